What follows belongs to an exercise in optimizing a design on an open flow for small area and a short achievable clock period; a production flow would make more cautious choices.
At most, simulation tests tie the RTL to the original design; equivalence was not proved.
Order is by start time. A run may have started before the one above it ended, and the first run may already hold edits.
Some runs may be left out. An edit can pass the tests and still lose a function that they never use.
No functional check of the RTL was part of runs 3 to 13, 18 to 21 and 28.
No activity file was given, so power comes from the tool's default toggle rates.

--- design.v ---
module ALU (
	input wire [15:0] ex_ir,
	input wire [15:0] reg_A,
	input wire [15:0] reg_B,
	input wire cfin,
	input wire [15:0] ALUi,
	output reg cfout,
	output reg [15:0] ALUo
    );
always @ (*)      
    case(ex_ir[15:11])
        5'b00010   : {cfout, ALUo} <= reg_A + reg_B;
        5'b00011  : {cfout, ALUo} <= reg_A + reg_B;
        5'b01000    : {cfout, ALUo} <= reg_A + reg_B;
        5'b01001   : {cfout, ALUo} <= reg_A + reg_B;
        5'b00100   : {cfout, ALUo} <= {cfin, reg_B};
        5'b10001   : {cfout, ALUo} <= reg_A + reg_B + cfin;
        5'b10010    : {cfout, ALUo} <= reg_A - reg_B;
        5'b10011   : {cfout, ALUo} <= reg_A - reg_B;
        5'b10100   : {cfout, ALUo} <= reg_A - reg_B - cfin;
        5'b01100    : {cfout, ALUo} <= reg_A - reg_B;
        5'b01101    : {cfout, ALUo} <= reg_A & reg_B;
        5'b01110     : {cfout, ALUo} <= reg_A | reg_B;
        5'b01111    : {cfout, ALUo} <= reg_A ^ reg_B;
        5'b00100    : {cfout, ALUo} <= reg_A << reg_B[3:0];
        5'b00101    : {cfout, ALUo} <= reg_A >> reg_B[3:0];
        5'b00110    : {cfout, ALUo} <= $signed(reg_A) <<< reg_B[3:0];
        5'b00111    : {cfout, ALUo} <= $signed(reg_A) >>> reg_B[3:0];
        5'b11010     : {cfout, ALUo} <= reg_A + reg_B;
        5'b11011    : {cfout, ALUo} <= reg_A + reg_B;
        5'b11100     : {cfout, ALUo} <= reg_A + reg_B;
        5'b11101    : {cfout, ALUo} <= reg_A + reg_B;
        5'b11110     : {cfout, ALUo} <= reg_A + reg_B;
        5'b11111    : {cfout, ALUo} <= reg_A + reg_B;
        default : {cfout, ALUo} <= {cfin, ALUi};
     endcase
endmodule
module JP (
	input wire [15:0] mem_ir,
	input wire zf,
	input wire sf,
	input wire cf,
	output wire jump
    );
assign jump = (
				   ((mem_ir[15:11] == 5'b11010 ) && (zf == 1'b1))
				|| ((mem_ir[15:11] == 5'b11011) && (zf == 1'b0))
				|| ((mem_ir[15:11] == 5'b11100 ) && (sf == 1'b1))
				|| ((mem_ir[15:11] == 5'b11101) && (sf == 1'b0))
				|| ((mem_ir[15:11] == 5'b11110)  && (cf == 1'b1))
				|| ((mem_ir[15:11] == 5'b11111) && (cf == 1'b0))
			  );
endmodule
module CPU_Control (
	input wire clock,
	input wire reset,
	input wire [15:0] wb_ir,
	output reg state
	);
reg next_state;
always @ (posedge clock or negedge reset) begin
	if (!reset)
		state <= 1'b1;
	else
		state <= next_state;
end
always @ (*) begin
	if((wb_ir[15:11] == 5'b00001))
		next_state<=1'b0;
	else
		next_state<=state;
end
endmodule
module IF (
	input wire clock,
	input wire reset,
	input wire state,
	input wire [15:0] reg_C,
	input wire jump,
	input wire [15:0] mem_ir,
	input wire [15:0] i_datain,
	output reg [15:0] id_ir,
	output wire [7:0] i_addr
    );
reg [7:0] pc;
assign i_addr = pc;
always @ (posedge clock or negedge reset) begin
	if (!reset) begin
		id_ir <= 16'b0000_0000_0000_0000;
		pc <= 8'b0000_0000;
	end
	else if (state == 1'b1) begin
		if (jump) begin
			id_ir <= 16'b0000_0000_0000_0000;
			pc <= reg_C[7:0];
		end
		else if (id_ir[15:11] == 5'b11000) begin
			id_ir <= 16'b0000_0000_0000_0000;
			pc <= id_ir[7:0];
		end
		else if (  
			     (id_ir[15:11] == 5'b00010) &&
			     	(   (( (i_datain[15:11] == 5'b00100) || (i_datain[15:11] == 5'b00111) 
			     		|| (i_datain[15:11] == 5'b00101) || (i_datain[15:11] == 5'b00110)
	            		) && (id_ir[10:8] == i_datain[6:4]))
			     	|| 
	                    ((
	                    	(i_datain[15:11] == 5'b01000) || (i_datain[15:11] == 5'b10001)
	                    ||	(i_datain[15:11] == 5'b10010) || (i_datain[15:11] == 5'b10100)
	                    ||	(i_datain[15:11] == 5'b01100) || (i_datain[15:11] == 5'b01101)
	                    ||	(i_datain[15:11] == 5'b01110)  || (i_datain[15:11] == 5'b01111)
	                    ) && ((id_ir[10:8] == i_datain[6:4]) || (id_ir[10:8] == i_datain[2:0])))
	                ||
	                	((i_datain[15:11] == 5'b01001) || (i_datain[15:11] == 5'b10011)
						|| i_datain[15:11] == 5'b00100 || (i_datain[15:11] == 5'b00100)) 
	                	&& (id_ir[10:8] == i_datain[10:8])
	                ) 
			    ) begin
			id_ir <= 16'b0000_0000_0000_0000;
			pc <= pc;
		end
		else begin 
			pc <= pc + 1'b1;
			id_ir <= i_datain;
		end 
	end
end
endmodule
module ID (
    input wire clock,
    input wire reset,
    input wire state,
    input wire [15:0] id_ir,
    input wire [15:0] mem_ir,
    input wire [15:0] wb_ir,
    input wire [15:0] ALUo,
    input wire [15:0] reg_C,
    input wire [15:0] reg_C1,
    input wire [15:0] d_datain,
    input wire [15:0] gr0,
    input wire [15:0] gr1,
    input wire [15:0] gr2,
    input wire [15:0] gr3,
    input wire [15:0] gr4,
    input wire [15:0] gr5,
    input wire [15:0] gr6,
    input wire [15:0] gr7,
    input wire jump,
    output reg [15:0] ex_ir,
    output reg [15:0] reg_A,
    output reg [15:0] reg_B,
    output reg [15:0] smdr
    );
wire [15:0] gr [7:0];
assign gr[0] = gr0;
assign gr[1] = gr1;
assign gr[2] = gr2;
assign gr[3] = gr3;
assign gr[4] = gr4;
assign gr[5] = gr5;
assign gr[6] = gr6;
assign gr[7] = gr7;
always @ (posedge clock or negedge reset) begin
    if(!reset) begin
        ex_ir <= 16'b0000_0000_0000_0000;
        reg_A <= 16'b0000_0000_0000_0000;
        reg_B <= 16'b0000_0000_0000_0000;
        smdr  <= 16'b0000_0000_0000_0000;
    end
    else if (state == 1'b1) begin
        if (id_ir[15:11] == 5'b11000 || jump) 
            ex_ir <= 16'b0000_0000_0000_0000;
        else begin
            ex_ir <= id_ir;
            if (  
                   (id_ir[15:11] == 5'b11010) || (id_ir[15:11] == 5'b11011)
                || (id_ir[15:11] == 5'b11100) || (id_ir[15:11] == 5'b11101)
                || (id_ir[15:11] == 5'b11110) || (id_ir[15:11] == 5'b11111)
                || (id_ir[15:11] == 5'b01001)|| (id_ir[15:11] == 5'b10011)
                ||  (id_ir[15:11] == 5'b00100)
               ) begin
                    if ( 
                        (
                             (ex_ir[15:11] == 5'b00111) || (ex_ir[15:11] == 5'b00100)
                        ||  (ex_ir[15:11] == 5'b01000)  || (ex_ir[15:11] == 5'b01001)
                        ||  (ex_ir[15:11] == 5'b10001) || (ex_ir[15:11] == 5'b10010)
                        ||  (ex_ir[15:11] == 5'b10011) || (ex_ir[15:11] == 5'b10100)
                        ||  (ex_ir[15:11] == 5'b01101)  || (ex_ir[15:11] == 5'b01110)
                        ||  (ex_ir[15:11] == 5'b01111)  || (ex_ir[15:11] == 5'b00100)
                        ||  (ex_ir[15:11] == 5'b00101)  || (ex_ir[15:11] == 5'b00110)
                        ) && (id_ir[10:8] == ex_ir[10:8])
                       )
                        reg_A <= ALUo;
                    else if (
                        (
                            (mem_ir[15:11] == 5'b00111)  || (mem_ir[15:11] == 5'b00100)
                        ||  (mem_ir[15:11] == 5'b01000)  || (mem_ir[15:11] == 5'b01001)
                        ||  (mem_ir[15:11] == 5'b10001) || (mem_ir[15:11] == 5'b10010)
                        ||  (mem_ir[15:11] == 5'b10011) || (mem_ir[15:11] == 5'b10100)
                        ||  (mem_ir[15:11] == 5'b01101)  || (mem_ir[15:11] == 5'b01110)
                        ||  (mem_ir[15:11] == 5'b01111)  || (mem_ir[15:11] == 5'b00100)
                        ||  (mem_ir[15:11] == 5'b00101)  || (mem_ir[15:11] == 5'b00110) 
                        ) && (id_ir[10:8] == mem_ir[10:8])
                       )
                        reg_A <= reg_C;
                    else if ((mem_ir[15:11] == 5'b00010) && (id_ir[10:8] == mem_ir[10:8]))  
                        reg_A <= d_datain;
                    else if (
                        (
                            (wb_ir[15:11] == 5'b00111)  || (wb_ir[15:11] == 5'b00100)
                        ||  (wb_ir[15:11] == 5'b01000)  || (wb_ir[15:11] == 5'b01001)
                        ||  (wb_ir[15:11] == 5'b10001) || (wb_ir[15:11] == 5'b10010)
                        ||  (wb_ir[15:11] == 5'b10011) || (wb_ir[15:11] == 5'b10100)
                        ||  (wb_ir[15:11] == 5'b01101)  || (wb_ir[15:11] == 5'b01110)
                        ||  (wb_ir[15:11] == 5'b01111)  || (wb_ir[15:11] == 5'b00100)
                        ||  (wb_ir[15:11] == 5'b00101)  || (wb_ir[15:11] == 5'b00110)
                        ||  (wb_ir[15:11] == 5'b00010)
                        ) && (id_ir[10:8] == wb_ir[10:8])
                       )
                        reg_A <= reg_C1;
                    else
                        reg_A <= gr[id_ir[10:8]];
                end
            else if (
                        (id_ir[15:11] == 5'b00010)|| (id_ir[15:11] == 5'b00011)
                     || (id_ir[15:11] == 5'b01000) || (id_ir[15:11] == 5'b10001)
                     || (id_ir[15:11] == 5'b10010) || (id_ir[15:11] == 5'b10100)
                     || (id_ir[15:11] == 5'b01100) || (id_ir[15:11] == 5'b01101)
                     || (id_ir[15:11] == 5'b01110)  || (id_ir[15:11] == 5'b01111)
                     || (id_ir[15:11] == 5'b00100) || (id_ir[15:11] == 5'b00101)
                     || (id_ir[15:11] == 5'b00110) || (id_ir[15:11] == 5'b00111)
                    ) begin
                    if ( 
                        (
                            (ex_ir[15:11] == 5'b00111)  || (ex_ir[15:11] == 5'b00100)
                        ||  (ex_ir[15:11] == 5'b01000)  || (ex_ir[15:11] == 5'b01001)
                        ||  (ex_ir[15:11] == 5'b10001) || (ex_ir[15:11] == 5'b10010)
                        ||  (ex_ir[15:11] == 5'b10011) || (ex_ir[15:11] == 5'b10100)
                        ||  (ex_ir[15:11] == 5'b01101)  || (ex_ir[15:11] == 5'b01110)
                        ||  (ex_ir[15:11] == 5'b01111)  || (ex_ir[15:11] == 5'b00100)
                        ||  (ex_ir[15:11] == 5'b00101)  || (ex_ir[15:11] == 5'b00110)
                        ) && (id_ir[6:4] == ex_ir[10:8])
                       )
                        reg_A <= ALUo;
                    else if (
                        (
                            (mem_ir[15:11] == 5'b00111)  || (mem_ir[15:11] == 5'b00100)
                        ||  (mem_ir[15:11] == 5'b01000)  || (mem_ir[15:11] == 5'b01001)
                        ||  (mem_ir[15:11] == 5'b10001) || (mem_ir[15:11] == 5'b10010)
                        ||  (mem_ir[15:11] == 5'b10011) || (mem_ir[15:11] == 5'b10100)
                        ||  (mem_ir[15:11] == 5'b01101)  || (mem_ir[15:11] == 5'b01110)
                        ||  (mem_ir[15:11] == 5'b01111)  || (mem_ir[15:11] == 5'b00100)
                        ||  (mem_ir[15:11] == 5'b00101)  || (mem_ir[15:11] == 5'b00110)
                        ) && (id_ir[6:4] == mem_ir[10:8])
                       )
                        reg_A <= reg_C;
                    else if ((mem_ir[15:11] == 5'b00010) && (id_ir[6:4] == mem_ir[10:8]))  
                        reg_A <= d_datain;
                    else if (
                        (
                            (wb_ir[15:11] == 5'b00111)  || (wb_ir[15:11] == 5'b00100)
                        ||  (wb_ir[15:11] == 5'b01000)  || (wb_ir[15:11] == 5'b01001)
                        ||  (wb_ir[15:11] == 5'b10001) || (wb_ir[15:11] == 5'b10010)
                        ||  (wb_ir[15:11] == 5'b10011) || (wb_ir[15:11] == 5'b10100)
                        ||  (wb_ir[15:11] == 5'b01101)  || (wb_ir[15:11] == 5'b01110)
                        ||  (wb_ir[15:11] == 5'b01111)  || (wb_ir[15:11] == 5'b00100)
                        ||  (wb_ir[15:11] == 5'b00101)  || (wb_ir[15:11] == 5'b00110)
                        ||  (wb_ir[15:11] == 5'b00010)
                        ) && (id_ir[6:4] == wb_ir[10:8])
                       )
                        reg_A <= reg_C1;
                    else
                        reg_A <= gr[id_ir[6:4]];
                    end
            if (  
                    (id_ir[15:11] == 5'b00010) || (id_ir[15:11] == 5'b00100)
                 || (id_ir[15:11] == 5'b00101)  || (id_ir[15:11] == 5'b00110)
                 || (id_ir[15:11] == 5'b00111)  || (id_ir[15:11] == 5'b00011)
               )
                reg_B <= {12'b0000_0000_0000, id_ir[3:0]};
            else if (
                       (id_ir[15:11] == 5'b11010) || (id_ir[15:11] == 5'b11011)
                    || (id_ir[15:11] == 5'b11100) || (id_ir[15:11] == 5'b11101)
                    || (id_ir[15:11] == 5'b11110) || (id_ir[15:11] == 5'b11111)
                    || (id_ir[15:11] == 5'b01001) || (id_ir[15:11] == 5'b10011)
                    || (id_ir[15:11] == 5'b00100)
                    )
                reg_B <= {8'b0000_0000, id_ir[7:0]};
            else if (
                        (id_ir[15:11] == 5'b01000) || (id_ir[15:11] == 5'b10001)
                     || (id_ir[15:11] == 5'b10010) || (id_ir[15:11] == 5'b10100)
                     || (id_ir[15:11] == 5'b01100) || (id_ir[15:11] == 5'b01101)
                     || (id_ir[15:11] == 5'b01110)  || (id_ir[15:11] == 5'b01111)
                    ) begin
                        if (
                            (
                                (ex_ir[15:11] == 5'b00111)  || (ex_ir[15:11] == 5'b00100)
                            ||  (ex_ir[15:11] == 5'b01000)  || (ex_ir[15:11] == 5'b01001)
                            ||  (ex_ir[15:11] == 5'b10001) || (ex_ir[15:11] == 5'b10010)
                            ||  (ex_ir[15:11] == 5'b10011) || (ex_ir[15:11] == 5'b10100)
                            ||  (ex_ir[15:11] == 5'b01101)  || (ex_ir[15:11] == 5'b01110)
                            ||  (ex_ir[15:11] == 5'b01111)  || (ex_ir[15:11] == 5'b00100)
                            ||  (ex_ir[15:11] == 5'b00101)  || (ex_ir[15:11] == 5'b00110)
                            ) && (id_ir[2:0] == ex_ir[10:8])
                           )
                            reg_B <= ALUo;
                        else if (
                            (
                                (mem_ir[15:11] == 5'b00111)  || (mem_ir[15:11] == 5'b00100)
                            ||  (mem_ir[15:11] == 5'b01000)  || (mem_ir[15:11] == 5'b01001)
                            ||  (mem_ir[15:11] == 5'b10001) || (mem_ir[15:11] == 5'b10010)
                            ||  (mem_ir[15:11] == 5'b10011) || (mem_ir[15:11] == 5'b10100)
                            ||  (mem_ir[15:11] == 5'b01101)  || (mem_ir[15:11] == 5'b01110)
                            ||  (mem_ir[15:11] == 5'b01111)  || (mem_ir[15:11] == 5'b00100)
                            ||  (mem_ir[15:11] == 5'b00101)  || (mem_ir[15:11] == 5'b00110)
                            ) && (id_ir[2:0] == mem_ir[10:8])
                           )
                            reg_B <= reg_C;
                        else if ((mem_ir[15:11] == 5'b00010) && (id_ir[2:0] == mem_ir[10:8]))  
                            reg_B <= d_datain;
                        else if (
                            (
                                (wb_ir[15:11] == 5'b00111)  || (wb_ir[15:11] == 5'b00100)
                            ||  (wb_ir[15:11] == 5'b01000)  || (wb_ir[15:11] == 5'b01001)
                            ||  (wb_ir[15:11] == 5'b10001) || (wb_ir[15:11] == 5'b10010)
                            ||  (wb_ir[15:11] == 5'b10011) || (wb_ir[15:11] == 5'b10100)
                            ||  (wb_ir[15:11] == 5'b01101)  || (wb_ir[15:11] == 5'b01110)
                            ||  (wb_ir[15:11] == 5'b01111)  || (wb_ir[15:11] == 5'b00100)
                            ||  (wb_ir[15:11] == 5'b00101)  || (wb_ir[15:11] == 5'b00110)
                            ||  (wb_ir[15:11] == 5'b00010)
                            ) && (id_ir[2:0] == wb_ir[10:8])
                           )
                            reg_B <= reg_C1;
                        else 
                            reg_B <= gr[id_ir[2:0]];
                    end
            if (id_ir[15:11] == 5'b00011) begin
                if (
                    (
                        (ex_ir[15:11] == 5'b00111)  || (ex_ir[15:11] == 5'b00100)
                    ||  (ex_ir[15:11] == 5'b01000)  || (ex_ir[15:11] == 5'b01001)
                    ||  (ex_ir[15:11] == 5'b10001) || (ex_ir[15:11] == 5'b10010)
                    ||  (ex_ir[15:11] == 5'b10011) || (ex_ir[15:11] == 5'b10100)
                    ||  (ex_ir[15:11] == 5'b01101)  || (ex_ir[15:11] == 5'b01110)
                    ||  (ex_ir[15:11] == 5'b01111)  || (ex_ir[15:11] == 5'b00100)
                    ||  (ex_ir[15:11] == 5'b00101)  || (ex_ir[15:11] == 5'b00110)
                    ) && (id_ir[10:8] == ex_ir[10:8])
                   )
                    smdr <= ALUo;
                else if (
                    (
                        (mem_ir[15:11] == 5'b00111)  ||(mem_ir[15:11] == 5'b00100)
                    ||  (mem_ir[15:11] == 5'b01000)  || (mem_ir[15:11] == 5'b01001)
                    ||  (mem_ir[15:11] == 5'b10001) || (mem_ir[15:11] == 5'b10010)
                    ||  (mem_ir[15:11] == 5'b10011) || (mem_ir[15:11] == 5'b10100)
                    ||  (mem_ir[15:11] == 5'b01101)  || (mem_ir[15:11] == 5'b01110)
                    ||  (mem_ir[15:11] == 5'b01111)  || (mem_ir[15:11] == 5'b00100)
                    ||  (mem_ir[15:11] == 5'b00101)  || (mem_ir[15:11] == 5'b00110)
                    ) && (id_ir[10:8] == mem_ir[10:8])
                   )
                    smdr <= reg_C;
                else if ((mem_ir[15:11] == 5'b00010) && (id_ir[10:8] == mem_ir[10:8]))  
                    smdr <= d_datain;
                else if (
                    (
                        (wb_ir[15:11] == 5'b00111)  || (wb_ir[15:11] == 5'b00100)
                    ||  (wb_ir[15:11] == 5'b01000)  || (wb_ir[15:11] == 5'b01001)
                    ||  (wb_ir[15:11] == 5'b10001) || (wb_ir[15:11] == 5'b10010)
                    ||  (wb_ir[15:11] == 5'b10011) || (wb_ir[15:11] == 5'b10100)
                    ||  (wb_ir[15:11] == 5'b01101)  || (wb_ir[15:11] == 5'b01110)
                    ||  (wb_ir[15:11] == 5'b01111)  || (wb_ir[15:11] == 5'b00100)
                    ||  (wb_ir[15:11] == 5'b00101)  || (wb_ir[15:11] == 5'b00110)
                    ||  (wb_ir[15:11] == 5'b00010)
                    ) && (id_ir[10:8] == wb_ir[10:8])
                   )
                    smdr <= reg_C1;
                else
                    smdr <= gr[id_ir[10:8]];
            end
        end
    end
end
endmodule
module EX (
	input wire clock,
	input wire reset,
	input wire state,
	input wire [15:0] ex_ir,
	input wire [15:0] reg_B,
	input wire [15:0] reg_A,
	input wire [15:0] smdr,
	input wire jump,
	output wire [15:0] ALUo,
	output reg [15:0] mem_ir,
	output reg zf,
	output reg sf,
	output reg cf,
	output reg [15:0] reg_C,
	output reg dw,
	output reg [15:0] smdr1
	);
wire [15:0] ALUi;
wire cfin, cfout;
ALU ALU (
	.ex_ir(ex_ir), .reg_A(reg_A), .reg_B(reg_B),
	.cfin(cfin), .cfout(cfout),
	.ALUo(ALUo), .ALUi(ALUi)
		);
assign cfin = cf;
assign ALUi = reg_C;
always @ (posedge clock or negedge reset) begin
	if(!reset) begin
		mem_ir <= 16'b0000_0000_0000_0000;
		smdr1  <= 16'b0000_0000_0000_0000;
		reg_C  <= 16'b0000_0000_0000_0000;
		dw     <= 1'b0;
		zf     <= 1'b0;
		sf     <= 1'b0;
		cf     <= 1'b0;
	end
	else if (state == 1'b1) begin
		if (jump)
			mem_ir <= 16'b0000_0000_0000_0000;
		else begin
			mem_ir <= ex_ir;
			reg_C <= ALUo;
			if (
				(ex_ir[15:11] == 5'b01000)  
			 || (ex_ir[15:11] == 5'b01001) || (ex_ir[15:11] == 5'b10001)
			 || (ex_ir[15:11] == 5'b10010)  || (ex_ir[15:11] == 5'b10011)
			 || (ex_ir[15:11] == 5'b10100) || (ex_ir[15:11] == 5'b01100)
			   ) begin
				if (ALUo == 16'b0000_0000_0000_0000)
					zf <= 1'b1;
				else
					zf <= 1'b0;
				if (ALUo[15] == 1'b1)
					sf <= 1'b1;
				else
					sf <= 1'b0;
				cf <= cfout;
			end
			if (ex_ir[15:11] == 5'b00011) begin
				dw    <= 1'b1;
				smdr1 <= smdr;
			end
			else begin
				dw <= 1'b0;
				smdr1 <= 16'b0000_0000_0000_0000;
			end
		end
	end	
end
endmodule
module MEM (
    input wire clock,
    input wire reset,
    input wire state,
    input wire [15:0] mem_ir,
    input wire [15:0] reg_C,
    input wire dw,
    input wire hit,
    input wire [15:0] d_datain,
    input wire [15:0] smdr1,
    output reg [15:0] wb_ir,
    output reg [15:0] reg_C1,
    output wire [15:0] d_dataout,
    output wire [15:0] d_addr,
    output wire d_we
    );
assign d_addr = reg_C;
assign d_dataout = smdr1;
assign d_we = dw;
always @ (posedge clock or negedge reset) begin
    if(!reset) begin
        wb_ir     <= 16'b0000_0000_0000_0000;
        reg_C1    <= 16'b0000_0000_0000_0000;
    end
    else if (state == 1'b1) begin
        wb_ir <= mem_ir;
        if (mem_ir[15:11] == 5'b00010) begin
            reg_C1 <= d_datain;
        end else
            reg_C1 <= reg_C;
    end
end
endmodule
module WB (
	input wire clock,
	input wire reset,
	input wire state,
	input wire [15:0] wb_ir,
	input wire [15:0] reg_C1,
	output reg [15:0] gr0,
	output reg [15:0] gr1,
	output reg [15:0] gr2,
	output reg [15:0] gr3,
	output reg [15:0] gr4,
	output reg [15:0] gr5,
	output reg [15:0] gr6,
	output reg [15:0] gr7
    );
always @ (posedge clock or negedge reset) begin 
	if(!reset) begin
		gr7 <= 16'b0000_0000_0000_0000;
		gr6 <= 16'b0000_0000_0000_0000;
		gr5 <= 16'b0000_0000_0000_0000;
		gr4 <= 16'b0000_0000_0000_0000;
		gr3 <= 16'b0000_0000_0000_0000;
		gr2 <= 16'b0000_0000_0000_0000;
		gr1 <= 16'b0000_0000_0000_0000;
		gr0 <= 16'b0000_0000_0000_0000;
	end
	else if (state == 1'b1) begin
		if (
			(wb_ir[15:11] == 5'b00010) || (wb_ir[15:11] == 5'b00100)
		 || (wb_ir[15:11] == 5'b01000)  || (wb_ir[15:11] == 5'b01001)
		 || (wb_ir[15:11] == 5'b10001) || (wb_ir[15:11] == 5'b10010)
		 || (wb_ir[15:11] == 5'b10011) || (wb_ir[15:11] == 5'b10100)
		 || (wb_ir[15:11] == 5'b01101)  || (wb_ir[15:11] == 5'b01110)
		 || (wb_ir[15:11] == 5'b01111)  || (wb_ir[15:11] == 5'b00100)
		 || (wb_ir[15:11] == 5'b00101)  || (wb_ir[15:11] == 5'b00110)
		 || (wb_ir[15:11] == 5'b00111)
		   )
			case(wb_ir[10:8])
				3'b000 : gr0 <= reg_C1;
				3'b001 : gr1 <= reg_C1;
				3'b010 : gr2 <= reg_C1;
				3'b011 : gr3 <= reg_C1;
				3'b100 : gr4 <= reg_C1;
				3'b101 : gr5 <= reg_C1;
				3'b110 : gr6 <= reg_C1;
				3'b111 : gr7 <= reg_C1;
			endcase
	end
end
endmodule
module PCPU (
	input wire clock,
	input wire [15:0] d_datain,
	input wire enable,
	input wire [15:0] i_datain,
	input wire reset,
	input wire start,
	output wire [15:0] d_addr,
	output wire [15:0] d_dataout,
	output wire d_we,
	output wire [7:0] i_addr,
	output wire [15:0] regi0,
	output wire [15:0] regi1,
	output wire [15:0] regi2,
	output wire [15:0] regi3,
	output wire [15:0] regi4,
	output wire [15:0] regi5,
	output wire [15:0] regi6,
	output wire [15:0] regi7,
	output wire [2:0] wb_addr
);
wire state;
wire [15:0] reg_A;
wire [15:0] reg_B;
wire [15:0] reg_C;
wire [15:0] reg_C1;
wire [15:0] smdr;
wire [15:0] smdr1;
wire dw;
wire zf, sf, cf;
wire jump;
wire [15:0] ex_ir;
wire [15:0] mem_ir;
wire [15:0] wb_ir;
wire [15:0] id_ir;
wire [15:0] ALUo;
assign wb_addr=wb_ir[10:8];
reg [15:0] gr [7:0];
wire [15:0] gr0;
wire [15:0] gr1;
wire [15:0] gr2;
wire [15:0] gr3;
wire [15:0] gr4;
wire [15:0] gr5;
wire [15:0] gr6;
wire [15:0] gr7;
always @ (*) begin
	gr[0] <= gr0;
	gr[1] <= gr1;
	gr[2] <= gr2;
	gr[3] <= gr3;
	gr[4] <= gr4;
	gr[5] <= gr5;
	gr[6] <= gr6;
	gr[7] <= gr7;
end
assign regi0 = gr[0];
assign regi1 = gr[1];
assign regi2 = gr[2];
assign regi3 = gr[3];
assign regi4 = gr[4];
assign regi5 = gr[5];
assign regi6 = gr[6];
assign regi7 = gr[7];
CPU_Control co (
	.clock(clock), .reset(reset), .state(state),
	.wb_ir(wb_ir)
	);
IF IF (
	.clock(clock), .reset(reset), .state(state),
	.reg_C(reg_C), .jump(jump),
	.mem_ir(mem_ir), .i_addr(i_addr), .i_datain(i_datain),
	.id_ir(id_ir)
	  );
ID ID (
	.clock(clock), .reset(reset), .state(state),
	.id_ir(id_ir), .ex_ir(ex_ir), .mem_ir(mem_ir), .wb_ir(wb_ir),
	.ALUo(ALUo), .reg_C(reg_C), .reg_C1(reg_C1), .d_datain(d_datain),
	.reg_A(reg_A), .reg_B(reg_B), .smdr(smdr), .jump(jump),
	.gr0(gr[0]), .gr1(gr[1]), .gr2(gr[2]), .gr3(gr[3]),
	.gr4(gr[4]), .gr5(gr[5]), .gr6(gr[6]), .gr7(gr[7])
	  );
EX EX (
	.clock(clock), .reset(reset), .state(state),
	.ex_ir(ex_ir), .mem_ir(mem_ir), .jump(jump),
	.ALUo(ALUo),
	.reg_A(reg_A), .reg_B(reg_B),
	.smdr(smdr), .smdr1(smdr1),
	.zf(zf), .sf(sf), .cf(cf),
	.reg_C(reg_C), .dw(dw)
	  );
MEM MEM (
	.clock(clock), .reset(reset), .state(state),
	.d_dataout(d_dataout), .d_addr(d_addr), .d_we(d_we),
	.reg_C(reg_C), .dw(dw), .smdr1(smdr1), .mem_ir(mem_ir),
	.wb_ir(wb_ir), .reg_C1(reg_C1),
	.d_datain(d_datain)
	    );
WB WB (
	.clock(clock), .reset(reset), .state(state),
	.wb_ir(wb_ir), .reg_C1(reg_C1),
	.gr0(gr0), .gr1(gr1), .gr2(gr2), .gr3(gr3),
	.gr4(gr4), .gr5(gr5), .gr6(gr6), .gr7(gr7)
	  );
JP JP (
	.mem_ir(mem_ir), .zf(zf), .sf(sf), .cf(cf),
	.jump(jump)
	  );
endmodule
--- config.mk ---
export PLATFORM = sky130hd
export DESIGN_NAME = PCPU
export DESIGN_NICKNAME = PCPU
export VERILOG_FILES = /design/flow/design.v
export SDC_FILE = /design/flow/constraint.sdc
export NUM_CORES = 4
export LEC_CHECK = 0
export CAP_MARGIN = 20
export CORE_MARGIN = 2
export CORE_UTILIZATION = 40
export SLEW_MARGIN = 20
--- run.sh ---
#!/bin/bash
# synth_recipe.tcl (not shown) runs the flow's synth.tcl, then flattens the netlist and writes it again
# the make line also repeats each setting of config.mk as NAME=value (left out here)
make -C /OpenROAD-flow-scripts/flow DESIGN_CONFIG=/design/flow/config.mk WORK_HOME=/design/flow/orfs CLKGATE_MAP_FILE= SYNTH_SCRIPT=/design/flow/synth_recipe.tcl finish
--- constraint.sdc ---
create_clock -name core_clock -period 6.0 [get_ports {clock}]
set_input_delay 1.2000 -clock core_clock [delete_from_list [all_inputs] [get_ports {clock}]]
set_output_delay 1.2000 -clock core_clock [all_outputs]
set_load 0.01 [all_outputs]
==> summary.txt, run 1 <==
* Antenna violations before repair at 4
* I/O Buffers at 205
* Diode count at 0
* Area of the die at approximately 58,000 um2
* Hold Path Class: reg -> reg
* Sum Neg Setup Slack at 0 ps
* Most used cell, CP: o21ai_1
* Grt total ovfl at 0
* Hold Vio Cnt, Final at 0
* Top_reg_cell synth: dfrtp_1
* CP peak stage delay at 750 ps
* FFs w/ async S/R, synth at 1.00
* Max Fclk at 208 MHz
* Die height at 241 um
* Vias at 22,200
* Reg2Reg Launch Point: ID.reg_A[4]$_DFFE_PN0P_
* Vias in the first global route at ~21,000
* Clock Pin Slew Worst Setup and Hold Paths at about 70 ps
* Worst Skew at 30.1 ps
* Critical Path Fanout Max at 15
* Final wirelength at between 90 and 100 mm
* NumNets Final at ~2,800
* Post-synth EDFFs at 0
* Initial Util at 0.406
* Slew margin rel. at 0.261
* CTS root buf: clkbuf_16
* Dpl hpwl at 68.6 mm
* Fin crit share at 0.803
* Yosys cell types at a little over 90
* Later-pin clock latency in the skew report at around 590 ps
* Residual DRC count at 0
* CTS H-tree depth at 1
* Hold endpoint: EX.dw$_DFFE_PN0P_
* Routability cong. at 0.997
* CTS Buf Count at 28
* Max-cap violations at 0
* Share of cells above drive strength 1 at 0.135
* Synth Warn # at 10
* R2r setup slk at 1180 ps
* DR iter-0 viols at about 2,600
* Worst R2R Path Depth at 13
* Detail Route Antenna Nets at 0
* Final design instance area without fill at 26,000 um2
* Terminus of the critical flop-to-flop path: ID.reg_A[15]$_DFFE_PN0P_
* Gate Count Post-Synth at 2,640
* Synthesized net count at 2,732
* Hold_buf cts at 0
* Setup-failing EPs final at 0
* Final Non-Filler Cells at 3,495
* Slew Limit Fails at 0
* First-pass GRT wire length at 140 mm
* Cell count along the critical path at 13
* Row count at 86
* CP max stage cell: dfrtp_1
* CP endpoint kind: register
* Hold depth at 1
* Largest net degree at the start of global routing at 105
* Area post-placement at between 20,000 and 30,000 um2
* Clock sink total at 277
* Placed insts at 3,443
* Crit path cell chain: inv_1 > ha_1 > a21o_1 > a41o_1 > o21ai_0 > or2_2 > nor3_2 > nand3_1 > o31a_1 > o21ai_1 > o211a_4 > o21ai_1 > a221o_1
* Routed WL per cell at 26.7 um
* Mapped cell area at around 22,000 um2
* First-pass detailed-route iteration total at 6
* Core Footprint at 55,200 um2
* Crit path required time at 6450 ps
* Final min period at 4820 ps
* Yosys reg bits at 277
* Post-CTS Setup Bufs at 0
* Clk buf depth at 3
* Gr usage total at 0.317
* Critical path arrival at 5270 ps
* TritonCTS clock tree: yes
* Seq/Total Area, Yosys at 0.310
* Critical path startpoint category: register
* Status: finished clean
* Buf+Inv Stages, Crit Path at 1
* Worst-margin pin slew at 1110 ps
* Syn avg cell area at 8.48 um2
* Min-delay src: EX.dw$_DFFE_PN0P_
* DR vias/cell at 6.35
* Unrepaired setup endpoints after global routing: no
* Area growth syn-to-layout at 16.2%
* Delay-heaviest family, CP: compound AO/OA/AOI/OAI gates
* IO Pins at 208
* Die X-Extent at 241 um
* Critical path type: reg -> reg
* # resized after CTS at 0
metal layers:
metal | global-route usage | vias to the layer above | wire length [um]
li1 | - | 9907 | -
met1 | 0.422 | 10800 | 38400
met2 | 0.503 | 1200 | 42000
met3 | 0.0454 | 248 | 7460
met4 | 0.163 | 8 | 5370
met5 | 0 | - | 51
cell type report:
cell class              instances  area, um2
clock buffers                  39        782
multi-input cells            2045      14200
well taps                     748        936
repair buffers                276       2600
fillers                      5322      29200
inverters                      97        364
flip-flops and latches        277       6940
clock inverters                13        139
logic make-up after synthesis:
kind of cell             after synthesis  synth area share
AO/OA/AOI/OAI                        814             0.241
adder cells (fa/ha/maj)               56            0.0320
flip-flops                           277             0.310
AND/OR/NAND/NOR                      816             0.166
buffers and inverters                318            0.0562
multiplexers                         272             0.160
XOR/XNOR                              87            0.0350
how the worst max path moves through the flow:
stage / slack [ps] / startpoint / endpoint
after CTS: 1290 / ID.reg_A[4]$_DFFE_PN0P_ / ID.reg_A[14]$_DFFE_PN0P_
after global routing: 840 / ID.reg_B[1]$_DFFE_PN0P_ / ID.reg_A[9]$_DFFE_PN0P_
after floorplan: 2140 / ID.reg_B[1]$_DFFE_PN0P_ / ID.reg_A[9]$_DFFE_PN0P_
final: 1180 / ID.reg_A[4]$_DFFE_PN0P_ / ID.reg_A[15]$_DFFE_PN0P_
after detailed placement: 1310 / ID.reg_A[4]$_DFFE_PN0P_ / ID.reg_A[14]$_DFFE_PN0P_
after global placement: 1370 / ID.reg_A[4]$_DFFE_PN0P_ / ID.reg_A[14]$_DFFE_PN0P_
Yosys cell counts, types with 10 or more instances:
master     count  area, um2
mux2_2       149       1680
nor2_1       231        867
and2_1        12       75.1
dfrtp_1      276       6910
a211oi_1      49        368
o211ai_1      37        278
a21oi_1      173        866
mux2i_1       70        701
a221oi_1      30        263
nor3_1        54        270
and3_1        18        113
nand3_1       59        295
nand2_1      313       1170
buf_2         33        165
a31o_2        10       87.6
a31oi_1       38        238
ha_1          54        676
nand2b_1      18        113
o21ai_0      210       1050
nand4_1       15       93.8
o2111ai_1     10       87.6
inv_1         88        330
a22oi_1       26        195
xor2_1        18        158
nor4_1        11       68.8
o22ai_1       49        307
a22o_1        32        280
xnor2_1       66        578
buf_1         23       86.3
nor2b_1       23        144
or3_1         11       68.8
mux4_2        53       1190
o221ai_1      20        175
clkbuf_1     160        601
stage by stage:
step	hold WS (ps)	worst slack (ps)	util
after global placement	463	1370	0.454
after floorplan	448	2140	-
after global routing	502	844	0.471
final	483	1180	0.471
after CTS	487	1290	0.471
after detailed placement	473	1310	0.454
placed cells by master (no fill, tap or decap), types with 17 or more instances in the layout:
cell type / instances
nand2_1: 313
dfrtp_1: 270
nor2_1: 231
o21ai_0: 209
clkdlybuf4s50_1: 204
a21oi_1: 173
mux2_2: 149
inv_1: 88
mux2i_1: 70
buf_4: 70
xnor2_1: 66
nand3_1: 59
ha_1: 54
mux4_2: 53
nor3_1: 52
o22ai_1: 49
a211oi_1: 49
o211ai_1: 37
a31oi_1: 36
a22o_1: 32
a221oi_1: 30
clkbuf_16: 28
a22oi_1: 26
nor2b_1: 23
o221ai_1: 20
xor2_1: 18
and3_1: 18
nand2b_1: 17
Power of run 1 is not shown: the default activity estimate is doubtful for this run.
==> run 2: changes to the inputs <==
==> design.v (replaced) <==
module PCPU (
	input wire clock,
	input wire [15:0] d_datain,
	input wire enable,
	input wire [15:0] i_datain,
	input wire reset,
	input wire start,
	output wire [15:0] d_addr,
	output wire [15:0] d_dataout,
	output wire d_we,
	output wire [7:0] i_addr,
	output wire [15:0] regi0,
	output wire [15:0] regi1,
	output wire [15:0] regi2,
	output wire [15:0] regi3,
	output wire [15:0] regi4,
	output wire [15:0] regi5,
	output wire [15:0] regi6,
	output wire [15:0] regi7,
	output wire [2:0] wb_addr
);
localparam [4:0] OP_LOAD = 5'b00010, OP_STORE = 5'b00011, OP_MOVI = 5'b00100,
                 OP_SHR  = 5'b00101, OP_CAL   = 5'b00110, OP_CAR  = 5'b00111,
                 OP_ADD  = 5'b01000, OP_ADDI  = 5'b01001, OP_ADDC = 5'b10001,
                 OP_SUB  = 5'b10010, OP_SUBI  = 5'b10011, OP_SUBC = 5'b10100,
                 OP_CMP  = 5'b01100, OP_AND   = 5'b01101, OP_OR   = 5'b01110,
                 OP_XOR  = 5'b01111, OP_JUMP  = 5'b11000, OP_HALT = 5'b00001;
reg        run;                  
reg [7:0]  pc;
reg [4:0]  id_op;
reg [2:0]  id_rd;
reg [7:0]  id_lo;                
reg [4:0]  ex_op;
reg [2:0]  ex_rd;
reg        ex_sub;               
reg        ex_usec;              
reg [15:0] reg_A, reg_B, smdr;
reg        mem_wr, mem_load, mem_fs, mem_halt;
reg [2:0]  mem_rd;
reg        dw, jump;
reg [15:0] reg_C, smdr1;
reg        zf, sf, cf;
reg        wb_wr, wb_halt;
reg [2:0]  wb_rd;
reg [15:0] reg_C1;
reg [15:0] gr [0:7];
assign i_addr    = pc;
assign d_addr    = reg_C;
assign d_dataout = smdr1;
assign d_we      = dw;
assign wb_addr   = wb_rd;
assign regi0 = gr[0];
assign regi1 = gr[1];
assign regi2 = gr[2];
assign regi3 = gr[3];
assign regi4 = gr[4];
assign regi5 = gr[5];
assign regi6 = gr[6];
assign regi7 = gr[7];
wire wb_we = run & wb_wr;
wire [15:0] grn [0:7];           
genvar gi;
generate
	for (gi = 0; gi < 8; gi = gi + 1) begin : g_rf
		assign grn[gi] = (wb_we && wb_rd == gi) ? reg_C1 : gr[gi];
		always @(posedge clock or negedge reset)
			if (!reset) gr[gi] <= 16'd0;
			else        gr[gi] <= grn[gi];
	end
endgenerate
wire [15:0] c1n = mem_load ? d_datain : reg_C;
wire ex_wr = (ex_op == OP_MOVI) || (ex_op == OP_SHR) || (ex_op == OP_CAL) ||
             (ex_op == OP_CAR)  || (ex_op == OP_ADD) || (ex_op == OP_ADDI) ||
             (ex_op == OP_ADDC) || (ex_op == OP_SUB) || (ex_op == OP_SUBI) ||
             (ex_op == OP_SUBC) || (ex_op == OP_AND) || (ex_op == OP_OR) ||
             (ex_op == OP_XOR);
wire ex_fs = (ex_op == OP_ADD)  || (ex_op == OP_ADDI) || (ex_op == OP_ADDC) ||
             (ex_op == OP_SUB)  || (ex_op == OP_SUBI) || (ex_op == OP_SUBC) ||
             (ex_op == OP_CMP);
wire ex_load  = ex_op == OP_LOAD;
wire ex_store = ex_op == OP_STORE;
wire ex_halt  = ex_op == OP_HALT;
wire ex_br    = (ex_op[4:3] == 2'b11) && (ex_op[2:1] != 2'b00);
wire        cin = ex_sub ^ (ex_usec & cf);
wire [15:0] bx  = reg_B ^ {16{ex_sub}};
wire [17:0] sum18 = {1'b0, reg_A, 1'b1} + {1'b0, bx, cin};
wire [15:0] sum = sum18[16:1];
wire        cout = sum18[17];
wire        is_cal = ex_op == OP_CAL;
wire [15:0] a_rev;
genvar bi;
generate
	for (bi = 0; bi < 16; bi = bi + 1) begin : g_rev
		assign a_rev[bi] = reg_A[15 - bi];
	end
endgenerate
wire [15:0] sh_in = is_cal ? a_rev : reg_A;
wire        fill  = (ex_op == OP_CAR) & reg_A[15];
wire [3:0]  n = reg_B[3:0];
wire [15:0] s1 = n[0] ? {fill, sh_in[15:1]} : sh_in;
wire [15:0] s2 = n[1] ? {{2{fill}}, s1[15:2]} : s1;
wire [15:0] s3 = n[2] ? {{4{fill}}, s2[15:4]} : s2;
wire [15:0] s4 = n[3] ? {{8{fill}}, s3[15:8]} : s3;
wire [15:0] s4_rev;
generate
	for (bi = 0; bi < 16; bi = bi + 1) begin : g_rev2
		assign s4_rev[bi] = s4[15 - bi];
	end
endgenerate
reg [15:0] alu;
always @(*) begin
	case (ex_op)
		OP_MOVI: alu = reg_B;
		OP_AND:  alu = reg_A & reg_B;
		OP_OR:   alu = reg_A | reg_B;
		OP_XOR:  alu = reg_A ^ reg_B;
		OP_SHR:  alu = s4;
		OP_CAR:  alu = s4;
		OP_CAL:  alu = s4_rev;
		default: alu = sum;
	endcase
end
wire id_rdA = (id_op[4:3] == 2'b11 && id_op[2:1] != 2'b00) ||
              (id_op == OP_ADDI) || (id_op == OP_SUBI) || (id_op == OP_MOVI);
wire id_store = id_op == OP_STORE;
wire id_imm4 = (id_op == OP_LOAD) || (id_op == OP_STORE) || (id_op == OP_MOVI) ||
               (id_op == OP_SHR)  || (id_op == OP_CAL)   || (id_op == OP_CAR);
wire id_imm8 = (id_op[4:3] == 2'b11 && id_op[2:1] != 2'b00) ||
               (id_op == OP_ADDI) || (id_op == OP_SUBI);
wire id_jump = id_op == OP_JUMP;
wire [2:0] aA = id_rdA ? id_rd : id_lo[6:4];
wire [2:0] aB = id_store ? id_rd : id_lo[2:0];
wire fA_ex  = ex_wr  && ex_rd  == aA;
wire fA_mem = mem_wr && mem_rd == aA;
wire fB_ex  = ex_wr  && ex_rd  == aB;
wire fB_mem = mem_wr && mem_rd == aB;
wire [15:0] rA = fA_ex ? alu : fA_mem ? c1n : grn[aA];
wire [15:0] rB = fB_ex ? alu : fB_mem ? c1n : grn[aB];
wire id_sub  = (id_op == OP_SUB) || (id_op == OP_SUBI) || (id_op == OP_SUBC) || (id_op == OP_CMP);
wire id_usec = (id_op == OP_ADDC) || (id_op == OP_SUBC);
wire [4:0] i_op = i_datain[15:11];
wire id_load = id_op == OP_LOAD;
wire stall = id_load && (
	((i_op[4:2] == 3'b001) && (id_rd == i_datain[6:4])) ||
	(((i_op == OP_ADD) || (i_op == OP_ADDC) || (i_op == OP_SUB) || (i_op == OP_SUBC) ||
	  (i_op == OP_CMP) || (i_op == OP_AND)  || (i_op == OP_OR)  || (i_op == OP_XOR)) &&
	 ((id_rd == i_datain[6:4]) || (id_rd == i_datain[2:0]))) ||
	(((i_op == OP_ADDI) || (i_op == OP_SUBI) || (i_op == OP_MOVI)) && (id_rd == i_datain[10:8])));
wire zf_now = mem_fs ? (reg_C == 16'd0) : zf;
reg  cond;
always @(*) begin
	case (ex_op[2:1])
		2'b01:   cond = zf_now;
		2'b10:   cond = sf;
		default: cond = cf;
	endcase
end
always @(posedge clock or negedge reset) begin
	if (!reset) begin
		run <= 1'b1;
		pc <= 8'd0;
		id_op <= 5'd0; id_rd <= 3'd0;
		ex_op <= 5'd0; ex_rd <= 3'd0; ex_sub <= 1'b0; ex_usec <= 1'b0;
		mem_wr <= 1'b0; mem_load <= 1'b0; mem_fs <= 1'b0; mem_halt <= 1'b0;
		mem_rd <= 3'd0; dw <= 1'b0; jump <= 1'b0;
		zf <= 1'b0; sf <= 1'b0; cf <= 1'b0;
		wb_wr <= 1'b0; wb_halt <= 1'b0; wb_rd <= 3'd0;
	end else begin
		run <= run & ~wb_halt;
		if (run) begin
			if (jump)         pc <= reg_C[7:0];
			else if (id_jump) pc <= id_lo;
			else if (!stall)  pc <= pc + 8'd1;
		end
		if (jump || id_jump || stall) begin
			id_op <= 5'd0; id_rd <= 3'd0;
		end else begin
			id_op <= i_datain[15:11]; id_rd <= i_datain[10:8];
		end
		if (jump || id_jump) begin
			ex_op <= 5'd0; ex_rd <= 3'd0; ex_sub <= 1'b0; ex_usec <= 1'b0;
		end else begin
			ex_op <= id_op; ex_rd <= id_rd; ex_sub <= id_sub; ex_usec <= id_usec;
		end
		if (jump) begin
			mem_wr <= 1'b0; mem_load <= 1'b0; mem_fs <= 1'b0; mem_halt <= 1'b0;
			mem_rd <= 3'd0;
		end else begin
			mem_wr <= ex_wr | ex_load; mem_load <= ex_load; mem_fs <= ex_fs;
			mem_halt <= ex_halt; mem_rd <= ex_rd;
		end
		if (run) dw <= ex_store & ~jump;
		jump <= ~jump & ex_br & (cond ^ ex_op[0]);
		zf <= zf_now;
		if (ex_fs && !jump) begin
			sf <= alu[15];
			cf <= cout ^ ex_sub;
		end
		wb_wr <= mem_wr; wb_halt <= mem_halt;
		if (run) wb_rd <= mem_rd;
	end
end
always @(posedge clock) begin
	id_lo <= i_datain[7:0];
	reg_A <= rA;
	reg_B <= id_imm4 ? {12'd0, id_lo[3:0]} : id_imm8 ? {8'd0, id_lo} : rB;
	smdr  <= rB;
	if (run) begin
		reg_C <= alu;
		smdr1 <= smdr;
	end
	reg_C1 <= c1n;
end
endmodule
==> summary.txt, run 2 <==
* Status: finished clean
* Crit path required time at 6320 ps
* Area of the die at ~44,000 um2
* # resized after CTS at 0
* Grt total ovfl at 0
* Max Fclk at 224 MHz
* Max rail drop VDD at 0.194 mV
* Gate Count Post-Synth at 1,715
* Critical path startpoint category: register
* Routability cong. at 0.982
* Seq/Total Area, Yosys at 0.401
* Initial Util at 0.407
* Hold_buf cts at 0
* Mapped cell area at around 17,000 um2
* Post-synth EDFFs at 32
* Residual DRC count at 0
* Delay-heaviest family, CP: compound AO/OA/AOI/OAI gates
* Critical path arrival at between 4000 and 5000 ps
* FFs w/ async S/R, synth at 0.623
* Routed WL per cell at 28.4 um
* Area post-placement at 19,300 um2
* Largest net degree at the start of global routing at 76
* Post-synth top cells: 171 x dfrtp_1, 121 x nand2_1, 109 x mux2_2
* Antenna violations before repair at 1
* Yosys reg bits at 276
* Vias in the first global route at 15,000
* Clock sink total at around 280
* Max-cap violations at 0
* DR vias/cell at approximately 6.5
* Most common cell after layout, fill and taps aside: clkdlybuf4s50_1
* I/O Buffers at between 200 and 250
* Slew Limit Fails at 0
* Area growth syn-to-layout at 21.4%
* Unrepaired setup endpoints after global routing: no
* First-pass detailed-route iteration total at 8
* Setup-failing EPs final at 0
* Hold Path Class: reg -> reg
* Vias at roughly 16,000
* Final min period at 4470 ps
* Gr usage total at 0.309
* Worst-margin pin slew at ~1200 ps
* Critical Path Fanout Max at 19
* Fillers at 3,838
* Share of the synthesized area in the top cell type at 0.256
* Post-CTS Setup Bufs at 0
* Diode count at 0
* CP endpoint kind: register
* Largest area contributor in the netlist: dfrtp_1
* First-pass GRT wire length at roughly 100 mm
* Clock Pin Slew Worst Setup and Hold Paths at ~60 ps
* CTS Buf Count at 30
* IO Pins at 208
* NumNets Final at 1,974
* Detail Route Antenna Nets at 0
* Yosys cell types at 101
* Synthesized net count at 1,804
* Die height at 209 um
* Final Non-Filler Cells at 2,441
* CP peak stage delay at 1090 ps
* Final design instance area without fill at 20,300 um2
* Final wirelength at 69.2 mm
* Syn avg cell area at 9.76 um2
* Main area contributors after synthesis: dfrtp_1 26%, dfxtp_1 8.6%, mux2_2 7.3%
* Most flops, register: gr
* Static leakage at 8.72 nW
* CTS root buf: clkbuf_16
* Share of cells above drive strength 1 at 0.125
* CP max stage cell: dfrtp_1
* Worst Skew at 9.63 ps
* Placed insts at 2,385
* Commonest cells after routing, fill and taps aside: 204 x clkdlybuf4s50_1, 171 x dfrtp_1, 121 x nand2_1
* TritonCTS clock tree: yes
* PwrDens at 365 nW/um2
* Clk buf depth at 3
* Die X-Extent at 209 um
* Top-count cell post-synth: dfrtp_1
* CTS H-tree depth at 1
* Synth Warn # at 2
* Critical path type: reg -> reg
* Hold Vio Cnt, Final at 0
* Row count at 74
* Later-pin clock latency in the skew report at 570 ps
* Core Footprint at 41,100 um2
* Buf+Inv Stages, Crit Path at 1
* Max FFs per register at 128
* Total power draw at ~0.0074 W
* Fin crit share at 0.746
* Dpl hpwl at approximately 52 mm
* Slew margin rel. at 0.184
* DR iter-0 viols at around 1,700
* Crit path cell chain: nand3b_1 > and2_1 > fa_1 > nor2b_1 > o31ai_1 > a21oi_1 > a311o_1 > o41ai_1 > mux2i_1 > nor3_1 > inv_1
* Sum Neg Setup Slack at 0 ps
* Top_reg_cell synth: dfrtp_1
run 2: cell count changes in the layout (fill, tap and decap cells not counted), moves of 25 or more:
| cell | delta |
|---|---|
| nand2_1 | -192 |
| o21ai_0 | -143 |
| nor2_1 | -139 |
| dfrtp_1 | -99 |
| a21oi_1 | -87 |
| dfxtp_1 | +72 |
| xnor2_1 | -46 |
| buf_4 | -45 |
| mux4_2 | -43 |
| mux2_2 | -40 |
| a22oi_1 | +32 |
| edfxtp_1 | +32 |
| a211oi_1 | -28 |
| o22ai_1 | -25 |
run 2: layer usage:
metal  vias up  track usage  part of all wire
met5         -       0.0122           0.00081
met4         2       0.0983             0.035
met3       147       0.0640              0.10
met2       978        0.463              0.43
met1      7819        0.445              0.44
li1       6838            -                 -
run 2: layout make-up:
type                       count  area (um2)  share of cell area
inverter                     105         394              0.0194
tap                          532         666              0.0327
clock inverter                21         245              0.0121
timing repair buffer         230        2240               0.110
sequential                   276        6710               0.330
clock buffer                  35         779              0.0383
multi-input combinational   1242        9300               0.457
run 2: path summary, 6_finish.rpt:
kind / from / to / slack, ps / cells after the start
setup / recovery: ex_sub$_DFF_PN0_ / reg_C[15]$_DFFE_PP_ / 1530 / 11
hold / removal: mem_halt$_DFF_PN0_ / wb_halt$_DFF_PN0_ / 370 / 0
setup reg to reg: ex_sub$_DFF_PN0_ / reg_C[15]$_DFFE_PP_ / 1530 / 11
hold reg to reg: mem_halt$_DFF_PN0_ / wb_halt$_DFF_PN0_ / 370 / 0
max in group asynchronous: reset / gr[6][14]$_DFF_PN0_ / 4130 / 2
min in group asynchronous: reset / gr[6][4]$_DFF_PN0_ / 640 / 1
run 2: through the flow:
| step | hold slack, ps | utilization | setup WS (ps) |
|---|---|---|---|
| after floorplan | 331 | - | 2350 |
| after global placement | 335 | 0.469 | 1730 |
| after detailed placement | 343 | 0.470 | 1610 |
| after CTS | 372 | 0.494 | 1610 |
| after global routing | 394 | 0.495 | 1260 |
| final | 367 | 0.495 | 1530 |
run 2: kinds of logic (layout without fill, tap and decap cells):
logic type	count (synthesis)	after routing	share of synthesized area
DFF	276	276	0.401
adders and majority gates	53	53	0.0401
and+or+nand+nor	455	455	0.142
xor gates and xnor gates	49	49	0.0256
buffers and inverters	197	391	0.0471
muxes	181	181	0.124
AOI/OAI and AO/OA	504	504	0.220
run 2: report_power, final:
part	switching, W	internal (W)	leakage, nW
Combinational	0.00195	0.00102	5.00
Sequential	0.000406	0.00212	3.21
Clock	0.000780	0.00114	0.503
Total	0.00314	0.00429	8.72
==> run 3: changes to the inputs <==
--- a/design.v
+++ b/design.v
@@ -34,7 +34,9 @@
 reg [2:0]  ex_rd;
 reg        ex_sub;               
 reg        ex_usec;              
-reg [15:0] reg_A, reg_B, smdr;
+reg        ex_i4;                
+reg [3:0]  ex_imm4;
+reg [15:0] reg_A, reg_B;
 reg        mem_wr, mem_load, mem_fs, mem_halt;
 reg [2:0]  mem_rd;
 reg        dw, jump;
@@ -82,7 +84,8 @@
 wire ex_halt  = ex_op == OP_HALT;
 wire ex_br    = (ex_op[4:3] == 2'b11) && (ex_op[2:1] != 2'b00);
 wire        cin = ex_sub ^ (ex_usec & cf);
-wire [15:0] bx  = reg_B ^ {16{ex_sub}};
+wire [15:0] bop = ex_i4 ? {12'd0, ex_imm4} : reg_B;
+wire [15:0] bx  = bop ^ {16{ex_sub}};
 wire [17:0] sum18 = {1'b0, reg_A, 1'b1} + {1'b0, bx, cin};
 wire [15:0] sum = sum18[16:1];
 wire        cout = sum18[17];
@@ -96,7 +99,7 @@
 endgenerate
 wire [15:0] sh_in = is_cal ? a_rev : reg_A;
 wire        fill  = (ex_op == OP_CAR) & reg_A[15];
-wire [3:0]  n = reg_B[3:0];
+wire [3:0]  n = ex_imm4;
 wire [15:0] s1 = n[0] ? {fill, sh_in[15:1]} : sh_in;
 wire [15:0] s2 = n[1] ? {{2{fill}}, s1[15:2]} : s1;
 wire [15:0] s3 = n[2] ? {{4{fill}}, s2[15:4]} : s2;
@@ -110,7 +113,7 @@
 reg [15:0] alu;
 always @(*) begin
 	case (ex_op)
-		OP_MOVI: alu = reg_B;
+		OP_MOVI: alu = {12'd0, ex_imm4};
 		OP_AND:  alu = reg_A & reg_B;
 		OP_OR:   alu = reg_A | reg_B;
 		OP_XOR:  alu = reg_A ^ reg_B;
@@ -160,7 +163,7 @@
 		run <= 1'b1;
 		pc <= 8'd0;
 		id_op <= 5'd0; id_rd <= 3'd0;
-		ex_op <= 5'd0; ex_rd <= 3'd0; ex_sub <= 1'b0; ex_usec <= 1'b0;
+		ex_op <= 5'd0; ex_rd <= 3'd0; ex_sub <= 1'b0; ex_usec <= 1'b0; ex_i4 <= 1'b0;
 		mem_wr <= 1'b0; mem_load <= 1'b0; mem_fs <= 1'b0; mem_halt <= 1'b0;
 		mem_rd <= 3'd0; dw <= 1'b0; jump <= 1'b0;
 		zf <= 1'b0; sf <= 1'b0; cf <= 1'b0;
@@ -178,9 +181,9 @@
 			id_op <= i_datain[15:11]; id_rd <= i_datain[10:8];
 		end
 		if (jump || id_jump) begin
-			ex_op <= 5'd0; ex_rd <= 3'd0; ex_sub <= 1'b0; ex_usec <= 1'b0;
+			ex_op <= 5'd0; ex_rd <= 3'd0; ex_sub <= 1'b0; ex_usec <= 1'b0; ex_i4 <= 1'b0;
 		end else begin
-			ex_op <= id_op; ex_rd <= id_rd; ex_sub <= id_sub; ex_usec <= id_usec;
+			ex_op <= id_op; ex_rd <= id_rd; ex_sub <= id_sub; ex_usec <= id_usec; ex_i4 <= id_imm4;
 		end
 		if (jump) begin
 			mem_wr <= 1'b0; mem_load <= 1'b0; mem_fs <= 1'b0; mem_halt <= 1'b0;
@@ -203,11 +206,11 @@
 always @(posedge clock) begin
 	id_lo <= i_datain[7:0];
 	reg_A <= rA;
-	reg_B <= id_imm4 ? {12'd0, id_lo[3:0]} : id_imm8 ? {8'd0, id_lo} : rB;
-	smdr  <= rB;
+	reg_B <= id_imm8 ? {8'd0, id_lo} : rB;
+	ex_imm4 <= id_lo[3:0];
 	if (run) begin
 		reg_C <= alu;
-		smdr1 <= smdr;
+		smdr1 <= reg_B;
 	end
 	reg_C1 <= c1n;
 end
--- a/config.mk
+++ b/config.mk
@@ -7,5 +7,7 @@
 export LEC_CHECK = 0
 export CAP_MARGIN = 20
 export CORE_MARGIN = 2
-export CORE_UTILIZATION = 40
+export CORE_UTILIZATION = 60
+export CTS_BUF_LIST = sky130_fd_sc_hd__clkbuf_4
+export CTS_CLUSTER_SIZE = 30
 export SLEW_MARGIN = 20
==> summary.txt, run 3 <==
* Status: finished clean
* Worst setup margin at approximately 1600 ps
* Synthesized net count at 1,827
* Max FFs per register at 128
* Seq/Total Area, Yosys at 0.393
* CTS Buf Count at 70
* Crit path cell chain: xnor2_1 > ha_1 > and2_1 > a2111o_1 > a211oi_1 > o31ai_1 > xnor2_1 > nor2_1 > nor4b_1 > o22ai_1
* Clock Pin Slew Worst Setup and Hold Paths at 70 ps
* Setup-failing EPs final at 0
* Vias in the first global route at ~16,000
* Yosys cell types at 101
* Critical path arrival at 4940 ps
* Sum Neg Setup Slack at 0 ps
* Clock sink total at 265
* Start point of the critical path: ex_sub$_DFF_PN0_
* Syn avg cell area at between 9 and 10 um2
* Share of cells above drive strength 1 at 0.156
* Final min period at ~4400 ps
* Share of the synthesized area in the top cell type at 0.260
* Yosys reg bits at 265
* # resized after CTS at 0
* Area growth syn-to-layout at 20.2%
* CP peak stage delay at 1050 ps
* Commonest cells after routing, fill and taps aside: 204 x clkdlybuf4s50_1, 172 x dfrtp_1, 128 x inv_1
* Grt total ovfl at 0
* CP max stage cell: dfrtp_1
* Terminus of the critical flop-to-flop path: reg_A[10]$_DFF_P_
* CTS root buf: clkbuf_4
* Area post-placement at 18,900 um2
* Crit path required time at 6510 ps
* Critical path type: reg -> reg
* Max Fclk at about 230 MHz
* Main area contributors after synthesis: dfrtp_1 26%, dfxtp_1 7.3%, mux2_2 6.9%
* Synth Warn # at 2
* Largest area contributor in the netlist: dfrtp_1
* Fin crit share at 0.738
* Max-cap violations at 0
* Min-delay src: mem_halt$_DFF_PN0_
* Fillers at 1,921
* Max rail drop VDD at ~0.28 mV
* TritonCTS clock tree: yes
* Largest net degree at the start of global routing at approximately 110
* Register area at ~6500 um2
* CP Capture Point: reg_A[10]$_DFF_P_
* Later-pin clock latency in the skew report at 740 ps
* Row count at 60
* I/O Buffers at roughly 210
* Unrepaired setup endpoints after global routing: no
* Most flops, register: gr
* Post-Place Setup Slack at about 1800 ps
* Hold Path Class: reg -> reg
* Routed WL per cell at 27.4 um
* DR vias/cell at 7.13
* Hold Vio Cnt, Final at 0
* Top_reg_cell synth: dfrtp_1
* Post-CTS Setup Bufs at 0
* Worst R2R Path Depth at 10
* Slew margin rel. at 0.246
* Multi-input logic area at ~9100 um2
* First-pass detailed-route iteration total at 9
* Die X-Extent at roughly 170 um
* Most used cell, CP: xnor2_1
* PwrDens at 331 nW/um2
* Post-synth top cells: 172 x dfrtp_1, 128 x inv_1, 109 x nor2_1
* IO Pins at 208
* Gate Count Post-Synth at 1,738
* FFs w/ async S/R, synth at 0.653
* Routability cong. at 0.988
* Worst Skew at 107 ps
* Core Footprint at 27,000 um2
* Clk buf depth at 3
* Final design instance area without fill at 19,900 um2
* Mapped cell area at 16,500 um2
* Gr usage total at 0.442
* Area of the die at 28,900 um2
* Residual DRC count at 0
* Detail Route Antenna Nets at 0
* First-pass GRT wire length at just under 100 mm
* Initial Util at 0.612
* Critical Path Fanout Max at 21
* Post-synth EDFFs at 32
* Most common cell after layout, fill and taps aside: clkdlybuf4s50_1
* CP endpoint kind: register
* Final wirelength at around 64 mm
* Antenna violations before repair at 1
* CTS H-tree depth at 3
* R2r setup slk at 1570 ps
* Dpl hpwl at 45.9 mm
* Top-count cell post-synth: dfrtp_1
* Slew Limit Fails at 0
* Vias at 16,700
* Reg2Reg Launch Point: ex_sub$_DFF_PN0_
* Hold_buf cts at 0
* Critical path startpoint category: register
* Worst-margin pin slew at 1130 ps
* Die height at ~170 um
* NumNets Final at 2,037
* Static leakage at 8.80 nW
* DR iter-0 viols at roughly 2,700
==> run 3: cell count changes after synthesis, moves of 11 or more <==
cell,delta
inv_1,+25
a21o_1,+11
xor2_1,-16
and2_1,-12
mux2i_1,+11
o221ai_1,-12
dfxtp_1,-12
nand2_1,-20
o22ai_1,+12
a22oi_1,-28
xnor2_1,+20
nor2_1,+17
==> run 3: worst min path at each step <==
stage,cells after the start,endpoint
3_5_place_dp,0,wb_halt$_DFF_PN0_
6_report,0,wb_halt$_DFF_PN0_
5_1_grt,0,wb_halt$_DFF_PN0_
4_1_cts,0,wb_halt$_DFF_PN0_
2_1_floorplan,0,ex_imm4[0]$_DFF_P_
3_3_place_gp,0,wb_halt$_DFF_PN0_
==> run 3: kinds of logic (layout without fill, tap and decap cells) <==
logic type                 count (synthesis)  after routing  synth area share
other                                      0              1                 0
adders and majority gates                 53             53            0.0406
buffers and inverters                    239            506            0.0573
muxes                                    187            187             0.130
AOI/OAI and AO/OA                        500            500             0.214
DFF                                      265            265             0.393
and+or+nand+nor                          441            441             0.137
xor gates and xnor gates                  53             53            0.0281
==> run 3: worst max-delay path, delay by kind of cell (launching register included) <==
| kind | cells | cell delay (ps) |
|---|---|---|
| DFF | 1 | 1050 |
| and+or+nand+nor | 3 | 1050 |
| xor gates and xnor gates | 2 | 380 |
| AOI/OAI and AO/OA | 4 | 1470 |
| adders and majority gates | 1 | 330 |
==> run 3: through the flow <==
| stage | cells | total power (W) | hold WS (ps) | util |
|---|---|---|---|---|
| 2_1_floorplan | 1738 | 0.00391 | 329 | - |
| 3_3_place_gp | 2217 | 0.00467 | 344 | 0.699 |
| 3_5_place_dp | 2217 | 0.00472 | 337 | 0.699 |
| 4_1_cts | 2346 | 0.00645 | 359 | 0.735 |
| 5_1_grt | 2347 | 0.00685 | 370 | 0.735 |
| 6_report | 2347 | 0.00657 | 363 | 0.735 |
==> run 3: layout make-up <==
class                   instances  share of cell area
clock inverters                22             0.00900
well taps                     341              0.0215
flip-flops and latches        265               0.327
multi-input cells            1234               0.459
repair buffers                246               0.119
clock buffers                 107              0.0404
inverters                     131              0.0247
diodes                          1            0.000126
==> run 3: power by group <==
group | internal [W] | leakage [nW] | switching [W] | total [W]
Sequential | 0.00200 | 3.12 | 0.000360 | 0.00236
Clock | 0.000919 | 0.578 | 0.000833 | 0.00175
Combinational | 0.000920 | 5.10 | 0.00154 | 0.00246
==> run 3: routing by layer <==
metal | vias to the layer above | GRT usage | share of wire
li1 | 6926 | - | -
met1 | 7973 | 0.593 | 0.37
met2 | 1492 | 0.664 | 0.43
met3 | 350 | 0.118 | 0.14
met4 | 0 | 0.221 | 0.058
met5 | - | 0 | 0
==> run 4: changes to the inputs <==
--- a/config.mk
+++ b/config.mk
@@ -8,6 +8,5 @@
 export CAP_MARGIN = 20
 export CORE_MARGIN = 2
 export CORE_UTILIZATION = 60
-export CTS_BUF_LIST = sky130_fd_sc_hd__clkbuf_4
-export CTS_CLUSTER_SIZE = 30
+export SETUP_SLACK_MARGIN = 2.5
 export SLEW_MARGIN = 20
==> summary.txt, run 4 <==
* Area growth syn-to-layout at 22.8%
* Clk buf depth at 3
* Vias in the first global route at between 15,000 and 20,000
* Synth Warn # at 2
* Gate Count Post-Synth at 1,738
* Max rail drop VDD at 0.324 mV
* Unrepaired setup endpoints after global routing: yes
* Residual DRC count at 0
* Delay-heaviest family, CP: compound AO/OA/AOI/OAI gates
* Yosys reg bits at 265
* Post-synth top cells: 172 x dfrtp_1, 128 x inv_1, 109 x nor2_1
* Crit path required time at ~6400 ps
* Most common cell after layout, fill and taps aside: clkdlybuf4s50_1
* Gr usage total at 0.438
* Sum Neg Setup Slack at 0 ps
* Die X-Extent at 170 um
* R2r setup slk at approximately 2500 ps
* Grt total ovfl at 0
* Status: finished clean
* Routed WL per cell at 28.0 um
* Clock sink total at 265
* PwrDens at between 300 and 400 nW/um2
* Largest net degree at the start of global routing at 93
* Worst R2R Path Depth at 12
* Main area contributors after synthesis: dfrtp_1 26%, dfxtp_1 7.3%, mux2_2 6.9%
* First-pass detailed-route iteration total at 9
* Layout Utilization at 0.751
* Share of the synthesized area in the top cell type at 0.260
* Clock Pin Slew Worst Setup and Hold Paths at 60 ps
* Slew margin rel. at 0.259
* CTS H-tree depth at 1
* Slew Limit Fails at 0
* Terminus of the critical flop-to-flop path: reg_B[14]$_SDFF_PN0_
* Top-count cell post-synth: dfrtp_1
* Hold Vio Cnt, Final at 0
* Critical path startpoint category: register
* Synthesized net count at 1,827
* Total power draw at 0.00675 W
* TritonCTS clock tree: yes
* Area of the die at 28,900 um2
* Placed insts at 2,218
* Worst Skew at 55.1 ps
* Fin crit share at 0.580
* Max Fclk at around 290 MHz
* Critical path type: reg -> reg
* Dpl hpwl at 45.5 mm
* Yosys cell types at 101
* Hold_buf cts at 0
* Critical Path Fanout Max at 25
* Detail Route Antenna Nets at 0
* Share of cells above drive strength 1 at 0.149
* Worst-margin pin slew at 1100 ps
* FFs w/ async S/R, synth at 0.653
* Mapped cell area at roughly 17,000 um2
* Min-delay src: mem_halt$_DFF_PN0_
* Final design instance area without fill at 20,300 um2
* Max FFs per register at 128
* Later-pin clock latency in the skew report at roughly 590 ps
* Initial Util at 0.612
* Syn avg cell area at 9.51 um2
* Buf+Inv Stages, Crit Path at 1
* DR vias/cell at 7.24
* DR iter-0 viols at 2,770
* CP peak stage delay at 490 ps
* Diode count at 0
* Most flops, register: gr
* Top_reg_cell synth: dfrtp_1
* Vias at about 17,000
* Reg2Reg Launch Point: ex_imm4[0]$_DFF_P_
* Static leakage at 8.86 nW
* Die height at 170 um
* Crit path cell chain: buf_12 > mux2i_1 > xnor2_1 > ha_1 > and4b_1 > a2111o_1 > a211oi_4 > nor4_2 > or4_1 > a31o_2 > o21ai_2 > o22ai_1
* Hold Path Class: reg -> reg
* IO Pins at 208
* Hold endpoint: wb_halt$_DFF_PN0_
* I/O Buffers at 205
* Commonest cells after routing, fill and taps aside: 204 x clkdlybuf4s50_1, 169 x dfrtp_1, 128 x inv_1
* Fillers at 1,859
* Critical path arrival at between 3000 and 4000 ps
* Largest area contributor in the netlist: dfrtp_1
* Routability cong. at 1.00
* CTS Buf Count at 28
* CP endpoint kind: register
* Max-cap violations at 0
* First-pass GRT wire length at 95.2 mm
* Final Non-Filler Cells at around 2,300
* Final wirelength at ~64 mm
* Post-synth EDFFs at 32
* NumNets Final at 2,022
* Setup-failing EPs final at 0
* Antenna violations before repair at 1
* CP max stage cell: a2111o_1
* Final min period at 3480 ps
* Seq/Total Area, Yosys at 0.393
* CTS root buf: clkbuf_16
* Core Footprint at 27,000 um2
* Area post-placement at 18,900 um2
* Hold depth at 0
* Row count at 60
==> run 4: metal layers <==
metal  vias to the layer above  wire length, um  track usage
met5                         -               13            0
met4                         2             4150        0.212
met3                       358             9040        0.113
met2                      1446            27400        0.650
met1                      7959            23800        0.600
li1                       6853                -            -
==> run 4: per-stage QoR <==
stage / hold WS [ps] / setup WS, ps
after global routing: 355 / 2440
after CTS: 351 / 2500
after global placement: 336 / 2050
after floorplan: 329 / 2530
after detailed placement: 349 / 1940
final: 349 / 2520
==> run 4: cell families (layout without fill, tap and decap cells) <==
logic type                 Yosys count  count (layout)  share of synthesized area
xor gates and xnor gates            53              53                     0.0281
adders and majority gates           53              53                     0.0406
muxes                              187             187                      0.130
DFF                                265             265                      0.393
buffers and inverters              239             455                     0.0573
AOI/OAI and AO/OA                  500             500                      0.214
and+or+nand+nor                    441             441                      0.137
==> run 4: worst max path at each step <==
stage | depth (start not counted) | from | to
6_report | 12 | ex_imm4[0]$_DFF_P_ | reg_B[14]$_SDFF_PN0_
3_5_place_dp | 11 | ex_sub$_DFF_PN0_ | reg_C[13]$_DFFE_PP_
3_3_place_gp | 7 | id_op[2]$_DFF_PN0_ | reg_B[12]$_SDFF_PN0_
2_1_floorplan | 14 | ex_imm4[0]$_DFF_P_ | reg_C[14]$_DFFE_PP_
5_1_grt | 12 | ex_imm4[0]$_DFF_P_ | reg_C[14]$_DFFE_PP_
4_1_cts | 8 | ex_op[3]$_DFF_PN0_ | reg_B[11]$_SDFF_PN0_
==> run 4: what timing repair did <==
| action | in CTS | in global routing |
|---|---|---|
| buffers inserted | 5 | 21 |
| gates resized for setup | 25 | 25 |
| pin swaps | 5 | 13 |
| setup endpoints to repair | 44 | 38 |
| hold endpoints to repair | 0 | 0 |
==> run 4: power by group <==
| group | leakage [nW] | switching [W] | internal (W) |
|---|---|---|---|
| clock | 0.453 | 0.000754 | 0.00100 |
| sequential | 3.11 | 0.000347 | 0.00201 |
| combinational | 5.29 | 0.00165 | 0.000996 |
==> run 4: final cells by class <==
type / count / area, um2 / area share
clock buffers: 41 / 790 / 0.0389
clock inverters: 10 / 131 / 0.00647
inverters: 131 / 495 / 0.0244
multi-input cells: 1234 / 9300 / 0.458
flip-flops and latches: 265 / 6500 / 0.320
well taps: 341 / 427 / 0.0210
repair buffers: 273 / 2650 / 0.131
==> run 5: changes to the inputs <==
--- a/design.v
+++ b/design.v
@@ -110,19 +110,25 @@
 		assign s4_rev[bi] = s4[15 - bi];
 	end
 endgenerate
-reg [15:0] alu;
+reg [3:0] lut;
 always @(*) begin
 	case (ex_op)
-		OP_MOVI: alu = {12'd0, ex_imm4};
-		OP_AND:  alu = reg_A & reg_B;
-		OP_OR:   alu = reg_A | reg_B;
-		OP_XOR:  alu = reg_A ^ reg_B;
-		OP_SHR:  alu = s4;
-		OP_CAR:  alu = s4;
-		OP_CAL:  alu = s4_rev;
-		default: alu = sum;
+		OP_AND:  lut = 4'b1000;
+		OP_OR:   lut = 4'b1110;
+		OP_XOR:  lut = 4'b0110;
+		default: lut = 4'b1010;         
 	endcase
 end
+wire ex_shift = (ex_op == OP_SHR) || (ex_op == OP_CAL) || (ex_op == OP_CAR);
+wire ex_logic = (ex_op == OP_AND) || (ex_op == OP_OR) || (ex_op == OP_XOR) || (ex_op == OP_MOVI);
+wire [15:0] lg;
+generate
+	for (bi = 0; bi < 16; bi = bi + 1) begin : g_lut
+		assign lg[bi] = lut[{reg_A[bi], bop[bi]}];
+	end
+endgenerate
+wire [15:0] sh  = is_cal ? s4_rev : s4;
+wire [15:0] alu = ex_logic ? lg : ex_shift ? sh : sum;
 wire id_rdA = (id_op[4:3] == 2'b11 && id_op[2:1] != 2'b00) ||
               (id_op == OP_ADDI) || (id_op == OP_SUBI) || (id_op == OP_MOVI);
 wire id_store = id_op == OP_STORE;
@@ -137,6 +143,17 @@
 wire fA_mem = mem_wr && mem_rd == aA;
 wire fB_ex  = ex_wr  && ex_rd  == aB;
 wire fB_mem = mem_wr && mem_rd == aB;
+wire [7:0] selA = 8'd1 << aA;
+wire [7:0] selB = 8'd1 << aB;
+reg [15:0] rfA, rfB;
+integer ri;
+always @(*) begin
+	rfA = 16'd0; rfB = 16'd0;
+	for (ri = 0; ri < 8; ri = ri + 1) begin
+		rfA = rfA | ({16{selA[ri]}} & grn[ri]);
+		rfB = rfB | ({16{selB[ri]}} & grn[ri]);
+	end
+end
 wire [15:0] rA = fA_ex ? alu : fA_mem ? c1n : grn[aA];
 wire [15:0] rB = fB_ex ? alu : fB_mem ? c1n : grn[aB];
 wire id_sub  = (id_op == OP_SUB) || (id_op == OP_SUBI) || (id_op == OP_SUBC) || (id_op == OP_CMP);
--- a/config.mk
+++ b/config.mk
@@ -8,5 +8,5 @@
 export CAP_MARGIN = 20
 export CORE_MARGIN = 2
 export CORE_UTILIZATION = 60
-export SETUP_SLACK_MARGIN = 2.5
+export SETUP_SLACK_MARGIN = 3.5
 export SLEW_MARGIN = 20
==> summary.txt, run 5 <==
* Status: finished clean
* CTS root buf: clkbuf_16
* Max Fclk at 296 MHz
* Post-Place Setup Slack at 2020 ps
* Area post-placement at around 18,000 um2
* Reg2Reg Launch Point: ex_i4$_DFF_PN0_
* Clock Pin Slew Worst Setup and Hold Paths at 70 ps
* NumNets Final at 1,947
* Hold depth at 0
* Diode count at 0
* Detail Route Antenna Nets at 0
* CP endpoint kind: register
* Die height at between 150 and 200 um
* Initial Util at 0.612
* Critical Path Fanout Max at 6
* Worst setup margin at about 2600 ps
* Sum Neg Setup Slack at 0 ps
* Most common cell after layout, fill and taps aside: dfrtp_1
* Vias at 16,600
* Hold Vio Cnt, Final at 0
* Worst R2R Path Depth at 10
* Hold endpoint: wb_halt$_DFF_PN0_
* Area growth syn-to-layout at 37.6%
* Largest area contributor in the netlist: dfrtp_1
* R2r setup slk at 2620 ps
* Max FFs per register at about 130
* Syn avg cell area at 9.90 um2
* Gate Count Post-Synth at 1,561
* Setup-failing EPs final at 0
* Grt total ovfl at 0
* IO Pins at 208
* Post-synth EDFFs at 32
* First-pass detailed-route iteration total at 9
* Final wirelength at roughly 67 mm
* Die X-Extent at 164 um
* Worst-margin pin slew at 1130 ps
* Hold Path Class: reg -> reg
* Synthesized net count at 1,618
* Dpl hpwl at slightly below 40 mm
* First-pass GRT wire length at 94.6 mm
* Antenna violations before repair at 0
* Slew margin rel. at 0.246
* Fin crit share at 0.563
* Post-synth top cells: 172 x dfrtp_1, 112 x mux2_2, 94 x nand2_1
* Yosys reg bits at roughly 270
* TritonCTS clock tree: yes
* Crit path required time at approximately 6300 ps
* Main area contributors after synthesis: dfrtp_1 28%, mux2_2 8.2%, dfxtp_1 7.8%
* Commonest cells after routing, fill and taps aside: 159 x dfrtp_1, 154 x dlygate4sd2_1, 152 x buf_4
* I/O Buffers at around 210
* Clk buf depth at 3
* Min-delay src: mem_halt$_DFF_PN0_
* Clock sink total at 265
* Most flops, register: gr
* FFs w/ async S/R, synth at 0.653
* Critical path arrival at between 3000 and 4000 ps
* DR iter-0 viols at 2,922
* Row count at 58
* CTS H-tree depth at 1
* Max-cap violations at 0
* Later-pin clock latency in the skew report at 590 ps
* Area of the die at around 27,000 um2
* Static leakage at ~9.9 nW
* Max rail drop VDD at ~0.28 mV
* Share of cells above drive strength 1 at 0.303
* Terminus of the critical flop-to-flop path: reg_C[15]$_DFFE_PP_
* Final min period at 3380 ps
* Synth Warn # at 2
* Share of the synthesized area in the top cell type at 0.279
* Top_reg_cell synth: dfrtp_1
* Critical path type: reg -> reg
* Final design instance area without fill at 21,300 um2
* Gr usage total at 0.467
* Slew Limit Fails at 0
* Mapped cell area at 15,400 um2
* Worst Skew at slightly below 20 ps
* PwrDens at between 300 and 400 nW/um2
* Largest net degree at the start of global routing at between 150 and 200
* CTS Buf Count at 29
* Routed WL per cell at just under 30 um
* Top-count cell post-synth: dfrtp_1
* Residual DRC count at 0
* DR vias/cell at 7.41
* Yosys cell types at 83
* Core Footprint at about 25,000 um2
* Seq/Total Area, Yosys at 0.420
* Routability cong. at 1.00
* Critical path startpoint category: register
* Vias in the first global route at 15,800
* Fin Hold WS at 356 ps
* Unrepaired setup endpoints after global routing: yes
run 5: cell count changes after synthesis, sizes merged, moves of 16 or more:
cell | before | now
a22oi | 30 | 61
ha | 52 | 20
inv | 130 | 79
nand4 | 8 | 24
nor2 | 113 | 80
nor3 | 34 | 17
o22ai | 36 | 10
run 5: layout make-up:
cell class	instances	area, um2
Multi-Input combinational cell	1116	9410
Sequential cell	265	6530
Fill cell	1406	4000
Timing Repair Buffer	399	3590
Clock buffer	44	915
Tap cell	330	413
Inverter	79	300
Clock inverter	9	95.1
run 5: worst max-delay path by stage:
stage                             startpoint                   to  slack, ps  cells past startpoint
final                        ex_i4$_DFF_PN0_  reg_C[15]$_DFFE_PP_       2620                     10
after global routing         ex_i4$_DFF_PN0_  reg_C[13]$_DFFE_PP_       2610                     11
after CTS                 ex_op[0]$_DFF_PN0_  reg_C[12]$_DFFE_PP_       2750                      8
after detailed placement  ex_op[3]$_DFF_PN0_   reg_C[3]$_DFFE_PP_       2020                      8
after global placement    ex_op[3]$_DFF_PN0_   reg_C[3]$_DFFE_PP_       2020                      8
after floorplan              ex_i4$_DFF_PN0_  reg_C[11]$_DFFE_PP_       2880                     13
run 5: worst max-delay path, stage by stage, from the launching register on:
cell	delay (ps)
dfrtp_4	530
buf_12	170
nor2b_2	230
xor2_1	120
ha_1	470
nor2_1	110
o21ai_0	730
a31oi_4	170
o21a_1	240
o21ai_4	260
nand2_1	90
run 5: cells by family after synthesis:
| group | after synthesis | synth area share |
|---|---|---|
| xor+xnor | 65 | 0.0369 |
| buf+inv | 182 | 0.0465 |
| flops | 265 | 0.420 |
| fa+ha+maj | 21 | 0.0175 |
| compound gates | 471 | 0.213 |
| mux | 187 | 0.143 |
| simple gates | 370 | 0.123 |
run 5: where the power goes:
| part | switching, W | leakage [nW] | internal [W] | total [W] |
|---|---|---|---|---|
| clock | 0.000789 | 0.499 | 0.00110 | 0.00189 |
| sequential | 0.000343 | 3.15 | 0.00201 | 0.00235 |
| combinational | 0.00205 | 6.24 | 0.00149 | 0.00355 |
run 5: routing by layer:
metal | track usage | share of wire
met1 | 0.590 | 0.33
met2 | 0.713 | 0.42
met3 | 0.149 | 0.16
met4 | 0.260 | 0.083
met5 | 0 | 0
run 5: metrics by stage:
stage	util	power [W]	std cells
final	0.842	0.00779	2242
after global routing	0.842	0.00795	2242
after CTS	0.821	0.00714	2210
after detailed placement	0.712	0.00460	2021
after global placement	0.712	0.00456	2021
after floorplan	-	0.00389	1561
run 5: what timing repair did:
item / 4_1_cts / 5_1_grt
pin swaps: 78 / 65
hold buffers: 0 / 0
cloned: 3 / 1
setup endpoints to repair: 290 / 86
gates resized for setup: 368 / 92
buffers inserted: 133 / 31
==> run 6: changes to the inputs <==
--- a/config.mk
+++ b/config.mk
@@ -8,5 +8,5 @@
 export CAP_MARGIN = 20
 export CORE_MARGIN = 2
 export CORE_UTILIZATION = 60
-export SETUP_SLACK_MARGIN = 3.5
+export SETUP_SLACK_MARGIN = 3.0
 export SLEW_MARGIN = 20
==> summary.txt, run 6 <==
* Status: finished clean
* Vias in the first global route at approximately 15,000
* CTS root buf: clkbuf_16
* Critical path type: reg -> reg
* Critical path startpoint category: register
* Die height at 164 um
* DR vias/cell at 7.09
* Largest area contributor in the netlist: dfrtp_1
* CTS Buf Count at 28
* R2r setup slk at 2680 ps
* Final design instance area without fill at 20,200 um2
* First-pass GRT wire length at a little under 90 mm
* Most flops, register: gr
* Yosys cell types at 83
* CTS H-tree depth at 1
* Total power draw at between 0.007 and 0.008 W
* Crit path required time at 6350 ps
* FFs w/ async S/R, synth at 0.653
* Yosys reg bits at 265
* Largest net degree at the start of global routing at 71
* Fin crit share at 0.554
* IO Pins at ~210
* Final Non-Filler Cells at 2,152
* CP endpoint kind: register
* Static leakage at around 8.5 nW
* Share of the synthesized area in the top cell type at 0.279
* Antenna violations before repair at 0
* Main area contributors after synthesis: dfrtp_1 28%, mux2_2 8.2%, dfxtp_1 7.8%
* Commonest cells after routing, fill and taps aside: 203 x clkdlybuf4s50_1, 163 x dfrtp_1, 110 x mux2_2
* Later-pin clock latency in the skew report at 600 ps
* Detail Route Antenna Nets at 0
* Sum Neg Setup Slack at 0 ps
* Reg2Reg Launch Point: ex_i4$_DFF_PN0_
* Mapped cell area at 15,400 um2
* Share of cells above drive strength 1 at 0.228
* TritonCTS clock tree: yes
* Slew margin rel. at 0.308
* Routed WL per cell at 27.5 um
* Post-synth EDFFs at 32
* PwrDens at 358 nW/um2
* Max Fclk at between 300 and 400 MHz
* Area of the die at 27,000 um2
* First-pass detailed-route iteration total at 10
* Clk buf depth at 3
* Residual DRC count at 0
* Synthesized net count at between 1,500 and 2,000
* Initial Util at 0.612
* Top_reg_cell synth: dfrtp_1
* DR iter-0 viols at 2,294
* Vias at 15,300
* Synth Warn # at 2
* Fin Hold WS at 364 ps
* I/O Buffers at slightly above 200
* Critical Path Fanout Max at 5
* Area post-placement at 17,800 um2
* Final min period at approximately 3300 ps
* Die X-Extent at ~160 um
* Post-synth top cells: 172 x dfrtp_1, 112 x mux2_2, 94 x nand2_1
* Clock Pin Slew Worst Setup and Hold Paths at 70 ps
* Dpl hpwl at between 30 and 40 mm
* Placed insts at approximately 2,000
* Grt total ovfl at 0
* Max-cap violations at 0
* Worst Skew at 58.0 ps
* Max FFs per register at 128
* Most common cell after layout, fill and taps aside: clkdlybuf4s50_1
* Row count at 58
* Gr usage total at 0.429
* Syn avg cell area at 9.90 um2
* Max rail drop VDD at just over 0.3 mV
* Start point of the critical path: ex_i4$_DFF_PN0_
* Final wirelength at 59.2 mm
* Top-count cell post-synth: dfrtp_1
* Hold Vio Cnt, Final at 0
* Routability cong. at between 1 and 1.5
* Worst-margin pin slew at 1030 ps
* Unrepaired setup endpoints after global routing: yes
* Area growth syn-to-layout at 30.8%
* CP Capture Point: reg_C[10]$_DFFE_PP_
* Core Footprint at 25,300 um2
* Clock sink total at 265
* Setup-failing EPs final at 0
* Critical path arrival at between 3000 and 4000 ps
* Gate Count Post-Synth at 1,561
* Slew Limit Fails at 0
* NumNets Final at 1,856
* Terminus of the critical flop-to-flop path: reg_C[10]$_DFFE_PP_
* Hold Path Class: reg -> reg
* Seq/Total Area, Yosys at 0.420
* Worst R2R Path Depth at 16
-- run 6: changes by cell type in the layout (fill, tap and decap cells not counted), sizes merged --
cell | before | now
clkinv | 6 | 14
clkdlybuf4s15 | 10 | 0
clkdlybuf4s50 | 21 | 203
clkbuf | 53 | 33
dlymetal6s2s | 4 | 1
inv | 79 | 80
buf | 200 | 104
bufbuf | 1 | 2
and2 | 22 | 21
diode | 0 | 1
bufinv | 1 | 2
dlygate4sd2 | 154 | 0
-- run 6: power by group --
group          switching (W)  total, W  internal, W  leakage [nW]
clock               0.000771   0.00176     0.000984         0.456
sequential          0.000320   0.00233      0.00201          3.15
combinational        0.00185   0.00315      0.00130          4.94
total                0.00294   0.00724      0.00430          8.54
-- run 6: worst max-delay path, stage by stage (launching register included) --
cell and delay, ps:
dfrtp_4 530, mux2_4 340, xor2_1 160, ha_1 330, buf_4 120, buf_6 110
buf_6 100, nand2_4 50, a211oi_4 170, buf_6 180, nor3_4 60, buf_4 140
o31ai_2 200, xnor2_1 200, a21oi_2 120, a31oi_4 240, inv_1 60
-- run 6: how the worst min path moves through the flow --
stage	start	end	slack (ps)	cells past startpoint
floorplan	mem_halt$_DFF_PN0_	wb_halt$_DFF_PN0_	330	0
CTS	mem_halt$_DFF_PN0_	wb_halt$_DFF_PN0_	370	0
finish	mem_halt$_DFF_PN0_	wb_halt$_DFF_PN0_	360	0
detailed placement	mem_halt$_DFF_PN0_	wb_halt$_DFF_PN0_	350	0
global placement	mem_halt$_DFF_PN0_	wb_halt$_DFF_PN0_	330	0
global route	mem_halt$_DFF_PN0_	wb_halt$_DFF_PN0_	370	0
-- run 6: area by class of cell --
| cell class | instances | area (um2) |
|---|---|---|
| multi-input combinational | 1115 | 9030 |
| tap | 330 | 413 |
| timing repair buffer | 310 | 3020 |
| inverter | 79 | 300 |
| antenna | 1 | 2.50 |
| clock buffer | 33 | 751 |
| clock inverter | 19 | 171 |
| fill | 1652 | 5050 |
| sequential | 265 | 6510 |
-- run 6: metrics by stage --
stage / util / setup slack (ps)
final: 0.800 / 2680
after CTS: 0.785 / 2730
after floorplan: - / 2870
after detailed placement: 0.706 / 1960
after global routing: 0.800 / 2630
after global placement: 0.706 / 2000
-- run 6: cells by family (layout without fill, tap and decap cells) --
| kind of cell | after synthesis | count (layout) | share of synthesized area |
|---|---|---|---|
| xor gates and xnor gates | 65 | 65 | 0.0369 |
| AOI/OAI and AO/OA | 471 | 471 | 0.213 |
| adders and majority gates | 21 | 21 | 0.0175 |
| DFF | 265 | 265 | 0.420 |
| buffers and inverters | 182 | 441 | 0.0465 |
| and+or+nand+nor | 370 | 371 | 0.123 |
| muxes | 187 | 187 | 0.143 |
| other | 0 | 1 | 0 |
-- run 6: metal layers --
metal / GRT usage / share of wire / wire, um
met1: 0.576 / 0.37 / 21700
met2: 0.648 / 0.43 / 25700
met3: 0.127 / 0.14 / 8480
met4: 0.189 / 0.057 / 3370
met5: 0 / 0 / 0
-- run 6: repair_timing --
item                       in CTS  in global routing
hold buffers                    0                  0
gates resized for setup       126                 58
buffers inserted               54                 14
setup endpoints to repair      54                 65
pin swaps                      43                 32
cloned                          3                  0
==> run 7: changes to the inputs <==
==> flow/run.sh (new file) <==
#!/bin/bash
# Standard layout, with the port buffers made from the smallest buffer cell and
# the clock tree built without dummy loads.
set -euo pipefail
export BUFFER_PORTS_ARGS="-buffer_cell sky130_fd_sc_hd__buf_1"
export CTS_ARGS="-sink_clustering_enable -repair_clock_nets -dont_use_dummy_load"
bash standard.sh > standard.log 2>&1
==> standard.sh (new file) <==
#!/bin/bash
# synth_recipe.tcl (not shown) runs the flow's synth.tcl, then flattens the netlist and writes it again
# the make line also repeats each setting of config.mk as NAME=value (left out here)
make -C /OpenROAD-flow-scripts/flow DESIGN_CONFIG=/design/flow/config.mk WORK_HOME=/design/flow/orfs CLKGATE_MAP_FILE= SYNTH_SCRIPT=/design/flow/synth_recipe.tcl "${@:-finish}"
removed: run.sh
==> summary.txt, run 7 <==
* Critical path arrival at 3570 ps
* Core Footprint at 25,300 um2
* Start point of the critical path: ex_op[3]$_DFF_PN0_
* Most flops, register: gr
* Comb pwr share at 0.451
* Switching share of power at 0.400
* Max Fclk at approximately 300 MHz
* Clock Pin Slew Worst Setup and Hold Paths at roughly 50 ps
* I/O Buffers at 205
* IO Pins at 208
* TritonCTS clock tree: yes
* Initial Util at 0.612
* Total power draw at 0.00697 W
* FFs w/ async S/R, synth at 0.653
* Final wirelength at 57.3 mm
* Routed WL per cell at ~27 um
* Fillers at 1,809
* Cell internal pwr at about 0.0042 W
* Post-synth top cells: 172 x dfrtp_1, 112 x mux2_2, 94 x nand2_1
* Layout Utilization at 0.751
* Seq/Total Area, Yosys at 0.420
* Critical path type: reg -> reg
* Detail Route Antenna Nets at 0
* Largest area contributor in the netlist: dfrtp_1
* First-pass detailed-route iteration total at 9
* Sum Neg Setup Slack at 0 ps
* Hold_buf cts at 0
* Residual DRC count at 0
* Vias at 15,000
* Hold Vio Cnt, Final at 0
* Clock sink total at approximately 270
* Fin crit share at 0.551
* Slew margin rel. at 0.348
* Worst Skew at 59.2 ps
* Commonest cells after routing, fill and taps aside: 204 x buf_1, 162 x dfrtp_1, 110 x mux2_2
* Worst-margin pin slew at between 900 and 1000 ps
* Seq pwr share at 0.335
* Max FFs per register at between 100 and 150
* Share of cells above drive strength 1 at 0.242
* Vias in the first global route at about 14,000
* Post-synth EDFFs at 32
* Hold Path Class: reg -> reg
* Slew Limit Fails at 0
* CTS Buf Count at 29
* Die height at 164 um
* Synthesized net count at 1,618
* Grt total ovfl at 0
* Row count at 58
* Yosys cell types at between 80 and 90
* Area of the die at 27,000 um2
* Terminus of the critical flop-to-flop path: reg_C[12]$_DFFE_PP_
* Share of the synthesized area in the top cell type at 0.279
* Max rail drop VDD at 0.255 mV
* Antenna violations before repair at 0
* Yosys reg bits at 265
* Reg2Reg Launch Point: ex_op[3]$_DFF_PN0_
* Most common cell after layout, fill and taps aside: buf_1
* Unrepaired setup endpoints after global routing: yes
* Main area contributors after synthesis: dfrtp_1 28%, mux2_2 8.2%, dfxtp_1 7.8%
* Mapped cell area at around 15,000 um2
* Syn avg cell area at 9.90 um2
* Worst R2R Path Depth at 8
* Critical path startpoint category: register
* Post-Place Setup Slack at 2000 ps
* CP Capture Point: reg_C[12]$_DFFE_PP_
* CTS root buf: clkbuf_16
* Max-cap violations at 0
* Synth Warn # at 2
* Dpl hpwl at around 40 mm
* First-pass GRT wire length at 83.1 mm
* Worst setup margin at 2690 ps
* CTS H-tree depth at 1
* Multi-input logic area at 9110 um2
* Top-count cell post-synth: dfrtp_1
* Routability cong. at 1.02
* DR iter-0 viols at 2,109
* Largest net degree at the start of global routing at 147
* PwrDens at ~370 nW/um2
* DR vias/cell at 7.02
* Final min period at 3310 ps
* CP endpoint kind: register
* Status: finished clean
* Switching Power at 0.00279 W
* Gr usage total at 0.409
* Gate Count Post-Synth at 1,561
* Later-pin clock latency in the skew report at 570 ps
* Area growth syn-to-layout at 22.8%
* Clk buf depth at 3
* Setup-failing EPs final at 0
* Crit path required time at approximately 6300 ps
* Register area at 6520 um2
* Top_reg_cell synth: dfrtp_1
* Static leakage at 8.04 nW
* Critical Path Fanout Max at 3
* NumNets Final at 1,872
* Die X-Extent at 164 um
* R2r setup slk at 2690 ps
* Clock power share at 0.215
==> run 7: cell types whose count changed in the layout (fill, tap and decap cells not counted), sizes merged <==
cell           delta
or4b              +1
dlymetal6s2s      -1
clkbuf            -2
clkdlybuf4s50   -203
bufinv            -2
clkinv           -14
inv               -2
buf             +216
clkinvlp          -1
==> run 7: repair_timing <==
action,in CTS,in global routing
pin swaps,47,36
gates cloned,3,2
setup endpoints to repair,51,50
gates resized for setup,149,72
setup buffers,44,37
==> run 7: worst min path at each step <==
stage,from,end,slack [ps],depth (start not counted)
after floorplan,mem_halt$_DFF_PN0_,wb_halt$_DFF_PN0_,330,0
after global placement,mem_halt$_DFF_PN0_,wb_halt$_DFF_PN0_,330,0
after detailed placement,mem_halt$_DFF_PN0_,wb_halt$_DFF_PN0_,340,0
after CTS,mem_halt$_DFF_PN0_,wb_halt$_DFF_PN0_,350,0
after global routing,mem_halt$_DFF_PN0_,wb_halt$_DFF_PN0_,350,0
final,mem_halt$_DFF_PN0_,wb_halt$_DFF_PN0_,350,0
==> run 7: cells by family (layout without fill, tap and decap cells) <==
| family | Yosys count | after routing | share of synthesized area |
|---|---|---|---|
| DFF | 265 | 265 | 0.420 |
| muxes | 187 | 187 | 0.143 |
| other | 0 | 1 | 0 |
| buffers and inverters | 182 | 432 | 0.0465 |
| xor gates and xnor gates | 65 | 65 | 0.0369 |
| and+or+nand+nor | 370 | 372 | 0.123 |
| adders and majority gates | 21 | 21 | 0.0175 |
| AOI/OAI and AO/OA | 471 | 471 | 0.213 |
==> run 7: stage by stage <==
stage / hold slack [ps] / instance area [um2] / instances
global route: 351 / 19000 / 2143
floorplan: 331 / 15500 / 1561
CTS: 350 / 18300 / 2104
detailed placement: 339 / 16600 / 2028
finish: 352 / 19000 / 2144
global placement: 334 / 16600 / 2028
==> run 7: layout make-up <==
| cell class | instances | area share |
|---|---|---|
| multi-input combinational | 1116 | 0.480 |
| sequential | 265 | 0.343 |
| timing repair buffer | 324 | 0.100 |
| clock buffer | 29 | 0.0382 |
| tap | 330 | 0.0218 |
| inverter | 79 | 0.0158 |
| antenna | 1 | 0.000132 |
==> run 7: critical path, cell delays in order, from the launching register on <==
cell and delay, ps:
dfrtp_4 500, or3b_4 450, nor2_8 160, mux4_2 540, mux2_4 300, mux4_2 490, nand3b_1 240, a31oi_4 300
inv_2 50
==> run 7: power by group through the flow <==
stage                     logic (W)  registers [W]  clock network (W)
after detailed placement    0.00221        0.00234                  0
after CTS                   0.00275        0.00231            0.00150
after global routing        0.00331        0.00234            0.00156
after global placement      0.00218        0.00234                  0
final                       0.00314        0.00234            0.00150
after floorplan             0.00169        0.00215                  0
==> run 7: routing by layer <==
| metal | track usage | share of wire | vias up |
|---|---|---|---|
| met1 | 0.573 | 0.38 | 7295 |
| met5 | 0 | 0 | - |
| li1 | - | - | 6380 |
| met4 | 0.155 | 0.049 | 0 |
| met2 | 0.611 | 0.43 | 1146 |
| met3 | 0.106 | 0.13 | 221 |
==> run 8: changes to the inputs <==
--- a/design.v
+++ b/design.v
@@ -34,9 +34,7 @@
 reg [2:0]  ex_rd;
 reg        ex_sub;               
 reg        ex_usec;              
-reg        ex_i4;                
-reg [3:0]  ex_imm4;
-reg [15:0] reg_A, reg_B;
+reg [15:0] reg_A, reg_B, smdr;
 reg        mem_wr, mem_load, mem_fs, mem_halt;
 reg [2:0]  mem_rd;
 reg        dw, jump;
@@ -84,7 +82,7 @@
 wire ex_halt  = ex_op == OP_HALT;
 wire ex_br    = (ex_op[4:3] == 2'b11) && (ex_op[2:1] != 2'b00);
 wire        cin = ex_sub ^ (ex_usec & cf);
-wire [15:0] bop = ex_i4 ? {12'd0, ex_imm4} : reg_B;
+wire [15:0] bop = reg_B;
 wire [15:0] bx  = bop ^ {16{ex_sub}};
 wire [17:0] sum18 = {1'b0, reg_A, 1'b1} + {1'b0, bx, cin};
 wire [15:0] sum = sum18[16:1];
@@ -99,7 +97,7 @@
 endgenerate
 wire [15:0] sh_in = is_cal ? a_rev : reg_A;
 wire        fill  = (ex_op == OP_CAR) & reg_A[15];
-wire [3:0]  n = ex_imm4;
+wire [3:0]  n = reg_B[3:0];
 wire [15:0] s1 = n[0] ? {fill, sh_in[15:1]} : sh_in;
 wire [15:0] s2 = n[1] ? {{2{fill}}, s1[15:2]} : s1;
 wire [15:0] s3 = n[2] ? {{4{fill}}, s2[15:4]} : s2;
@@ -180,7 +178,7 @@
 		run <= 1'b1;
 		pc <= 8'd0;
 		id_op <= 5'd0; id_rd <= 3'd0;
-		ex_op <= 5'd0; ex_rd <= 3'd0; ex_sub <= 1'b0; ex_usec <= 1'b0; ex_i4 <= 1'b0;
+		ex_op <= 5'd0; ex_rd <= 3'd0;
 		mem_wr <= 1'b0; mem_load <= 1'b0; mem_fs <= 1'b0; mem_halt <= 1'b0;
 		mem_rd <= 3'd0; dw <= 1'b0; jump <= 1'b0;
 		zf <= 1'b0; sf <= 1'b0; cf <= 1'b0;
@@ -198,9 +196,9 @@
 			id_op <= i_datain[15:11]; id_rd <= i_datain[10:8];
 		end
 		if (jump || id_jump) begin
-			ex_op <= 5'd0; ex_rd <= 3'd0; ex_sub <= 1'b0; ex_usec <= 1'b0; ex_i4 <= 1'b0;
+			ex_op <= 5'd0; ex_rd <= 3'd0;
 		end else begin
-			ex_op <= id_op; ex_rd <= id_rd; ex_sub <= id_sub; ex_usec <= id_usec; ex_i4 <= id_imm4;
+			ex_op <= id_op; ex_rd <= id_rd;
 		end
 		if (jump) begin
 			mem_wr <= 1'b0; mem_load <= 1'b0; mem_fs <= 1'b0; mem_halt <= 1'b0;
@@ -223,11 +221,13 @@
 always @(posedge clock) begin
 	id_lo <= i_datain[7:0];
 	reg_A <= rA;
-	reg_B <= id_imm8 ? {8'd0, id_lo} : rB;
-	ex_imm4 <= id_lo[3:0];
+	reg_B <= id_imm4 ? {12'd0, id_lo[3:0]} : id_imm8 ? {8'd0, id_lo} : rB;
+	smdr  <= rB;
+	ex_sub  <= id_sub;
+	ex_usec <= id_usec;
 	if (run) begin
 		reg_C <= alu;
-		smdr1 <= reg_B;
+		smdr1 <= smdr;
 	end
 	reg_C1 <= c1n;
 end
==> run.sh (new file) <==
#!/bin/bash
# synth_recipe.tcl (not shown) runs the flow's synth.tcl, then flattens the netlist and writes it again
# the make line also repeats each setting of config.mk as NAME=value (left out here)
make -C /OpenROAD-flow-scripts/flow DESIGN_CONFIG=/design/flow/config.mk WORK_HOME=/design/flow/orfs CLKGATE_MAP_FILE= SYNTH_SCRIPT=/design/flow/synth_recipe.tcl finish
removed: flow/run.sh
removed: standard.sh
==> summary.txt, run 8 <==
* Status: finished clean
* Slew Limit Fails at 0
* Clock sink total at 276
* Vias at ~19,000
* I/O Buffers at 205
* DR vias/cell at 7.71
* Clock Pin Slew Worst Setup and Hold Paths at 70 ps
* CTS H-tree depth at 1
* Critical path type: reg -> reg
* Area post-placement at 19,300 um2
* Die X-Extent at 172 um
* Top_reg_cell synth: dfrtp_1
* Max-cap violations at 0
* Dpl hpwl at roughly 50 mm
* Grt total ovfl at 0
* IO Pins at approximately 210
* Diode count at 0
* Vias in the first global route at 17,400
* Hold endpoint: run$_DFF_PN1_
* Largest area contributor in the netlist: dfrtp_1
* Crit path required time at between 6000 and 7000 ps
* Hold Vio Cnt, Final at 0
* Share of cells above drive strength 1 at 0.264
* Share of the synthesized area in the top cell type at 0.251
* Final design instance area without fill at 22,800 um2
* Final min period at 3340 ps
* Main area contributors after synthesis: dfrtp_1 25%, dfxtp_1 8.8%, mux2_2 7.6%
* Most common cell after layout, fill and taps aside: clkdlybuf4s50_1
* Post-synth top cells: 169 x dfrtp_1, 133 x nand2_1, 118 x a21oi_1
* Hold depth at 1
* Slew margin rel. at 0.252
* NumNets Final at 2,162
* R2r setup slk at between 2000 and 3000 ps
* Switching share of power at 0.441
* Clock power share at 0.216
* Placed insts at 2,295
* Terminus of the critical flop-to-flop path: reg_A[1]$_DFF_P_
* CTS Buf Count at 29
* Hold_buf cts at 0
* Syn avg cell area at 9.45 um2
* Start point of the critical path: id_op[3]$_DFF_PN0_
* Row count at 61
* Max FFs per register at ~130
* Most flops, register: gr
* CP endpoint kind: register
* Clk buf depth at 3
* Cell internal pwr at 0.00496 W
* Sum Neg Setup Slack at 0 ps
* Post-synth EDFFs at 32
* Commonest cells after routing, fill and taps aside: 203 x clkdlybuf4s50_1, 160 x dfrtp_1, 154 x buf_4
* Max rail drop VDD at 0.274 mV
* Final wirelength at about 81 mm
* Worst Skew at 37.2 ps
* First-pass detailed-route iteration total at 17
* Routability cong. at roughly 1.1
* First-pass GRT wire length at 109 mm
* Critical Path Fanout Max at 9
* Unrepaired setup endpoints after global routing: yes
* TritonCTS clock tree: yes
* Area growth syn-to-layout at 35.5%
* Core Footprint at 27,700 um2
* Reg2Reg Launch Point: id_op[3]$_DFF_PN0_
* Max Fclk at 300 MHz
* PwrDens at slightly below 400 nW/um2
* Static leakage at approximately 9.6 nW
* Seq pwr share at 0.293
* Synth Warn # at 2
* Gr busiest metal: met2
* Met1 Resource Use GR at 0.633
* Worst-margin pin slew at around 1100 ps
* Switching Power at 0.00391 W
* Min-delay src: wb_halt$_DFF_PN0_
* Detail Route Antenna Nets at 0
* Fin crit share at 0.556
* Critical path arrival at 3820 ps
* Die height at 172 um
* Seq/Total Area, Yosys at 0.398
* Comb pwr share at 0.491
* Worst R2R Path Depth at 11
* Layout Utilization at 0.824
* Residual DRC count at 0
* Setup-failing EPs final at 0
* Antenna violations before repair at 0
* Largest net degree at the start of global routing at 140
* Synthesized net count at 1,839
* Later-pin clock latency in the skew report at roughly 600 ps
* Gate Count Post-Synth at 1,782
* CTS root buf: clkbuf_16
* Top-count cell post-synth: dfrtp_1
* DR iter-0 viols at roughly 4,000
* Yosys cell types at roughly 100
* Mapped cell area at 16,800 um2
* Gr usage total at 0.500
* Grt met2 use at 0.727
* Area of the die at 29,400 um2
* Initial Util at 0.608
* Routed WL per cell at approximately 32 um
* Critical path startpoint category: register
* FFs w/ async S/R, synth at 0.616
* Yosys reg bits at 276
* GRT met3 Usage at 0.200
* Hold Path Class: reg -> reg
* Final Non-Filler Cells at ~2,500
[run 8: cell types whose count changed after synthesis, moves of 12 or more]
cell	before	now
nand3_1	40	61
and2_1	20	41
a22oi_1	61	48
a222oi_1	28	11
clkbuf_1	82	61
xor2_1	18	31
o22ai_1	10	22
o21ai_0	72	100
nand2_1	94	133
a21oi_1	88	118
a211oi_1	34	22
xnor2_1	47	27
dfxtp_1	60	74
buf_2	9	30
[run 8: kinds of logic (layout without fill, tap and decap cells)]
logic type                 Yosys count  count (layout)  share of synthesized area
AOI/OAI and AO/OA                  578             579                      0.242
DFF                                276             276                      0.398
muxes                              179             179                      0.121
xor gates and xnor gates            58              58                     0.0302
buffers and inverters              191             535                     0.0470
adders and majority gates           21              21                     0.0160
and+or+nand+nor                    479             480                      0.147
[run 8: routing by layer]
layer  vias to the layer above  share of wire  routed length, um
met2                      2176           0.40              32800
met1                      9011           0.33              27000
met3                       757           0.17              14200
met4                         0          0.087               7060
met5                         -              0                  0
li1                       7366              -                  -
[run 8: area by class of cell]
cell class	count	area, um2
clock buffers	42	857
clock inverters	12	139
fillers	1515	4880
inverters	79	302
multi-input cells	1317	10400
flip-flops and latches	276	6720
well taps	378	473
repair buffers	402	3900
[run 8: worst max-delay path by stage]
stage	end	slack [ps]	cells past startpoint
final	reg_A[1]$_DFF_P_	2660	11
after global routing	reg_B[6]$_SDFF_PP0_	2670	12
after CTS	reg_B[15]$_SDFF_PP0_	2970	12
after detailed placement	reg_B[13]$_SDFF_PP0_	1700	11
after global placement	reg_B[15]$_SDFF_PP0_	1700	11
after floorplan	reg_B[0]$_DFF_P_	2990	9
[run 8: power by group through the flow]
stage | logic [W] | clock network (W) | registers [W]
detailed placement | 0.00313 | 0 | 0.00255
floorplan | 0.00232 | 0 | 0.00228
CTS | 0.00358 | 0.00187 | 0.00252
finish | 0.00436 | 0.00191 | 0.00260
global placement | 0.00310 | 0 | 0.00255
global route | 0.00449 | 0.00195 | 0.00258
[run 8: repair_timing]
action	in CTS	in global routing
resized for setup	160	122
setup endpoints to repair	84	73
buffers inserted	78	72
hold endpoints to repair	0	0
pin swaps	40	48
cloned	5	2
[run 8: per-stage QoR]
stage	hold slack (ps)	power, W	setup slack (ps)
after floorplan	331	0.00460	2990
after global placement	335	0.00564	1700
after detailed placement	349	0.00568	1700
after CTS	363	0.00798	2970
after global routing	396	0.00902	2670
final	373	0.00887	2660
[run 8: worst max-delay path, stage by stage (launching register included)]
cell	delay, ps
dfrtp_2	440
buf_4	140
buf_4	130
nand2_1	220
a2bb2oi_4	300
buf_4	180
nand2_2	120
o21ai_2	810
a22oi_1	310
o2111ai_2	190
o211ai_1	190
a22oi_1	210
==> run 9: changes to the inputs <==
==> flow/run.sh (new file) <==
#!/bin/bash
# Standard layout, with the port buffers made from the smallest buffer cell and
# the clock tree built without dummy loads.
set -euo pipefail
export BUFFER_PORTS_ARGS="-buffer_cell sky130_fd_sc_hd__buf_1"
export CTS_ARGS="-sink_clustering_enable -repair_clock_nets -dont_use_dummy_load"
bash standard.sh > standard.log 2>&1
==> standard.sh (new file) <==
#!/bin/bash
# synth_recipe.tcl (not shown) runs the flow's synth.tcl, then flattens the netlist and writes it again
# the make line also repeats each setting of config.mk as NAME=value (left out here)
make -C /OpenROAD-flow-scripts/flow DESIGN_CONFIG=/design/flow/config.mk WORK_HOME=/design/flow/orfs CLKGATE_MAP_FILE= SYNTH_SCRIPT=/design/flow/synth_recipe.tcl "${@:-finish}"
--- a/config.mk
+++ b/config.mk
@@ -8,5 +8,5 @@
 export CAP_MARGIN = 20
 export CORE_MARGIN = 2
 export CORE_UTILIZATION = 60
-export SETUP_SLACK_MARGIN = 3.0
+export SETUP_SLACK_MARGIN = 2.7
 export SLEW_MARGIN = 20
removed: run.sh
==> summary.txt, run 9 <==
* Final design instance area without fill at 19,500 um2
* Seq/Total Area, Yosys at 0.398
* Slew Limit Fails at 0
* Routability cong. at 1.04
* Critical path type: reg -> reg
* FFs w/ async S/R, synth at 0.616
* Vias at 17,100
* Diode count at 0
* Final wirelength at 66.1 mm
* Sum Neg Setup Slack at 0 ps
* CTS root buf: clkbuf_16
* Worst Skew at 45.6 ps
* Seq pwr share at 0.336
* Slew margin rel. at 0.163
* Clk buf depth at 3
* Comb pwr share at 0.472
* Syn avg cell area at 9.45 um2
* Clock power share at 0.192
* Multi-input logic area at 9740 um2
* Die height at 172 um
* Largest area contributor in the netlist: dfrtp_1
* Residual DRC count at 0
* Status: finished clean
* Gate Count Post-Synth at between 1,500 and 2,000
* Main area contributors after synthesis: dfrtp_1 25%, dfxtp_1 8.8%, mux2_2 7.6%
* Fin crit share at 0.548
* I/O Buffers at approximately 210
* Critical path startpoint category: register
* Switching share of power at 0.435
* Area post-placement at 17,900 um2
* PwrDens at between 300 and 400 nW/um2
* Largest net degree at the start of global routing at 171
* Detail Route Antenna Nets at 0
* Hold Path Class: reg -> reg
* Most common cell after layout, fill and taps aside: buf_1
* Vias in the first global route at 15,400
* Register area at 6710 um2
* Max-cap violations at 0
* CTS H-tree depth at 1
* Fillers at roughly 2,200
* Row count at 61
* Synth Warn # at 2
* Max FFs per register at 128
* Share of the synthesized area in the top cell type at 0.251
* Hold_buf cts at 0
* Setup-failing EPs final at 0
* CP endpoint kind: register
* Post-synth top cells: 169 x dfrtp_1, 133 x nand2_1, 118 x a21oi_1
* Clock Pin Slew Worst Setup and Hold Paths at 60 ps
* Area growth syn-to-layout at 15.9%
* Die X-Extent at 172 um
* Max rail drop VDD at about 0.24 mV
* Most flops, register: gr
* NumNets Final at 2,064
* Yosys reg bits at 276
* CTS Buf Count at 27
* Top-count cell post-synth: dfrtp_1
* Synthesized net count at 1,839
* Yosys cell types at 103
* Mapped cell area at 16,800 um2
* Dpl hpwl at 47.8 mm
* Post-synth EDFFs at 32
* DR iter-0 viols at 2,813
* Later-pin clock latency in the skew report at 560 ps
* First-pass GRT wire length at 95.7 mm
* Crit path required time at 6480 ps
* Grt total ovfl at 0
* Core Footprint at 27,700 um2
* Critical Path Fanout Max at 11
* Clock sink total at 276
* Unrepaired setup endpoints after global routing: yes
* Critical path arrival at 3770 ps
* Static leakage at 8.28 nW
* Cell internal pwr at 0.00424 W
* DR vias/cell at 7.16
* Switching Power at about 0.0033 W
* Commonest cells after routing, fill and taps aside: 204 x buf_1, 162 x dfrtp_1, 128 x nand2_1
* Area of the die at 29,400 um2
* Share of cells above drive strength 1 at 0.180
* Max Fclk at 304 MHz
* Gr usage total at 0.437
* Hold Vio Cnt, Final at 0
* First-pass detailed-route iteration total at 9
* Initial Util at 0.608
* TritonCTS clock tree: yes
* R2r setup slk at 2710 ps
* Worst-margin pin slew at about 1200 ps
* Final min period at 3290 ps
* Routed WL per cell at 27.8 um
* IO Pins at 208
* Antenna violations before repair at 1
* Top_reg_cell synth: dfrtp_1
-- run 9: cell counts after synthesis --
Identical to the previous run, type by type.
-- run 9: area by class of cell --
| type | count | share of cell area |
|---|---|---|
| Inverter | 79 | 0.0154 |
| Timing Repair Buffer | 307 | 0.0834 |
| Clock buffer | 27 | 0.0346 |
| Tap cell | 378 | 0.0242 |
| Multi-Input combinational cell | 1316 | 0.499 |
| Sequential cell | 276 | 0.344 |
-- run 9: timing repair --
action	4_1_cts	5_1_grt
setup endpoints to repair	63	48
cloned	1	0
buffers inserted	13	48
resized for setup	63	47
pin swaps	7	19
-- run 9: cell families (layout without fill, tap and decap cells) --
kind of cell    after synthesis  in the layout  share of synthesized area
simple gates                479            480                      0.147
fa+ha+maj                    21             21                     0.0160
flops                       276            276                      0.398
mux                         179            179                      0.121
compound gates              578            578                      0.242
buf+inv                     191            413                     0.0470
xor+xnor                     58             58                     0.0302
-- run 9: worst paths after layout --
| path | start | end | cells past startpoint |
|---|---|---|---|
| worst min-delay path | mem_halt$_DFF_PN0_ | wb_halt$_DFF_PN0_ | 0 |
| worst max register to register | id_op[4]$_DFF_PN0_ | reg_B[5]$_SDFF_PP0_ | 9 |
| worst max-delay path | id_op[4]$_DFF_PN0_ | reg_B[5]$_SDFF_PP0_ | 9 |
| worst min register to register | mem_halt$_DFF_PN0_ | wb_halt$_DFF_PN0_ | 0 |
| max in group asynchronous | reset | id_op[0]$_DFF_PN0_ | 2 |
| min in group asynchronous | reset | gr[5][5]$_DFF_PN0_ | 2 |
-- run 9: power groups by stage --
stage               registers [W]  logic, W  clock network (W)
finish                    0.00252   0.00354            0.00144
global route              0.00252   0.00373            0.00151
CTS                       0.00249   0.00320            0.00144
detailed placement        0.00252   0.00308                  0
global placement          0.00252   0.00305                  0
floorplan                 0.00228   0.00231                  0
-- run 9: worst max-delay path: stages, from the launching register on --
cell	delay, ps
dfrtp_2	510
nor4b_4	320
buf_4	190
nand2_2	160
mux2i_1	970
nand2_1	120
o211ai_1	180
o221ai_2	190
a32oi_2	370
a22o_1	200
-- run 9: layer usage --
layer | track usage | part of all wire | up-vias
met5 | 0 | 0 | -
met4 | 0.187 | 0.057 | 0
met3 | 0.122 | 0.15 | 305
met2 | 0.638 | 0.42 | 1411
met1 | 0.610 | 0.38 | 8192
li1 | - | - | 7148
-- run 9: per-stage QoR --
stage | hold WS [ps] | worst slack [ps] | std cells | utilization | total power (W)
global placement | 337 | 1730 | 2294 | 0.647 | 0.00557
finish | 360 | 2710 | 2383 | 0.705 | 0.00750
detailed placement | 338 | 1640 | 2294 | 0.647 | 0.00560
floorplan | 331 | 2730 | 1782 | - | 0.00459
CTS | 361 | 2560 | 2335 | 0.684 | 0.00712
global route | 375 | 2640 | 2383 | 0.705 | 0.00777
==> run 10: changes to the inputs <==
--- a/design.v
+++ b/design.v
@@ -88,26 +88,18 @@
 wire [15:0] sum = sum18[16:1];
 wire        cout = sum18[17];
 wire        is_cal = ex_op == OP_CAL;
-wire [15:0] a_rev;
-genvar bi;
-generate
-	for (bi = 0; bi < 16; bi = bi + 1) begin : g_rev
-		assign a_rev[bi] = reg_A[15 - bi];
-	end
-endgenerate
-wire [15:0] sh_in = is_cal ? a_rev : reg_A;
-wire        fill  = (ex_op == OP_CAR) & reg_A[15];
-wire [3:0]  n = reg_B[3:0];
-wire [15:0] s1 = n[0] ? {fill, sh_in[15:1]} : sh_in;
-wire [15:0] s2 = n[1] ? {{2{fill}}, s1[15:2]} : s1;
-wire [15:0] s3 = n[2] ? {{4{fill}}, s2[15:4]} : s2;
-wire [15:0] s4 = n[3] ? {{8{fill}}, s3[15:8]} : s3;
-wire [15:0] s4_rev;
-generate
-	for (bi = 0; bi < 16; bi = bi + 1) begin : g_rev2
-		assign s4_rev[bi] = s4[15 - bi];
-	end
-endgenerate
+wire        fill   = (ex_op == OP_CAR) & reg_A[15];
+wire [3:0]  r  = reg_B[3:0];
+wire [15:0] q1 = r[0] ? {reg_A[14:0], reg_A[15]}  : reg_A;
+wire [15:0] q2 = r[1] ? {q1[13:0], q1[15:14]}     : q1;
+wire [15:0] q3 = r[2] ? {q2[11:0], q2[15:12]}     : q2;
+wire [15:0] q4 = r[3] ? {q3[7:0],  q3[15:8]}      : q3;
+reg  [15:0] keep;
+integer ki;
+always @(*)
+	for (ki = 0; ki < 16; ki = ki + 1)
+		keep[ki] = is_cal ? (ki >= r) : ((r == 4'd0) || (ki < r));
+wire [15:0] sh = (q4 & keep) | ({16{fill}} & ~keep);
 reg [3:0] lut;
 always @(*) begin
 	case (ex_op)
@@ -120,12 +112,12 @@
 wire ex_shift = (ex_op == OP_SHR) || (ex_op == OP_CAL) || (ex_op == OP_CAR);
 wire ex_logic = (ex_op == OP_AND) || (ex_op == OP_OR) || (ex_op == OP_XOR) || (ex_op == OP_MOVI);
 wire [15:0] lg;
+genvar bi;
 generate
 	for (bi = 0; bi < 16; bi = bi + 1) begin : g_lut
 		assign lg[bi] = lut[{reg_A[bi], bop[bi]}];
 	end
 endgenerate
-wire [15:0] sh  = is_cal ? s4_rev : s4;
 wire [15:0] alu = ex_logic ? lg : ex_shift ? sh : sum;
 wire id_rdA = (id_op[4:3] == 2'b11 && id_op[2:1] != 2'b00) ||
               (id_op == OP_ADDI) || (id_op == OP_SUBI) || (id_op == OP_MOVI);
@@ -135,6 +127,7 @@
 wire id_imm8 = (id_op[4:3] == 2'b11 && id_op[2:1] != 2'b00) ||
                (id_op == OP_ADDI) || (id_op == OP_SUBI);
 wire id_jump = id_op == OP_JUMP;
+wire id_rsh  = (id_op == OP_SHR) || (id_op == OP_CAR);
 wire [2:0] aA = id_rdA ? id_rd : id_lo[6:4];
 wire [2:0] aB = id_store ? id_rd : id_lo[2:0];
 wire fA_ex  = ex_wr  && ex_rd  == aA;
@@ -221,7 +214,7 @@
 always @(posedge clock) begin
 	id_lo <= i_datain[7:0];
 	reg_A <= rA;
-	reg_B <= id_imm4 ? {12'd0, id_lo[3:0]} : id_imm8 ? {8'd0, id_lo} : rB;
+	reg_B <= id_rsh ? {12'd0, 4'd0 - id_lo[3:0]} : id_imm4 ? {12'd0, id_lo[3:0]} : id_imm8 ? {8'd0, id_lo} : rB;
 	smdr  <= rB;
 	ex_sub  <= id_sub;
 	ex_usec <= id_usec;
==> flow/run.sh (replaced) <==
#!/bin/bash
# Standard layout (standard.sh) with two changes: the port buffers use
# the smallest buffer cell, and the clock tree is built with larger sink
# clusters and no dummy loads. Each tool's output is in standard.log and in
# orfs/logs/.
set -euo pipefail
export BUFFER_PORTS_ARGS="-buffer_cell sky130_fd_sc_hd__buf_1"
export CTS_ARGS="-sink_clustering_enable -repair_clock_nets -dont_use_dummy_load -sink_clustering_size 25 -sink_clustering_max_diameter 80"
bash standard.sh > standard.log 2>&1
--- a/config.mk
+++ b/config.mk
@@ -7,6 +7,6 @@
 export LEC_CHECK = 0
 export CAP_MARGIN = 20
 export CORE_MARGIN = 2
-export CORE_UTILIZATION = 60
-export SETUP_SLACK_MARGIN = 2.7
+export CORE_UTILIZATION = 50
+export SETUP_SLACK_MARGIN = 3.0
 export SLEW_MARGIN = 20
==> summary.txt, run 10 <==
* Status: finished clean
* Start point of the critical path: ex_sub$_DFF_P_
* Max Fclk at between 300 and 400 MHz
* Slew margin rel. at 0.198
* Die height at 187 um
* Terminus of the critical flop-to-flop path: reg_A[11]$_DFF_P_
* Comb pwr share at 0.532
* Top Layer Used: met5
* Top_reg_cell synth: dfrtp_1
* CTS H-tree depth at 1
* Routed WL per cell at approximately 28 um
* Post-synth top cells: 169 x dfrtp_1, 130 x mux2_2, 122 x nor2_1
* PwrDens at 384 nW/um2
* Hold Path Class: reg -> reg
* Antenna violations before repair at 1
* Switching share of power at 0.435
* Largest area contributor in the netlist: dfrtp_1
* Cell internal pwr at 0.00448 W
* Die X-Extent at 187 um
* Mapped cell area at 16,700 um2
* Dpl hpwl at around 45 mm
* Detail Route Antenna Nets at 0
* Final min period at roughly 3200 ps
* Gate Count Post-Synth at 1,678
* Yosys cell types at between 100 and 150
* Crit path required time at 6430 ps
* TritonCTS clock tree: yes
* Worst-margin pin slew at 1190 ps
* Seq pwr share at 0.326
* Initial Util at 0.509
* Clk buf depth at 3
* Diode count at 0
* Static leakage at 8.75 nW
* Clock sink total at ~280
* Sum Neg Setup Slack at 0 ps
* Area of the die at 34,800 um2
* Top-count cell post-synth: dfrtp_1
* Critical Path Fanout Max at 7
* Yosys reg bits at 276
* Met2 Routed Length at 29.0 mm
* FFs w/ async S/R, synth at 0.616
* Unrepaired setup endpoints after global routing: yes
* NumNets Final at 2,022
* Row count at 66
* DR iter-0 viols at 2,108
* Gr usage total at 0.366
* Seq/Total Area, Yosys at 0.402
* Switching Power at around 0.0034 W
* Commonest cells after routing, fill and taps aside: 204 x buf_1, 160 x dfrtp_1, 134 x buf_4
* Max rail drop VDD at 0.300 mV
* Worst Skew at roughly 54 ps
* Final wirelength at 66.6 mm
* Area growth syn-to-layout at 23.9%
* I/O Buffers at 205
* Fin crit share at 0.538
* Grt total ovfl at 0
* Critical path startpoint category: register
* Met3 WL at 7.63 mm
* Max FFs per register at 128
* Main area contributors after synthesis: dfrtp_1 25%, dfxtp_1 8.9%, mux2_2 8.8%
* Core Footprint at 32,700 um2
* CTS root buf: clkbuf_16
* Slew Limit Fails at 0
* Layout Utilization at 0.631
* Clock power share at 0.141
* DR vias/cell at 6.64
* Critical path arrival at 3660 ps
* Critical path type: reg -> reg
* Synth Warn # at 2
* Later-pin clock latency in the skew report at 520 ps
* IO Pins at 208
* R2r setup slk at 2770 ps
* Syn avg cell area at 9.93 um2
* Routability cong. at between 0.9 and 1
* First-pass detailed-route iteration total at 9
* Share of cells above drive strength 1 at 0.266
* Share of the synthesized area in the top cell type at 0.254
* CP endpoint kind: register
* Clock Pin Slew Worst Setup and Hold Paths at roughly 80 ps
* Reg2Reg Launch Point: ex_sub$_DFF_P_
* Residual DRC count at 0
* Largest net degree at the start of global routing at 171
* Max-cap violations at 0
* Most flops, register: gr
* Hold Vio Cnt, Final at 0
* CTS Buf Count at 17
* Worst R2R Path Depth at 12
* Met1 Wirelength at 26.7 mm
* Hold_buf cts at 0
* Vias in the first global route at 14,700
* Setup-failing EPs final at 0
* Most common cell after layout, fill and taps aside: buf_1
* CP Capture Point: reg_A[11]$_DFF_P_
* First-pass GRT wire length at 96.6 mm
* Post-synth EDFFs at 32
* Synthesized net count at around 1,700
* Vias at approximately 16,000
## run 10: cell types whose count changed after synthesis, sizes merged, moves of 12 or more
| cell | before | now |
|---|---|---|
| nand2 | 134 | 79 |
| nor2 | 81 | 124 |
| a21oi | 119 | 91 |
| o21ai | 105 | 77 |
| mux2i | 58 | 79 |
| and2 | 42 | 23 |
| nand3 | 62 | 43 |
| mux2 | 113 | 130 |
| a221oi | 15 | 30 |
| mux4 | 8 | 21 |
| a22oi | 48 | 36 |
## run 10: power by group through the flow
stage	registers [W]	clock network, W	logic [W]
2_1_floorplan	0.00234	0	0.00245
3_3_place_gp	0.00261	0	0.00314
3_5_place_dp	0.00261	0	0.00316
4_1_cts	0.00253	0.00113	0.00368
5_1_grt	0.00260	0.00119	0.00444
6_report	0.00258	0.00112	0.00422
## run 10: worst min-delay path by stage
stage / from / end / slack (ps) / cells past startpoint
6_report: mem_halt$_DFF_PN0_ / wb_halt$_DFF_PN0_ / 350 / 0
5_1_grt: mem_halt$_DFF_PN0_ / wb_halt$_DFF_PN0_ / 370 / 0
4_1_cts: mem_halt$_DFF_PN0_ / wb_halt$_DFF_PN0_ / 350 / 0
3_5_place_dp: mem_halt$_DFF_PN0_ / wb_halt$_DFF_PN0_ / 350 / 0
3_3_place_gp: mem_halt$_DFF_PN0_ / wb_halt$_DFF_PN0_ / 340 / 0
2_1_floorplan: mem_halt$_DFF_PN0_ / wb_halt$_DFF_PN0_ / 330 / 0
## run 10: critical path: stages, from the launching register on
cell and delay (ps):
dfxtp_4 370, buf_12 140, xor2_2 170, inv_2 60
fa_2 440, nor2b_4 130, o31a_1 170, o31a_1 300
a41o_1 270, a21oi_2 70, or4_4 590, mux2_4 290
a31oi_1 140
## run 10: logic make-up (layout without fill, tap and decap cells)
group / after synthesis / count (layout) / share of synthesized area
flip-flops: 276 / 276 / 0.402
adder cells (fa/ha/maj): 22 / 22 / 0.0170
XOR/XNOR: 59 / 59 / 0.0310
multiplexers: 230 / 230 / 0.164
buffers and inverters: 191 / 471 / 0.0501
AND/OR/NAND/NOR: 426 / 430 / 0.132
AO/OA/AOI/OAI: 474 / 474 / 0.204
## run 10: area by class of cell
| cell class | instances | area (um2) |
|---|---|---|
| clock buffers | 17 | 425 |
| well taps | 442 | 553 |
| flip-flops and latches | 276 | 6730 |
| repair buffers | 376 | 2420 |
| fillers | 2802 | 12100 |
| inverters | 78 | 294 |
| multi-input cells | 1215 | 10200 |
## run 10: per-layer routing
layer,GRT usage,vias up
li1,-,6891
met1,0.518,7786
met2,0.558,1089
met3,0.0726,199
met4,0.136,2
met5,0,-
## run 10: what timing repair did
item	in CTS	in global routing
endpoints found under the setup margin	65	51
pin swaps	34	66
setup buffers	75	64
gates cloned	5	2
gates resized for setup	108	99
## run 10: per-stage QoR
stage	power, W	cell area, um2	worst slack [ps]	hold WS (ps)	instances
2_1_floorplan	0.00479	16800	2750	331	1678
3_3_place_gp	0.00575	17900	1910	335	2241
3_5_place_dp	0.00577	17900	1990	347	2241
4_1_cts	0.00735	19600	2830	354	2338
5_1_grt	0.00824	20600	2670	367	2404
6_report	0.00792	20600	2770	351	2404
==> run 11: changes to the inputs <==
--- a/config.mk
+++ b/config.mk
@@ -8,5 +8,5 @@
 export CAP_MARGIN = 20
 export CORE_MARGIN = 2
 export CORE_UTILIZATION = 50
-export SETUP_SLACK_MARGIN = 3.0
+export SETUP_SLACK_MARGIN = 2.5
 export SLEW_MARGIN = 20
==> summary.txt, run 11 <==
* Status: finished clean
* PwrDens at 381 nW/um2
* Fin crit share at 0.584
* Largest area contributor in the netlist: dfrtp_1
* Antenna violations before repair at 1
* I/O Buffers at about 200
* Slew margin rel. at 0.268
* R2r setup slk at approximately 2500 ps
* Hold Vio Cnt, Final at 0
* Max Fclk at 286 MHz
* Hold endpoint: wb_halt$_DFF_PN0_
* Most common cell after layout, fill and taps aside: buf_1
* Synthesized net count at around 1,700
* Post-synth EDFFs at 32
* Residual DRC count at 0
* Gr usage total at 0.345
* Largest net degree at the start of global routing at ~170
* Seq/Total Area, Yosys at 0.402
* Vias at 15,100
* First-pass detailed-route iteration total at 6
* Clock sink total at 276
* Hold depth at 0
* Max FFs per register at ~130
* Top-count cell post-synth: dfrtp_1
* Detail Route Antenna Nets at 0
* Clk buf depth at 3
* Initial Util at 0.509
* Die height at 187 um
* CTS root buf: clkbuf_16
* Sum Neg Setup Slack at 0 ps
* NumNets Final at between 1,500 and 2,000
* Routed WL per cell at 27.2 um
* TritonCTS clock tree: yes
* Max-cap violations at 0
* Terminus of the critical flop-to-flop path: smdr[2]$_DFF_P_
* Final design instance area without fill at 18,600 um2
* Critical Path Fanout Max at 12
* DR iter-0 viols at ~1,900
* Worst R2R Path Depth at 9
* Core Footprint at 32,700 um2
* Syn avg cell area at 9.93 um2
* Vias in the first global route at 14,100
* Die X-Extent at between 150 and 200 um
* Clock Pin Slew Worst Setup and Hold Paths at 90 ps
* Slew Limit Fails at 0
* Final min period at 3500 ps
* Static leakage at just under 8 nW
* Fillers at between 3,000 and 4,000
* Max rail drop VDD at 0.226 mV
* Unrepaired setup endpoints after global routing: no
* Gate Count Post-Synth at 1,678
* Main area contributors after synthesis: dfrtp_1 25%, dfxtp_1 8.9%, mux2_2 8.8%
* Hold Path Class: reg -> reg
* Worst Skew at 45.7 ps
* Final Non-Filler Cells at 2,283
* DR vias/cell at 6.64
* Most flops, register: gr
* Critical path startpoint category: register
* Placed insts at roughly 2,300
* Yosys reg bits at 276
* Mapped cell area at between 15,000 and 20,000 um2
* Area of the die at 34,800 um2
* First-pass GRT wire length at 91.4 mm
* Share of cells above drive strength 1 at 0.162
* Later-pin clock latency in the skew report at 530 ps
* Hold_buf cts at 0
* Commonest cells after routing, fill and taps aside: 204 x buf_1, 166 x dfrtp_1, 130 x mux2_2
* Final wirelength at between 60 and 70 mm
* Row count at 66
* Worst-margin pin slew at 1090 ps
* Share of the synthesized area in the top cell type at 0.254
* Area post-placement at 17,800 um2
* Min-delay src: mem_halt$_DFF_PN0_
* Critical path arrival at 3890 ps
* Critical path type: reg -> reg
* Post-synth top cells: 169 x dfrtp_1, 130 x mux2_2, 122 x nor2_1
* Synth Warn # at 2
* Crit path required time at 6390 ps
* CTS H-tree depth at 1
* Fin Hold WS at 353 ps
* Routability cong. at between 0.9 and 1
* Reg2Reg Launch Point: id_op[1]$_DFF_PN0_
* Diode count at 0
* Yosys cell types at 102
* Dpl hpwl at 44.7 mm
* Area growth syn-to-layout at 11.7%
* Layout Utilization at 0.569
* CTS Buf Count at 17
* Setup-failing EPs final at 0
* Grt total ovfl at 0
* CP endpoint kind: register
* IO Pins at around 210
* FFs w/ async S/R, synth at 0.616
* Top_reg_cell synth: dfrtp_1
==> run 11: cell count changes in the layout (fill, tap and decap cells not counted), sizes merged <==
| cell | before | now |
|---|---|---|
| clkbuf | 19 | 18 |
| or4b | 2 | 1 |
| clkinvlp | 0 | 1 |
| clkinv | 3 | 2 |
| nor2 | 127 | 125 |
| buf | 372 | 255 |
==> run 11: layer usage <==
layer	up-vias	share of wire	GRT usage
li1	6648	-	-
met1	7416	0.43	0.503
met2	940	0.43	0.514
met3	144	0.095	0.0527
met4	0	0.045	0.140
met5	-	0	0
==> run 11: critical path, stage by stage (launching register included) <==
cell and delay (ps):
dfrtp_1 520, or4b_4 410, nor2_8 100, buf_12 150, o31ai_1 860, a222oi_1 170
or2_2 340, a32oi_1 330, a21oi_1 200, nor2_1 270
==> run 11: where the power goes <==
| group | leakage (nW) | total, W | internal (W) | switching, W |
|---|---|---|---|---|
| Sequential | 3.20 | 0.00253 | 0.00214 | 0.000387 |
| Clock | 0.209 | 0.00113 | 0.000507 | 0.000619 |
| Combinational | 4.51 | 0.00344 | 0.00138 | 0.00206 |
| Total | 7.92 | 0.00709 | 0.00403 | 0.00306 |
==> run 11: worst max path at each step <==
stage,startpoint,endpoint,depth (start not counted)
final,id_op[1]$_DFF_PN0_,smdr[2]$_DFF_P_,9
after CTS,id_op[2]$_DFF_PN0_,reg_B[0]$_DFF_P_,8
after floorplan,reg_B[1]$_DFF_P_,reg_C[15]$_DFFE_PP_,13
after detailed placement,reg_B[0]$_DFF_P_,reg_B[4]$_SDFF_PP0_,11
after global routing,id_op[1]$_DFF_PN0_,reg_B[10]$_SDFF_PP0_,8
after global placement,id_op[2]$_DFF_PN0_,reg_B[0]$_DFF_P_,8
==> run 11: metrics by stage <==
step           total power [W]  setup slack, ps
2_1_floorplan          0.00469             2510
3_3_place_gp           0.00566             2130
3_5_place_dp           0.00569             2040
4_1_cts                0.00695             2500
5_1_grt                0.00742             2500
6_report               0.00709             2500
==> run 11: logic make-up (layout without fill, tap and decap cells) <==
kind of cell	Yosys count	in the layout	share of synthesized area
buffers and inverters	191	353	0.0501
adder cells (fa/ha/maj)	22	22	0.0170
multiplexers	230	230	0.164
XOR/XNOR	59	59	0.0310
flip-flops	276	276	0.402
AND/OR/NAND/NOR	426	427	0.132
AO/OA/AOI/OAI	474	474	0.204
==> run 11: timing repair <==
item	in CTS	in global routing
resized for setup	25	20
pin swaps	4	3
gates cloned	2	1
endpoints found under the setup margin	40	32
buffers inserted	5	5
==> run 11: final cells by class <==
class,instances,area [um2],area share
Clock buffer,17,425,0.0229
Tap cell,442,553,0.0297
Multi-Input combinational cell,1212,9340,0.502
Timing Repair Buffer,258,1280,0.0690
Inverter,78,297,0.0159
Sequential cell,276,6710,0.360
==> run 12: changes to the inputs <==
--- a/design.v
+++ b/design.v
@@ -30,6 +30,7 @@
 reg [4:0]  id_op;
 reg [2:0]  id_rd;
 reg [7:0]  id_lo;                
+reg [7:0]  id_sA, id_sB;         
 reg [4:0]  ex_op;
 reg [2:0]  ex_rd;
 reg        ex_sub;               
@@ -128,25 +129,25 @@
                (id_op == OP_ADDI) || (id_op == OP_SUBI);
 wire id_jump = id_op == OP_JUMP;
 wire id_rsh  = (id_op == OP_SHR) || (id_op == OP_CAR);
-wire [2:0] aA = id_rdA ? id_rd : id_lo[6:4];
-wire [2:0] aB = id_store ? id_rd : id_lo[2:0];
-wire fA_ex  = ex_wr  && ex_rd  == aA;
-wire fA_mem = mem_wr && mem_rd == aA;
-wire fB_ex  = ex_wr  && ex_rd  == aB;
-wire fB_mem = mem_wr && mem_rd == aB;
-wire [7:0] selA = 8'd1 << aA;
-wire [7:0] selB = 8'd1 << aB;
+wire [4:0] f_op = i_datain[15:11];
+wire f_rdA = (f_op[4:3] == 2'b11 && f_op[2:1] != 2'b00) ||
+             (f_op == OP_ADDI) || (f_op == OP_SUBI) || (f_op == OP_MOVI);
+wire f_store = f_op == OP_STORE;
+wire fA_ex  = ex_wr  && id_sA[ex_rd];
+wire fA_mem = mem_wr && id_sA[mem_rd];
+wire fB_ex  = ex_wr  && id_sB[ex_rd];
+wire fB_mem = mem_wr && id_sB[mem_rd];
 reg [15:0] rfA, rfB;
 integer ri;
 always @(*) begin
 	rfA = 16'd0; rfB = 16'd0;
 	for (ri = 0; ri < 8; ri = ri + 1) begin
-		rfA = rfA | ({16{selA[ri]}} & grn[ri]);
-		rfB = rfB | ({16{selB[ri]}} & grn[ri]);
-	end
-end
-wire [15:0] rA = fA_ex ? alu : fA_mem ? c1n : grn[aA];
-wire [15:0] rB = fB_ex ? alu : fB_mem ? c1n : grn[aB];
+		rfA = rfA | ({16{id_sA[ri]}} & gr[ri]);
+		rfB = rfB | ({16{id_sB[ri]}} & gr[ri]);
+	end
+end
+wire [15:0] rA = fA_ex ? alu : fA_mem ? c1n : (wb_we & id_sA[wb_rd]) ? reg_C1 : rfA;
+wire [15:0] rB = fB_ex ? alu : fB_mem ? c1n : (wb_we & id_sB[wb_rd]) ? reg_C1 : rfB;
 wire id_sub  = (id_op == OP_SUB) || (id_op == OP_SUBI) || (id_op == OP_SUBC) || (id_op == OP_CMP);
 wire id_usec = (id_op == OP_ADDC) || (id_op == OP_SUBC);
 wire [4:0] i_op = i_datain[15:11];
@@ -213,6 +214,8 @@
 end
 always @(posedge clock) begin
 	id_lo <= i_datain[7:0];
+	id_sA <= 8'd1 << (f_rdA ? i_datain[10:8] : i_datain[6:4]);
+	id_sB <= 8'd1 << (f_store ? i_datain[10:8] : i_datain[2:0]);
 	reg_A <= rA;
 	reg_B <= id_rsh ? {12'd0, 4'd0 - id_lo[3:0]} : id_imm4 ? {12'd0, id_lo[3:0]} : id_imm8 ? {8'd0, id_lo} : rB;
 	smdr  <= rB;
--- a/config.mk
+++ b/config.mk
@@ -8,5 +8,5 @@
 export CAP_MARGIN = 20
 export CORE_MARGIN = 2
 export CORE_UTILIZATION = 50
-export SETUP_SLACK_MARGIN = 2.5
+export SETUP_SLACK_MARGIN = 2.7
 export SLEW_MARGIN = 20
==> summary.txt, run 12 <==
* Slew margin rel. at 0.227
* Slew Limit Fails at 0
* Clk buf depth at 3
* Clock Pin Slew Worst Setup and Hold Paths at 100 ps
* Clock sink total at between 200 and 300
* Layout Utilization at 0.561
* Crit path required time at 6390 ps
* Critical path type: reg -> reg
* Worst Skew at 74.9 ps
* Final wirelength at 55.6 mm
* Mapped cell area at 16,600 um2
* Total power draw at 0.00563 W
* Register area at 7020 um2
* Syn avg cell area at 10.3 um2
* Worst-margin pin slew at between 1000 and 1500 ps
* CP peak stage delay at 580 ps
* Max FFs per register at about 130
* Top-count cell post-synth: dfrtp_1
* First-pass detailed-route iteration total at 7
* Max rail drop VDD at 0.198 mV
* CP endpoint kind: register
* I/O Buffers at approximately 210
* CTS Buf Count at 17
* Area growth syn-to-layout at 10.3%
* Routability cong. at 0.914
* Hold Path Class: reg -> reg
* Start point of the critical path: reg_B[0]$_DFF_P_
* Routed WL per cell at around 25 um
* Commonest cells after routing, fill and taps aside: 204 x buf_1, 169 x dfrtp_1, 158 x mux2_2
* Worst R2R Path Depth at 9
* Seq/Total Area, Yosys at 0.423
* Initial Util at 0.509
* Largest net degree at the start of global routing at ~170
* Later-pin clock latency in the skew report at ~540 ps
* Critical path startpoint category: register
* Vias in the first global route at about 14,000
* Post-synth EDFFs at 32
* CTS root buf: clkbuf_16
* Residual DRC count at 0
* Hold Vio Cnt, Final at 0
* Area of the die at approximately 35,000 um2
* Crit path cell chain: buf_12 > mux4_2 > mux4_2 > a311oi_1 > nor2_1 > a31o_1 > nor3_4 > inv_2 > mux2_4
* Top_reg_cell synth: dfrtp_1
* Most used cell, CP: mux4_2
* NumNets Final at between 1,500 and 2,000
* Share of the synthesized area in the top cell type at 0.255
* Setup-failing EPs final at 0
* DR vias/cell at 6.49
* Max-cap violations at 0
* Dpl hpwl at about 39 mm
* IO Pins at 208
* Final min period at approximately 3200 ps
* Core Footprint at ~33,000 um2
* Static leakage at between 7 and 8 nW
* Share of cells above drive strength 1 at 0.166
* Status: finished clean
* CTS H-tree depth at 1
* Fin crit share at 0.530
* Yosys reg bits at ~290
* First-pass GRT wire length at 83.7 mm
* Fillers at 2,935
* TritonCTS clock tree: yes
* Sum Neg Setup Slack at 0 ps
* Hold_buf cts at 0
* CP max stage cell: mux4_2
* Largest area contributor in the netlist: dfrtp_1
* Critical path arrival at 3570 ps
* Die height at ~190 um
* Max Fclk at 314 MHz
* Detail Route Antenna Nets at 0
* Antenna violations before repair at 1
* Yosys cell types at 85
* Gate Count Post-Synth at approximately 1,600
* Hold depth at 0
* Min-delay src: mem_halt$_DFF_PN0_
* Most common cell after layout, fill and taps aside: buf_1
* Row count at 66
* FFs w/ async S/R, synth at 0.582
* Multi-input logic area at 8970 um2
* PwrDens at 308 nW/um2
* Unrepaired setup endpoints after global routing: no
* Synthesized net count at 1,666
* Vias at about 14,000
* Diode count at 0
* Synth Warn # at 2
* Post-synth top cells: 169 x dfrtp_1, 158 x mux2_2, 128 x a22oi_1
* Gr usage total at 0.320
* Main area contributors after synthesis: dfrtp_1 25%, dfxtp_1 11%, mux2_2 11%
* Most flops, register: gr
* DR iter-0 viols at 1,453
* Die X-Extent at 186 um
* Reg2Reg Launch Point: reg_B[0]$_DFF_P_
* Grt total ovfl at 0
* Critical Path Fanout Max at 20
==> run 12: cell count changes in the layout (fill, tap and decap cells not counted), sizes merged, moves of 15 or more <==
cell	before	now
a221oi	30	6
o21ai	77	47
dfxtp	74	90
nand4	12	32
mux4	21	36
a22oi	36	128
mux2	130	161
nor2	125	99
inv	75	43
nand3	43	24
==> run 12: metrics by stage <==
step | instance area, um2 | hold slack [ps] | cells | setup WS [ps]
6_report | 18300 | 357 | 2186 | 2820
5_1_grt | 18300 | 375 | 2186 | 2650
4_1_cts | 18200 | 359 | 2182 | 2600
3_5_place_dp | 17800 | 338 | 2165 | 2340
3_3_place_gp | 17800 | 335 | 2165 | 2320
2_1_floorplan | 16600 | 331 | 1608 | 2710
==> run 12: worst max-delay path: cells and delay by family (launching register included) <==
family / cells / cell delay [ps]
muxes: 3 / 1330
buffers and inverters: 2 / 290
AOI/OAI and AO/OA: 2 / 610
and+or+nand+nor: 2 / 350
DFF: 1 / 480
==> run 12: path summary, 6_finish.rpt <==
kind,end,slack [ps]
worst max-delay path,sf$_DFFE_PN0P_,2820
worst min-delay path,wb_halt$_DFF_PN0_,360
worst max register to register,sf$_DFFE_PN0P_,2820
worst min register to register,wb_halt$_DFF_PN0_,360
max in group asynchronous,cf$_DFFE_PN0P_,4340
min in group asynchronous,gr[4][4]$_DFFE_PN0P_,800
==> run 12: power by group <==
group	switching, W	internal (W)	leakage, nW
Combinational	0.00123	0.000802	3.86
Sequential	0.000271	0.00218	3.37
Clock	0.000645	0.000508	0.209
Total	0.00215	0.00349	7.43
==> run 12: timing repair <==
action,in CTS,in global routing
setup buffers,0,4
pin swaps,0,1
resized for setup,5,16
setup endpoints to repair,23,31
==> run 12: final cells by class <==
class / instances / share of cell area
multi-input cells: 1139 / 0.490
flip-flops and latches: 292 / 0.384
repair buffers: 252 / 0.0638
well taps: 442 / 0.0302
clock buffers: 17 / 0.0232
inverters: 44 / 0.00923
==> run 12: routing by layer <==
layer  wire length, um  track usage  vias up
met5                 8            0        -
met2             25200        0.504      711
met4              2750        0.144        2
met3              4710       0.0617      159
met1             22900        0.429     7003
li1                  -            -     6320
==> run 12: cell families after synthesis <==
| kind of cell | Yosys count | share of synthesized area |
|---|---|---|
| buf+inv | 177 | 0.0422 |
| xor+xnor | 42 | 0.0222 |
| flops | 292 | 0.423 |
| compound gates | 432 | 0.181 |
| mux | 268 | 0.201 |
| fa+ha+maj | 23 | 0.0176 |
| simple gates | 374 | 0.113 |
==> run 13: changes to the inputs <==
--- a/design.v
+++ b/design.v
@@ -90,17 +90,18 @@
 wire        cout = sum18[17];
 wire        is_cal = ex_op == OP_CAL;
 wire        fill   = (ex_op == OP_CAR) & reg_A[15];
-wire [3:0]  r  = reg_B[3:0];
-wire [15:0] q1 = r[0] ? {reg_A[14:0], reg_A[15]}  : reg_A;
-wire [15:0] q2 = r[1] ? {q1[13:0], q1[15:14]}     : q1;
-wire [15:0] q3 = r[2] ? {q2[11:0], q2[15:12]}     : q2;
-wire [15:0] q4 = r[3] ? {q3[7:0],  q3[15:8]}      : q3;
-reg  [15:0] keep;
-integer ki;
-always @(*)
-	for (ki = 0; ki < 16; ki = ki + 1)
-		keep[ki] = is_cal ? (ki >= r) : ((r == 4'd0) || (ki < r));
-wire [15:0] sh = (q4 & keep) | ({16{fill}} & ~keep);
+wire [3:0]  n = reg_B[3:0];
+wire [15:0] a_rev, s4_rev;
+generate for (gi = 0; gi < 16; gi = gi + 1) begin : g_rv
+	assign a_rev[gi] = reg_A[15 - gi];
+	assign s4_rev[gi] = s4[15 - gi];
+end endgenerate
+wire [15:0] sh_in = is_cal ? a_rev : reg_A;
+wire [15:0] s1 = n[0] ? {fill, sh_in[15:1]} : sh_in;
+wire [15:0] s2 = n[1] ? {{2{fill}}, s1[15:2]} : s1;
+wire [15:0] s3 = n[2] ? {{4{fill}}, s2[15:4]} : s2;
+wire [15:0] s4 = n[3] ? {{8{fill}}, s3[15:8]} : s3;
+wire [15:0] sh = is_cal ? s4_rev : s4;
 reg [3:0] lut;
 always @(*) begin
 	case (ex_op)
@@ -217,7 +218,7 @@
 	id_sA <= 8'd1 << (f_rdA ? i_datain[10:8] : i_datain[6:4]);
 	id_sB <= 8'd1 << (f_store ? i_datain[10:8] : i_datain[2:0]);
 	reg_A <= rA;
-	reg_B <= id_rsh ? {12'd0, 4'd0 - id_lo[3:0]} : id_imm4 ? {12'd0, id_lo[3:0]} : id_imm8 ? {8'd0, id_lo} : rB;
+	reg_B <= id_imm4 ? {12'd0, id_lo[3:0]} : id_imm8 ? {8'd0, id_lo} : rB;
 	smdr  <= rB;
 	ex_sub  <= id_sub;
 	ex_usec <= id_usec;
==> summary.txt, run 13 <==
* Final min period at about 3300 ps
* Final wirelength at 56.8 mm
* DR iter-0 viols at 1,358
* Seq/Total Area, Yosys at 0.428
* Critical path startpoint category: register
* Gate Count Post-Synth at 1,610
* Sum Neg Setup Slack at 0 ps
* Critical path type: reg -> reg
* Yosys cell types at 81
* Largest area contributor in the netlist: dfrtp_1
* Total power draw at slightly above 0.006 W
* CTS Buf Count at 17
* Diode count at 0
* CTS root buf: clkbuf_16
* Residual DRC count at 0
* Max rail drop VDD at ~0.27 mV
* Slew margin rel. at 0.205
* I/O Buffers at around 210
* TritonCTS clock tree: yes
* First-pass GRT wire length at 84.3 mm
* Core Footprint at 32,400 um2
* Most flops, register: gr
* Initial Util at 0.506
* Vias in the first global route at about 14,000
* Clk buf depth at 3
* Clock sink total at 292
* Mapped cell area at 16,400 um2
* Dpl hpwl at roughly 39 mm
* NumNets Final at ~1,800
* Worst setup margin at approximately 2700 ps
* Worst-margin pin slew at ~1200 ps
* Antenna violations before repair at 0
* IO Pins at 208
* Grt total ovfl at 0
* Crit path required time at 6270 ps
* Unrepaired setup endpoints after global routing: yes
* Final Non-Filler Cells at 2,204
* Gr usage total at 0.326
* Slew Limit Fails at 0
* Static leakage at 7.56 nW
* Post-synth top cells: 169 x dfrtp_1, 156 x mux2_2, 140 x a22oi_1
* Largest net degree at the start of global routing at 171
* Commonest cells after routing, fill and taps aside: 204 x buf_1, 166 x dfrtp_1, 156 x mux2_2
* CTS H-tree depth at 1
* PwrDens at about 330 nW/um2
* Fin Hold WS at 353 ps
* CP endpoint kind: register
* FFs w/ async S/R, synth at 0.582
* Placed insts at 2,156
* Main area contributors after synthesis: dfrtp_1 26%, dfxtp_1 11%, mux2_2 11%
* Row count at 66
* First-pass detailed-route iteration total at 5
* Critical Path Fanout Max at 5
* Die X-Extent at 185 um
* Most common cell after layout, fill and taps aside: buf_1
* Area of the die at 34,200 um2
* Share of the synthesized area in the top cell type at 0.258
* Synth Warn # at 2
* Share of cells above drive strength 1 at 0.186
* Max-cap violations at 0
* Routability cong. at 0.949
* Clock Pin Slew Worst Setup and Hold Paths at 90 ps
* Hold_buf cts at 0
* Fin crit share at 0.554
* Hold Path Class: reg -> reg
* Max FFs per register at 128
* Detail Route Antenna Nets at 0
* Post-Place Setup Slack at 1970 ps
* Later-pin clock latency in the skew report at 520 ps
* Worst Skew at 49.6 ps
* Area growth syn-to-layout at 13.1%
* Vias at roughly 14,000
* Fillers at ~3,000
* Top_reg_cell synth: dfrtp_1
* Hold Vio Cnt, Final at 0
* Die height at 185 um
* Critical path arrival at 3590 ps
* Yosys reg bits at 292
* Syn avg cell area at 10.2 um2
* Setup-failing EPs final at 0
* Max Fclk at 301 MHz
* Routed WL per cell at around 26 um
* DR vias/cell at 6.51
* Synthesized net count at approximately 1,700
* Status: finished clean
* Post-synth EDFFs at 32
* Top-count cell post-synth: dfrtp_1
run 13: final cells by class:
type,instances,area [um2],area share
Sequential cell,292,7030,0.380
Timing Repair Buffer,272,1440,0.0778
Tap cell,442,553,0.0299
Clock buffer,17,425,0.0230
Multi-Input combinational cell,1154,8970,0.484
Inverter,27,101,0.00547
run 13: worst paths after layout:
path	end	cells after the start	slack [ps]	startpoint
setup / recovery	reg_C[14]$_DFFE_PP_	10	2670	ex_op[3]$_DFF_PN0_
max in group asynchronous	gr[4][13]$_DFFE_PN0P_	2	4430	reset
setup reg to reg	reg_C[14]$_DFFE_PP_	10	2670	ex_op[3]$_DFF_PN0_
hold / removal	wb_halt$_DFF_PN0_	0	350	mem_halt$_DFF_PN0_
hold reg to reg	wb_halt$_DFF_PN0_	0	350	mem_halt$_DFF_PN0_
min in group asynchronous	gr[3][5]$_DFFE_PN0P_	2	860	reset
run 13: what timing repair did:
item / 4_1_cts / 5_1_grt
setup endpoints to repair: 62 / 41
buffers inserted: 12 / 15
resized for setup: 28 / 41
gates cloned: 1 / 3
pin swaps: 9 / 15
run 13: cell families (layout without fill, tap and decap cells):
| family | after synthesis | in the layout | share of synthesized area |
|---|---|---|---|
| flip-flops | 292 | 292 | 0.428 |
| adder cells (fa/ha/maj) | 21 | 21 | 0.0165 |
| multiplexers | 234 | 234 | 0.173 |
| buffers and inverters | 164 | 316 | 0.0388 |
| XOR/XNOR | 48 | 48 | 0.0257 |
| AND/OR/NAND/NOR | 399 | 399 | 0.124 |
| AO/OA/AOI/OAI | 452 | 452 | 0.194 |
run 13: worst max-delay path: stages, from the launching register on:
cell,delay (ps)
dfrtp_2,430
buf_12,130
or3b_4,420
nor2_4,190
mux4_2,560
mux4_2,510
mux2i_1,190
a221oi_2,120
o41ai_2,310
buf_4,180
inv_1,40
run 13: per-stage QoR:
step / instance area [um2] / utilization
final: 18500 / 0.572
after global routing: 18500 / 0.572
after CTS: 18200 / 0.561
after detailed placement: 17500 / 0.540
after global placement: 17500 / 0.540
after floorplan: 16400 / -
run 13: power by group:
part	switching, W	leakage [nW]	total [W]	internal [W]
logic	0.00142	3.99	0.00242	0.000994
clock network	0.000640	0.209	0.00115	0.000508
registers	0.000306	3.36	0.00249	0.00218
total	0.00237	7.56	0.00606	0.00369
run 13: per-layer routing:
metal  track usage  vias to the layer above  share of wire
met5             0                        -              0
met4         0.143                        0          0.051
met3        0.0676                      188          0.084
met2         0.521                      751           0.46
met1         0.429                     7028           0.41
li1              -                     6374              -
==> run 14: changes to the inputs <==
--- a/design.v
+++ b/design.v
@@ -36,6 +36,7 @@
 reg        ex_sub;               
 reg        ex_usec;              
 reg [15:0] reg_A, reg_B, smdr;
+reg [3:0]  ex_sh;                
 reg        mem_wr, mem_load, mem_fs, mem_halt;
 reg [2:0]  mem_rd;
 reg        dw, jump;
@@ -90,18 +91,17 @@
 wire        cout = sum18[17];
 wire        is_cal = ex_op == OP_CAL;
 wire        fill   = (ex_op == OP_CAR) & reg_A[15];
-wire [3:0]  n = reg_B[3:0];
-wire [15:0] a_rev, s4_rev;
-generate for (gi = 0; gi < 16; gi = gi + 1) begin : g_rv
-	assign a_rev[gi] = reg_A[15 - gi];
-	assign s4_rev[gi] = s4[15 - gi];
-end endgenerate
-wire [15:0] sh_in = is_cal ? a_rev : reg_A;
-wire [15:0] s1 = n[0] ? {fill, sh_in[15:1]} : sh_in;
-wire [15:0] s2 = n[1] ? {{2{fill}}, s1[15:2]} : s1;
-wire [15:0] s3 = n[2] ? {{4{fill}}, s2[15:4]} : s2;
-wire [15:0] s4 = n[3] ? {{8{fill}}, s3[15:8]} : s3;
-wire [15:0] sh = is_cal ? s4_rev : s4;
+wire [3:0]  r  = ex_sh;
+wire [15:0] q1 = r[0] ? {reg_A[14:0], reg_A[15]}  : reg_A;
+wire [15:0] q2 = r[1] ? {q1[13:0], q1[15:14]}     : q1;
+wire [15:0] q3 = r[2] ? {q2[11:0], q2[15:12]}     : q2;
+wire [15:0] q4 = r[3] ? {q3[7:0],  q3[15:8]}      : q3;
+reg  [15:0] keep;
+integer ki;
+always @(*)
+	for (ki = 0; ki < 16; ki = ki + 1)
+		keep[ki] = is_cal ? (ki >= r) : ((r == 4'd0) || (ki < r));
+wire [15:0] sh = (q4 & keep) | ({16{fill}} & ~keep);
 reg [3:0] lut;
 always @(*) begin
 	case (ex_op)
@@ -120,7 +120,9 @@
 		assign lg[bi] = lut[{reg_A[bi], bop[bi]}];
 	end
 endgenerate
-wire [15:0] alu = ex_logic ? lg : ex_shift ? sh : sum;
+wire ex_arith = ~(ex_logic | ex_shift);
+wire [15:0] alu_ns = ex_logic ? lg : sh;        
+wire [15:0] alu = ex_arith ? sum : alu_ns;
 wire id_rdA = (id_op[4:3] == 2'b11 && id_op[2:1] != 2'b00) ||
               (id_op == OP_ADDI) || (id_op == OP_SUBI) || (id_op == OP_MOVI);
 wire id_store = id_op == OP_STORE;
@@ -147,8 +149,8 @@
 		rfB = rfB | ({16{id_sB[ri]}} & gr[ri]);
 	end
 end
-wire [15:0] rA = fA_ex ? alu : fA_mem ? c1n : (wb_we & id_sA[wb_rd]) ? reg_C1 : rfA;
-wire [15:0] rB = fB_ex ? alu : fB_mem ? c1n : (wb_we & id_sB[wb_rd]) ? reg_C1 : rfB;
+wire [15:0] rA = (fA_ex & ex_arith) ? sum : fA_ex ? alu_ns : fA_mem ? c1n : (wb_we & id_sA[wb_rd]) ? reg_C1 : rfA;
+wire [15:0] rB = (fB_ex & ex_arith) ? sum : fB_ex ? alu_ns : fB_mem ? c1n : (wb_we & id_sB[wb_rd]) ? reg_C1 : rfB;
 wire id_sub  = (id_op == OP_SUB) || (id_op == OP_SUBI) || (id_op == OP_SUBC) || (id_op == OP_CMP);
 wire id_usec = (id_op == OP_ADDC) || (id_op == OP_SUBC);
 wire [4:0] i_op = i_datain[15:11];
@@ -218,6 +220,7 @@
 	id_sA <= 8'd1 << (f_rdA ? i_datain[10:8] : i_datain[6:4]);
 	id_sB <= 8'd1 << (f_store ? i_datain[10:8] : i_datain[2:0]);
 	reg_A <= rA;
+	ex_sh <= id_rsh ? 4'd0 - id_lo[3:0] : id_lo[3:0];
 	reg_B <= id_imm4 ? {12'd0, id_lo[3:0]} : id_imm8 ? {8'd0, id_lo} : rB;
 	smdr  <= rB;
 	ex_sub  <= id_sub;
==> summary.txt, run 14 <==
* Status: finished clean
* Max FFs per register at 128
* Switching share of power at 0.357
* Largest net degree at the start of global routing at approximately 100
* First-pass detailed-route iteration total at 6
* GRT met3 Usage at 0.0689
* Post-synth EDFFs at 32
* Hold Path Class: reg -> reg
* Max Fclk at 313 MHz
* Die X-Extent at 184 um
* Register area at between 7000 and 8000 um2
* Setup-failing EPs final at 0
* Detail Route Antenna Nets at 0
* Slew Limit Fails at 0
* Fin Hold WS at 354 ps
* Clk buf depth at 3
* Area growth syn-to-layout at 10.1%
* Gate Count Post-Synth at 1,504
* Critical path arrival at 3590 ps
* Post-synth top cells: 174 x mux2_2, 169 x dfrtp_1, 107 x a22oi_1
* TritonCTS clock tree: yes
* DR vias/cell at 6.57
* Critical path startpoint category: primary input
* Largest area contributor in the netlist: dfrtp_1
* First-pass GRT wire length at between 80 and 90 mm
* Critical Path Fanout Max at 7
* Comb pwr share at 0.315
* Max rail drop VDD at 0.182 mV
* Critical path type: in -> reg
* Fillers at 2,826
* Core Footprint at 31,700 um2
* Clock sink total at a little under 300
* Worst-margin pin slew at 1100 ps
* Cell internal pwr at 0.00347 W
* Grt met2 use at 0.504
* Multi-input logic area at 8570 um2
* Most flops, register: gr
* Top_reg_cell synth: dfrtp_1
* Seq/Total Area, Yosys at 0.438
* Delay-heaviest family, CP: compound AO/OA/AOI/OAI gates
* Layout Utilization at 0.563
* CP endpoint kind: register
* Hold Vio Cnt, Final at 0
* Clock Pin Slew Worst Setup and Hold Paths at roughly 80 ps
* Synth Warn # at 2
* PwrDens at between 300 and 400 nW/um2
* Residual DRC count at 0
* Vias at approximately 13,000
* Switching Power at 0.00193 W
* Gr busiest metal: met2
* Met1 Resource Use GR at 0.427
* FFs w/ async S/R, synth at 0.574
* Buf+Inv Stages, Crit Path at 1
* Crit path cell chain: buf_1 > nor2b_1 > a21oi_1 > nor3_1 > a41oi_1 > o41ai_2 > a31oi_1 > mux2_2
* Grt total ovfl at 0
* Mapped cell area at 16,200 um2
* NumNets Final at 1,702
* Seq pwr share at 0.459
* CTS root buf: clkbuf_16
* Clock power share at 0.227
* Gr usage total at 0.315
* Top-count cell post-synth: mux2_2
* Final design instance area without fill at 17,900 um2
* Routability cong. at about 0.94
* Sum Neg Setup Slack at 0 ps
* DR iter-0 viols at between 1,000 and 1,500
* Worst Skew at 60.4 ps
* I/O Buffers at 205
* Initial Util at 0.511
* Synthesized net count at about 1,600
* Crit path required time at 6400 ps
* Syn avg cell area at 10.8 um2
* CTS H-tree depth at 1
* Share of the synthesized area in the top cell type at 0.261
* Routed WL per cell at 26.4 um
* Later-pin clock latency in the skew report at around 530 ps
* Area post-placement at ~17,000 um2
* Die height at 184 um
* Slew margin rel. at 0.268
* Commonest cells after routing, fill and taps aside: 204 x buf_1, 174 x mux2_2, 169 x dfrtp_1
* Main area contributors after synthesis: dfrtp_1 26%, mux2_2 12%, dfxtp_1 12%
* Antenna violations before repair at 1
* Total power draw at 0.00540 W
* Yosys cell types at 76
* CTS Buf Count at 19
* IO Pins at 208
* Area of the die at around 34,000 um2
* Most common cell after layout, fill and taps aside: buf_1
* Vias in the first global route at 12,900
* Share of cells above drive strength 1 at 0.175
* Yosys reg bits at about 300
* Fin crit share at 0.532
* CP max stage cell: o41ai_2
* Final wirelength at 54.0 mm
* CP peak stage delay at around 560 ps
* Static leakage at 7.44 nW
* Dpl hpwl at between 30 and 40 mm
* Max-cap violations at 0
* Final min period at 3190 ps
* Row count at 65
* Unrepaired setup endpoints after global routing: no
-- run 14: cell types whose count changed after synthesis, moves of 9 or more --
cell and change:
a221oi_1 +9, a22o_1 +14, a22oi_1 -33, and2_1 -10
clkbuf_1 -11, mux2_2 +18, mux2i_1 +10, mux4_1 +10
nand2_1 -46, nor2_1 -14, o21a_1 -12
-- run 14: logic make-up (layout without fill, tap and decap cells) --
family / count (synthesis) / after routing / synth area share
other: 0 / 1 / 0
muxes: 272 / 272 / 0.209
DFF: 296 / 296 / 0.438
buffers and inverters: 155 / 293 / 0.0377
and+or+nand+nor: 298 / 298 / 0.0938
xor gates and xnor gates: 45 / 45 / 0.0243
AOI/OAI and AO/OA: 416 / 416 / 0.180
adders and majority gates: 22 / 22 / 0.0174
-- run 14: cell type report --
cell class / instances / share of cell area
Antenna cell: 1 / 0.000140
Clock buffer: 19 / 0.0266
Inverter: 28 / 0.00589
Multi-Input combinational cell: 1053 / 0.480
Sequential cell: 296 / 0.398
Tap cell: 402 / 0.0282
Timing Repair Buffer: 246 / 0.0612
-- run 14: metal layers --
metal	share of wire	routed length (um)
met5	0.00024	13
met4	0.032	1710
met3	0.087	4700
met2	0.46	25000
met1	0.42	22500
-- run 14: power groups by stage --
stage | combinational (W) | sequential, W | clock (W)
2_1_floorplan | 0.00126 | 0.00238 | 0
3_3_place_gp | 0.00161 | 0.00252 | 0
3_5_place_dp | 0.00164 | 0.00252 | 0
4_1_cts | 0.00168 | 0.00247 | 0.00125
5_1_grt | 0.00185 | 0.00250 | 0.00131
6_report | 0.00170 | 0.00248 | 0.00122
-- run 14: path summary, 6_finish.rpt --
check                                          start               endpoint  slack, ps  cells after the start
worst max-delay path                    i_datain[11]      pc[3]$_DFFE_PN0P_       2810                      8
worst min-delay path              mem_halt$_DFF_PN0_      wb_halt$_DFF_PN0_        350                      0
worst max register to register  wb_rd[0]$_DFFE_PN0P_   reg_B[13]$_SDFF_PP0_       2830                      8
worst min register to register    mem_halt$_DFF_PN0_      wb_halt$_DFF_PN0_        350                      0
max in group asynchronous                      reset         cf$_DFFE_PN0P_       4020                      2
min in group asynchronous                      reset  gr[7][12]$_DFFE_PN0P_        800                      1
-- run 14: through the flow --
step,setup WS (ps),cells
floorplan,2820,1504
detailed placement,1890,2022
CTS,2790,2044
finish,2810,2045
global placement,1940,2022
global route,2700,2044
-- run 14: repair_timing --
action	4_1_cts	5_1_grt
hold buffers	0	0
setup endpoints to repair	57	6
setup buffers	3	0
pin swaps	0	1
resized for setup	6	3
==> run 15: changes to the inputs <==
--- a/config.mk
+++ b/config.mk
@@ -8,5 +8,5 @@
 export CAP_MARGIN = 20
 export CORE_MARGIN = 2
 export CORE_UTILIZATION = 50
-export SETUP_SLACK_MARGIN = 2.7
+export SETUP_SLACK_MARGIN = 3.0
 export SLEW_MARGIN = 20
==> summary.txt, run 15 <==
* Status: finished clean
* Unrepaired setup endpoints after global routing: yes
* Largest net degree at the start of global routing at approximately 170
* Share of cells above drive strength 1 at 0.192
* Critical path startpoint category: primary input
* Core Footprint at 31,700 um2
* Max rail drop VDD at 0.185 mV
* Switching share of power at 0.360
* Seq/Total Area, Yosys at 0.438
* CP peak stage delay at 500 ps
* Critical Path Fanout Max at 7
* CTS root buf: clkbuf_16
* Main area contributors after synthesis: dfrtp_1 26%, mux2_2 12%, dfxtp_1 12%
* Crit path required time at 6390 ps
* Layout Utilization at 0.568
* Critical path arrival at 3410 ps
* CTS Buf Count at 19
* Switching Power at 0.00198 W
* FFs w/ async S/R, synth at 0.574
* Register area at 7110 um2
* Comb pwr share at 0.324
* DR iter-0 viols at approximately 1,200
* DR vias/cell at about 6.6
* I/O Buffers at slightly above 200
* Vias at 13,500
* Cell internal pwr at approximately 0.0035 W
* Max FFs per register at 128
* Gate Count Post-Synth at 1,504
* Hold Vio Cnt, Final at 0
* Final wirelength at between 50 and 60 mm
* Critical path type: in -> reg
* Hold Path Class: reg -> reg
* IO Pins at 208
* Max Fclk at ~330 MHz
* Detail Route Antenna Nets at 0
* Residual DRC count at 0
* Final min period at 3010 ps
* Top_reg_cell synth: dfrtp_1
* Share of the synthesized area in the top cell type at 0.261
* Worst Skew at 48.9 ps
* Commonest cells after routing, fill and taps aside: 204 x buf_1, 174 x mux2_2, 168 x dfrtp_1
* Later-pin clock latency in the skew report at about 530 ps
* Crit path cell chain: buf_1 > nor2b_1 > a21oi_1 > nor3_1 > a41oi_1 > o41ai_4 > a31oi_4 > mux2_2
* Multi-input logic area at 8720 um2
* Max-cap violations at 0
* Die height at roughly 180 um
* Largest area contributor in the netlist: dfrtp_1
* CP endpoint kind: register
* Routability cong. at 0.954
* Clk buf depth at 3
* Syn avg cell area at 10.8 um2
* Initial Util at 0.511
* Die X-Extent at roughly 180 um
* Row count at 65
* Post-synth top cells: 174 x mux2_2, 169 x dfrtp_1, 107 x a22oi_1
* Seq pwr share at 0.452
* Clock sink total at 296
* Top-count cell post-synth: mux2_2
* Slew margin rel. at 0.293
* Slew Limit Fails at 0
* CTS H-tree depth at 1
* Routed WL per cell at around 26 um
* Sum Neg Setup Slack at 0 ps
* PwrDens at roughly 300 nW/um2
* Area of the die at 33,900 um2
* Dpl hpwl at 37.1 mm
* Synth Warn # at 2
* Antenna violations before repair at 0
* First-pass detailed-route iteration total at 8
* Most common cell after layout, fill and taps aside: buf_1
* Clock power share at 0.224
* TritonCTS clock tree: yes
* Yosys cell types at 76
* Setup-failing EPs final at 0
* Worst-margin pin slew at 1060 ps
* Fillers at 2,805
* Grt total ovfl at 0
* CP max stage cell: o41ai_4
* NumNets Final at 1,703
* First-pass GRT wire length at between 80 and 90 mm
* Gr usage total at 0.318
* Fin crit share at 0.502
* Most flops, register: gr
* Vias in the first global route at 13,100
* Synthesized net count at 1,562
* Mapped cell area at approximately 16,000 um2
* Area growth syn-to-layout at 11.1%
* Static leakage at 7.48 nW
* Post-synth EDFFs at 32
* Clock Pin Slew Worst Setup and Hold Paths at 60 ps
* Diode count at 0
* Yosys reg bits at slightly below 300
==> run 15: cell counts after synthesis <==
No cell type changed its count.
==> run 15: power groups by stage <==
stage	Combinational, W	Sequential, W	Clock [W]
2_1_floorplan	0.00126	0.00238	0
4_1_cts	0.00169	0.00247	0.00126
5_1_grt	0.00192	0.00251	0.00133
6_report	0.00177	0.00248	0.00123
3_3_place_gp	0.00161	0.00252	0
3_5_place_dp	0.00164	0.00252	0
==> run 15: path summary, 6_finish.rpt <==
kind | from | to | slack (ps) | cells past startpoint
max | i_datain[11] | pc[3]$_DFFE_PN0P_ | 2990 | 8
min | mem_halt$_DFF_PN0_ | wb_halt$_DFF_PN0_ | 350 | 0
max reg2reg | reg_B[0]$_DFF_P_ | reg_A[15]$_DFF_P_ | 3100 | 10
min reg2reg | mem_halt$_DFF_PN0_ | wb_halt$_DFF_PN0_ | 350 | 0
max in group asynchronous | reset | cf$_DFFE_PN0P_ | 4310 | 2
min in group asynchronous | reset | gr[0][12]$_DFFE_PN0P_ | 810 | 2
==> run 15: logic make-up (layout without fill, tap and decap cells) <==
logic type               count (synthesis)  count (layout)  share of synthesized area
AO/OA/AOI/OAI                          416             416                      0.180
XOR/XNOR                                45              45                     0.0243
adder cells (fa/ha/maj)                 22              22                     0.0174
buffers and inverters                  155             294                     0.0377
flip-flops                             296             296                      0.438
multiplexers                           272             272                      0.209
AND/OR/NAND/NOR                        298             298                     0.0938
==> run 15: critical path, delay by kind of cell <==
family | cells | cell delay [ps]
and+or+nand+nor | 2 | 590
AOI/OAI and AO/OA | 4 | 1000
buffers and inverters | 1 | 250
muxes | 1 | 340
==> run 15: metrics by stage <==
stage	total power (W)	hold WS (ps)	setup WS (ps)	instances	instance area, um2
after floorplan	0.00364	331	3030	1504	16200
after global placement	0.00413	336	1670	2020	17300
after detailed placement	0.00417	348	1550	2020	17300
after CTS	0.00542	357	3000	2043	17900
after global routing	0.00576	371	2850	2045	18000
final	0.00548	354	2990	2045	18000
==> run 15: area by class of cell <==
cell class / instances / area share
Tap cell: 402 / 0.0279
Inverter: 28 / 0.00583
Timing Repair Buffer: 247 / 0.0613
Multi-Input combinational cell: 1053 / 0.484
Sequential cell: 296 / 0.395
Clock buffer: 19 / 0.0264
==> run 15: metal layers <==
metal,GRT usage,vias to the layer above,share of wire
met1,0.438,6765,0.42
met5,0,-,0
met4,0.128,0,0.045
met2,0.491,631,0.45
met3,0.0654,147,0.088
li1,-,5981,-
==> run 15: what timing repair did <==
item,CTS,global route
gates resized for setup,20,26
pin swaps,2,4
endpoints found under the setup margin,75,58
cloned,0,0
buffers inserted,4,2
hold buffers,0,0
==> run 16: changes to the inputs <==
--- a/config.mk
+++ b/config.mk
@@ -8,5 +8,5 @@
 export CAP_MARGIN = 20
 export CORE_MARGIN = 2
 export CORE_UTILIZATION = 50
-export SETUP_SLACK_MARGIN = 3.0
+export SETUP_SLACK_MARGIN = 3.4
 export SLEW_MARGIN = 20
==> summary.txt, run 16 <==
* Grt total ovfl at 0
* Share of cells above drive strength 1 at 0.258
* Gate Count Post-Synth at 1,504
* Top-count cell post-synth: mux2_2
* Most used cell, CP: xor2_1
* Crit path required time at 6450 ps
* Top_reg_cell synth: dfrtp_1
* Max FFs per register at around 130
* Routability cong. at 0.909
* IO Pins at 208
* Placed insts at 2,021
* Core Footprint at between 30,000 and 40,000 um2
* Register area at a little over 7000 um2
* Diode count at 0
* I/O Buffers at between 200 and 250
* Final wirelength at roughly 56 mm
* TritonCTS clock tree: yes
* Setup-failing EPs final at 0
* Die height at 184 um
* Detail Route Antenna Nets at 0
* CP max stage cell: dfxtp_4
* Later-pin clock latency in the skew report at 510 ps
* Clock Pin Slew Worst Setup and Hold Paths at 90 ps
* Area post-placement at 17,400 um2
* Clock sink total at 296
* Post-synth top cells: 174 x mux2_2, 169 x dfrtp_1, 107 x a22oi_1
* Critical Path Fanout Max at 5
* Most common cell after layout, fill and taps aside: buf_1
* Max Fclk at approximately 350 MHz
* Unrepaired setup endpoints after global routing: yes
* Largest area contributor in the netlist: dfrtp_1
* Routed WL per cell at 26.8 um
* Max rail drop VDD at 0.259 mV
* Area of the die at 33,900 um2
* Layout Utilization at 0.595
* Most flops, register: gr
* Delay-heaviest family, CP: compound AO/OA/AOI/OAI gates
* Vias at 13,800
* Gr usage total at 0.320
* Dpl hpwl at 37.1 mm
* CTS Buf Count at 16
* Crit path cell chain: buf_12 > xor2_1 > ha_1 > or2_4 > o31a_1 > a31oi_4 > buf_4 > xor2_1 > a221oi_2 > a2bb2oi_2 > o221a_2
* Max-cap violations at 0
* Seq/Total Area, Yosys at 0.438
* Synthesized net count at about 1,600
* FFs w/ async S/R, synth at 0.574
* DR iter-0 viols at 1,043
* CTS H-tree depth at 1
* Hold_buf cts at 0
* Clk buf depth at 3
* Residual DRC count at 0
* Commonest cells after routing, fill and taps aside: 200 x buf_1, 168 x mux2_2, 164 x dfrtp_1
* Status: finished clean
* First-pass detailed-route iteration total at 6
* Critical path type: reg -> reg
* Post-synth EDFFs at 32
* Slew margin rel. at 0.182
* Final Non-Filler Cells at 2,082
* Worst Skew at 40.2 ps
* Worst-margin pin slew at between 1000 and 1500 ps
* Final min period at 2820 ps
* Yosys reg bits at 296
* Syn avg cell area at ~11 um2
* Die X-Extent at 184 um
* Area growth syn-to-layout at 16.3%
* Main area contributors after synthesis: dfrtp_1 26%, mux2_2 12%, dfxtp_1 12%
* Share of the synthesized area in the top cell type at 0.261
* CTS root buf: clkbuf_16
* Initial Util at 0.511
* Critical path arrival at 3270 ps
* Largest net degree at the start of global routing at 127
* Yosys cell types at 76
* First-pass GRT wire length at 82.2 mm
* Sum Neg Setup Slack at 0 ps
* CP peak stage delay at 390 ps
* Row count at 65
* CP endpoint kind: register
* PwrDens at 305 nW/um2
* Total power draw at 0.00575 W
* Synth Warn # at 2
* Buf+Inv Stages, Crit Path at 2
* Fillers at 2,782
* Slew Limit Fails at 0
* Hold Vio Cnt, Final at 0
* Vias in the first global route at approximately 13,000
* Multi-input logic area at 9130 um2
* Final design instance area without fill at about 19,000 um2
* Critical path startpoint category: register
* Antenna violations before repair at 0
* Static leakage at 7.70 nW
* NumNets Final at between 1,500 and 2,000
* Mapped cell area at approximately 16,000 um2
* DR vias/cell at 6.62
* Hold Path Class: reg -> reg
* Fin crit share at 0.470
[run 16: cell counts after synthesis]
Identical to the previous run, type by type.
[run 16: report_power, final]
| group | switching [W] | internal [W] | total [W] |
|---|---|---|---|
| registers | 0.000266 | 0.00224 | 0.00250 |
| logic | 0.00122 | 0.000922 | 0.00214 |
| clock network | 0.000628 | 0.000480 | 0.00111 |
[run 16: cells by family after synthesis]
kind of cell,after synthesis,synth area share
XOR/XNOR,45,0.0243
flip-flops,296,0.438
AO/OA/AOI/OAI,416,0.180
adder cells (fa/ha/maj),22,0.0174
AND/OR/NAND/NOR,298,0.0938
buffers and inverters,155,0.0377
multiplexers,272,0.209
[run 16: through the flow]
step	hold slack (ps)	worst slack, ps
after floorplan	331	3300
after global placement	335	2310
after detailed placement	339	2300
after CTS	364	3200
after global routing	367	3090
final	358	3180
[run 16: worst paths after layout]
kind	from	to	slack (ps)	depth (start not counted)
hold / removal	mem_halt$_DFF_PN0_	wb_halt$_DFF_PN0_	360	0
hold reg to reg	mem_halt$_DFF_PN0_	wb_halt$_DFF_PN0_	360	0
setup reg to reg	ex_sub$_DFF_P_	reg_B[7]$_SDFF_PP0_	3180	11
max in group asynchronous	reset	ex_op[3]$_DFF_PN0_	4060	2
min in group asynchronous	reset	gr[1][12]$_DFFE_PN0P_	740	1
setup / recovery	ex_sub$_DFF_P_	reg_B[7]$_SDFF_PP0_	3180	11
[run 16: worst register-to-register path: stages (launching register included)]
cell,delay [ps]
dfxtp_4,390
buf_12,150
xor2_1,150
ha_1,310
or2_4,240
o31a_1,150
a31oi_4,250
buf_4,150
xor2_1,70
a221oi_2,390
a2bb2oi_2,270
o221a_2,230
[run 16: layout make-up]
cell class                      count  share of cell area
Tap cell                          402              0.0267
Inverter                           28             0.00597
Sequential cell                   296               0.378
Clock buffer                       16              0.0212
Timing Repair Buffer              287              0.0846
Multi-Input combinational cell   1053               0.484
[run 16: layer usage]
layer / vias up / GRT usage / routed length (um) / share of wire
met5: - / 0 / 0 / 0
met4: 0 / 0.106 / 2140 / 0.038
met3: 145 / 0.0485 / 3980 / 0.071
met2: 664 / 0.529 / 26600 / 0.48
met1: 6909 / 0.431 / 23000 / 0.41
li1: 6067 / - / - / -
[run 16: timing repair]
action,CTS,global route
cloned,2,2
gates resized for setup,94,79
pin swaps,26,26
buffers inserted,25,16
endpoints found under the setup margin,136,97
==> run 17: changes to the inputs <==
--- a/design.v
+++ b/design.v
@@ -155,12 +155,18 @@
 wire id_usec = (id_op == OP_ADDC) || (id_op == OP_SUBC);
 wire [4:0] i_op = i_datain[15:11];
 wire id_load = id_op == OP_LOAD;
-wire stall = id_load && (
-	((i_op[4:2] == 3'b001) && (id_rd == i_datain[6:4])) ||
-	(((i_op == OP_ADD) || (i_op == OP_ADDC) || (i_op == OP_SUB) || (i_op == OP_SUBC) ||
-	  (i_op == OP_CMP) || (i_op == OP_AND)  || (i_op == OP_OR)  || (i_op == OP_XOR)) &&
-	 ((id_rd == i_datain[6:4]) || (id_rd == i_datain[2:0]))) ||
-	(((i_op == OP_ADDI) || (i_op == OP_SUBI) || (i_op == OP_MOVI)) && (id_rd == i_datain[10:8])));
+wire f_c1 = i_op[4:2] == 3'b001;                                    
+wire f_c2 = (i_op == OP_ADD) || (i_op == OP_ADDC) || (i_op == OP_SUB) || (i_op == OP_SUBC) ||
+            (i_op == OP_CMP) || (i_op == OP_AND)  || (i_op == OP_OR)  || (i_op == OP_XOR);
+wire f_c3 = (i_op == OP_ADDI) || (i_op == OP_SUBI) || (i_op == OP_MOVI);  
+wire hz = ((f_c1 | f_c2) & (id_rd == i_datain[6:4])) |
+          (f_c2 & (id_rd == i_datain[2:0])) |
+          (f_c3 & (id_rd == i_datain[10:8]));
+wire kill    = jump | id_jump;                  
+wire ld_live = id_load & ~jump;                 
+wire f_bub   = kill | (ld_live & hz);           
+wire pc_hold = ~run | (ld_live & hz);
+wire [7:0] pc_new = jump ? reg_C[7:0] : id_jump ? id_lo : pc + 8'd1;
 wire zf_now = mem_fs ? (reg_C == 16'd0) : zf;
 reg  cond;
 always @(*) begin
@@ -182,12 +188,8 @@
 		wb_wr <= 1'b0; wb_halt <= 1'b0; wb_rd <= 3'd0;
 	end else begin
 		run <= run & ~wb_halt;
-		if (run) begin
-			if (jump)         pc <= reg_C[7:0];
-			else if (id_jump) pc <= id_lo;
-			else if (!stall)  pc <= pc + 8'd1;
-		end
-		if (jump || id_jump || stall) begin
+		if (!pc_hold) pc <= pc_new;
+		if (f_bub) begin
 			id_op <= 5'd0; id_rd <= 3'd0;
 		end else begin
 			id_op <= i_datain[15:11]; id_rd <= i_datain[10:8];
==> summary.txt, run 17 <==
* Diode count at 0
* Share of the synthesized area in the top cell type at 0.259
* Max rail drop VDD at 0.197 mV
* Setup-failing EPs final at 0
* Main area contributors after synthesis: dfrtp_1 26%, mux2_2 12%, dfxtp_1 12%
* Fin crit share at 0.455
* Top_reg_cell synth: dfrtp_1
* Final min period at 2730 ps
* Clock Pin Slew Worst Setup and Hold Paths at 90 ps
* Routability cong. at 0.939
* Detail Route Antenna Nets at 0
* Crit path required time at 6370 ps
* Top-count cell post-synth: mux2_2
* Area of the die at 34,100 um2
* Hold Vio Cnt, Final at 0
* Hold Path Class: reg -> reg
* Final wirelength at slightly below 60 mm
* Critical path arrival at 3100 ps
* Worst-margin pin slew at 1110 ps
* Clk buf depth at 3
* Largest area contributor in the netlist: dfrtp_1
* Antenna violations before repair at 0
* Vias in the first global route at 13,400
* Initial Util at 0.505
* I/O Buffers at 205
* Commonest cells after routing, fill and taps aside: 203 x buf_1, 165 x mux2_2, 162 x dfrtp_1
* Switching Power at around 0.0021 W
* First-pass GRT wire length at 85.2 mm
* Worst Skew at 50.5 ps
* Largest net degree at the start of global routing at 171
* Most flops, register: gr
* Static leakage at 8.04 nW
* DR iter-0 viols at ~1,400
* Routed WL per cell at 26.7 um
* Clock sink total at 296
* Clock power share at 0.193
* Grt total ovfl at 0
* CTS H-tree depth at 1
* Worst setup margin at 3270 ps
* Syn avg cell area at 10.7 um2
* Unrepaired setup endpoints after global routing: yes
* Gate Count Post-Synth at 1,527
* Synthesized net count at 1,585
* Seq/Total Area, Yosys at 0.435
* Row count at 66
* CTS root buf: clkbuf_16
* Later-pin clock latency in the skew report at 530 ps
* First-pass detailed-route iteration total at 5
* Cell internal pwr at 0.00369 W
* Max-cap violations at 0
* Layout Utilization at 0.603
* Status: finished clean
* Critical path startpoint category: register
* Dpl hpwl at 38.8 mm
* Synth Warn # at 2
* CTS Buf Count at 16
* TritonCTS clock tree: yes
* Comb pwr share at 0.378
* DR vias/cell at 6.52
* Share of cells above drive strength 1 at 0.275
* PwrDens at 298 nW/um2
* CP endpoint kind: register
* Critical Path Fanout Max at 10
* Post-synth top cells: 170 x mux2_2, 169 x dfrtp_1, 97 x nor2_1
* Vias at 14,200
* Slew Limit Fails at 0
* Critical path type: reg -> reg
* Yosys cell types at 83
* Yosys reg bits at a little under 300
* Seq pwr share at 0.429
* Core Footprint at 32,300 um2
* Gr usage total at 0.334
* Max FFs per register at ~130
* Post-synth EDFFs at 32
* IO Pins at between 200 and 250
* Most common cell after layout, fill and taps aside: buf_1
* Slew margin rel. at 0.260
* Max Fclk at between 300 and 400 MHz
* Die height at 185 um
* Switching share of power at 0.364
* Post-Place Setup Slack at between 2000 and 2500 ps
* Mapped cell area at 16,300 um2
* FFs w/ async S/R, synth at 0.574
* NumNets Final at ~1,800
* Die X-Extent at 185 um
* Residual DRC count at 0
* Sum Neg Setup Slack at 0 ps
* Area growth syn-to-layout at 19.4%
## run 17: changes by cell type after synthesis, sizes merged, moves of 7 or more
cell,change
mux2i,-14
a211oi,-10
nand2,+7
a221oi,+10
nand4,-8
buf,+10
nor3b,+13
xor2,+11
a22oi,-31
a21oi,+19
clkbuf,-8
o21ai,-9
a22o,+11
nor2,+33
## run 17: final cells by class
| cell class | instances | area [um2] |
|---|---|---|
| multi-input combinational | 1080 | 9390 |
| sequential | 296 | 7140 |
| clock buffer | 16 | 400 |
| inverter | 23 | 86.3 |
| tap | 442 | 553 |
| fill | 2737 | 12800 |
| timing repair buffer | 324 | 1890 |
## run 17: per-stage QoR
step                instances  instance area, um2  hold WS [ps]  power, W
detailed placement       2080               17500           342   0.00410
global route             2181               19500           393   0.00606
CTS                      2142               18700           364   0.00549
global placement         2079               17400           334   0.00408
floorplan                1527               16400           331   0.00359
finish                   2181               19500           363   0.00581
## run 17: power groups by stage
| stage | combinational [W] | sequential, W | clock (W) |
|---|---|---|---|
| after floorplan | 0.00125 | 0.00235 | 0 |
| after global placement | 0.00157 | 0.00251 | 0 |
| after detailed placement | 0.00158 | 0.00251 | 0 |
| after CTS | 0.00188 | 0.00247 | 0.00114 |
| after global routing | 0.00234 | 0.00251 | 0.00122 |
| final | 0.00220 | 0.00249 | 0.00112 |
## run 17: worst max-delay path, cell delays in order, from the launching register on
cell and delay, ps:
dfxtp_4 410, buf_6 130, buf_12 140, xor2_2 170, ha_1 310, a21o_1 160, a211o_1 290, nor2_2 130
a21oi_2 80, xor2_2 190, mux2_4 300, mux2_4 270
## run 17: final timing paths
kind                                   startpoint                   end  slack, ps  depth (start not counted)
worst max-delay path               ex_sub$_DFF_P_     reg_A[15]$_DFF_P_       3270                         11
worst min-delay path            wb_halt$_DFF_PN0_         run$_DFF_PN1_        360                          1
worst max register to register     ex_sub$_DFF_P_     reg_A[15]$_DFF_P_       3270                         11
worst min register to register  wb_halt$_DFF_PN0_         run$_DFF_PN1_        360                          1
max in group asynchronous                   reset    ex_op[1]$_DFF_PN0_       4290                          2
min in group asynchronous                   reset  gr[2][7]$_DFFE_PN0P_        860                          2
## run 17: repair_timing
| action | 4_1_cts | 5_1_grt |
|---|---|---|
| setup buffers | 43 | 38 |
| cloned | 3 | 1 |
| endpoints found under the setup margin | 120 | 67 |
| hold buffers | 0 | 0 |
| gates resized for setup | 102 | 92 |
| pin swaps | 31 | 38 |
## run 17: per-layer routing
metal,GRT usage,vias up,wire [um]
met5,0,-,0
met4,0.149,0,3440
met3,0.0719,202,5500
met2,0.526,788,26600
met1,0.443,7051,22700
li1,-,6180,-
## run 17: cell families after synthesis
| group | Yosys count | synth area share |
|---|---|---|
| AO/OA/AOI/OAI | 413 | 0.180 |
| AND/OR/NAND/NOR | 339 | 0.106 |
| flip-flops | 296 | 0.435 |
| multiplexers | 252 | 0.194 |
| buffers and inverters | 152 | 0.0384 |
| XOR/XNOR | 53 | 0.0285 |
| adder cells (fa/ha/maj) | 22 | 0.0173 |
==> run 18: changes to the inputs <==
--- a/design.v
+++ b/design.v
@@ -149,8 +149,12 @@
 		rfB = rfB | ({16{id_sB[ri]}} & gr[ri]);
 	end
 end
-wire [15:0] rA = (fA_ex & ex_arith) ? sum : fA_ex ? alu_ns : fA_mem ? c1n : (wb_we & id_sA[wb_rd]) ? reg_C1 : rfA;
-wire [15:0] rB = (fB_ex & ex_arith) ? sum : fB_ex ? alu_ns : fB_mem ? c1n : (wb_we & id_sB[wb_rd]) ? reg_C1 : rfB;
+wire [15:0] oA = fA_ex ? alu_ns : fA_mem ? c1n : (wb_we & id_sA[wb_rd]) ? reg_C1 : rfA;
+wire [15:0] oB = fB_ex ? alu_ns : fB_mem ? c1n : (wb_we & id_sB[wb_rd]) ? reg_C1 : rfB;
+wire [15:0] oBi = id_imm4 ? {12'd0, id_lo[3:0]} : id_imm8 ? {8'd0, id_lo} : oB;
+wire sA  = fA_ex & ex_arith;
+wire sB  = fB_ex & ex_arith;
+wire sBi = sB & ~id_imm4 & ~id_imm8;
 wire id_sub  = (id_op == OP_SUB) || (id_op == OP_SUBI) || (id_op == OP_SUBC) || (id_op == OP_CMP);
 wire id_usec = (id_op == OP_ADDC) || (id_op == OP_SUBC);
 wire [4:0] i_op = i_datain[15:11];
@@ -221,10 +225,10 @@
 	id_lo <= i_datain[7:0];
 	id_sA <= 8'd1 << (f_rdA ? i_datain[10:8] : i_datain[6:4]);
 	id_sB <= 8'd1 << (f_store ? i_datain[10:8] : i_datain[2:0]);
-	reg_A <= rA;
+	reg_A <= sA ? sum : oA;
 	ex_sh <= id_rsh ? 4'd0 - id_lo[3:0] : id_lo[3:0];
-	reg_B <= id_imm4 ? {12'd0, id_lo[3:0]} : id_imm8 ? {8'd0, id_lo} : rB;
-	smdr  <= rB;
+	reg_B <= sBi ? sum : oBi;
+	smdr  <= sB ? sum : oB;
 	ex_sub  <= id_sub;
 	ex_usec <= id_usec;
 	if (run) begin
==> summary.txt, run 18 <==
* Status: finished clean
* Post-synth EDFFs at 32
* Largest area contributor in the netlist: dfrtp_1
* Die height at 186 um
* Mapped cell area at 16,600 um2
* Critical path startpoint category: register
* Diode count at 0
* Hold Path Class: reg -> reg
* Setup-failing EPs final at 0
* TritonCTS clock tree: yes
* Yosys reg bits at 296
* Routability cong. at 0.894
* Crit path required time at 6290 ps
* Max rail drop VDD at 0.192 mV
* Clock sink total at 296
* I/O Buffers at 205
* Hold Vio Cnt, Final at 0
* Max Fclk at 344 MHz
* CTS Buf Count at 18
* Worst Skew at 73.0 ps
* Fin crit share at 0.485
* Max-cap violations at 0
* Core Footprint at 32,500 um2
* Synthesized net count at roughly 1,600
* Vias at 14,600
* Worst-margin pin slew at 1130 ps
* Dpl hpwl at 39.1 mm
* Main area contributors after synthesis: dfrtp_1 26%, dfxtp_1 11%, mux2_2 11%
* Top_reg_cell synth: dfrtp_1
* First-pass GRT wire length at 87.8 mm
* Max FFs per register at 128
* Area post-placement at 17,800 um2
* Row count at 66
* Detail Route Antenna Nets at 0
* Yosys cell types at about 90
* Seq/Total Area, Yosys at 0.429
* Initial Util at 0.509
* Gate Count Post-Synth at 1,556
* IO Pins at 208
* CP endpoint kind: register
* Die X-Extent at 186 um
* Slew Limit Fails at 0
* NumNets Final at approximately 1,800
* Reg2Reg Launch Point: ex_sub$_DFF_P_
* Unrepaired setup endpoints after global routing: yes
* Final wirelength at a little under 60 mm
* PwrDens at roughly 300 nW/um2
* Critical Path Fanout Max at 5
* Gr usage total at 0.339
* Area of the die at 34,600 um2
* Static leakage at 8.12 nW
* Largest net degree at the start of global routing at 115
* Top-count cell post-synth: dfrtp_1
* Residual DRC count at 0
* Syn avg cell area at 10.6 um2
* First-pass detailed-route iteration total at 5
* Critical path arrival at 3200 ps
* Synth Warn # at 2
* Critical path type: reg -> reg
* Sum Neg Setup Slack at 0 ps
* Most flops, register: gr
* Routed WL per cell at 26.8 um
* Final design instance area without fill at 19,800 um2
* Clock Pin Slew Worst Setup and Hold Paths at 100 ps
* Most common cell after layout, fill and taps aside: buf_1
* Vias in the first global route at 14,000
* Grt total ovfl at 0
* CTS H-tree depth at 1
* Post-synth top cells: 169 x dfrtp_1, 167 x mux2_2, 94 x dfxtp_1
* Area growth syn-to-layout at 19.8%
* Commonest cells after routing, fill and taps aside: 199 x buf_1, 162 x dfrtp_1, 155 x mux2_2
* Share of cells above drive strength 1 at 0.277
* DR iter-0 viols at 1,251
* CTS root buf: clkbuf_16
* FFs w/ async S/R, synth at 0.574
* Min-delay src: mem_halt$_DFF_PN0_
* DR vias/cell at 6.57
* Start point of the critical path: ex_sub$_DFF_P_
* Share of the synthesized area in the top cell type at 0.255
* Antenna violations before repair at 0
* Final min period at 2910 ps
* Slew margin rel. at 0.246
* Later-pin clock latency in the skew report at 520 ps
* Clk buf depth at 3
-- run 18: final cells by class --
cell class | count | area [um2]
inverter | 30 | 113
fill | 2785 | 12700
timing repair buffer | 327 | 1930
tap | 442 | 553
sequential | 296 | 7130
multi-input combinational | 1106 | 9660
clock buffer | 18 | 450
-- run 18: critical path: stages (launching register included) --
cell and delay (ps):
dfxtp_4 380, buf_12 140, xor2_1 150, ha_1 310
nor2b_4 140, o31a_1 270, o31a_1 280, o31a_1 360
xor2_2 180, a221oi_2 240, buf_4 180, inv_2 30
-- run 18: path summary, 6_finish.rpt --
kind                            cells after the start  slack (ps)               endpoint
worst max register to register                     11        3090    reg_C[13]$_DFFE_PP_
worst max-delay path                               11        3090    reg_C[13]$_DFFE_PP_
worst min register to register                      0         360      wb_halt$_DFF_PN0_
min in group asynchronous                           1         790   gr[4][5]$_DFFE_PN0P_
max in group asynchronous                           2        4080  gr[7][14]$_DFFE_PN0P_
worst min-delay path                                0         360      wb_halt$_DFF_PN0_
-- run 18: where the power goes --
| group | switching (W) | internal, W |
|---|---|---|
| Clock | 0.000655 | 0.000536 |
| Combinational | 0.00121 | 0.000976 |
| Sequential | 0.000277 | 0.00220 |
| Total | 0.00215 | 0.00371 |
-- run 18: routing by layer --
metal,vias to the layer above,wire length (um),track usage
met5,-,0,0
met1,7247,23300,0.445
met2,828,27700,0.551
met3,183,5850,0.0702
met4,0,2630,0.131
li1,6320,-,-
-- run 18: cell families (layout without fill, tap and decap cells) --
family / count (synthesis) / after routing / share of synthesized area
adders and majority gates: 22 / 22 / 0.0171
AOI/OAI and AO/OA: 421 / 421 / 0.181
and+or+nand+nor: 354 / 354 / 0.110
muxes: 263 / 263 / 0.201
DFF: 296 / 296 / 0.429
xor gates and xnor gates: 46 / 46 / 0.0243
buffers and inverters: 154 / 375 / 0.0382
-- run 18: stage by stage --
stage                     total power [W]  hold WS, ps  instances   util  worst slack, ps
final                             0.00586          360       2219  0.609             3090
after global routing              0.00610          372       2219  0.609             3000
after CTS                         0.00558          364       2187  0.589             3090
after detailed placement          0.00408          344       2120  0.546             2410
after global placement            0.00405          336       2120  0.546             2450
after floorplan                   0.00356          331       1556      -             3070
-- run 18: timing repair --
item                                    in CTS  in global routing
pin swaps                                   30                 41
endpoints found under the setup margin     125                 94
cloned                                       1                  2
hold buffers                                 0                  0
resized for setup                          132                 83
buffers inserted                            48                 30
==> run 19: changes to the inputs <==
--- a/design.v
+++ b/design.v
@@ -85,7 +85,7 @@
 wire ex_br    = (ex_op[4:3] == 2'b11) && (ex_op[2:1] != 2'b00);
 wire        cin = ex_sub ^ (ex_usec & cf);
 wire [15:0] bop = reg_B;
-wire [15:0] bx  = bop ^ {16{ex_sub}};
+wire [15:0] bx  = bop;                  
 wire [17:0] sum18 = {1'b0, reg_A, 1'b1} + {1'b0, bx, cin};
 wire [15:0] sum = sum18[16:1];
 wire        cout = sum18[17];
@@ -227,7 +227,7 @@
 	id_sB <= 8'd1 << (f_store ? i_datain[10:8] : i_datain[2:0]);
 	reg_A <= sA ? sum : oA;
 	ex_sh <= id_rsh ? 4'd0 - id_lo[3:0] : id_lo[3:0];
-	reg_B <= sBi ? sum : oBi;
+	reg_B <= (sBi ? sum : oBi) ^ {16{id_sub}};
 	smdr  <= sB ? sum : oB;
 	ex_sub  <= id_sub;
 	ex_usec <= id_usec;
==> summary.txt, run 19 <==
* Worst Skew at 36.3 ps
* FFs w/ async S/R, synth at 0.574
* Status: finished clean
* Fin Hold WS at between 300 and 400 ps
* Commonest cells after routing, fill and taps aside: 199 x buf_1, 163 x mux2_2, 160 x dfrtp_1
* First-pass GRT wire length at 84.2 mm
* CTS Buf Count at 16
* Clk buf depth at 3
* Max Fclk at 344 MHz
* Most common cell after layout, fill and taps aside: buf_1
* Later-pin clock latency in the skew report at 510 ps
* Mapped cell area at ~16,000 um2
* Synth Warn # at 2
* Synthesized net count at approximately 1,600
* Initial Util at 0.506
* CTS H-tree depth at 1
* I/O Buffers at 205
* Top_reg_cell synth: dfrtp_1
* Crit path required time at around 6400 ps
* CP max stage cell: dfrtp_1
* Final wirelength at 56.8 mm
* Static leakage at a little under 8 nW
* Core Footprint at 32,400 um2
* Top-count cell post-synth: dfrtp_1
* Antenna violations before repair at 1
* Gate Count Post-Synth at between 1,500 and 2,000
* Area growth syn-to-layout at 18.3%
* Delay-heaviest family, CP: compound AO/OA/AOI/OAI gates
* Critical path arrival at 3320 ps
* Clock sink total at 296
* IO Pins at 208
* Most flops, register: gr
* Grt total ovfl at 0
* Unrepaired setup endpoints after global routing: yes
* Routed WL per cell at ~26 um
* CTS root buf: clkbuf_16
* Largest net degree at the start of global routing at about 110
* Fin crit share at 0.485
* Dpl hpwl at between 30 and 40 mm
* CP peak stage delay at 410 ps
* Clock Pin Slew Worst Setup and Hold Paths at 100 ps
* Routability cong. at 0.922
* Die X-Extent at 185 um
* Critical path type: reg -> reg
* Vias at 14,300
* Critical path startpoint category: register
* Vias in the first global route at roughly 13,000
* Main area contributors after synthesis: dfrtp_1 26%, dfxtp_1 11%, mux2_2 11%
* Sum Neg Setup Slack at 0 ps
* DR vias/cell at 6.43
* Post-synth top cells: 169 x dfrtp_1, 165 x mux2_2, 117 x a22oi_1
* TritonCTS clock tree: yes
* Slew Limit Fails at 0
* Syn avg cell area at 10.4 um2
* Hold Path Class: reg -> reg
* Detail Route Antenna Nets at 0
* PwrDens at 305 nW/um2
* Slew margin rel. at 0.254
* Reg2Reg Launch Point: cf$_DFFE_PN0P_
* Worst-margin pin slew at between 1000 and 1500 ps
* Min-delay src: mem_halt$_DFF_PN0_
* Post-synth EDFFs at 32
* Critical Path Fanout Max at 5
* Largest area contributor in the netlist: dfrtp_1
* Buf+Inv Stages, Crit Path at 0
* NumNets Final at 1,835
* Yosys reg bits at 296
* Diode count at 0
* DR iter-0 viols at 1,534
* Yosys cell types at 80
* Crit path cell chain: a21boi_2 > nor2_2 > fa_2 > nor2b_2 > o31a_1 > a21oi_2 > o211ai_1 > mux2i_2 > a31oi_4 > a21o_1 > o21a_1
* Share of the synthesized area in the top cell type at 0.258
* Final min period at 2910 ps
* Gr usage total at 0.326
* CP endpoint kind: register
* Residual DRC count at 0
* Max rail drop VDD at 0.192 mV
* First-pass detailed-route iteration total at 8
* Die height at 185 um
* Max FFs per register at around 130
* Seq/Total Area, Yosys at 0.434
* Start point of the critical path: cf$_DFFE_PN0P_
* Share of cells above drive strength 1 at 0.266
* Area of the die at ~34,000 um2
* Hold Vio Cnt, Final at 0
* Hold_buf cts at 0
* Setup-failing EPs final at 0
* Row count at 66
* Max-cap violations at 0
## run 19: per-stage QoR
stage | util | cell area (um2) | worst slack (ps) | power, W | cells
2_1_floorplan | - | 16400 | 3260 | 0.00368 | 1568
3_3_place_gp | 0.540 | 17500 | 2330 | 0.00420 | 2120
3_5_place_dp | 0.540 | 17500 | 2320 | 0.00423 | 2120
4_1_cts | 0.576 | 18700 | 3150 | 0.00560 | 2176
5_1_grt | 0.599 | 19400 | 2980 | 0.00616 | 2217
6_report | 0.599 | 19400 | 3090 | 0.00590 | 2217
## run 19: final timing paths
path	end	cells after the start	slack, ps
min reg2reg	wb_halt$_DFF_PN0_	0	360
min	wb_halt$_DFF_PN0_	0	360
max in group asynchronous	ex_op[1]$_DFF_PN0_	2	3920
min in group asynchronous	gr[1][9]$_DFFE_PN0P_	1	850
max reg2reg	reg_A[15]$_DFF_P_	11	3090
max	reg_A[15]$_DFF_P_	11	3090
## run 19: final cells by class
cell class              instances  area, um2
fillers                      2798      13000
multi-input cells            1119       9360
flip-flops and latches        296       7180
repair buffers                313       1760
well taps                     442        553
clock buffers                  16        400
inverters                      31        125
## run 19: repair_timing
item	CTS	global route
endpoints found under the setup margin	135	84
hold endpoints to repair	0	0
buffers inserted	39	40
gates resized for setup	120	95
gates cloned	1	1
pin swaps	24	44
## run 19: report_power, final
part / total [W] / switching (W) / internal, W
combinational: 0.00220 / 0.00121 / 0.000991
sequential: 0.00258 / 0.000340 / 0.00224
clock: 0.00112 / 0.000639 / 0.000480
## run 19: logic make-up (layout without fill, tap and decap cells)
| family | Yosys count | after routing | synth area share |
|---|---|---|---|
| AOI/OAI and AO/OA | 414 | 414 | 0.174 |
| muxes | 271 | 271 | 0.205 |
| adders and majority gates | 22 | 22 | 0.0173 |
| and+or+nand+nor | 369 | 370 | 0.110 |
| buffers and inverters | 154 | 360 | 0.0372 |
| DFF | 296 | 296 | 0.434 |
| xor gates and xnor gates | 42 | 42 | 0.0225 |
## run 19: worst reg2reg max path: stages (launching register included)
cell and delay (ps):
dfrtp_1 410, a21boi_2 180, nor2_2 70, fa_2 350
nor2b_2 140, o31a_1 340, a21oi_2 100, o211ai_1 340
mux2i_2 350, a31oi_4 190, a21o_1 200, o21a_1 160
## run 19: metal layers
metal  vias up  GRT usage  share of wire
met4         0      0.149          0.052
met3       184     0.0667          0.090
met2       762      0.509           0.46
met5         -          0              0
met1      6971      0.437           0.40
li1       6333          -              -
==> run 20: changes to the inputs <==
--- a/design.v
+++ b/design.v
@@ -149,12 +149,8 @@
 		rfB = rfB | ({16{id_sB[ri]}} & gr[ri]);
 	end
 end
-wire [15:0] oA = fA_ex ? alu_ns : fA_mem ? c1n : (wb_we & id_sA[wb_rd]) ? reg_C1 : rfA;
-wire [15:0] oB = fB_ex ? alu_ns : fB_mem ? c1n : (wb_we & id_sB[wb_rd]) ? reg_C1 : rfB;
-wire [15:0] oBi = id_imm4 ? {12'd0, id_lo[3:0]} : id_imm8 ? {8'd0, id_lo} : oB;
-wire sA  = fA_ex & ex_arith;
-wire sB  = fB_ex & ex_arith;
-wire sBi = sB & ~id_imm4 & ~id_imm8;
+wire [15:0] rA = (fA_ex & ex_arith) ? sum : fA_ex ? alu_ns : fA_mem ? c1n : (wb_we & id_sA[wb_rd]) ? reg_C1 : rfA;
+wire [15:0] rB = (fB_ex & ex_arith) ? sum : fB_ex ? alu_ns : fB_mem ? c1n : (wb_we & id_sB[wb_rd]) ? reg_C1 : rfB;
 wire id_sub  = (id_op == OP_SUB) || (id_op == OP_SUBI) || (id_op == OP_SUBC) || (id_op == OP_CMP);
 wire id_usec = (id_op == OP_ADDC) || (id_op == OP_SUBC);
 wire [4:0] i_op = i_datain[15:11];
@@ -225,10 +221,10 @@
 	id_lo <= i_datain[7:0];
 	id_sA <= 8'd1 << (f_rdA ? i_datain[10:8] : i_datain[6:4]);
 	id_sB <= 8'd1 << (f_store ? i_datain[10:8] : i_datain[2:0]);
-	reg_A <= sA ? sum : oA;
+	reg_A <= rA;
 	ex_sh <= id_rsh ? 4'd0 - id_lo[3:0] : id_lo[3:0];
-	reg_B <= (sBi ? sum : oBi) ^ {16{id_sub}};
-	smdr  <= sB ? sum : oB;
+	reg_B <= (id_imm4 ? {12'd0, id_lo[3:0]} : id_imm8 ? {8'd0, id_lo} : rB) ^ {16{id_sub}};
+	smdr  <= rB;
 	ex_sub  <= id_sub;
 	ex_usec <= id_usec;
 	if (run) begin
==> summary.txt, run 20 <==
* Dpl hpwl at 38.3 mm
* Critical path type: reg -> reg
* PwrDens at 320 nW/um2
* Most common cell after layout, fill and taps aside: buf_1
* Post-synth EDFFs at 32
* Detail Route Antenna Nets at 0
* Post-synth top cells: 169 x dfrtp_1, 161 x mux2_2, 127 x a22oi_1
* Crit path required time at between 6000 and 7000 ps
* Vias at 14,300
* Area growth syn-to-layout at 16.4%
* Vias in the first global route at 13,600
* Top_reg_cell synth: dfrtp_1
* Fin crit share at 0.483
* Top-count cell post-synth: dfrtp_1
* Worst-margin pin slew at 1070 ps
* Grt total ovfl at 0
* Static leakage at 7.85 nW
* Clock sink total at ~300
* FFs w/ async S/R, synth at 0.574
* Synthesized net count at 1,641
* Yosys cell types at 92
* Final wirelength at around 57 mm
* Area of the die at 34,800 um2
* Routability cong. at 0.923
* Max Fclk at 345 MHz
* Max-cap violations at 0
* Hold Vio Cnt, Final at 0
* Fin Hold WS at 356 ps
* Share of cells above drive strength 1 at 0.257
* Core Footprint at 32,600 um2
* Clock Pin Slew Worst Setup and Hold Paths at 100 ps
* Mapped cell area at 16,600 um2
* CTS root buf: clkbuf_16
* Row count at 66
* Max FFs per register at 128
* IO Pins at 208
* Antenna violations before repair at 1
* Later-pin clock latency in the skew report at 520 ps
* First-pass detailed-route iteration total at 6
* Setup-failing EPs final at 0
* Status: finished clean
* Gr usage total at 0.316
* Unrepaired setup endpoints after global routing: yes
* Clk buf depth at 3
* Slew margin rel. at 0.288
* Share of the synthesized area in the top cell type at 0.254
* Post-Place Setup Slack at approximately 2700 ps
* CTS Buf Count at 17
* Seq/Total Area, Yosys at 0.427
* TritonCTS clock tree: yes
* Syn avg cell area at 10.5 um2
* NumNets Final at ~1,800
* Final min period at slightly below 3000 ps
* Hold Path Class: reg -> reg
* Gate Count Post-Synth at 1,583
* I/O Buffers at roughly 200
* CP endpoint kind: register
* Routed WL per cell at about 26 um
* Diode count at 0
* Residual DRC count at 0
* Max rail drop VDD at 0.291 mV
* Die X-Extent at approximately 190 um
* Critical Path Fanout Max at 6
* Total power draw at about 0.0062 W
* DR vias/cell at around 6.4
* DR iter-0 viols at approximately 1,300
* Worst setup margin at approximately 3100 ps
* Critical path arrival at 3340 ps
* Yosys reg bits at 296
* Sum Neg Setup Slack at 0 ps
* Main area contributors after synthesis: dfrtp_1 25%, dfxtp_1 11%, mux2_2 11%
* Largest area contributor in the netlist: dfrtp_1
* Critical path startpoint category: register
* Initial Util at 0.510
* Slew Limit Fails at 0
* Synth Warn # at 2
* Worst Skew at about 52 ps
* Die height at 186 um
* Commonest cells after routing, fill and taps aside: 199 x buf_1, 163 x dfrtp_1, 160 x mux2_2
* Largest net degree at the start of global routing at 171
* Most flops, register: gr
* First-pass GRT wire length at between 80 and 90 mm
* CTS H-tree depth at 1
## run 20: changes by cell type after synthesis, sizes merged, moves of 8 or more
cell	previous run	this run
o21ai	64	56
a22oi	117	127
clkbuf	93	57
xnor2	24	35
buf	30	70
## run 20: final cells by class
| cell class | instances | area, um2 |
|---|---|---|
| multi-input cells | 1132 | 9290 |
| well taps | 442 | 553 |
| repair buffers | 313 | 1860 |
| clock buffers | 17 | 425 |
| inverters | 29 | 113 |
| fillers | 2820 | 13200 |
| flip-flops and latches | 296 | 7140 |
## run 20: timing repair
item | in CTS | in global routing
resized for setup | 88 | 60
hold buffers | 0 | 0
endpoints found under the setup margin | 145 | 67
cloned | 3 | 2
endpoints found under the hold margin | 0 | 0
setup buffers | 44 | 30
pin swaps | 41 | 33
## run 20: routing by layer
metal,vias to the layer above,share of wire,wire length (um),global-route usage
li1,6349,-,-,-
met1,7071,0.41,23400,0.427
met2,731,0.46,26500,0.508
met3,167,0.083,4790,0.0493
met4,2,0.048,2730,0.129
met5,-,0.00023,13,0
## run 20: path summary, 6_finish.rpt
path	start	endpoint	slack [ps]	depth (start not counted)
hold / removal	mem_halt$_DFF_PN0_	wb_halt$_DFF_PN0_	360	0
setup / recovery	cf$_DFFE_PN0P_	reg_B[15]$_DFF_P_	3100	12
max in group asynchronous	reset	cf$_DFFE_PN0P_	4370	2
setup reg to reg	cf$_DFFE_PN0P_	reg_B[15]$_DFF_P_	3100	12
hold reg to reg	mem_halt$_DFF_PN0_	wb_halt$_DFF_PN0_	360	0
min in group asynchronous	reset	gr[1][3]$_DFFE_PN0P_	810	2
## run 20: critical path: stages (launching register included)
cell and delay [ps]:
dfrtp_1 420, a21bo_2 220, and2_4 140, fa_2 360
nor2b_2 150, o31a_1 300, buf_4 170, o2111ai_1 170
a21o_1 250, a221oi_4 270, o21a_1 210, a21oi_1 80
a31oi_1 140
## run 20: kinds of logic (layout without fill, tap and decap cells)
family | Yosys count | count (layout) | share of synthesized area
muxes | 256 | 256 | 0.188
and+or+nand+nor | 376 | 377 | 0.114
DFF | 296 | 296 | 0.427
xor gates and xnor gates | 59 | 59 | 0.0310
AOI/OAI and AO/OA | 418 | 418 | 0.180
adders and majority gates | 22 | 22 | 0.0170
buffers and inverters | 156 | 359 | 0.0433
## run 20: where the power goes
group          leakage, nW  total, W  internal (W)  switching (W)
Combinational         4.25   0.00246       0.00110        0.00136
Clock                0.209   0.00116      0.000509       0.000649
Sequential            3.40   0.00257       0.00224       0.000328
Total                 7.85   0.00619       0.00385        0.00234
## run 20: through the flow
stage                     utilization  instance area [um2]  instances
after global placement          0.541                17600       2133
after detailed placement        0.541                17600       2133
after floorplan                     -                16700       1583
after global routing            0.594                19400       2229
after CTS                       0.578                18900       2197
final                           0.594                19400       2229
==> run 21: changes to the inputs <==
--- a/design.v
+++ b/design.v
@@ -85,10 +85,10 @@
 wire ex_br    = (ex_op[4:3] == 2'b11) && (ex_op[2:1] != 2'b00);
 wire        cin = ex_sub ^ (ex_usec & cf);
 wire [15:0] bop = reg_B;
-wire [15:0] bx  = bop;                  
-wire [17:0] sum18 = {1'b0, reg_A, 1'b1} + {1'b0, bx, cin};
-wire [15:0] sum = sum18[16:1];
-wire        cout = sum18[17];
+wire [15:0] bx  = bop ^ {16{ex_sub}};
+wire [15:0] sum;
+wire        cout;
+PCPU_add u_add (.a(reg_A), .b(bx), .ci(cin), .s(sum), .co(cout));
 wire        is_cal = ex_op == OP_CAL;
 wire        fill   = (ex_op == OP_CAR) & reg_A[15];
 wire [3:0]  r  = ex_sh;
@@ -122,7 +122,8 @@
 endgenerate
 wire ex_arith = ~(ex_logic | ex_shift);
 wire [15:0] alu_ns = ex_logic ? lg : sh;        
-wire [15:0] alu = ex_arith ? sum : alu_ns;
+wire [15:0] alu;
+PCPU_mux16 u_malu (.s(ex_arith), .a(sum), .b(alu_ns), .y(alu));
 wire id_rdA = (id_op[4:3] == 2'b11 && id_op[2:1] != 2'b00) ||
               (id_op == OP_ADDI) || (id_op == OP_SUBI) || (id_op == OP_MOVI);
 wire id_store = id_op == OP_STORE;
@@ -149,8 +150,16 @@
 		rfB = rfB | ({16{id_sB[ri]}} & gr[ri]);
 	end
 end
-wire [15:0] rA = (fA_ex & ex_arith) ? sum : fA_ex ? alu_ns : fA_mem ? c1n : (wb_we & id_sA[wb_rd]) ? reg_C1 : rfA;
-wire [15:0] rB = (fB_ex & ex_arith) ? sum : fB_ex ? alu_ns : fB_mem ? c1n : (wb_we & id_sB[wb_rd]) ? reg_C1 : rfB;
+wire [15:0] oA = fA_ex ? alu_ns : fA_mem ? c1n : (wb_we & id_sA[wb_rd]) ? reg_C1 : rfA;
+wire [15:0] oB = fB_ex ? alu_ns : fB_mem ? c1n : (wb_we & id_sB[wb_rd]) ? reg_C1 : rfB;
+wire [15:0] oBi = id_imm4 ? {12'd0, id_lo[3:0]} : id_imm8 ? {8'd0, id_lo} : oB;
+wire sA  = fA_ex & ex_arith;
+wire sB  = fB_ex & ex_arith;
+wire sBi = sB & ~id_imm4 & ~id_imm8;
+wire [15:0] nA, nB, nS;
+PCPU_mux16 u_ma (.s(sA),  .a(sum), .b(oA),  .y(nA));
+PCPU_mux16 u_mb (.s(sBi), .a(sum), .b(oBi), .y(nB));
+PCPU_mux16 u_ms (.s(sB),  .a(sum), .b(oB),  .y(nS));
 wire id_sub  = (id_op == OP_SUB) || (id_op == OP_SUBI) || (id_op == OP_SUBC) || (id_op == OP_CMP);
 wire id_usec = (id_op == OP_ADDC) || (id_op == OP_SUBC);
 wire [4:0] i_op = i_datain[15:11];
@@ -221,10 +230,10 @@
 	id_lo <= i_datain[7:0];
 	id_sA <= 8'd1 << (f_rdA ? i_datain[10:8] : i_datain[6:4]);
 	id_sB <= 8'd1 << (f_store ? i_datain[10:8] : i_datain[2:0]);
-	reg_A <= rA;
+	reg_A <= nA;
 	ex_sh <= id_rsh ? 4'd0 - id_lo[3:0] : id_lo[3:0];
-	reg_B <= (id_imm4 ? {12'd0, id_lo[3:0]} : id_imm8 ? {8'd0, id_lo} : rB) ^ {16{id_sub}};
-	smdr  <= rB;
+	reg_B <= nB;
+	smdr  <= nS;
 	ex_sub  <= id_sub;
 	ex_usec <= id_usec;
 	if (run) begin
@@ -234,3 +243,22 @@
 	reg_C1 <= c1n;
 end
 endmodule
+module PCPU_add (
+	input  wire [15:0] a,
+	input  wire [15:0] b,
+	input  wire        ci,
+	output wire [15:0] s,
+	output wire        co
+);
+wire [17:0] t = {1'b0, a, 1'b1} + {1'b0, b, ci};
+assign s  = t[16:1];
+assign co = t[17];
+endmodule
+module PCPU_mux16 (
+	input  wire        s,
+	input  wire [15:0] a,
+	input  wire [15:0] b,
+	output wire [15:0] y
+);
+assign y = s ? a : b;
+endmodule
--- a/config.mk
+++ b/config.mk
@@ -10,3 +10,4 @@
 export CORE_UTILIZATION = 50
 export SETUP_SLACK_MARGIN = 3.4
 export SLEW_MARGIN = 20
+export SYNTH_HIERARCHICAL = 1
==> summary.txt, run 21 <==
* Hold Vio Cnt, Final at 0
* Crit path required time at 6400 ps
* Final min period at 2870 ps
* Die height at 191 um
* Max Fclk at approximately 350 MHz
* Top_reg_cell synth: dfrtp_1
* Share of cells above drive strength 1 at 0.348
* TritonCTS clock tree: yes
* First-pass detailed-route iteration total at 6
* Most common cell after layout, fill and taps aside: buf_1
* Hold depth at 0
* Mapped cell area at approximately 17,000 um2
* Max-cap violations at 0
* PwrDens at roughly 280 nW/um2
* Fillers at 2,902
* Top-count cell post-synth: mux2_2
* Row count at 68
* CTS root buf: clkbuf_16
* Vias at between 15,000 and 20,000
* Residual DRC count at 0
* Critical path startpoint category: register
* Combinational family with the most area after synthesis: multiplexers
* Most flops, register: gr
* Most used cell, CP: mux2_4
* Delay-heaviest family, CP: compound AO/OA/AOI/OAI gates
* Synth Warn # at 8
* Max rail drop VDD at 0.190 mV
* Grt total ovfl at 0
* Switching Power at 0.00214 W
* Post-synth top cells: 193 x mux2_2, 169 x dfrtp_1, 104 x a22oi_1
* Main area contributors after synthesis: dfrtp_1 24%, mux2_2 12%, dfxtp_1 11%
* Unrepaired setup endpoints after global routing: yes
* Antenna violations before repair at 0
* Vias in the first global route at 14,700
* CP endpoint kind: register
* Fin crit share at 0.478
* Max FFs per register at 128
* Largest net degree at the start of global routing at 171
* Commonest cells after routing, fill and taps aside: 199 x buf_1, 171 x mux2_2, 161 x dfrtp_1
* First-pass GRT wire length at 93.7 mm
* Hold Path Class: reg -> reg
* Routability cong. at 0.916
* Slew margin rel. at 0.247
* Area growth syn-to-layout at 23.8%
* Synthesized net count at 1,664
* Hold_buf cts at 0
* Slew Limit Fails at 0
* Sum Neg Setup Slack at 0 ps
* Share of the synthesized area in the top cell type at 0.242
* Initial Util at 0.507
* Grt met2 use at 0.558
* Later-pin clock latency in the skew report at between 500 and 600 ps
* Core Footprint at 34,500 um2
* Seq/Total Area, Yosys at 0.406
* CP max stage cell: dfxtp_4
* Adder-Cell Fraction of Synth Area at 0.0162
* Buf+Inv Stages, Crit Path at 1
* Area post-placement at roughly 19,000 um2
* Setup-failing EPs final at 0
* Post-Synth XOR/XNOR Area at 0.0271
* Cell internal pwr at roughly 0.0039 W
* Final Non-Filler Cells at 2,326
* CTS H-tree depth at 1
* Critical path arrival at roughly 3300 ps
* Mux contribution to synthesized area at 0.231
* IO Pins at around 210
* Clk buf depth at 3
* DR vias/cell at 6.58
* Worst R2R Path Depth at 11
* Gate Count Post-Synth at 1,606
* Gr busiest metal: met2
* Clock sink total at 296
* Final wirelength at 64.4 mm
* Crit path cell chain: buf_8 > xor2_2 > ha_4 > o21a_1 > o211ai_2 > a31oi_4 > nand2b_4 > a41oi_4 > xnor2_2 > mux2_4 > mux2_4
* Worst Skew at 72.8 ps
* Yosys reg bits at about 300
* Post-synthesis simple-gate area fraction at 0.0976
* Critical Path Fanout Max at 6
* Worst-margin pin slew at 1130 ps
* Detail Route Antenna Nets at 0
* CTS Buf Count at 20
* Post-synth EDFFs at 32
* Gr usage total at 0.341
* Switching share of power at 0.354
* Cell count along the critical path at 11
* Placed insts at 2,155
* Complex-gate fraction of the synthesized area at 0.174
* Dpl hpwl at 40.5 mm
* Clock power share at 0.210
* Yosys cell types at 94
* Largest area contributor in the netlist: dfrtp_1
* Status: finished clean
* Comb pwr share at 0.382
* Static leakage at a little over 9 nW
* NumNets Final at 1,930
* Seq pwr share at 0.408
* I/O Buffers at 205
* Critical path type: reg -> reg
* FFs w/ async S/R, synth at 0.574
* GRT met3 Usage at 0.0567
* Clock Pin Slew Worst Setup and Hold Paths at 70 ps
* CP peak stage delay at 500 ps
* Syn avg cell area at 10.9 um2
* Area of the die at ~36,000 um2
* Final design instance area without fill at roughly 22,000 um2
* Met1 Resource Use GR at 0.448
* Die X-Extent at 191 um
* DR iter-0 viols at 1,233
* Routed WL per cell at 27.7 um
==> run 21: changes by cell type after synthesis, moves of 10 or more <==
cell	change
clkbuf_1	+38
inv_1	+17
xnor2_1	-12
buf_2	-22
nand2_1	-33
a22o_1	+11
a22oi_1	-23
a221oi_1	+14
o21ai_0	-23
a21oi_1	-10
a31oi_1	+10
nor2_1	-37
mux2_4	+41
mux2_2	+32
==> run 21: path summary, 6_finish.rpt <==
path	start	to	slack, ps
worst max-delay path	ex_sub$_DFF_P_	sf$_DFFE_PN0P_	3130
worst min-delay path	mem_halt$_DFF_PN0_	wb_halt$_DFF_PN0_	360
worst max register to register	ex_sub$_DFF_P_	sf$_DFFE_PN0P_	3130
worst min register to register	mem_halt$_DFF_PN0_	wb_halt$_DFF_PN0_	360
max in group asynchronous	reset	ex_op[4]$_DFF_PN0_	4250
min in group asynchronous	reset	gr[4][13]$_DFFE_PN0P_	820
==> run 21: final cells by class <==
cell class | count | area (um2) | area share
Clock buffer | 20 | 500 | 0.0231
Antenna cell | 1 | 2.50 | 0.000116
Multi-Input combinational cell | 1126 | 10700 | 0.494
Sequential cell | 296 | 7150 | 0.331
Timing Repair Buffer | 379 | 2540 | 0.117
Tap cell | 455 | 569 | 0.0263
Inverter | 49 | 191 | 0.00884
==> run 21: metrics by stage <==
stage | setup slack (ps) | util | power [W] | hold WS, ps
floorplan | 3210 | - | 0.00364 | 331
global placement | 2200 | 0.537 | 0.00406 | 341
detailed placement | 2170 | 0.537 | 0.00408 | 351
CTS | 3180 | 0.596 | 0.00569 | 361
global route | 3090 | 0.628 | 0.00628 | 372
finish | 3130 | 0.628 | 0.00606 | 359
==> run 21: metal layers <==
metal	part of all wire	vias to the layer above
met2	0.47	810
met4	0.049	0
li1	-	6644
met3	0.076	191
met5	0	-
met1	0.40	7658
==> run 21: repair_timing <==
item	CTS	global route
resized for setup	158	143
setup endpoints to repair	173	84
pin swaps	40	58
cloned	6	1
setup buffers	95	48
==> run 21: modules after synthesis, one instance, submodules excluded <==
module,copies in the design,cells inside,area [um2]
PCPU,1,1424,15700
PCPU_add,1,110,807
PCPU_mux16,4,18,249
==> run 21: power groups by stage <==
stage | clock network [W] | registers, W | logic (W)
finish | 0.00128 | 0.00247 | 0.00231
global route | 0.00136 | 0.00249 | 0.00243
CTS | 0.00129 | 0.00245 | 0.00194
detailed placement | 0 | 0.00250 | 0.00158
global placement | 0 | 0.00250 | 0.00156
floorplan | 0 | 0.00234 | 0.00130
==> run 21: cells by family after synthesis <==
logic type / Yosys count
buffers and inverters: 186
and+or+nand+nor: 318
DFF: 296
AOI/OAI and AO/OA: 409
adders and majority gates: 22
xor gates and xnor gates: 54
muxes: 321
==> run 22: changes to the inputs <==
==> design.v: back to that of run 17 <==
--- a/config.mk
+++ b/config.mk
@@ -8,6 +8,5 @@
 export CAP_MARGIN = 20
 export CORE_MARGIN = 2
 export CORE_UTILIZATION = 50
-export SETUP_SLACK_MARGIN = 3.4
+export SETUP_SLACK_MARGIN = 3.7
 export SLEW_MARGIN = 20
-export SYNTH_HIERARCHICAL = 1
==> summary.txt, run 22 <==
* Buf+Inv Stages, Crit Path at 2
* Worst Skew at 37.1 ps
* Die X-Extent at 185 um
* Fin crit share at 0.468
* Top-count cell post-synth: mux2_2
* Synthesized net count at 1,585
* Critical path startpoint category: register
* IO Pins at 208
* Worst setup margin at 3190 ps
* Vias at 14,900
* Hold endpoint: wb_halt$_DFF_PN0_
* Slew Limit Fails at 0
* CP max stage cell: dfxtp_4
* Residual DRC count at 0
* Commonest cells after routing, fill and taps aside: 222 x buf_4, 158 x mux2_2, 157 x dfrtp_1
* Main area contributors after synthesis: dfrtp_1 26%, mux2_2 12%, dfxtp_1 12%
* Terminus of the critical flop-to-flop path: smdr[15]$_DFF_P_
* Clock sink total at approximately 300
* DR iter-0 viols at roughly 1,700
* Clk buf depth at 3
* Hold Vio Cnt, Final at 0
* First-pass detailed-route iteration total at 6
* Status: finished clean
* Die height at roughly 180 um
* Crit path required time at 6440 ps
* Max Fclk at 356 MHz
* Post-synth top cells: 170 x mux2_2, 169 x dfrtp_1, 97 x nor2_1
* Routability cong. at around 0.96
* Yosys reg bits at 296
* Critical Path Fanout Max at 8
* Share of the synthesized area in the top cell type at 0.259
* Routed WL per cell at 26.7 um
* Initial Util at 0.505
* Dpl hpwl at a little under 40 mm
* Antenna violations before repair at 1
* Detail Route Antenna Nets at 0
* Post-synth EDFFs at 32
* Share of cells above drive strength 1 at 0.399
* Gr usage total at 0.353
* Clock Pin Slew Worst Setup and Hold Paths at 100 ps
* DR vias/cell at 6.43
* Crit path cell chain: buf_4 > xor2_2 > fa_2 > nor2b_4 > o31a_1 > o211ai_1 > buf_4 > a21oi_4 > xor2_2 > mux2_4 > o21a_1
* PwrDens at 279 nW/um2
* Vias in the first global route at around 14,000
* Critical path type: reg -> reg
* Static leakage at just over 9 nW
* Placed insts at 2,081
* Top_reg_cell synth: dfrtp_1
* Syn avg cell area at 10.7 um2
* CTS Buf Count at 16
* CTS root buf: clkbuf_16
* Final min period at 2810 ps
* Most common cell after layout, fill and taps aside: buf_4
* Max FFs per register at 128
* Setup-failing EPs final at 0
* Grt total ovfl at 0
* Post-synthesis simple-gate area fraction at 0.106
* Adder-Cell Fraction of Synth Area at 0.0173
* Sum Neg Setup Slack at 0 ps
* Hold depth at 0
* Most flops, register: gr
* Area growth syn-to-layout at 28.9%
* Combinational family with the most area after synthesis: multiplexers
* Final Non-Filler Cells at 2,319
* Min-delay src: mem_halt$_DFF_PN0_
* Core Footprint at roughly 32,000 um2
* Largest area contributor in the netlist: dfrtp_1
* CTS H-tree depth at 1
* Seq/Total Area, Yosys at 0.435
* TritonCTS clock tree: yes
* Yosys cell types at 83
* CP endpoint kind: register
* R2r setup slk at 3190 ps
* Post-Place Setup Slack at 2260 ps
* Delay-heaviest family, CP: compound AO/OA/AOI/OAI gates
* Unrepaired setup endpoints after global routing: yes
* Area of the die at 34,100 um2
* Slew margin rel. at 0.303
* Mux contribution to synthesized area at 0.194
* Critical path arrival at 3240 ps
* Hold_buf cts at 0
* Largest net degree at the start of global routing at approximately 170
* Max-cap violations at 0
* Worst-margin pin slew at ~1000 ps
* Worst R2R Path Depth at 11
* Reg2Reg Launch Point: ex_sub$_DFF_P_
* Mapped cell area at 16,300 um2
* Gate Count Post-Synth at 1,527
* Later-pin clock latency in the skew report at 520 ps
* Hold Path Class: reg -> reg
* I/O Buffers at 205
* Complex-gate fraction of the synthesized area at 0.180
* FFs w/ async S/R, synth at 0.574
* CP peak stage delay at about 410 ps
* NumNets Final at 1,936
* Final wirelength at 61.8 mm
* Synth Warn # at 2
* Max rail drop VDD at roughly 0.2 mV
* Post-Synth XOR/XNOR Area at 0.0285
* First-pass GRT wire length at 89.3 mm
* Row count at 66
[run 22: cell count changes after synthesis, moves of 11 or more]
cell / delta
nand2_1: +16
mux2_4: -41
inv_1: -23
a22oi_1: -28
a22o_1: +11
nor2_1: +30
mux2_2: -23
and3_1: -11
o21ai_0: +35
[run 22: layout make-up]
type / instances / area, um2
sequential: 296 / 7130
fill: 2647 / 11300
antenna: 1 / 2.50
clock buffer: 16 / 400
timing repair buffer: 462 / 3170
tap: 442 / 553
inverter: 23 / 86.3
multi-input combinational: 1079 / 9660
[run 22: worst reg2reg max path: stages (launching register included)]
cell,delay (ps)
dfxtp_4,410
buf_4,160
xor2_2,170
fa_2,380
nor2b_4,120
o31a_1,270
o211ai_1,140
buf_4,180
a21oi_4,150
xor2_2,310
mux2_4,260
o21a_1,200
[run 22: worst max-delay path by stage]
stage / start / endpoint / slack (ps) / cells past startpoint
6_report: ex_sub$_DFF_P_ / smdr[15]$_DFF_P_ / 3190 / 11
3_3_place_gp: ex_sub$_DFF_P_ / smdr[15]$_DFF_P_ / 2290 / 10
5_1_grt: ex_sub$_DFF_P_ / reg_A[11]$_DFF_P_ / 3130 / 13
4_1_cts: ex_sub$_DFF_P_ / reg_A[15]$_DFF_P_ / 3220 / 11
3_5_place_dp: ex_sub$_DFF_P_ / smdr[15]$_DFF_P_ / 2260 / 10
2_1_floorplan: ex_sub$_DFF_P_ / reg_C[14]$_DFFE_PP_ / 3320 / 11
[run 22: repair_timing]
item | in CTS | in global routing
endpoints found under the setup margin | 264 | 170
cloned | 1 | 0
setup buffers | 141 | 79
gates resized for setup | 219 | 146
pin swaps | 48 | 31
[run 22: cells by family after synthesis]
kind of cell	count (synthesis)
AOI/OAI and AO/OA	413
xor gates and xnor gates	53
adders and majority gates	22
buffers and inverters	152
DFF	296
muxes	252
and+or+nand+nor	339
[run 22: stage by stage]
| stage | total power (W) | hold WS [ps] | util | cell area (um2) |
|---|---|---|---|---|
| floorplan | 0.00363 | 331 | - | 16600 |
| global placement | 0.00413 | 333 | 0.546 | 17600 |
| detailed placement | 0.00416 | 340 | 0.546 | 17600 |
| CTS | 0.00565 | 359 | 0.616 | 19900 |
| global route | 0.00608 | 371 | 0.651 | 21000 |
| finish | 0.00587 | 357 | 0.651 | 21000 |
[run 22: power breakdown]
part	leakage (nW)	switching, W	internal, W
Sequential	3.38	0.000269	0.00221
Combinational	5.66	0.00125	0.00101
Clock	0.197	0.000652	0.000481
Total	9.24	0.00217	0.00369
[run 22: metal layers]
layer | vias to the layer above | GRT usage | part of all wire | wire length (um)
met1 | 7375 | 0.467 | 0.39 | 24400
met5 | - | 0 | 0 | 0
li1 | 6471 | - | - | -
met2 | 861 | 0.549 | 0.46 | 28200
met3 | 212 | 0.0676 | 0.091 | 5630
met4 | 0 | 0.191 | 0.059 | 3650
==> run 23: changes to the inputs <==
--- a/config.mk
+++ b/config.mk
@@ -8,5 +8,5 @@
 export CAP_MARGIN = 20
 export CORE_MARGIN = 2
 export CORE_UTILIZATION = 50
-export SETUP_SLACK_MARGIN = 3.7
+export SETUP_SLACK_MARGIN = 3.2
 export SLEW_MARGIN = 20
==> summary.txt, run 23 <==
* Share of the synthesized area in the top cell type at 0.259
* Critical path startpoint category: register
* Syn avg cell area at around 11 um2
* Comb pwr share at 0.344
* Later-pin clock latency in the skew report at 530 ps
* Routability cong. at 0.957
* Post-synth EDFFs at 32
* Routed WL per cell at between 20 and 30 um
* Slew Limit Fails at 0
* Vias in the first global route at 13,100
* First-pass GRT wire length at around 83 mm
* Cell internal pwr at 0.00363 W
* Fin Hold WS at 358 ps
* Core Footprint at 32,300 um2
* CTS Buf Count at 19
* Row count at 66
* Yosys reg bits at 296
* TritonCTS clock tree: yes
* Mux contribution to synthesized area at 0.194
* Synth Warn # at 2
* Largest net degree at the start of global routing at 156
* Seq pwr share at 0.440
* Gate Count Post-Synth at about 1,500
* Crit path required time at 6230 ps
* Largest area contributor in the netlist: dfrtp_1
* Top-count cell post-synth: mux2_2
* I/O Buffers at 205
* Hold Path Class: reg -> reg
* Clock sink total at 296
* Diode count at 0
* Post-Synth XOR/XNOR Area at 0.0285
* PwrDens at approximately 300 nW/um2
* Initial Util at 0.505
* Die X-Extent at 185 um
* Max-cap violations at 0
* Crit path cell chain: buf_12 > buf_8 > xor2_2 > ha_2 > or3_1 > a211o_1 > a31oi_4 > a31oi_4 > a21boi_2 > xor2_2 > mux2i_1
* NumNets Final at approximately 1,800
* Final design instance area without fill at 18,700 um2
* Residual DRC count at 0
* Post-Place Setup Slack at roughly 2700 ps
* Post-synth top cells: 170 x mux2_2, 169 x dfrtp_1, 97 x nor2_1
* Vias at around 14,000
* Fin crit share at 0.486
* DR iter-0 viols at 1,412
* Detail Route Antenna Nets at 0
* Slew margin rel. at 0.359
* Top_reg_cell synth: dfrtp_1
* Dpl hpwl at 38.7 mm
* Clock Pin Slew Worst Setup and Hold Paths at 100 ps
* Reg2Reg Launch Point: ex_sub$_DFF_P_
* Gr usage total at 0.325
* Status: finished clean
* Max rail drop VDD at around 0.17 mV
* FFs w/ async S/R, synth at 0.574
* Commonest cells after routing, fill and taps aside: 202 x buf_1, 169 x mux2_2, 164 x dfrtp_1
* Area growth syn-to-layout at 14.9%
* Post-synthesis simple-gate area fraction at 0.106
* Sum Neg Setup Slack at 0 ps
* Most flops, register: gr
* Start point of the critical path: ex_sub$_DFF_P_
* Synthesized net count at around 1,600
* Adder-Cell Fraction of Synth Area at 0.0173
* First-pass detailed-route iteration total at 6
* Layout Utilization at 0.580
* Grt total ovfl at 0
* Mapped cell area at around 16,000 um2
* CTS root buf: clkbuf_16
* Hold Vio Cnt, Final at 0
* Complex-gate fraction of the synthesized area at 0.180
* Min-delay src: mem_halt$_DFF_PN0_
* Worst setup margin at 3080 ps
* Share of cells above drive strength 1 at 0.234
* CP endpoint kind: register
* Antenna violations before repair at 1
* Worst Skew at 78.5 ps
* CTS H-tree depth at 1
* Max FFs per register at 128
* Worst-margin pin slew at 962 ps
* CP peak stage delay at 380 ps
* IO Pins at around 210
* Clock power share at 0.216
* Switching Power at 0.00202 W
* Critical path type: reg -> reg
* Unrepaired setup endpoints after global routing: yes
* DR vias/cell at about 6.5
* Area of the die at 34,100 um2
* Final min period at a little under 3000 ps
* Critical path arrival at about 3200 ps
* Switching share of power at 0.357
* Setup-failing EPs final at 0
* Final wirelength at 56.8 mm
* Clk buf depth at 3
* Static leakage at about 7.7 nW
* Critical Path Fanout Max at 6
* CP max stage cell: dfxtp_4
* Die height at 185 um
* Max Fclk at approximately 340 MHz
* Yosys cell types at 83
* Combinational family with the most area after synthesis: multiplexers
* Seq/Total Area, Yosys at 0.435
* Area post-placement at 17,400 um2
* Main area contributors after synthesis: dfrtp_1 26%, mux2_2 12%, dfxtp_1 12%
* Most common cell after layout, fill and taps aside: buf_1
-- run 23: changes by cell type in the layout (fill, tap and decap cells not counted), sizes merged --
cell,change
buf,-149
diode,-1
clkbuf,-28
bufbuf,+1
-- run 23: per-stage QoR --
step / std cells / power [W]
after floorplan: 1527 / 0.00357
after global placement: 2082 / 0.00404
after detailed placement: 2082 / 0.00407
after CTS: 2119 / 0.00545
after global routing: 2142 / 0.00589
final: 2142 / 0.00565
-- run 23: logic make-up after synthesis --
| family | Yosys count |
|---|---|
| and+or+nand+nor | 339 |
| adders and majority gates | 22 |
| DFF | 296 |
| AOI/OAI and AO/OA | 413 |
| muxes | 252 |
| buffers and inverters | 152 |
| xor gates and xnor gates | 53 |
-- run 23: timing repair --
| action | CTS | global route |
|---|---|---|
| hold buffers | 0 | 0 |
| cloned | 1 | 0 |
| setup endpoints to repair | 93 | 68 |
| endpoints found under the hold margin | 0 | 0 |
| setup buffers | 17 | 23 |
| pin swaps | 18 | 28 |
| gates resized for setup | 65 | 60 |
-- run 23: power by group through the flow --
stage,clock [W],sequential [W],combinational [W]
after floorplan,0,0.00235,0.00122
after global routing,0.00132,0.00250,0.00207
final,0.00122,0.00249,0.00194
after global placement,0,0.00250,0.00154
after CTS,0.00125,0.00248,0.00172
after detailed placement,0,0.00251,0.00156
-- run 23: worst paths after layout --
path | slack [ps] | cells past startpoint | to
max | 3080 | 11 | reg_C[14]$_DFFE_PP_
min | 360 | 0 | wb_halt$_DFF_PN0_
max reg2reg | 3080 | 11 | reg_C[14]$_DFFE_PP_
min reg2reg | 360 | 0 | wb_halt$_DFF_PN0_
max in group asynchronous | 4250 | 2 | gr[2][11]$_DFFE_PN0P_
min in group asynchronous | 560 | 1 | ex_op[1]$_DFF_PN0_
-- run 23: layer usage --
metal / vias up / global-route usage / part of all wire
met4: 2 / 0.127 / 0.044
li1: 6096 / - / -
met1: 6906 / 0.431 / 0.40
met5: - / 0 / 0.00018
met2: 741 / 0.521 / 0.47
met3: 172 / 0.0694 / 0.094
-- run 23: final cells by class --
cell class	instances	area (um2)
tap	442	553
inverter	23	86.3
timing repair buffer	283	1470
fill	2816	13600
sequential	296	7120
multi-input combinational	1079	9030
clock buffer	19	475
-- run 23: critical path: cells and delay by family (launching register included) --
kind / cells / cell delay, ps
simple gates: 1 / 300
compound gates: 4 / 920
flops: 1 / 380
xor+xnor: 2 / 420
mux: 1 / 130
fa+ha+maj: 1 / 200
buf+inv: 2 / 260
==> run 24: changes to the inputs <==
--- a/config.mk
+++ b/config.mk
@@ -8,5 +8,6 @@
 export CAP_MARGIN = 20
 export CORE_MARGIN = 2
 export CORE_UTILIZATION = 50
-export SETUP_SLACK_MARGIN = 3.2
+export PLACE_DENSITY = 0.9
+export SETUP_SLACK_MARGIN = 3.4
 export SLEW_MARGIN = 20
==> summary.txt, run 24 <==
* Grt total ovfl at 0
* Syn avg cell area at 10.7 um2
* Critical path startpoint category: register
* CP endpoint kind: register
* Antenna violations before repair at 1
* Fin crit share at 0.472
* Dpl hpwl at approximately 38 mm
* Routed WL per cell at approximately 27 um
* Core Footprint at roughly 32,000 um2
* Setup-failing EPs final at 0
* Final wirelength at 58.3 mm
* Later-pin clock latency in the skew report at around 520 ps
* Final Non-Filler Cells at 2,152
* Max-cap violations at 0
* Status: finished clean
* First-pass GRT wire length at ~85 mm
* Gate Count Post-Synth at 1,527
* Hold Vio Cnt, Final at 0
* Worst setup margin at roughly 3200 ps
* Max FFs per register at approximately 130
* Critical path type: reg -> reg
* Max rail drop VDD at 0.208 mV
* DR vias/cell at about 7
* Mapped cell area at roughly 16,000 um2
* Met2 Routed Length at around 26 mm
* Share of cells above drive strength 1 at 0.272
* Initial Util at 0.505
* Hold endpoint: wb_halt$_DFF_PN0_
* Final min period at between 2000 and 3000 ps
* Vias at 14,800
* Clock sink total at 296
* Worst R2R Path Depth at 10
* Largest area contributor in the netlist: dfrtp_1
* Met3 WL at 7.78 mm
* Slew Limit Fails at 0
* Yosys reg bits at slightly below 300
* Top_reg_cell synth: dfrtp_1
* Post-Place Setup Slack at 2710 ps
* FFs w/ async S/R, synth at 0.574
* First-pass detailed-route iteration total at 6
* Area growth syn-to-layout at 18.6%
* Worst Skew at around 60 ps
* Row count at 66
* Gr usage total at 0.327
* CTS Buf Count at 17
* Share of the synthesized area in the top cell type at 0.259
* Unrepaired setup endpoints after global routing: yes
* Main area contributors after synthesis: dfrtp_1 26%, mux2_2 12%, dfxtp_1 12%
* I/O Buffers at around 200
* DR iter-0 viols at 2,008
* Slew margin rel. at 0.362
* Placed insts at 2,063
* Static leakage at 7.85 nW
* Top-count cell post-synth: mux2_2
* Clock Pin Slew Worst Setup and Hold Paths at 100 ps
* Routability cong. at 1.03
* Critical path arrival at 3090 ps
* Terminus of the critical flop-to-flop path: reg_C[14]$_DFFE_PP_
* Crit path required time at 6260 ps
* Area of the die at 34,100 um2
* Top Layer Used: met4
* Commonest cells after routing, fill and taps aside: 202 x buf_1, 165 x mux2_2, 162 x dfrtp_1
* Sum Neg Setup Slack at 0 ps
* Die height at 185 um
* IO Pins at 208
* Clk buf depth at 3
* NumNets Final at 1,769
* TritonCTS clock tree: yes
* Start point of the critical path: ex_sub$_DFF_P_
* Worst-margin pin slew at 957 ps
* Residual DRC count at 0
* Post-synth top cells: 170 x mux2_2, 169 x dfrtp_1, 97 x nor2_1
* Post-synth EDFFs at 32
* Hold Path Class: reg -> reg
* Synthesized net count at 1,585
* Synth Warn # at 2
* PwrDens at 304 nW/um2
* Hold depth at 0
* Critical Path Fanout Max at 5
* Die X-Extent at 185 um
* Max Fclk at between 300 and 400 MHz
* Min-delay src: mem_halt$_DFF_PN0_
* Most common cell after layout, fill and taps aside: buf_1
* Yosys cell types at 83
* CTS H-tree depth at 1
* Detail Route Antenna Nets at 0
* Seq/Total Area, Yosys at 0.435
* Vias in the first global route at 14,200
* CTS root buf: clkbuf_16
* Most flops, register: gr
* Reg2Reg Launch Point: ex_sub$_DFF_P_
* R2r setup slk at roughly 3200 ps
* Largest net degree at the start of global routing at 132
* Met1 Wirelength at 20.3 mm
-- run 24: cell counts after synthesis --
No cell type changed its count.
-- run 24: timing repair --
item / 4_1_cts / 5_1_grt
cloned: 3 / 1
endpoints found under the setup margin: 200 / 88
gates resized for setup: 123 / 86
pin swaps: 39 / 21
buffers inserted: 39 / 28
hold buffers: 0 / 0
-- run 24: per-stage QoR --
step,cell area (um2),total power [W],utilization,hold WS [ps]
detailed placement,17300,0.00408,0.537,336
global placement,17300,0.00405,0.537,333
floorplan,16400,0.00359,-,331
global route,19300,0.00606,0.599,369
CTS,18700,0.00551,0.579,357
finish,19300,0.00588,0.599,355
-- run 24: power by group --
part	switching (W)	internal [W]
clock network	0.000645	0.000508
logic	0.00121	0.000990
registers	0.000318	0.00221
total	0.00218	0.00370
-- run 24: critical path: stages, from the launching register on --
cell      delay (ps)
dfxtp_4          380
buf_12           140
xor2_4           200
ha_4             180
or3_1            370
a211o_1          310
a31oi_4          240
a31oi_4          180
a21boi_2         200
xor2_2           250
mux2i_1          140
-- run 24: worst max path at each step --
stage	to	depth (start not counted)
global placement	pc[0]$_DFFE_PN0N_	8
CTS	reg_B[4]$_SDFF_PP0_	11
detailed placement	pc[0]$_DFFE_PN0N_	8
floorplan	reg_C[14]$_DFFE_PP_	11
global route	reg_B[14]$_SDFF_PP0_	10
finish	reg_C[14]$_DFFE_PP_	10
-- run 24: final cells by class --
type                       instances  area [um2]
inverter                          23        86.3
fill                            2450       13000
timing repair buffer             294        1690
multi-input combinational       1079        9420
clock buffer                      17         425
sequential                       296        7150
tap                              442         553
antenna                            1        2.50
-- run 24: metal layers --
layer | global-route usage | vias up
met4 | 0.196 | 0
met1 | 0.412 | 7119
li1 | - | 6121
met5 | 0 | -
met2 | 0.504 | 1248
met3 | 0.0889 | 348
-- run 24: cells by family (layout without fill, tap and decap cells) --
family                     after synthesis  after routing  share of synthesized area
AOI/OAI and AO/OA                      413            413                      0.180
xor gates and xnor gates                53             53                     0.0285
adders and majority gates               22             22                     0.0173
buffers and inverters                  152            334                     0.0384
DFF                                    296            296                      0.435
muxes                                  252            252                      0.194
other                                    0              1                          0
and+or+nand+nor                        339            339                      0.106
==> run 25: changes to the inputs <==
--- a/flow/run.sh
+++ b/flow/run.sh
@@ -6,4 +6,5 @@
 set -euo pipefail
 export BUFFER_PORTS_ARGS="-buffer_cell sky130_fd_sc_hd__buf_1"
 export CTS_ARGS="-sink_clustering_enable -repair_clock_nets -dont_use_dummy_load -sink_clustering_size 25 -sink_clustering_max_diameter 80"
+export ADDER_MAP_FILE=
 bash standard.sh > standard.log 2>&1
--- a/config.mk
+++ b/config.mk
@@ -8,6 +8,6 @@
 export CAP_MARGIN = 20
 export CORE_MARGIN = 2
 export CORE_UTILIZATION = 50
-export PLACE_DENSITY = 0.9
+export PLACE_DENSITY = 0.75
 export SETUP_SLACK_MARGIN = 3.4
 export SLEW_MARGIN = 20
==> summary.txt, run 25 <==
* Status: finished clean
* Critical path arrival at approximately 3100 ps
* Top-count cell post-synth: dfrtp_1
* Worst Skew at 68.4 ps
* Vias in the first global route at about 15,000
* DR iter-0 viols at about 2,000
* Fin Hold WS at 358 ps
* Critical path startpoint category: register
* IO Pins at 208
* Diode count at 0
* Clock sink total at 296
* Residual DRC count at 0
* Largest area contributor in the netlist: dfrtp_1
* Fin crit share at 0.446
* Yosys reg bits at 296
* Post-synth EDFFs at 32
* Commonest cells after routing, fill and taps aside: 204 x buf_1, 160 x dfrtp_1, 159 x mux2_2
* Vias at 15,500
* Grt total ovfl at 0
* Crit path required time at 6410 ps
* Unrepaired setup endpoints after global routing: yes
* Most flops, register: gr
* Clock Pin Slew Worst Setup and Hold Paths at 90 ps
* FFs w/ async S/R, synth at 0.574
* Synth Warn # at 2
* CTS H-tree depth at 1
* Fillers at between 2,000 and 3,000
* Later-pin clock latency in the skew report at 520 ps
* Slew margin rel. at 0.350
* Post-synth top cells: 169 x dfrtp_1, 163 x mux2_2, 125 x a22oi_1
* TritonCTS clock tree: yes
* Synthesized net count at 1,759
* Hold Path Class: reg -> reg
* Max rail drop VDD at 0.207 mV
* Top_reg_cell synth: dfrtp_1
* Max FFs per register at 128
* Clk buf depth at 3
* Max Fclk at 374 MHz
* Worst R2R Path Depth at 7
* Final wirelength at 57.4 mm
* CP Capture Point: reg_B[0]$_DFF_P_
* Share of cells above drive strength 1 at 0.248
* Dpl hpwl at 37.6 mm
* Hold_buf cts at 0
* Start point of the critical path: id_sB[2]$_SDFF_PP0_
* Die height at 190 um
* Total power draw at 0.00511 W
* Area of the die at ~36,000 um2
* Reg2Reg Launch Point: id_sB[2]$_SDFF_PP0_
* DR vias/cell at 6.65
* Main area contributors after synthesis: dfrtp_1 24%, dfxtp_1 11%, mux2_2 11%
* Core Footprint at approximately 34,000 um2
* PwrDens at 257 nW/um2
* Final min period at 2680 ps
* Multi-input logic area at 9840 um2
* Routed WL per cell at 24.6 um
* Sum Neg Setup Slack at 0 ps
* Static leakage at 7.84 nW
* Hold Vio Cnt, Final at 0
* Terminus of the critical flop-to-flop path: reg_B[0]$_DFF_P_
* Yosys cell types at 99
* Initial Util at 0.504
* I/O Buffers at 205
* Row count at 68
* R2r setup slk at 3320 ps
* Register area at 7210 um2
* Gr usage total at 0.300
* Mapped cell area at approximately 17,000 um2
* Routability cong. at 0.935
* Antenna violations before repair at 0
* Setup-failing EPs final at 0
* Max-cap violations at 0
* Most common cell after layout, fill and taps aside: buf_1
* NumNets Final at 1,920
* Area growth syn-to-layout at 15.2%
* CTS root buf: clkbuf_16
* Die X-Extent at between 150 and 200 um
* CTS Buf Count at 16
* Seq/Total Area, Yosys at 0.411
* Slew Limit Fails at 0
* First-pass GRT wire length at 85.1 mm
* Worst-margin pin slew at 975 ps
* Critical Path Fanout Max at 19
* Detail Route Antenna Nets at 0
* Largest net degree at the start of global routing at 171
* First-pass detailed-route iteration total at 6
* CP endpoint kind: register
* Gate Count Post-Synth at between 1,500 and 2,000
* Critical path type: reg -> reg
* Share of the synthesized area in the top cell type at 0.245
* Syn avg cell area at 10.0 um2
run 25: area by class of cell:
cell class,instances,area share
multi-input combinational,1224,0.494
tap,455,0.0286
sequential,296,0.362
timing repair inverter,1,0.000377
inverter,46,0.00905
timing repair buffer,299,0.0858
clock buffer,16,0.0201
run 25: per-stage QoR:
| step | worst slack [ps] | utilization | instance area [um2] | cells |
|---|---|---|---|---|
| 2_1_floorplan | 3460 | - | 17300 | 1723 |
| 3_3_place_gp | 2330 | 0.528 | 18100 | 2238 |
| 3_5_place_dp | 2230 | 0.528 | 18100 | 2238 |
| 4_1_cts | 3360 | 0.561 | 19200 | 2298 |
| 5_1_grt | 3280 | 0.581 | 19900 | 2337 |
| 6_report | 3320 | 0.581 | 19900 | 2337 |
run 25: worst min-delay path by stage:
stage / slack [ps] / cells after the start / from / endpoint
global route: 380 / 0 / mem_halt$_DFF_PN0_ / wb_halt$_DFF_PN0_
detailed placement: 350 / 0 / mem_halt$_DFF_PN0_ / wb_halt$_DFF_PN0_
finish: 360 / 0 / mem_halt$_DFF_PN0_ / wb_halt$_DFF_PN0_
global placement: 330 / 0 / mem_halt$_DFF_PN0_ / wb_halt$_DFF_PN0_
CTS: 360 / 0 / mem_halt$_DFF_PN0_ / wb_halt$_DFF_PN0_
floorplan: 330 / 0 / mem_halt$_DFF_PN0_ / wb_halt$_DFF_PN0_
run 25: where the power goes:
group          leakage, nW  internal [W]  switching (W)  total (W)
clock                0.197      0.000480       0.000628    0.00111
combinational         4.24      0.000683       0.000876    0.00156
sequential            3.40       0.00216       0.000284    0.00244
total                 7.84       0.00332        0.00179    0.00511
run 25: what timing repair did:
| action | 4_1_cts | 5_1_grt |
|---|---|---|
| setup buffers | 39 | 36 |
| pin swaps | 21 | 27 |
| resized for setup | 105 | 86 |
| endpoints found under the setup margin | 174 | 72 |
| cloned | 5 | 3 |
run 25: cells by family after synthesis:
family / synth area share
AO/OA/AOI/OAI: 0.187
AND/OR/NAND/NOR: 0.119
flip-flops: 0.411
multiplexers: 0.183
buffers and inverters: 0.0515
XOR/XNOR: 0.0420
adder cells (fa/ha/maj): 0.00637
run 25: routing by layer:
metal  wire length [um]  global-route usage  up-vias
met5                  0                   0        -
met2              26700               0.493     1020
met3               5610              0.0590      246
li1                   -                   -     6706
met1              21600               0.379     7574
met4               3460               0.149        0
run 25: worst max-delay path, cell delays in order, from the launching register on:
cell	delay, ps
dfxtp_2	710
mux4_2	350
mux2i_1	160
nor2b_4	430
nor2_1	100
a211oi_1	380
a21oi_1	120
mux2_2	310
==> run 26: changes to the inputs <==
--- a/flow/run.sh
+++ b/flow/run.sh
@@ -6,5 +6,4 @@
 set -euo pipefail
 export BUFFER_PORTS_ARGS="-buffer_cell sky130_fd_sc_hd__buf_1"
 export CTS_ARGS="-sink_clustering_enable -repair_clock_nets -dont_use_dummy_load -sink_clustering_size 25 -sink_clustering_max_diameter 80"
-export ADDER_MAP_FILE=
 bash standard.sh > standard.log 2>&1
==> summary.txt, run 26 <==
* Status: finished clean
* Routability cong. at 0.993
* Hold endpoint: run$_DFF_PN1_
* Critical path arrival at 3120 ps
* Gr usage total at 0.320
* First-pass GRT wire length at 82.9 mm
* CTS Buf Count at 16
* Gate Count Post-Synth at 1,527
* Fin crit share at 0.455
* DR iter-0 viols at 1,548
* Max-cap violations at 0
* Dpl hpwl at 37.8 mm
* Mapped cell area at approximately 16,000 um2
* Register area at 7150 um2
* Clock sink total at 296
* R2r setup slk at 3270 ps
* Critical Path Fanout Max at 6
* Hold Path Class: reg -> reg
* Synthesized net count at 1,585
* PwrDens at 298 nW/um2
* Top_reg_cell synth: dfrtp_1
* FFs w/ async S/R, synth at 0.574
* Routed WL per cell at 26.1 um
* Hold depth at 1
* Buf+Inv Stages, Crit Path at 2
* Static leakage at 7.83 nW
* CTS root buf: clkbuf_16
* Min-delay src: wb_halt$_DFF_PN0_
* Syn avg cell area at 10.7 um2
* Share of cells above drive strength 1 at 0.263
* CP max stage cell: mux4_2
* Worst Skew at 46.6 ps
* CP endpoint kind: register
* Seq/Total Area, Yosys at 0.435
* Fillers at 2,684
* Hold_buf cts at 0
* Most flops, register: gr
* I/O Buffers at 205
* Later-pin clock latency in the skew report at 510 ps
* Max rail drop VDD at 0.216 mV
* Grt total ovfl at 0
* DR vias/cell at between 6 and 7
* Detail Route Antenna Nets at 0
* Diode count at 0
* IO Pins at between 200 and 250
* Synth Warn # at 2
* Crit path cell chain: buf_12 > buf_8 > mux4_2 > mux4_2 > nand2_2 > mux2i_2 > a211o_1 > a2bb2oi_2 > mux2_4
* Critical path startpoint category: register
* Clock Pin Slew Worst Setup and Hold Paths at ~100 ps
* First-pass detailed-route iteration total at 6
* Post-synth top cells: 170 x mux2_2, 169 x dfrtp_1, 97 x nor2_1
* Commonest cells after routing, fill and taps aside: 202 x buf_1, 162 x mux2_2, 162 x dfrtp_1
* CTS H-tree depth at 1
* Slew margin rel. at 0.366
* Area post-placement at 17,400 um2
* Most common cell after layout, fill and taps aside: buf_1
* Largest net degree at the start of global routing at 171
* Vias at around 14,000
* Terminus of the critical flop-to-flop path: reg_B[2]$_DFF_P_
* Largest area contributor in the netlist: dfrtp_1
* Post-synth EDFFs at 32
* Clk buf depth at 3
* Yosys cell types at between 80 and 90
* Critical path type: reg -> reg
* Crit path required time at 6390 ps
* Setup-failing EPs final at 0
* Final Non-Filler Cells at 2,148
* Main area contributors after synthesis: dfrtp_1 26%, mux2_2 12%, dfxtp_1 12%
* Placed insts at 2,072
* Die height at about 180 um
* Core Footprint at 32,300 um2
* Initial Util at 0.505
* Max Fclk at 366 MHz
* Sum Neg Setup Slack at 0 ps
* TritonCTS clock tree: yes
* Fin Hold WS at 360 ps
* Area growth syn-to-layout at 16.7%
* Area of the die at around 34,000 um2
* Hold Vio Cnt, Final at 0
* Vias in the first global route at about 14,000
* Final min period at approximately 2700 ps
* Final design instance area without fill at roughly 19,000 um2
* Residual DRC count at 0
* Multi-input logic area at slightly above 9000 um2
* Layout Utilization at 0.589
* CP peak stage delay at roughly 540 ps
* Delay-heaviest family, CP: multiplexers
* Antenna violations before repair at 0
* Slew Limit Fails at 0
* Reg2Reg Launch Point: ex_sh[0]$_DFF_P_
* NumNets Final at 1,766
* Die X-Extent at 185 um
* Final wirelength at between 50 and 60 mm
* Share of the synthesized area in the top cell type at 0.259
* Worst R2R Path Depth at 9
* Most used cell, CP: mux4_2
* Top-count cell post-synth: mux2_2
* Max FFs per register at about 130
* Unrepaired setup endpoints after global routing: yes
* Yosys reg bits at 296
* Worst-margin pin slew at about 950 ps
* Row count at between 60 and 70
[run 26: cell count changes after synthesis, moves of 15 or more]
cell | previous run | this run
ha_1 | 0 | 21
xnor2_1 | 46 | 16
a22oi_1 | 125 | 76
buf_2 | 38 | 19
inv_1 | 43 | 23
a21oi_1 | 94 | 79
nand2_1 | 101 | 74
a221oi_1 | 8 | 29
a22o_1 | 5 | 30
mux2i_1 | 67 | 50
[run 26: metrics by stage]
stage,worst slack (ps),power [W]
CTS,3310,0.00540
detailed placement,2410,0.00409
global placement,2440,0.00405
finish,3270,0.00567
floorplan,3320,0.00359
global route,3220,0.00589
[run 26: timing repair]
action / in CTS / in global routing
setup buffers: 43 / 15
endpoints found under the setup margin: 101 / 102
resized for setup: 111 / 81
pin swaps: 28 / 30
hold endpoints to repair: 0 / 0
cloned: 2 / 0
[run 26: cell families after synthesis]
kind of cell	Yosys count	share of synthesized area
AND/OR/NAND/NOR	339	0.106
flip-flops	296	0.435
adder cells (fa/ha/maj)	22	0.0173
buffers and inverters	152	0.0384
multiplexers	252	0.194
XOR/XNOR	53	0.0285
AO/OA/AOI/OAI	413	0.180
[run 26: layer usage]
metal	vias up	track usage	wire [um]
met3	200	0.0786	6060
met1	7052	0.411	21000
met4	0	0.145	2850
met5	-	0	0
li1	6116	-	-
met2	925	0.513	26100
[run 26: cell type report]
cell class,count,area share
multi-input combinational,1079,0.486
sequential,296,0.376
timing repair buffer,292,0.0836
tap,442,0.0291
clock buffer,16,0.0210
inverter,23,0.00454
[run 26: worst max path at each step]
| stage | from | end | cells past startpoint | slack (ps) |
|---|---|---|---|---|
| final | ex_sh[0]$_DFF_P_ | reg_B[2]$_DFF_P_ | 9 | 3270 |
| after detailed placement | ex_sub$_DFF_P_ | reg_A[15]$_DFF_P_ | 9 | 2410 |
| after floorplan | ex_sub$_DFF_P_ | reg_C[14]$_DFFE_PP_ | 11 | 3320 |
| after CTS | ex_sh[3]$_DFF_P_ | reg_B[12]$_SDFF_PP0_ | 8 | 3310 |
| after global routing | ex_sub$_DFF_P_ | reg_A[15]$_DFF_P_ | 12 | 3220 |
| after global placement | ex_sub$_DFF_P_ | smdr[15]$_DFF_P_ | 10 | 2440 |
[run 26: report_power, final]
part           switching, W  internal, W
logic               0.00115     0.000914
clock network      0.000624     0.000480
registers          0.000293      0.00221
[run 26: worst register-to-register path, cell delays in order (launching register included)]
cell and delay [ps]:
dfxtp_4 370, buf_12 120, buf_8 120, mux4_2 540
mux4_2 490, nand2_2 90, mux2i_2 90, a211o_1 350
a2bb2oi_2 200, mux2_4 260
==> run 27: changes to the inputs <==
--- a/config.mk
+++ b/config.mk
@@ -9,5 +9,5 @@
 export CORE_MARGIN = 2
 export CORE_UTILIZATION = 50
 export PLACE_DENSITY = 0.75
-export SETUP_SLACK_MARGIN = 3.4
+export SETUP_SLACK_MARGIN = 3.6
 export SLEW_MARGIN = 20
==> summary.txt, run 27 <==
* Vias at ~14,000
* Most used cell, CP: a31oi_4
* Clock power share at 0.190
* Slew margin rel. at 0.352
* Hold_buf cts at 0
* Area post-placement at 17,500 um2
* NumNets Final at approximately 1,800
* Critical Path Fanout Max at 5
* Area of the die at 34,100 um2
* Comb pwr share at 0.381
* Top-count cell post-synth: mux2_2
* Seq/Total Area, Yosys at 0.435
* Gr usage total at 0.326
* Yosys reg bits at about 300
* Die height at 185 um
* Routability cong. at 0.989
* Cell count along the critical path at 11
* Yosys cell types at 83
* Sum Neg Setup Slack at 0 ps
* Buf+Inv Stages, Crit Path at 2
* Adder-Cell Fraction of Synth Area at 0.0173
* Top_reg_cell synth: dfrtp_1
* I/O Buffers at around 200
* Switching share of power at 0.366
* IO Pins at 208
* CP peak stage delay at 400 ps
* Post-synthesis simple-gate area fraction at 0.106
* Row count at 66
* Post-Synth XOR/XNOR Area at 0.0285
* Max rail drop VDD at about 0.26 mV
* Max FFs per register at roughly 130
* Final min period at 2910 ps
* Crit path required time at 6410 ps
* Combinational family with the most area after synthesis: multiplexers
* Initial Util at 0.505
* Most common cell after layout, fill and taps aside: buf_1
* Share of the synthesized area in the top cell type at 0.259
* Post-Place Setup Slack at 2540 ps
* Crit path cell chain: buf_12 > xor2_4 > ha_4 > or3_1 > a211o_1 > a31oi_4 > a31oi_4 > buf_4 > a211oi_4 > xor2_2 > o21ai_1
* Largest area contributor in the netlist: dfrtp_1
* R2r setup slk at 3090 ps
* Synth Warn # at 2
* Vias in the first global route at approximately 14,000
* Later-pin clock latency in the skew report at 520 ps
* Max-cap violations at 0
* Dpl hpwl at 38.0 mm
* CTS root buf: clkbuf_16
* Hold Path Class: reg -> reg
* Critical path startpoint category: register
* Largest net degree at the start of global routing at 171
* Cell internal pwr at 0.00368 W
* CP endpoint kind: register
* TritonCTS clock tree: yes
* Clock sink total at between 200 and 300
* Syn avg cell area at 10.7 um2
* Final wirelength at 57.2 mm
* Max Fclk at approximately 340 MHz
* Most flops, register: gr
* First-pass GRT wire length at about 84 mm
* Reg2Reg Launch Point: ex_sub$_DFF_P_
* Detail Route Antenna Nets at 0
* Share of cells above drive strength 1 at 0.290
* Worst setup margin at slightly above 3000 ps
* Hold depth at 0
* Static leakage at 8.05 nW
* Core Footprint at 32,300 um2
* Unrepaired setup endpoints after global routing: yes
* Clock Pin Slew Worst Setup and Hold Paths at 100 ps
* Mux contribution to synthesized area at 0.194
* FFs w/ async S/R, synth at 0.574
* Worst Skew at roughly 48 ps
* Gate Count Post-Synth at 1,527
* Mapped cell area at between 15,000 and 20,000 um2
* Worst R2R Path Depth at 11
* Grt total ovfl at 0
* PwrDens at 298 nW/um2
* Slew Limit Fails at 0
* Routed WL per cell at ~26 um
* Delay-heaviest family, CP: compound AO/OA/AOI/OAI gates
* Hold endpoint: wb_halt$_DFF_PN0_
* Main area contributors after synthesis: dfrtp_1 26%, mux2_2 12%, dfxtp_1 12%
* Critical path arrival at about 3300 ps
* Fin Hold WS at 368 ps
* Synthesized net count at 1,585
* DR iter-0 viols at 1,705
* Worst-margin pin slew at between 900 and 1000 ps
* Post-synth top cells: 170 x mux2_2, 169 x dfrtp_1, 97 x nor2_1
* Setup-failing EPs final at 0
* Area growth syn-to-layout at 19.8%
* Complex-gate fraction of the synthesized area at 0.180
* Residual DRC count at 0
* Min-delay src: mem_halt$_DFF_PN0_
* Die X-Extent at approximately 180 um
* Final design instance area without fill at 19,500 um2
* Critical path type: reg -> reg
* CP max stage cell: dfxtp_4
* Seq pwr share at 0.428
* Status: finished clean
* DR vias/cell at 6.66
* First-pass detailed-route iteration total at 6
* Hold Vio Cnt, Final at 0
* Commonest cells after routing, fill and taps aside: 189 x buf_1, 161 x mux2_2, 158 x dfrtp_1
* Switching Power at 0.00213 W
* Post-synth EDFFs at 32
* CTS H-tree depth at 1
* Clk buf depth at 3
* Terminus of the critical flop-to-flop path: cf$_DFFE_PN0P_
* CTS Buf Count at 16
* Fin crit share at 0.485
* Antenna violations before repair at 1
* Fillers at 2,616
==> run 27: worst register-to-register path: cells and delay by family, from the launching register on <==
| family | cells | cell delay (ps) |
|---|---|---|
| xor+xnor | 2 | 420 |
| simple gates | 1 | 360 |
| buf+inv | 2 | 330 |
| compound gates | 5 | 1130 |
| fa+ha+maj | 1 | 170 |
| flops | 1 | 400 |
==> run 27: cells by family (layout without fill, tap and decap cells) <==
| kind of cell | after synthesis | count (layout) |
|---|---|---|
| AO/OA/AOI/OAI | 413 | 413 |
| AND/OR/NAND/NOR | 339 | 339 |
| flip-flops | 296 | 296 |
| multiplexers | 252 | 252 |
| buffers and inverters | 152 | 357 |
| XOR/XNOR | 53 | 53 |
| adder cells (fa/ha/maj) | 22 | 22 |
| other | 0 | 1 |
==> run 27: power groups by stage <==
stage | sequential (W) | clock [W] | combinational (W)
5_1_grt | 0.00250 | 0.00118 | 0.00235
6_report | 0.00249 | 0.00111 | 0.00221
4_1_cts | 0.00246 | 0.00112 | 0.00196
3_3_place_gp | 0.00250 | 0 | 0.00159
2_1_floorplan | 0.00235 | 0 | 0.00126
3_5_place_dp | 0.00251 | 0 | 0.00161
==> run 27: worst max path at each step <==
stage                     startpoint             endpoint
floorplan             ex_sub$_DFF_P_  reg_C[14]$_DFFE_PP_
CTS                   ex_sub$_DFF_P_  reg_C[14]$_DFFE_PP_
global placement    ex_sh[0]$_DFF_P_  reg_B[5]$_SDFF_PP0_
finish                ex_sub$_DFF_P_       cf$_DFFE_PN0P_
detailed placement      i_datain[11]    pc[0]$_DFFE_PN0N_
global route          ex_sub$_DFF_P_    reg_A[15]$_DFF_P_
==> run 27: metrics by stage <==
step,total power (W),util,cells
after floorplan,0.00361,-,1527
after global placement,0.00409,0.541,2073
after detailed placement,0.00412,0.541,2073
after CTS,0.00554,0.588,2152
after global routing,0.00603,0.604,2174
final,0.00581,0.605,2175
==> run 27: area by class of cell <==
type                       instances  area [um2]  area share
antenna                            1        2.50    0.000128
clock buffer                      16         400      0.0205
inverter                          23        86.3     0.00442
multi-input combinational       1079        9470       0.485
sequential                       296        7150       0.366
tap                              442         553      0.0283
timing repair buffer             318        1860      0.0951
==> run 27: what timing repair did <==
action / in CTS / in global routing
pin swaps: 42 / 34
endpoints found under the setup margin: 183 / 88
resized for setup: 142 / 78
buffers inserted: 61 / 22
gates cloned: 2 / 0
==> run 27: per-layer routing <==
metal | GRT usage | up-vias | routed length (um)
met1 | 0.421 | 7130 | 21300
met4 | 0.182 | 0 | 3520
met5 | 0 | - | 0
met3 | 0.0690 | 224 | 6200
met2 | 0.512 | 945 | 26200
li1 | - | 6178 | -
==> run 28: changes to the inputs <==
--- a/design.v
+++ b/design.v
@@ -34,9 +34,9 @@
 reg [4:0]  ex_op;
 reg [2:0]  ex_rd;
 reg        ex_sub;               
-reg        ex_usec;              
+reg        ex_ci_c, ex_ci_n, ex_ci_1;  
 reg [15:0] reg_A, reg_B, smdr;
-reg [3:0]  ex_sh;                
+reg [3:0]  ex_r1, ex_r4;         
 reg        mem_wr, mem_load, mem_fs, mem_halt;
 reg [2:0]  mem_rd;
 reg        dw, jump;
@@ -83,19 +83,19 @@
 wire ex_store = ex_op == OP_STORE;
 wire ex_halt  = ex_op == OP_HALT;
 wire ex_br    = (ex_op[4:3] == 2'b11) && (ex_op[2:1] != 2'b00);
-wire        cin = ex_sub ^ (ex_usec & cf);
+wire        cin = (ex_ci_c & cf) | (ex_ci_n & ~cf) | ex_ci_1;
 wire [15:0] bop = reg_B;
-wire [15:0] bx  = bop ^ {16{ex_sub}};
+wire [15:0] bx  = bop;                  
 wire [17:0] sum18 = {1'b0, reg_A, 1'b1} + {1'b0, bx, cin};
 wire [15:0] sum = sum18[16:1];
 wire        cout = sum18[17];
 wire        is_cal = ex_op == OP_CAL;
 wire        fill   = (ex_op == OP_CAR) & reg_A[15];
-wire [3:0]  r  = ex_sh;
-wire [15:0] q1 = r[0] ? {reg_A[14:0], reg_A[15]}  : reg_A;
-wire [15:0] q2 = r[1] ? {q1[13:0], q1[15:14]}     : q1;
-wire [15:0] q3 = r[2] ? {q2[11:0], q2[15:12]}     : q2;
-wire [15:0] q4 = r[3] ? {q3[7:0],  q3[15:8]}      : q3;
+wire [3:0]  r  = {ex_r4[2] | ex_r4[3], ex_r4[1] | ex_r4[3], ex_r1[2] | ex_r1[3], ex_r1[1] | ex_r1[3]};
+wire [15:0] q1 = ({16{ex_r1[0]}} & reg_A) | ({16{ex_r1[1]}} & {reg_A[14:0], reg_A[15]}) |
+                 ({16{ex_r1[2]}} & {reg_A[13:0], reg_A[15:14]}) | ({16{ex_r1[3]}} & {reg_A[12:0], reg_A[15:13]});
+wire [15:0] q4 = ({16{ex_r4[0]}} & q1) | ({16{ex_r4[1]}} & {q1[11:0], q1[15:12]}) |
+                 ({16{ex_r4[2]}} & {q1[7:0], q1[15:8]}) | ({16{ex_r4[3]}} & {q1[3:0], q1[15:4]});
 reg  [15:0] keep;
 integer ki;
 always @(*)
@@ -132,6 +132,7 @@
                (id_op == OP_ADDI) || (id_op == OP_SUBI);
 wire id_jump = id_op == OP_JUMP;
 wire id_rsh  = (id_op == OP_SHR) || (id_op == OP_CAR);
+wire [3:0] id_ramt = id_rsh ? 4'd0 - id_lo[3:0] : id_lo[3:0];
 wire [4:0] f_op = i_datain[15:11];
 wire f_rdA = (f_op[4:3] == 2'b11 && f_op[2:1] != 2'b00) ||
              (f_op == OP_ADDI) || (f_op == OP_SUBI) || (f_op == OP_MOVI);
@@ -222,11 +223,14 @@
 	id_sA <= 8'd1 << (f_rdA ? i_datain[10:8] : i_datain[6:4]);
 	id_sB <= 8'd1 << (f_store ? i_datain[10:8] : i_datain[2:0]);
 	reg_A <= rA;
-	ex_sh <= id_rsh ? 4'd0 - id_lo[3:0] : id_lo[3:0];
-	reg_B <= id_imm4 ? {12'd0, id_lo[3:0]} : id_imm8 ? {8'd0, id_lo} : rB;
+	ex_r1 <= 4'd1 << id_ramt[1:0];
+	ex_r4 <= 4'd1 << id_ramt[3:2];
+	reg_B <= (id_imm4 ? {12'd0, id_lo[3:0]} : id_imm8 ? {8'd0, id_lo} : rB) ^ {16{id_sub}};
 	smdr  <= rB;
 	ex_sub  <= id_sub;
-	ex_usec <= id_usec;
+	ex_ci_c <= id_usec & ~id_sub;
+	ex_ci_n <= id_usec & id_sub;
+	ex_ci_1 <= id_sub & ~id_usec;
 	if (run) begin
 		reg_C <= alu;
 		smdr1 <= smdr;
--- a/config.mk
+++ b/config.mk
@@ -9,5 +9,5 @@
 export CORE_MARGIN = 2
 export CORE_UTILIZATION = 50
 export PLACE_DENSITY = 0.75
-export SETUP_SLACK_MARGIN = 3.6
+export SETUP_SLACK_MARGIN = 3.4
 export SLEW_MARGIN = 20
==> summary.txt, run 28 <==
* Status: finished clean
* I/O Buffers at just over 200
* First-pass detailed-route iteration total at 8
* Share of cells above drive strength 1 at 0.241
* Detail Route Antenna Nets at 0
* Worst-margin pin slew at roughly 1000 ps
* Seq/Total Area, Yosys at 0.437
* Area growth syn-to-layout at 15.3%
* CTS Buf Count at 16
* Worst Skew at 55.4 ps
* Final min period at 2730 ps
* Largest area contributor in the netlist: dfrtp_1
* DR vias/cell at roughly 6.6
* Gate Count Post-Synth at 1,622
* Commonest cells after routing, fill and taps aside: 198 x buf_1, 187 x a22oi_1, 160 x dfrtp_1
* Static leakage at 7.79 nW
* Vias at 14,900
* FFs w/ async S/R, synth at 0.563
* Unrepaired setup endpoints after global routing: yes
* Fin crit share at 0.455
* Synth Warn # at 2
* Routed WL per cell at 24.7 um
* IO Pins at 208
* Hold_buf cts at 0
* Critical path startpoint category: register
* Slew Limit Fails at 0
* Later-pin clock latency in the skew report at 530 ps
* Start point of the critical path: cf$_DFFE_PN0P_
* Largest net degree at the start of global routing at 101
* Placed insts at 2,155
* NumNets Final at 1,858
* CTS H-tree depth at 1
* Core Footprint at roughly 33,000 um2
* Syn avg cell area at 10.2 um2
* Clock Pin Slew Worst Setup and Hold Paths at ~100 ps
* Terminus of the critical flop-to-flop path: reg_B[7]$_DFF_P_
* Clock sink total at a little over 300
* Grt total ovfl at 0
* TritonCTS clock tree: yes
* Synthesized net count at ~1,700
* Row count at 66
* Critical path type: reg -> reg
* Yosys cell types at 90
* DR iter-0 viols at 1,903
* Critical path arrival at between 3000 and 4000 ps
* CP max stage cell: dfrtp_1
* Antenna violations before repair at 4
* Layout Utilization at 0.585
* First-pass GRT wire length at 83.2 mm
* Slew margin rel. at 0.307
* CP Capture Point: reg_B[7]$_DFF_P_
* Die height at 186 um
* Max rail drop VDD at approximately 0.19 mV
* Clk buf depth at 3
* Post-synth top cells: 187 x a22oi_1, 169 x dfrtp_1, 161 x mux2_2
* Final wirelength at 55.4 mm
* Worst R2R Path Depth at 11
* Area of the die at 34,500 um2
* Post-synth EDFFs at 32
* Dpl hpwl at 37.5 mm
* Share of the synthesized area in the top cell type at 0.256
* Top_reg_cell synth: dfrtp_1
* Mapped cell area at about 17,000 um2
* Hold depth at 0
* Gr usage total at 0.314
* Main area contributors after synthesis: dfrtp_1 26%, dfxtp_1 12%, mux2_2 11%
* Max-cap violations at 0
* Most common cell after layout, fill and taps aside: buf_1
* CP peak stage delay at 410 ps
* Post-Place Setup Slack at 2680 ps
* Total power draw at 0.00558 W
* Yosys reg bits at between 300 and 400
* Vias in the first global route at 14,000
* Max Fclk at 366 MHz
* R2r setup slk at 3270 ps
* Residual DRC count at 0
* Top-count cell post-synth: a22oi_1
* Setup-failing EPs final at 0
* PwrDens at 293 nW/um2
* Reg2Reg Launch Point: cf$_DFFE_PN0P_
* Critical Path Fanout Max at 3
* Die X-Extent at 186 um
* Hold Path Class: reg -> reg
* Crit path required time at 6380 ps
* Worst setup margin at ~3300 ps
* Max FFs per register at 128
* Sum Neg Setup Slack at 0 ps
* CTS root buf: clkbuf_16
* Hold Vio Cnt, Final at 0
* CP endpoint kind: register
* Routability cong. at ~0.97
* Crit path cell chain: mux2_4 > nor2_4 > fa_2 > nor2b_2 > o2111ai_2 > a21o_1 > o21ai_1 > o311ai_2 > o21a_1 > mux2i_1 > a221oi_1
* Most flops, register: gr
* Initial Util at 0.507
* Final Non-Filler Cells at approximately 2,200
## run 28: cell count changes in the layout (fill, tap and decap cells not counted), sizes merged, moves of 16 or more
cell / change
mux4: -20
xor2: -20
a221oi: -21
nand2: +23
buf: -16
a22oi: +112
nor3b: -16
mux2i: +21
a22o: -22
## run 28: timing repair
item | 4_1_cts | 5_1_grt
endpoints found under the setup margin | 99 | 68
cloned | 0 | 1
resized for setup | 110 | 73
pin swaps | 40 | 41
setup buffers | 41 | 27
## run 28: kinds of logic after synthesis
family / Yosys count / share of synthesized area
adders and majority gates: 23 / 0.0177
buffers and inverters: 163 / 0.0406
and+or+nand+nor: 372 / 0.111
DFF: 302 / 0.437
xor gates and xnor gates: 43 / 0.0228
AOI/OAI and AO/OA: 474 / 0.200
muxes: 245 / 0.171
## run 28: cell type report
class                           instances  area, um2
Clock buffer                           16        400
Multi-Input combinational cell       1157       9130
Tap cell                              442        553
Fill cell                            2757      13500
Sequential cell                       302       7310
Inverter                               32        120
Timing Repair Buffer                  291       1510
Antenna cell                            4       10.0
## run 28: power breakdown
group          total, W  internal, W  switching, W
clock           0.00112     0.000480      0.000638
combinational   0.00186     0.000802       0.00106
sequential      0.00260      0.00227      0.000334
total           0.00558      0.00355       0.00203
## run 28: layer usage
metal  track usage  part of all wire  vias up
met2         0.493              0.45      995
met3        0.0567              0.10      235
met1         0.428              0.39     7241
met5             0                 0        -
li1              -                 -     6427
met4         0.132             0.054        0
## run 28: worst max-delay path: cells and delay by family, from the launching register on
kind	cells	cell delay, ps
simple gates	2	140
compound gates	6	1430
flops	1	410
fa+ha+maj	1	210
mux	2	420
## run 28: worst min-delay path by stage
stage	end	startpoint	slack, ps
after floorplan	wb_halt$_DFF_PN0_	mem_halt$_DFF_PN0_	330
after global placement	wb_halt$_DFF_PN0_	mem_halt$_DFF_PN0_	340
after detailed placement	wb_halt$_DFF_PN0_	mem_halt$_DFF_PN0_	340
after CTS	wb_halt$_DFF_PN0_	mem_halt$_DFF_PN0_	360
after global routing	wb_halt$_DFF_PN0_	mem_halt$_DFF_PN0_	380
final	wb_halt$_DFF_PN0_	mem_halt$_DFF_PN0_	360
## run 28: through the flow
step / cell area (um2) / hold WS [ps]
2_1_floorplan: 16600 / 331
3_3_place_gp: 17500 / 339
3_5_place_dp: 17500 / 336
4_1_cts: 18500 / 357
5_1_grt: 19000 / 378
6_report: 19000 / 356
==> run 29: changes to the inputs <==
--- a/design.v
+++ b/design.v
@@ -36,7 +36,7 @@
 reg        ex_sub;               
 reg        ex_ci_c, ex_ci_n, ex_ci_1;  
 reg [15:0] reg_A, reg_B, smdr;
-reg [3:0]  ex_r1, ex_r4;         
+reg [3:0]  ex_sh;                
 reg        mem_wr, mem_load, mem_fs, mem_halt;
 reg [2:0]  mem_rd;
 reg        dw, jump;
@@ -91,11 +91,11 @@
 wire        cout = sum18[17];
 wire        is_cal = ex_op == OP_CAL;
 wire        fill   = (ex_op == OP_CAR) & reg_A[15];
-wire [3:0]  r  = {ex_r4[2] | ex_r4[3], ex_r4[1] | ex_r4[3], ex_r1[2] | ex_r1[3], ex_r1[1] | ex_r1[3]};
-wire [15:0] q1 = ({16{ex_r1[0]}} & reg_A) | ({16{ex_r1[1]}} & {reg_A[14:0], reg_A[15]}) |
-                 ({16{ex_r1[2]}} & {reg_A[13:0], reg_A[15:14]}) | ({16{ex_r1[3]}} & {reg_A[12:0], reg_A[15:13]});
-wire [15:0] q4 = ({16{ex_r4[0]}} & q1) | ({16{ex_r4[1]}} & {q1[11:0], q1[15:12]}) |
-                 ({16{ex_r4[2]}} & {q1[7:0], q1[15:8]}) | ({16{ex_r4[3]}} & {q1[3:0], q1[15:4]});
+wire [3:0]  r  = ex_sh;
+wire [15:0] q1 = r[0] ? {reg_A[14:0], reg_A[15]}  : reg_A;
+wire [15:0] q2 = r[1] ? {q1[13:0], q1[15:14]}     : q1;
+wire [15:0] q3 = r[2] ? {q2[11:0], q2[15:12]}     : q2;
+wire [15:0] q4 = r[3] ? {q3[7:0],  q3[15:8]}      : q3;
 reg  [15:0] keep;
 integer ki;
 always @(*)
@@ -132,7 +132,6 @@
                (id_op == OP_ADDI) || (id_op == OP_SUBI);
 wire id_jump = id_op == OP_JUMP;
 wire id_rsh  = (id_op == OP_SHR) || (id_op == OP_CAR);
-wire [3:0] id_ramt = id_rsh ? 4'd0 - id_lo[3:0] : id_lo[3:0];
 wire [4:0] f_op = i_datain[15:11];
 wire f_rdA = (f_op[4:3] == 2'b11 && f_op[2:1] != 2'b00) ||
              (f_op == OP_ADDI) || (f_op == OP_SUBI) || (f_op == OP_MOVI);
@@ -223,8 +222,7 @@
 	id_sA <= 8'd1 << (f_rdA ? i_datain[10:8] : i_datain[6:4]);
 	id_sB <= 8'd1 << (f_store ? i_datain[10:8] : i_datain[2:0]);
 	reg_A <= rA;
-	ex_r1 <= 4'd1 << id_ramt[1:0];
-	ex_r4 <= 4'd1 << id_ramt[3:2];
+	ex_sh <= id_rsh ? 4'd0 - id_lo[3:0] : id_lo[3:0];
 	reg_B <= (id_imm4 ? {12'd0, id_lo[3:0]} : id_imm8 ? {8'd0, id_lo} : rB) ^ {16{id_sub}};
 	smdr  <= rB;
 	ex_sub  <= id_sub;
--- a/config.mk
+++ b/config.mk
@@ -8,6 +8,6 @@
 export CAP_MARGIN = 20
 export CORE_MARGIN = 2
 export CORE_UTILIZATION = 50
-export PLACE_DENSITY = 0.75
-export SETUP_SLACK_MARGIN = 3.4
+export PLACE_DENSITY = 0.8
+export SETUP_SLACK_MARGIN = 3.5
 export SLEW_MARGIN = 20
==> summary.txt, run 29 <==
* Layout Utilization at 0.615
* Post-Place Setup Slack at ~2600 ps
* Slew margin rel. at 0.274
* Hold Vio Cnt, Final at 0
* Initial Util at 0.511
* Max-cap violations at 0
* Final wirelength at roughly 56 mm
* Routed WL per cell at 25.8 um
* Critical path type: reg -> reg
* Antenna violations before repair at 0
* Seq pwr share at 0.427
* Area growth syn-to-layout at 20.3%
* Terminus of the critical flop-to-flop path: reg_B[13]$_DFF_P_
* Diode count at 0
* Slew Limit Fails at 0
* DR iter-0 viols at 2,110
* Grt total ovfl at 0
* Vias in the first global route at between 10,000 and 15,000
* Clock Pin Slew Worst Setup and Hold Paths at 100 ps
* Die X-Extent at 184 um
* Final min period at between 2000 and 3000 ps
* CP peak stage delay at about 430 ps
* Clk buf depth at 3
* Worst R2R Path Depth at 12
* Synth Warn # at 2
* Crit path cell chain: mux2_4 > nor2_4 > fa_2 > nor2b_2 > o31ai_4 > nand4_1 > buf_4 > a31oi_4 > mux2i_2 > a31oi_2 > a21oi_1 > a31oi_1
* Routability cong. at 0.975
* Status: finished clean
* Share of the synthesized area in the top cell type at 0.261
* Most flops, register: gr
* Worst setup margin at 3260 ps
* Main area contributors after synthesis: dfrtp_1 26%, dfxtp_1 12%, mux2_2 11%
* Clock sink total at 298
* Switching Power at between 0.002 and 0.0025 W
* Critical path arrival at 3130 ps
* Yosys reg bits at around 300
* Area of the die at 33,900 um2
* NumNets Final at about 1,800
* DR vias/cell at 6.80
* Mapped cell area at between 15,000 and 20,000 um2
* Post-synth EDFFs at 32
* Residual DRC count at 0
* Hold Path Class: reg -> reg
* CP max stage cell: dfrtp_1
* FFs w/ async S/R, synth at 0.570
* Multi-input logic area at 9180 um2
* Sum Neg Setup Slack at 0 ps
* Critical path startpoint category: register
* Register area at 7200 um2
* Max Fclk at 365 MHz
* Critical Path Fanout Max at 3
* Crit path required time at 6390 ps
* CTS Buf Count at 18
* Later-pin clock latency in the skew report at 550 ps
* Area post-placement at 17,200 um2
* Delay-heaviest family, CP: compound AO/OA/AOI/OAI gates
* Synthesized net count at approximately 1,600
* Static leakage at 8.06 nW
* IO Pins at 208
* CTS root buf: clkbuf_16
* Commonest cells after routing, fill and taps aside: 198 x buf_1, 161 x dfrtp_1, 156 x mux2_2
* Worst Skew at ~88 ps
* Hold endpoint: run$_DFF_PN1_
* R2r setup slk at 3260 ps
* Largest area contributor in the netlist: dfrtp_1
* Top-count cell post-synth: dfrtp_1
* Hold depth at 1
* Gate Count Post-Synth at 1,529
* Cell internal pwr at 0.00385 W
* Buf+Inv Stages, Crit Path at 1
* Reg2Reg Launch Point: cf$_DFFE_PN0P_
* Worst-margin pin slew at 1090 ps
* Gr usage total at 0.317
* First-pass detailed-route iteration total at 8
* Post-synth top cells: 169 x dfrtp_1, 164 x mux2_2, 112 x a22oi_1
* Min-delay src: wb_halt$_DFF_PN0_
* Most common cell after layout, fill and taps aside: buf_1
* Die height at 184 um
* First-pass GRT wire length at 83.0 mm
* Seq/Total Area, Yosys at 0.440
* Share of cells above drive strength 1 at 0.291
* Row count at 65
* I/O Buffers at 205
* Comb pwr share at 0.377
* Vias at around 15,000
* Core Footprint at 31,700 um2
* Unrepaired setup endpoints after global routing: yes
* Dpl hpwl at 35.5 mm
* Fillers at 2,435
* Clock power share at 0.196
* CP endpoint kind: register
* Detail Route Antenna Nets at 0
* Switching share of power at 0.371
* Final design instance area without fill at 19,500 um2
* Largest net degree at the start of global routing at approximately 170
* Syn avg cell area at 10.6 um2
* Yosys cell types at 80
* TritonCTS clock tree: yes
* Setup-failing EPs final at 0
* Top_reg_cell synth: dfrtp_1
* CTS H-tree depth at 1
* PwrDens at 314 nW/um2
* Fin crit share at 0.457
* Max rail drop VDD at 0.235 mV
* Max FFs per register at 128
-- run 29: cell type report --
cell class,instances,share of cell area
inverters,34,0.00655
flip-flops and latches,298,0.369
clock buffers,18,0.0231
well taps,402,0.0258
multi-input cells,1077,0.471
repair buffers,333,0.105
-- run 29: kinds of logic (layout without fill, tap and decap cells) --
| logic type | count (synthesis) | count (layout) | synth area share |
|---|---|---|---|
| adders and majority gates | 22 | 22 | 0.0174 |
| muxes | 268 | 268 | 0.205 |
| and+or+nand+nor | 327 | 327 | 0.0987 |
| AOI/OAI and AO/OA | 413 | 413 | 0.174 |
| buffers and inverters | 154 | 385 | 0.0392 |
| xor gates and xnor gates | 47 | 47 | 0.0254 |
| DFF | 298 | 298 | 0.440 |
-- run 29: power groups by stage --
stage | Sequential [W] | Clock [W] | Combinational, W
after floorplan | 0.00244 | 0 | 0.00131
after global placement | 0.00262 | 0 | 0.00161
after detailed placement | 0.00262 | 0 | 0.00164
after CTS | 0.00258 | 0.00120 | 0.00195
after global routing | 0.00263 | 0.00127 | 0.00244
final | 0.00261 | 0.00120 | 0.00230
-- run 29: what timing repair did --
action                                  CTS  global route
gates cloned                              2             0
pin swaps                                36            49
setup buffers                            66            38
hold buffers                              0             0
gates resized for setup                 147           118
endpoints found under the setup margin  166           103
-- run 29: layer usage --
| metal | vias up | part of all wire | global-route usage | wire, um |
|---|---|---|---|---|
| li1 | 6202 | - | - | - |
| met1 | 7120 | 0.37 | 0.404 | 20600 |
| met2 | 1089 | 0.46 | 0.506 | 25400 |
| met3 | 290 | 0.11 | 0.0731 | 6280 |
| met4 | 0 | 0.061 | 0.161 | 3430 |
| met5 | - | 0 | 0 | 0 |
-- run 29: how the worst max path moves through the flow --
stage / from / slack (ps) / endpoint / cells after the start
2_1_floorplan: i_datain[2] / 3270 / pc[5]$_DFFE_PN0N_ / 7
3_3_place_gp: ex_sh[2]$_DFF_P_ / 2620 / reg_B[1]$_DFF_P_ / 9
3_5_place_dp: ex_sh[2]$_DFF_P_ / 2630 / reg_B[1]$_DFF_P_ / 9
4_1_cts: cf$_DFFE_PN0P_ / 3240 / reg_B[15]$_DFF_P_ / 11
5_1_grt: cf$_DFFE_PN0P_ / 3140 / reg_B[13]$_DFF_P_ / 12
6_report: cf$_DFFE_PN0P_ / 3260 / reg_B[13]$_DFF_P_ / 12
-- run 29: worst register-to-register path, stage by stage (launching register included) --
cell     delay [ps]
dfrtp_1         430
mux2_4          340
nor2_4           90
fa_2            220
nor2b_2          70
o31ai_4         250
nand4_1         180
buf_4           200
a31oi_4         190
mux2i_2         270
a31oi_2         160
a21oi_1         150
a31oi_1          50
-- run 29: per-stage QoR --
step | instances | power, W | hold slack (ps)
floorplan | 1529 | 0.00375 | 331
global placement | 2038 | 0.00423 | 335
detailed placement | 2038 | 0.00427 | 338
CTS | 2124 | 0.00573 | 357
global route | 2162 | 0.00634 | 383
finish | 2162 | 0.00612 | 356
==> run 30: changes to the inputs <==
--- a/config.mk
+++ b/config.mk
@@ -8,6 +8,6 @@
 export CAP_MARGIN = 20
 export CORE_MARGIN = 2
 export CORE_UTILIZATION = 50
-export PLACE_DENSITY = 0.8
-export SETUP_SLACK_MARGIN = 3.5
+export PLACE_DENSITY = 0.75
+export SETUP_SLACK_MARGIN = 3.4
 export SLEW_MARGIN = 20
==> summary.txt, run 30 <==
* Critical path arrival at 3000 ps
* I/O Buffers at 205
* Die X-Extent at 184 um
* Worst Skew at 104 ps
* Share of the synthesized area in the top cell type at 0.261
* Max-cap violations at 0
* Final wirelength at 53.9 mm
* Row count at 65
* Synth Warn # at 2
* Total power draw at 0.00587 W
* DR iter-0 viols at between 1,500 and 2,000
* Routed WL per cell at 25.5 um
* Final min period at ~2700 ps
* Gate Count Post-Synth at 1,529
* Max FFs per register at 128
* Hold Vio Cnt, Final at 0
* Later-pin clock latency in the skew report at 540 ps
* DR vias/cell at 6.75
* Grt total ovfl at 0
* CTS H-tree depth at 1
* Largest area contributor in the netlist: dfrtp_1
* Max Fclk at 372 MHz
* Fin Hold WS at roughly 360 ps
* PwrDens at about 310 nW/um2
* Vias in the first global route at approximately 14,000
* CTS root buf: clkbuf_16
* Initial Util at 0.511
* Seq/Total Area, Yosys at 0.440
* Gr usage total at 0.313
* Crit path required time at 6320 ps
* Final Non-Filler Cells at 2,108
* Placed insts at approximately 2,000
* Status: finished clean
* Commonest cells after routing, fill and taps aside: 199 x buf_1, 161 x dfrtp_1, 158 x mux2_2
* Most flops, register: gr
* CP endpoint kind: register
* Syn avg cell area at 10.6 um2
* Detail Route Antenna Nets at 0
* Worst-margin pin slew at between 1000 and 1500 ps
* Clock Pin Slew Worst Setup and Hold Paths at around 80 ps
* Slew Limit Fails at 0
* Fin crit share at 0.447
* Main area contributors after synthesis: dfrtp_1 26%, dfxtp_1 12%, mux2_2 11%
* Dpl hpwl at approximately 36 mm
* Unrepaired setup endpoints after global routing: yes
* Yosys reg bits at 298
* Yosys cell types at 80
* Critical Path Fanout Max at 7
* Hold_buf cts at 0
* Post-synth EDFFs at 32
* Mapped cell area at 16,200 um2
* Clock sink total at between 200 and 300
* NumNets Final at 1,766
* Share of cells above drive strength 1 at 0.244
* Critical path startpoint category: register
* Top-count cell post-synth: dfrtp_1
* Core Footprint at approximately 32,000 um2
* Hold Path Class: reg -> reg
* Synthesized net count at between 1,500 and 2,000
* Vias at 14,200
* Top_reg_cell synth: dfrtp_1
* Antenna violations before repair at 2
* Static leakage at 7.68 nW
* Most common cell after layout, fill and taps aside: buf_1
* First-pass detailed-route iteration total at 6
* Post-synth top cells: 169 x dfrtp_1, 164 x mux2_2, 112 x a22oi_1
* Die height at 184 um
* First-pass GRT wire length at 81.7 mm
* Area growth syn-to-layout at 15.5%
* Area of the die at 33,900 um2
* Diode count at 0
* CTS Buf Count at 17
* Clk buf depth at 3
* TritonCTS clock tree: yes
* Setup-failing EPs final at 0
* Max rail drop VDD at 0.204 mV
* Residual DRC count at 0
* Largest net degree at the start of global routing at 171
* Routability cong. at between 0.9 and 1
* Sum Neg Setup Slack at 0 ps
* IO Pins at roughly 210
* FFs w/ async S/R, synth at 0.570
* Critical path type: reg -> reg
* Slew margin rel. at 0.222
* Fillers at 2,626
==> run 30: cell counts after synthesis <==
No cell type changed its count.
==> run 30: critical path, stage by stage (launching register included) <==
cell and delay (ps):
dfxtp_4 410, buf_12 140, mux4_1 620, mux2_2 310, mux2i_1 140, mux2i_1 150
o211ai_1 350, a31oi_2 190, a21oi_1 160, a31oi_1 50
==> run 30: report_power, final <==
part / switching [W] / internal, W / total (W)
sequential: 0.000313 / 0.00228 / 0.00259
clock: 0.000638 / 0.000507 / 0.00114
combinational: 0.00121 / 0.000928 / 0.00214
total: 0.00216 / 0.00371 / 0.00587
==> run 30: cells by family (layout without fill, tap and decap cells) <==
| kind of cell | Yosys count | count (layout) | share of synthesized area |
|---|---|---|---|
| AOI/OAI and AO/OA | 413 | 414 | 0.174 |
| buffers and inverters | 154 | 329 | 0.0392 |
| DFF | 298 | 298 | 0.440 |
| adders and majority gates | 22 | 22 | 0.0174 |
| muxes | 268 | 268 | 0.205 |
| xor gates and xnor gates | 47 | 47 | 0.0254 |
| and+or+nand+nor | 327 | 328 | 0.0987 |
==> run 30: per-layer routing <==
layer  vias up  GRT usage  part of all wire
li1       6099          -                 -
met2      1017      0.507              0.47
met3       211     0.0765              0.11
met1      6907      0.398              0.37
met4         2      0.141             0.051
met5         -          0           0.00024
==> run 30: cell type report <==
class / count / area [um2] / area share
multi-input combinational: 1079 / 8970 / 0.479
sequential: 298 / 7200 / 0.385
timing repair buffer: 278 / 1490 / 0.0797
tap: 402 / 503 / 0.0269
clock buffer: 17 / 425 / 0.0227
inverter: 34 / 128 / 0.00682
==> run 30: path summary, 6_finish.rpt <==
kind,start,to,slack [ps],depth (start not counted)
worst max-delay path,ex_sh[0]$_DFF_P_,reg_B[13]$_DFF_P_,3320,9
worst min-delay path,wb_halt$_DFF_PN0_,run$_DFF_PN1_,360,1
worst max register to register,ex_sh[0]$_DFF_P_,reg_B[13]$_DFF_P_,3320,9
worst min register to register,wb_halt$_DFF_PN0_,run$_DFF_PN1_,360,1
max in group asynchronous,reset,ex_op[3]$_DFF_PN0_,4360,2
min in group asynchronous,reset,gr[4][0]$_DFFE_PN0P_,780,2
==> run 30: repair_timing <==
| item | 4_1_cts | 5_1_grt |
|---|---|---|
| setup endpoints to repair | 137 | 72 |
| pin swaps | 24 | 28 |
| setup buffers | 37 | 9 |
| gates resized for setup | 117 | 61 |
| gates cloned | 5 | 0 |
==> run 30: through the flow <==
step           setup WS (ps)  utilization  cell area (um2)
2_1_floorplan           3260            -            16300
3_3_place_gp            2370        0.543            17200
3_5_place_dp            2340        0.543            17200
4_1_cts                 3200        0.580            18400
5_1_grt                 3190        0.590            18700
6_report                3320        0.590            18700
==> run 31: changes to the inputs <==
--- a/config.mk
+++ b/config.mk
@@ -8,6 +8,6 @@
 export CAP_MARGIN = 20
 export CORE_MARGIN = 2
 export CORE_UTILIZATION = 50
-export PLACE_DENSITY = 0.75
+export PLACE_DENSITY = 0.7
 export SETUP_SLACK_MARGIN = 3.4
 export SLEW_MARGIN = 20
==> summary.txt, run 31 <==
* Yosys reg bits at 298
* Comb pwr share at 0.361
* CP max stage cell: dfrtp_2
* Cell internal pwr at 0.00379 W
* Most used cell, CP: buf_4
* Switching Power at 0.00219 W
* Sum Neg Setup Slack at 0 ps
* Residual DRC count at 0
* Terminus of the critical flop-to-flop path: reg_B[6]$_DFF_P_
* Adder-Cell Fraction of Synth Area at 0.0174
* Buf+Inv Stages, Crit Path at 2
* Hold Path Class: reg -> reg
* I/O Buffers at between 200 and 250
* Hold_buf cts at 0
* CTS H-tree depth at 1
* Hold endpoint: run$_DFF_PN1_
* Mapped cell area at 16,200 um2
* Worst Skew at between 50 and 60 ps
* Syn avg cell area at about 11 um2
* Seq pwr share at 0.433
* Share of the synthesized area in the top cell type at 0.261
* Synth Warn # at 2
* Clock sink total at 298
* Fin crit share at 0.442
* CTS root buf: clkbuf_16
* Static leakage at just under 8 nW
* Max rail drop VDD at 0.220 mV
* TritonCTS clock tree: yes
* Max FFs per register at ~130
* Delay-heaviest family, CP: compound AO/OA/AOI/OAI gates
* Top-count cell post-synth: dfrtp_1
* Switching share of power at 0.366
* Mux contribution to synthesized area at 0.205
* Worst-margin pin slew at 1170 ps
* Clk buf depth at 3
* Slew margin rel. at 0.217
* CTS Buf Count at 19
* Critical path type: reg -> reg
* Post-synth top cells: 169 x dfrtp_1, 164 x mux2_2, 112 x a22oi_1
* DR vias/cell at ~6.6
* First-pass GRT wire length at 80.5 mm
* Dpl hpwl at approximately 35 mm
* Post-Place Setup Slack at 2540 ps
* CP peak stage delay at roughly 480 ps
* Crit path cell chain: buf_4 > nor3b_4 > buf_4 > a31oi_1 > o221ai_1 > mux2i_1 > o221a_2 > o21a_4 > a22oi_2 > xnor2_1
* Gate Count Post-Synth at 1,529
* Max Fclk at between 300 and 400 MHz
* Synthesized net count at 1,587
* Largest net degree at the start of global routing at 171
* Die height at 184 um
* Yosys cell types at 80
* Min-delay src: wb_halt$_DFF_PN0_
* Crit path required time at between 6000 and 7000 ps
* Final wirelength at 53.7 mm
* Gr usage total at 0.310
* Setup-failing EPs final at 0
* Area of the die at 33,900 um2
* Reg2Reg Launch Point: ex_op[4]$_DFF_PN0_
* Critical Path Fanout Max at 10
* Row count at 65
* Post-synthesis simple-gate area fraction at 0.0986
* Antenna violations before repair at 0
* Vias in the first global route at 13,400
* Detail Route Antenna Nets at 0
* Unrepaired setup endpoints after global routing: yes
* First-pass detailed-route iteration total at 5
* Vias at 14,000
* Max-cap violations at 0
* Die X-Extent at 184 um
* Post-Synth XOR/XNOR Area at 0.0254
* Initial Util at 0.511
* Fin Hold WS at 359 ps
* R2r setup slk at about 3300 ps
* Critical path startpoint category: register
* Complex-gate fraction of the synthesized area at 0.174
* Status: finished clean
* Largest area contributor in the netlist: dfrtp_1
* Area growth syn-to-layout at 16.5%
* Most flops, register: gr
* Seq/Total Area, Yosys at 0.440
* Final min period at between 2000 and 3000 ps
* NumNets Final at 1,777
* Later-pin clock latency in the skew report at 530 ps
* Post-synth EDFFs at 32
* FFs w/ async S/R, synth at 0.570
* Worst setup margin at 3350 ps
* Top_reg_cell synth: dfrtp_1
* PwrDens at between 300 and 400 nW/um2
* Routed WL per cell at 25.4 um
* Most common cell after layout, fill and taps aside: buf_1
* Combinational family with the most area after synthesis: multiplexers
* Main area contributors after synthesis: dfrtp_1 26%, dfxtp_1 12%, mux2_2 11%
* Worst R2R Path Depth at 10
* Hold depth at 1
* Core Footprint at about 32,000 um2
* Critical path arrival at 2980 ps
* DR iter-0 viols at 1,377
* CP endpoint kind: register
* Clock Pin Slew Worst Setup and Hold Paths at around 90 ps
* Grt total ovfl at 0
* IO Pins at 208
* Slew Limit Fails at 0
* Routability cong. at between 0.9 and 1
* Diode count at 0
* Share of cells above drive strength 1 at 0.250
* Hold Vio Cnt, Final at 0
* Clock power share at 0.205
* Commonest cells after routing, fill and taps aside: 198 x buf_1, 161 x mux2_2, 161 x dfrtp_1
==> run 31: through the flow <==
step	util	cell area, um2	power, W	cells
6_report	0.596	18900	0.00598	2119
2_1_floorplan	-	16300	0.00375	1529
5_1_grt	0.596	18900	0.00625	2119
3_3_place_gp	0.543	17200	0.00424	2041
3_5_place_dp	0.543	17200	0.00427	2041
4_1_cts	0.579	18400	0.00571	2098
==> run 31: power by group through the flow <==
stage	sequential, W	clock, W	combinational [W]
2_1_floorplan	0.00244	0	0.00131
3_3_place_gp	0.00260	0	0.00164
3_5_place_dp	0.00261	0	0.00166
4_1_cts	0.00256	0.00125	0.00190
5_1_grt	0.00262	0.00131	0.00232
6_report	0.00259	0.00123	0.00216
==> run 31: repair_timing <==
action                     in CTS  in global routing
pin swaps                      24                 21
cloned                          2                  1
hold endpoints to repair        0                  0
buffers inserted               36                 20
gates resized for setup        93                 91
setup endpoints to repair     125                 66
==> run 31: final cells by class <==
class / count / area (um2)
fill: 2686 / 12800
sequential: 298 / 7200
multi-input combinational: 1077 / 8960
clock buffer: 19 / 475
tap: 402 / 503
timing repair buffer: 289 / 1620
inverter: 34 / 128
==> run 31: layer usage <==
layer  vias up  track usage  wire length [um]
met5         -            0                 0
met4         0        0.129              2620
met3       187       0.0628              4960
met2       766        0.508             25100
met1      6915        0.403             21000
li1       6124            -                 -
==> run 31: how the worst max path moves through the flow <==
stage                                  start                 to  slack, ps  cells after the start
after floorplan                  i_datain[2]  pc[5]$_DFFE_PN0N_       3260                      7
final                     ex_op[4]$_DFF_PN0_   reg_B[6]$_DFF_P_       3350                     10
after detailed placement      cf$_DFFE_PN0P_  reg_B[15]$_DFF_P_       2540                     11
after CTS                 ex_op[0]$_DFF_PN0_   reg_B[3]$_DFF_P_       3240                      7
after global routing          cf$_DFFE_PN0P_  reg_B[13]$_DFF_P_       3250                     11
after global placement        cf$_DFFE_PN0P_  reg_B[15]$_DFF_P_       2500                     11
==> run 31: cell families after synthesis <==
logic type	Yosys count
AOI/OAI and AO/OA	413
xor gates and xnor gates	47
adders and majority gates	22
buffers and inverters	154
DFF	298
muxes	268
and+or+nand+nor	327
==> run 32: changes to the inputs <==
--- a/config.mk
+++ b/config.mk
@@ -8,6 +8,6 @@
 export CAP_MARGIN = 20
 export CORE_MARGIN = 2
 export CORE_UTILIZATION = 50
-export PLACE_DENSITY = 0.7
-export SETUP_SLACK_MARGIN = 3.4
+export PLACE_DENSITY = 0.75
+export SETUP_SLACK_MARGIN = 3.3
 export SLEW_MARGIN = 20
==> summary.txt, run 32 <==
* Synth Warn # at 2
* Most used cell, CP: a31oi_2
* DR iter-0 viols at approximately 1,500
* Setup-failing EPs final at 0
* Post-synth top cells: 169 x dfrtp_1, 164 x mux2_2, 112 x a22oi_1
* Placed insts at 2,045
* Clock sink total at between 200 and 300
* CTS root buf: clkbuf_16
* Buf+Inv Stages, Crit Path at 1
* Hold Vio Cnt, Final at 0
* CTS Buf Count at 17
* Status: finished clean
* PwrDens at 312 nW/um2
* Die X-Extent at about 180 um
* Met1 Wirelength at 21.0 mm
* Delay-heaviest family, CP: compound AO/OA/AOI/OAI gates
* Largest area contributor in the netlist: dfrtp_1
* Largest net degree at the start of global routing at 106
* Cell count along the critical path at 12
* Yosys reg bits at between 200 and 300
* Clk buf depth at 3
* Hold depth at 0
* Vias in the first global route at roughly 13,000
* Slew Limit Fails at 0
* Max-cap violations at 0
* I/O Buffers at about 210
* First-pass detailed-route iteration total at 6
* Worst Skew at 99.6 ps
* Syn avg cell area at 10.6 um2
* Share of cells above drive strength 1 at 0.227
* Diode count at 0
* Critical path startpoint category: register
* Top_reg_cell synth: dfrtp_1
* Routed WL per cell at 25.1 um
* CP endpoint kind: register
* Die height at roughly 180 um
* Residual DRC count at 0
* Final design instance area without fill at approximately 19,000 um2
* Max FFs per register at between 100 and 150
* Final wirelength at ~53 mm
* Dpl hpwl at 35.7 mm
* Critical Path Fanout Max at 4
* TritonCTS clock tree: yes
* Share of the synthesized area in the top cell type at 0.261
* Grt total ovfl at 0
* Yosys cell types at 80
* Main area contributors after synthesis: dfrtp_1 26%, dfxtp_1 12%, mux2_2 11%
* Critical path arrival at between 3000 and 4000 ps
* Later-pin clock latency in the skew report at 540 ps
* Mapped cell area at 16,200 um2
* Critical path type: reg -> reg
* Commonest cells after routing, fill and taps aside: 199 x buf_1, 162 x mux2_2, 162 x dfrtp_1
* Hold Path Class: reg -> reg
* Met3 WL at 4.62 mm
* DR vias/cell at 6.63
* CP max stage cell: dfrtp_1
* Unrepaired setup endpoints after global routing: yes
* Fin crit share at 0.473
* Hold_buf cts at 0
* Most flops, register: gr
* Most common cell after layout, fill and taps aside: buf_1
* Worst-margin pin slew at 1030 ps
* Worst R2R Path Depth at 12
* NumNets Final at approximately 1,800
* Vias at 14,000
* Antenna violations before repair at 0
* Gate Count Post-Synth at 1,529
* Synthesized net count at 1,587
* Top-count cell post-synth: dfrtp_1
* CP peak stage delay at between 400 and 500 ps
* Detail Route Antenna Nets at 0
* Crit path required time at 6340 ps
* Slew margin rel. at 0.312
* Met2 Routed Length at around 25 mm
* Sum Neg Setup Slack at 0 ps
* Top Layer Used: met4
* Area post-placement at 17,200 um2
* Seq/Total Area, Yosys at 0.440
* FFs w/ async S/R, synth at 0.570
* Core Footprint at 31,700 um2
* Gr usage total at 0.307
* CTS H-tree depth at 1
* Final Non-Filler Cells at 2,113
* Final min period at ~2800 ps
* Area of the die at 33,900 um2
* Max Fclk at roughly 350 MHz
* Crit path cell chain: mux2_4 > nor2_4 > fa_2 > nor2b_2 > o31ai_2 > buf_4 > nand4_1 > a31oi_2 > mux2i_2 > a31oi_2 > a21oi_2 > a31oi_1
* Row count at 65
* Max rail drop VDD at approximately 0.24 mV
* Area growth syn-to-layout at 14.9%
* Post-synth EDFFs at 32
* Routability cong. at 0.946
* Clock Pin Slew Worst Setup and Hold Paths at 100 ps
* IO Pins at 208
* Static leakage at 7.71 nW
* First-pass GRT wire length at 80.6 mm
* Initial Util at 0.511
## run 32: path summary, 6_finish.rpt
| path | start | slack [ps] | to |
|---|---|---|---|
| worst min-delay path | mem_halt$_DFF_PN0_ | 350 | wb_halt$_DFF_PN0_ |
| max in group asynchronous | reset | 4110 | gr[1][12]$_DFFE_PN0P_ |
| min in group asynchronous | reset | 840 | gr[4][2]$_DFFE_PN0P_ |
| worst min register to register | mem_halt$_DFF_PN0_ | 350 | wb_halt$_DFF_PN0_ |
| worst max-delay path | cf$_DFFE_PN0P_ | 3160 | reg_B[13]$_DFF_P_ |
| worst max register to register | cf$_DFFE_PN0P_ | 3160 | reg_B[13]$_DFF_P_ |
## run 32: cell type report
cell class / instances / area (um2)
Fill cell: 2639 / 13100
Multi-Input combinational cell: 1077 / 8850
Sequential cell: 298 / 7160
Timing Repair Buffer: 285 / 1560
Tap cell: 402 / 503
Clock buffer: 17 / 425
Inverter: 34 / 128
## run 32: routing by layer
layer / vias up / GRT usage
met5: - / 0
met4: 0 / 0.113
met3: 153 / 0.0574
met2: 799 / 0.501
met1: 6950 / 0.409
li1: 6102 / -
## run 32: kinds of logic after synthesis
group | share of synthesized area
and+or+nand+nor | 0.0987
AOI/OAI and AO/OA | 0.174
DFF | 0.440
adders and majority gates | 0.0174
muxes | 0.205
xor gates and xnor gates | 0.0254
buffers and inverters | 0.0392
## run 32: repair_timing
item                       in CTS  in global routing
cloned                          1                  2
resized for setup              63                 70
pin swaps                       7                 21
setup endpoints to repair     112                 74
setup buffers                  21                 26
## run 32: power by group
| part | total (W) | switching, W | internal [W] |
|---|---|---|---|
| clock | 0.00116 | 0.000651 | 0.000507 |
| combinational | 0.00207 | 0.00118 | 0.000893 |
| sequential | 0.00258 | 0.000306 | 0.00228 |
| total | 0.00581 | 0.00214 | 0.00368 |
## run 32: stage by stage
step	worst slack (ps)	utilization	total power [W]	hold WS [ps]
after floorplan	3240	-	0.00375	331
after global placement	2480	0.544	0.00423	335
after detailed placement	2380	0.544	0.00427	337
after CTS	3190	0.570	0.00553	354
after global routing	3040	0.587	0.00607	374
final	3160	0.587	0.00581	350
==> run 33: changes to the inputs <==
--- a/config.mk
+++ b/config.mk
@@ -7,7 +7,8 @@
 export LEC_CHECK = 0
 export CAP_MARGIN = 20
 export CORE_MARGIN = 2
-export CORE_UTILIZATION = 50
+export CORE_UTILIZATION = 55
+export GPL_ROUTABILITY_DRIVEN = 1
 export PLACE_DENSITY = 0.75
-export SETUP_SLACK_MARGIN = 3.3
+export SETUP_SLACK_MARGIN = 3.4
 export SLEW_MARGIN = 20
==> summary.txt, run 33 <==
* Post-Synth XOR/XNOR Area at 0.0254
* Fin Hold WS at roughly 360 ps
* Dpl hpwl at approximately 35 mm
* PwrDens at 314 nW/um2
* I/O Buffers at ~210
* Core Footprint at roughly 29,000 um2
* DR vias/cell at 6.71
* CP endpoint kind: register
* Sum Neg Setup Slack at 0 ps
* CTS Buf Count at 17
* DR iter-0 viols at around 1,500
* CTS H-tree depth at 1
* Vias in the first global route at ~13,000
* Clock power share at 0.197
* Yosys reg bits at a little under 300
* Diode count at 0
* Hold Vio Cnt, Final at 0
* Max FFs per register at 128
* Comb pwr share at 0.362
* Post-synthesis simple-gate area fraction at 0.0986
* Combinational family with the most area after synthesis: multiplexers
* CTS root buf: clkbuf_16
* Worst setup margin at 3280 ps
* Area growth syn-to-layout at 16.0%
* IO Pins at 208
* Slew margin rel. at 0.220
* Slew Limit Fails at 0
* Most flops, register: gr
* Gr usage total at 0.329
* Main area contributors after synthesis: dfrtp_1 26%, dfxtp_1 12%, mux2_2 11%
* Syn avg cell area at between 10 and 15 um2
* Critical path startpoint category: register
* Worst-margin pin slew at approximately 1200 ps
* Max Fclk at between 300 and 400 MHz
* Clk buf depth at 3
* Clock sink total at 298
* Critical path type: reg -> reg
* Routability cong. at 0.939
* First-pass GRT wire length at 78.9 mm
* Complex-gate fraction of the synthesized area at 0.174
* Residual DRC count at 0
* Largest net degree at the start of global routing at 171
* Mux contribution to synthesized area at 0.205
* Yosys cell types at 80
* Largest area contributor in the netlist: dfrtp_1
* Crit path required time at 6330 ps
* Die height at 176 um
* Top_reg_cell synth: dfrtp_1
* TritonCTS clock tree: yes
* Detail Route Antenna Nets at 0
* Initial Util at 0.562
* Share of cells above drive strength 1 at 0.246
* NumNets Final at 1,786
* Fin crit share at 0.454
* Switching share of power at 0.367
* Die X-Extent at 176 um
* Max rail drop VDD at between 0.2 and 0.25 mV
* Cell internal pwr at between 0.003 and 0.004 W
* Mapped cell area at 16,200 um2
* Unrepaired setup endpoints after global routing: yes
* Synth Warn # at 2
* Switching Power at 0.00217 W
* Setup-failing EPs final at 0
* Critical Path Fanout Max at 3
* Row count at 62
* Multi-input logic area at 8900 um2
* Vias at 14,200
* Post-Place Setup Slack at 2400 ps
* Final min period at approximately 2700 ps
* Final wirelength at 52.6 mm
* Most common cell after layout, fill and taps aside: buf_1
* Grt total ovfl at 0
* Final Non-Filler Cells at 2,110
* Gate Count Post-Synth at 1,529
* Placed insts at 2,021
* FFs w/ async S/R, synth at 0.570
* Share of the synthesized area in the top cell type at 0.261
* Hold Path Class: reg -> reg
* Top-count cell post-synth: dfrtp_1
* Post-synth EDFFs at 32
* Critical path arrival at slightly above 3000 ps
* Commonest cells after routing, fill and taps aside: 199 x buf_1, 160 x dfrtp_1, 157 x mux2_2
* Post-synth top cells: 169 x dfrtp_1, 164 x mux2_2, 112 x a22oi_1
* Adder-Cell Fraction of Synth Area at 0.0174
* Max-cap violations at 0
* Worst Skew at between 60 and 70 ps
* Area of the die at 30,900 um2
* Clock Pin Slew Worst Setup and Hold Paths at 90 ps
* Static leakage at 7.80 nW
* Synthesized net count at between 1,500 and 2,000
* Status: finished clean
* First-pass detailed-route iteration total at 6
* Seq pwr share at 0.441
* Seq/Total Area, Yosys at 0.440
* Fillers at 2,246
* Routed WL per cell at about 25 um
* Later-pin clock latency in the skew report at between 500 and 600 ps
* Register area at just over 7000 um2
* Antenna violations before repair at 0
[run 33: changes by cell type in the layout (fill, tap and decap cells not counted), moves of 4 or more]
cell     before  now
mux4_2       28   32
mux2_4        2    7
mux2_2      162  157
o21ai_0      50   45
dfxtp_1      89   83
o21ai_1       4    8
buf_4        58   73
dfxtp_4       1    6
mux4_1        4    0
[run 33: path summary, 6_finish.rpt]
path                                          to  cells past startpoint                from  slack, ps
max reg2reg                     reg_B[3]$_DFF_P_                     11      cf$_DFFE_PN0P_       3280
max in group asynchronous  gr[0][14]$_DFFE_PN0P_                      2               reset       4420
max                             reg_B[3]$_DFF_P_                     11      cf$_DFFE_PN0P_       3280
min in group asynchronous   gr[6][5]$_DFFE_PN0P_                      2               reset        890
min                            wb_halt$_DFF_PN0_                      0  mem_halt$_DFF_PN0_        360
min reg2reg                    wb_halt$_DFF_PN0_                      0  mem_halt$_DFF_PN0_        360
[run 33: stage by stage]
step | total power (W) | util | cell area [um2]
5_1_grt | 0.00616 | 0.652 | 18800
3_5_place_dp | 0.00425 | 0.596 | 17200
2_1_floorplan | 0.00375 | - | 16300
3_3_place_gp | 0.00421 | 0.596 | 17200
4_1_cts | 0.00566 | 0.639 | 18400
6_report | 0.00590 | 0.652 | 18800
[run 33: repair_timing]
| item | in CTS | in global routing |
|---|---|---|
| pin swaps | 17 | 32 |
| endpoints found under the setup margin | 127 | 66 |
| hold buffers | 0 | 0 |
| setup buffers | 47 | 23 |
| gates cloned | 2 | 0 |
| gates resized for setup | 118 | 61 |
[run 33: critical path, stage by stage, from the launching register on]
cell and delay (ps):
dfrtp_1 420, mux2_4 330, nor2_4 90, fa_2 210
nor2b_2 60, o21ai_0 290, nand2b_1 110, xnor2_1 150
a221oi_2 350, o21a_1 250, mux2i_1 120, xnor2_1 150
[run 33: cell families after synthesis]
family,Yosys count
AO/OA/AOI/OAI,413
XOR/XNOR,47
adder cells (fa/ha/maj),22
flip-flops,298
buffers and inverters,154
AND/OR/NAND/NOR,327
multiplexers,268
[run 33: power by group through the flow]
stage | clock network [W] | registers, W | logic [W]
global placement | 0 | 0.00261 | 0.00160
global route | 0.00125 | 0.00262 | 0.00229
CTS | 0.00117 | 0.00258 | 0.00191
detailed placement | 0 | 0.00262 | 0.00163
finish | 0.00117 | 0.00260 | 0.00214
floorplan | 0 | 0.00244 | 0.00131
[run 33: final cells by class]
cell class,instances,share of cell area
inverters,34,0.00679
flip-flops and latches,298,0.382
multi-input cells,1077,0.474
clock buffers,17,0.0226
repair buffers,300,0.0893
well taps,384,0.0256
[run 33: per-layer routing]
layer	global-route usage	up-vias	part of all wire
li1	-	6129	-
met1	0.439	6941	0.39
met2	0.533	904	0.47
met3	0.0571	192	0.099
met4	0.140	0	0.047
met5	0	-	0
==> run 34: changes to the inputs <==
--- a/config.mk
+++ b/config.mk
@@ -7,8 +7,8 @@
 export LEC_CHECK = 0
 export CAP_MARGIN = 20
 export CORE_MARGIN = 2
-export CORE_UTILIZATION = 55
-export GPL_ROUTABILITY_DRIVEN = 1
+export CORE_UTILIZATION = 50
+export GPL_ROUTABILITY_DRIVEN = 0
 export PLACE_DENSITY = 0.75
 export SETUP_SLACK_MARGIN = 3.4
 export SLEW_MARGIN = 20
==> summary.txt, run 34 <==
* Met1 Resource Use GR at 0.389
* Die X-Extent at roughly 180 um
* First-pass GRT wire length at 82.2 mm
* Fillers at 2,550
* Vias in the first global route at 14,000
* TritonCTS clock tree: yes
* Final min period at 2770 ps
* Diode count at 0
* Max FFs per register at 128
* DR iter-0 viols at 1,792
* Critical path startpoint category: register
* Area growth syn-to-layout at 16.1%
* CP max stage cell: mux4_1
* Post-synthesis simple-gate area fraction at 0.0986
* NumNets Final at about 1,800
* Static leakage at 7.80 nW
* CTS Buf Count at 17
* Cell internal pwr at between 0.003 and 0.004 W
* Worst setup margin at 3230 ps
* IO Pins at 208
* GRT met3 Usage at 0.0804
* Hold Path Class: reg -> reg
* Later-pin clock latency in the skew report at 530 ps
* Share of the synthesized area in the top cell type at 0.261
* Yosys cell types at 80
* Die height at around 180 um
* Slew Limit Fails at 0
* Crit path cell chain: buf_6 > mux4_1 > mux2_2 > mux2i_1 > mux2i_1 > o211ai_1 > a31oi_4 > a21oi_1 > a31oi_1
* Grt total ovfl at 0
* Worst Skew at 48.9 ps
* Buf+Inv Stages, Crit Path at 1
* Core Footprint at 31,700 um2
* Post-Synth XOR/XNOR Area at 0.0254
* Clock power share at 0.194
* DR vias/cell at between 6 and 7
* Critical Path Fanout Max at 13
* Syn avg cell area at 10.6 um2
* Seq/Total Area, Yosys at 0.440
* Gr busiest metal: met2
* Initial Util at 0.511
* Clock Pin Slew Worst Setup and Hold Paths at 100 ps
* Share of cells above drive strength 1 at 0.246
* Vias at roughly 14,000
* Post-Place Setup Slack at about 2300 ps
* Switching Power at approximately 0.0022 W
* Top-count cell post-synth: dfrtp_1
* Critical path type: reg -> reg
* Sum Neg Setup Slack at 0 ps
* Delay-heaviest family, CP: multiplexers
* Most flops, register: gr
* Antenna violations before repair at 1
* Grt met2 use at 0.506
* CP peak stage delay at around 600 ps
* Mux contribution to synthesized area at 0.205
* Setup-failing EPs final at 0
* Crit path required time at 6360 ps
* Adder-Cell Fraction of Synth Area at 0.0174
* Max-cap violations at 0
* Yosys reg bits at about 300
* Hold Vio Cnt, Final at 0
* Post-synth EDFFs at 32
* Synth Warn # at 2
* CTS root buf: clkbuf_16
* Top_reg_cell synth: dfrtp_1
* Most used cell, CP: mux2i_1
* Clock sink total at 298
* Detail Route Antenna Nets at 0
* Gate Count Post-Synth at 1,529
* FFs w/ async S/R, synth at 0.570
* Switching share of power at 0.371
* Row count at 65
* Comb pwr share at 0.363
* First-pass detailed-route iteration total at 6
* CP endpoint kind: register
* Max rail drop VDD at 0.221 mV
* Area of the die at 33,900 um2
* PwrDens at ~310 nW/um2
* Largest area contributor in the netlist: dfrtp_1
* Dpl hpwl at 35.2 mm
* Seq pwr share at 0.443
* Worst-margin pin slew at 1130 ps
* Complex-gate fraction of the synthesized area at 0.174
* Status: finished clean
* Fin crit share at 0.462
* Critical path arrival at 3130 ps
* Combinational family with the most area after synthesis: multiplexers
* Max Fclk at between 300 and 400 MHz
* Slew margin rel. at 0.248
* Most common cell after layout, fill and taps aside: buf_1
* Layout Utilization at 0.594
* I/O Buffers at 205
* Gr usage total at 0.314
* Unrepaired setup endpoints after global routing: yes
* Routed WL per cell at 25.7 um
* Largest net degree at the start of global routing at between 150 and 200
* Synthesized net count at 1,587
* CTS H-tree depth at 1
* Final wirelength at about 55 mm
* Mapped cell area at around 16,000 um2
* Clk buf depth at 3
* Residual DRC count at 0
* Main area contributors after synthesis: dfrtp_1 26%, dfxtp_1 12%, mux2_2 11%
* Commonest cells after routing, fill and taps aside: 198 x buf_1, 161 x dfrtp_1, 158 x mux2_2
* Post-synth top cells: 169 x dfrtp_1, 164 x mux2_2, 112 x a22oi_1
==> run 34: cell types whose count changed in the layout (fill, tap and decap cells not counted), sizes merged <==
cell    previous run  this run
a211o              3         5
bufbuf             2         1
clkbuf            24        23
==> run 34: logic make-up after synthesis <==
family | count (synthesis)
and+or+nand+nor | 327
buffers and inverters | 154
AOI/OAI and AO/OA | 413
muxes | 268
adders and majority gates | 22
xor gates and xnor gates | 47
DFF | 298
==> run 34: cell type report <==
class	count	area, um2	area share
multi-input combinational	1079	8990	0.477
sequential	298	7190	0.382
inverter	34	128	0.00678
timing repair buffer	298	1590	0.0847
tap	402	503	0.0267
clock buffer	17	425	0.0226
==> run 34: repair_timing <==
| action | 4_1_cts | 5_1_grt |
|---|---|---|
| hold buffers | 0 | 0 |
| endpoints found under the setup margin | 149 | 71 |
| gates cloned | 3 | 0 |
| setup buffers | 51 | 21 |
| gates resized for setup | 102 | 63 |
| pin swaps | 24 | 31 |
==> run 34: power groups by stage <==
stage	clock [W]	combinational (W)	sequential, W
floorplan	0	0.00131	0.00244
finish	0.00115	0.00214	0.00261
CTS	0.00116	0.00192	0.00258
global route	0.00123	0.00226	0.00262
detailed placement	0	0.00163	0.00262
global placement	0	0.00158	0.00261
==> run 34: routing by layer <==
layer,vias up,share of wire
met1,6935,0.37
li1,6137,-
met3,263,0.11
met5,-,0.00026
met2,1045,0.46
met4,2,0.058
==> run 34: worst paths after layout <==
path | slack [ps] | endpoint | depth (start not counted) | startpoint
setup / recovery | 3230 | reg_B[13]$_DFF_P_ | 9 | ex_sh[0]$_DFF_P_
hold / removal | 360 | wb_halt$_DFF_PN0_ | 0 | mem_halt$_DFF_PN0_
setup reg to reg | 3230 | reg_B[13]$_DFF_P_ | 9 | ex_sh[0]$_DFF_P_
hold reg to reg | 360 | wb_halt$_DFF_PN0_ | 0 | mem_halt$_DFF_PN0_
max in group asynchronous | 4390 | gr[6][13]$_DFFE_PN0P_ | 2 | reset
min in group asynchronous | 830 | gr[0][4]$_DFFE_PN0P_ | 2 | reset
==> run 34: metrics by stage <==
stage,cell area (um2),hold WS [ps],total power [W],cells
floorplan,16300,331,0.00375,1529
global placement,17200,334,0.00419,2036
detailed placement,17200,340,0.00424,2036
CTS,18400,361,0.00565,2107
global route,18800,373,0.00611,2128
finish,18800,361,0.00589,2128

==> what the ideal ports hide <==
The flow's constraints put no driver on any port. The routed layouts listed below were extracted and timed again, unchanged, in two steps. Step 1 sets driving cells, clkbuf_16 on the clock port and buf_2 on the other inputs (assumed; they add their load-dependent delay and slew). Step 2 times the ports against the registers' clock, not the clock port: input delays grow and output delays shrink by t, the midpoint of the rising clock arrivals with the driver on. a / b / c = ideal / step 1 / step 2; a / b = the first two.
run | t, ns | slack for setup (ns) | worst setup path after step 2 | slew at the worst register clock pin (ns)
run 1 | 0.631 | 1.184 / 1.184 / 1.184 | register to register | 0.07 / 0.07
run 2 | 0.625 | 1.527 / 1.527 / 1.527 | register to register | 0.07 / 0.07
run 3 | 0.731 | 1.570 / 1.570 / 1.570 | register to register | 0.09 / 0.09
run 4 | 0.612 | 2.523 / 2.523 / 2.456 | input to register | 0.08 / 0.08
run 5 | 0.632 | 2.621 / 2.621 / 2.621 | register to register | 0.07 / 0.07
run 6 | 0.624 | 2.677 / 2.677 / 2.644 | input to register | 0.07 / 0.07
run 7 | 0.589 | 2.694 / 2.694 / 2.694 | register to register | 0.06 / 0.06
run 8 | 0.632 | 2.664 / 2.664 / 2.285 | input to register | 0.07 / 0.07
run 9 | 0.583 | 2.709 / 2.709 / 2.487 | input to register | 0.07 / 0.07
run 10 | 0.546 | 2.773 / 2.773 / 2.773 | register to register | 0.10 / 0.10
run 11 | 0.559 | 2.498 / 2.498 / 2.498 | register to register | 0.09 / 0.09
run 12 | 0.553 | 2.819 / 2.819 / 2.755 | input to register | 0.10 / 0.10
run 13 | 0.548 | 2.675 / 2.675 / 2.443 | input to register | 0.10 / 0.10
run 14 | 0.551 | 2.807 / 2.828 / 2.287 | input to register | 0.10 / 0.10
run 15 | 0.557 | 2.987 / 3.011 / 2.453 | input to register | 0.10 / 0.10
run 16 | 0.542 | 3.182 / 3.182 / 2.908 | input to register | 0.10 / 0.10
run 17 | 0.552 | 3.273 / 3.273 / 2.969 | input to register | 0.11 / 0.11
run 18 | 0.543 | 3.091 / 3.091 / 2.890 | input to register | 0.10 / 0.10
run 19 | 0.549 | 3.093 / 3.093 / 2.959 | input to register | 0.11 / 0.11
run 20 | 0.545 | 3.100 / 3.100 / 3.002 | input to register | 0.11 / 0.11
run 21 | 0.550 | 3.133 / 3.133 / 2.940 | input to register | 0.10 / 0.10
run 22 | 0.555 | 3.191 / 3.191 / 3.145 | input to register | 0.11 / 0.11
run 23 | 0.545 | 3.083 / 3.083 / 2.915 | input to register | 0.10 / 0.10
run 24 | 0.541 | 3.166 / 3.166 / 2.961 | input to register | 0.11 / 0.11
run 25 | 0.537 | 3.325 / 3.325 / 3.005 | input to register | 0.10 / 0.10
run 26 | 0.536 | 3.271 / 3.271 / 3.050 | input to register | 0.10 / 0.10
run 27 | 0.543 | 3.089 / 3.089 / 3.089 | register to register | 0.10 / 0.10
run 28 | 0.552 | 3.271 / 3.271 / 2.978 | input to register | 0.10 / 0.10
run 29 | 0.554 | 3.258 / 3.258 / 2.986 | input to register | 0.11 / 0.11
run 30 | 0.538 | 3.315 / 3.315 / 2.990 | input to register | 0.11 / 0.11
run 31 | 0.558 | 3.345 / 3.345 / 2.987 | input to register | 0.10 / 0.10
run 32 | 0.539 | 3.164 / 3.164 / 2.886 | input to register | 0.10 / 0.10
run 33 | 0.549 | 3.276 / 3.276 / 2.983 | input to register | 0.11 / 0.11
run 34 | 0.553 | 3.228 / 3.228 / 3.030 | input to register | 0.10 / 0.10
After both steps setup and hold are still met in every run listed. The setup slack of run 15, which loses most, moves by +0.024 ns with the drivers and by -0.534 ns with both steps.
